Source: an optimization exercise on an open RTL-to-GDS flow (aim: small area). Production flows keep margins and buffers that such runs may drop.
Where RTL was checked, it was by simulation tests only, not by an equivalence proof against the original.
Order is by start time. A run may have started before the one above it ended, and the first run may already hold edits.
Not every run is shown, and edits may drop behaviour that the tests do not exercise.
For runs 1 to 9, 13 to 17, 29, 34 to 36 and 40, only the layout was checked, not whether the RTL still works.

**design/flow/run.sh**
```bash
#!/bin/bash
# synth_recipe.tcl (not shown) runs the flow's synth.tcl, then flattens the netlist and writes it again
# the make line also repeats each setting of config.mk as NAME=value (left out here)
make -C /OpenROAD-flow-scripts/flow DESIGN_CONFIG=/design/flow/config.mk WORK_HOME=/design/flow/orfs CLKGATE_MAP_FILE= SYNTH_SCRIPT=/design/flow/synth_recipe.tcl finish
```
**design/flow/constraint.sdc**
```tcl
create_clock -name core_clock -period 4.0 [get_ports {clk}]
set_input_delay 0.8000 -clock core_clock [delete_from_list [all_inputs] [get_ports {clk}]]
set_output_delay 0.8000 -clock core_clock [all_outputs]
set_load 0.01 [all_outputs]
```
**design/flow/design.v**
```verilog
package AggrCDMAPkg;
    parameter int CDMA_CODE_WIDTH = 16;                      
    parameter int NUM_PORTS       = CDMA_CODE_WIDTH;         
    parameter int DATA_WIDTH      = 8;                       
    parameter int LOG_CODE_WIDTH  = $clog2(CDMA_CODE_WIDTH-1); 
    parameter int COUNTER_WIDTH   = $clog2(CDMA_CODE_WIDTH-1);   
    parameter logic [CDMA_CODE_WIDTH*CDMA_CODE_WIDTH-1:0] CDMA_CODES    
                   = { 16'd0,
                       16'd21845,
                       16'd13107,
                       16'd26214,
                       16'd3855,
                       16'd23130,
                       16'd15420,
                       16'd26985,
                       16'd255,
                       16'd21930,
                       16'd13260,
                       16'd26265,
                       16'd4080,
                       16'd23205,
                       16'd15555,
                       16'd27030};
    typedef   logic [DATA_WIDTH-1:0] dataWord;  
endpackage
import AggrCDMAPkg::*;
module encoder 
	#(
	parameter CODE_NUM = 0
	) (
	input clk,     
	input rst,   
	input  logic rotate_code,
	input  logic [COUNTER_WIDTH-1:0] counter,
	input  logic [DATA_WIDTH-1:0] data,
	output logic [DATA_WIDTH-1:0] encoded,
	output logic chip 
);
logic [CDMA_CODE_WIDTH-1:0] code_reg;
always_ff @(posedge clk) begin : proc_code_reg
	if(counter == {COUNTER_WIDTH{1'b1}}) begin
		code_reg <= CDMA_CODES[(CDMA_CODE_WIDTH-1-CODE_NUM)*CDMA_CODE_WIDTH +: CDMA_CODE_WIDTH];
	end else if(rotate_code) begin		 
		code_reg <= {code_reg[0], code_reg[CDMA_CODE_WIDTH-1:1]};	
	end
end
assign encoded = data ^ {(DATA_WIDTH){code_reg[0]}};
assign chip = code_reg[0];
endmodule
import AggrCDMAPkg::*;
module adder(
	input  logic clk,
	input  logic [NUM_PORTS-1:0] spreadingChips,
	input  logic [NUM_PORTS-1:0][DATA_WIDTH-1:0] encoded,
	output logic [DATA_WIDTH+LOG_CODE_WIDTH-1 :0] sum
);
logic [NUM_PORTS/2  -1:0][DATA_WIDTH+1:0] sum_stage1;
logic [NUM_PORTS/4  -1:0][DATA_WIDTH+2:0] sum_stage2;
logic [NUM_PORTS/8  -1:0][DATA_WIDTH+3:0] sum_stage3;
logic [DATA_WIDTH+4:0] sum_stage4;    
always_ff@(posedge clk) begin : proc_adder_stage1
	for (int i = 0; i < NUM_PORTS; i=i+2) begin    
		sum_stage1[i/2] <= {{2{encoded[i][DATA_WIDTH-1]}}, encoded[i]} + {{2{encoded[i+1][DATA_WIDTH-1]}}, encoded[i+1]} + spreadingChips[i] + spreadingChips[i+1];
	end
end
always_ff@(posedge clk) begin : proc_adder_stage2
	for (int i = 0; i < NUM_PORTS/2; i=i+2) begin  
		sum_stage2[i/2] <= {sum_stage1[  i][DATA_WIDTH+1], sum_stage1[  i]} 
						+ {sum_stage1[i+1][DATA_WIDTH+1], sum_stage1[i+1]};
	end
end
always_ff@(posedge clk) begin : proc_adder_stage3
	for (int i = 0; i < NUM_PORTS/4; i=i+2) begin  
		sum_stage3[i/2] <= {sum_stage2[  i][DATA_WIDTH+2], sum_stage2[  i]} 
						+ {sum_stage2[i+1][DATA_WIDTH+2], sum_stage2[i+1]};
	end
end
generate 
	if (CDMA_CODE_WIDTH==16) begin
		always_ff@(posedge clk) begin : proc_adder_stage4
			sum_stage4 <= {sum_stage3[0][DATA_WIDTH+3], sum_stage3[0]} 
						+ {sum_stage3[1][DATA_WIDTH+3], sum_stage3[1]};
		end
		assign sum = sum_stage4[DATA_WIDTH+LOG_CODE_WIDTH-1:0];
	end else begin
		assign sum = sum_stage3[0][DATA_WIDTH+LOG_CODE_WIDTH-1:0];
	end
endgenerate
endmodule  
import AggrCDMAPkg::*;
module decoder 	#(
	parameter CODE_NUM = 0
	) (
	input clk,     
	input rst,   
	input  logic rotate_code,
	input  logic [COUNTER_WIDTH-1:0] counter,
	input  logic [DATA_WIDTH+LOG_CODE_WIDTH-1:0] channel,
	output logic [DATA_WIDTH-1:0] decoded
);
logic [CDMA_CODE_WIDTH-1:0] code_reg;
logic [DATA_WIDTH + 2*LOG_CODE_WIDTH -2:0] acc, acc_input, srcA, srcB;
logic chip, srcC;
always_ff @(posedge clk) begin : proc_code_reg
	if(counter == {COUNTER_WIDTH{1'b1}}) begin
		code_reg <= CDMA_CODES[(CDMA_CODE_WIDTH-1-CODE_NUM)*CDMA_CODE_WIDTH +: CDMA_CODE_WIDTH];
	end else if(rotate_code) begin		 
		code_reg <= {code_reg[0], code_reg[CDMA_CODE_WIDTH-1:1]};	
	end
end
always@(posedge clk) begin
    acc = acc_input;
end
assign chip = code_reg[0];
always@(*) begin
    if(chip == 0) begin
        srcB = {1'b0, channel};
        srcC = 0;
    end else begin
        srcB = {1'b0, ~channel};
        srcC = 1;
    end
    if(counter == 0)
    	srcA = 0;
    else
    	srcA = acc;
end
assign acc_input = srcA + srcB + srcC;
assign decoded = acc >> LOG_CODE_WIDTH;
endmodule
import AggrCDMAPkg::*;
module acdma_top (
	input  clk,    	 
	input  rst, 	 
	input  logic [NUM_PORTS*DATA_WIDTH-1:0] data_in,
	output logic [NUM_PORTS*DATA_WIDTH-1:0] decoded_out
);
logic [NUM_PORTS-1:0][DATA_WIDTH-1:0] data, decoded;
assign data        = data_in;
assign decoded_out = decoded;
logic [NUM_PORTS-1:0][DATA_WIDTH-1:0] encoded, encoded_reg1;
logic [NUM_PORTS-1:0] spreadingChips, spreadingChips_reg1;
logic [COUNTER_WIDTH-1:0] counter, counter_reg1, counter_reg2, counter_reg3, counter_reg4;
logic [COUNTER_WIDTH-1:0] counter1_reg4;  
logic [COUNTER_WIDTH-1:0] decoder_counter, decoder_counter1;
logic [DATA_WIDTH+LOG_CODE_WIDTH-1:0] channel;
logic rotate_code;
genvar x;
always_ff @(posedge clk) begin : proc_counter
	if(rst) begin
		counter  <= -1;
	end else begin
		counter  <= counter + 1;
	end
end
generate
	for ( x = 0; x < NUM_PORTS; x++) begin
		encoder #(
			.CODE_NUM(x)
		) encoder (
			.clk(clk),
			.rst(rst),
			.rotate_code(rotate_code),
			.counter(counter),
			.data(data[x]),
			.encoded(encoded[x]),
			.chip(spreadingChips[x])
		);
	end
endgenerate
assign rotate_code = 1'b1;
always_ff@(posedge clk) begin 
	encoded_reg1 <= encoded;
	counter_reg1 <= counter;
	spreadingChips_reg1 <= spreadingChips;
end
adder adder (
	.clk(clk),
	.spreadingChips(spreadingChips_reg1),
	.encoded(encoded_reg1),
	.sum(channel)
);
always_ff@(posedge clk) begin 
	counter_reg2  <= counter_reg1;
	counter_reg3  <= counter_reg2;
	counter_reg4  <= counter_reg3;
	counter1_reg4 <= counter_reg3;
end
generate
	if (CDMA_CODE_WIDTH==16) begin
		logic [COUNTER_WIDTH-1:0] counter_reg5, counter1_reg5;
		always_ff@(posedge clk) begin 
			counter_reg5  <= counter_reg4;
			counter1_reg5 <= counter_reg4;
		end
		assign decoder_counter  = counter_reg5;
		assign decoder_counter1 = counter1_reg5;
	end else begin
		assign decoder_counter  = counter_reg4;
		assign decoder_counter1 = counter1_reg4;
	end
endgenerate
generate
	for ( x = 0; x < NUM_PORTS/2; x++) begin
		decoder #(
		.CODE_NUM(x)
		) decoder (
		.clk(clk),     
		.rst(rst),   
		.rotate_code(rotate_code),
		.counter(decoder_counter),
		.channel(channel),
		.decoded(decoded[x])
		);
	end
	for ( x = NUM_PORTS/2; x < NUM_PORTS; x++) begin
		decoder #(
		.CODE_NUM(x)
		) decoder (
		.clk(clk),     
		.rst(rst),   
		.rotate_code(rotate_code),
		.counter(decoder_counter1),
		.channel(channel),
		.decoded(decoded[x])
		);
	end
endgenerate
endmodule
```
**design/flow/config.mk**
```make
export PLATFORM = sky130hd
export DESIGN_NAME = acdma_top
export DESIGN_NICKNAME = acdma_top
export VERILOG_FILES = /design/flow/design.v
export SDC_FILE = /design/flow/constraint.sdc
export NUM_CORES = 4
export LEC_CHECK = 0
export CAP_MARGIN = 20
export CORE_MARGIN = 2
export CORE_UTILIZATION = 40
export PLACE_DENSITY = 0.6
export SLEW_MARGIN = 20
```
==> results of run 1 <==
per-layer routing:
| layer | wire, um | vias to the layer above | share of wire, % | global-route usage (%) |
|---|---|---|---|---|
| met3 | 3540 | 152 | 4.3 | 2.80 |
| met4 | 2320 | 2 | 2.8 | 4.95 |
| met2 | 36500 | 430 | 44 | 24.0 |
| li1 | - | 14100 | - | - |
| met5 | 15 | - | 0.018 | 0 |
| met1 | 40500 | 12400 | 49 | 19.9 |
cell usage in the layout (no fill, tap or decap), types with 19 or more instances in the layout:
cell                n
o21a_1             19
and2_1            440
a21oi_1           196
nand2_1           127
o21ai_0           117
clkinv_2           23
or2_2              20
xor2_1            384
nor2_1             97
dfxtp_1          1032
nor2b_1            20
clkbuf_8           24
o21bai_1           25
a21boi_0           23
clkbuf_16         108
inv_1             120
nor3_1             37
fa_1               39
nor4_1             36
nand3_1            39
ha_1              306
xnor2_1           242
clkdlybuf4s50_1   257
buf_4              31
a31oi_1            25
or3_1              22
a21o_1             59
nand2b_1          261
final timing paths:
check / startpoint / end / slack [ps] / cells after the start
worst max register to register: genblk2.counter1_reg5[0]$_DFF_P_ / genblk4[13].decoder.acc[11]$_DFF_P_ / 570 / 11
worst min-delay path: counter_reg1[0]$_DFF_P_ / counter_reg2[0]$_DFF_P_ / 330 / 0
worst min register to register: counter_reg1[0]$_DFF_P_ / counter_reg2[0]$_DFF_P_ / 330 / 0
worst max-delay path: genblk2.counter1_reg5[0]$_DFF_P_ / genblk4[13].decoder.acc[11]$_DFF_P_ / 570 / 11
layout make-up:
cell class                      count  area (um2)
Fill cell                       10100       57900
Multi-Input combinational cell   2756       20900
Sequential cell                  1032       20700
Clock buffer                      141        3070
Timing Repair Buffer              294        2930
Tap cell                         1414        1770
Clock inverter                     55         733
Inverter                          121         454
critical path: stages (launching register included):
cell	delay, ps
dfxtp_1	320
or4_4	720
buf_12	310
buf_4	260
and2_1	170
ha_1	210
or2_2	300
a221o_1	310
a41oi_2	260
nand3b_1	180
a31oi_1	110
xnor2_1	130
stage by stage:
step	instances	cell area (um2)	worst slack, ps	util (%)	hold WS, ps
after floorplan	4192	43500	802	-	310
after global placement	5617	46700	608	43.1	314
after detailed placement	5617	46700	582	43.1	312
after CTS	5813	50500	545	46.6	326
after global routing	5813	50500	355	46.6	329
final	5813	50500	566	46.6	325
kinds of logic (layout without fill, tap and decap cells):
| family | count (synthesis) | after routing | share of synthesized area (%) |
|---|---|---|---|
| AOI/OAI and AO/OA | 605 | 605 | 9.09 |
| xor gates and xnor gates | 626 | 626 | 12.6 |
| adders and majority gates | 345 | 345 | 10.6 |
| buffers and inverters | 404 | 611 | 4.60 |
| DFF | 1032 | 1032 | 47.4 |
| muxes | 3 | 3 | 0.0718 |
| and+or+nand+nor | 1177 | 1177 | 15.6 |
==> qor.txt, run 1 <==
Worst Skew: 29.6 ps
post-CTS sizing: 0
max reg flops: 256
Post-synth top cells: 1032 x dfxtp_1, 440 x and2_1, 384 x xor2_1
Final setup viols: 0
Seq cells post-synth: 1032
Rel. slew slack: 24.5%
most common cell in the synthesized netlist: dfxtp_1
dominant cell type by area after synthesis: dfxtp_1
hold_buf cts: 0
top_reg_cell synth: dfxtp_1
startpoint types: flip-flop
Setup crit end kind: flip-flop
total core area: 108000 um2
Detailed Place HPWL: 56600 um
Horiz. Die Dim: 334 um
Synth Instances: 4192
Setup TNS: 0 ps
CTS Buffer Depth: 3
Port Buffers: 257
total track usage: 14.9%
critical path class: reg -> reg
first-pass GRT wire length: 136000 um
TritonCTS buffer count: 108
drt pass-1 iters: 7
fin crit period: 3430 ps
ANT nets after route: 0
post-CTS setup repair buffer count: 0
EDFF count, synth: 0
Async SR Flop Fraction: 0%
Nets: 4788
# Max-Cap Violations: 0
pin count of the biggest net entering global routing: 226
antenna violations before repair: 3
total gr overflow: 0
clk root buf: clkbuf_16
Routability Congestion: 0.844
max-slew violation count: 0
initial core utilization: 40.2%
Top Ports: 258
CTS tree: done
share of cells above drive strength 1: 6.41%
H-tree levels: 3
CTS sink cnt: 1032
Worst Tran Pin Value: 1130 ps
number of global-route vias before repair: 26.6k
clk slew on worst S/H paths: 60 ps
outcome: finished clean
post-synth top area share: 47.4%
library cells used by synthesis: 79
Max Clk Rate: 291 MHz
RSZ-0062 raised after global routing: false
num rows: 121
clock latency on the worst-skew pair: 690 ps
Avg WL per Cell: 14.3 um
Synth area leaders: dfxtp_1 47%, ha_1 8.8%, xor2_1 7.7%, and2_1 6.3%, xnor2_1 4.9%
Hold Violations, Final: 0
die area: 112000 um2
final cycle utilization of the critical path: 85.9%
Avg Cell Area, Syn: 10.4 um2
final routed DRC violation total: 0
P&R area growth vs syn: 16.0%
WP data required: 4570 ps
synth warn: 34
Arrival @ worst endpoint: 4000 ps
Worst Path Max Fanout: 107
vias post-DR: 27.1k
Post-Syn Nets: 4667
routed wire length: 82900 um
sequential cell area fraction in the yosys report: 47.4%
Min-Delay Path Class: reg -> reg
antenna fix cells: 0
DR vias/cell: 4.66
Die Y: 334 um
number of DRC markers in iteration 0: 1161
Post-Syn Area: 43500 um2
Power of run 1 is not shown: default switching activity piles up to over one toggle a cycle in this logic, so the estimate is an artifact.
==> run 2, diff against run 1 <==
==> design/flow/design.v (replaced) <==
package AggrCDMAPkg;
    parameter int CDMA_CODE_WIDTH = 16;                      
    parameter int NUM_PORTS       = CDMA_CODE_WIDTH;         
    parameter int DATA_WIDTH      = 8;                       
    parameter int LOG_CODE_WIDTH  = $clog2(CDMA_CODE_WIDTH-1); 
    parameter int COUNTER_WIDTH   = $clog2(CDMA_CODE_WIDTH-1);   
    parameter logic [CDMA_CODE_WIDTH*CDMA_CODE_WIDTH-1:0] CDMA_CODES    
                   = { 16'd0,
                       16'd21845,
                       16'd13107,
                       16'd26214,
                       16'd3855,
                       16'd23130,
                       16'd15420,
                       16'd26985,
                       16'd255,
                       16'd21930,
                       16'd13260,
                       16'd26265,
                       16'd4080,
                       16'd23205,
                       16'd15555,
                       16'd27030};
    typedef   logic [DATA_WIDTH-1:0] dataWord;  
endpackage
module acdma_top (
  input  logic         clk,
  input  logic         rst,
  input  logic [127:0] data_in,
  output logic [127:0] decoded_out
);
  logic [3:0] ph;
  always_ff @(posedge clk) ph <= rst ? 4'hf : ph + 4'h1;
  logic [15:0] chip;
  wire [3:0] nph = ~ph;
  assign chip[0] = 1'b0;
  assign chip[1] = nph[0];
  assign chip[2] = nph[1];
  assign chip[3] = nph[0] ^ nph[1];
  assign chip[4] = nph[2];
  assign chip[5] = nph[0] ^ nph[2];
  assign chip[6] = nph[1] ^ nph[2];
  assign chip[7] = nph[0] ^ nph[1] ^ nph[2];
  assign chip[8] = nph[3];
  assign chip[9] = nph[0] ^ nph[3];
  assign chip[10] = nph[1] ^ nph[3];
  assign chip[11] = nph[0] ^ nph[1] ^ nph[3];
  assign chip[12] = nph[2] ^ nph[3];
  assign chip[13] = nph[0] ^ nph[2] ^ nph[3];
  assign chip[14] = nph[1] ^ nph[2] ^ nph[3];
  assign chip[15] = nph[0] ^ nph[1] ^ nph[2] ^ nph[3];
  logic [127:0] w;
  assign w[7:0] = {~(data_in[7] ^ chip[0]), data_in[6:0] ^ {7{chip[0]}}};
  assign w[15:8] = {~(data_in[15] ^ chip[1]), data_in[14:8] ^ {7{chip[1]}}};
  assign w[23:16] = {~(data_in[23] ^ chip[2]), data_in[22:16] ^ {7{chip[2]}}};
  assign w[31:24] = {~(data_in[31] ^ chip[3]), data_in[30:24] ^ {7{chip[3]}}};
  assign w[39:32] = {~(data_in[39] ^ chip[4]), data_in[38:32] ^ {7{chip[4]}}};
  assign w[47:40] = {~(data_in[47] ^ chip[5]), data_in[46:40] ^ {7{chip[5]}}};
  assign w[55:48] = {~(data_in[55] ^ chip[6]), data_in[54:48] ^ {7{chip[6]}}};
  assign w[63:56] = {~(data_in[63] ^ chip[7]), data_in[62:56] ^ {7{chip[7]}}};
  assign w[71:64] = {~(data_in[71] ^ chip[8]), data_in[70:64] ^ {7{chip[8]}}};
  assign w[79:72] = {~(data_in[79] ^ chip[9]), data_in[78:72] ^ {7{chip[9]}}};
  assign w[87:80] = {~(data_in[87] ^ chip[10]), data_in[86:80] ^ {7{chip[10]}}};
  assign w[95:88] = {~(data_in[95] ^ chip[11]), data_in[94:88] ^ {7{chip[11]}}};
  assign w[103:96] = {~(data_in[103] ^ chip[12]), data_in[102:96] ^ {7{chip[12]}}};
  assign w[111:104] = {~(data_in[111] ^ chip[13]), data_in[110:104] ^ {7{chip[13]}}};
  assign w[119:112] = {~(data_in[119] ^ chip[14]), data_in[118:112] ^ {7{chip[14]}}};
  assign w[127:120] = {~(data_in[127] ^ chip[15]), data_in[126:120] ^ {7{chip[15]}}};
  wire ts0, tc0;
  assign {tc0, ts0} = w[120] + w[112] + w[104];
  wire ts1, tc1;
  assign {tc1, ts1} = w[96] + w[88];
  wire ts2, tc2;
  assign {tc2, ts2} = w[121] + w[113] + w[105];
  wire ts3, tc3;
  assign {tc3, ts3} = w[97] + w[89] + w[81];
  wire ts4, tc4;
  assign {tc4, ts4} = w[73] + w[65];
  wire ts5, tc5;
  assign {tc5, ts5} = w[122] + w[114] + w[106];
  wire ts6, tc6;
  assign {tc6, ts6} = w[98] + w[90] + w[82];
  wire ts7, tc7;
  assign {tc7, ts7} = w[74] + w[66] + w[58];
  wire ts8, tc8;
  assign {tc8, ts8} = w[123] + w[115] + w[107];
  wire ts9, tc9;
  assign {tc9, ts9} = w[99] + w[91] + w[83];
  wire ts10, tc10;
  assign {tc10, ts10} = w[75] + w[67] + w[59];
  wire ts11, tc11;
  assign {tc11, ts11} = w[124] + w[116] + w[108];
  wire ts12, tc12;
  assign {tc12, ts12} = w[100] + w[92] + w[84];
  wire ts13, tc13;
  assign {tc13, ts13} = w[76] + w[68] + w[60];
  wire ts14, tc14;
  assign {tc14, ts14} = w[125] + w[117] + w[109];
  wire ts15, tc15;
  assign {tc15, ts15} = w[101] + w[93] + w[85];
  wire ts16, tc16;
  assign {tc16, ts16} = w[77] + w[69] + w[61];
  wire ts17, tc17;
  assign {tc17, ts17} = w[126] + w[118] + w[110];
  wire ts18, tc18;
  assign {tc18, ts18} = w[102] + w[94] + w[86];
  wire ts19, tc19;
  assign {tc19, ts19} = w[78] + w[70] + w[62];
  wire ts20, tc20;
  assign {tc20, ts20} = w[127] + w[119] + w[111];
  wire ts21, tc21;
  assign {tc21, ts21} = w[103] + w[95] + w[87];
  wire ts22, tc22;
  assign {tc22, ts22} = w[79] + w[71] + w[63];
  wire ts23, tc23;
  assign {tc23, ts23} = w[80] + w[72] + w[64];
  wire ts24, tc24;
  assign {tc24, ts24} = w[56] + w[48] + w[40];
  wire ts25, tc25;
  assign {tc25, ts25} = tc1 + tc0 + w[57];
  wire ts26, tc26;
  assign {tc26, ts26} = w[49] + w[41] + w[33];
  wire ts27, tc27;
  assign {tc27, ts27} = w[25] + w[17] + w[9];
  wire ts28, tc28;
  assign {tc28, ts28} = tc4 + tc3 + tc2;
  wire ts29, tc29;
  assign {tc29, ts29} = w[50] + w[42] + w[34];
  wire ts30, tc30;
  assign {tc30, ts30} = w[26] + w[18] + w[10];
  wire ts31, tc31;
  assign {tc31, ts31} = w[2] + ts7;
  wire ts32, tc32;
  assign {tc32, ts32} = tc7 + tc6 + tc5;
  wire ts33, tc33;
  assign {tc33, ts33} = w[51] + w[43] + w[35];
  wire ts34, tc34;
  assign {tc34, ts34} = w[27] + w[19] + w[11];
  wire ts35, tc35;
  assign {tc35, ts35} = w[3] + ts10 + ts9;
  wire ts36, tc36;
  assign {tc36, ts36} = tc10 + tc9 + tc8;
  wire ts37, tc37;
  assign {tc37, ts37} = w[52] + w[44] + w[36];
  wire ts38, tc38;
  assign {tc38, ts38} = w[28] + w[20] + w[12];
  wire ts39, tc39;
  assign {tc39, ts39} = w[4] + ts13 + ts12;
  wire ts40, tc40;
  assign {tc40, ts40} = tc13 + tc12 + tc11;
  wire ts41, tc41;
  assign {tc41, ts41} = w[53] + w[45] + w[37];
  wire ts42, tc42;
  assign {tc42, ts42} = w[29] + w[21] + w[13];
  wire ts43, tc43;
  assign {tc43, ts43} = w[5] + ts16 + ts15;
  wire ts44, tc44;
  assign {tc44, ts44} = tc16 + tc15 + tc14;
  wire ts45, tc45;
  assign {tc45, ts45} = w[54] + w[46] + w[38];
  wire ts46, tc46;
  assign {tc46, ts46} = w[30] + w[22] + w[14];
  wire ts47, tc47;
  assign {tc47, ts47} = w[6] + ts19 + ts18;
  wire ts48, tc48;
  assign {tc48, ts48} = tc19 + tc18 + tc17;
  wire ts49, tc49;
  assign {tc49, ts49} = w[55] + w[47] + w[39];
  wire ts50, tc50;
  assign {tc50, ts50} = w[31] + w[23] + w[15];
  wire ts51, tc51;
  assign {tc51, ts51} = w[7] + ts22 + ts21;
  wire ts52, tc52;
  assign {tc52, ts52} = w[32] + w[24] + w[16];
  wire ts53, tc53;
  assign {tc53, ts53} = w[8] + w[0];
  wire ts54, tc54;
  assign {tc54, ts54} = tc24 + tc23 + w[1];
  wire ts55, tc55;
  assign {tc55, ts55} = ts4 + ts3 + ts2;
  wire ts56, tc56;
  assign {tc56, ts56} = ts27 + ts26;
  wire ts57, tc57;
  assign {tc57, ts57} = tc27 + tc26 + tc25;
  wire ts58, tc58;
  assign {tc58, ts58} = ts6 + ts5 + ts31;
  wire ts59, tc59;
  assign {tc59, ts59} = ts30 + ts29 + ts28;
  wire ts60, tc60;
  assign {tc60, ts60} = tc31 + tc30 + tc29;
  wire ts61, tc61;
  assign {tc61, ts61} = tc28 + ts8 + ts35;
  wire ts62, tc62;
  assign {tc62, ts62} = ts34 + ts33 + ts32;
  wire ts63, tc63;
  assign {tc63, ts63} = tc35 + tc34 + tc33;
  wire ts64, tc64;
  assign {tc64, ts64} = tc32 + ts11 + ts39;
  wire ts65, tc65;
  assign {tc65, ts65} = ts38 + ts37 + ts36;
  wire ts66, tc66;
  assign {tc66, ts66} = tc39 + tc38 + tc37;
  wire ts67, tc67;
  assign {tc67, ts67} = tc36 + ts14 + ts43;
  wire ts68, tc68;
  assign {tc68, ts68} = ts42 + ts41 + ts40;
  wire ts69, tc69;
  assign {tc69, ts69} = tc43 + tc42 + tc41;
  wire ts70, tc70;
  assign {tc70, ts70} = tc40 + ts17 + ts47;
  wire ts71, tc71;
  assign {tc71, ts71} = ts46 + ts45 + ts44;
  wire ts72, tc72;
  assign {tc72, ts72} = tc47 + tc46 + tc45;
  wire ts73, tc73;
  assign {tc73, ts73} = tc44 + ts20 + ts51;
  wire ts74, tc74;
  assign {tc74, ts74} = ts50 + ts49 + ts48;
  wire ts75, tc75;
  assign {tc75, ts75} = tc51 + tc50 + tc49;
  wire ts76, tc76;
  assign {tc76, ts76} = tc48 + tc22 + tc21;
  wire ts77, tc77;
  assign {tc77, ts77} = ts1 + ts0 + ts24;
  wire ts78, tc78;
  assign {tc78, ts78} = tc53 + tc52 + ts25;
  wire ts79, tc79;
  assign {tc79, ts79} = ts56 + ts55;
  wire ts80, tc80;
  assign {tc80, ts80} = tc56 + tc55 + tc54;
  wire ts81, tc81;
  assign {tc81, ts81} = ts59 + ts58 + ts57;
  wire ts82, tc82;
  assign {tc82, ts82} = tc59 + tc58 + tc57;
  wire ts83, tc83;
  assign {tc83, ts83} = ts62 + ts61 + ts60;
  wire ts84, tc84;
  assign {tc84, ts84} = tc62 + tc61 + tc60;
  wire ts85, tc85;
  assign {tc85, ts85} = ts65 + ts64 + ts63;
  wire ts86, tc86;
  assign {tc86, ts86} = tc65 + tc64 + tc63;
  wire ts87, tc87;
  assign {tc87, ts87} = ts68 + ts67 + ts66;
  wire ts88, tc88;
  assign {tc88, ts88} = tc68 + tc67 + tc66;
  wire ts89, tc89;
  assign {tc89, ts89} = ts71 + ts70 + ts69;
  wire ts90, tc90;
  assign {tc90, ts90} = tc71 + tc70 + tc69;
  wire ts91, tc91;
  assign {tc91, ts91} = ts74 + ts73 + ts72;
  wire ts92, tc92;
  assign {tc92, ts92} = tc74 + tc73 + tc72;
  wire ts93, tc93;
  assign {tc93, ts93} = tc20 + ts76 + ts75;
  wire ts94, tc94;
  assign {tc94, ts94} = ts23 + ts53;
  wire ts95, tc95;
  assign {tc95, ts95} = tc77 + ts54 + ts79;
  wire ts96, tc96;
  assign {tc96, ts96} = tc79 + tc78 + ts81;
  wire ts97, tc97;
  assign {tc97, ts97} = tc81 + tc80 + ts83;
  wire ts98, tc98;
  assign {tc98, ts98} = tc83 + tc82 + ts85;
  wire ts99, tc99;
  assign {tc99, ts99} = tc85 + tc84 + ts87;
  wire ts100, tc100;
  assign {tc100, ts100} = tc87 + tc86 + ts89;
  wire ts101, tc101;
  assign {tc101, ts101} = tc89 + tc88 + ts91;
  wire ts102, tc102;
  assign {tc102, ts102} = tc91 + tc90 + ts93;
  wire ts103, tc103;
  assign {tc103, ts103} = tc93 + tc92 + tc76;
  wire ts104, tc104;
  assign {tc104, ts104} = ts52 + ts77;
  wire ts105, tc105;
  assign {tc105, ts105} = tc94 + ts78 + ts95;
  wire ts106, tc106;
  assign {tc106, ts106} = tc95 + ts80 + ts96;
  wire ts107, tc107;
  assign {tc107, ts107} = tc96 + ts82 + ts97;
  wire ts108, tc108;
  assign {tc108, ts108} = tc97 + ts84 + ts98;
  wire ts109, tc109;
  assign {tc109, ts109} = tc98 + ts86 + ts99;
  wire ts110, tc110;
  assign {tc110, ts110} = tc99 + ts88 + ts100;
  wire ts111, tc111;
  assign {tc111, ts111} = tc100 + ts90 + ts101;
  wire ts112, tc112;
  assign {tc112, ts112} = tc101 + ts92 + ts102;
  wire ts113, tc113;
  assign {tc113, ts113} = tc102 + tc75 + ts103;
  wire [11:0] ts = {1'b0, tc103, ts113, ts112, ts111, ts110, ts109, ts108, ts107, ts106, ts105, ts104};
  wire [11:0] tk = {1'b0, tc113, tc112, tc111, tc110, tc109, tc108, tc107, tc106, tc105, tc104, ts94};
  logic [11:0] as, ak, r1, r2, r3, x;
  logic [7:0]  xd;
  wire sel = ~ph[0];   
  always_ff @(posedge clk) begin
    as <= ts; ak <= tk;
    r1 <= as + ak; r2 <= r1; r3 <= r2;
    x  <= r2 + (sel ? ~r3 : r1) + {11'd0, sel};
    xd <= x[11:4];
  end
  logic [7:0] sl, sh;
  logic clr_lo, clr_hi;
  logic [3:0] klo [0:7];
  logic [7:0] khi [0:7];
  assign clr_lo = (ph == 4'd4) | (ph == 4'd5);
  assign clr_hi = (ph == 4'd5) | (ph == 4'd6);
  always_comb begin
    case (ph)
      4'd0: begin sl = 8'haa; sh = 8'hcc; end
      4'd1: begin sl = 8'h55; sh = 8'haa; end
      4'd2: begin sl = 8'h00; sh = 8'h55; end
      4'd3: begin sl = 8'h00; sh = 8'h00; end
      4'd4: begin sl = 8'h5a; sh = 8'h00; end
      4'd5: begin sl = 8'hb4; sh = 8'h5a; end
      4'd6: begin sl = 8'he1; sh = 8'hb4; end
      4'd7: begin sl = 8'hc3; sh = 8'he1; end
      4'd8: begin sl = 8'ha5; sh = 8'hc3; end
      4'd9: begin sl = 8'h4b; sh = 8'ha5; end
      4'd10: begin sl = 8'h1e; sh = 8'h4b; end
      4'd11: begin sl = 8'h3c; sh = 8'h1e; end
      4'd12: begin sl = 8'h99; sh = 8'h3c; end
      4'd13: begin sl = 8'h33; sh = 8'h99; end
      4'd14: begin sl = 8'h66; sh = 8'h33; end
      4'd15: begin sl = 8'hcc; sh = 8'h66; end
      default: begin sl = 8'h00; sh = 8'h00; end
    endcase
  end
  assign klo[0] = ph[0] ? 4'hc : 4'hc;
  assign khi[0] = ph[0] ? 8'hff : 8'hff;
  assign klo[1] = ph[0] ? 4'hc : 4'hc;
  assign khi[1] = ph[0] ? 8'hff : 8'hff;
  assign klo[2] = ph[0] ? 4'hc : 4'h8;
  assign khi[2] = ph[0] ? 8'h07 : 8'hff;
  assign klo[3] = ph[0] ? 4'h8 : 4'hc;
  assign khi[3] = ph[0] ? 8'hff : 8'hff;
  assign klo[4] = ph[0] ? 4'hc : 4'hc;
  assign khi[4] = ph[0] ? 8'hff : 8'hff;
  assign klo[5] = ph[0] ? 4'hc : 4'hc;
  assign khi[5] = ph[0] ? 8'hff : 8'hff;
  assign klo[6] = ph[0] ? 4'hc : 4'hc;
  assign khi[6] = ph[0] ? 8'hff : 8'hff;
  assign klo[7] = ph[0] ? 4'hc : 4'hc;
  assign khi[7] = ph[0] ? 8'hff : 8'hff;
  logic [11:0] ring [0:15];
  logic [7:0]  cy;
  always_ff @(posedge clk) begin
    {cy[0], ring[1][3:0]} <= {1'b0, clr_lo ? klo[0] : ring[0][3:0]} + {1'b0, x[3:0] ^ {4{sl[0]}}};
    ring[1][11:4] <= ring[0][11:4];
    ring[2][11:4] <= (clr_hi ? khi[0] : ring[1][11:4]) + (xd ^ {8{sh[0]}}) + {7'd0, cy[0]};
    ring[2][3:0] <= ring[1][3:0];
    {cy[1], ring[3][3:0]} <= {1'b0, clr_lo ? klo[1] : ring[2][3:0]} + {1'b0, x[3:0] ^ {4{sl[1]}}};
    ring[3][11:4] <= ring[2][11:4];
    ring[4][11:4] <= (clr_hi ? khi[1] : ring[3][11:4]) + (xd ^ {8{sh[1]}}) + {7'd0, cy[1]};
    ring[4][3:0] <= ring[3][3:0];
    {cy[2], ring[5][3:0]} <= {1'b0, clr_lo ? klo[2] : ring[4][3:0]} + {1'b0, x[3:0] ^ {4{sl[2]}}};
    ring[5][11:4] <= ring[4][11:4];
    ring[6][11:4] <= (clr_hi ? khi[2] : ring[5][11:4]) + (xd ^ {8{sh[2]}}) + {7'd0, cy[2]};
    ring[6][3:0] <= ring[5][3:0];
    {cy[3], ring[7][3:0]} <= {1'b0, clr_lo ? klo[3] : ring[6][3:0]} + {1'b0, x[3:0] ^ {4{sl[3]}}};
    ring[7][11:4] <= ring[6][11:4];
    ring[8][11:4] <= (clr_hi ? khi[3] : ring[7][11:4]) + (xd ^ {8{sh[3]}}) + {7'd0, cy[3]};
    ring[8][3:0] <= ring[7][3:0];
    {cy[4], ring[9][3:0]} <= {1'b0, clr_lo ? klo[4] : ring[8][3:0]} + {1'b0, x[3:0] ^ {4{sl[4]}}};
    ring[9][11:4] <= ring[8][11:4];
    ring[10][11:4] <= (clr_hi ? khi[4] : ring[9][11:4]) + (xd ^ {8{sh[4]}}) + {7'd0, cy[4]};
    ring[10][3:0] <= ring[9][3:0];
    {cy[5], ring[11][3:0]} <= {1'b0, clr_lo ? klo[5] : ring[10][3:0]} + {1'b0, x[3:0] ^ {4{sl[5]}}};
    ring[11][11:4] <= ring[10][11:4];
    ring[12][11:4] <= (clr_hi ? khi[5] : ring[11][11:4]) + (xd ^ {8{sh[5]}}) + {7'd0, cy[5]};
    ring[12][3:0] <= ring[11][3:0];
    {cy[6], ring[13][3:0]} <= {1'b0, clr_lo ? klo[6] : ring[12][3:0]} + {1'b0, x[3:0] ^ {4{sl[6]}}};
    ring[13][11:4] <= ring[12][11:4];
    ring[14][11:4] <= (clr_hi ? khi[6] : ring[13][11:4]) + (xd ^ {8{sh[6]}}) + {7'd0, cy[6]};
    ring[14][3:0] <= ring[13][3:0];
    {cy[7], ring[15][3:0]} <= {1'b0, clr_lo ? klo[7] : ring[14][3:0]} + {1'b0, x[3:0] ^ {4{sl[7]}}};
    ring[15][11:4] <= ring[14][11:4];
    ring[0][11:4] <= (clr_hi ? khi[7] : ring[15][11:4]) + (xd ^ {8{sh[7]}}) + {7'd0, cy[7]};
    ring[0][3:0] <= ring[15][3:0];
  end
  assign decoded_out[7:0] = ring[5][11:4];
  assign decoded_out[15:8] = ring[6][11:4];
  assign decoded_out[23:16] = ring[7][11:4];
  assign decoded_out[31:24] = ring[8][11:4];
  assign decoded_out[39:32] = ring[9][11:4];
  assign decoded_out[47:40] = ring[10][11:4];
  assign decoded_out[55:48] = ring[11][11:4];
  assign decoded_out[63:56] = ring[12][11:4];
  assign decoded_out[71:64] = ring[13][11:4];
  assign decoded_out[79:72] = ring[14][11:4];
  assign decoded_out[87:80] = ring[15][11:4];
  assign decoded_out[95:88] = ring[0][11:4];
  assign decoded_out[103:96] = ring[1][11:4];
  assign decoded_out[111:104] = ring[2][11:4];
  assign decoded_out[119:112] = ring[3][11:4];
  assign decoded_out[127:120] = ring[4][11:4];
endmodule
==> qor.txt, run 2 <==
outcome: complete, but fails checks (was finished clean)
Fail Reasons: setup timing
CP max stage cell: fa_2 (was or4_4)
number of global-route vias before repair: 11.6k (was 26.6k)
fin crit period: 4400 ps (was 3430 ps)
total track usage: 17.7% (was 14.9%)
Horiz. Die Dim: 211 um (was 334 um)
Synth area leaders: dfxtp_1 35%, fa_1 16%, ha_1 8.9%, xor2_1 8.1%, xnor2_1 7.5% (was dfxtp_1 47%, ha_1 8.8%, xor2_1 7.7%, and2_1 6.3%, xnor2_1 4.9%)
Setup crit end kind: flip-flop (unchanged)
library cells used by synthesis: 57 (was 79)
Nets: 2148 (was 4788)
Final setup viols: 16 (was 0)
total core area: 42100 um2 (was 108000 um2)
WP data required: 4450 ps (was 4570 ps)
hold slack: 324 ps (was 325 ps)
TritonCTS buffer count: 30 (was 108)
CTS sink cnt: 297 (was 1032)
Worst Tran Pin Value: 739 ps (was 1130 ps)
post-synth top area share: 34.7% (was 47.4%)
Routability Congestion: 0.818 (was 0.844)
RSZ-0062 raised after global routing: true (was false)
Cell Chain, Critical Path: inv_8 > ha_4 > xnor2_4 > xnor2_4 > buf_12 > xor2_4 > fa_2 > fa_2 > fa_2 > fa_1 > inv_2 > fa_2 > fa_2 (was or4_4 > buf_12 > buf_4 > and2_1 > ha_1 > or2_2 > a221o_1 > a41oi_2 > nand3b_1 > a31oi_1 > xnor2_1)
EDFF count, synth: 0 (unchanged)
sequential cell area fraction in the yosys report: 34.7% (was 47.4%)
synth warn: 4 (was 34)
initial core utilization: 40.7% (was 40.2%)
Worst Skew: 28.1 ps (was 29.6 ps)
max-slew violation count: 0 (unchanged)
Post-Syn Nets: 1988 (was 4667)
Worst Path Max Fanout: 8 (was 107)
final core occ: 49.8% (was 46.6%)
Top Ports: 258 (unchanged)
critical path class: reg -> reg (unchanged)
hold_buf cts: 0 (unchanged)
clk slew on worst S/H paths: 70 ps (was 60 ps)
max reg flops: 192 (was 256)
Avg WL per Cell: 16.4 um (was 14.3 um)
final cycle utilization of the critical path: 110% (was 85.9%)
Min-Delay Path Class: reg -> reg (unchanged)
CP peak stage delay: 570 ps (was 720 ps)
die area: 44500 um2 (was 112000 um2)
final routed DRC violation total: 0 (unchanged)
Arrival @ worst endpoint: 4840 ps (was 4000 ps)
clk root buf: clkbuf_16 (unchanged)
Synth Instances: 1603 (was 4192)
routed wire length: 38100 um (was 82900 um)
final setup margin: -398 ps (was 566 ps)
Die Y: 211 um (was 334 um)
antenna violations before repair: 1 (was 3)
worst path bufs/invs: 3 (was 2)
P&R area growth vs syn: 22.4% (was 16.0%)
Avg Cell Area, Syn: 10.7 um2 (was 10.4 um2)
top_reg_cell synth: dfxtp_1 (unchanged)
total gr overflow: 0 (unchanged)
DR vias/cell: 4.58 (was 4.66)
H-tree levels: 1 (was 3)
number of DRC markers in iteration 0: 358 (was 1161)
commonest cells after routing, fill and taps aside: 295 x dfxtp_1, 257 x clkdlybuf4s50_1, 154 x xor2_1, 142 x xnor2_1, 127 x inv_1 (was 1032 x dfxtp_1, 440 x and2_1, 384 x xor2_1, 306 x ha_1, 261 x nand2b_1)
Post-synth top cells: 297 x dfxtp_1, 158 x xor2_1, 147 x xnor2_1 (was 1032 x dfxtp_1, 440 x and2_1, 384 x xor2_1)
Async SR Flop Fraction: 0% (unchanged)
first-pass GRT wire length: 61600 um (was 136000 um)
share of cells above drive strength 1: 8.90% (was 6.41%)
clock latency on the worst-skew pair: 590 ps (was 690 ps)
Seq cells post-synth: 297 (was 1032)
Max Clk Rate: 227 MHz (was 291 MHz)
crit-path most repeated cell: fa_2
Port Buffers: 257 (unchanged)
dominant cell type by area after synthesis: dfxtp_1 (unchanged)
vias post-DR: 10.7k (was 27.1k)
filler cell count: 3755 (was 10.1k)
ANT nets after route: 0 (unchanged)
drt pass-1 iters: 4 (was 7)
startpoint types: flip-flop (unchanged)
most common cell in the synthesized netlist: dfxtp_1 (unchanged)
Setup TNS: -4190 ps (was 0 ps)
Rel. slew slack: 50.6% (was 24.5%)
# Max-Cap Violations: 0 (unchanged)
pin count of the biggest net entering global routing: 35 (was 226)
commonest non-fill, non-tap cell in the layout: dfxtp_1 (unchanged)
num rows: 75 (was 121)
cell family with most CP delay: adder cells (was simple AND/OR/NAND/NOR gates)
CTS Buffer Depth: 3 (unchanged)
Detailed Place HPWL: 30700 um (was 56600 um)
CTS tree: done (unchanged)
Post-Syn Area: 17100 um2 (was 43500 um2)
Hold Violations, Final: 0 (unchanged)
run 2: cell types whose count changed in the layout (fill, tap and decap cells not counted), moves of 109 or more:
cell,before,now
xor2_1,384,154
a21oi_1,196,68
and2_1,440,18
ha_1,306,120
dfxtp_1,1032,295
nand2_1,127,18
nand2b_1,261,62
run 2: cell families after synthesis:
group / count (synthesis) / share of synthesized area, %
XOR/XNOR: 314 / 16.7
buffers and inverters: 312 / 9.83
flip-flops: 297 / 34.7
adder cells (fa/ha/maj): 255 / 24.4
AND/OR/NAND/NOR: 229 / 6.90
AO/OA/AOI/OAI: 191 / 7.00
multiplexers: 5 / 0.452
run 2: cell type report:
type                    count  area, um2  area share (%)
flip-flops and latches    297       5950            28.4
clock buffers              44        883            4.21
diodes                      1       2.50          0.0119
repair buffers            301       3010            14.3
inverters                 139        529            2.52
multi-input cells         994       9690            46.2
clock inverters            12        240            1.15
well taps                 539        674            3.21
run 2: path summary, 6_finish.rpt:
| path | slack, ps | cells after the start | startpoint | to |
|---|---|---|---|---|
| setup / recovery | -400 | 13 | ph[0]$_SDFF_PP1_ | as[7]$_DFF_P_ |
| hold / removal | 320 | 0 | ring[9][2]$_DFF_P_ | ring[10][2]$_DFF_P_ |
| setup reg to reg | -400 | 13 | ph[0]$_SDFF_PP1_ | as[7]$_DFF_P_ |
| hold reg to reg | 320 | 0 | ring[9][2]$_DFF_P_ | ring[10][2]$_DFF_P_ |
run 2: per-stage QoR:
| stage | worst slack, ps | area (um2) | std cells |
|---|---|---|---|
| 3_5_place_dp | -623 | 19700 | 2268 |
| 6_report | -398 | 21000 | 2327 |
| 3_3_place_gp | -595 | 19700 | 2268 |
| 4_1_cts | -377 | 20900 | 2325 |
| 5_1_grt | -500 | 21000 | 2327 |
| 2_1_floorplan | -720 | 17200 | 1603 |
run 2: repair_timing:
item	CTS	global route
setup buffers	1	1
endpoints found under the setup margin	16	16
pin swaps	11	20
resized for setup	14	22
run 2: layer usage:
metal	vias to the layer above	wire, um	track usage [%]
li1	5273	-	-
met1	5128	16200	21.8
met2	189	19500	32.2
met3	62	1380	2.50
met4	0	1080	5.10
met5	-	0	0
Power of run 2 is left out for the same reason.
==> run 3, diff against run 2 <==
--- a/design/flow/design.v
+++ b/design/flow/design.v
@@ -29,43 +29,47 @@
   input  logic [127:0] data_in,
   output logic [127:0] decoded_out
 );
-  logic [3:0] ph;
-  always_ff @(posedge clk) ph <= rst ? 4'hf : ph + 4'h1;
-  logic [15:0] chip;
-  wire [3:0] nph = ~ph;
-  assign chip[0] = 1'b0;
-  assign chip[1] = nph[0];
-  assign chip[2] = nph[1];
-  assign chip[3] = nph[0] ^ nph[1];
-  assign chip[4] = nph[2];
-  assign chip[5] = nph[0] ^ nph[2];
-  assign chip[6] = nph[1] ^ nph[2];
-  assign chip[7] = nph[0] ^ nph[1] ^ nph[2];
-  assign chip[8] = nph[3];
-  assign chip[9] = nph[0] ^ nph[3];
-  assign chip[10] = nph[1] ^ nph[3];
-  assign chip[11] = nph[0] ^ nph[1] ^ nph[3];
-  assign chip[12] = nph[2] ^ nph[3];
-  assign chip[13] = nph[0] ^ nph[2] ^ nph[3];
-  assign chip[14] = nph[1] ^ nph[2] ^ nph[3];
-  assign chip[15] = nph[0] ^ nph[1] ^ nph[2] ^ nph[3];
+  logic [15:1] chip;
+  wire  [15:0] chipx = {chip, 1'b0};
+  wire  [3:0]  ph = ~{chip[8], chip[4], chip[2], chip[1]};
+  wire  [3:0]  nn = ~(ph + 4'h1);
+  always_ff @(posedge clk) begin
+    if (rst) chip <= 15'd0;
+    else begin
+      chip[1] <= nn[0];
+      chip[2] <= nn[1];
+      chip[3] <= nn[0] ^ nn[1];
+      chip[4] <= nn[2];
+      chip[5] <= nn[0] ^ nn[2];
+      chip[6] <= nn[1] ^ nn[2];
+      chip[7] <= nn[0] ^ nn[1] ^ nn[2];
+      chip[8] <= nn[3];
+      chip[9] <= nn[0] ^ nn[3];
+      chip[10] <= nn[1] ^ nn[3];
+      chip[11] <= nn[0] ^ nn[1] ^ nn[3];
+      chip[12] <= nn[2] ^ nn[3];
+      chip[13] <= nn[0] ^ nn[2] ^ nn[3];
+      chip[14] <= nn[1] ^ nn[2] ^ nn[3];
+      chip[15] <= nn[0] ^ nn[1] ^ nn[2] ^ nn[3];
+    end
+  end
   logic [127:0] w;
-  assign w[7:0] = {~(data_in[7] ^ chip[0]), data_in[6:0] ^ {7{chip[0]}}};
-  assign w[15:8] = {~(data_in[15] ^ chip[1]), data_in[14:8] ^ {7{chip[1]}}};
-  assign w[23:16] = {~(data_in[23] ^ chip[2]), data_in[22:16] ^ {7{chip[2]}}};
-  assign w[31:24] = {~(data_in[31] ^ chip[3]), data_in[30:24] ^ {7{chip[3]}}};
-  assign w[39:32] = {~(data_in[39] ^ chip[4]), data_in[38:32] ^ {7{chip[4]}}};
-  assign w[47:40] = {~(data_in[47] ^ chip[5]), data_in[46:40] ^ {7{chip[5]}}};
-  assign w[55:48] = {~(data_in[55] ^ chip[6]), data_in[54:48] ^ {7{chip[6]}}};
-  assign w[63:56] = {~(data_in[63] ^ chip[7]), data_in[62:56] ^ {7{chip[7]}}};
-  assign w[71:64] = {~(data_in[71] ^ chip[8]), data_in[70:64] ^ {7{chip[8]}}};
-  assign w[79:72] = {~(data_in[79] ^ chip[9]), data_in[78:72] ^ {7{chip[9]}}};
-  assign w[87:80] = {~(data_in[87] ^ chip[10]), data_in[86:80] ^ {7{chip[10]}}};
-  assign w[95:88] = {~(data_in[95] ^ chip[11]), data_in[94:88] ^ {7{chip[11]}}};
-  assign w[103:96] = {~(data_in[103] ^ chip[12]), data_in[102:96] ^ {7{chip[12]}}};
-  assign w[111:104] = {~(data_in[111] ^ chip[13]), data_in[110:104] ^ {7{chip[13]}}};
-  assign w[119:112] = {~(data_in[119] ^ chip[14]), data_in[118:112] ^ {7{chip[14]}}};
-  assign w[127:120] = {~(data_in[127] ^ chip[15]), data_in[126:120] ^ {7{chip[15]}}};
+  assign w[7:0] = {~(data_in[7] ^ chipx[0]), data_in[6:0] ^ {7{chipx[0]}}};
+  assign w[15:8] = {~(data_in[15] ^ chipx[1]), data_in[14:8] ^ {7{chipx[1]}}};
+  assign w[23:16] = {~(data_in[23] ^ chipx[2]), data_in[22:16] ^ {7{chipx[2]}}};
+  assign w[31:24] = {~(data_in[31] ^ chipx[3]), data_in[30:24] ^ {7{chipx[3]}}};
+  assign w[39:32] = {~(data_in[39] ^ chipx[4]), data_in[38:32] ^ {7{chipx[4]}}};
+  assign w[47:40] = {~(data_in[47] ^ chipx[5]), data_in[46:40] ^ {7{chipx[5]}}};
+  assign w[55:48] = {~(data_in[55] ^ chipx[6]), data_in[54:48] ^ {7{chipx[6]}}};
+  assign w[63:56] = {~(data_in[63] ^ chipx[7]), data_in[62:56] ^ {7{chipx[7]}}};
+  assign w[71:64] = {~(data_in[71] ^ chipx[8]), data_in[70:64] ^ {7{chipx[8]}}};
+  assign w[79:72] = {~(data_in[79] ^ chipx[9]), data_in[78:72] ^ {7{chipx[9]}}};
+  assign w[87:80] = {~(data_in[87] ^ chipx[10]), data_in[86:80] ^ {7{chipx[10]}}};
+  assign w[95:88] = {~(data_in[95] ^ chipx[11]), data_in[94:88] ^ {7{chipx[11]}}};
+  assign w[103:96] = {~(data_in[103] ^ chipx[12]), data_in[102:96] ^ {7{chipx[12]}}};
+  assign w[111:104] = {~(data_in[111] ^ chipx[13]), data_in[110:104] ^ {7{chipx[13]}}};
+  assign w[119:112] = {~(data_in[119] ^ chipx[14]), data_in[118:112] ^ {7{chipx[14]}}};
+  assign w[127:120] = {~(data_in[127] ^ chipx[15]), data_in[126:120] ^ {7{chipx[15]}}};
   wire ts0, tc0;
   assign {tc0, ts0} = w[120] + w[112] + w[104];
   wire ts1, tc1;
--- a/design/flow/config.mk
+++ b/design/flow/config.mk
@@ -7,6 +7,6 @@
 export LEC_CHECK = 0
 export CAP_MARGIN = 20
 export CORE_MARGIN = 2
-export CORE_UTILIZATION = 40
-export PLACE_DENSITY = 0.6
+export CORE_UTILIZATION = 65
+export PLACE_DENSITY = 0.8
 export SLEW_MARGIN = 20
==> qor.txt, run 3 <==
outcome: complete, but fails checks (unchanged)
Fail Reasons: setup timing (unchanged)
Nets: 2122 (was 2148)
DR vias/cell: 5.24 (was 4.58)
first-pass GRT wire length: 61500 um (was 61600 um)
CP peak stage delay: 590 ps (was 570 ps)
critical path depth: 9 (was 13)
Worst Tran Pin Value: 692 ps (was 739 ps)
clock latency on the worst-skew pair: 560 ps (was 590 ps)
Post-Syn Area: 17100 um2 (about the same)
R2R depth: 10 (was 13)
fin crit period: 4030 ps (was 4400 ps)
final cycle utilization of the critical path: 101% (was 110%)
crit-path most repeated cell: fa_1 (was fa_2)
Avg WL per Cell: 18.2 um (was 16.4 um)
commonest cells after routing, fill and taps aside: 286 x dfxtp_1, 230 x clkdlybuf4s50_1, 212 x xnor2_1, 123 x fa_1, 116 x ha_1 (was 295 x dfxtp_1, 257 x clkdlybuf4s50_1, 154 x xor2_1, 142 x xnor2_1, 127 x inv_1)
share of cells above drive strength 1: 8.32% (was 8.90%)
clk slew on worst S/H paths: 60 ps (was 70 ps)
CTS Buffer Depth: 3 (unchanged)
CP max stage cell: fa_1 (was fa_2)
total track usage: 27.8% (was 17.7%)
Worst Skew: 21.7 ps (was 28.1 ps)
Routability Congestion: 0.911 (was 0.818)
max-slew violation count: 0 (unchanged)
Avg Cell Area, Syn: 10.6 um2 (was 10.7 um2)
design area: 20400 um2 (was 21000 um2)
post-synth top area share: 34.3% (was 34.7%)
worst path bufs/invs: 2 (was 3)
P&R area growth vs syn: 19.5% (was 22.4%)
Worst Path Max Fanout: 1 (was 8)
sequential cell area fraction in the yosys report: 34.3% (was 34.7%)
Port Buffers: 257 (unchanged)
Setup crit end kind: flip-flop (unchanged)
Layout Cells excl Fill: 2102 (was 2327)
Largest regs: ring (192), chip (15)
total core area: 25900 um2 (was 42100 um2)
cell family with most CP delay: adder cells (unchanged)
total gr overflow: 0 (unchanged)
Min-Delay Path Class: reg -> reg (unchanged)
TritonCTS buffer count: 30 (unchanged)
initial core utilization: 66.0% (was 40.7%)
Detailed Place HPWL: 28900 um (was 30700 um)
Hold Violations, Final: 0 (unchanged)
Seq cells post-synth: 293 (was 297)
library cells used by synthesis: 60 (was 57)
dominant cell type by area after synthesis: dfxtp_1 (unchanged)
synth warn: 4 (unchanged)
RSZ-0062 raised after global routing: true (unchanged)
H-tree levels: 1 (unchanged)
clk root buf: clkbuf_16 (unchanged)
Final setup viols: 1 (was 16)
vias post-DR: 11.0k (was 10.7k)
placed cell count: 2045 (was 2268)
Die Y: 166 um (was 211 um)
depth of the worst hold-timing path: 0 (unchanged)
Setup TNS: -27.2 ps (was -4190 ps)
max reg flops: 192 (unchanged)
placed cell area: 19100 um2 (was 19700 um2)
number of DRC markers in iteration 0: 596 (was 358)
Top Ports: 258 (unchanged)
die area: 27600 um2 (was 44500 um2)
Arrival @ worst endpoint: 4450 ps (was 4840 ps)
pin count of the biggest net entering global routing: 35 (unchanged)
# Max-Cap Violations: 0 (unchanged)
EDFF count, synth: 0 (unchanged)
antenna violations before repair: 1 (unchanged)
final routed DRC violation total: 0 (unchanged)
num rows: 59 (was 75)
number of global-route vias before repair: 12.3k (was 11.6k)
final setup margin: -27.2 ps (was -398 ps)
ANT nets after route: 0 (unchanged)
Async SR Flop Fraction: 0% (unchanged)
routed wire length: 38200 um (was 38100 um)
CTS tree: done (unchanged)
top_reg_cell synth: dfxtp_1 (unchanged)
Synth Instances: 1607 (was 1603)
most common cell in the synthesized netlist: dfxtp_1 (unchanged)
Rel. slew slack: 53.8% (was 50.6%)
startpoint types: input port (was flip-flop)
Horiz. Die Dim: 166 um (was 211 um)
critical path class: in -> reg (was reg -> reg)
Max Clk Rate: 248 MHz (was 227 MHz)
commonest non-fill, non-tap cell in the layout: dfxtp_1 (unchanged)
Post-synth top cells: 293 x dfxtp_1, 234 x xnor2_1, 133 x fa_1 (was 297 x dfxtp_1, 158 x xor2_1, 147 x xnor2_1)
Post-Syn Nets: 1986 (was 1988)
Cell Chain, Critical Path: clkdlybuf4s50_1 > xor2_2 > fa_1 > fa_2 > fa_1 > fa_1 > inv_1 > fa_1 > fa_1 (was inv_8 > ha_4 > xnor2_4 > xnor2_4 > buf_12 > xor2_4 > fa_2 > fa_2 > fa_2 > fa_1 > inv_2 > fa_2 > fa_2)
WP data required: 4420 ps (was 4450 ps)
CTS sink cnt: 293 (was 297)
Place WS: -623 ps (about the same)
Synth area leaders: dfxtp_1 34%, fa_1 16%, xnor2_1 12%, ha_1 8.5%, buf_4 5.8% (was dfxtp_1 35%, fa_1 16%, ha_1 8.9%, xor2_1 8.1%, xnor2_1 7.5%)
drt pass-1 iters: 5 (was 4)
## run 3: cell types whose count changed after synthesis, sizes merged, moves of 6 or more
cell    before  now
nand2       18   29
inv        139  115
clkbuf      31   24
nand2b      62   69
a21oi       68   79
buf        142  159
xnor2      153  236
xor2       161   77
ha         122  116
nand3        2    9
## run 3: through the flow
| step | hold WS, ps | utilization [%] |
|---|---|---|
| floorplan | 310 | - |
| global placement | 310 | 73.8 |
| detailed placement | 312 | 73.8 |
| CTS | 317 | 78.0 |
| global route | 329 | 78.9 |
| finish | 325 | 78.9 |
## run 3: area by class of cell
cell class / instances / area, um2
multi-input cells: 1016 / 9780
flip-flops and latches: 293 / 5880
fillers: 1659 / 5480
repair buffers: 287 / 2890
clock buffers: 47 / 915
inverters: 115 / 432
well taps: 335 / 419
clock inverters: 8 / 111
diodes: 1 / 2.50
## run 3: worst paths after layout
kind | from | to | slack (ps)
setup reg to reg | chip[8]$_SDFF_PP0_ | as[3]$_DFF_P_ | 100
setup / recovery | data_in[95] | as[7]$_DFF_P_ | -30
hold reg to reg | ring[5][2]$_DFF_P_ | ring[6][2]$_DFF_P_ | 330
hold / removal | ring[5][2]$_DFF_P_ | ring[6][2]$_DFF_P_ | 330
## run 3: metal layers
metal  track usage, %  vias up  share of wire (%)
met2             51.1      264                 52
met4             10.1        0                3.7
met1             33.2     5427                 41
met3             3.65       97                3.9
met5                0        -                  0
li1                 -     5236                  -
## run 3: cells by family after synthesis
kind of cell             Yosys count  synth area share (%)
adder cells (fa/ha/maj)          249                  24.1
AO/OA/AOI/OAI                    193                  7.59
AND/OR/NAND/NOR                  258                  7.86
multiplexers                       3                 0.176
buffers and inverters            298                  9.83
XOR/XNOR                         313                  16.2
flip-flops                       293                  34.3
## run 3: worst register-to-register path, delay by kind of cell (launching register included)
family,cells,cell delay [ps]
adder cells (fa/ha/maj),6,2970
flip-flops,1,520
buffers and inverters,3,150
XOR/XNOR,1,130
## run 3: what timing repair did
action | 4_1_cts | 5_1_grt
endpoints found under the setup margin | 14 | 17
pin swaps | 14 | 32
resized for setup | 23 | 48
buffers inserted | 0 | 1
endpoints found under the hold margin | 0 | 0
hold buffers | 0 | 0
Power of run 3 is left out for the same reason.
==> run 4, diff against run 3 <==
--- a/design/flow/config.mk
+++ b/design/flow/config.mk
@@ -7,6 +7,6 @@
 export LEC_CHECK = 0
 export CAP_MARGIN = 20
 export CORE_MARGIN = 2
-export CORE_UTILIZATION = 65
-export PLACE_DENSITY = 0.8
+export CORE_UTILIZATION = 40
+export PLACE_DENSITY = 0.6
 export SLEW_MARGIN = 20
==> qor.txt, run 4 <==
outcome: finished clean (was complete, but fails checks)
filler cell count: 3819 (was 1659)
Detailed Place HPWL: 30500 um (was 28900 um)
CP max stage cell: fa_2 (was fa_1)
Cell Chain, Critical Path: clkdlybuf4s50_1 > xor2_1 > fa_1 > fa_2 > fa_1 > fa_1 > inv_1 > fa_1 > fa_1 (was clkdlybuf4s50_1 > xor2_2 > fa_1 > fa_2 > fa_1 > fa_1 > inv_1 > fa_1 > fa_1)
Setup crit end kind: flip-flop (unchanged)
number of DRC markers in iteration 0: 386 (was 596)
depth of the worst hold-timing path: 0 (unchanged)
Worst Path Max Fanout: 1 (unchanged)
critical path class: in -> reg (unchanged)
Final setup viols: 0 (was 1)
fin crit period: 3940 ps (was 4030 ps)
RR Startpoint: chip[11]$_SDFF_PP0_ (was chip[8]$_SDFF_PP0_)
CTS tree: done (unchanged)
Post-Syn Area: 17100 um2 (unchanged)
Min-Delay Path Class: reg -> reg (unchanged)
Largest regs: ring (192), chip (15) (unchanged)
share of cells above drive strength 1: 8.14% (was 8.32%)
clk root buf: clkbuf_16 (unchanged)
M1 WL: 16300 um (was 15500 um)
Worst Hold End: ring[2][3]$_DFF_P_ (was ring[6][2]$_DFF_P_)
Synth Instances: 1607 (unchanged)
RSZ-0062 raised after global routing: true (unchanged)
Rel. slew slack: 40.7% (was 53.8%)
worst path bufs/invs: 2 (unchanged)
Top Ports: 258 (unchanged)
clock latency on the worst-skew pair: 560 ps (about the same)
Horiz. Die Dim: 211 um (was 166 um)
ANT nets after route: 0 (unchanged)
R2R setup slack: 100 ps (about the same)
hold_buf cts: 0 (unchanged)
WP data required: 4420 ps (about the same)
WL met2: 20100 um (was 19800 um)
Routability Congestion: 0.826 (was 0.911)
final core occ: 49.1% (was 78.9%)
Port Buffers: 257 (unchanged)
# Max-Cap Violations: 0 (unchanged)
Post-Syn Nets: 1986 (unchanged)
pin count of the biggest net entering global routing: 33 (was 35)
drt pass-1 iters: 4 (was 5)
Register Area: 5890 um2 (was 5880 um2)
H-tree levels: 1 (unchanged)
Avg WL per Cell: 16.7 um (was 18.2 um)
CP peak stage delay: 560 ps (was 590 ps)
FF-to-FF End: as[5]$_DFF_P_ (was as[3]$_DFF_P_)
total track usage: 17.5% (was 27.8%)
Nets: 2124 (was 2122)
TritonCTS buffer count: 31 (was 30)
final routed DRC violation total: 0 (unchanged)
total core area: 42000 um2 (was 25900 um2)
P&R area growth vs syn: 20.8% (was 19.5%)
Synth area leaders: dfxtp_1 34%, fa_1 16%, xnor2_1 12%, ha_1 8.5%, buf_4 5.8% (unchanged)
Seq cells post-synth: 293 (unchanged)
Post-synth top cells: 293 x dfxtp_1, 234 x xnor2_1, 133 x fa_1 (unchanged)
num rows: 75 (was 59)
DR vias/cell: 4.62 (was 5.24)
first-pass GRT wire length: 60800 um (was 61500 um)
vias post-DR: 10.7k (was 11.0k)
clk slew on worst S/H paths: 60 ps (about the same)
Worst Tran Pin Value: 890 ps (was 692 ps)
Avg Cell Area, Syn: 10.6 um2 (unchanged)
met3 routed WL: 1370 um (was 1480 um)
startpoint types: input port (unchanged)
CTS sink cnt: 293 (unchanged)
Max Clk Rate: 254 MHz (was 248 MHz)
CTS Buffer Depth: 3 (unchanged)
antenna violations before repair: 1 (unchanged)
Multi-input gate area: 9750 um2 (was 9780 um2)
crit-path most repeated cell: fa_1 (unchanged)
cell family with most CP delay: adder cells (unchanged)
sequential cell area fraction in the yosys report: 34.3% (unchanged)
total gr overflow: 0 (unchanged)
initial core utilization: 40.7% (was 66.0%)
most common cell in the synthesized netlist: dfxtp_1 (unchanged)
number of global-route vias before repair: 11.5k (was 12.3k)
uppermost layer routed: met4 (unchanged)
commonest cells after routing, fill and taps aside: 283 x dfxtp_1, 230 x clkdlybuf4s50_1, 214 x xnor2_1, 127 x fa_1, 116 x ha_1 (was 286 x dfxtp_1, 230 x clkdlybuf4s50_1, 212 x xnor2_1, 123 x fa_1, 116 x ha_1)
Arrival @ worst endpoint: 4360 ps (was 4450 ps)
Worst Skew: 17.7 ps (was 21.7 ps)
post-synth top area share: 34.3% (unchanged)
R2R depth: 11 (was 10)
max reg flops: 192 (unchanged)
max-slew violation count: 0 (unchanged)
top_reg_cell synth: dfxtp_1 (unchanged)
Die Y: 211 um (was 166 um)
synth warn: 4 (unchanged)
EDFF count, synth: 0 (unchanged)
dominant cell type by area after synthesis: dfxtp_1 (unchanged)
routed wire length: 38500 um (was 38200 um)
die area: 44400 um2 (was 27600 um2)
worst hold start: ring[1][3]$_DFF_P_ (was ring[5][2]$_DFF_P_)
library cells used by synthesis: 60 (unchanged)
Async SR Flop Fraction: 0% (unchanged)
Hold Violations, Final: 0 (unchanged)
commonest non-fill, non-tap cell in the layout: dfxtp_1 (unchanged)
final cycle utilization of the critical path: 98.5% (was 101%)
hold slack: 323 ps (was 325 ps)
==> run 4: through the flow <==
step / setup slack [ps] / area, um2 / setup TNS [ps] / std cells
6_report: 60.5 / 20600 / 0 / 2309
2_1_floorplan: -42.7 / 17100 / -171 / 1607
3_3_place_gp: -598 / 19400 / -8270 / 2248
5_1_grt: -39.3 / 20600 / -50.4 / 2309
4_1_cts: -8.81 / 20500 / -8.81 / 2305
3_5_place_dp: -624 / 19400 / -8940 / 2248
==> run 4: metal layers <==
layer	vias to the layer above	global-route usage, %
li1	5253	-
met1	5198	21.4
met2	176	32.6
met3	43	2.53
met4	0	3.45
met5	-	0
==> run 4: cells by family after synthesis <==
group,count (synthesis),synth area share [%]
AO/OA/AOI/OAI,193,7.59
XOR/XNOR,313,16.2
adder cells (fa/ha/maj),249,24.1
buffers and inverters,298,9.83
flip-flops,293,34.3
multiplexers,3,0.176
AND/OR/NAND/NOR,258,7.86
==> run 4: cell type report <==
type,instances,share of cell area [%]
multi-input cells,1016,47.2
flip-flops and latches,293,28.5
repair buffers,288,13.9
clock buffers,42,4.10
well taps,539,3.27
inverters,115,2.09
clock inverters,15,0.927
diodes,1,0.0121
==> run 4: how the worst max path moves through the flow <==
| stage | from | endpoint | slack (ps) | depth (start not counted) |
|---|---|---|---|---|
| 3_5_place_dp | data_in[93] | as[5]$_DFF_P_ | -620 | 11 |
| 6_report | data_in[79] | as[7]$_DFF_P_ | 60 | 9 |
| 3_3_place_gp | data_in[93] | as[5]$_DFF_P_ | -600 | 11 |
| 4_1_cts | data_in[93] | as[5]$_DFF_P_ | -9 | 11 |
| 5_1_grt | data_in[100] | as[4]$_DFF_P_ | -40 | 11 |
| 2_1_floorplan | data_in[91] | as[3]$_DFF_P_ | -40 | 10 |
==> run 4: timing repair <==
action / CTS / global route
setup endpoints to repair: 15 / 12
setup buffers: 0 / 3
pin swaps: 21 / 31
resized for setup: 37 / 30
Power of run 4 is left out for the same reason.
==> run 5, diff against run 4 <==
--- a/design/flow/design.v
+++ b/design/flow/design.v
@@ -354,39 +354,215 @@
   assign khi[7] = ph[0] ? 8'hff : 8'hff;
   logic [11:0] ring [0:15];
   logic [7:0]  cy;
+  wire [3:0] la0 = clr_lo ? klo[0] : ring[0][3:0];
+  wire [3:0] lb0 = x[3:0] ^ {4{sl[0]}};
+  wire [4:0] lc0;
+  wire [3:0] ls0;
+  assign lc0[0] = 1'b0;
+  assign {lc0[1], ls0[0]} = la0[0] + lb0[0] + lc0[0];
+  assign {lc0[2], ls0[1]} = la0[1] + lb0[1] + lc0[1];
+  assign {lc0[3], ls0[2]} = la0[2] + lb0[2] + lc0[2];
+  assign {lc0[4], ls0[3]} = la0[3] + lb0[3] + lc0[3];
+  wire [7:0] ha0 = clr_hi ? khi[0] : ring[1][11:4];
+  wire [7:0] hb0 = xd ^ {8{sh[0]}};
+  wire [8:0] hc0;
+  wire [7:0] hs0;
+  assign hc0[0] = cy[0];
+  assign {hc0[1], hs0[0]} = ha0[0] + hb0[0] + hc0[0];
+  assign {hc0[2], hs0[1]} = ha0[1] + hb0[1] + hc0[1];
+  assign {hc0[3], hs0[2]} = ha0[2] + hb0[2] + hc0[2];
+  assign {hc0[4], hs0[3]} = ha0[3] + hb0[3] + hc0[3];
+  assign {hc0[5], hs0[4]} = ha0[4] + hb0[4] + hc0[4];
+  assign {hc0[6], hs0[5]} = ha0[5] + hb0[5] + hc0[5];
+  assign {hc0[7], hs0[6]} = ha0[6] + hb0[6] + hc0[6];
+  assign hs0[7] = ha0[7] ^ hb0[7] ^ hc0[7];
+  assign hc0[8] = 1'b0;
+  wire [3:0] la1 = clr_lo ? klo[1] : ring[2][3:0];
+  wire [3:0] lb1 = x[3:0] ^ {4{sl[1]}};
+  wire [4:0] lc1;
+  wire [3:0] ls1;
+  assign lc1[0] = 1'b0;
+  assign {lc1[1], ls1[0]} = la1[0] + lb1[0] + lc1[0];
+  assign {lc1[2], ls1[1]} = la1[1] + lb1[1] + lc1[1];
+  assign {lc1[3], ls1[2]} = la1[2] + lb1[2] + lc1[2];
+  assign {lc1[4], ls1[3]} = la1[3] + lb1[3] + lc1[3];
+  wire [7:0] ha1 = clr_hi ? khi[1] : ring[3][11:4];
+  wire [7:0] hb1 = xd ^ {8{sh[1]}};
+  wire [8:0] hc1;
+  wire [7:0] hs1;
+  assign hc1[0] = cy[1];
+  assign {hc1[1], hs1[0]} = ha1[0] + hb1[0] + hc1[0];
+  assign {hc1[2], hs1[1]} = ha1[1] + hb1[1] + hc1[1];
+  assign {hc1[3], hs1[2]} = ha1[2] + hb1[2] + hc1[2];
+  assign {hc1[4], hs1[3]} = ha1[3] + hb1[3] + hc1[3];
+  assign {hc1[5], hs1[4]} = ha1[4] + hb1[4] + hc1[4];
+  assign {hc1[6], hs1[5]} = ha1[5] + hb1[5] + hc1[5];
+  assign {hc1[7], hs1[6]} = ha1[6] + hb1[6] + hc1[6];
+  assign hs1[7] = ha1[7] ^ hb1[7] ^ hc1[7];
+  assign hc1[8] = 1'b0;
+  wire [3:0] la2 = clr_lo ? klo[2] : ring[4][3:0];
+  wire [3:0] lb2 = x[3:0] ^ {4{sl[2]}};
+  wire [4:0] lc2;
+  wire [3:0] ls2;
+  assign lc2[0] = 1'b0;
+  assign {lc2[1], ls2[0]} = la2[0] + lb2[0] + lc2[0];
+  assign {lc2[2], ls2[1]} = la2[1] + lb2[1] + lc2[1];
+  assign {lc2[3], ls2[2]} = la2[2] + lb2[2] + lc2[2];
+  assign {lc2[4], ls2[3]} = la2[3] + lb2[3] + lc2[3];
+  wire [7:0] ha2 = clr_hi ? khi[2] : ring[5][11:4];
+  wire [7:0] hb2 = xd ^ {8{sh[2]}};
+  wire [8:0] hc2;
+  wire [7:0] hs2;
+  assign hc2[0] = cy[2];
+  assign {hc2[1], hs2[0]} = ha2[0] + hb2[0] + hc2[0];
+  assign {hc2[2], hs2[1]} = ha2[1] + hb2[1] + hc2[1];
+  assign {hc2[3], hs2[2]} = ha2[2] + hb2[2] + hc2[2];
+  assign {hc2[4], hs2[3]} = ha2[3] + hb2[3] + hc2[3];
+  assign {hc2[5], hs2[4]} = ha2[4] + hb2[4] + hc2[4];
+  assign {hc2[6], hs2[5]} = ha2[5] + hb2[5] + hc2[5];
+  assign {hc2[7], hs2[6]} = ha2[6] + hb2[6] + hc2[6];
+  assign hs2[7] = ha2[7] ^ hb2[7] ^ hc2[7];
+  assign hc2[8] = 1'b0;
+  wire [3:0] la3 = clr_lo ? klo[3] : ring[6][3:0];
+  wire [3:0] lb3 = x[3:0] ^ {4{sl[3]}};
+  wire [4:0] lc3;
+  wire [3:0] ls3;
+  assign lc3[0] = 1'b0;
+  assign {lc3[1], ls3[0]} = la3[0] + lb3[0] + lc3[0];
+  assign {lc3[2], ls3[1]} = la3[1] + lb3[1] + lc3[1];
+  assign {lc3[3], ls3[2]} = la3[2] + lb3[2] + lc3[2];
+  assign {lc3[4], ls3[3]} = la3[3] + lb3[3] + lc3[3];
+  wire [7:0] ha3 = clr_hi ? khi[3] : ring[7][11:4];
+  wire [7:0] hb3 = xd ^ {8{sh[3]}};
+  wire [8:0] hc3;
+  wire [7:0] hs3;
+  assign hc3[0] = cy[3];
+  assign {hc3[1], hs3[0]} = ha3[0] + hb3[0] + hc3[0];
+  assign {hc3[2], hs3[1]} = ha3[1] + hb3[1] + hc3[1];
+  assign {hc3[3], hs3[2]} = ha3[2] + hb3[2] + hc3[2];
+  assign {hc3[4], hs3[3]} = ha3[3] + hb3[3] + hc3[3];
+  assign {hc3[5], hs3[4]} = ha3[4] + hb3[4] + hc3[4];
+  assign {hc3[6], hs3[5]} = ha3[5] + hb3[5] + hc3[5];
+  assign {hc3[7], hs3[6]} = ha3[6] + hb3[6] + hc3[6];
+  assign hs3[7] = ha3[7] ^ hb3[7] ^ hc3[7];
+  assign hc3[8] = 1'b0;
+  wire [3:0] la4 = clr_lo ? klo[4] : ring[8][3:0];
+  wire [3:0] lb4 = x[3:0] ^ {4{sl[4]}};
+  wire [4:0] lc4;
+  wire [3:0] ls4;
+  assign lc4[0] = 1'b0;
+  assign {lc4[1], ls4[0]} = la4[0] + lb4[0] + lc4[0];
+  assign {lc4[2], ls4[1]} = la4[1] + lb4[1] + lc4[1];
+  assign {lc4[3], ls4[2]} = la4[2] + lb4[2] + lc4[2];
+  assign {lc4[4], ls4[3]} = la4[3] + lb4[3] + lc4[3];
+  wire [7:0] ha4 = clr_hi ? khi[4] : ring[9][11:4];
+  wire [7:0] hb4 = xd ^ {8{sh[4]}};
+  wire [8:0] hc4;
+  wire [7:0] hs4;
+  assign hc4[0] = cy[4];
+  assign {hc4[1], hs4[0]} = ha4[0] + hb4[0] + hc4[0];
+  assign {hc4[2], hs4[1]} = ha4[1] + hb4[1] + hc4[1];
+  assign {hc4[3], hs4[2]} = ha4[2] + hb4[2] + hc4[2];
+  assign {hc4[4], hs4[3]} = ha4[3] + hb4[3] + hc4[3];
+  assign {hc4[5], hs4[4]} = ha4[4] + hb4[4] + hc4[4];
+  assign {hc4[6], hs4[5]} = ha4[5] + hb4[5] + hc4[5];
+  assign {hc4[7], hs4[6]} = ha4[6] + hb4[6] + hc4[6];
+  assign hs4[7] = ha4[7] ^ hb4[7] ^ hc4[7];
+  assign hc4[8] = 1'b0;
+  wire [3:0] la5 = clr_lo ? klo[5] : ring[10][3:0];
+  wire [3:0] lb5 = x[3:0] ^ {4{sl[5]}};
+  wire [4:0] lc5;
+  wire [3:0] ls5;
+  assign lc5[0] = 1'b0;
+  assign {lc5[1], ls5[0]} = la5[0] + lb5[0] + lc5[0];
+  assign {lc5[2], ls5[1]} = la5[1] + lb5[1] + lc5[1];
+  assign {lc5[3], ls5[2]} = la5[2] + lb5[2] + lc5[2];
+  assign {lc5[4], ls5[3]} = la5[3] + lb5[3] + lc5[3];
+  wire [7:0] ha5 = clr_hi ? khi[5] : ring[11][11:4];
+  wire [7:0] hb5 = xd ^ {8{sh[5]}};
+  wire [8:0] hc5;
+  wire [7:0] hs5;
+  assign hc5[0] = cy[5];
+  assign {hc5[1], hs5[0]} = ha5[0] + hb5[0] + hc5[0];
+  assign {hc5[2], hs5[1]} = ha5[1] + hb5[1] + hc5[1];
+  assign {hc5[3], hs5[2]} = ha5[2] + hb5[2] + hc5[2];
+  assign {hc5[4], hs5[3]} = ha5[3] + hb5[3] + hc5[3];
+  assign {hc5[5], hs5[4]} = ha5[4] + hb5[4] + hc5[4];
+  assign {hc5[6], hs5[5]} = ha5[5] + hb5[5] + hc5[5];
+  assign {hc5[7], hs5[6]} = ha5[6] + hb5[6] + hc5[6];
+  assign hs5[7] = ha5[7] ^ hb5[7] ^ hc5[7];
+  assign hc5[8] = 1'b0;
+  wire [3:0] la6 = clr_lo ? klo[6] : ring[12][3:0];
+  wire [3:0] lb6 = x[3:0] ^ {4{sl[6]}};
+  wire [4:0] lc6;
+  wire [3:0] ls6;
+  assign lc6[0] = 1'b0;
+  assign {lc6[1], ls6[0]} = la6[0] + lb6[0] + lc6[0];
+  assign {lc6[2], ls6[1]} = la6[1] + lb6[1] + lc6[1];
+  assign {lc6[3], ls6[2]} = la6[2] + lb6[2] + lc6[2];
+  assign {lc6[4], ls6[3]} = la6[3] + lb6[3] + lc6[3];
+  wire [7:0] ha6 = clr_hi ? khi[6] : ring[13][11:4];
+  wire [7:0] hb6 = xd ^ {8{sh[6]}};
+  wire [8:0] hc6;
+  wire [7:0] hs6;
+  assign hc6[0] = cy[6];
+  assign {hc6[1], hs6[0]} = ha6[0] + hb6[0] + hc6[0];
+  assign {hc6[2], hs6[1]} = ha6[1] + hb6[1] + hc6[1];
+  assign {hc6[3], hs6[2]} = ha6[2] + hb6[2] + hc6[2];
+  assign {hc6[4], hs6[3]} = ha6[3] + hb6[3] + hc6[3];
+  assign {hc6[5], hs6[4]} = ha6[4] + hb6[4] + hc6[4];
+  assign {hc6[6], hs6[5]} = ha6[5] + hb6[5] + hc6[5];
+  assign {hc6[7], hs6[6]} = ha6[6] + hb6[6] + hc6[6];
+  assign hs6[7] = ha6[7] ^ hb6[7] ^ hc6[7];
+  assign hc6[8] = 1'b0;
+  wire [3:0] la7 = clr_lo ? klo[7] : ring[14][3:0];
+  wire [3:0] lb7 = x[3:0] ^ {4{sl[7]}};
+  wire [4:0] lc7;
+  wire [3:0] ls7;
+  assign lc7[0] = 1'b0;
+  assign {lc7[1], ls7[0]} = la7[0] + lb7[0] + lc7[0];
+  assign {lc7[2], ls7[1]} = la7[1] + lb7[1] + lc7[1];
+  assign {lc7[3], ls7[2]} = la7[2] + lb7[2] + lc7[2];
+  assign {lc7[4], ls7[3]} = la7[3] + lb7[3] + lc7[3];
+  wire [7:0] ha7 = clr_hi ? khi[7] : ring[15][11:4];
+  wire [7:0] hb7 = xd ^ {8{sh[7]}};
+  wire [8:0] hc7;
+  wire [7:0] hs7;
+  assign hc7[0] = cy[7];
+  assign {hc7[1], hs7[0]} = ha7[0] + hb7[0] + hc7[0];
+  assign {hc7[2], hs7[1]} = ha7[1] + hb7[1] + hc7[1];
+  assign {hc7[3], hs7[2]} = ha7[2] + hb7[2] + hc7[2];
+  assign {hc7[4], hs7[3]} = ha7[3] + hb7[3] + hc7[3];
+  assign {hc7[5], hs7[4]} = ha7[4] + hb7[4] + hc7[4];
+  assign {hc7[6], hs7[5]} = ha7[5] + hb7[5] + hc7[5];
+  assign {hc7[7], hs7[6]} = ha7[6] + hb7[6] + hc7[6];
+  assign hs7[7] = ha7[7] ^ hb7[7] ^ hc7[7];
+  assign hc7[8] = 1'b0;
   always_ff @(posedge clk) begin
-    {cy[0], ring[1][3:0]} <= {1'b0, clr_lo ? klo[0] : ring[0][3:0]} + {1'b0, x[3:0] ^ {4{sl[0]}}};
-    ring[1][11:4] <= ring[0][11:4];
-    ring[2][11:4] <= (clr_hi ? khi[0] : ring[1][11:4]) + (xd ^ {8{sh[0]}}) + {7'd0, cy[0]};
-    ring[2][3:0] <= ring[1][3:0];
-    {cy[1], ring[3][3:0]} <= {1'b0, clr_lo ? klo[1] : ring[2][3:0]} + {1'b0, x[3:0] ^ {4{sl[1]}}};
-    ring[3][11:4] <= ring[2][11:4];
-    ring[4][11:4] <= (clr_hi ? khi[1] : ring[3][11:4]) + (xd ^ {8{sh[1]}}) + {7'd0, cy[1]};
-    ring[4][3:0] <= ring[3][3:0];
-    {cy[2], ring[5][3:0]} <= {1'b0, clr_lo ? klo[2] : ring[4][3:0]} + {1'b0, x[3:0] ^ {4{sl[2]}}};
-    ring[5][11:4] <= ring[4][11:4];
-    ring[6][11:4] <= (clr_hi ? khi[2] : ring[5][11:4]) + (xd ^ {8{sh[2]}}) + {7'd0, cy[2]};
-    ring[6][3:0] <= ring[5][3:0];
-    {cy[3], ring[7][3:0]} <= {1'b0, clr_lo ? klo[3] : ring[6][3:0]} + {1'b0, x[3:0] ^ {4{sl[3]}}};
-    ring[7][11:4] <= ring[6][11:4];
-    ring[8][11:4] <= (clr_hi ? khi[3] : ring[7][11:4]) + (xd ^ {8{sh[3]}}) + {7'd0, cy[3]};
-    ring[8][3:0] <= ring[7][3:0];
-    {cy[4], ring[9][3:0]} <= {1'b0, clr_lo ? klo[4] : ring[8][3:0]} + {1'b0, x[3:0] ^ {4{sl[4]}}};
-    ring[9][11:4] <= ring[8][11:4];
-    ring[10][11:4] <= (clr_hi ? khi[4] : ring[9][11:4]) + (xd ^ {8{sh[4]}}) + {7'd0, cy[4]};
-    ring[10][3:0] <= ring[9][3:0];
-    {cy[5], ring[11][3:0]} <= {1'b0, clr_lo ? klo[5] : ring[10][3:0]} + {1'b0, x[3:0] ^ {4{sl[5]}}};
-    ring[11][11:4] <= ring[10][11:4];
-    ring[12][11:4] <= (clr_hi ? khi[5] : ring[11][11:4]) + (xd ^ {8{sh[5]}}) + {7'd0, cy[5]};
-    ring[12][3:0] <= ring[11][3:0];
-    {cy[6], ring[13][3:0]} <= {1'b0, clr_lo ? klo[6] : ring[12][3:0]} + {1'b0, x[3:0] ^ {4{sl[6]}}};
-    ring[13][11:4] <= ring[12][11:4];
-    ring[14][11:4] <= (clr_hi ? khi[6] : ring[13][11:4]) + (xd ^ {8{sh[6]}}) + {7'd0, cy[6]};
-    ring[14][3:0] <= ring[13][3:0];
-    {cy[7], ring[15][3:0]} <= {1'b0, clr_lo ? klo[7] : ring[14][3:0]} + {1'b0, x[3:0] ^ {4{sl[7]}}};
-    ring[15][11:4] <= ring[14][11:4];
-    ring[0][11:4] <= (clr_hi ? khi[7] : ring[15][11:4]) + (xd ^ {8{sh[7]}}) + {7'd0, cy[7]};
-    ring[0][3:0] <= ring[15][3:0];
+    ring[1] <= {ring[0][11:4], ls0};
+    cy[0] <= lc0[4];
+    ring[2] <= {hs0, ring[1][3:0]};
+    ring[3] <= {ring[2][11:4], ls1};
+    cy[1] <= lc1[4];
+    ring[4] <= {hs1, ring[3][3:0]};
+    ring[5] <= {ring[4][11:4], ls2};
+    cy[2] <= lc2[4];
+    ring[6] <= {hs2, ring[5][3:0]};
+    ring[7] <= {ring[6][11:4], ls3};
+    cy[3] <= lc3[4];
+    ring[8] <= {hs3, ring[7][3:0]};
+    ring[9] <= {ring[8][11:4], ls4};
+    cy[4] <= lc4[4];
+    ring[10] <= {hs4, ring[9][3:0]};
+    ring[11] <= {ring[10][11:4], ls5};
+    cy[5] <= lc5[4];
+    ring[12] <= {hs5, ring[11][3:0]};
+    ring[13] <= {ring[12][11:4], ls6};
+    cy[6] <= lc6[4];
+    ring[14] <= {hs6, ring[13][3:0]};
+    ring[15] <= {ring[14][11:4], ls7};
+    cy[7] <= lc7[4];
+    ring[0] <= {hs7, ring[15][3:0]};
   end
   assign decoded_out[7:0] = ring[5][11:4];
   assign decoded_out[15:8] = ring[6][11:4];
==> qor.txt, run 5 <==
critical path depth: 17 (was 9)
Detailed Place HPWL: 27900 um (was 30500 um)
Hold Violations, Final: 0 (unchanged)
CP peak stage delay: 420 ps (was 560 ps)
share of cells above drive strength 1: 19.2% (was 8.14%)
Min-Delay Path Class: reg -> reg (unchanged)
total core area: 39500 um2 (was 42000 um2)
most common cell in the synthesized netlist: dfxtp_1 (unchanged)
# Max-Cap Violations: 0 (unchanged)
ANT nets after route: 0 (unchanged)
die area: 41500 um2 (was 44400 um2)
clk slew on worst S/H paths: 60 ps (about the same)
CP max stage cell: fa_2 (unchanged)
TritonCTS buffer count: 31 (unchanged)
Post-Syn Area: 16000 um2 (was 17100 um2)
post-synth top area share: 36.8% (was 34.3%)
antenna violations before repair: 2 (was 1)
clk root buf: clkbuf_16 (unchanged)
Routability Congestion: 0.821 (was 0.826)
outcome: complete, but fails checks (was finished clean)
number of DRC markers in iteration 0: 190 (was 386)
CTS Buffer Depth: 3 (unchanged)
Horiz. Die Dim: 204 um (was 211 um)
CP startpoint: chip[2]$_SDFF_PP0_ (was data_in[79])
Rel. slew slack: 56.0% (was 40.7%)
commonest cells after routing, fill and taps aside: 282 x dfxtp_1, 239 x clkdlybuf4s50_1, 175 x xnor2_1, 139 x inv_1, 127 x fa_1 (was 283 x dfxtp_1, 230 x clkdlybuf4s50_1, 214 x xnor2_1, 127 x fa_1, 116 x ha_1)
Async SR Flop Fraction: 0% (unchanged)
Avg Cell Area, Syn: 11.5 um2 (was 10.6 um2)
DR vias/cell: 4.36 (was 4.62)
Avg WL per Cell: 16.2 um (was 16.7 um)
Max Clk Rate: 224 MHz (was 254 MHz)
total gr overflow: 0 (unchanged)
Post-synth top cells: 293 x dfxtp_1, 202 x xnor2_1, 189 x fa_1 (was 293 x dfxtp_1, 234 x xnor2_1, 133 x fa_1)
vias post-DR: 9330 (was 10.7k)
Worst Skew: 14.2 ps (was 17.7 ps)
FF-to-FF End: ring[14][11]$_DFF_P_ (was as[5]$_DFF_P_)
placed cell area: 18700 um2 (was 19400 um2)
first-pass GRT wire length: 54500 um (was 60800 um)
final routed DRC violation total: 0 (unchanged)
depth of the worst hold-timing path: 0 (unchanged)
top_reg_cell synth: dfxtp_1 (unchanged)
startpoint types: flip-flop (was input port)
placed cell count: 2052 (was 2248)
Worst Tran Pin Value: 659 ps (was 890 ps)
P&R area growth vs syn: 27.8% (was 20.8%)
Port Buffers: 257 (unchanged)
design area: 20400 um2 (was 20600 um2)
final setup margin: -468 ps (was 60.5 ps)
Synth Instances: 1388 (was 1607)
Die Y: 204 um (was 211 um)
Fail Reasons: setup timing
cell family with most CP delay: adder cells (unchanged)
Nets: 1953 (was 2124)
Final setup viols: 18 (was 0)
worst path bufs/invs: 3 (was 2)
H-tree levels: 1 (unchanged)
Largest regs: ring (192), chip (15) (unchanged)
Layout Cells excl Fill: 2140 (was 2309)
final cycle utilization of the critical path: 112% (was 98.5%)
sequential cell area fraction in the yosys report: 36.8% (was 34.3%)
pin count of the biggest net entering global routing: 39 (was 33)
synth warn: 4 (unchanged)
RR Startpoint: chip[2]$_SDFF_PP0_ (was chip[11]$_SDFF_PP0_)
Setup crit end kind: flip-flop (unchanged)
clock latency on the worst-skew pair: 570 ps (was 560 ps)
fin crit period: 4470 ps (was 3940 ps)
Worst Path Max Fanout: 4 (was 1)
Arrival @ worst endpoint: 4930 ps (was 4360 ps)
commonest non-fill, non-tap cell in the layout: dfxtp_1 (unchanged)
dominant cell type by area after synthesis: dfxtp_1 (unchanged)
CTS sink cnt: 293 (unchanged)
critical path class: reg -> reg (was in -> reg)
CTS tree: done (unchanged)
R2R setup slack: -470 ps (was 100 ps)
WP data required: 4460 ps (was 4420 ps)
library cells used by synthesis: 66 (was 60)
Synth area leaders: dfxtp_1 37%, fa_1 24%, xnor2_1 11%, buf_4 6.4%, ha_1 3.6% (was dfxtp_1 34%, fa_1 16%, xnor2_1 12%, ha_1 8.5%, buf_4 5.8%)
hold_buf cts: 0 (unchanged)
R2R depth: 17 (was 11)
EDFF count, synth: 0 (unchanged)
max reg flops: 192 (unchanged)
Cell Chain, Critical Path: buf_6 > ha_4 > buf_6 > a21oi_4 > a22oi_4 > xnor2_2 > fa_2 > inv_2 > fa_2 > fa_2 > fa_2 > fa_2 > fa_2 > fa_2 > xnor2_2 > xnor2_1 > xnor2_1 (was clkdlybuf4s50_1 > xor2_1 > fa_1 > fa_2 > fa_1 > fa_1 > inv_1 > fa_1 > fa_1)
max-slew violation count: 0 (unchanged)
initial core utilization: 40.3% (was 40.7%)
Seq cells post-synth: 293 (unchanged)
total track usage: 17.0% (was 17.5%)
routed wire length: 34700 um (was 38500 um)
Setup TNS: -3710 ps (was 0 ps)
drt pass-1 iters: 4 (unchanged)
number of global-route vias before repair: 10.3k (was 11.5k)
crit-path most repeated cell: fa_2 (was fa_1)
Top Ports: 258 (unchanged)
Post-Syn Nets: 1753 (was 1986)
hold slack: 315 ps (was 323 ps)
num rows: 73 (was 75)
RSZ-0062 raised after global routing: true (unchanged)
CP endpoint: ring[14][11]$_DFF_P_ (was as[7]$_DFF_P_)
[run 5: kinds of logic (layout without fill, tap and decap cells)]
group	count (synthesis)	in the layout	share of synthesized area, %
buffers and inverters	334	559	11.3
muxes	6	6	0.463
xor gates and xnor gates	262	262	14.6
DFF	293	293	36.8
other	0	2	0
and+or+nand+nor	174	174	5.83
AOI/OAI and AO/OA	84	84	3.71
adders and majority gates	235	235	27.3
[run 5: cell type report]
cell class              count  area [um2]
fillers                  3459       19200
multi-input cells         761        8840
flip-flops and latches    293        5890
repair buffers            346        3350
clock buffers              45         918
well taps                 525         657
inverters                 155         599
clock inverters            13         119
diodes                      2        5.00
[run 5: per-layer routing]
| metal | track usage (%) | share of wire (%) | vias to the layer above |
|---|---|---|---|
| li1 | - | - | 4462 |
| met1 | 20.7 | 42 | 4606 |
| met2 | 31.2 | 52 | 208 |
| met3 | 2.60 | 4.2 | 54 |
| met4 | 4.48 | 2.5 | 0 |
| met5 | 0 | 0 | - |
[run 5: repair_timing]
item | CTS | global route
setup endpoints to repair | 31 | 30
resized for setup | 65 | 44
buffers inserted | 11 | 17
pin swaps | 46 | 40
cloned | 0 | 0
[run 5: stage by stage]
step | util (%) | setup slack, ps
global route | 51.5 | -639
CTS | 50.8 | -509
global placement | 47.3 | -600
finish | 51.5 | -468
detailed placement | 47.3 | -644
floorplan | - | -531
[run 5: how the worst min path moves through the flow]
stage,start,endpoint,slack [ps]
floorplan,ring[15][0]$_DFF_P_,ring[0][0]$_DFF_P_,310
detailed placement,ring[15][2]$_DFF_P_,ring[0][2]$_DFF_P_,310
global placement,x[6]$_DFF_P_,xd[2]$_DFF_P_,310
global route,ring[5][2]$_DFF_P_,ring[6][2]$_DFF_P_,320
CTS,ring[5][2]$_DFF_P_,ring[6][2]$_DFF_P_,310
finish,x[6]$_DFF_P_,xd[2]$_DFF_P_,320
Power of run 5 is left out for the same reason.
==> run 6, diff against run 5 <==
--- a/design/flow/design.v
+++ b/design/flow/design.v
@@ -278,72 +278,60 @@
   assign {tc102, ts102} = tc91 + tc90 + ts93;
   wire ts103, tc103;
   assign {tc103, ts103} = tc93 + tc92 + tc76;
-  wire ts104, tc104;
-  assign {tc104, ts104} = ts52 + ts77;
-  wire ts105, tc105;
-  assign {tc105, ts105} = tc94 + ts78 + ts95;
-  wire ts106, tc106;
-  assign {tc106, ts106} = tc95 + ts80 + ts96;
-  wire ts107, tc107;
-  assign {tc107, ts107} = tc96 + ts82 + ts97;
-  wire ts108, tc108;
-  assign {tc108, ts108} = tc97 + ts84 + ts98;
-  wire ts109, tc109;
-  assign {tc109, ts109} = tc98 + ts86 + ts99;
-  wire ts110, tc110;
-  assign {tc110, ts110} = tc99 + ts88 + ts100;
-  wire ts111, tc111;
-  assign {tc111, ts111} = tc100 + ts90 + ts101;
-  wire ts112, tc112;
-  assign {tc112, ts112} = tc101 + ts92 + ts102;
-  wire ts113, tc113;
-  assign {tc113, ts113} = tc102 + tc75 + ts103;
-  wire [11:0] ts = {1'b0, tc103, ts113, ts112, ts111, ts110, ts109, ts108, ts107, ts106, ts105, ts104};
-  wire [11:0] tk = {1'b0, tc113, tc112, tc111, tc110, tc109, tc108, tc107, tc106, tc105, tc104, ts94};
-  logic [11:0] as, ak, r1, r2, r3, x;
-  logic [7:0]  xd;
+  wire [11:0] t0 = {1'b0, tc103, ts103, ts102, ts101, ts100, ts99, ts98, ts97, ts96, ts95, ts94};
+  wire [11:0] t1 = {1'b0, 1'b0, tc75, ts92, ts90, ts88, ts86, ts84, ts82, ts80, ts78, ts77};
+  wire [11:0] t2 = {1'b0, 1'b0, tc102, tc101, tc100, tc99, tc98, tc97, tc96, tc95, tc94, ts52};
+  logic [11:0] a0, a1, a2;
+  logic [11:0] r1, r2, x;
+  logic [7:0] xd;
   wire sel = ~ph[0];   
   always_ff @(posedge clk) begin
-    as <= ts; ak <= tk;
-    r1 <= as + ak; r2 <= r1; r3 <= r2;
-    x  <= r2 + (sel ? ~r3 : r1) + {11'd0, sel};
+    a0 <= t0;
+    a1 <= t1;
+    a2 <= t2;
+    r1 <= a0 + a1 + a2;
+    r2 <= r1;
+    x  <= (sel ? {r2[10:0], 1'b0} : r2) + (sel ? ~x : r1);
     xd <= x[11:4];
   end
   logic [7:0] sl, sh;
   logic clr_lo, clr_hi;
-  logic [3:0] klo [0:7];
-  logic [7:0] khi [0:7];
   assign clr_lo = (ph == 4'd4) | (ph == 4'd5);
-  assign clr_hi = (ph == 4'd5) | (ph == 4'd6);
   always_comb begin
     case (ph)
-      4'd0: begin sl = 8'haa; sh = 8'hcc; end
-      4'd1: begin sl = 8'h55; sh = 8'haa; end
-      4'd2: begin sl = 8'h00; sh = 8'h55; end
-      4'd3: begin sl = 8'h00; sh = 8'h00; end
-      4'd4: begin sl = 8'h5a; sh = 8'h00; end
-      4'd5: begin sl = 8'hb4; sh = 8'h5a; end
-      4'd6: begin sl = 8'he1; sh = 8'hb4; end
-      4'd7: begin sl = 8'hc3; sh = 8'he1; end
-      4'd8: begin sl = 8'ha5; sh = 8'hc3; end
-      4'd9: begin sl = 8'h4b; sh = 8'ha5; end
-      4'd10: begin sl = 8'h1e; sh = 8'h4b; end
-      4'd11: begin sl = 8'h3c; sh = 8'h1e; end
-      4'd12: begin sl = 8'h99; sh = 8'h3c; end
-      4'd13: begin sl = 8'h33; sh = 8'h99; end
-      4'd14: begin sl = 8'h66; sh = 8'h33; end
-      4'd15: begin sl = 8'hcc; sh = 8'h66; end
-      default: begin sl = 8'h00; sh = 8'h00; end
+      4'd0: sl = 8'haa;
+      4'd1: sl = 8'h55;
+      4'd2: sl = 8'h00;
+      4'd3: sl = 8'h00;
+      4'd4: sl = 8'h5a;
+      4'd5: sl = 8'hb4;
+      4'd6: sl = 8'he1;
+      4'd7: sl = 8'hc3;
+      4'd8: sl = 8'ha5;
+      4'd9: sl = 8'h4b;
+      4'd10: sl = 8'h1e;
+      4'd11: sl = 8'h3c;
+      4'd12: sl = 8'h99;
+      4'd13: sl = 8'h33;
+      4'd14: sl = 8'h66;
+      4'd15: sl = 8'hcc;
+      default: sl = 8'h00;
     endcase
   end
+  always_ff @(posedge clk) begin
+    sh <= sl;
+    clr_hi <= clr_lo;
+  end
+  logic [3:0] klo [0:7];
+  logic [7:0] khi [0:7];
   assign klo[0] = ph[0] ? 4'hc : 4'hc;
   assign khi[0] = ph[0] ? 8'hff : 8'hff;
   assign klo[1] = ph[0] ? 4'hc : 4'hc;
   assign khi[1] = ph[0] ? 8'hff : 8'hff;
   assign klo[2] = ph[0] ? 4'hc : 4'h8;
-  assign khi[2] = ph[0] ? 8'h07 : 8'hff;
-  assign klo[3] = ph[0] ? 4'h8 : 4'hc;
-  assign khi[3] = ph[0] ? 8'hff : 8'hff;
+  assign khi[2] = ph[0] ? 8'h7 : 8'hff;
+  assign klo[3] = ph[0] ? 4'h0 : 4'hc;
+  assign khi[3] = ph[0] ? 8'hff : 8'h0;
   assign klo[4] = ph[0] ? 4'hc : 4'hc;
   assign khi[4] = ph[0] ? 8'hff : 8'hff;
   assign klo[5] = ph[0] ? 4'hc : 4'hc;
@@ -365,7 +353,7 @@
   assign {lc0[4], ls0[3]} = la0[3] + lb0[3] + lc0[3];
   wire [7:0] ha0 = clr_hi ? khi[0] : ring[1][11:4];
   wire [7:0] hb0 = xd ^ {8{sh[0]}};
-  wire [8:0] hc0;
+  wire [7:0] hc0;
   wire [7:0] hs0;
   assign hc0[0] = cy[0];
   assign {hc0[1], hs0[0]} = ha0[0] + hb0[0] + hc0[0];
@@ -376,7 +364,6 @@
   assign {hc0[6], hs0[5]} = ha0[5] + hb0[5] + hc0[5];
   assign {hc0[7], hs0[6]} = ha0[6] + hb0[6] + hc0[6];
   assign hs0[7] = ha0[7] ^ hb0[7] ^ hc0[7];
-  assign hc0[8] = 1'b0;
   wire [3:0] la1 = clr_lo ? klo[1] : ring[2][3:0];
   wire [3:0] lb1 = x[3:0] ^ {4{sl[1]}};
   wire [4:0] lc1;
@@ -388,7 +375,7 @@
   assign {lc1[4], ls1[3]} = la1[3] + lb1[3] + lc1[3];
   wire [7:0] ha1 = clr_hi ? khi[1] : ring[3][11:4];
   wire [7:0] hb1 = xd ^ {8{sh[1]}};
-  wire [8:0] hc1;
+  wire [7:0] hc1;
   wire [7:0] hs1;
   assign hc1[0] = cy[1];
   assign {hc1[1], hs1[0]} = ha1[0] + hb1[0] + hc1[0];
@@ -399,7 +386,6 @@
   assign {hc1[6], hs1[5]} = ha1[5] + hb1[5] + hc1[5];
   assign {hc1[7], hs1[6]} = ha1[6] + hb1[6] + hc1[6];
   assign hs1[7] = ha1[7] ^ hb1[7] ^ hc1[7];
-  assign hc1[8] = 1'b0;
   wire [3:0] la2 = clr_lo ? klo[2] : ring[4][3:0];
   wire [3:0] lb2 = x[3:0] ^ {4{sl[2]}};
   wire [4:0] lc2;
@@ -411,7 +397,7 @@
   assign {lc2[4], ls2[3]} = la2[3] + lb2[3] + lc2[3];
   wire [7:0] ha2 = clr_hi ? khi[2] : ring[5][11:4];
   wire [7:0] hb2 = xd ^ {8{sh[2]}};
-  wire [8:0] hc2;
+  wire [7:0] hc2;
   wire [7:0] hs2;
   assign hc2[0] = cy[2];
   assign {hc2[1], hs2[0]} = ha2[0] + hb2[0] + hc2[0];
@@ -422,7 +408,6 @@
   assign {hc2[6], hs2[5]} = ha2[5] + hb2[5] + hc2[5];
   assign {hc2[7], hs2[6]} = ha2[6] + hb2[6] + hc2[6];
   assign hs2[7] = ha2[7] ^ hb2[7] ^ hc2[7];
-  assign hc2[8] = 1'b0;
   wire [3:0] la3 = clr_lo ? klo[3] : ring[6][3:0];
   wire [3:0] lb3 = x[3:0] ^ {4{sl[3]}};
   wire [4:0] lc3;
@@ -434,7 +419,7 @@
   assign {lc3[4], ls3[3]} = la3[3] + lb3[3] + lc3[3];
   wire [7:0] ha3 = clr_hi ? khi[3] : ring[7][11:4];
   wire [7:0] hb3 = xd ^ {8{sh[3]}};
-  wire [8:0] hc3;
+  wire [7:0] hc3;
   wire [7:0] hs3;
   assign hc3[0] = cy[3];
   assign {hc3[1], hs3[0]} = ha3[0] + hb3[0] + hc3[0];
@@ -445,7 +430,6 @@
   assign {hc3[6], hs3[5]} = ha3[5] + hb3[5] + hc3[5];
   assign {hc3[7], hs3[6]} = ha3[6] + hb3[6] + hc3[6];
   assign hs3[7] = ha3[7] ^ hb3[7] ^ hc3[7];
-  assign hc3[8] = 1'b0;
   wire [3:0] la4 = clr_lo ? klo[4] : ring[8][3:0];
   wire [3:0] lb4 = x[3:0] ^ {4{sl[4]}};
   wire [4:0] lc4;
@@ -457,7 +441,7 @@
   assign {lc4[4], ls4[3]} = la4[3] + lb4[3] + lc4[3];
   wire [7:0] ha4 = clr_hi ? khi[4] : ring[9][11:4];
   wire [7:0] hb4 = xd ^ {8{sh[4]}};
-  wire [8:0] hc4;
+  wire [7:0] hc4;
   wire [7:0] hs4;
   assign hc4[0] = cy[4];
   assign {hc4[1], hs4[0]} = ha4[0] + hb4[0] + hc4[0];
@@ -468,7 +452,6 @@
   assign {hc4[6], hs4[5]} = ha4[5] + hb4[5] + hc4[5];
   assign {hc4[7], hs4[6]} = ha4[6] + hb4[6] + hc4[6];
   assign hs4[7] = ha4[7] ^ hb4[7] ^ hc4[7];
-  assign hc4[8] = 1'b0;
   wire [3:0] la5 = clr_lo ? klo[5] : ring[10][3:0];
   wire [3:0] lb5 = x[3:0] ^ {4{sl[5]}};
   wire [4:0] lc5;
@@ -480,7 +463,7 @@
   assign {lc5[4], ls5[3]} = la5[3] + lb5[3] + lc5[3];
   wire [7:0] ha5 = clr_hi ? khi[5] : ring[11][11:4];
   wire [7:0] hb5 = xd ^ {8{sh[5]}};
-  wire [8:0] hc5;
+  wire [7:0] hc5;
   wire [7:0] hs5;
   assign hc5[0] = cy[5];
   assign {hc5[1], hs5[0]} = ha5[0] + hb5[0] + hc5[0];
@@ -491,7 +474,6 @@
   assign {hc5[6], hs5[5]} = ha5[5] + hb5[5] + hc5[5];
   assign {hc5[7], hs5[6]} = ha5[6] + hb5[6] + hc5[6];
   assign hs5[7] = ha5[7] ^ hb5[7] ^ hc5[7];
-  assign hc5[8] = 1'b0;
   wire [3:0] la6 = clr_lo ? klo[6] : ring[12][3:0];
   wire [3:0] lb6 = x[3:0] ^ {4{sl[6]}};
   wire [4:0] lc6;
@@ -503,7 +485,7 @@
   assign {lc6[4], ls6[3]} = la6[3] + lb6[3] + lc6[3];
   wire [7:0] ha6 = clr_hi ? khi[6] : ring[13][11:4];
   wire [7:0] hb6 = xd ^ {8{sh[6]}};
-  wire [8:0] hc6;
+  wire [7:0] hc6;
   wire [7:0] hs6;
   assign hc6[0] = cy[6];
   assign {hc6[1], hs6[0]} = ha6[0] + hb6[0] + hc6[0];
@@ -514,7 +496,6 @@
   assign {hc6[6], hs6[5]} = ha6[5] + hb6[5] + hc6[5];
   assign {hc6[7], hs6[6]} = ha6[6] + hb6[6] + hc6[6];
   assign hs6[7] = ha6[7] ^ hb6[7] ^ hc6[7];
-  assign hc6[8] = 1'b0;
   wire [3:0] la7 = clr_lo ? klo[7] : ring[14][3:0];
   wire [3:0] lb7 = x[3:0] ^ {4{sl[7]}};
   wire [4:0] lc7;
@@ -526,7 +507,7 @@
   assign {lc7[4], ls7[3]} = la7[3] + lb7[3] + lc7[3];
   wire [7:0] ha7 = clr_hi ? khi[7] : ring[15][11:4];
   wire [7:0] hb7 = xd ^ {8{sh[7]}};
-  wire [8:0] hc7;
+  wire [7:0] hc7;
   wire [7:0] hs7;
   assign hc7[0] = cy[7];
   assign {hc7[1], hs7[0]} = ha7[0] + hb7[0] + hc7[0];
@@ -537,7 +518,6 @@
   assign {hc7[6], hs7[5]} = ha7[5] + hb7[5] + hc7[5];
   assign {hc7[7], hs7[6]} = ha7[6] + hb7[6] + hc7[6];
   assign hs7[7] = ha7[7] ^ hb7[7] ^ hc7[7];
-  assign hc7[8] = 1'b0;
   always_ff @(posedge clk) begin
     ring[1] <= {ring[0][11:4], ls0};
     cy[0] <= lc0[4];
==> qor.txt, run 6 <==
ANT nets after route: 0 (unchanged)
Hold Violations, Final: 0 (unchanged)
die area: 41300 um2 (was 41500 um2)
Async SR Flop Fraction: 0% (unchanged)
Synth Area in XOR/XNOR: 14.8% (was 14.6%)
clk slew on worst S/H paths: 60 ps (about the same)
Max Clk Rate: 261 MHz (was 224 MHz)
dominant cell type by area after synthesis: dfxtp_1 (unchanged)
placed cell count: 2019 (was 2052)
Detailed Place HPWL: 27400 um (was 27900 um)
total gr overflow: 0 (unchanged)
filler cell count: 3488 (was 3459)
Nets: 1897 (was 1953)
Min-Delay Path Class: reg -> reg (unchanged)
startpoint types: flip-flop (unchanged)
number of DRC markers in iteration 0: 223 (was 190)
Post-Syn Nets: 1745 (was 1753)
commonest cells after routing, fill and taps aside: 296 x dfxtp_1, 257 x clkdlybuf4s50_1, 187 x xnor2_1, 175 x inv_1, 168 x fa_1 (was 282 x dfxtp_1, 239 x clkdlybuf4s50_1, 175 x xnor2_1, 139 x inv_1, 127 x fa_1)
TritonCTS buffer count: 35 (was 31)
H-tree levels: 2 (was 1)
num rows: 72 (was 73)
Post-Syn Area: 15900 um2 (was 16000 um2)
Synth area leaders: dfxtp_1 38%, fa_1 24%, xnor2_1 10%, buf_4 6.3%, inv_1 4.1% (was dfxtp_1 37%, fa_1 24%, xnor2_1 11%, buf_4 6.4%, ha_1 3.6%)
main combinational cell family by area after synthesis: adder cells (unchanged)
routed wire length: 33100 um (was 34700 um)
WL met2: 17100 um (was 17900 um)
RSZ-0062 raised after global routing: false (was true)
max-slew violation count: 0 (unchanged)
final routed DRC violation total: 0 (unchanged)
M1 WL: 13600 um (was 14500 um)
most common cell in the synthesized netlist: dfxtp_1 (unchanged)
DR vias/cell: 4.30 (was 4.36)
WP data required: 4390 ps (was 4460 ps)
Worst Skew: 11.7 ps (was 14.2 ps)
Place WS: -255 ps (was -644 ps)
CTS Buffer Depth: 3 (unchanged)
Worst Tran Pin Value: 614 ps (was 659 ps)
Routability Congestion: 0.851 (was 0.821)
outcome: finished clean (was complete, but fails checks)
critical path class: reg -> reg (unchanged)
synth warn: 4 (unchanged)
share of cells above drive strength 1: 12.4% (was 19.2%)
uppermost layer routed: met4 (unchanged)
Compound-Gate Fraction of Synth Area: 2.65% (was 3.71%)
total track usage: 16.6% (was 17.0%)
Horiz. Die Dim: 203 um (was 204 um)
clk root buf: clkbuf_16 (unchanged)
top_reg_cell synth: dfxtp_1 (unchanged)
Synth Instances: 1386 (was 1388)
drt pass-1 iters: 4 (unchanged)
Rel. slew slack: 59.0% (was 56.0%)
Avg Cell Area, Syn: 11.4 um2 (was 11.5 um2)
Setup TNS: 0 ps (was -3710 ps)
final cycle utilization of the critical path: 95.9% (was 112%)
mux share of post-synthesis cell area: 1.37% (was 0.463%)
P&R area growth vs syn: 22.7% (was 27.8%)
CTS sink cnt: 299 (was 293)
hold_buf cts: 0 (unchanged)
vias post-DR: 8931 (was 9330)
Synth Area in Simple Gates: 4.65% (was 5.83%)
Avg WL per Cell: 15.9 um (was 16.2 um)
Seq cells post-synth: 299 (was 293)
Adder-Cell Fraction of Synth Area: 27.0% (was 27.3%)
Layout Cells excl Fill: 2078 (was 2140)
sequential cell area fraction in the yosys report: 37.7% (was 36.8%)
library cells used by synthesis: 42 (was 66)
antenna fix cells: 0 (was 2)
final setup margin: 162 ps (was -468 ps)
commonest non-fill, non-tap cell in the layout: dfxtp_1 (unchanged)
EDFF count, synth: 0 (unchanged)
Die Y: 203 um (was 204 um)
Largest regs: ring (192), chip (15) (unchanged)
Port Buffers: 257 (unchanged)
Post-synth top cells: 299 x dfxtp_1, 190 x xnor2_1, 189 x fa_1 (was 293 x dfxtp_1, 202 x xnor2_1, 189 x fa_1)
CTS tree: done (unchanged)
total core area: 38900 um2 (was 39500 um2)
Setup crit end kind: flip-flop (unchanged)
initial core utilization: 40.8% (was 40.3%)
Top Ports: 258 (unchanged)
antenna violations before repair: 0 (was 2)
first-pass GRT wire length: 52400 um (was 54500 um)
post-CTS setup repair buffer count: 0 (was 11)
Arrival @ worst endpoint: 4220 ps (was 4930 ps)
fin crit period: 3840 ps (was 4470 ps)
pin count of the biggest net entering global routing: 34 (was 39)
Final setup viols: 0 (was 18)
Worst Path Max Fanout: 10 (was 4)
max reg flops: 192 (unchanged)
post-synth top area share: 37.7% (was 36.8%)
# Max-Cap Violations: 0 (unchanged)
number of global-route vias before repair: 9899 (was 10.3k)
met3 routed WL: 1650 um (was 1450 um)
clock latency on the worst-skew pair: 500 ps (was 570 ps)
[run 6: cell types whose count changed in the layout (fill, tap and decap cells not counted), moves of 12 or more]
cell	change
buf_4	-33
clkdlybuf4s50_1	+18
dfxtp_1	+14
fa_1	+41
fa_2	-41
inv_1	+36
inv_2	-13
nand2b_1	-42
or2_2	+38
xnor2_1	+12
xnor2_2	-23
xor2_1	+17
[run 6: cell families (layout without fill, tap and decap cells)]
logic type / after synthesis / in the layout
buffers and inverters: 359 / 533
adder cells (fa/ha/maj): 229 / 229
XOR/XNOR: 265 / 265
AO/OA/AOI/OAI: 67 / 67
flip-flops: 299 / 299
AND/OR/NAND/NOR: 147 / 147
multiplexers: 20 / 20
[run 6: cell type report]
type / instances / area [um2] / share of cell area [%]
multi-input combinational: 728 / 8110 / 41.6
sequential: 299 / 5990 / 30.8
inverter: 176 / 662 / 3.40
timing repair buffer: 298 / 2910 / 14.9
clock inverter: 8 / 97.6 / 0.501
tap: 518 / 648 / 3.33
clock buffer: 51 / 1060 / 5.44
[run 6: path summary, 6_finish.rpt]
check / cells after the start / slack, ps / start / to
setup / recovery: 12 / 160 / clr_hi$_DFF_P_ / ring[12][11]$_DFF_P_
hold / removal: 0 / 320 / ring[5][1]$_DFF_P_ / ring[6][1]$_DFF_P_
setup reg to reg: 12 / 160 / clr_hi$_DFF_P_ / ring[12][11]$_DFF_P_
hold reg to reg: 0 / 320 / ring[5][1]$_DFF_P_ / ring[6][1]$_DFF_P_
[run 6: stage by stage]
stage / hold WS [ps] / cell area (um2) / util (%)
2_1_floorplan: 310 / 15900 / -
3_3_place_gp: 310 / 18200 / 46.9
3_5_place_dp: 312 / 18200 / 46.9
4_1_cts: 316 / 19400 / 49.9
5_1_grt: 329 / 19500 / 50.0
6_report: 323 / 19500 / 50.0
[run 6: critical path, cell delays in order (launching register included)]
cell and delay (ps):
dfxtp_2 340, buf_12 140, buf_4 140, nor2_1 150, fa_1 190, inv_1 50
fa_1 430, fa_1 440, fa_2 410, fa_1 430, fa_1 430, fa_1 430
xnor2_1 140
[run 6: routing by layer]
layer / GRT usage, % / vias to the layer above
met5: 0 / -
met1: 19.4 / 4363
li1: - / 4307
met4: 4.72 / 0
met2: 31.1 / 207
met3: 2.73 / 54
[run 6: timing repair]
item / 4_1_cts / 5_1_grt
gates resized for setup: 5 / 21
setup endpoints to repair: 6 / 8
pin swaps: 1 / 4
Power of run 6 is not shown: the default activity estimate is doubtful for this run.
==> run 7: too many edits to list; what changed since run 6 <==
design/flow/design.v: 563 -> 574 lines; modules unchanged: 0
  acdma_top: edited, 538 -> 549 lines, shown in part
==> module acdma_top, changes in run 7, first 53 of 402 lines <==
@@ -258,7 +258,7 @@
   wire [11:0] t2 = {1'b0, 1'b0, tc102, tc101, tc100, tc99, tc98, tc97, tc96, tc95, tc94, ts52};
   logic [11:0] a0, a1, a2;
   logic [11:0] r1, r2, x;
-  logic [7:0] xd;
+  logic [6:0] xd;
   wire sel = ~ph[0];   
   always_ff @(posedge clk) begin
     a0 <= t0;
@@ -267,7 +267,7 @@
     r1 <= a0 + a1 + a2;
     r2 <= r1;
     x  <= (sel ? {r2[10:0], 1'b0} : r2) + (sel ? ~x : r1);
-    xd <= x[11:4];
+    xd <= x[11:5];
   end
   logic [7:0] sl, sh;
   logic clr_lo, clr_hi;
@@ -297,39 +297,40 @@
     sh <= sl;
     clr_hi <= clr_lo;
   end
-  logic [3:0] klo [0:7];
-  logic [7:0] khi [0:7];
-  assign klo[0] = ph[0] ? 4'hc : 4'hc;
-  assign khi[0] = ph[0] ? 8'hff : 8'hff;
-  assign klo[1] = ph[0] ? 4'hc : 4'hc;
-  assign khi[1] = ph[0] ? 8'hff : 8'hff;
-  assign klo[2] = ph[0] ? 4'hc : 4'h8;
-  assign khi[2] = ph[0] ? 8'h7 : 8'hff;
-  assign klo[3] = ph[0] ? 4'h0 : 4'hc;
-  assign khi[3] = ph[0] ? 8'hff : 8'h0;
-  assign klo[4] = ph[0] ? 4'hc : 4'hc;
-  assign khi[4] = ph[0] ? 8'hff : 8'hff;
-  assign klo[5] = ph[0] ? 4'hc : 4'hc;
-  assign khi[5] = ph[0] ? 8'hff : 8'hff;
-  assign klo[6] = ph[0] ? 4'hc : 4'hc;
-  assign khi[6] = ph[0] ? 8'hff : 8'hff;
-  assign klo[7] = ph[0] ? 4'hc : 4'hc;
-  assign khi[7] = ph[0] ? 8'hff : 8'hff;
+  logic [4:0] klo [0:7];
+  logic [6:0] khi [0:7];
+  assign klo[0] = ph[0] ? 5'h1c : 5'h1c;
+  assign khi[0] = ph[0] ? 7'h7f : 7'h7f;
+  assign klo[1] = ph[0] ? 5'h1c : 5'h1c;
+  assign khi[1] = ph[0] ? 7'h7f : 7'h7f;
+  assign klo[2] = ph[0] ? 5'h1c : 5'h18;
+  assign khi[2] = ph[0] ? 7'h3 : 7'h7f;
+  assign klo[3] = ph[0] ? 5'h0 : 5'h1c;
+  assign khi[3] = ph[0] ? 7'h7f : 7'h0;
+  assign klo[4] = ph[0] ? 5'h1c : 5'h1c;
+  assign khi[4] = ph[0] ? 7'h7f : 7'h7f;
+  assign klo[5] = ph[0] ? 5'h1c : 5'h1c;
==> qor.txt, run 7 <==
Synth area leaders: dfxtp_1 38%, fa_1 23%, xnor2_1 11%, buf_4 6.1%, inv_1 4.1% (was dfxtp_1 38%, fa_1 24%, xnor2_1 10%, buf_4 6.3%, inv_1 4.1%)
worst hold start: ring[5][2]$_DFF_P_ (was ring[5][1]$_DFF_P_)
cell family with most CP delay: adder cells (unchanged)
CP max stage cell: dfxtp_2 (was fa_1)
Seq cells post-synth: 306 (was 299)
CTS Buffer Depth: 3 (unchanged)
total track usage: 16.3% (was 16.6%)
Avg WL per Cell: 15.6 um (was 15.9 um)
worst path bufs/invs: 3 (unchanged)
max-slew violation count: 0 (unchanged)
CTS sink cnt: 306 (was 299)
vias post-DR: 9179 (was 8931)
final cycle utilization of the critical path: 94.7% (was 95.9%)
Cell Chain, Critical Path: clkinv_1 > ha_1 > nor2b_2 > a211oi_1 > a21oi_4 > xnor2_1 > ha_1 > fa_1 > fa_1 > fa_1 > inv_1 > fa_1 > inv_1 (was buf_12 > buf_4 > nor2_1 > fa_1 > inv_1 > fa_1 > fa_1 > fa_2 > fa_1 > fa_1 > fa_1 > xnor2_1)
Avg Cell Area, Syn: 11.5 um2 (was 11.4 um2)
clk slew on worst S/H paths: 60 ps (about the same)
Worst Skew: 27.4 ps (was 11.7 ps)
drt pass-1 iters: 6 (was 4)
commonest cells after routing, fill and taps aside: 303 x dfxtp_1, 257 x clkdlybuf4s50_1, 201 x xnor2_1, 189 x fa_1, 177 x inv_1 (was 296 x dfxtp_1, 257 x clkdlybuf4s50_1, 187 x xnor2_1, 175 x inv_1, 168 x fa_1)
Port Buffers: 257 (unchanged)
TritonCTS buffer count: 35 (unchanged)
EDFF count, synth: 0 (unchanged)
top_reg_cell synth: dfxtp_1 (unchanged)
Post-Syn Area: 16300 um2 (was 15900 um2)
Setup crit end kind: flip-flop (unchanged)
Post-synth top cells: 306 x dfxtp_1, 201 x xnor2_1, 189 x fa_1 (was 299 x dfxtp_1, 190 x xnor2_1, 189 x fa_1)
clock latency on the worst-skew pair: 530 ps (was 500 ps)
Nets: 1928 (was 1897)
share of cells above drive strength 1: 10.1% (was 12.4%)
pin count of the biggest net entering global routing: 45 (was 34)
Min-Delay Path Class: reg -> reg (unchanged)
filler cell count: 3631 (was 3488)
H-tree levels: 2 (unchanged)
crit-path most repeated cell: fa_1 (unchanged)
final routed DRC violation total: 0 (unchanged)
number of DRC markers in iteration 0: 303 (was 223)
met3 routed WL: 1870 um (was 1650 um)
critical path class: reg -> reg (unchanged)
initial core utilization: 40.7% (was 40.8%)
Post-Syn Nets: 1780 (was 1745)
antenna fix cells: 0 (unchanged)
number of global-route vias before repair: 10.0k (was 9899)
CTS tree: done (unchanged)
first-pass GRT wire length: 52600 um (was 52400 um)
num rows: 73 (was 72)
Async SR Flop Fraction: 0% (unchanged)
CP peak stage delay: 440 ps (about the same)
DR vias/cell: 4.34 (was 4.30)
design area: 19700 um2 (was 19500 um2)
CP startpoint: chip[1]$_SDFF_PP0_ (was clr_hi$_DFF_P_)
ANT nets after route: 0 (unchanged)
Arrival @ worst endpoint: 4250 ps (was 4220 ps)
post-synth top area share: 37.7% (about the same)
P&R area growth vs syn: 21.2% (was 22.7%)
Final setup viols: 0 (unchanged)
WL met2: 16400 um (was 17100 um)
max reg flops: 192 (unchanged)
Die Y: 206 um (was 203 um)
clk root buf: clkbuf_16 (unchanged)
# Max-Cap Violations: 0 (unchanged)
sequential cell area fraction in the yosys report: 37.7% (about the same)
commonest non-fill, non-tap cell in the layout: dfxtp_1 (unchanged)
Rel. slew slack: 59.7% (was 59.0%)
startpoint types: flip-flop (unchanged)
Largest regs: ring (192), chip (15) (unchanged)
total core area: 39900 um2 (was 38900 um2)
RR Startpoint: chip[1]$_SDFF_PP0_ (was clr_hi$_DFF_P_)
antenna violations before repair: 1 (was 0)
most common cell in the synthesized netlist: dfxtp_1 (unchanged)
Worst Tran Pin Value: 604 ps (was 614 ps)
M1 WL: 13800 um (was 13600 um)
Worst Path Max Fanout: 6 (was 10)
RSZ-0062 raised after global routing: false (unchanged)
die area: 42300 um2 (was 41300 um2)
library cells used by synthesis: 58 (was 42)
placed cell area: 18600 um2 (was 18200 um2)
outcome: finished clean (unchanged)
total gr overflow: 0 (unchanged)
Hold Violations, Final: 0 (unchanged)
synth warn: 5 (was 4)
Routability Congestion: 0.838 (was 0.851)
Detailed Place HPWL: 27500 um (was 27400 um)
Max Clk Rate: 264 MHz (was 261 MHz)
fin crit period: 3790 ps (was 3840 ps)
routed wire length: 33000 um (was 33100 um)
final core occ: 49.4% (was 50.0%)
Top Ports: 258 (unchanged)
dominant cell type by area after synthesis: dfxtp_1 (unchanged)
uppermost layer routed: met4 (unchanged)
Horiz. Die Dim: 206 um (was 203 um)
Synth Instances: 1419 (was 1386)
WP data required: 4460 ps (was 4390 ps)
==> run 7: repair_timing <==
item	in CTS	in global routing
endpoints found under the hold margin	0	0
buffers inserted	0	0
endpoints found under the setup margin	0	4
hold buffers	0	0
gates resized for setup	0	2
==> run 7: layer usage <==
metal,track usage (%),vias to the layer above
li1,-,4430
met4,5.01,0
met2,29.1,246
met3,3.29,60
met1,19.6,4443
met5,0,-
==> run 7: final cells by class <==
cell class / instances / area (um2) / share of cell area, %
repair buffers: 294 / 2860 / 14.5
flip-flops and latches: 306 / 6130 / 31.1
well taps: 525 / 657 / 3.33
inverters: 180 / 676 / 3.43
clock inverters: 9 / 104 / 0.527
clock buffers: 49 / 1020 / 5.17
multi-input cells: 750 / 8260 / 41.9
==> run 7: final timing paths <==
kind | to | slack [ps] | cells past startpoint
setup / recovery | ring[15][4]$_DFF_P_ | 210 | 13
hold / removal | ring[6][2]$_DFF_P_ | 310 | 0
setup reg to reg | ring[15][4]$_DFF_P_ | 210 | 13
hold reg to reg | ring[6][2]$_DFF_P_ | 310 | 0
==> run 7: cells by family after synthesis <==
group                    count (synthesis)  synth area share [%]
XOR/XNOR                               262                  14.3
buffers and inverters                  363                  11.5
adder cells (fa/ha/maj)                231                  26.5
AO/OA/AOI/OAI                           80                  3.78
multiplexers                            15                  1.00
AND/OR/NAND/NOR                        162                  5.21
flip-flops                             306                  37.7
==> run 7: worst register-to-register path: stages (launching register included) <==
cell	delay [ps]
dfxtp_2	440
clkinv_1	120
ha_1	340
nor2b_2	200
a211oi_1	390
a21oi_4	70
xnor2_1	150
ha_1	220
fa_1	420
fa_1	430
fa_1	410
inv_1	90
fa_1	410
inv_1	60
==> run 7: through the flow <==
step	cells	hold slack (ps)	setup TNS, ps	worst slack, ps
2_1_floorplan	1419	310	0	72.8
3_3_place_gp	2055	310	-1910	-260
3_5_place_dp	2055	312	-2170	-250
4_1_cts	2113	313	0	155
5_1_grt	2113	327	0	5.42
6_report	2113	313	0	212
Power of run 7 is not shown: the default activity estimate is doubtful for this run.
--- run 8: outline of the changes from run 7 ---
design/flow/design.v: 574 -> 574 lines; modules unchanged: 0
  acdma_top: edited, 549 -> 549 lines, shown in part
==> module acdma_top, changes in run 8, first 52 of 411 lines <==
@@ -258,7 +258,7 @@
   wire [11:0] t2 = {1'b0, 1'b0, tc102, tc101, tc100, tc99, tc98, tc97, tc96, tc95, tc94, ts52};
   logic [11:0] a0, a1, a2;
   logic [11:0] r1, r2, x;
-  logic [6:0] xd;
+  logic [5:0] xd;
   wire sel = ~ph[0];   
   always_ff @(posedge clk) begin
     a0 <= t0;
@@ -267,7 +267,7 @@
     r1 <= a0 + a1 + a2;
     r2 <= r1;
     x  <= (sel ? {r2[10:0], 1'b0} : r2) + (sel ? ~x : r1);
-    xd <= x[11:5];
+    xd <= x[11:6];
   end
   logic [7:0] sl, sh;
   logic clr_lo, clr_hi;
@@ -297,253 +297,253 @@
     sh <= sl;
     clr_hi <= clr_lo;
   end
-  logic [4:0] klo [0:7];
-  logic [6:0] khi [0:7];
-  assign klo[0] = ph[0] ? 5'h1c : 5'h1c;
-  assign khi[0] = ph[0] ? 7'h7f : 7'h7f;
-  assign klo[1] = ph[0] ? 5'h1c : 5'h1c;
-  assign khi[1] = ph[0] ? 7'h7f : 7'h7f;
-  assign klo[2] = ph[0] ? 5'h1c : 5'h18;
-  assign khi[2] = ph[0] ? 7'h3 : 7'h7f;
-  assign klo[3] = ph[0] ? 5'h0 : 5'h1c;
-  assign khi[3] = ph[0] ? 7'h7f : 7'h0;
-  assign klo[4] = ph[0] ? 5'h1c : 5'h1c;
-  assign khi[4] = ph[0] ? 7'h7f : 7'h7f;
-  assign klo[5] = ph[0] ? 5'h1c : 5'h1c;
-  assign khi[5] = ph[0] ? 7'h7f : 7'h7f;
-  assign klo[6] = ph[0] ? 5'h1c : 5'h1c;
-  assign khi[6] = ph[0] ? 7'h7f : 7'h7f;
-  assign klo[7] = ph[0] ? 5'h1c : 5'h1c;
-  assign khi[7] = ph[0] ? 7'h7f : 7'h7f;
+  logic [5:0] klo [0:7];
+  logic [5:0] khi [0:7];
+  assign klo[0] = ph[0] ? 6'h3c : 6'h3c;
+  assign khi[0] = ph[0] ? 6'h3f : 6'h3f;
+  assign klo[1] = ph[0] ? 6'h3c : 6'h3c;
+  assign khi[1] = ph[0] ? 6'h3f : 6'h3f;
+  assign klo[2] = ph[0] ? 6'h3c : 6'h38;
+  assign khi[2] = ph[0] ? 6'h1 : 6'h3f;
+  assign klo[3] = ph[0] ? 6'h0 : 6'h3c;
+  assign khi[3] = ph[0] ? 6'h3f : 6'h0;
+  assign klo[4] = ph[0] ? 6'h3c : 6'h3c;
+  assign khi[4] = ph[0] ? 6'h3f : 6'h3f;
==> qor.txt, run 8 <==
sequential cell area fraction in the yosys report: 38.9% (was 37.7%)
antenna fix cells: 0 (unchanged)
Worst Skew: 17.9 ps (was 27.4 ps)
Setup crit end kind: flip-flop (unchanged)
CTS sink cnt: 313 (was 306)
placed cell count: 2040 (was 2055)
main combinational cell family by area after synthesis: adder cells (unchanged)
top_reg_cell synth: dfxtp_1 (unchanged)
RSZ-0062 raised after global routing: false (unchanged)
Horiz. Die Dim: 205 um (was 206 um)
CTS Buffer Depth: 3 (unchanged)
M2 GR Usage: 30.0% (was 29.1%)
H-tree levels: 2 (unchanged)
Routability Congestion: 0.869 (was 0.838)
Final setup viols: 0 (unchanged)
Avg Cell Area, Syn: 11.6 um2 (was 11.5 um2)
filler cell count: 3559 (was 3631)
Synth Instances: 1390 (was 1419)
Post-Syn Nets: 1751 (was 1780)
Hold Violations, Final: 0 (unchanged)
Top Ports: 258 (unchanged)
Post-Syn Area: 16100 um2 (was 16300 um2)
met1 usage: 20.4% (was 19.6%)
dominant cell type by area after synthesis: dfxtp_1 (unchanged)
Multi-input gate area: 8190 um2 (was 8260 um2)
R2R setup slack: 200 ps (was 210 ps)
library cells used by synthesis: 47 (was 58)
Avg WL per Cell: 15.8 um (was 15.6 um)
placed cell area: 18600 um2 (about the same)
synth warn: 5 (unchanged)
num rows: 73 (unchanged)
fin crit period: 3800 ps (was 3790 ps)
met3 Use GR: 2.94% (was 3.29%)
critical path class: reg -> reg (unchanged)
CP startpoint: chip[1]$_SDFF_PP0_ (unchanged)
drt pass-1 iters: 4 (was 6)
initial core utilization: 40.6% (was 40.7%)
Die Y: 205 um (was 206 um)
total gr overflow: 0 (unchanged)
Seq cells post-synth: 313 (was 306)
pin count of the biggest net entering global routing: 46 (was 45)
share of cells above drive strength 1: 10.5% (was 10.1%)
commonest cells after routing, fill and taps aside: 311 x dfxtp_1, 257 x clkdlybuf4s50_1, 206 x xnor2_1, 179 x fa_1, 172 x inv_1 (was 303 x dfxtp_1, 257 x clkdlybuf4s50_1, 201 x xnor2_1, 189 x fa_1, 177 x inv_1)
# Max-Cap Violations: 0 (unchanged)
Largest regs: ring (192), cap (16), chip (15) (was ring (192), chip (15))
Min-Delay Path Class: reg -> reg (unchanged)
die area: 41900 um2 (was 42300 um2)
Compound-Gate Fraction of Synth Area: 3.34% (was 3.78%)
Port Buffers: 257 (unchanged)
CP peak stage delay: 440 ps (about the same)
RR Startpoint: chip[1]$_SDFF_PP0_ (unchanged)
commonest non-fill, non-tap cell in the layout: dfxtp_1 (unchanged)
final routed DRC violation total: 0 (unchanged)
outcome: finished clean (unchanged)
Synth area leaders: dfxtp_1 39%, fa_1 23%, xnor2_1 11%, buf_4 5.4%, inv_1 4.1% (was dfxtp_1 38%, fa_1 23%, xnor2_1 11%, buf_4 6.1%, inv_1 4.1%)
post-synth top area share: 38.9% (was 37.7%)
DR vias/cell: 4.33 (was 4.34)
Post-synth top cells: 313 x dfxtp_1, 206 x xnor2_1, 189 x fa_1 (was 306 x dfxtp_1, 201 x xnor2_1, 189 x fa_1)
Rel. slew slack: 55.3% (was 59.7%)
most common cell in the synthesized netlist: dfxtp_1 (unchanged)
mux share of post-synthesis cell area: 1.01% (was 1.00%)
CP endpoint: ring[13][5]$_DFF_P_ (was ring[15][4]$_DFF_P_)
crit-path most repeated cell: fa_1 (unchanged)
final core occ: 50.0% (was 49.4%)
Worst Tran Pin Value: 669 ps (was 604 ps)
number of global-route vias before repair: 10.1k (was 10.0k)
design area: 19900 um2 (was 19700 um2)
clk slew on worst S/H paths: 60 ps (about the same)
startpoint types: flip-flop (unchanged)
Nets: 1915 (was 1928)
P&R area growth vs syn: 23.1% (was 21.2%)
Arrival @ worst endpoint: 4250 ps (about the same)
Cell Chain, Critical Path: inv_4 > ha_1 > a211oi_1 > a21oi_4 > xnor2_1 > ha_1 > fa_1 > fa_1 > fa_1 > fa_1 > inv_1 > fa_1 > inv_1 (was clkinv_1 > ha_1 > nor2b_2 > a211oi_1 > a21oi_4 > xnor2_1 > ha_1 > fa_1 > fa_1 > fa_1 > inv_1 > fa_1 > inv_1)
ANT nets after route: 0 (unchanged)
FF-to-FF End: ring[13][5]$_DFF_P_ (was ring[15][4]$_DFF_P_)
Worst Path Max Fanout: 4 (was 6)
Place WS: -259 ps (was -250 ps)
Detailed Place HPWL: 27500 um (about the same)
max reg flops: 192 (unchanged)
Register Area: 6270 um2 (was 6130 um2)
clk root buf: clkbuf_16 (unchanged)
routed wire length: 33200 um (was 33000 um)
total core area: 39700 um2 (was 39900 um2)
CP max stage cell: fa_1 (was dfxtp_2)
Synth Area in Simple Gates: 4.77% (was 5.21%)
Synth Area in XOR/XNOR: 14.5% (was 14.3%)
most used routing layer: met2 (unchanged)
vias post-DR: 9119 (was 9179)
first-pass GRT wire length: 53300 um (was 52600 um)
CTS tree: done (unchanged)
WP data required: 4460 ps (about the same)
EDFF count, synth: 0 (unchanged)
hold_buf cts: 0 (unchanged)
TritonCTS buffer count: 35 (unchanged)
Max Clk Rate: 263 MHz (was 264 MHz)
max-slew violation count: 0 (unchanged)
Async SR Flop Fraction: 0% (unchanged)
R2R depth: 13 (unchanged)
number of DRC markers in iteration 0: 236 (was 303)
Layout Cells excl Fill: 2104 (was 2113)
antenna violations before repair: 0 (was 1)
final setup margin: 204 ps (was 212 ps)
total track usage: 16.5% (was 16.3%)
final cycle utilization of the critical path: 94.9% (was 94.7%)
Adder-Cell Fraction of Synth Area: 26.7% (was 26.5%)
clock latency on the worst-skew pair: 510 ps (was 530 ps)
[run 8: changes by cell type after synthesis, sizes merged, moves of 3 or more]
cell,change
a21o,-5
buf,-18
dfxtp,+7
nand2,+4
nand2b,+10
nand3,-3
nor2,-10
nor3,-5
o21ai,+3
or2,-7
or3,+3
xnor2,+5
[run 8: worst min-delay path by stage]
stage                         from             endpoint  cells after the start
5_1_grt         ring[5][2]$_DFF_P_   ring[6][2]$_DFF_P_                      0
4_1_cts         ring[7][5]$_DFF_P_   ring[8][5]$_DFF_P_                      0
3_3_place_gp    ring[3][5]$_DFF_P_   ring[4][5]$_DFF_P_                      0
6_report        ring[5][2]$_DFF_P_   ring[6][2]$_DFF_P_                      0
3_5_place_dp   ring[11][4]$_DFF_P_  ring[12][4]$_DFF_P_                      0
2_1_floorplan  ring[15][0]$_DFF_P_   ring[0][0]$_DFF_P_                      0
[run 8: logic make-up (layout without fill, tap and decap cells)]
family / Yosys count / count (layout)
buffers and inverters: 343 / 532
adders and majority gates: 231 / 231
AOI/OAI and AO/OA: 74 / 74
DFF: 313 / 313
muxes: 15 / 15
xor gates and xnor gates: 265 / 265
and+or+nand+nor: 149 / 149
[run 8: area by class of cell]
class                           count  share of cell area, %
Clock inverter                     11                  0.876
Multi-Input combinational cell    734                   41.3
Inverter                          177                   3.36
Timing Repair Buffer              293                   14.4
Tap cell                          525                   3.31
Clock buffer                       51                   5.17
Sequential cell                   313                   31.6
[run 8: through the flow]
| stage | hold WS (ps) | setup TNS [ps] |
|---|---|---|
| floorplan | 310 | 0 |
| global placement | 310 | -1620 |
| detailed placement | 312 | -1770 |
| CTS | 309 | 0 |
| global route | 317 | 0 |
| finish | 309 | 0 |
[run 8: timing repair]
action,4_1_cts,5_1_grt
setup endpoints to repair,0,4
gates resized for setup,0,3
buffers inserted,0,2
[run 8: metal layers]
| layer | vias up | routed length (um) |
|---|---|---|
| met5 | - | 0 |
| met2 | 235 | 16900 |
| met1 | 4474 | 14000 |
| met4 | 0 | 538 |
| li1 | 4371 | - |
| met3 | 39 | 1740 |
[run 8: critical path, delay by kind of cell, from the launching register on]
kind            cells  cell delay [ps]
fa+ha+maj           7             2560
compound gates      2              440
flops               1              410
buf+inv             3              220
xor+xnor            1              140
Power of run 8 is not shown: the default activity estimate is doubtful for this run.
==> run 9: too many edits to list; what changed since run 8 <==
design/flow/design.v: 574 -> 581 lines; modules unchanged: 0
  acdma_top: edited, 549 -> 556 lines, shown in part
==> module acdma_top, changes in run 9, first 49 of 440 lines <==
@@ -253,21 +253,39 @@
   assign {tc102, ts102} = tc91 + tc90 + ts93;
   wire ts103, tc103;
   assign {tc103, ts103} = tc93 + tc92 + tc76;
-  wire [11:0] t0 = {1'b0, tc103, ts103, ts102, ts101, ts100, ts99, ts98, ts97, ts96, ts95, ts94};
-  wire [11:0] t1 = {1'b0, 1'b0, tc75, ts92, ts90, ts88, ts86, ts84, ts82, ts80, ts78, ts77};
-  wire [11:0] t2 = {1'b0, 1'b0, tc102, tc101, tc100, tc99, tc98, tc97, tc96, tc95, tc94, ts52};
-  logic [11:0] a0, a1, a2;
+  wire ts104, tc104;
+  assign {tc104, ts104} = ts52 + ts77;
+  wire ts105, tc105;
+  assign {tc105, ts105} = tc94 + ts78 + ts95;
+  wire ts106, tc106;
+  assign {tc106, ts106} = tc95 + ts80 + ts96;
+  wire ts107, tc107;
+  assign {tc107, ts107} = tc96 + ts82 + ts97;
+  wire ts108, tc108;
+  assign {tc108, ts108} = tc97 + ts84 + ts98;
+  wire ts109, tc109;
+  assign {tc109, ts109} = tc98 + ts86 + ts99;
+  wire ts110, tc110;
+  assign {tc110, ts110} = tc99 + ts88 + ts100;
+  wire ts111, tc111;
+  assign {tc111, ts111} = tc100 + ts90 + ts101;
+  wire ts112, tc112;
+  assign {tc112, ts112} = tc101 + ts92 + ts102;
+  wire ts113, tc113;
+  assign {tc113, ts113} = tc102 + tc75 + ts103;
+  wire [11:0] t0 = {1'b0, tc103, ts113, ts112, ts111, ts110, ts109, ts108, ts107, ts106, ts105, ts104};
+  wire [11:0] t1 = {1'b0, tc113, tc112, tc111, tc110, tc109, tc108, tc107, tc106, tc105, tc104, ts94};
+  logic [11:0] a0, a1;
   logic [11:0] r1, r2, x;
-  logic [5:0] xd;
+  logic [7:0] xd;
   wire sel = ~ph[0];   
   always_ff @(posedge clk) begin
     a0 <= t0;
     a1 <= t1;
-    a2 <= t2;
-    r1 <= a0 + a1 + a2;
+    r1 <= a0 + a1;
     r2 <= r1;
     x  <= (sel ? {r2[10:0], 1'b0} : r2) + (sel ? ~x : r1);
-    xd <= x[11:6];
+    xd <= x[11:4];
   end
   logic [7:0] sl, sh;
   logic clr_lo, clr_hi;
@@ -297,253 +315,242 @@
==> qor.txt, run 9 <==
outcome: finished clean (unchanged)
share of cells above drive strength 1: 15.9% (was 10.5%)
top_reg_cell synth: dfxtp_1 (unchanged)
Async SR Flop Fraction: 0% (unchanged)
met3 Use GR: 2.83% (was 2.94%)
placed cell area: 18100 um2 (was 18600 um2)
CP endpoint: a0[6]$_DFF_P_ (was ring[13][5]$_DFF_P_)
total gr overflow: 0 (unchanged)
critical path class: in -> reg (was reg -> reg)
startpoint types: input port (was flip-flop)
Arrival @ worst endpoint: 4400 ps (was 4250 ps)
post-synth top area share: 36.7% (was 38.9%)
Avg Cell Area, Syn: 11.4 um2 (was 11.6 um2)
RR Startpoint: chip[11]$_SDFF_PP0_ (was chip[1]$_SDFF_PP0_)
Max Clk Rate: 252 MHz (was 263 MHz)
library cells used by synthesis: 59 (was 47)
antenna violations before repair: 1 (was 0)
Setup TNS: 0 ps (unchanged)
TritonCTS buffer count: 31 (was 35)
number of DRC markers in iteration 0: 256 (was 236)
Worst Skew: 31.7 ps (was 17.9 ps)
clk root buf: clkbuf_16 (unchanged)
drt pass-1 iters: 6 (was 4)
Adder-Cell Fraction of Synth Area: 27.1% (was 26.7%)
synth warn: 4 (was 5)
max-slew violation count: 0 (unchanged)
FF-to-FF End: a0[6]$_DFF_P_ (was ring[13][5]$_DFF_P_)
post-CTS setup repair buffer count: 0 (unchanged)
number of global-route vias before repair: 10.3k (was 10.1k)
CP startpoint: data_in[109] (was chip[1]$_SDFF_PP0_)
dominant cell type by area after synthesis: dfxtp_1 (unchanged)
CTS sink cnt: 290 (was 313)
Port Buffers: 257 (unchanged)
RSZ-0062 raised after global routing: true (was false)
Post-synth top cells: 290 x dfxtp_1, 192 x xnor2_1, 188 x fa_1 (was 313 x dfxtp_1, 206 x xnor2_1, 189 x fa_1)
Synth Area in Simple Gates: 5.26% (was 4.77%)
final core occ: 50.9% (was 50.0%)
Rel. slew slack: 46.3% (was 55.3%)
num rows: 72 (was 73)
Synth Area in XOR/XNOR: 14.7% (was 14.5%)
clk slew on worst S/H paths: 60 ps (about the same)
R2R setup slack: 80 ps (was 200 ps)
Synth Instances: 1391 (was 1390)
CTS Buffer Depth: 3 (unchanged)
Seq cells post-synth: 290 (was 313)
fin crit period: 3970 ps (was 3800 ps)
routed wire length: 33300 um (was 33200 um)
Avg WL per Cell: 16.1 um (was 15.8 um)
met1 usage: 19.9% (was 20.4%)
# Max-Cap Violations: 0 (unchanged)
die area: 41200 um2 (was 41900 um2)
Hold Violations, Final: 0 (unchanged)
most used routing layer: met2 (unchanged)
clock latency on the worst-skew pair: 580 ps (was 510 ps)
mux share of post-synthesis cell area: 1.38% (was 1.01%)
total core area: 38800 um2 (was 39700 um2)
ANT nets after route: 0 (unchanged)
final routed DRC violation total: 0 (unchanged)
CTS tree: done (unchanged)
final setup margin: 32.3 ps (was 204 ps)
R2R depth: 11 (was 13)
commonest cells after routing, fill and taps aside: 279 x dfxtp_1, 224 x clkdlybuf4s50_1, 158 x fa_1, 156 x xnor2_1, 155 x inv_1 (was 311 x dfxtp_1, 257 x clkdlybuf4s50_1, 206 x xnor2_1, 179 x fa_1, 172 x inv_1)
total track usage: 16.6% (was 16.5%)
pin count of the biggest net entering global routing: 27 (was 46)
Die Y: 203 um (was 205 um)
EDFF count, synth: 0 (unchanged)
Compound-Gate Fraction of Synth Area: 3.38% (was 3.34%)
final cycle utilization of the critical path: 99.2% (was 94.9%)
Nets: 1885 (was 1915)
Synth area leaders: dfxtp_1 37%, fa_1 24%, xnor2_1 11%, buf_4 6.2%, inv_1 3.8% (was dfxtp_1 39%, fa_1 23%, xnor2_1 11%, buf_4 5.4%, inv_1 4.1%)
Min-Delay Path Class: reg -> reg (unchanged)
Top Ports: 258 (unchanged)
design area: 19700 um2 (was 19900 um2)
P&R area growth vs syn: 24.8% (was 23.1%)
Worst Tran Pin Value: 805 ps (was 669 ps)
initial core utilization: 40.8% (was 40.6%)
M2 GR Usage: 30.8% (was 30.0%)
Post-Syn Nets: 1751 (unchanged)
main combinational cell family by area after synthesis: adder cells (unchanged)
Largest regs: ring (192), chip (15) (was ring (192), cap (16), chip (15))
Final setup viols: 0 (unchanged)
DR vias/cell: 4.38 (was 4.33)
commonest non-fill, non-tap cell in the layout: dfxtp_1 (unchanged)
sequential cell area fraction in the yosys report: 36.7% (was 38.9%)
Setup crit end kind: flip-flop (unchanged)
Horiz. Die Dim: 203 um (was 205 um)
Worst Path Max Fanout: 1 (was 4)
Routability Congestion: 0.814 (was 0.869)
WP data required: 4430 ps (was 4460 ps)
Detailed Place HPWL: 27400 um (was 27500 um)
filler cell count: 3440 (was 3559)
Post-Syn Area: 15800 um2 (was 16100 um2)
H-tree levels: 1 (was 2)
max reg flops: 192 (unchanged)
vias post-DR: 9062 (was 9119)
first-pass GRT wire length: 53500 um (was 53300 um)
Place WS: -639 ps (was -259 ps)
most common cell in the synthesized netlist: dfxtp_1 (unchanged)
-- run 9: changes by cell type after synthesis, moves of 10 or more --
cell / delta
dfxtp_1: -23
nand2b_1: -21
or2_2: +21
nor2b_1: +17
buf_4: +15
and2_1: -14
xnor2_1: -14
inv_1: -12
xor2_1: +10
-- run 9: critical path: stages --
cell and delay [ps]:
clkdlybuf4s50_1 430, xnor2_1 170, fa_2 390, fa_1 550
fa_1 540, fa_1 520, inv_1 50, fa_2 540
fa_1 410
-- run 9: cell families (layout without fill, tap and decap cells) --
logic type	count (synthesis)	count (layout)
compound gates	79	79
xor+xnor	261	261
fa+ha+maj	230	230
buf+inv	351	510
flops	290	290
mux	20	20
other cells	0	1
simple gates	160	160
-- run 9: cell type report --
class                   count  area (um2)  area share, %
repair buffers            289        2900           14.7
multi-input cells         750        8570           43.4
inverters                 163         613           3.10
well taps                 518         648           3.28
clock buffers              37         818           4.14
flip-flops and latches    290        5830           29.5
diodes                      1        2.50         0.0127
clock inverters            21         359           1.82
-- run 9: worst min path at each step --
stage | end | start | slack (ps) | cells after the start
2_1_floorplan | ring[0][0]$_DFF_P_ | ring[15][0]$_DFF_P_ | 310 | 0
3_3_place_gp | ring[12][1]$_DFF_P_ | ring[11][1]$_DFF_P_ | 310 | 0
3_5_place_dp | ring[12][0]$_DFF_P_ | ring[11][0]$_DFF_P_ | 310 | 0
4_1_cts | ring[4][3]$_DFF_P_ | ring[3][3]$_DFF_P_ | 300 | 0
5_1_grt | ring[4][3]$_DFF_P_ | ring[3][3]$_DFF_P_ | 310 | 0
6_report | ring[4][3]$_DFF_P_ | ring[3][3]$_DFF_P_ | 310 | 0
-- run 9: per-stage QoR --
| stage | hold WS, ps | std cells |
|---|---|---|
| after floorplan | 310 | 1391 |
| after global placement | 310 | 2010 |
| after detailed placement | 312 | 2010 |
| after CTS | 298 | 2068 |
| after global routing | 310 | 2069 |
| final | 306 | 2069 |
-- run 9: per-layer routing --
metal | vias up | share of wire (%)
li1 | 4337 | -
met1 | 4471 | 41
met2 | 209 | 52
met3 | 45 | 4.9
met4 | 0 | 2.0
met5 | - | 0
-- run 9: timing repair --
action / 4_1_cts / 5_1_grt
pin swaps: 25 / 41
gates cloned: 0 / 0
hold buffers: 0 / 0
setup endpoints to repair: 20 / 21
gates resized for setup: 39 / 86
Power of run 9 is not shown: default switching activity piles up to over one toggle a cycle in this logic, so the estimate is an artifact.
## Run 10: large edit since run 9, in outline
design/flow/design.v: 581 -> 582 lines; modules unchanged: 0
  fa3: new, 10 lines
  ha2: new, 9 lines
  acdma_top: edited, 556 -> 538 lines, shown in part
==> module fa3 as of run 10 <==
module fa3 (
  input  logic a,
  input  logic b,
  input  logic c,
  output logic s,
  output logic co
);
  assign s  = a ^ b ^ c;
  assign co = (a & b) | (a & c) | (b & c);
endmodule
==> module ha2 as of run 10 <==
module ha2 (
  input  logic a,
  input  logic b,
  output logic s,
  output logic co
);
  assign s  = a ^ b;
  assign co = a & b;
endmodule
==> module acdma_top, changes in run 10, first 40 of 619 lines <==
@@ -46,243 +46,225 @@
   assign w[119:112] = {~(data_in[119] ^ chipx[14]), data_in[118:112] ^ {7{chipx[14]}}};
   assign w[127:120] = {~(data_in[127] ^ chipx[15]), data_in[126:120] ^ {7{chipx[15]}}};
   wire ts0, tc0;
-  assign {tc0, ts0} = w[120] + w[112] + w[104];
+  fa3 uts0 (.a(w[120]), .b(w[112]), .c(w[104]), .s(ts0), .co(tc0));
   wire ts1, tc1;
-  assign {tc1, ts1} = w[96] + w[88];
+  ha2 uts1 (.a(w[96]), .b(w[88]), .s(ts1), .co(tc1));
   wire ts2, tc2;
-  assign {tc2, ts2} = w[121] + w[113] + w[105];
+  fa3 uts2 (.a(w[121]), .b(w[113]), .c(w[105]), .s(ts2), .co(tc2));
   wire ts3, tc3;
-  assign {tc3, ts3} = w[97] + w[89] + w[81];
+  fa3 uts3 (.a(w[97]), .b(w[89]), .c(w[81]), .s(ts3), .co(tc3));
   wire ts4, tc4;
-  assign {tc4, ts4} = w[73] + w[65];
+  ha2 uts4 (.a(w[73]), .b(w[65]), .s(ts4), .co(tc4));
   wire ts5, tc5;
-  assign {tc5, ts5} = w[122] + w[114] + w[106];
+  fa3 uts5 (.a(w[122]), .b(w[114]), .c(w[106]), .s(ts5), .co(tc5));
   wire ts6, tc6;
-  assign {tc6, ts6} = w[98] + w[90] + w[82];
+  fa3 uts6 (.a(w[98]), .b(w[90]), .c(w[82]), .s(ts6), .co(tc6));
   wire ts7, tc7;
-  assign {tc7, ts7} = w[74] + w[66] + w[58];
+  fa3 uts7 (.a(w[74]), .b(w[66]), .c(w[58]), .s(ts7), .co(tc7));
   wire ts8, tc8;
-  assign {tc8, ts8} = w[123] + w[115] + w[107];
+  fa3 uts8 (.a(w[123]), .b(w[115]), .c(w[107]), .s(ts8), .co(tc8));
   wire ts9, tc9;
-  assign {tc9, ts9} = w[99] + w[91] + w[83];
+  fa3 uts9 (.a(w[99]), .b(w[91]), .c(w[83]), .s(ts9), .co(tc9));
   wire ts10, tc10;
-  assign {tc10, ts10} = w[75] + w[67] + w[59];
+  fa3 uts10 (.a(w[75]), .b(w[67]), .c(w[59]), .s(ts10), .co(tc10));
   wire ts11, tc11;
-  assign {tc11, ts11} = w[124] + w[116] + w[108];
+  fa3 uts11 (.a(w[124]), .b(w[116]), .c(w[108]), .s(ts11), .co(tc11));
   wire ts12, tc12;
--- a/design/flow/config.mk
+++ b/design/flow/config.mk
@@ -10,3 +10,5 @@
 export CORE_UTILIZATION = 40
 export PLACE_DENSITY = 0.6
 export SLEW_MARGIN = 20
+export SYNTH_HIERARCHICAL = 1
+export SYNTH_MINIMUM_KEEP_SIZE = 0
==> qor.txt, run 10 <==
EDFF count, synth: 0 (unchanged)
Async SR Flop Fraction: 0% (unchanged)
number of DRC markers in iteration 0: 219 (was 256)
critical path class: reg -> reg (was in -> reg)
post-synth top area share: 38.6% (was 36.7%)
clock latency on the worst-skew pair: 500 ps (was 580 ps)
total gr overflow: 0 (unchanged)
CP max stage cell: fa_2 (was fa_1)
Post-Syn Area: 15500 um2 (was 15800 um2)
Top Ports: 258 (unchanged)
share of cells above drive strength 1: 13.9% (was 15.9%)
most common cell in the synthesized netlist: dfxtp_1 (unchanged)
post-CTS setup repair buffer count: 0 (unchanged)
num rows: 72 (unchanged)
vias post-DR: 8604 (was 9062)
Worst Skew: 16.0 ps (was 31.7 ps)
Horiz. Die Dim: 201 um (was 203 um)
Min-Delay Path Class: reg -> reg (unchanged)
sequential cell area fraction in the yosys report: 38.6% (was 36.7%)
Setup TNS: 0 ps (unchanged)
commonest non-fill, non-tap cell in the layout: dfxtp_1 (unchanged)
Arrival @ worst endpoint: 4300 ps (was 4400 ps)
Detailed Place HPWL: 26400 um (was 27400 um)
max-slew violation count: 0 (unchanged)
worst path bufs/invs: 0 (was 2)
Rel. slew slack: 52.8% (was 46.3%)
clk root buf: clkbuf_16 (unchanged)
Hold Violations, Final: 0 (unchanged)
Synth Instances: 1275 (was 1391)
crit-path most repeated cell: fa_2 (was fa_1)
ANT nets after route: 0 (unchanged)
final cycle utilization of the critical path: 97.7% (was 99.2%)
# Max-Cap Violations: 0 (unchanged)
DR vias/cell: 4.41 (was 4.38)
P&R area growth vs syn: 22.3% (was 24.8%)
antenna violations before repair: 0 (was 1)
WP data required: 4390 ps (was 4430 ps)
Post-synth top cells: 299 x dfxtp_1, 189 x fa_1, 170 x xor2_1 (was 290 x dfxtp_1, 192 x xnor2_1, 188 x fa_1)
H-tree levels: 2 (was 1)
total core area: 38500 um2 (was 38800 um2)
CP peak stage delay: 400 ps (was 550 ps)
Synth area leaders: dfxtp_1 39%, fa_1 24%, xor2_1 9.6%, buf_4 6.3%, xnor2_1 4.9% (was dfxtp_1 37%, fa_1 24%, xnor2_1 11%, buf_4 6.2%, inv_1 3.8%)
Routability Congestion: 0.835 (was 0.814)
filler cell count: 3431 (was 3440)
Cell Chain, Critical Path: or2_2 > fa_2 > fa_2 > fa_2 > fa_1 > fa_1 > fa_1 > fa_2 > xnor2_1 > xnor2_1 > xnor2_1 (was clkdlybuf4s50_1 > xnor2_1 > fa_2 > fa_1 > fa_1 > fa_1 > inv_1 > fa_2 > fa_1)
library cells used by synthesis: 51 (was 59)
drt pass-1 iters: 6 (unchanged)
Worst Tran Pin Value: 708 ps (was 805 ps)
max reg flops: 192 (unchanged)
fin crit period: 3910 ps (was 3970 ps)
Die Y: 201 um (was 203 um)
Final setup viols: 0 (unchanged)
Largest regs: ring (192), chip (15) (unchanged)
clk slew on worst S/H paths: 60 ps (about the same)
die area: 40300 um2 (was 41200 um2)
cell family with most CP delay: adder cells (unchanged)
Avg Cell Area, Syn: 12.2 um2 (was 11.4 um2)
synth warn: 10 (was 4)
dominant cell type by area after synthesis: dfxtp_1 (unchanged)
number of global-route vias before repair: 9804 (was 10.3k)
TritonCTS buffer count: 34 (was 31)
Register Area: 5990 um2 (was 5830 um2)
hold slack: 312 ps (was 306 ps)
pin count of the biggest net entering global routing: 51 (was 27)
final routed DRC violation total: 0 (unchanged)
first-pass GRT wire length: 52000 um (was 53500 um)
startpoint types: flip-flop (was input port)
Post-Syn Nets: 1634 (was 1751)
routed wire length: 32600 um (was 33300 um)
CTS sink cnt: 299 (was 290)
Port Buffers: 257 (unchanged)
RSZ-0062 raised after global routing: true (unchanged)
Worst Path Max Fanout: 4 (was 1)
CTS Buffer Depth: 3 (unchanged)
Avg WL per Cell: 16.7 um (was 16.1 um)
Setup crit end kind: flip-flop (unchanged)
Seq cells post-synth: 299 (was 290)
outcome: finished clean (unchanged)
Nets: 1774 (was 1885)
initial core utilization: 40.3% (was 40.8%)
total track usage: 16.6% (about the same)
CTS tree: done (unchanged)
top_reg_cell synth: dfxtp_1 (unchanged)
Multi-input gate area: 8280 um2 (was 8570 um2)
Max Clk Rate: 256 MHz (was 252 MHz)
commonest cells after routing, fill and taps aside: 297 x dfxtp_1, 257 x clkdlybuf4s50_1, 170 x xor2_1, 141 x fa_1, 85 x xnor2_1 (was 279 x dfxtp_1, 224 x clkdlybuf4s50_1, 158 x fa_1, 156 x xnor2_1, 155 x inv_1)
[run 10: cell count changes in the layout (fill, tap and decap cells not counted), sizes merged, moves of 9 or more]
cell / previous run / this run
nand2b: 4 / 18
dfxtp: 290 / 299
and2: 2 / 17
xnor2: 194 / 88
nor2b: 22 / 6
xor2: 67 / 171
clkbuf: 37 / 51
nor2: 50 / 41
clkdlybuf4s50: 224 / 257
dlymetal6s2s: 24 / 0
inv: 164 / 41
dlygate4sd2: 9 / 0
[run 10: final cells by class]
cell class,count,share of cell area [%]
diodes,1,0.0132
well taps,518,3.42
clock buffers,51,5.26
repair buffers,290,14.9
flip-flops and latches,299,31.6
clock inverters,4,0.284
multi-input cells,750,43.7
inverters,40,0.793
[run 10: through the flow]
| stage | worst slack, ps | cells | utilization, % | instance area, um2 |
|---|---|---|---|---|
| after floorplan | 0.760 | 1275 | - | 15600 |
| after global placement | -51.1 | 1897 | 46.3 | 17800 |
| after detailed placement | -105 | 1897 | 46.3 | 17800 |
| after CTS | 17.6 | 1952 | 49.1 | 18900 |
| after global routing | -13.7 | 1952 | 49.2 | 18900 |
| final | 93.0 | 1953 | 49.2 | 18900 |
[run 10: timing repair]
action                                  in CTS  in global routing
gates resized for setup                     15                 13
pin swaps                                    5                  8
endpoints found under the setup margin       8                  8
hold buffers                                 0                  0
[run 10: kinds of logic (layout without fill, tap and decap cells)]
| kind of cell | Yosys count | count (layout) | share of synthesized area, % |
|---|---|---|---|
| AOI/OAI and AO/OA | 79 | 79 | 3.21 |
| adders and majority gates | 229 | 229 | 27.7 |
| xor gates and xnor gates | 259 | 259 | 14.9 |
| and+or+nand+nor | 170 | 170 | 5.83 |
| other | 0 | 1 | 0 |
| muxes | 13 | 13 | 1.03 |
| buffers and inverters | 226 | 385 | 8.79 |
| DFF | 299 | 299 | 38.6 |
[run 10: modules after synthesis, one instance, submodules excluded]
| module | copies in the design | cell area [um2] |
|---|---|---|
| fa3 | 177 | 20.0 |
| acdma_top | 1 | 11800 |
| ha2 | 15 | 12.5 |
[run 10: routing by layer]
| layer | track usage, % | part of all wire [%] | vias to the layer above |
|---|---|---|---|
| met4 | 5.50 | 2.9 | 0 |
| li1 | - | - | 4101 |
| met5 | 0 | 0 | - |
| met3 | 2.84 | 3.9 | 57 |
| met2 | 30.6 | 52 | 181 |
| met1 | 19.5 | 41 | 4265 |
[run 10: worst paths after layout]
kind | from | end | slack [ps] | cells past startpoint
setup / recovery | clr_hi$_DFF_P_ | ring[2][11]$_DFF_P_ | 90 | 11
hold / removal | ring[3][1]$_DFF_P_ | ring[4][1]$_DFF_P_ | 310 | 0
setup reg to reg | clr_hi$_DFF_P_ | ring[2][11]$_DFF_P_ | 90 | 11
hold reg to reg | ring[3][1]$_DFF_P_ | ring[4][1]$_DFF_P_ | 310 | 0
Power of run 10 is not shown: the default activity estimate is doubtful for this run.
==> run 11, diff against run 10 <==
==> design/flow/flow/run.sh (new file) <==
#!/bin/bash
# The standard layout, with the smallest buffer on every input and output port
# instead of the flow's default choice.  make's output goes to flow_make.log.
set -euo pipefail
export BUFFER_PORTS_ARGS="-buffer_cell sky130_fd_sc_hd__buf_1"
bash standard.sh > flow_make.log 2>&1
==> design/flow/standard.sh (new file) <==
#!/bin/bash
# synth_recipe.tcl (not shown) runs the flow's synth.tcl, then flattens the netlist and writes it again
# the make line also repeats each setting of config.mk as NAME=value (left out here)
make -C /OpenROAD-flow-scripts/flow DESIGN_CONFIG=/design/flow/config.mk WORK_HOME=/design/flow/orfs CLKGATE_MAP_FILE= SYNTH_SCRIPT=/design/flow/synth_recipe.tcl "${@:-finish}"
removed: design/flow/run.sh
==> qor.txt, run 11 <==
antenna violations before repair: 0 (unchanged)
sequential cell area fraction in the yosys report: 38.6% (unchanged)
Synth area leaders: dfxtp_1 39%, fa_1 24%, xor2_1 9.6%, buf_4 6.3%, xnor2_1 4.9% (unchanged)
Cell Chain, Critical Path: buf_6 > or2_2 > fa_2 > fa_2 > fa_2 > fa_2 > fa_2 > fa_2 > fa_2 > xnor2_1 > xnor2_1 > xnor2_1 (was or2_2 > fa_2 > fa_2 > fa_2 > fa_1 > fa_1 > fa_1 > fa_2 > xnor2_1 > xnor2_1 > xnor2_1)
WP data required: 4440 ps (was 4390 ps)
final routed DRC violation total: 0 (unchanged)
max-slew violation count: 0 (unchanged)
clk slew on worst S/H paths: 60 ps (about the same)
fin crit period: 3910 ps (about the same)
filler cell count: 3590 (was 3431)
Arrival @ worst endpoint: 4350 ps (was 4300 ps)
antenna fix cells: 0 (was 1)
CP max stage cell: fa_2 (unchanged)
Port Buffers: 257 (unchanged)
Seq cells post-synth: 299 (unchanged)
Die Y: 201 um (unchanged)
H-tree levels: 1 (was 2)
CTS tree: done (unchanged)
CTS sink cnt: 299 (unchanged)
Worst Skew: 11.7 ps (was 16.0 ps)
Avg Cell Area, Syn: 12.2 um2 (unchanged)
Max Clk Rate: 256 MHz (about the same)
worst path bufs/invs: 1 (was 0)
CP peak stage delay: 430 ps (was 400 ps)
EDFF count, synth: 0 (unchanged)
CTS Buffer Depth: 3 (unchanged)
Setup crit end kind: flip-flop (unchanged)
# Max-Cap Violations: 0 (unchanged)
total core area: 38500 um2 (unchanged)
clk root buf: clkbuf_16 (unchanged)
max reg flops: 192 (unchanged)
top_reg_cell synth: dfxtp_1 (unchanged)
Async SR Flop Fraction: 0% (unchanged)
P&R area growth vs syn: 12.8% (was 22.3%)
library cells used by synthesis: 51 (unchanged)
Layout Cells excl Fill: 1953 (unchanged)
Worst Path Max Fanout: 11 (was 4)
clock latency on the worst-skew pair: 560 ps (was 500 ps)
M2 GR Usage: 30.0% (was 30.6%)
post-CTS setup repair buffer count: 0 (unchanged)
number of global-route vias before repair: 9702 (was 9804)
Min-Delay Path Class: reg -> reg (unchanged)
met1 usage: 18.7% (was 19.5%)
Nets: 1769 (was 1774)
ANT nets after route: 0 (unchanged)
initial core utilization: 40.3% (unchanged)
Avg WL per Cell: 15.8 um (was 16.7 um)
share of cells above drive strength 1: 14.7% (was 13.9%)
commonest cells after routing, fill and taps aside: 297 x dfxtp_1, 257 x buf_1, 170 x xor2_1, 139 x fa_1, 84 x xnor2_1 (was 297 x dfxtp_1, 257 x clkdlybuf4s50_1, 170 x xor2_1, 141 x fa_1, 85 x xnor2_1)
total gr overflow: 0 (unchanged)
num rows: 72 (unchanged)
vias post-DR: 8564 (was 8604)
Hold Violations, Final: 0 (unchanged)
post-synth top area share: 38.6% (unchanged)
drt pass-1 iters: 4 (was 6)
most common cell in the synthesized netlist: dfxtp_1 (unchanged)
synth warn: 10 (unchanged)
Post-Syn Area: 15500 um2 (unchanged)
Top Ports: 258 (unchanged)
die area: 40300 um2 (unchanged)
routed wire length: 30800 um (was 32600 um)
critical path class: reg -> reg (unchanged)
Largest regs: ring (192), chip (15) (unchanged)
final cycle utilization of the critical path: 97.8% (was 97.7%)
RSZ-0062 raised after global routing: true (unchanged)
Rel. slew slack: 55.7% (was 52.8%)
Routability Congestion: 0.857 (was 0.835)
total track usage: 15.8% (was 16.6%)
TritonCTS buffer count: 31 (was 34)
most used routing layer: met2 (unchanged)
first-pass GRT wire length: 50300 um (was 52000 um)
commonest non-fill, non-tap cell in the layout: dfxtp_1 (unchanged)
placed cell count: 1895 (was 1897)
dominant cell type by area after synthesis: dfxtp_1 (unchanged)
startpoint types: flip-flop (unchanged)
number of DRC markers in iteration 0: 301 (was 219)
met3 Use GR: 2.27% (was 2.84%)
DR vias/cell: 4.39 (was 4.41)
crit-path most repeated cell: fa_2 (unchanged)
Detailed Place HPWL: 24700 um (was 26400 um)
Post-synth top cells: 299 x dfxtp_1, 189 x fa_1, 170 x xor2_1 (unchanged)
Horiz. Die Dim: 201 um (unchanged)
pin count of the biggest net entering global routing: 51 (unchanged)
Final setup viols: 0 (unchanged)
Post-Syn Nets: 1634 (unchanged)
Worst Tran Pin Value: 663 ps (was 708 ps)
outcome: finished clean (unchanged)
Synth Instances: 1275 (unchanged)
cell family with most CP delay: adder cells (unchanged)
[run 11: cell counts after synthesis]
No cell type changed its count.
[run 11: cell type report]
class                   count  area (um2)  share of cell area [%]
multi-input cells         750        8290                    47.4
flip-flops and latches    299        5990                    34.3
repair buffers            288        1210                    6.95
clock buffers              39         856                    4.90
well taps                 518         648                    3.71
clock inverters            19         330                    1.89
inverters                  40         150                   0.859
[run 11: logic make-up after synthesis]
| logic type | synth area share (%) |
|---|---|
| flip-flops | 38.6 |
| multiplexers | 1.03 |
| AO/OA/AOI/OAI | 3.21 |
| XOR/XNOR | 14.9 |
| AND/OR/NAND/NOR | 5.83 |
| adder cells (fa/ha/maj) | 27.7 |
| buffers and inverters | 8.79 |
[run 11: routing by layer]
layer	routed length, um	part of all wire [%]
met5	0	0
met3	1080	3.5
met2	16400	53
met4	794	2.6
met1	12500	41
[run 11: metrics by stage]
step | hold WS, ps | TNS, ps | utilization [%] | area (um2) | setup slack, ps
after floorplan | 310 | 0 | - | 15600 | 0.760
after global placement | 310 | 0 | 42.1 | 16200 | 27.7
after detailed placement | 312 | -78.7 | 42.1 | 16200 | -30.6
after CTS | 326 | 0 | 45.3 | 17400 | 4.21
after global routing | 328 | -27.5 | 45.4 | 17500 | -25.4
final | 317 | 0 | 45.4 | 17500 | 89.2
[run 11: worst paths after layout]
check	cells past startpoint	slack, ps	endpoint	from
worst min register to register	0	320	ring[4][3]$_DFF_P_	ring[3][3]$_DFF_P_
worst max register to register	12	90	ring[14][11]$_DFF_P_	clr_hi$_DFF_P_
worst min-delay path	0	320	ring[4][3]$_DFF_P_	ring[3][3]$_DFF_P_
worst max-delay path	12	90	ring[14][11]$_DFF_P_	clr_hi$_DFF_P_
[run 11: what timing repair did]
| action | CTS | global route |
|---|---|---|
| endpoints found under the setup margin | 5 | 8 |
| gates resized for setup | 7 | 23 |
| hold buffers | 0 | 0 |
| pin swaps | 4 | 14 |
[run 11: per-module statistics from Yosys, one instance, submodules excluded]
| module | cells inside | flip-flops and latches | times used | cell area, um2 |
|---|---|---|---|---|
| acdma_top | 1083 | 299 | 1 | 11800 |
| ha2 | 1 | 0 | 15 | 12.5 |
| fa3 | 1 | 0 | 177 | 20.0 |
Power of run 11 is left out: the tool's default activity adds up to more than one toggle a clock period on the data nets, which glitch-free logic cannot reach.
==> run 12, diff against run 11 <==
==> design/flow/flow/run.sh (replaced) <==
#!/bin/bash
# The standard layout, with the smallest buffer on every input and output port
# instead of the flow's default choice, and clock tree synthesis without dummy
# loads and with smaller clock buffers.  make's output goes to flow_make.log.
set -euo pipefail
export BUFFER_PORTS_ARGS="-buffer_cell sky130_fd_sc_hd__buf_1"
export CTS_ARGS="-sink_clustering_enable -repair_clock_nets -dont_use_dummy_load -buf_list {sky130_fd_sc_hd__clkbuf_4 sky130_fd_sc_hd__clkbuf_8}"
bash standard.sh > flow_make.log 2>&1
==> qor.txt, run 12 <==
Seq cells post-synth: 299 (unchanged)
Post-Syn Nets: 1634 (unchanged)
clk root buf: clkbuf_8 (was clkbuf_16)
num rows: 72 (unchanged)
Worst Path Max Fanout: 11 (unchanged)
total track usage: 16.0% (was 15.8%)
number of global-route vias before repair: 9830 (was 9702)
worst path bufs/invs: 1 (unchanged)
routed wire length: 30800 um (about the same)
Setup crit end kind: flip-flop (unchanged)
most common cell in the synthesized netlist: dfxtp_1 (unchanged)
final cycle utilization of the critical path: 97.6% (was 97.8%)
ANT nets after route: 0 (unchanged)
WP data required: 4490 ps (was 4440 ps)
Cell Chain, Critical Path: buf_4 > or2_2 > fa_2 > fa_2 > fa_2 > fa_2 > fa_2 > fa_2 > fa_2 > xnor2_2 > xnor2_1 > xnor2_1 (was buf_6 > or2_2 > fa_2 > fa_2 > fa_2 > fa_2 > fa_2 > fa_2 > fa_2 > xnor2_1 > xnor2_1 > xnor2_1)
Worst Skew: 93.0 ps (was 11.7 ps)
Synth Instances: 1275 (unchanged)
Rel. slew slack: 51.7% (was 55.7%)
CTS sink cnt: 299 (unchanged)
Avg WL per Cell: 15.8 um (about the same)
total gr overflow: 0 (unchanged)
Port Buffers: 257 (unchanged)
Hold Violations, Final: 0 (unchanged)
Top Ports: 258 (unchanged)
first-pass GRT wire length: 50200 um (was 50300 um)
CTS tree: done (unchanged)
top_reg_cell synth: dfxtp_1 (unchanged)
Multi-input gate area: 8300 um2 (was 8290 um2)
# Max-Cap Violations: 0 (unchanged)
CTS Buffer Depth: 3 (unchanged)
TritonCTS buffer count: 49 (was 31)
clk slew on worst S/H paths: 60 ps (about the same)
Largest regs: ring (192), chip (15) (unchanged)
filler cell count: 3646 (was 3590)
FF-to-FF End: ring[10][11]$_DFF_P_ (was ring[14][11]$_DFF_P_)
DR vias/cell: 4.45 (was 4.39)
Layout Cells excl Fill: 1944 (was 1953)
Worst Tran Pin Value: 724 ps (was 663 ps)
pin count of the biggest net entering global routing: 51 (unchanged)
EDFF count, synth: 0 (unchanged)
number of DRC markers in iteration 0: 246 (was 301)
final routed DRC violation total: 0 (unchanged)
antenna fix cells: 0 (unchanged)
critical path depth: 12 (unchanged)
sequential cell area fraction in the yosys report: 38.6% (unchanged)
max reg flops: 192 (unchanged)
Post-synth top cells: 299 x dfxtp_1, 189 x fa_1, 170 x xor2_1 (unchanged)
Final setup viols: 0 (unchanged)
hold slack: 241 ps (was 317 ps)
Register Area: 5990 um2 (unchanged)
H-tree levels: 2 (was 1)
share of cells above drive strength 1: 14.5% (was 14.7%)
dominant cell type by area after synthesis: dfxtp_1 (unchanged)
Async SR Flop Fraction: 0% (unchanged)
Die Y: 201 um (unchanged)
CP endpoint: ring[10][11]$_DFF_P_ (was ring[14][11]$_DFF_P_)
Avg Cell Area, Syn: 12.2 um2 (unchanged)
initial core utilization: 40.3% (unchanged)
Nets: 1787 (was 1769)
startpoint types: flip-flop (unchanged)
fin crit period: 3910 ps (about the same)
Post-Syn Area: 15500 um2 (unchanged)
hold_buf cts: 0 (unchanged)
crit-path most repeated cell: fa_2 (unchanged)
drt pass-1 iters: 4 (unchanged)
clock latency on the worst-skew pair: 580 ps (was 560 ps)
RSZ-0062 raised after global routing: true (unchanged)
Max Clk Rate: 256 MHz (about the same)
commonest cells after routing, fill and taps aside: 297 x dfxtp_1, 257 x buf_1, 170 x xor2_1, 138 x fa_1, 83 x xnor2_1 (was 297 x dfxtp_1, 257 x buf_1, 170 x xor2_1, 139 x fa_1, 84 x xnor2_1)
Min-Delay Path Class: reg -> reg (unchanged)
antenna violations before repair: 0 (unchanged)
critical path class: reg -> reg (unchanged)
P&R area growth vs syn: 9.53% (was 12.8%)
cell family with most CP delay: adder cells (unchanged)
post-synth top area share: 38.6% (unchanged)
library cells used by synthesis: 51 (unchanged)
outcome: finished clean (unchanged)
RR Startpoint: clr_hi$_DFF_P_ (unchanged)
R2R depth: 12 (unchanged)
Arrival @ worst endpoint: 4400 ps (was 4350 ps)
depth of the worst hold-timing path: 0 (unchanged)
R2R setup slack: 90 ps (about the same)
Detailed Place HPWL: 24700 um (unchanged)
Setup TNS: 0 ps (unchanged)
CP startpoint: clr_hi$_DFF_P_ (unchanged)
Routability Congestion: 0.857 (unchanged)
commonest non-fill, non-tap cell in the layout: dfxtp_1 (unchanged)
total core area: 38500 um2 (unchanged)
post-CTS setup repair buffer count: 0 (unchanged)
die area: 40300 um2 (unchanged)
placed cell count: 1895 (unchanged)
synth warn: 10 (unchanged)
max-slew violation count: 0 (unchanged)
Horiz. Die Dim: 201 um (unchanged)
vias post-DR: 8645 (was 8564)
Synth area leaders: dfxtp_1 39%, fa_1 24%, xor2_1 9.6%, buf_4 6.3%, xnor2_1 4.9% (unchanged)
CP peak stage delay: 400 ps (was 430 ps)
CP max stage cell: fa_2 (unchanged)
[run 12: cell counts after synthesis]
No cell type changed its count.
[run 12: routing by layer]
layer / global-route usage, % / share of wire [%]
met5: 0 / 0
met4: 5.00 / 2.4
met3: 2.95 / 4.4
met2: 29.9 / 53
met1: 18.3 / 40
[run 12: worst min path at each step]
stage | from | end | slack [ps]
after CTS | ring[3][3]$_DFF_P_ | ring[4][3]$_DFF_P_ | 240
after floorplan | ring[15][0]$_DFF_P_ | ring[0][0]$_DFF_P_ | 310
after detailed placement | ring[9][0]$_DFF_P_ | ring[10][0]$_DFF_P_ | 310
after global placement | ring[5][3]$_DFF_P_ | ring[6][3]$_DFF_P_ | 310
after global routing | ring[3][3]$_DFF_P_ | ring[4][3]$_DFF_P_ | 260
final | ring[3][3]$_DFF_P_ | ring[4][3]$_DFF_P_ | 240
[run 12: worst register-to-register path, delay by kind of cell (launching register included)]
kind / cells / cell delay, ps
XOR/XNOR: 3 / 490
AND/OR/NAND/NOR: 1 / 320
flip-flops: 1 / 340
buffers and inverters: 1 / 170
adder cells (fa/ha/maj): 7 / 2490
[run 12: area by class of cell]
cell class              count  area share [%]
inverters                  40           0.885
flip-flops and latches    299            35.3
well taps                 518            3.82
multi-input cells         750            48.9
repair buffers            288            7.13
clock buffers              49            3.97
[run 12: metrics by stage]
step	setup slack (ps)	instance area [um2]	util [%]
floorplan	0.760	15600	-
global placement	27.7	16200	42.1
detailed placement	-30.6	16200	42.1
CTS	4.43	16900	44.0
global route	-40.8	17000	44.1
finish	94.1	17000	44.1
[run 12: kinds of logic (layout without fill, tap and decap cells)]
logic type / after synthesis / count (layout) / synth area share (%)
flops: 299 / 299 / 38.6
buf+inv: 226 / 377 / 8.79
mux: 13 / 13 / 1.03
fa+ha+maj: 229 / 229 / 27.7
compound gates: 79 / 79 / 3.21
xor+xnor: 259 / 259 / 14.9
simple gates: 170 / 170 / 5.83
[run 12: what timing repair did]
action,in CTS,in global routing
gates resized for setup,17,14
endpoints found under the setup margin,8,8
pin swaps,9,16
[run 12: per-module statistics from Yosys (local to each module, per instance)]
module	cells inside	flops+latches	copies in the design
fa3	1	0	177
acdma_top	1083	299	1
ha2	1	0	15
Power of run 12 is left out for the same reason.
==> run 13, diff against run 12 <==
--- a/design/flow/design.v
+++ b/design/flow/design.v
@@ -297,22 +297,67 @@
   fa3 uts102 (.a(tc91), .b(tc90), .c(ts93), .s(ts102), .co(tc102));
   wire ts103, tc103;
   fa3 uts103 (.a(tc93), .b(tc92), .c(tc76), .s(ts103), .co(tc103));
-  wire [11:0] t0 = {1'b0, tc103, ts103, ts102, ts101, ts100, ts99, ts98, ts97, ts96, ts95, ts94};
-  wire [11:0] t1 = {1'b0, 1'b0, tc75, ts92, ts90, ts88, ts86, ts84, ts82, ts80, ts78, ts77};
-  wire [11:0] t2 = {1'b0, 1'b0, tc102, tc101, tc100, tc99, tc98, tc97, tc96, tc95, tc94, ts52};
-  logic [11:0] a0, a1, a2;
-  logic [11:0] r1, r2, x;
+  wire ts104, tc104;
+  ha2 uts104 (.a(ts52), .b(ts77), .s(ts104), .co(tc104));
+  wire ts105, tc105;
+  fa3 uts105 (.a(tc94), .b(ts78), .c(ts95), .s(ts105), .co(tc105));
+  wire ts106, tc106;
+  fa3 uts106 (.a(tc95), .b(ts80), .c(ts96), .s(ts106), .co(tc106));
+  wire ts107, tc107;
+  fa3 uts107 (.a(tc96), .b(ts82), .c(ts97), .s(ts107), .co(tc107));
+  wire ts108, tc108;
+  fa3 uts108 (.a(tc97), .b(ts84), .c(ts98), .s(ts108), .co(tc108));
+  wire ts109, tc109;
+  fa3 uts109 (.a(tc98), .b(ts86), .c(ts99), .s(ts109), .co(tc109));
+  wire ts110, tc110;
+  fa3 uts110 (.a(tc99), .b(ts88), .c(ts100), .s(ts110), .co(tc110));
+  wire ts111, tc111;
+  fa3 uts111 (.a(tc100), .b(ts90), .c(ts101), .s(ts111), .co(tc111));
+  wire ts112, tc112;
+  fa3 uts112 (.a(tc101), .b(ts92), .c(ts102), .s(ts112), .co(tc112));
+  wire ts113, tc113;
+  fa3 uts113 (.a(tc102), .b(tc75), .c(ts103), .s(ts113), .co(tc113));
+  wire [11:0] t0 = {1'b0, tc103, ts113, ts112, ts111, ts110, ts109, ts108, ts107, ts106, ts105, ts104};
+  wire [11:0] t1 = {1'b0, tc113, tc112, tc111, tc110, tc109, tc108, tc107, tc106, tc105, tc104, ts94};
+  logic [11:0] a0, a1;
+  logic [11:0] r1, r2;
+  logic [11:3] r3;
+  logic [3:0] xl;
   logic [7:0] xd;
-  wire sel = ~ph[0];   
+  logic cx;
+  wire sel = ~ph[0];
+  wire [3:0] xa = sel ? {r2[2:0], 1'b0} : r2[3:0];
+  wire [3:0] xb = sel ? ~xl : r1[3:0];
+  wire [4:0] xc;
+  wire [3:0] xs;
+  ha2 uxl0 (.a(xa[0]), .b(xb[0]), .s(xs[0]), .co(xc[1]));
+  fa3 uxl1 (.a(xa[1]), .b(xb[1]), .c(xc[1]), .s(xs[1]), .co(xc[2]));
+  fa3 uxl2 (.a(xa[2]), .b(xb[2]), .c(xc[2]), .s(xs[2]), .co(xc[3]));
+  fa3 uxl3 (.a(xa[3]), .b(xb[3]), .c(xc[3]), .s(xs[3]), .co(xc[4]));
+  wire [7:0] ya = sel ? r3[11:4] : r3[10:3];
+  wire [7:0] yb = sel ? r2[11:4] : ~xd;
+  wire [8:0] yc;
+  wire [7:0] ys;
+  assign yc[0] = cx;
+  fa3 uxh0 (.a(ya[0]), .b(yb[0]), .c(yc[0]), .s(ys[0]), .co(yc[1]));
+  fa3 uxh1 (.a(ya[1]), .b(yb[1]), .c(yc[1]), .s(ys[1]), .co(yc[2]));
+  fa3 uxh2 (.a(ya[2]), .b(yb[2]), .c(yc[2]), .s(ys[2]), .co(yc[3]));
+  fa3 uxh3 (.a(ya[3]), .b(yb[3]), .c(yc[3]), .s(ys[3]), .co(yc[4]));
+  fa3 uxh4 (.a(ya[4]), .b(yb[4]), .c(yc[4]), .s(ys[4]), .co(yc[5]));
+  fa3 uxh5 (.a(ya[5]), .b(yb[5]), .c(yc[5]), .s(ys[5]), .co(yc[6]));
+  fa3 uxh6 (.a(ya[6]), .b(yb[6]), .c(yc[6]), .s(ys[6]), .co(yc[7]));
+  assign ys[7] = ya[7] ^ yb[7] ^ yc[7];
   always_ff @(posedge clk) begin
     a0 <= t0;
     a1 <= t1;
-    a2 <= t2;
-    r1 <= a0 + a1 + a2;
+    r1 <= a0 + a1;
     r2 <= r1;
-    x  <= (sel ? {r2[10:0], 1'b0} : r2) + (sel ? ~x : r1);
-    xd <= x[11:4];
+    r3 <= r2[11:3];
+    xl <= xs;
+    cx <= xc[4];
+    xd <= ys;
   end
+  wire [3:0] xlo = xl;
   logic [7:0] sl, sh;
   logic clr_lo, clr_hi;
   assign clr_lo = (ph == 4'd4) | (ph == 4'd5);
@@ -362,7 +407,7 @@
   logic [11:0] ring [0:15];
   logic [7:0]  cy;
   wire [3:0] la0 = clr_lo ? klo[0] : ring[0][3:0];
-  wire [3:0] lb0 = x[3:0] ^ {4{sl[0]}};
+  wire [3:0] lb0 = xlo ^ {4{sl[0]}};
   wire [4:0] lc0;
   wire [3:0] ls0;
   assign lc0[0] = 1'b0;
@@ -384,7 +429,7 @@
   fa3 uh0_6 (.a(ha0[6]), .b(hb0[6]), .c(hc0[6]), .s(hs0[6]), .co(hc0[7]));
   assign hs0[7] = ha0[7] ^ hb0[7] ^ hc0[7];
   wire [3:0] la1 = clr_lo ? klo[1] : ring[2][3:0];
-  wire [3:0] lb1 = x[3:0] ^ {4{sl[1]}};
+  wire [3:0] lb1 = xlo ^ {4{sl[1]}};
   wire [4:0] lc1;
   wire [3:0] ls1;
   assign lc1[0] = 1'b0;
@@ -406,7 +451,7 @@
   fa3 uh1_6 (.a(ha1[6]), .b(hb1[6]), .c(hc1[6]), .s(hs1[6]), .co(hc1[7]));
   assign hs1[7] = ha1[7] ^ hb1[7] ^ hc1[7];
   wire [3:0] la2 = clr_lo ? klo[2] : ring[4][3:0];
-  wire [3:0] lb2 = x[3:0] ^ {4{sl[2]}};
+  wire [3:0] lb2 = xlo ^ {4{sl[2]}};
   wire [4:0] lc2;
   wire [3:0] ls2;
   assign lc2[0] = 1'b0;
@@ -428,7 +473,7 @@
   fa3 uh2_6 (.a(ha2[6]), .b(hb2[6]), .c(hc2[6]), .s(hs2[6]), .co(hc2[7]));
   assign hs2[7] = ha2[7] ^ hb2[7] ^ hc2[7];
   wire [3:0] la3 = clr_lo ? klo[3] : ring[6][3:0];
-  wire [3:0] lb3 = x[3:0] ^ {4{sl[3]}};
+  wire [3:0] lb3 = xlo ^ {4{sl[3]}};
   wire [4:0] lc3;
   wire [3:0] ls3;
   assign lc3[0] = 1'b0;
@@ -450,7 +495,7 @@
   fa3 uh3_6 (.a(ha3[6]), .b(hb3[6]), .c(hc3[6]), .s(hs3[6]), .co(hc3[7]));
   assign hs3[7] = ha3[7] ^ hb3[7] ^ hc3[7];
   wire [3:0] la4 = clr_lo ? klo[4] : ring[8][3:0];
-  wire [3:0] lb4 = x[3:0] ^ {4{sl[4]}};
+  wire [3:0] lb4 = xlo ^ {4{sl[4]}};
   wire [4:0] lc4;
   wire [3:0] ls4;
   assign lc4[0] = 1'b0;
@@ -472,7 +517,7 @@
   fa3 uh4_6 (.a(ha4[6]), .b(hb4[6]), .c(hc4[6]), .s(hs4[6]), .co(hc4[7]));
   assign hs4[7] = ha4[7] ^ hb4[7] ^ hc4[7];
   wire [3:0] la5 = clr_lo ? klo[5] : ring[10][3:0];
-  wire [3:0] lb5 = x[3:0] ^ {4{sl[5]}};
+  wire [3:0] lb5 = xlo ^ {4{sl[5]}};
   wire [4:0] lc5;
   wire [3:0] ls5;
   assign lc5[0] = 1'b0;
@@ -494,7 +539,7 @@
   fa3 uh5_6 (.a(ha5[6]), .b(hb5[6]), .c(hc5[6]), .s(hs5[6]), .co(hc5[7]));
   assign hs5[7] = ha5[7] ^ hb5[7] ^ hc5[7];
   wire [3:0] la6 = clr_lo ? klo[6] : ring[12][3:0];
-  wire [3:0] lb6 = x[3:0] ^ {4{sl[6]}};
+  wire [3:0] lb6 = xlo ^ {4{sl[6]}};
   wire [4:0] lc6;
   wire [3:0] ls6;
   assign lc6[0] = 1'b0;
@@ -516,7 +561,7 @@
   fa3 uh6_6 (.a(ha6[6]), .b(hb6[6]), .c(hc6[6]), .s(hs6[6]), .co(hc6[7]));
   assign hs6[7] = ha6[7] ^ hb6[7] ^ hc6[7];
   wire [3:0] la7 = clr_lo ? klo[7] : ring[14][3:0];
-  wire [3:0] lb7 = x[3:0] ^ {4{sl[7]}};
+  wire [3:0] lb7 = xlo ^ {4{sl[7]}};
   wire [4:0] lc7;
   wire [3:0] ls7;
   assign lc7[0] = 1'b0;
==> qor.txt, run 13 <==
outcome: finished clean (unchanged)
Avg WL per Cell: 16.3 um (was 15.8 um)
Die Y: 198 um (was 201 um)
Async SR Flop Fraction: 0% (unchanged)
pin count of the biggest net entering global routing: 49 (was 51)
critical path class: reg -> reg (unchanged)
Hold Violations, Final: 0 (unchanged)
total track usage: 16.2% (was 16.0%)
Largest regs: ring (192), chip (15) (unchanged)
drt pass-1 iters: 4 (unchanged)
Detailed Place HPWL: 24700 um (about the same)
Nets: 1737 (was 1787)
worst hold start: ring[8][7]$_DFF_P_ (was ring[3][3]$_DFF_P_)
post-synth top area share: 38.8% (was 38.6%)
final routed DRC violation total: 0 (unchanged)
startpoint types: flip-flop (unchanged)
ANT nets after route: 0 (unchanged)
Synth area leaders: dfxtp_1 39%, fa_1 26%, xor2_1 9.6%, buf_4 6.4%, xnor2_1 5.1% (was dfxtp_1 39%, fa_1 24%, xor2_1 9.6%, buf_4 6.3%, xnor2_1 4.9%)
Post-Syn Area: 15100 um2 (was 15500 um2)
Layout Cells excl Fill: 1885 (was 1944)
dominant cell type by area after synthesis: dfxtp_1 (unchanged)
Avg Cell Area, Syn: 12.5 um2 (was 12.2 um2)
initial core utilization: 40.3% (about the same)
CTS Buffer Depth: 3 (unchanged)
R2R depth: 9 (was 12)
commonest non-fill, non-tap cell in the layout: dfxtp_1 (unchanged)
CTS tree: done (unchanged)
# Max-Cap Violations: 0 (unchanged)
antenna fix cells: 0 (unchanged)
H-tree levels: 2 (unchanged)
R2R setup slack: 100 ps (was 90 ps)
depth of the worst hold-timing path: 0 (unchanged)
TritonCTS buffer count: 47 (was 49)
clk slew on worst S/H paths: 50 ps (was 60 ps)
num rows: 71 (was 72)
fin crit period: 3900 ps (was 3910 ps)
clk root buf: clkbuf_8 (unchanged)
first-pass GRT wire length: 48600 um (was 50200 um)
clock latency on the worst-skew pair: 550 ps (was 580 ps)
Setup TNS: 0 ps (unchanged)
synth warn: 10 (unchanged)
RR Startpoint: chip[1]$_SDFF_PP0_ (was clr_hi$_DFF_P_)
Post-synth top cells: 292 x dfxtp_1, 197 x fa_1, 165 x xor2_1 (was 299 x dfxtp_1, 189 x fa_1, 170 x xor2_1)
total core area: 37400 um2 (was 38500 um2)
Post-Syn Nets: 1569 (was 1634)
Worst Tran Pin Value: 685 ps (was 724 ps)
WP data required: 4380 ps (was 4490 ps)
top_reg_cell synth: dfxtp_1 (unchanged)
Top Ports: 258 (unchanged)
design area: 16700 um2 (was 17000 um2)
placed cell count: 1838 (was 1895)
Horiz. Die Dim: 198 um (was 201 um)
library cells used by synthesis: 41 (was 51)
Min-Delay Path Class: reg -> reg (unchanged)
Rel. slew slack: 54.3% (was 51.7%)
vias post-DR: 8290 (was 8645)
antenna violations before repair: 0 (unchanged)
CTS sink cnt: 292 (was 299)
commonest cells after routing, fill and taps aside: 287 x dfxtp_1, 257 x buf_1, 165 x xor2_1, 146 x fa_1, 87 x xnor2_1 (was 297 x dfxtp_1, 257 x buf_1, 170 x xor2_1, 138 x fa_1, 83 x xnor2_1)
Worst Path Max Fanout: 6 (was 11)
sequential cell area fraction in the yosys report: 38.8% (was 38.6%)
Arrival @ worst endpoint: 4270 ps (was 4400 ps)
Seq cells post-synth: 292 (was 299)
hold slack: 286 ps (was 241 ps)
P&R area growth vs syn: 10.9% (was 9.53%)
routed wire length: 30700 um (was 30800 um)
total gr overflow: 0 (unchanged)
post-CTS setup repair buffer count: 0 (unchanged)
most common cell in the synthesized netlist: dfxtp_1 (unchanged)
number of DRC markers in iteration 0: 284 (was 246)
final cycle utilization of the critical path: 97.4% (was 97.6%)
Synth Instances: 1208 (was 1275)
Routability Congestion: 0.833 (was 0.857)
die area: 39200 um2 (was 40300 um2)
placed cell area: 16000 um2 (was 16200 um2)
hold_buf cts: 0 (unchanged)
Worst Skew: 71.7 ps (was 93.0 ps)
Worst Hold End: ring[9][7]$_DFF_P_ (was ring[4][3]$_DFF_P_)
number of global-route vias before repair: 9229 (was 9830)
FF-to-FF End: xd[7]$_DFF_P_ (was ring[10][11]$_DFF_P_)
share of cells above drive strength 1: 15.4% (was 14.5%)
Port Buffers: 257 (unchanged)
DR vias/cell: 4.40 (was 4.45)
Final setup viols: 0 (unchanged)
RSZ-0062 raised after global routing: true (unchanged)
max-slew violation count: 0 (unchanged)
Max Clk Rate: 257 MHz (was 256 MHz)
EDFF count, synth: 0 (unchanged)
max reg flops: 192 (unchanged)
Setup crit end kind: flip-flop (unchanged)
-- run 13: cell types whose count changed in the layout (fill, tap and decap cells not counted), sizes merged, moves of 6 or more --
cell / before / now
ha: 40 / 34
dfxtp: 299 / 292
buf: 288 / 302
nor2: 41 / 30
xor2: 171 / 165
inv: 40 / 24
fa: 189 / 197
a21oi: 27 / 12
-- run 13: layout make-up --
class	count	area, um2
multi-input combinational	709	8090
fill	3534	20700
sequential	292	5850
inverter	24	90.1
timing repair buffer	302	1380
clock buffer	47	647
tap	511	639
-- run 13: how the worst max path moves through the flow --
stage	start	endpoint	slack, ps	depth (start not counted)
finish	chip[1]$_SDFF_PP0_	xd[7]$_DFF_P_	100	9
detailed placement	data_in[100]	a0[5]$_DFF_P_	-250	9
floorplan	chip[1]$_SDFF_PP0_	xd[7]$_DFF_P_	-20	11
global route	xd[0]$_DFF_P_	xd[7]$_DFF_P_	-30	10
CTS	clr_hi$_DFF_P_	ring[6][11]$_DFF_P_	0.02	12
global placement	data_in[100]	a0[5]$_DFF_P_	-200	9
-- run 13: cells by family (layout without fill, tap and decap cells) --
group	after synthesis	count (layout)	synth area share [%]
AO/OA/AOI/OAI	63	63	2.72
adder cells (fa/ha/maj)	231	231	29.0
XOR/XNOR	255	255	15.0
AND/OR/NAND/NOR	148	148	5.22
multiplexers	12	12	0.880
flip-flops	292	292	38.8
buffers and inverters	207	373	8.40
-- run 13: critical path, cell delays in order (launching register included) --
cell,delay (ps)
dfxtp_4,400
mux2_2,360
fa_1,460
fa_1,410
fa_1,400
fa_1,390
fa_1,400
fa_1,390
fa_1,380
xnor2_1,140
-- run 13: per-layer routing --
layer  routed length [um]  up-vias  track usage, %
met4                  744        0            5.04
met1                13500     4057            20.7
met5                    0        -               0
met2                15000      273            28.0
met3                 1480       50            2.73
li1                     -     3910               -
-- run 13: stage by stage --
step	worst slack, ps	utilization (%)
floorplan	-23.2	-
global placement	-201	42.7
detailed placement	-252	42.7
CTS	0.0226	44.5
global route	-30.8	44.7
finish	105	44.7
-- run 13: modules after synthesis, one instance, submodules excluded --
module | area [um2] | flip-flops and latches
fa3 | 20.0 | 0
acdma_top | 10900 | 292
ha2 | 12.5 | 0
-- run 13: timing repair --
action                                  in CTS  in global routing
endpoints found under the setup margin       9                 15
endpoints found under the hold margin        0                  0
pin swaps                                    5                 12
resized for setup                           17                 19
Power of run 13 is left out for the same reason.
==> run 14, diff against run 13 <==
--- a/design/flow/design.v
+++ b/design/flow/design.v
@@ -297,29 +297,10 @@
   fa3 uts102 (.a(tc91), .b(tc90), .c(ts93), .s(ts102), .co(tc102));
   wire ts103, tc103;
   fa3 uts103 (.a(tc93), .b(tc92), .c(tc76), .s(ts103), .co(tc103));
-  wire ts104, tc104;
-  ha2 uts104 (.a(ts52), .b(ts77), .s(ts104), .co(tc104));
-  wire ts105, tc105;
-  fa3 uts105 (.a(tc94), .b(ts78), .c(ts95), .s(ts105), .co(tc105));
-  wire ts106, tc106;
-  fa3 uts106 (.a(tc95), .b(ts80), .c(ts96), .s(ts106), .co(tc106));
-  wire ts107, tc107;
-  fa3 uts107 (.a(tc96), .b(ts82), .c(ts97), .s(ts107), .co(tc107));
-  wire ts108, tc108;
-  fa3 uts108 (.a(tc97), .b(ts84), .c(ts98), .s(ts108), .co(tc108));
-  wire ts109, tc109;
-  fa3 uts109 (.a(tc98), .b(ts86), .c(ts99), .s(ts109), .co(tc109));
-  wire ts110, tc110;
-  fa3 uts110 (.a(tc99), .b(ts88), .c(ts100), .s(ts110), .co(tc110));
-  wire ts111, tc111;
-  fa3 uts111 (.a(tc100), .b(ts90), .c(ts101), .s(ts111), .co(tc111));
-  wire ts112, tc112;
-  fa3 uts112 (.a(tc101), .b(ts92), .c(ts102), .s(ts112), .co(tc112));
-  wire ts113, tc113;
-  fa3 uts113 (.a(tc102), .b(tc75), .c(ts103), .s(ts113), .co(tc113));
-  wire [11:0] t0 = {1'b0, tc103, ts113, ts112, ts111, ts110, ts109, ts108, ts107, ts106, ts105, ts104};
-  wire [11:0] t1 = {1'b0, tc113, tc112, tc111, tc110, tc109, tc108, tc107, tc106, tc105, tc104, ts94};
-  logic [11:0] a0, a1;
+  wire [11:0] t0 = {1'b0, tc103, ts103, ts102, ts101, ts100, ts99, ts98, ts97, ts96, ts95, ts94};
+  wire [11:0] t1 = {1'b0, 1'b0, tc75, ts92, ts90, ts88, ts86, ts84, ts82, ts80, ts78, ts77};
+  wire [11:0] t2 = {1'b0, 1'b0, tc102, tc101, tc100, tc99, tc98, tc97, tc96, tc95, tc94, ts52};
+  logic [11:0] a0, a1, a2;
   logic [11:0] r1, r2;
   logic [11:3] r3;
   logic [3:0] xl;
@@ -350,7 +331,8 @@
   always_ff @(posedge clk) begin
     a0 <= t0;
     a1 <= t1;
-    r1 <= a0 + a1;
+    a2 <= t2;
+    r1 <= a0 + a1 + a2;
     r2 <= r1;
     r3 <= r2[11:3];
     xl <= xs;
==> qor.txt, run 14 <==
ANT nets after route: 0 (unchanged)
clock latency on the worst-skew pair: 560 ps (was 550 ps)
pin count of the biggest net entering global routing: 27 (was 49)
Final setup viols: 0 (unchanged)
WL met2: 15100 um (was 15000 um)
EDFF count, synth: 0 (unchanged)
Cell Chain, Critical Path: or2_2 > fa_1 > fa_2 > fa_2 > fa_2 > fa_1 > fa_2 > fa_1 > xnor2_1 > xnor2_1 > xnor2_1 (was mux2_2 > fa_1 > fa_1 > fa_1 > fa_1 > fa_1 > fa_1 > fa_1 > xnor2_1)
clk root buf: clkbuf_8 (unchanged)
DR vias/cell: 4.34 (was 4.40)
placed cell count: 1829 (was 1838)
Largest regs: ring (192), chip (15) (unchanged)
Die Y: 199 um (was 198 um)
Rel. slew slack: 52.9% (was 54.3%)
Post-Syn Area: 15200 um2 (was 15100 um2)
H-tree levels: 2 (unchanged)
number of DRC markers in iteration 0: 244 (was 284)
Worst Skew: 47.3 ps (was 71.7 ps)
most common cell in the synthesized netlist: dfxtp_1 (unchanged)
Worst Tran Pin Value: 707 ps (was 685 ps)
final core occ: 44.4% (was 44.7%)
total gr overflow: 0 (unchanged)
post-CTS setup repair buffer count: 0 (unchanged)
Top Ports: 258 (unchanged)
Synth Instances: 1212 (was 1208)
CTS Buffer Depth: 3 (unchanged)
final cycle utilization of the critical path: 97.1% (was 97.4%)
CP max stage cell: fa_1 (unchanged)
CTS tree: done (unchanged)
synth warn: 10 (unchanged)
uppermost layer routed: met4 (unchanged)
crit-path most repeated cell: fa_2 (was fa_1)
initial core utilization: 40.5% (was 40.3%)
Layout Cells excl Fill: 1878 (was 1885)
startpoint types: flip-flop (unchanged)
TritonCTS buffer count: 49 (was 47)
total core area: 37600 um2 (was 37400 um2)
fin crit period: 3880 ps (was 3900 ps)
max reg flops: 192 (unchanged)
Hold Violations, Final: 0 (unchanged)
max-slew violation count: 0 (unchanged)
Detailed Place HPWL: 26000 um (was 24700 um)
clk slew on worst S/H paths: 60 ps (was 50 ps)
cell family with most CP delay: adder cells (unchanged)
worst path bufs/invs: 0 (unchanged)
die area: 39600 um2 (was 39200 um2)
met3 routed WL: 1990 um (was 1480 um)
number of global-route vias before repair: 9241 (was 9229)
CP peak stage delay: 440 ps (was 460 ps)
M1 WL: 13800 um (was 13500 um)
library cells used by synthesis: 46 (was 41)
commonest non-fill, non-tap cell in the layout: dfxtp_1 (unchanged)
antenna fix cells: 0 (unchanged)
Nets: 1727 (was 1737)
commonest cells after routing, fill and taps aside: 298 x dfxtp_1, 257 x buf_1, 166 x xor2_1, 148 x fa_1, 84 x xnor2_1 (was 287 x dfxtp_1, 257 x buf_1, 165 x xor2_1, 146 x fa_1, 87 x xnor2_1)
dominant cell type by area after synthesis: dfxtp_1 (unchanged)
Setup crit end kind: flip-flop (unchanged)
Post-Syn Nets: 1570 (was 1569)
Setup TNS: 0 ps (unchanged)
placed cell area: 15900 um2 (was 16000 um2)
Seq cells post-synth: 301 (was 292)
# Max-Cap Violations: 0 (unchanged)
Avg WL per Cell: 16.8 um (was 16.3 um)
Post-synth top cells: 301 x dfxtp_1, 198 x fa_1, 166 x xor2_1 (was 292 x dfxtp_1, 197 x fa_1, 165 x xor2_1)
final routed DRC violation total: 0 (unchanged)
top_reg_cell synth: dfxtp_1 (unchanged)
share of cells above drive strength 1: 15.1% (was 15.4%)
num rows: 71 (unchanged)
outcome: finished clean (unchanged)
Avg Cell Area, Syn: 12.6 um2 (was 12.5 um2)
Max Clk Rate: 257 MHz (about the same)
Arrival @ worst endpoint: 4370 ps (was 4270 ps)
drt pass-1 iters: 5 (was 4)
WP data required: 4490 ps (was 4380 ps)
RSZ-0062 raised after global routing: true (unchanged)
first-pass GRT wire length: 49000 um (was 48600 um)
design area: 16700 um2 (about the same)
Async SR Flop Fraction: 0% (unchanged)
Port Buffers: 257 (unchanged)
routed wire length: 31500 um (was 30700 um)
total track usage: 16.4% (was 16.2%)
Min-Delay Path Class: reg -> reg (unchanged)
post-synth top area share: 39.6% (was 38.8%)
vias post-DR: 8153 (was 8290)
Routability Congestion: 0.888 (was 0.833)
Worst Path Max Fanout: 4 (was 6)
antenna violations before repair: 0 (unchanged)
Horiz. Die Dim: 199 um (was 198 um)
critical path class: reg -> reg (unchanged)
P&R area growth vs syn: 9.63% (was 10.9%)
CTS sink cnt: 301 (was 292)
Synth area leaders: dfxtp_1 40%, fa_1 26%, xor2_1 9.6%, buf_4 6.5%, xnor2_1 4.9% (was dfxtp_1 39%, fa_1 26%, xor2_1 9.6%, buf_4 6.4%, xnor2_1 5.1%)
sequential cell area fraction in the yosys report: 39.6% (was 38.8%)
[run 14: per-stage QoR]
step           hold WS [ps]  worst slack, ps
2_1_floorplan           310            -54.6
3_3_place_gp            310           -0.635
4_1_cts                 316            -34.1
6_report                312              115
5_1_grt                 319            -35.5
3_5_place_dp            312            -53.4
[run 14: repair_timing]
action / in CTS / in global routing
hold buffers: 0 / 0
pin swaps: 4 / 17
resized for setup: 10 / 21
endpoints found under the setup margin: 6 / 8
[run 14: worst reg2reg max path, delay by kind of cell (launching register included)]
family	cells	cell delay, ps
xor+xnor	3	480
simple gates	1	310
fa+ha+maj	7	2700
flops	1	330
[run 14: final timing paths]
kind	startpoint	endpoint	slack [ps]	cells after the start
worst min register to register	ring[7][1]$_DFF_P_	ring[8][1]$_DFF_P_	310	0
worst max-delay path	clr_hi$_DFF_P_	ring[2][11]$_DFF_P_	120	11
worst min-delay path	ring[7][1]$_DFF_P_	ring[8][1]$_DFF_P_	310	0
worst max register to register	clr_hi$_DFF_P_	ring[2][11]$_DFF_P_	120	11
[run 14: cells by family (layout without fill, tap and decap cells)]
kind of cell	after synthesis	after routing	synth area share (%)
DFF	301	301	39.6
xor gates and xnor gates	254	254	14.8
adders and majority gates	228	228	28.5
buffers and inverters	222	377	8.82
and+or+nand+nor	142	142	4.99
AOI/OAI and AO/OA	52	52	2.20
muxes	13	13	1.04
[run 14: modules after synthesis (local to each module, per instance)]
module     cell area [um2]  copies in the design
acdma_top            11300                     1
fa3                   20.0                   187
ha2                   12.5                    16
[run 14: per-layer routing]
layer	GRT usage, %	up-vias
met5	0	-
met4	4.56	0
met3	3.39	49
met2	28.2	293
met1	20.9	3950
li1	-	3861
[run 14: cell type report]
type / instances / area (um2)
Fill cell: 3547 / 20900
Multi-Input combinational cell: 689 / 7990
Sequential cell: 301 / 6030
Timing Repair Buffer: 290 / 1210
Clock buffer: 49 / 674
Tap cell: 511 / 639
Inverter: 38 / 143
Power of run 14 is left out for the same reason.
==> run 15, diff against run 14 <==
==> design/flow/flow/run.sh (replaced) <==
#!/bin/bash
# The standard layout, with the smallest buffer on every input and output port
# instead of the flow's default choice, and clock tree synthesis without dummy
# loads and with smaller clock buffers.  make's output goes to flow_make.log.
set -euo pipefail
export BUFFER_PORTS_ARGS="-buffer_cell sky130_fd_sc_hd__buf_1"
export CTS_ARGS="-sink_clustering_enable -repair_clock_nets -dont_use_dummy_load -buf_list {sky130_fd_sc_hd__clkbuf_8 sky130_fd_sc_hd__clkbuf_16} -sink_clustering_size 30 -sink_clustering_max_diameter 100"
bash standard.sh > flow_make.log 2>&1
==> qor.txt, run 15 <==
outcome: finished clean (unchanged)
Setup crit end kind: flip-flop (unchanged)
Horiz. Die Dim: 199 um (unchanged)
fin crit period: 3900 ps (was 3880 ps)
hold slack: 299 ps (was 312 ps)
Arrival @ worst endpoint: 4340 ps (was 4370 ps)
P&R area growth vs syn: 7.53% (was 9.63%)
commonest cells after routing, fill and taps aside: 298 x dfxtp_1, 257 x buf_1, 166 x xor2_1, 145 x fa_1, 84 x xnor2_1 (was 298 x dfxtp_1, 257 x buf_1, 166 x xor2_1, 148 x fa_1, 84 x xnor2_1)
CP peak stage delay: 420 ps (was 440 ps)
Avg Cell Area, Syn: 12.6 um2 (unchanged)
Post-synth top cells: 301 x dfxtp_1, 198 x fa_1, 166 x xor2_1 (unchanged)
Port Buffers: 257 (unchanged)
H-tree levels: 1 (was 2)
pin count of the biggest net entering global routing: 31 (was 27)
sequential cell area fraction in the yosys report: 39.6% (unchanged)
final cycle utilization of the critical path: 97.6% (was 97.1%)
Largest regs: ring (192), chip (15) (unchanged)
Die Y: 199 um (unchanged)
clk root buf: clkbuf_16 (was clkbuf_8)
cell family with most CP delay: adder cells (unchanged)
WP data required: 4430 ps (was 4490 ps)
number of DRC markers in iteration 0: 255 (was 244)
antenna violations before repair: 0 (unchanged)
Seq cells post-synth: 301 (unchanged)
Top Ports: 258 (unchanged)
Rel. slew slack: 53.9% (was 52.9%)
Synth Instances: 1212 (unchanged)
Min-Delay Path Class: reg -> reg (unchanged)
antenna fix cells: 0 (unchanged)
first-pass GRT wire length: 48200 um (was 49000 um)
dominant cell type by area after synthesis: dfxtp_1 (unchanged)
drt pass-1 iters: 4 (was 5)
Cell Chain, Critical Path: buf_4 > or2_2 > fa_2 > fa_2 > fa_2 > fa_2 > fa_2 > fa_2 > fa_2 > xnor2_1 > xnor2_1 > xnor2_1 (was or2_2 > fa_1 > fa_2 > fa_2 > fa_2 > fa_1 > fa_2 > fa_1 > xnor2_1 > xnor2_1 > xnor2_1)
initial core utilization: 40.5% (unchanged)
commonest non-fill, non-tap cell in the layout: dfxtp_1 (unchanged)
ANT nets after route: 0 (unchanged)
worst path bufs/invs: 1 (was 0)
library cells used by synthesis: 46 (unchanged)
top_reg_cell synth: dfxtp_1 (unchanged)
Post-Syn Area: 15200 um2 (unchanged)
DR vias/cell: 4.31 (was 4.34)
num rows: 71 (unchanged)
vias post-DR: 7952 (was 8153)
Worst Tran Pin Value: 691 ps (was 707 ps)
die area: 39600 um2 (unchanged)
Detailed Place HPWL: 26000 um (unchanged)
filler cell count: 3562 (was 3547)
most common cell in the synthesized netlist: dfxtp_1 (unchanged)
Nets: 1692 (was 1727)
Final setup viols: 0 (unchanged)
Max Clk Rate: 256 MHz (was 257 MHz)
Worst Path Max Fanout: 7 (was 4)
Async SR Flop Fraction: 0% (unchanged)
TritonCTS buffer count: 14 (was 49)
final routed DRC violation total: 0 (unchanged)
max-slew violation count: 0 (unchanged)
EDFF count, synth: 0 (unchanged)
Hold Violations, Final: 0 (unchanged)
clock latency on the worst-skew pair: 480 ps (was 560 ps)
CTS tree: done (unchanged)
share of cells above drive strength 1: 13.1% (was 15.1%)
Worst Skew: 35.8 ps (was 47.3 ps)
CP max stage cell: fa_2 (was fa_1)
CTS Buffer Depth: 3 (unchanged)
CTS sink cnt: 301 (unchanged)
crit-path most repeated cell: fa_2 (unchanged)
max reg flops: 192 (unchanged)
Post-Syn Nets: 1570 (unchanged)
total core area: 37600 um2 (unchanged)
Avg WL per Cell: 16.8 um (about the same)
startpoint types: flip-flop (unchanged)
post-synth top area share: 39.6% (unchanged)
Routability Congestion: 0.888 (unchanged)
clk slew on worst S/H paths: 110 ps (was 60 ps)
RSZ-0062 raised after global routing: true (unchanged)
Synth area leaders: dfxtp_1 40%, fa_1 26%, xor2_1 9.6%, buf_4 6.5%, xnor2_1 4.9% (unchanged)
# Max-Cap Violations: 0 (unchanged)
routed wire length: 30900 um (was 31500 um)
critical path class: reg -> reg (unchanged)
number of global-route vias before repair: 8934 (was 9241)
synth warn: 10 (unchanged)
total track usage: 16.0% (was 16.4%)
total gr overflow: 0 (unchanged)
[run 15: cell counts after synthesis]
Identical to the previous run, type by type.
[run 15: what timing repair did]
item / CTS / global route
endpoints found under the setup margin: 7 / 8
buffers inserted: 0 / 0
hold buffers: 0 / 0
resized for setup: 16 / 17
pin swaps: 8 / 17
[run 15: metrics by stage]
stage	cell area [um2]	instances	setup slack [ps]	TNS [ps]	utilization, %
after detailed placement	15900	1829	-53.4	-228	42.4
final	16400	1843	97.3	0	43.5
after global routing	16400	1843	-57.1	-78.4	43.5
after floorplan	15300	1212	-54.6	-54.6	-
after global placement	15900	1829	-0.635	-0.875	42.4
after CTS	16300	1843	15.8	0	43.4
[run 15: layer usage]
| metal | vias to the layer above | track usage (%) | share of wire (%) |
|---|---|---|---|
| met1 | 3888 | 21.1 | 45 |
| li1 | 3790 | - | - |
| met2 | 242 | 28.1 | 48 |
| met4 | 0 | 3.18 | 1.7 |
| met3 | 32 | 2.23 | 4.9 |
| met5 | - | 0 | 0 |
[run 15: area by class of cell]
cell class                      count  area (um2)  area share [%]
Tap cell                          511         639            3.91
Timing Repair Buffer              290        1210            7.41
Inverter                           38         143           0.872
Sequential cell                   301        6030            36.8
Clock buffer                       14         350            2.14
Multi-Input combinational cell    689        7990            48.8
[run 15: cells by family after synthesis]
| group | count (synthesis) | share of synthesized area (%) |
|---|---|---|
| multiplexers | 13 | 1.04 |
| flip-flops | 301 | 39.6 |
| buffers and inverters | 222 | 8.82 |
| AO/OA/AOI/OAI | 52 | 2.20 |
| XOR/XNOR | 254 | 14.8 |
| adder cells (fa/ha/maj) | 228 | 28.5 |
| AND/OR/NAND/NOR | 142 | 4.99 |
[run 15: path summary, 6_finish.rpt]
check | startpoint | to | slack (ps) | cells past startpoint
max | clr_hi$_DFF_P_ | ring[12][11]$_DFF_P_ | 100 | 12
min | r1[8]$_DFF_P_ | r2[8]$_DFF_P_ | 300 | 0
max reg2reg | clr_hi$_DFF_P_ | ring[12][11]$_DFF_P_ | 100 | 12
min reg2reg | r1[8]$_DFF_P_ | r2[8]$_DFF_P_ | 300 | 0
[run 15: per-module statistics from Yosys, one instance, submodules excluded]
module     cells  times used  flops+latches
acdma_top   1009           1            301
ha2            1          16              0
fa3            1         187              0
Power of run 15 is left out for the same reason.
==> run 16, diff against run 15 <==
==> design/flow/flow/run.sh (replaced) <==
#!/bin/bash
# The standard layout, with the smallest buffer on every input and output port
# instead of the flow's default choice, and clock tree synthesis without dummy
# loads and with smaller clock buffers.  make's output goes to flow_make.log.
set -euo pipefail
export BUFFER_PORTS_ARGS="-buffer_cell sky130_fd_sc_hd__buf_1"
export CTS_ARGS="-sink_clustering_enable -repair_clock_nets -dont_use_dummy_load -buf_list {sky130_fd_sc_hd__clkbuf_2 sky130_fd_sc_hd__clkbuf_4 sky130_fd_sc_hd__clkbuf_8}"
bash standard.sh > flow_make.log 2>&1
==> qor.txt, run 16 <==
outcome: finished clean (unchanged)
depth of the worst hold-timing path: 0 (unchanged)
commonest non-fill, non-tap cell in the layout: dfxtp_1 (unchanged)
total core area: 37600 um2 (unchanged)
Min-Delay Path Class: reg -> reg (unchanged)
antenna violations before repair: 0 (unchanged)
Post-synth top cells: 301 x dfxtp_1, 198 x fa_1, 166 x xor2_1 (unchanged)
die area: 39600 um2 (unchanged)
Setup crit end kind: flip-flop (unchanged)
Detailed Place HPWL: 26000 um (unchanged)
worst hold start: ring[7][1]$_DFF_P_ (was r1[8]$_DFF_P_)
total track usage: 16.4% (was 16.0%)
library cells used by synthesis: 46 (unchanged)
Compound-Gate Fraction of Synth Area: 2.20% (unchanged)
max-slew violation count: 0 (unchanged)
Synth Area in Simple Gates: 4.99% (unchanged)
Avg Cell Area, Syn: 12.6 um2 (unchanged)
ANT nets after route: 0 (unchanged)
RR Startpoint: clr_hi$_DFF_P_ (unchanged)
Horiz. Die Dim: 199 um (unchanged)
TritonCTS buffer count: 49 (was 14)
# Max-Cap Violations: 0 (unchanged)
Post-Syn Area: 15200 um2 (unchanged)
Nets: 1727 (was 1692)
startpoint types: flip-flop (unchanged)
CTS sink cnt: 301 (unchanged)
Seq cells post-synth: 301 (unchanged)
max reg flops: 192 (unchanged)
clk slew on worst S/H paths: 60 ps (was 110 ps)
hold_buf cts: 0 (unchanged)
clk root buf: clkbuf_8 (was clkbuf_16)
Top Ports: 258 (unchanged)
share of cells above drive strength 1: 15.1% (was 13.1%)
FF-to-FF End: ring[2][11]$_DFF_P_ (was ring[12][11]$_DFF_P_)
CP startpoint: clr_hi$_DFF_P_ (unchanged)
most common cell in the synthesized netlist: dfxtp_1 (unchanged)
CTS Buffer Depth: 3 (unchanged)
Place WS: -53.4 ps (unchanged)
synth warn: 10 (unchanged)
number of global-route vias before repair: 9241 (was 8934)
clock latency on the worst-skew pair: 560 ps (was 480 ps)
post-synth top area share: 39.6% (unchanged)
final routed DRC violation total: 0 (unchanged)
critical path class: reg -> reg (unchanged)
R2R setup slack: 120 ps (was 100 ps)
Worst Skew: 47.3 ps (was 35.8 ps)
first-pass GRT wire length: 49000 um (was 48200 um)
CTS tree: done (unchanged)
Hold Violations, Final: 0 (unchanged)
Largest regs: ring (192), chip (15) (unchanged)
Synth Area in XOR/XNOR: 14.8% (unchanged)
final cycle utilization of the critical path: 97.1% (was 97.6%)
Async SR Flop Fraction: 0% (unchanged)
Worst Hold End: ring[8][1]$_DFF_P_ (was r2[8]$_DFF_P_)
initial core utilization: 40.5% (unchanged)
Worst Tran Pin Value: 707 ps (was 691 ps)
number of DRC markers in iteration 0: 244 (was 255)
commonest cells after routing, fill and taps aside: 298 x dfxtp_1, 257 x buf_1, 166 x xor2_1, 148 x fa_1, 84 x xnor2_1 (was 298 x dfxtp_1, 257 x buf_1, 166 x xor2_1, 145 x fa_1, 84 x xnor2_1)
P&R area growth vs syn: 9.63% (was 7.53%)
Rel. slew slack: 52.9% (was 53.9%)
sequential cell area fraction in the yosys report: 39.6% (unchanged)
pin count of the biggest net entering global routing: 27 (was 31)
num rows: 71 (unchanged)
main combinational cell family by area after synthesis: adder cells (unchanged)
Synth Instances: 1212 (unchanged)
DR vias/cell: 4.34 (was 4.31)
fin crit period: 3880 ps (was 3900 ps)
Synth area leaders: dfxtp_1 40%, fa_1 26%, xor2_1 9.6%, buf_4 6.5%, xnor2_1 4.9% (unchanged)
Die Y: 199 um (unchanged)
dominant cell type by area after synthesis: dfxtp_1 (unchanged)
top_reg_cell synth: dfxtp_1 (unchanged)
EDFF count, synth: 0 (unchanged)
Routability Congestion: 0.888 (unchanged)
Arrival @ worst endpoint: 4370 ps (was 4340 ps)
RSZ-0062 raised after global routing: true (unchanged)
Worst Path Max Fanout: 4 (was 7)
Adder-Cell Fraction of Synth Area: 28.5% (unchanged)
Post-Syn Nets: 1570 (unchanged)
Max Clk Rate: 257 MHz (was 256 MHz)
Avg WL per Cell: 16.8 um (about the same)
vias post-DR: 8153 (was 7952)
mux share of post-synthesis cell area: 1.04% (unchanged)
Final setup viols: 0 (unchanged)
Port Buffers: 257 (unchanged)
R2R depth: 11 (was 12)
hold slack: 312 ps (was 299 ps)
H-tree levels: 2 (was 1)
WP data required: 4490 ps (was 4430 ps)
drt pass-1 iters: 5 (was 4)
total gr overflow: 0 (unchanged)
antenna fix cells: 0 (unchanged)
final setup margin: 115 ps (was 97.3 ps)
Setup TNS: 0 ps (unchanged)
routed wire length: 31500 um (was 30900 um)
==> run 16: per-layer routing <==
| layer | share of wire [%] | wire length [um] | global-route usage [%] | vias up |
|---|---|---|---|---|
| li1 | - | - | - | 3861 |
| met1 | 44 | 13800 | 20.9 | 3950 |
| met2 | 48 | 15100 | 28.2 | 293 |
| met3 | 6.3 | 1990 | 3.39 | 49 |
| met4 | 1.9 | 612 | 4.56 | 0 |
| met5 | 0 | 0 | 0 | - |
==> run 16: worst max-delay path, cell delays in order, from the launching register on <==
cell,delay [ps]
dfxtp_2,330
or2_2,310
fa_1,440
fa_2,360
fa_2,360
fa_2,410
fa_1,390
fa_2,350
fa_1,390
xnor2_1,150
xnor2_1,200
xnor2_1,130
==> run 16: logic make-up (layout without fill, tap and decap cells) <==
| logic type | count (synthesis) | in the layout |
|---|---|---|
| XOR/XNOR | 254 | 254 |
| adder cells (fa/ha/maj) | 228 | 228 |
| buffers and inverters | 222 | 377 |
| multiplexers | 13 | 13 |
| AO/OA/AOI/OAI | 52 | 52 |
| flip-flops | 301 | 301 |
| AND/OR/NAND/NOR | 142 | 142 |
==> run 16: how the worst max path moves through the flow <==
stage                                      end  slack (ps)  cells after the start
after floorplan            ring[6][11]$_DFF_P_         -50                     13
after global placement     ring[8][11]$_DFF_P_        -0.6                     13
after detailed placement   ring[6][11]$_DFF_P_         -50                     12
after CTS                  ring[6][11]$_DFF_P_         -30                     12
after global routing      ring[12][11]$_DFF_P_         -40                     12
final                      ring[2][11]$_DFF_P_         120                     11
==> run 16: what timing repair did <==
| item | in CTS | in global routing |
|---|---|---|
| gates resized for setup | 10 | 21 |
| buffers inserted | 0 | 0 |
| pin swaps | 4 | 17 |
| endpoints found under the setup margin | 6 | 8 |
| gates cloned | 0 | 0 |
==> run 16: area by class of cell <==
cell class	instances	area, um2
Fill cell	3547	20900
Inverter	38	143
Clock buffer	49	674
Tap cell	511	639
Timing Repair Buffer	290	1210
Multi-Input combinational cell	689	7990
Sequential cell	301	6030
==> run 16: per-module statistics from Yosys (local to each module, per instance) <==
module | cells inside | flops+latches
acdma_top | 1009 | 301
fa3 | 1 | 0
ha2 | 1 | 0
==> run 16: per-stage QoR <==
stage	utilization, %	cell area (um2)	cells
floorplan	-	15300	1212
global placement	42.4	15900	1829
detailed placement	42.4	15900	1829
CTS	44.3	16600	1878
global route	44.4	16700	1878
finish	44.4	16700	1878
Power of run 16 is left out for the same reason.
==> run 17, diff against run 16 <==
--- a/design/flow/design.v
+++ b/design/flow/design.v
@@ -53,25 +53,25 @@
   wire  [3:0]  ph = ~{chip[8], chip[4], chip[2], chip[1]};
   wire  [3:0]  nn = ~(ph + 4'h1);
   always_ff @(posedge clk) begin
-    if (rst) chip <= 15'd0;
+    if (rst) {chip[12], chip[8], chip[4], chip[3], chip[2], chip[1]} <= 6'd0;
     else begin
       chip[1] <= nn[0];
       chip[2] <= nn[1];
       chip[3] <= nn[0] ^ nn[1];
       chip[4] <= nn[2];
-      chip[5] <= nn[0] ^ nn[2];
-      chip[6] <= nn[1] ^ nn[2];
-      chip[7] <= nn[0] ^ nn[1] ^ nn[2];
       chip[8] <= nn[3];
-      chip[9] <= nn[0] ^ nn[3];
-      chip[10] <= nn[1] ^ nn[3];
-      chip[11] <= nn[0] ^ nn[1] ^ nn[3];
       chip[12] <= nn[2] ^ nn[3];
-      chip[13] <= nn[0] ^ nn[2] ^ nn[3];
-      chip[14] <= nn[1] ^ nn[2] ^ nn[3];
-      chip[15] <= nn[0] ^ nn[1] ^ nn[2] ^ nn[3];
     end
   end
+  assign chip[5] = chip[1] ^ chip[4];
+  assign chip[6] = chip[2] ^ chip[4];
+  assign chip[7] = chip[3] ^ chip[4];
+  assign chip[9] = chip[1] ^ chip[8];
+  assign chip[10] = chip[2] ^ chip[8];
+  assign chip[11] = chip[3] ^ chip[8];
+  assign chip[13] = chip[1] ^ chip[12];
+  assign chip[14] = chip[2] ^ chip[12];
+  assign chip[15] = chip[3] ^ chip[12];
   logic [127:0] w;
   assign w[7:0] = {~(data_in[7] ^ chipx[0]), data_in[6:0] ^ {7{chipx[0]}}};
   assign w[15:8] = {~(data_in[15] ^ chipx[1]), data_in[14:8] ^ {7{chipx[1]}}};
@@ -297,10 +297,29 @@
   fa3 uts102 (.a(tc91), .b(tc90), .c(ts93), .s(ts102), .co(tc102));
   wire ts103, tc103;
   fa3 uts103 (.a(tc93), .b(tc92), .c(tc76), .s(ts103), .co(tc103));
-  wire [11:0] t0 = {1'b0, tc103, ts103, ts102, ts101, ts100, ts99, ts98, ts97, ts96, ts95, ts94};
-  wire [11:0] t1 = {1'b0, 1'b0, tc75, ts92, ts90, ts88, ts86, ts84, ts82, ts80, ts78, ts77};
-  wire [11:0] t2 = {1'b0, 1'b0, tc102, tc101, tc100, tc99, tc98, tc97, tc96, tc95, tc94, ts52};
-  logic [11:0] a0, a1, a2;
+  wire ts104, tc104;
+  ha2 uts104 (.a(ts52), .b(ts77), .s(ts104), .co(tc104));
+  wire ts105, tc105;
+  fa3 uts105 (.a(tc94), .b(ts78), .c(ts95), .s(ts105), .co(tc105));
+  wire ts106, tc106;
+  fa3 uts106 (.a(tc95), .b(ts80), .c(ts96), .s(ts106), .co(tc106));
+  wire ts107, tc107;
+  fa3 uts107 (.a(tc96), .b(ts82), .c(ts97), .s(ts107), .co(tc107));
+  wire ts108, tc108;
+  fa3 uts108 (.a(tc97), .b(ts84), .c(ts98), .s(ts108), .co(tc108));
+  wire ts109, tc109;
+  fa3 uts109 (.a(tc98), .b(ts86), .c(ts99), .s(ts109), .co(tc109));
+  wire ts110, tc110;
+  fa3 uts110 (.a(tc99), .b(ts88), .c(ts100), .s(ts110), .co(tc110));
+  wire ts111, tc111;
+  fa3 uts111 (.a(tc100), .b(ts90), .c(ts101), .s(ts111), .co(tc111));
+  wire ts112, tc112;
+  fa3 uts112 (.a(tc101), .b(ts92), .c(ts102), .s(ts112), .co(tc112));
+  wire ts113, tc113;
+  fa3 uts113 (.a(tc102), .b(tc75), .c(ts103), .s(ts113), .co(tc113));
+  wire [11:0] t0 = {1'b0, tc103, ts113, ts112, ts111, ts110, ts109, ts108, ts107, ts106, ts105, ts104};
+  wire [11:0] t1 = {1'b0, tc113, tc112, tc111, tc110, tc109, tc108, tc107, tc106, tc105, tc104, ts94};
+  logic [11:0] a0, a1;
   logic [11:0] r1, r2;
   logic [11:3] r3;
   logic [3:0] xl;
@@ -331,8 +350,7 @@
   always_ff @(posedge clk) begin
     a0 <= t0;
     a1 <= t1;
-    a2 <= t2;
-    r1 <= a0 + a1 + a2;
+    r1 <= a0 + a1;
     r2 <= r1;
     r3 <= r2[11:3];
     xl <= xs;
==> design/flow/flow/run.sh (replaced) <==
#!/bin/bash
# The standard layout, with the smallest buffer on every input and output port
# instead of the flow's default choice, and clock tree synthesis without dummy
# loads and with smaller clock buffers.  make's output goes to flow_make.log.
set -euo pipefail
export BUFFER_PORTS_ARGS="-buffer_cell sky130_fd_sc_hd__buf_1"
export CTS_ARGS="-sink_clustering_enable -repair_clock_nets -dont_use_dummy_load -buf_list {sky130_fd_sc_hd__clkbuf_8 sky130_fd_sc_hd__clkbuf_16} -sink_clustering_size 30 -sink_clustering_max_diameter 100"
bash standard.sh > flow_make.log 2>&1
==> qor.txt, run 17 <==
outcome: complete, but fails checks (was finished clean)
Fail Reasons: setup timing
sequential cell area fraction in the yosys report: 38.1% (was 39.6%)
RSZ-0062 raised after global routing: true (unchanged)
Async SR Flop Fraction: 0% (unchanged)
num rows: 70 (was 71)
Post-Syn Area: 14900 um2 (was 15200 um2)
startpoint types: flip-flop (unchanged)
Synth Area in Simple Gates: 5.20% (was 4.99%)
number of DRC markers in iteration 0: 274 (was 244)
Seq cells post-synth: 283 (was 301)
library cells used by synthesis: 43 (was 46)
most common cell in the synthesized netlist: dfxtp_1 (unchanged)
Synth area leaders: dfxtp_1 38%, fa_1 27%, xnor2_1 7.7%, xor2_1 6.8%, buf_4 6.6% (was dfxtp_1 40%, fa_1 26%, xor2_1 9.6%, buf_4 6.5%, xnor2_1 4.9%)
Compound-Gate Fraction of Synth Area: 2.54% (was 2.20%)
fin crit period: 4050 ps (was 3880 ps)
initial core utilization: 40.6% (was 40.5%)
total track usage: 16.1% (was 16.4%)
mux share of post-synthesis cell area: 0.892% (was 1.04%)
Max Clk Rate: 247 MHz (was 257 MHz)
R2R setup slack: -50 ps (was 120 ps)
Final setup viols: 3 (was 0)
Post-Syn Nets: 1538 (was 1570)
Rel. slew slack: 52.3% (was 52.9%)
dominant cell type by area after synthesis: dfxtp_1 (unchanged)
WP data required: 4350 ps (was 4490 ps)
clk root buf: clkbuf_16 (was clkbuf_8)
CP startpoint: chip[3]$_SDFF_PP0_ (was clr_hi$_DFF_P_)
# Max-Cap Violations: 0 (unchanged)
H-tree levels: 1 (was 2)
vias post-DR: 8049 (was 8153)
Multi-input gate area: 8410 um2 (was 7990 um2)
Avg Cell Area, Syn: 12.6 um2 (about the same)
total core area: 36600 um2 (was 37600 um2)
max-slew violation count: 0 (unchanged)
number of global-route vias before repair: 8892 (was 9241)
Horiz. Die Dim: 197 um (was 199 um)
clk slew on worst S/H paths: 110 ps (was 60 ps)
DR vias/cell: 4.46 (was 4.34)
Top Ports: 258 (unchanged)
CTS sink cnt: 283 (was 301)
RR Startpoint: chip[3]$_SDFF_PP0_ (was clr_hi$_DFF_P_)
P&R area growth vs syn: 12.5% (was 9.63%)
Routability Congestion: 0.836 (was 0.888)
Nets: 1700 (was 1727)
Worst Skew: 21.2 ps (was 47.3 ps)
Worst Tran Pin Value: 714 ps (was 707 ps)
first-pass GRT wire length: 48200 um (was 49000 um)
ANT nets after route: 0 (unchanged)
Post-synth top cells: 283 x dfxtp_1, 197 x fa_1, 130 x buf_4, 130 x xnor2_1, 116 x xor2_1 (was 301 x dfxtp_1, 198 x fa_1, 166 x xor2_1)
commonest non-fill, non-tap cell in the layout: dfxtp_1 (unchanged)
top_reg_cell synth: dfxtp_1 (unchanged)
Worst Path Max Fanout: 6 (was 4)
Avg WL per Cell: 16.8 um (about the same)
critical path class: reg -> reg (unchanged)
Synth Instances: 1177 (was 1212)
antenna violations before repair: 0 (unchanged)
max reg flops: 192 (unchanged)
depth of the worst hold-timing path: 0 (unchanged)
final cycle utilization of the critical path: 101% (was 97.1%)
total gr overflow: 0 (unchanged)
Synth Area in XOR/XNOR: 15.4% (was 14.8%)
post-synth top area share: 38.1% (was 39.6%)
antenna fix cells: 0 (unchanged)
CTS tree: done (unchanged)
R2R depth: 10 (was 11)
final setup margin: -46.3 ps (was 115 ps)
hold_buf cts: 0 (unchanged)
main combinational cell family by area after synthesis: adder cells (unchanged)
Register Area: 5680 um2 (was 6030 um2)
Arrival @ worst endpoint: 4390 ps (was 4370 ps)
hold slack: 330 ps (was 312 ps)
CTS Buffer Depth: 3 (unchanged)
routed wire length: 30400 um (was 31500 um)
EDFF count, synth: 0 (unchanged)
Min-Delay Path Class: reg -> reg (unchanged)
synth warn: 19 (was 10)
pin count of the biggest net entering global routing: 40 (was 27)
Setup TNS: -102 ps (was 0 ps)
Setup crit end kind: flip-flop (unchanged)
share of cells above drive strength 1: 19.1% (was 15.1%)
CP endpoint: a0[5]$_DFF_P_ (was ring[2][11]$_DFF_P_)
final routed DRC violation total: 0 (unchanged)
Largest regs: ring (192), r1 (12), r2 (12) (was ring (192), chip (15))
filler cell count: 3401 (was 3547)
Port Buffers: 257 (unchanged)
Hold Violations, Final: 0 (unchanged)
die area: 38700 um2 (was 39600 um2)
TritonCTS buffer count: 13 (was 49)
commonest cells after routing, fill and taps aside: 276 x dfxtp_1, 257 x buf_1, 122 x fa_1, 114 x xnor2_1, 112 x xor2_1 (was 298 x dfxtp_1, 257 x buf_1, 166 x xor2_1, 148 x fa_1, 84 x xnor2_1)
clock latency on the worst-skew pair: 480 ps (was 560 ps)
Die Y: 197 um (was 199 um)
Adder-Cell Fraction of Synth Area: 29.4% (was 28.5%)
FF-to-FF End: a0[5]$_DFF_P_ (was ring[2][11]$_DFF_P_)
drt pass-1 iters: 4 (was 5)
Detailed Place HPWL: 25000 um (was 26000 um)
-- run 17: how the worst min path moves through the flow --
stage | end | from
after floorplan | r2[10]$_DFF_P_ | r1[10]$_DFF_P_
after detailed placement | r2[7]$_DFF_P_ | r1[7]$_DFF_P_
after global routing | ring[4][3]$_DFF_P_ | ring[3][3]$_DFF_P_
after CTS | r2[7]$_DFF_P_ | r1[7]$_DFF_P_
final | ring[4][3]$_DFF_P_ | ring[3][3]$_DFF_P_
after global placement | ring[12][1]$_DFF_P_ | ring[11][1]$_DFF_P_
-- run 17: cells by family after synthesis --
kind of cell | after synthesis
AOI/OAI and AO/OA | 58
DFF | 283
adders and majority gates | 231
xor gates and xnor gates | 254
and+or+nand+nor | 140
buffers and inverters | 199
muxes | 12
-- run 17: Yosys stat by module, one instance, submodules excluded --
module | flops+latches | times used | area [um2] | cells inside
acdma_top | 283 | 1 | 10700 | 964
fa3 | 0 | 196 | 20.0 | 1
ha2 | 0 | 17 | 12.5 | 1
-- run 17: area by class of cell --
type | instances | share of cell area (%)
Multi-Input combinational cell | 695 | 50.3
Sequential cell | 283 | 34.0
Timing Repair Buffer | 323 | 9.79
Tap cell | 468 | 3.50
Clock buffer | 13 | 1.95
Inverter | 23 | 0.516
-- run 17: repair_timing --
action,4_1_cts,5_1_grt
gates resized for setup,31,60
setup buffers,3,5
endpoints found under the setup margin,24,24
pin swaps,13,29
-- run 17: critical path, cell delays in order, from the launching register on --
cell	delay (ps)
dfxtp_4	360
buf_12	140
xnor2_4	150
buf_12	150
xnor2_2	150
fa_2	580
fa_1	440
fa_1	530
fa_2	450
fa_2	540
fa_2	430
-- run 17: per-layer routing --
metal  vias up  GRT usage, %  wire [um]
met5         -             0          0
met4         0          2.76        437
met3        26          2.04       1400
met2       242          28.6      15100
met1      3956          21.2      13400
li1       3825             -          -
-- run 17: metrics by stage --
| step | area [um2] | util, % | std cells | worst slack, ps |
|---|---|---|---|---|
| finish | 16700 | 45.7 | 1805 | -46.3 |
| global route | 16700 | 45.7 | 1805 | -136 |
| CTS | 16400 | 44.9 | 1800 | -6.80 |
| detailed placement | 15900 | 43.5 | 1784 | -204 |
| global placement | 15900 | 43.5 | 1784 | -183 |
| floorplan | 15000 | - | 1177 | -18.9 |
Power of run 17 is left out for the same reason.
==> run 18, diff against run 17 <==
--- a/design/flow/design.v
+++ b/design/flow/design.v
@@ -297,29 +297,10 @@
   fa3 uts102 (.a(tc91), .b(tc90), .c(ts93), .s(ts102), .co(tc102));
   wire ts103, tc103;
   fa3 uts103 (.a(tc93), .b(tc92), .c(tc76), .s(ts103), .co(tc103));
-  wire ts104, tc104;
-  ha2 uts104 (.a(ts52), .b(ts77), .s(ts104), .co(tc104));
-  wire ts105, tc105;
-  fa3 uts105 (.a(tc94), .b(ts78), .c(ts95), .s(ts105), .co(tc105));
-  wire ts106, tc106;
-  fa3 uts106 (.a(tc95), .b(ts80), .c(ts96), .s(ts106), .co(tc106));
-  wire ts107, tc107;
-  fa3 uts107 (.a(tc96), .b(ts82), .c(ts97), .s(ts107), .co(tc107));
-  wire ts108, tc108;
-  fa3 uts108 (.a(tc97), .b(ts84), .c(ts98), .s(ts108), .co(tc108));
-  wire ts109, tc109;
-  fa3 uts109 (.a(tc98), .b(ts86), .c(ts99), .s(ts109), .co(tc109));
-  wire ts110, tc110;
-  fa3 uts110 (.a(tc99), .b(ts88), .c(ts100), .s(ts110), .co(tc110));
-  wire ts111, tc111;
-  fa3 uts111 (.a(tc100), .b(ts90), .c(ts101), .s(ts111), .co(tc111));
-  wire ts112, tc112;
-  fa3 uts112 (.a(tc101), .b(ts92), .c(ts102), .s(ts112), .co(tc112));
-  wire ts113, tc113;
-  fa3 uts113 (.a(tc102), .b(tc75), .c(ts103), .s(ts113), .co(tc113));
-  wire [11:0] t0 = {1'b0, tc103, ts113, ts112, ts111, ts110, ts109, ts108, ts107, ts106, ts105, ts104};
-  wire [11:0] t1 = {1'b0, tc113, tc112, tc111, tc110, tc109, tc108, tc107, tc106, tc105, tc104, ts94};
-  logic [11:0] a0, a1;
+  wire [11:0] t0 = {1'b0, tc103, ts103, ts102, ts101, ts100, ts99, ts98, ts97, ts96, ts95, ts94};
+  wire [11:0] t1 = {1'b0, 1'b0, tc75, ts92, ts90, ts88, ts86, ts84, ts82, ts80, ts78, ts77};
+  wire [11:0] t2 = {1'b0, 1'b0, tc102, tc101, tc100, tc99, tc98, tc97, tc96, tc95, tc94, ts52};
+  logic [11:0] a0, a1, a2;
   logic [11:0] r1, r2;
   logic [11:3] r3;
   logic [3:0] xl;
@@ -350,7 +331,8 @@
   always_ff @(posedge clk) begin
     a0 <= t0;
     a1 <= t1;
-    r1 <= a0 + a1;
+    a2 <= t2;
+    r1 <= a0 + a1 + a2;
     r2 <= r1;
     r3 <= r2[11:3];
     xl <= xs;
==> qor.txt, run 18 <==
outcome: finished clean (was complete, but fails checks)
P&R area growth vs syn: 8.06% (was 12.5%)
Avg WL per Cell: 16.9 um (was 16.8 um)
commonest non-fill, non-tap cell in the layout: dfxtp_1 (unchanged)
antenna violations before repair: 0 (unchanged)
drt pass-1 iters: 4 (unchanged)
Largest regs: ring (192), r1 (12), r2 (12) (unchanged)
TritonCTS buffer count: 13 (unchanged)
CTS tree: done (unchanged)
routed wire length: 30900 um (was 30400 um)
dominant cell type by area after synthesis: dfxtp_1 (unchanged)
RSZ-0062 raised after global routing: true (unchanged)
final cycle utilization of the critical path: 97.9% (was 101%)
number of global-route vias before repair: 8665 (was 8892)
clock latency on the worst-skew pair: 490 ps (was 480 ps)
vias post-DR: 7839 (was 8049)
Setup crit end kind: flip-flop (unchanged)
Avg Cell Area, Syn: 12.7 um2 (was 12.6 um2)
WP data required: 4410 ps (was 4350 ps)
Horiz. Die Dim: 198 um (was 197 um)
Die Y: 198 um (was 197 um)
initial core utilization: 40.3% (was 40.6%)
post-synth top area share: 38.8% (was 38.1%)
clk slew on worst S/H paths: 110 ps (about the same)
Max Clk Rate: 255 MHz (was 247 MHz)
Port Buffers: 257 (unchanged)
Multi-input gate area: 8050 um2 (was 8410 um2)
pin count of the biggest net entering global routing: 35 (was 40)
Seq cells post-synth: 292 (was 283)
total track usage: 16.0% (was 16.1%)
Setup TNS: 0 ps (was -102 ps)
share of cells above drive strength 1: 14.0% (was 19.1%)
Routability Congestion: 0.868 (was 0.836)
Nets: 1675 (was 1700)
post-CTS setup repair buffer count: 0 (was 3)
Hold Violations, Final: 0 (unchanged)
worst path bufs/invs: 1 (was 2)
Arrival @ worst endpoint: 4320 ps (was 4390 ps)
filler cell count: 3528 (was 3401)
CTS Buffer Depth: 3 (unchanged)
placed cell area: 15900 um2 (about the same)
design area: 16300 um2 (was 16700 um2)
clk root buf: clkbuf_16 (unchanged)
final setup margin: 84.5 ps (was -46.3 ps)
commonest cells after routing, fill and taps aside: 289 x dfxtp_1, 257 x buf_1, 145 x fa_1, 128 x xnor2_1, 116 x xor2_1 (was 276 x dfxtp_1, 257 x buf_1, 122 x fa_1, 114 x xnor2_1, 112 x xor2_1)
sequential cell area fraction in the yosys report: 38.8% (was 38.1%)
max reg flops: 192 (unchanged)
H-tree levels: 1 (unchanged)
Worst Tran Pin Value: 810 ps (was 714 ps)
Post-Syn Nets: 1541 (was 1538)
total gr overflow: 0 (unchanged)
Rel. slew slack: 45.7% (was 52.3%)
Synth area leaders: dfxtp_1 39%, fa_1 26%, xnor2_1 7.5%, xor2_1 6.7%, buf_4 6.6% (was dfxtp_1 38%, fa_1 27%, xnor2_1 7.7%, xor2_1 6.8%, buf_4 6.6%)
DR vias/cell: 4.29 (was 4.46)
Place WS: -82.5 ps (was -204 ps)
Worst Path Max Fanout: 11 (was 6)
cell family with most CP delay: adder cells (unchanged)
Min-Delay Path Class: reg -> reg (unchanged)
Worst Skew: 37.9 ps (was 21.2 ps)
Detailed Place HPWL: 25800 um (was 25000 um)
Final setup viols: 0 (was 3)
Post-synth top cells: 292 x dfxtp_1, 198 x fa_1, 133 x buf_4 (was 283 x dfxtp_1, 197 x fa_1, 130 x buf_4, 130 x xnor2_1, 116 x xor2_1)
CTS sink cnt: 292 (was 283)
critical path class: reg -> reg (unchanged)
first-pass GRT wire length: 47800 um (was 48200 um)
num rows: 71 (was 70)
Cell Chain, Critical Path: buf_6 > or2_2 > fa_2 > fa_2 > fa_2 > fa_2 > fa_2 > fa_2 > fa_2 > xnor2_2 > xnor2_1 > xnor2_1 (was buf_12 > xnor2_4 > buf_12 > xnor2_2 > fa_2 > fa_1 > fa_1 > fa_2 > fa_2 > fa_2)
library cells used by synthesis: 45 (was 43)
# Max-Cap Violations: 0 (unchanged)
Synth Instances: 1183 (was 1177)
hold_buf cts: 0 (unchanged)
Top Ports: 258 (unchanged)
top_reg_cell synth: dfxtp_1 (unchanged)
CP max stage cell: fa_2 (unchanged)
ANT nets after route: 0 (unchanged)
EDFF count, synth: 0 (unchanged)
CP peak stage delay: 400 ps (was 580 ps)
Post-Syn Area: 15100 um2 (was 14900 um2)
die area: 39300 um2 (was 38700 um2)
number of DRC markers in iteration 0: 224 (was 274)
antenna fix cells: 0 (unchanged)
fin crit period: 3920 ps (was 4050 ps)
startpoint types: flip-flop (unchanged)
Async SR Flop Fraction: 0% (unchanged)
most common cell in the synthesized netlist: dfxtp_1 (unchanged)
crit-path most repeated cell: fa_2 (unchanged)
Register Area: 5850 um2 (was 5680 um2)
total core area: 37400 um2 (was 36600 um2)
synth warn: 19 (unchanged)
max-slew violation count: 0 (unchanged)
final routed DRC violation total: 0 (unchanged)
-- run 18: changes by cell type in the layout (fill, tap and decap cells not counted), sizes merged, moves of 3 or more --
cell    change
o21ai      +13
inv        +15
nand2       +6
a211oi      -3
a21oi       -7
a21boi      +3
dfxtp       +9
nand3       -9
buf        -29
nor2b       -4
ha          -4
o21a        -7
-- run 18: cell type report --
class,count,share of cell area [%]
Inverter,38,0.952
Timing Repair Buffer,294,7.80
Sequential cell,292,35.9
Clock buffer,13,2.00
Tap cell,511,3.92
Multi-Input combinational cell,678,49.4
-- run 18: Yosys stat by module, one instance, submodules excluded --
module	cells	flip-flops and latches	copies in the design
acdma_top	980	292	1
fa3	1	0	187
ha2	1	0	16
-- run 18: repair_timing --
item	CTS	global route
resized for setup	19	18
pin swaps	10	16
endpoints found under the setup margin	9	10
-- run 18: stage by stage --
step / std cells / hold WS [ps] / utilization (%)
floorplan: 1183 / 310 / -
global placement: 1813 / 310 / 42.4
detailed placement: 1813 / 312 / 42.4
CTS: 1826 / 321 / 43.4
global route: 1826 / 325 / 43.6
finish: 1826 / 322 / 43.6
-- run 18: cells by family after synthesis --
kind of cell,after synthesis,share of synthesized area (%)
buffers and inverters,213,8.82
and+or+nand+nor,132,4.78
DFF,292,38.8
adders and majority gates,228,28.8
AOI/OAI and AO/OA,52,2.20
muxes,13,1.05
xor gates and xnor gates,253,15.6
-- run 18: worst reg2reg max path: stages (launching register included) --
cell     delay (ps)
dfxtp_4         370
buf_6           130
or2_2           310
fa_2            400
fa_2            360
fa_2            370
fa_2            350
fa_2            340
fa_2            350
fa_2            370
xnor2_2         150
xnor2_1         190
xnor2_1         140
-- run 18: path summary, 6_finish.rpt --
| check | startpoint | to | slack [ps] | cells past startpoint |
|---|---|---|---|---|
| max reg2reg | clr_hi$_DFF_P_ | ring[4][11]$_DFF_P_ | 80 | 12 |
| max | clr_hi$_DFF_P_ | ring[4][11]$_DFF_P_ | 80 | 12 |
| min reg2reg | ring[7][0]$_DFF_P_ | ring[8][0]$_DFF_P_ | 320 | 0 |
| min | ring[7][0]$_DFF_P_ | ring[8][0]$_DFF_P_ | 320 | 0 |
-- run 18: metal layers --
metal | global-route usage, % | routed length (um) | vias to the layer above
met4 | 3.43 | 448 | 0
met3 | 1.82 | 1530 | 25
met5 | 0 | 0 | -
met2 | 27.2 | 14600 | 247
met1 | 22.0 | 14300 | 3829
li1 | - | - | 3738
Power of run 18 is left out for the same reason.
==> run 19, diff against run 18 <==
--- a/design/flow/config.mk
+++ b/design/flow/config.mk
@@ -8,6 +8,7 @@
 export CAP_MARGIN = 20
 export CORE_MARGIN = 2
 export CORE_UTILIZATION = 40
+export GPL_TIMING_DRIVEN = 0
 export PLACE_DENSITY = 0.6
 export SLEW_MARGIN = 20
 export SYNTH_HIERARCHICAL = 1
==> qor.txt, run 19 <==
outcome: complete, but fails checks (was finished clean)
Fail Reasons: setup timing
commonest non-fill, non-tap cell in the layout: dfxtp_1 (unchanged)
Routability Congestion: 0.863 (was 0.868)
top_reg_cell synth: dfxtp_1 (unchanged)
WP data required: 4400 ps (was 4410 ps)
final routed DRC violation total: 0 (unchanged)
Synth Instances: 1183 (unchanged)
P&R area growth vs syn: 15.3% (was 8.06%)
Largest regs: ring (192), r1 (12), r2 (12) (unchanged)
startpoint types: flip-flop (unchanged)
clk slew on worst S/H paths: 110 ps (about the same)
sequential cell area fraction in the yosys report: 38.8% (unchanged)
DR vias/cell: 4.23 (was 4.29)
vias post-DR: 8295 (was 7839)
Max Clk Rate: 249 MHz (was 255 MHz)
# Max-Cap Violations: 0 (unchanged)
Port Buffers: 257 (unchanged)
CTS tree: done (unchanged)
Avg Cell Area, Syn: 12.7 um2 (unchanged)
Place WS: -448 ps (was -82.5 ps)
Multi-input gate area: 8110 um2 (was 8050 um2)
Nets: 1811 (was 1675)
EDFF count, synth: 0 (unchanged)
share of cells above drive strength 1: 22.1% (was 14.0%)
max-slew violation count: 0 (unchanged)
Rel. slew slack: 45.6% (was 45.7%)
total gr overflow: 0 (unchanged)
number of global-route vias before repair: 9151 (was 8665)
CP startpoint: clr_hi$_DFF_P_ (unchanged)
Register Area: 5860 um2 (was 5850 um2)
ANT nets after route: 0 (unchanged)
H-tree levels: 1 (unchanged)
Worst Skew: 20.8 ps (was 37.9 ps)
Post-Syn Nets: 1541 (unchanged)
Hold Violations, Final: 0 (unchanged)
Min-Delay Path Class: reg -> reg (unchanged)
commonest cells after routing, fill and taps aside: 286 x dfxtp_1, 261 x buf_1, 139 x buf_4, 138 x fa_1, 127 x xnor2_1 (was 289 x dfxtp_1, 257 x buf_1, 145 x fa_1, 128 x xnor2_1, 116 x xor2_1)
Top Ports: 258 (unchanged)
num rows: 71 (unchanged)
clock latency on the worst-skew pair: 490 ps (about the same)
worst hold start: ring[11][1]$_DFF_P_ (was ring[7][0]$_DFF_P_)
R2R setup slack: -20 ps (was 80 ps)
Avg WL per Cell: 16.1 um (was 16.9 um)
Arrival @ worst endpoint: 4420 ps (was 4320 ps)
Horiz. Die Dim: 198 um (unchanged)
initial core utilization: 40.3% (unchanged)
fin crit period: 4020 ps (was 3920 ps)
Synth area leaders: dfxtp_1 39%, fa_1 26%, xnor2_1 7.5%, xor2_1 6.7%, buf_4 6.6% (unchanged)
first-pass GRT wire length: 50100 um (was 47800 um)
antenna violations before repair: 0 (unchanged)
hold slack: 334 ps (was 322 ps)
CTS Buffer Depth: 3 (unchanged)
Die Y: 198 um (unchanged)
total core area: 37400 um2 (unchanged)
Post-synth top cells: 292 x dfxtp_1, 198 x fa_1, 133 x buf_4 (unchanged)
RSZ-0062 raised after global routing: true (unchanged)
max reg flops: 192 (unchanged)
dominant cell type by area after synthesis: dfxtp_1 (unchanged)
Seq cells post-synth: 292 (unchanged)
total track usage: 16.7% (was 16.0%)
final setup margin: -15.8 ps (was 84.5 ps)
RR Startpoint: clr_hi$_DFF_P_ (unchanged)
Setup crit end kind: flip-flop (unchanged)
Worst Tran Pin Value: 812 ps (was 810 ps)
critical path class: reg -> reg (unchanged)
antenna fix cells: 0 (unchanged)
Final setup viols: 2 (was 0)
pin count of the biggest net entering global routing: 31 (was 35)
die area: 39300 um2 (unchanged)
most common cell in the synthesized netlist: dfxtp_1 (unchanged)
Worst Path Max Fanout: 5 (was 11)
TritonCTS buffer count: 13 (unchanged)
synth warn: 19 (unchanged)
drt pass-1 iters: 4 (unchanged)
Post-Syn Area: 15100 um2 (unchanged)
number of DRC markers in iteration 0: 321 (was 224)
post-synth top area share: 38.8% (unchanged)
clk root buf: clkbuf_16 (unchanged)
library cells used by synthesis: 45 (unchanged)
Detailed Place HPWL: 26200 um (was 25800 um)
Async SR Flop Fraction: 0% (unchanged)
final cycle utilization of the critical path: 100% (was 97.9%)
CTS sink cnt: 292 (unchanged)
filler cell count: 3469 (was 3528)
routed wire length: 31600 um (was 30900 um)
[run 19: cell counts after synthesis]
Identical to the previous run, type by type.
[run 19: logic make-up after synthesis]
family,Yosys count,synth area share (%)
xor+xnor,253,15.6
buf+inv,213,8.82
compound gates,52,2.20
flops,292,38.8
simple gates,132,4.78
fa+ha+maj,228,28.8
mux,13,1.05
[run 19: layer usage]
| layer | global-route usage (%) | routed length, um | vias to the layer above |
|---|---|---|---|
| met1 | 21.4 | 13900 | 4003 |
| met5 | 0 | 0 | - |
| li1 | - | - | 4013 |
| met2 | 30.1 | 15500 | 252 |
| met4 | 3.43 | 537 | 0 |
| met3 | 2.04 | 1620 | 27 |
[run 19: layout make-up]
class	count	share of cell area [%]
Sequential cell	292	33.7
Timing Repair Buffer	265	5.96
Multi-Input combinational cell	678	46.6
Buffer	165	7.30
Inverter	38	0.892
Clock buffer	13	1.87
Tap cell	511	3.68
[run 19: repair_timing]
action / 4_1_cts / 5_1_grt
setup buffers: 5 / 3
pin swaps: 13 / 15
resized for setup: 47 / 18
setup endpoints to repair: 28 / 24
hold buffers: 0 / 0
[run 19: through the flow]
stage / util, % / instances / setup TNS, ps / area, um2
finish: 46.5 / 1962 / -23.7 / 17400
global route: 46.5 / 1962 / -607 / 17400
CTS: 46.3 / 1959 / -377 / 17300
detailed placement: 45.0 / 1951 / -6690 / 16800
global placement: 45.0 / 1951 / -6010 / 16800
floorplan: - / 1183 / -15.1 / 15200
[run 19: per-module statistics from Yosys, one instance, submodules excluded]
module	cells inside	cell area, um2	flip-flops and latches
acdma_top	980	11100	292
fa3	1	20.0	0
ha2	1	12.5	0
[run 19: final timing paths]
path / end / cells after the start
max: ring[4][11]$_DFF_P_ / 13
min: ring[12][1]$_DFF_P_ / 0
max reg2reg: ring[4][11]$_DFF_P_ / 13
min reg2reg: ring[12][1]$_DFF_P_ / 0
[run 19: critical path, cell delays in order (launching register included)]
cell	delay [ps]
dfxtp_4	380
clkbuf_16	160
clkbuf_16	140
or2_4	250
fa_2	390
fa_2	360
fa_2	370
fa_2	350
fa_2	340
fa_2	360
fa_2	350
xnor2_1	140
xnor2_1	200
xnor2_1	160
Power of run 19 is not shown: the default activity estimate is doubtful for this run.
==> run 20, diff against run 19 <==
==> design/flow/config.mk (replaced) <==
export PLATFORM = sky130hd
export DESIGN_NAME = acdma_top
export DESIGN_NICKNAME = acdma_top
export VERILOG_FILES = /design/flow/design.v
export SDC_FILE = /design/flow/constraint.sdc
export NUM_CORES = 4
export LEC_CHECK = 0
export CAP_MARGIN = 0
export CORE_MARGIN = 2
export CORE_UTILIZATION = 40
export PLACE_DENSITY = 0.6
export SLEW_MARGIN = 0
export SYNTH_HIERARCHICAL = 1
export SYNTH_MINIMUM_KEEP_SIZE = 0
==> qor.txt, run 20 <==
synth warn: 19 (unchanged)
Cell Chain, Critical Path: buf_6 > or2_2 > fa_2 > fa_2 > fa_2 > fa_2 > fa_2 > fa_2 > fa_2 > xnor2_2 > xnor2_1 > xnor2_1 (was clkbuf_16 > clkbuf_16 > or2_4 > fa_2 > fa_2 > fa_2 > fa_2 > fa_2 > fa_2 > fa_2 > xnor2_1 > xnor2_1 > xnor2_1)
Final setup viols: 0 (was 2)
die area: 39300 um2 (unchanged)
# Max-Cap Violations: 0 (unchanged)
Worst Tran Pin Value: 810 ps (was 812 ps)
Top Ports: 258 (unchanged)
first-pass GRT wire length: 47800 um (was 50100 um)
Post-Syn Area: 15100 um2 (unchanged)
WP data required: 4410 ps (was 4400 ps)
Die Y: 198 um (unchanged)
crit-path most repeated cell: fa_2 (unchanged)
Arrival @ worst endpoint: 4320 ps (was 4420 ps)
P&R area growth vs syn: 8.06% (was 15.3%)
post-CTS setup repair buffer count: 0 (was 5)
R2R depth: 12 (was 13)
total gr overflow: 0 (unchanged)
Async SR Flop Fraction: 0% (unchanged)
startpoint types: flip-flop (unchanged)
clk root buf: clkbuf_16 (unchanged)
Synth Instances: 1183 (unchanged)
drt pass-1 iters: 4 (unchanged)
ANT nets after route: 0 (unchanged)
antenna violations before repair: 0 (unchanged)
library cells used by synthesis: 45 (unchanged)
critical path class: reg -> reg (unchanged)
H-tree levels: 1 (unchanged)
outcome: finished clean (was complete, but fails checks)
Setup crit end kind: flip-flop (unchanged)
Synth area leaders: dfxtp_1 39%, fa_1 26%, xnor2_1 7.5%, xor2_1 6.7%, buf_4 6.6% (unchanged)
clock latency on the worst-skew pair: 490 ps (about the same)
Rel. slew slack: 45.7% (was 45.6%)
depth of the worst hold-timing path: 0 (unchanged)
routed wire length: 30900 um (was 31600 um)
max reg flops: 192 (unchanged)
Horiz. Die Dim: 198 um (unchanged)
EDFF count, synth: 0 (unchanged)
CP max stage cell: fa_2 (unchanged)
clk slew on worst S/H paths: 110 ps (about the same)
Worst Path Max Fanout: 11 (was 5)
commonest non-fill, non-tap cell in the layout: dfxtp_1 (unchanged)
vias post-DR: 7839 (was 8295)
commonest cells after routing, fill and taps aside: 289 x dfxtp_1, 257 x buf_1, 145 x fa_1, 128 x xnor2_1, 116 x xor2_1 (was 286 x dfxtp_1, 261 x buf_1, 139 x buf_4, 138 x fa_1, 127 x xnor2_1)
Max Clk Rate: 255 MHz (was 249 MHz)
total track usage: 16.0% (was 16.7%)
Largest regs: ring (192), r1 (12), r2 (12) (unchanged)
TritonCTS buffer count: 13 (unchanged)
pin count of the biggest net entering global routing: 35 (was 31)
R2R setup slack: 80 ps (was -20 ps)
antenna fix cells: 0 (unchanged)
final routed DRC violation total: 0 (unchanged)
top_reg_cell synth: dfxtp_1 (unchanged)
num rows: 71 (unchanged)
Nets: 1675 (was 1811)
hold slack: 322 ps (was 334 ps)
Seq cells post-synth: 292 (unchanged)
Hold Violations, Final: 0 (unchanged)
initial core utilization: 40.3% (unchanged)
total core area: 37400 um2 (unchanged)
max-slew violation count: 0 (unchanged)
Min-Delay Path Class: reg -> reg (unchanged)
dominant cell type by area after synthesis: dfxtp_1 (unchanged)
Avg Cell Area, Syn: 12.7 um2 (unchanged)
fin crit period: 3920 ps (was 4020 ps)
CTS Buffer Depth: 3 (unchanged)
Post-Syn Nets: 1541 (unchanged)
Post-synth top cells: 292 x dfxtp_1, 198 x fa_1, 133 x buf_4 (unchanged)
Port Buffers: 257 (unchanged)
Avg WL per Cell: 16.9 um (was 16.1 um)
sequential cell area fraction in the yosys report: 38.8% (unchanged)
number of global-route vias before repair: 8665 (was 9151)
share of cells above drive strength 1: 14.0% (was 22.1%)
final cycle utilization of the critical path: 97.9% (was 100%)
RSZ-0062 raised after global routing: true (unchanged)
Routability Congestion: 0.868 (was 0.863)
post-synth top area share: 38.8% (unchanged)
number of DRC markers in iteration 0: 224 (was 321)
most common cell in the synthesized netlist: dfxtp_1 (unchanged)
CTS tree: done (unchanged)
CTS sink cnt: 292 (unchanged)
DR vias/cell: 4.29 (was 4.23)
Worst Skew: 37.9 ps (was 20.8 ps)
Detailed Place HPWL: 25800 um (was 26200 um)
CP peak stage delay: 400 ps (was 390 ps)
-- run 20: cell counts after synthesis --
Identical to the previous run, type by type.
-- run 20: logic make-up after synthesis --
family,Yosys count,share of synthesized area [%]
compound gates,52,2.20
buf+inv,213,8.82
mux,13,1.05
simple gates,132,4.78
flops,292,38.8
fa+ha+maj,228,28.8
xor+xnor,253,15.6
-- run 20: cell type report --
type	instances	area, um2
inverter	38	155
multi-input combinational	678	8050
clock buffer	13	325
sequential	292	5850
fill	3528	21100
tap	511	639
timing repair buffer	294	1270
-- run 20: per-module statistics from Yosys (local to each module, per instance) --
module / flops+latches / cells inside
ha2: 0 / 1
fa3: 0 / 1
acdma_top: 292 / 980
-- run 20: worst max-delay path, delay by kind of cell (launching register included) --
| family | cells | cell delay, ps |
|---|---|---|
| adder cells (fa/ha/maj) | 7 | 2540 |
| buffers and inverters | 1 | 130 |
| flip-flops | 1 | 370 |
| AND/OR/NAND/NOR | 1 | 310 |
| XOR/XNOR | 3 | 480 |
-- run 20: per-stage QoR --
step	instances	setup slack, ps	cell area (um2)	setup TNS (ps)	utilization [%]
after global routing	1826	-21.0	16300	-40.7	43.6
after floorplan	1183	-15.1	15200	-15.1	-
after detailed placement	1813	-82.5	15900	-220	42.4
after CTS	1826	-3.10	16200	-3.10	43.4
after global placement	1813	-9.82	15900	-18.2	42.4
final	1826	84.5	16300	0	43.6
-- run 20: repair_timing --
action                     4_1_cts  5_1_grt
gates resized for setup         19       18
hold buffers                     0        0
cloned                           0        0
pin swaps                       10       16
setup endpoints to repair        9       10
-- run 20: final timing paths --
kind | start | end
worst min-delay path | ring[7][0]$_DFF_P_ | ring[8][0]$_DFF_P_
worst max register to register | clr_hi$_DFF_P_ | ring[4][11]$_DFF_P_
worst max-delay path | clr_hi$_DFF_P_ | ring[4][11]$_DFF_P_
worst min register to register | ring[7][0]$_DFF_P_ | ring[8][0]$_DFF_P_
-- run 20: routing by layer --
metal | vias to the layer above | share of wire, % | GRT usage (%)
met3 | 25 | 4.9 | 1.82
met2 | 247 | 47 | 27.2
li1 | 3738 | - | -
met5 | - | 0 | 0
met4 | 0 | 1.5 | 3.43
met1 | 3829 | 46 | 22.0
Power of run 20 is not shown: default switching activity piles up to over one toggle a cycle in this logic, so the estimate is an artifact.
--- run 21: outline of the changes from run 20 ---
design/flow/design.v: 609 -> 620 lines; modules unchanged: 2
  acdma_top: edited, 565 -> 576 lines, shown in part
==> module acdma_top, changes in run 21, first 47 of 445 lines <==
@@ -258,23 +258,24 @@
   wire [11:0] t2 = {1'b0, 1'b0, tc102, tc101, tc100, tc99, tc98, tc97, tc96, tc95, tc94, ts52};
   logic [11:0] a0, a1, a2;
   logic [11:0] r1, r2;
-  logic [11:3] r3;
-  logic [3:0] xl;
-  logic [7:0] xd;
+  logic [11:4] r3;
+  logic [4:0] xl;
+  logic [6:0] xd;
   logic cx;
   wire sel = ~ph[0];
-  wire [3:0] xa = sel ? {r2[2:0], 1'b0} : r2[3:0];
-  wire [3:0] xb = sel ? ~xl : r1[3:0];
-  wire [4:0] xc;
-  wire [3:0] xs;
+  wire [4:0] xa = sel ? {r2[3:0], 1'b0} : r2[4:0];
+  wire [4:0] xb = sel ? ~xl : r1[4:0];
+  wire [5:0] xc;
+  wire [4:0] xs;
   ha2 uxl0 (.a(xa[0]), .b(xb[0]), .s(xs[0]), .co(xc[1]));
   fa3 uxl1 (.a(xa[1]), .b(xb[1]), .c(xc[1]), .s(xs[1]), .co(xc[2]));
   fa3 uxl2 (.a(xa[2]), .b(xb[2]), .c(xc[2]), .s(xs[2]), .co(xc[3]));
   fa3 uxl3 (.a(xa[3]), .b(xb[3]), .c(xc[3]), .s(xs[3]), .co(xc[4]));
-  wire [7:0] ya = sel ? r3[11:4] : r3[10:3];
-  wire [7:0] yb = sel ? r2[11:4] : ~xd;
-  wire [8:0] yc;
-  wire [7:0] ys;
+  fa3 uxl4 (.a(xa[4]), .b(xb[4]), .c(xc[4]), .s(xs[4]), .co(xc[5]));
+  wire [6:0] ya = sel ? r3[11:5] : r3[10:4];
+  wire [6:0] yb = sel ? r2[11:5] : ~xd;
+  wire [7:0] yc;
+  wire [6:0] ys;
   assign yc[0] = cx;
   fa3 uxh0 (.a(ya[0]), .b(yb[0]), .c(yc[0]), .s(ys[0]), .co(yc[1]));
   fa3 uxh1 (.a(ya[1]), .b(yb[1]), .c(yc[1]), .s(ys[1]), .co(yc[2]));
@@ -282,20 +283,19 @@
   fa3 uxh3 (.a(ya[3]), .b(yb[3]), .c(yc[3]), .s(ys[3]), .co(yc[4]));
   fa3 uxh4 (.a(ya[4]), .b(yb[4]), .c(yc[4]), .s(ys[4]), .co(yc[5]));
   fa3 uxh5 (.a(ya[5]), .b(yb[5]), .c(yc[5]), .s(ys[5]), .co(yc[6]));
-  fa3 uxh6 (.a(ya[6]), .b(yb[6]), .c(yc[6]), .s(ys[6]), .co(yc[7]));
-  assign ys[7] = ya[7] ^ yb[7] ^ yc[7];
+  assign ys[6] = ya[6] ^ yb[6] ^ yc[6];
   always_ff @(posedge clk) begin
     a0 <= t0;
     a1 <= t1;
     a2 <= t2;
--- a/design/flow/config.mk
+++ b/design/flow/config.mk
@@ -5,10 +5,10 @@
 export SDC_FILE = /design/flow/constraint.sdc
 export NUM_CORES = 4
 export LEC_CHECK = 0
-export CAP_MARGIN = 0
+export CAP_MARGIN = 20
 export CORE_MARGIN = 2
 export CORE_UTILIZATION = 40
 export PLACE_DENSITY = 0.6
-export SLEW_MARGIN = 0
+export SLEW_MARGIN = 20
 export SYNTH_HIERARCHICAL = 1
 export SYNTH_MINIMUM_KEEP_SIZE = 0
==> qor.txt, run 21 <==
critical path class: reg -> reg (unchanged)
Final setup viols: 0 (unchanged)
worst hold start: r1[5]$_DFF_P_ (was ring[7][0]$_DFF_P_)
share of cells above drive strength 1: 9.07% (was 14.0%)
fin crit period: 3810 ps (was 3920 ps)
final routed DRC violation total: 0 (unchanged)
Max Clk Rate: 262 MHz (was 255 MHz)
TritonCTS buffer count: 13 (unchanged)
Largest regs: ring (192), r1 (12), r2 (12) (unchanged)
most common cell in the synthesized netlist: dfxtp_1 (unchanged)
Compound-Gate Fraction of Synth Area: 2.14% (was 2.20%)
routed wire length: 29700 um (was 30900 um)
outcome: finished clean (unchanged)
Rel. slew slack: 44.5% (was 45.7%)
vias post-DR: 7935 (was 7839)
Synth area leaders: dfxtp_1 39%, fa_1 26%, xnor2_1 7.9%, buf_4 6.6%, xor2_1 6.2% (was dfxtp_1 39%, fa_1 26%, xnor2_1 7.5%, xor2_1 6.7%, buf_4 6.6%)
Port Buffers: 257 (unchanged)
H-tree levels: 1 (unchanged)
R2R setup slack: 190 ps (was 80 ps)
dominant cell type by area after synthesis: dfxtp_1 (unchanged)
die area: 39500 um2 (was 39300 um2)
Worst Hold End: r2[5]$_DFF_P_ (was ring[8][0]$_DFF_P_)
# Max-Cap Violations: 0 (unchanged)
DR vias/cell: 4.33 (was 4.29)
Post-Syn Nets: 1549 (was 1541)
clk root buf: clkbuf_16 (unchanged)
P&R area growth vs syn: 7.13% (was 8.06%)
R2R depth: 10 (was 12)
ANT nets after route: 0 (unchanged)
main combinational cell family by area after synthesis: adder cells (unchanged)
Detailed Place HPWL: 24800 um (was 25800 um)
Worst Path Max Fanout: 21 (was 11)
final cycle utilization of the critical path: 95.4% (was 97.9%)
Cell Chain, Critical Path: or2_2 > fa_1 > fa_1 > fa_1 > fa_1 > fa_1 > fa_1 > xnor2_1 > xnor2_1 > xnor2_1 (was buf_6 > or2_2 > fa_2 > fa_2 > fa_2 > fa_2 > fa_2 > fa_2 > fa_2 > xnor2_2 > xnor2_1 > xnor2_1)
antenna fix cells: 0 (unchanged)
number of global-route vias before repair: 8663 (was 8665)
Worst Skew: 10.7 ps (was 37.9 ps)
top_reg_cell synth: dfxtp_1 (unchanged)
Setup crit end kind: flip-flop (unchanged)
Setup TNS: 0 ps (unchanged)
num rows: 71 (unchanged)
crit-path most repeated cell: fa_1 (was fa_2)
Synth Area in XOR/XNOR: 15.3% (was 15.6%)
Routability Congestion: 0.908 (was 0.868)
Worst Tran Pin Value: 828 ps (was 810 ps)
depth of the worst hold-timing path: 0 (unchanged)
antenna violations before repair: 0 (unchanged)
Arrival @ worst endpoint: 4220 ps (was 4320 ps)
hold slack: 330 ps (was 322 ps)
Synth Instances: 1191 (was 1183)
Async SR Flop Fraction: 0% (unchanged)
CTS sink cnt: 299 (was 292)
Adder-Cell Fraction of Synth Area: 28.6% (was 28.8%)
Avg Cell Area, Syn: 12.7 um2 (about the same)
clock latency on the worst-skew pair: 480 ps (was 490 ps)
WP data required: 4410 ps (about the same)
Nets: 1683 (was 1675)
library cells used by synthesis: 42 (was 45)
commonest non-fill, non-tap cell in the layout: dfxtp_1 (unchanged)
CTS tree: done (unchanged)
cell family with most CP delay: adder cells (unchanged)
Post-synth top cells: 299 x dfxtp_1, 198 x fa_1, 137 x xnor2_1 (was 292 x dfxtp_1, 198 x fa_1, 133 x buf_4)
RSZ-0062 raised after global routing: false (was true)
post-synth top area share: 39.4% (was 38.8%)
RR Startpoint: clr_hi$_DFF_P_ (unchanged)
total gr overflow: 0 (unchanged)
synth warn: 20 (was 19)
EDFF count, synth: 0 (unchanged)
max reg flops: 192 (unchanged)
Die Y: 199 um (was 198 um)
total core area: 37500 um2 (was 37400 um2)
clk slew on worst S/H paths: 110 ps (about the same)
CP peak stage delay: 440 ps (was 400 ps)
Min-Delay Path Class: reg -> reg (unchanged)
pin count of the biggest net entering global routing: 31 (was 35)
Avg WL per Cell: 16.2 um (was 16.9 um)
Seq cells post-synth: 299 (was 292)
initial core utilization: 40.5% (was 40.3%)
commonest cells after routing, fill and taps aside: 297 x dfxtp_1, 257 x buf_1, 198 x fa_1, 137 x xnor2_1, 108 x xor2_1 (was 289 x dfxtp_1, 257 x buf_1, 145 x fa_1, 128 x xnor2_1, 116 x xor2_1)
sequential cell area fraction in the yosys report: 39.4% (was 38.8%)
total track usage: 15.6% (was 16.0%)
Hold Violations, Final: 0 (unchanged)
mux share of post-synthesis cell area: 1.10% (was 1.05%)
Top Ports: 258 (unchanged)
Post-Syn Area: 15200 um2 (was 15100 um2)
hold_buf cts: 0 (unchanged)
max-slew violation count: 0 (unchanged)
startpoint types: flip-flop (unchanged)
CP max stage cell: fa_1 (was fa_2)
CTS Buffer Depth: 3 (unchanged)
first-pass GRT wire length: 47200 um (was 47800 um)
Synth Area in Simple Gates: 4.74% (was 4.78%)
Horiz. Die Dim: 199 um (was 198 um)
number of DRC markers in iteration 0: 252 (was 224)
worst path bufs/invs: 0 (was 1)
drt pass-1 iters: 4 (unchanged)
FF-to-FF End: ring[4][11]$_DFF_P_ (unchanged)
[run 21: how the worst max path moves through the flow]
stage,start,end,slack [ps],cells past startpoint
2_1_floorplan,chip[2]$_SDFF_PP0_,ring[15][4]$_DFF_P_,130,12
3_3_place_gp,chip[1]$_SDFF_PP0_,ring[8][11]$_DFF_P_,40,12
5_1_grt,clr_hi$_DFF_P_,ring[6][11]$_DFF_P_,2,10
6_report,clr_hi$_DFF_P_,ring[4][11]$_DFF_P_,190,10
3_5_place_dp,chip[1]$_SDFF_PP0_,ring[8][11]$_DFF_P_,50,12
4_1_cts,chip[1]$_SDFF_PP0_,ring[8][11]$_DFF_P_,30,12
[run 21: cell type report]
type / instances / area, um2
repair buffers: 295 / 1270
inverters: 37 / 143
fillers: 3572 / 21200
clock buffers: 13 / 325
well taps: 511 / 639
multi-input cells: 679 / 7880
flip-flops and latches: 299 / 5990
[run 21: Yosys stat by module, one instance, submodules excluded]
| module | copies in the design | flops+latches | cell area, um2 |
|---|---|---|---|
| fa3 | 187 | 0 | 20.0 |
| acdma_top | 1 | 299 | 11200 |
| ha2 | 16 | 0 | 12.5 |
[run 21: cell families (layout without fill, tap and decap cells)]
logic type | Yosys count | after routing
flops | 299 | 299
buf+inv | 213 | 345
fa+ha+maj | 228 | 228
compound gates | 51 | 51
simple gates | 134 | 134
xor+xnor | 253 | 253
mux | 13 | 13
[run 21: per-stage QoR]
step           setup slack (ps)  cells  util (%)  instance area [um2]
2_1_floorplan               133   1191         -                15200
3_5_place_dp               47.4   1815      42.3                15900
3_3_place_gp               44.8   1815      42.3                15900
6_report                    186   1834      43.4                16300
4_1_cts                    29.0   1828      43.2                16200
5_1_grt                    1.69   1834      43.4                16300
[run 21: what timing repair did]
item,CTS,global route
gates resized for setup,0,4
endpoints found under the setup margin,0,10
setup buffers,0,6
[run 21: layer usage]
layer / vias to the layer above / GRT usage (%) / wire [um]
met5: - / 0 / 0
met4: 0 / 2.79 / 388
met3: 26 / 1.75 / 1420
met2: 248 / 27.1 / 14200
met1: 3899 / 21.2 / 13700
li1: 3762 / - / -
Power of run 21 is left out for the same reason.
==> run 22, diff against run 21 <==
--- a/design/flow/config.mk
+++ b/design/flow/config.mk
@@ -7,8 +7,8 @@
 export LEC_CHECK = 0
 export CAP_MARGIN = 20
 export CORE_MARGIN = 2
-export CORE_UTILIZATION = 40
-export PLACE_DENSITY = 0.6
+export CORE_UTILIZATION = 55
+export PLACE_DENSITY = 0.7
 export SLEW_MARGIN = 20
 export SYNTH_HIERARCHICAL = 1
 export SYNTH_MINIMUM_KEEP_SIZE = 0
==> qor.txt, run 22 <==
total gr overflow: 0 (unchanged)
Layout Cells excl Fill: 1649 (was 1834)
CP max stage cell: xnor2_2 (was fa_1)
CTS sink cnt: 299 (unchanged)
post-synth top area share: 39.4% (unchanged)
drt pass-1 iters: 4 (unchanged)
crit-path most repeated cell: fa_1 (unchanged)
Avg WL per Cell: 17.4 um (was 16.2 um)
antenna violations before repair: 0 (unchanged)
final setup margin: 131 ps (was 186 ps)
pin count of the biggest net entering global routing: 31 (unchanged)
Worst Tran Pin Value: 783 ps (was 828 ps)
Multi-input gate area: 7870 um2 (was 7880 um2)
Detailed Place HPWL: 24000 um (was 24800 um)
Max Clk Rate: 258 MHz (was 262 MHz)
placed cell count: 1636 (was 1815)
final routed DRC violation total: 0 (unchanged)
ANT nets after route: 0 (unchanged)
Min-Delay Path Class: reg -> reg (unchanged)
top_reg_cell synth: dfxtp_1 (unchanged)
clk root buf: clkbuf_16 (unchanged)
RSZ-0062 raised after global routing: true (was false)
worst hold start: r1[7]$_DFF_P_ (was r1[5]$_DFF_P_)
cell family with most CP delay: adder cells (unchanged)
first-pass GRT wire length: 45300 um (was 47200 um)
CP peak stage delay: 610 ps (was 440 ps)
Routability Congestion: 0.875 (was 0.908)
Cell Chain, Critical Path: buf_12 > xnor2_2 > xnor2_1 > fa_1 > fa_1 > fa_1 > fa_1 > fa_1 (was or2_2 > fa_1 > fa_1 > fa_1 > fa_1 > fa_1 > fa_1 > xnor2_1 > xnor2_1 > xnor2_1)
Nets: 1668 (was 1683)
final cycle utilization of the critical path: 96.7% (was 95.4%)
P&R area growth vs syn: 4.96% (was 7.13%)
total track usage: 20.6% (was 15.6%)
Place WS: 111 ps (was 47.4 ps)
outcome: finished clean (unchanged)
die area: 28900 um2 (was 39500 um2)
hold slack: 336 ps (was 330 ps)
Seq cells post-synth: 299 (unchanged)
clock latency on the worst-skew pair: 480 ps (about the same)
Die Y: 170 um (was 199 um)
Rel. slew slack: 47.5% (was 44.5%)
number of global-route vias before repair: 8534 (was 8663)
post-CTS sizing: 0 (unchanged)
share of cells above drive strength 1: 8.03% (was 9.07%)
Horiz. Die Dim: 170 um (was 199 um)
startpoint types: flip-flop (unchanged)
antenna fix cells: 0 (unchanged)
total core area: 27000 um2 (was 37500 um2)
num rows: 60 (was 71)
CTS Buffer Depth: 3 (unchanged)
post-CTS setup repair buffer count: 0 (unchanged)
clk slew on worst S/H paths: 110 ps (about the same)
vias post-DR: 7813 (was 7935)
EDFF count, synth: 0 (unchanged)
commonest non-fill, non-tap cell in the layout: dfxtp_1 (unchanged)
H-tree levels: 1 (unchanged)
dominant cell type by area after synthesis: dfxtp_1 (unchanged)
most common cell in the synthesized netlist: dfxtp_1 (unchanged)
library cells used by synthesis: 42 (unchanged)
fin crit period: 3870 ps (was 3810 ps)
commonest cells after routing, fill and taps aside: 296 x dfxtp_1, 257 x buf_1, 198 x fa_1, 137 x xnor2_1, 108 x xor2_1 (was 297 x dfxtp_1, 257 x buf_1, 198 x fa_1, 137 x xnor2_1, 108 x xor2_1)
Register Area: 5990 um2 (about the same)
number of DRC markers in iteration 0: 288 (was 252)
Post-synth top cells: 299 x dfxtp_1, 198 x fa_1, 137 x xnor2_1 (unchanged)
max-slew violation count: 0 (unchanged)
Worst Skew: 13.6 ps (was 10.7 ps)
worst path bufs/invs: 1 (was 0)
Top Ports: 258 (unchanged)
TritonCTS buffer count: 13 (unchanged)
critical path class: reg -> reg (unchanged)
Hold Violations, Final: 0 (unchanged)
Arrival @ worst endpoint: 4240 ps (was 4220 ps)
Port Buffers: 257 (unchanged)
sequential cell area fraction in the yosys report: 39.4% (unchanged)
Setup crit end kind: flip-flop (unchanged)
Largest regs: ring (192), r1 (12), r2 (12) (unchanged)
Async SR Flop Fraction: 0% (unchanged)
max reg flops: 192 (unchanged)
filler cell count: 2217 (was 3572)
Synth Instances: 1191 (unchanged)
WP data required: 4370 ps (was 4410 ps)
CP startpoint: chip[8]$_SDFF_PP0_ (was clr_hi$_DFF_P_)
# Max-Cap Violations: 0 (unchanged)
Setup TNS: 0 ps (unchanged)
Post-Syn Nets: 1549 (unchanged)
Worst Path Max Fanout: 9 (was 21)
routed wire length: 28700 um (was 29700 um)
initial core utilization: 56.2% (was 40.5%)
DR vias/cell: 4.74 (was 4.33)
RR Startpoint: chip[8]$_SDFF_PP0_ (was clr_hi$_DFF_P_)
Final setup viols: 0 (unchanged)
CTS tree: done (unchanged)
synth warn: 20 (unchanged)
Avg Cell Area, Syn: 12.7 um2 (unchanged)
Synth area leaders: dfxtp_1 39%, fa_1 26%, xnor2_1 7.9%, buf_4 6.6%, xor2_1 6.2% (unchanged)
hold_buf cts: 0 (unchanged)
Post-Syn Area: 15200 um2 (unchanged)
-- run 22: cell counts after synthesis --
No cell type changed its count.
-- run 22: metal layers --
| metal | global-route usage [%] | share of wire (%) | vias up |
|---|---|---|---|
| met3 | 2.72 | 5.1 | 23 |
| met1 | 26.7 | 43 | 3807 |
| met5 | 0 | 0 | - |
| met2 | 37.1 | 50 | 247 |
| li1 | - | - | 3736 |
| met4 | 3.98 | 1.4 | 0 |
-- run 22: worst paths after layout --
path,to,slack [ps],cells past startpoint
worst min register to register,r2[7]$_DFF_P_,340,0
worst max register to register,a0[3]$_DFF_P_,130,8
worst max-delay path,a0[3]$_DFF_P_,130,8
worst min-delay path,r2[7]$_DFF_P_,340,0
-- run 22: kinds of logic (layout without fill, tap and decap cells) --
family                   count (synthesis)  in the layout  synth area share (%)
AND/OR/NAND/NOR                        134            134                  4.74
XOR/XNOR                               253            253                  15.3
AO/OA/AOI/OAI                           51             51                  2.14
multiplexers                            13             13                  1.10
buffers and inverters                  213            330                  8.69
adder cells (fa/ha/maj)                228            228                  28.6
flip-flops                             299            299                  39.4
-- run 22: area by class of cell --
cell class / count / share of cell area, %
clock buffer: 13 / 2.04
timing repair buffer: 280 / 7.38
tap: 341 / 2.68
sequential: 299 / 37.6
multi-input combinational: 679 / 49.4
inverter: 37 / 0.872
-- run 22: worst reg2reg max path, delay by kind of cell, from the launching register on --
family     cells  cell delay, ps
flops          1             350
xor+xnor       2             850
buf+inv        1             160
fa+ha+maj      5            2390
-- run 22: modules after synthesis, one instance, submodules excluded --
module	cells	flip-flops and latches	times used
acdma_top	988	299	1
fa3	1	0	187
ha2	1	0	16
-- run 22: stage by stage --
step | utilization, % | instance area, um2
floorplan | - | 15200
global placement | 57.7 | 15600
detailed placement | 57.7 | 15600
CTS | 58.9 | 15900
global route | 58.9 | 15900
finish | 58.9 | 15900
Power of run 22 is left out for the same reason.
==> run 23, diff against run 22 <==
--- a/design/flow/config.mk
+++ b/design/flow/config.mk
@@ -7,8 +7,8 @@
 export LEC_CHECK = 0
 export CAP_MARGIN = 20
 export CORE_MARGIN = 2
-export CORE_UTILIZATION = 55
-export PLACE_DENSITY = 0.7
+export CORE_UTILIZATION = 30
+export PLACE_DENSITY = 0.5
 export SLEW_MARGIN = 20
 export SYNTH_HIERARCHICAL = 1
 export SYNTH_MINIMUM_KEEP_SIZE = 0
==> qor.txt, run 23 <==
outcome: finished clean (unchanged)
startpoint types: flip-flop (unchanged)
WP data required: 4380 ps (was 4370 ps)
clk slew on worst S/H paths: 110 ps (about the same)
ANT nets after route: 0 (unchanged)
Max Clk Rate: 260 MHz (was 258 MHz)
most common cell in the synthesized netlist: dfxtp_1 (unchanged)
first-pass GRT wire length: 51200 um (was 45300 um)
FF-to-FF End: ring[8][11]$_DFF_P_ (was a0[3]$_DFF_P_)
clock latency on the worst-skew pair: 490 ps (was 480 ps)
Final setup viols: 0 (unchanged)
P&R area growth vs syn: 8.62% (was 4.96%)
RSZ-0062 raised after global routing: false (was true)
RR Startpoint: chip[1]$_SDFF_PP0_ (was chip[8]$_SDFF_PP0_)
Arrival @ worst endpoint: 4220 ps (was 4240 ps)
Port Buffers: 257 (unchanged)
antenna fix cells: 0 (unchanged)
final core occ: 32.9% (was 58.9%)
Rel. slew slack: 46.7% (was 47.5%)
Avg Cell Area, Syn: 12.7 um2 (unchanged)
Worst Hold End: ring[6][2]$_DFF_P_ (was r2[7]$_DFF_P_)
Post-synth top cells: 299 x dfxtp_1, 198 x fa_1, 137 x xnor2_1 (unchanged)
number of global-route vias before repair: 8779 (was 8534)
max-slew violation count: 0 (unchanged)
vias post-DR: 7774 (was 7813)
EDFF count, synth: 0 (unchanged)
Async SR Flop Fraction: 0% (unchanged)
Top Ports: 258 (unchanged)
Setup TNS: 0 ps (unchanged)
total core area: 50100 um2 (was 27000 um2)
R2R depth: 12 (was 8)
Horiz. Die Dim: 229 um (was 170 um)
depth of the worst hold-timing path: 0 (unchanged)
Avg WL per Cell: 16.5 um (was 17.4 um)
CTS tree: done (unchanged)
commonest cells after routing, fill and taps aside: 295 x dfxtp_1, 257 x buf_1, 198 x fa_1, 135 x xnor2_1, 108 x xor2_1 (was 296 x dfxtp_1, 257 x buf_1, 198 x fa_1, 137 x xnor2_1, 108 x xor2_1)
worst hold start: ring[5][2]$_DFF_P_ (was r1[7]$_DFF_P_)
Worst Path Max Fanout: 6 (was 9)
Nets: 1677 (was 1668)
pin count of the biggest net entering global routing: 31 (unchanged)
synth warn: 20 (unchanged)
Post-Syn Area: 15200 um2 (unchanged)
Setup crit end kind: flip-flop (unchanged)
Post-Syn Nets: 1549 (unchanged)
fin crit period: 3840 ps (was 3870 ps)
share of cells above drive strength 1: 8.96% (was 8.03%)
Routability Congestion: 0.813 (was 0.875)
Synth Instances: 1191 (unchanged)
# Max-Cap Violations: 0 (unchanged)
num rows: 82 (was 60)
total track usage: 12.6% (was 20.6%)
Die Y: 229 um (was 170 um)
H-tree levels: 1 (unchanged)
max reg flops: 192 (unchanged)
TritonCTS buffer count: 15 (was 13)
Worst Skew: 51.4 ps (was 13.6 ps)
commonest non-fill, non-tap cell in the layout: dfxtp_1 (unchanged)
Worst Tran Pin Value: 796 ps (was 783 ps)
drt pass-1 iters: 4 (unchanged)
initial core utilization: 30.3% (was 56.2%)
dominant cell type by area after synthesis: dfxtp_1 (unchanged)
number of DRC markers in iteration 0: 255 (was 288)
CTS Buffer Depth: 3 (unchanged)
routed wire length: 32900 um (was 28700 um)
CTS sink cnt: 299 (unchanged)
final cycle utilization of the critical path: 96.0% (was 96.7%)
final routed DRC violation total: 0 (unchanged)
critical path class: reg -> reg (unchanged)
Synth area leaders: dfxtp_1 39%, fa_1 26%, xnor2_1 7.9%, buf_4 6.6%, xor2_1 6.2% (unchanged)
antenna violations before repair: 0 (unchanged)
post-synth top area share: 39.4% (unchanged)
Largest regs: ring (192), r1 (12), r2 (12) (unchanged)
hold_buf cts: 0 (unchanged)
Seq cells post-synth: 299 (unchanged)
top_reg_cell synth: dfxtp_1 (unchanged)
R2R setup slack: 160 ps (was 130 ps)
library cells used by synthesis: 42 (unchanged)
die area: 52400 um2 (was 28900 um2)
sequential cell area fraction in the yosys report: 39.4% (unchanged)
DR vias/cell: 3.91 (was 4.74)
Min-Delay Path Class: reg -> reg (unchanged)
Detailed Place HPWL: 27000 um (was 24000 um)
clk root buf: clkbuf_16 (unchanged)
total gr overflow: 0 (unchanged)
Hold Violations, Final: 0 (unchanged)
-- run 23: cell counts after synthesis --
No cell type changed its count.
-- run 23: per-stage QoR --
stage               hold slack (ps)  worst slack, ps  cells  area (um2)
global route                    298             10.7   1989       16500
detailed placement              312             59.9   1971       16000
global placement                310             73.8   1971       16000
floorplan                       310              133   1191       15200
finish                          292              159   1989       16500
CTS                             293             2.54   1986       16400
-- run 23: critical path: stages (launching register included) --
cell and delay [ps]:
dfxtp_4 420, clkinvlp_4 180, nand2_1 120, o21ai_0 120, fa_1 470, fa_1 410, fa_1 390, fa_1 390
fa_1 390, fa_1 380, xor2_1 160, xnor2_1 160, xnor2_1 130
-- run 23: timing repair --
| action | 4_1_cts | 5_1_grt |
|---|---|---|
| buffers inserted | 0 | 2 |
| setup endpoints to repair | 0 | 7 |
| hold endpoints to repair | 0 | 0 |
| resized for setup | 0 | 8 |
-- run 23: how the worst max path moves through the flow --
stage	start	endpoint	slack, ps
2_1_floorplan	chip[2]$_SDFF_PP0_	ring[15][4]$_DFF_P_	130
3_3_place_gp	chip[12]$_SDFF_PP0_	a0[6]$_DFF_P_	70
3_5_place_dp	chip[12]$_SDFF_PP0_	a0[6]$_DFF_P_	60
4_1_cts	chip[12]$_SDFF_PP0_	a0[6]$_DFF_P_	3
5_1_grt	chip[1]$_SDFF_PP0_	a0[6]$_DFF_P_	10
6_report	chip[1]$_SDFF_PP0_	ring[8][11]$_DFF_P_	160
-- run 23: cells by family after synthesis --
logic type      after synthesis  share of synthesized area, %
flops                       299                          39.4
mux                          13                          1.10
simple gates                134                          4.74
compound gates               51                          2.14
fa+ha+maj                   228                          28.6
buf+inv                     213                          8.69
xor+xnor                    253                          15.3
-- run 23: metal layers --
layer	track usage, %	wire, um	part of all wire [%]	up-vias
li1	-	-	-	3751
met1	17.4	15700	48	3774
met2	21.5	15400	47	226
met3	1.66	1350	4.1	23
met4	2.05	439	1.3	0
met5	0	0	0	-
-- run 23: final cells by class --
class / count / area [um2]
Clock buffer: 15 / 375
Fill cell: 5081 / 33600
Inverter: 37 / 143
Multi-Input combinational cell: 679 / 7900
Sequential cell: 299 / 6000
Tap cell: 672 / 841
Timing Repair Buffer: 287 / 1230
-- run 23: modules after synthesis, one instance, submodules excluded --
| module | cells | flops+latches | times used | area (um2) |
|---|---|---|---|---|
| acdma_top | 988 | 299 | 1 | 11200 |
| fa3 | 1 | 0 | 187 | 20.0 |
| ha2 | 1 | 0 | 16 | 12.5 |
Power of run 23 is left out for the same reason.
==> run 24, diff against run 23 <==
--- a/design/flow/config.mk
+++ b/design/flow/config.mk
@@ -7,8 +7,8 @@
 export LEC_CHECK = 0
 export CAP_MARGIN = 20
 export CORE_MARGIN = 2
-export CORE_UTILIZATION = 30
-export PLACE_DENSITY = 0.5
+export CORE_UTILIZATION = 60
+export PLACE_DENSITY = 0.9
 export SLEW_MARGIN = 20
 export SYNTH_HIERARCHICAL = 1
 export SYNTH_MINIMUM_KEEP_SIZE = 0
==> qor.txt, run 24 <==
clk root buf: clkbuf_16 (unchanged)
outcome: finished clean (unchanged)
sequential cell area fraction in the yosys report: 39.4% (unchanged)
P&R area growth vs syn: 5.24% (was 8.62%)
final routed DRC violation total: 0 (unchanged)
DR vias/cell: 5.02 (was 3.91)
Max Clk Rate: 259 MHz (was 260 MHz)
routed wire length: 31200 um (was 32900 um)
Layout Cells excl Fill: 1641 (was 1989)
library cells used by synthesis: 42 (unchanged)
Setup crit end kind: flip-flop (unchanged)
Synth Instances: 1191 (unchanged)
Arrival @ worst endpoint: 4280 ps (was 4220 ps)
antenna violations before repair: 0 (unchanged)
initial core utilization: 60.6% (was 30.3%)
Place WS: 38.5 ps (was 59.9 ps)
max reg flops: 192 (unchanged)
antenna fix cells: 0 (unchanged)
CTS tree: done (unchanged)
share of cells above drive strength 1: 8.39% (was 8.96%)
pin count of the biggest net entering global routing: 47 (was 31)
clk slew on worst S/H paths: 110 ps (about the same)
Worst Tran Pin Value: 756 ps (was 796 ps)
Top Ports: 258 (unchanged)
total gr overflow: 0 (unchanged)
Hold Violations, Final: 0 (unchanged)
placed cell count: 1628 (was 1971)
post-synth top area share: 39.4% (unchanged)
number of global-route vias before repair: 9225 (was 8779)
top_reg_cell synth: dfxtp_1 (unchanged)
vias post-DR: 8239 (was 7774)
total track usage: 23.9% (was 12.6%)
post-CTS setup repair buffer count: 0 (unchanged)
Horiz. Die Dim: 163 um (was 229 um)
H-tree levels: 1 (unchanged)
Worst Path Max Fanout: 46 (was 6)
number of DRC markers in iteration 0: 393 (was 255)
Routability Congestion: 0.932 (was 0.813)
placed cell area: 15600 um2 (was 16000 um2)
Port Buffers: 257 (unchanged)
# Max-Cap Violations: 0 (unchanged)
Min-Delay Path Class: reg -> reg (unchanged)
ANT nets after route: 0 (unchanged)
filler cell count: 1883 (was 5081)
CTS sink cnt: 299 (unchanged)
final setup margin: 134 ps (was 159 ps)
critical path class: reg -> reg (unchanged)
Die Y: 163 um (was 229 um)
drt pass-1 iters: 4 (unchanged)
commonest non-fill, non-tap cell in the layout: dfxtp_1 (unchanged)
Final setup viols: 0 (unchanged)
die area: 26600 um2 (was 52400 um2)
post-CTS sizing: 0 (unchanged)
Synth area leaders: dfxtp_1 39%, fa_1 26%, xnor2_1 7.9%, buf_4 6.6%, xor2_1 6.2% (unchanged)
commonest cells after routing, fill and taps aside: 298 x dfxtp_1, 257 x buf_1, 195 x fa_1, 137 x xnor2_1, 108 x xor2_1 (was 295 x dfxtp_1, 257 x buf_1, 198 x fa_1, 135 x xnor2_1, 108 x xor2_1)
Rel. slew slack: 49.3% (was 46.7%)
Async SR Flop Fraction: 0% (unchanged)
Largest regs: ring (192), r1 (12), r2 (12) (unchanged)
Seq cells post-synth: 299 (unchanged)
design area: 16000 um2 (was 16500 um2)
Avg WL per Cell: 19.0 um (was 16.5 um)
first-pass GRT wire length: 48100 um (was 51200 um)
Post-Syn Area: 15200 um2 (unchanged)
Post-Syn Nets: 1549 (unchanged)
Nets: 1671 (was 1677)
Avg Cell Area, Syn: 12.7 um2 (unchanged)
Detailed Place HPWL: 25400 um (was 27000 um)
Post-synth top cells: 299 x dfxtp_1, 198 x fa_1, 137 x xnor2_1 (unchanged)
most common cell in the synthesized netlist: dfxtp_1 (unchanged)
synth warn: 20 (unchanged)
fin crit period: 3870 ps (was 3840 ps)
EDFF count, synth: 0 (unchanged)
num rows: 58 (was 82)
final cycle utilization of the critical path: 96.6% (was 96.0%)
WP data required: 4420 ps (was 4380 ps)
CTS Buffer Depth: 3 (unchanged)
hold_buf cts: 0 (unchanged)
total core area: 25000 um2 (was 50100 um2)
TritonCTS buffer count: 13 (was 15)
max-slew violation count: 0 (unchanged)
RSZ-0062 raised after global routing: false (unchanged)
startpoint types: flip-flop (unchanged)
Worst Skew: 16.5 ps (was 51.4 ps)
dominant cell type by area after synthesis: dfxtp_1 (unchanged)
Setup TNS: 0 ps (unchanged)
clock latency on the worst-skew pair: 490 ps (about the same)
## run 24: cell counts after synthesis
No cell type changed its count.
## run 24: kinds of logic after synthesis
| logic type | after synthesis | synth area share, % |
|---|---|---|
| simple gates | 134 | 4.74 |
| flops | 299 | 39.4 |
| mux | 13 | 1.10 |
| fa+ha+maj | 228 | 28.6 |
| compound gates | 51 | 2.14 |
| xor+xnor | 253 | 15.3 |
| buf+inv | 213 | 8.69 |
## run 24: area by class of cell
cell class,count,area [um2],share of cell area [%]
Sequential cell,299,5990,37.5
Timing Repair Buffer,283,1220,7.65
Clock buffer,13,325,2.04
Inverter,37,139,0.870
Tap cell,330,413,2.59
Multi-Input combinational cell,679,7880,49.3
## run 24: worst paths after layout
kind / start / end / cells after the start / slack [ps]
worst max-delay path: clr_hi$_DFF_P_ / ring[4][11]$_DFF_P_ / 11 / 130
worst min-delay path: r1[11]$_DFF_P_ / r2[11]$_DFF_P_ / 0 / 340
worst max register to register: clr_hi$_DFF_P_ / ring[4][11]$_DFF_P_ / 11 / 130
worst min register to register: r1[11]$_DFF_P_ / r2[11]$_DFF_P_ / 0 / 340
## run 24: stage by stage
stage | hold WS, ps | util (%)
6_report | 336 | 63.8
5_1_grt | 340 | 63.8
4_1_cts | 335 | 63.7
3_5_place_dp | 312 | 62.4
3_3_place_gp | 310 | 62.4
2_1_floorplan | 310 | -
## run 24: routing by layer
metal | up-vias | track usage [%] | routed length, um
met2 | 332 | 44.6 | 16300
li1 | 3742 | - | -
met5 | - | 0 | 0
met1 | 4116 | 28.4 | 12300
met4 | 0 | 7.00 | 807
met3 | 49 | 3.81 | 1730
## run 24: worst max-delay path, cell delays in order (launching register included)
cell and delay (ps):
dfxtp_1 340, buf_12 170, or2_2 330, fa_1 430, fa_1 420, fa_1 400
fa_1 390, fa_1 400, fa_1 390, xnor2_1 210, xnor2_1 160, xnor2_1 150
## run 24: modules after synthesis, one instance, submodules excluded
module	times used	area [um2]	cells
ha2	16	12.5	1
fa3	187	20.0	1
acdma_top	1	11200	988
Power of run 24 is left out for the same reason.
==> run 25, diff against run 24 <==
--- a/design/flow/config.mk
+++ b/design/flow/config.mk
@@ -7,8 +7,8 @@
 export LEC_CHECK = 0
 export CAP_MARGIN = 20
 export CORE_MARGIN = 2
-export CORE_UTILIZATION = 60
-export PLACE_DENSITY = 0.9
+export CORE_UTILIZATION = 70
+export PLACE_DENSITY = 0.8
 export SLEW_MARGIN = 20
 export SYNTH_HIERARCHICAL = 1
 export SYNTH_MINIMUM_KEEP_SIZE = 0
==> qor.txt, run 25 <==
share of cells above drive strength 1: 8.17% (was 8.39%)
fin crit period: 3830 ps (was 3870 ps)
Synth area leaders: dfxtp_1 39%, fa_1 26%, xnor2_1 7.9%, buf_4 6.6%, xor2_1 6.2% (unchanged)
post-CTS setup repair buffer count: 0 (unchanged)
clk root buf: clkbuf_16 (unchanged)
Async SR Flop Fraction: 0% (unchanged)
filler cell count: 1411 (was 1883)
Cell Chain, Critical Path: xnor2_2 > xnor2_1 > fa_1 > fa_1 > fa_1 > fa_1 > fa_1 (was buf_12 > or2_2 > fa_1 > fa_1 > fa_1 > fa_1 > fa_1 > fa_1 > xnor2_1 > xnor2_1 > xnor2_1)
Horiz. Die Dim: 151 um (was 163 um)
commonest cells after routing, fill and taps aside: 295 x dfxtp_1, 257 x buf_1, 198 x fa_1, 137 x xnor2_1, 108 x xor2_1 (was 298 x dfxtp_1, 257 x buf_1, 195 x fa_1, 137 x xnor2_1, 108 x xor2_1)
Rel. slew slack: 45.6% (was 49.3%)
ANT nets after route: 0 (unchanged)
post-CTS sizing: 0 (unchanged)
antenna fix cells: 0 (unchanged)
final routed DRC violation total: 0 (unchanged)
most common cell in the synthesized netlist: dfxtp_1 (unchanged)
Avg WL per Cell: 17.7 um (was 19.0 um)
main combinational cell family by area after synthesis: adder cells (unchanged)
design area: 15800 um2 (was 16000 um2)
worst path bufs/invs: 0 (was 1)
CTS tree: done (unchanged)
Post-Syn Area: 15200 um2 (unchanged)
Setup TNS: 0 ps (unchanged)
final core occ: 74.9% (was 63.8%)
Place WS: 52.8 ps (was 38.5 ps)
num rows: 53 (was 58)
clock latency on the worst-skew pair: 490 ps (about the same)
Arrival @ worst endpoint: 4180 ps (was 4280 ps)
max-slew violation count: 0 (unchanged)
initial core utilization: 71.7% (was 60.6%)
CTS Buffer Depth: 3 (unchanged)
Largest regs: ring (192), r1 (12), r2 (12) (unchanged)
EDFF count, synth: 0 (unchanged)
vias post-DR: 7950 (was 8239)
max reg flops: 192 (unchanged)
Synth Area in XOR/XNOR: 15.3% (unchanged)
CTS sink cnt: 299 (unchanged)
Die Y: 151 um (was 163 um)
number of DRC markers in iteration 0: 314 (was 393)
pin count of the biggest net entering global routing: 32 (was 47)
# Max-Cap Violations: 0 (unchanged)
final setup margin: 169 ps (was 134 ps)
Worst Path Max Fanout: 8 (was 46)
H-tree levels: 1 (unchanged)
cell family with most CP delay: adder cells (unchanged)
Nets: 1669 (was 1671)
total core area: 21200 um2 (was 25000 um2)
Detailed Place HPWL: 23200 um (was 25400 um)
Synth Instances: 1191 (unchanged)
hold_buf cts: 0 (unchanged)
Avg Cell Area, Syn: 12.7 um2 (unchanged)
Post-Syn Nets: 1549 (unchanged)
routed wire length: 28000 um (was 31200 um)
Synth Area in Simple Gates: 4.74% (unchanged)
Post-synth top cells: 299 x dfxtp_1, 198 x fa_1, 137 x xnor2_1 (unchanged)
dominant cell type by area after synthesis: dfxtp_1 (unchanged)
Hold Violations, Final: 0 (unchanged)
post-synth top area share: 39.4% (unchanged)
clk slew on worst S/H paths: 100 ps (was 110 ps)
Min-Delay Path Class: reg -> reg (unchanged)
CP max stage cell: xnor2_2 (was fa_1)
total gr overflow: 0 (unchanged)
outcome: finished clean (unchanged)
first-pass GRT wire length: 44700 um (was 48100 um)
Compound-Gate Fraction of Synth Area: 2.14% (unchanged)
commonest non-fill, non-tap cell in the layout: dfxtp_1 (unchanged)
critical path class: reg -> reg (unchanged)
Worst Tran Pin Value: 812 ps (was 756 ps)
Seq cells post-synth: 299 (unchanged)
WP data required: 4350 ps (was 4420 ps)
placed cell area: 15500 um2 (was 15600 um2)
RSZ-0062 raised after global routing: false (unchanged)
Final setup viols: 0 (unchanged)
drt pass-1 iters: 4 (unchanged)
Routability Congestion: 0.872 (was 0.932)
sequential cell area fraction in the yosys report: 39.4% (unchanged)
CP peak stage delay: 680 ps (was 430 ps)
mux share of post-synthesis cell area: 1.10% (unchanged)
Worst Skew: 40.5 ps (was 16.5 ps)
Max Clk Rate: 261 MHz (was 259 MHz)
synth warn: 20 (unchanged)
Adder-Cell Fraction of Synth Area: 28.6% (unchanged)
final cycle utilization of the critical path: 95.8% (was 96.6%)
top_reg_cell synth: dfxtp_1 (unchanged)
startpoint types: flip-flop (unchanged)
DR vias/cell: 5.02 (about the same)
P&R area growth vs syn: 4.41% (was 5.24%)
crit-path most repeated cell: fa_1 (unchanged)
die area: 22900 um2 (was 26600 um2)
Port Buffers: 257 (unchanged)
TritonCTS buffer count: 13 (unchanged)
antenna violations before repair: 0 (unchanged)
library cells used by synthesis: 42 (unchanged)
number of global-route vias before repair: 8964 (was 9225)
total track usage: 25.7% (was 23.9%)
Top Ports: 258 (unchanged)
Setup crit end kind: flip-flop (unchanged)
-- run 25: changes by cell type in the layout (fill, tap and decap cells not counted), sizes merged --
cell / previous run / this run
buf: 283 / 281
-- run 25: cells by family (layout without fill, tap and decap cells) --
logic type | Yosys count | in the layout
flops | 299 | 299
xor+xnor | 253 | 253
fa+ha+maj | 228 | 228
buf+inv | 213 | 331
simple gates | 134 | 134
compound gates | 51 | 51
mux | 13 | 13
-- run 25: per-module statistics from Yosys, one instance, submodules excluded --
module / copies in the design / cells inside / cell area, um2 / flip-flops and latches
acdma_top: 1 / 988 / 11200 / 299
fa3: 187 / 1 / 20.0 / 0
ha2: 16 / 1 / 12.5 / 0
-- run 25: metrics by stage --
stage / instances / hold slack [ps]
floorplan: 1191 / 310
global placement: 1571 / 310
detailed placement: 1571 / 312
CTS: 1584 / 306
global route: 1584 / 320
finish: 1584 / 309
-- run 25: per-layer routing --
metal / track usage, % / vias up / share of wire (%)
li1: - / 3733 / -
met1: 31.7 / 3888 / 40
met2: 47.3 / 279 / 52
met3: 3.43 / 50 / 5.3
met4: 7.20 / 0 / 2.7
met5: 0 / - / 0
-- run 25: layout make-up --
cell class | instances | area [um2] | area share [%]
clock buffer | 13 | 325 | 2.05
inverter | 37 | 139 | 0.876
multi-input combinational | 679 | 7880 | 49.7
sequential | 299 | 5990 | 37.8
tap | 275 | 344 | 2.17
timing repair buffer | 281 | 1160 | 7.33
-- run 25: final timing paths --
check,depth (start not counted),startpoint,end,slack [ps]
worst max-delay path,7,chip[2]$_SDFF_PP0_,a0[3]$_DFF_P_,170
worst max register to register,7,chip[2]$_SDFF_PP0_,a0[3]$_DFF_P_,170
worst min register to register,0,ring[3][3]$_DFF_P_,ring[4][3]$_DFF_P_,310
worst min-delay path,0,ring[3][3]$_DFF_P_,ring[4][3]$_DFF_P_,310
-- run 25: worst reg2reg max path, cell delays in order (launching register included) --
cell     delay, ps
dfxtp_1        420
xnor2_2        680
xnor2_1        200
fa_1           440
fa_1           550
fa_1           440
fa_1           580
fa_1           420
Power of run 25 is left out for the same reason.
==> run 26, diff against run 25 <==
==> design/flow/flow/run.sh (replaced) <==
#!/bin/bash
# The standard layout, with the smallest buffer on every input and output port
# instead of the flow's default choice, and clock tree synthesis without dummy
# loads and with smaller clock buffers.  make's output goes to flow_make.log.
set -euo pipefail
export BUFFER_PORTS_ARGS="-buffer_cell sky130_fd_sc_hd__buf_1"
export CTS_ARGS="-sink_clustering_enable -repair_clock_nets -dont_use_dummy_load -buf_list {sky130_fd_sc_hd__clkbuf_8} -sink_clustering_size 20 -sink_clustering_max_diameter 60"
bash standard.sh > flow_make.log 2>&1
==> qor.txt, run 26 <==
Synth area leaders: dfxtp_1 39%, fa_1 26%, xnor2_1 7.9%, buf_4 6.6%, xor2_1 6.2% (unchanged)
WP data required: 4410 ps (was 4350 ps)
Synth Instances: 1191 (unchanged)
final cycle utilization of the critical path: 96.4% (was 95.8%)
Post-Syn Nets: 1549 (unchanged)
TritonCTS buffer count: 19 (was 13)
Die Y: 151 um (unchanged)
FF-to-FF End: a0[3]$_DFF_P_ (unchanged)
RSZ-0062 raised after global routing: false (unchanged)
Worst Tran Pin Value: 809 ps (was 812 ps)
commonest cells after routing, fill and taps aside: 295 x dfxtp_1, 257 x buf_1, 198 x fa_1, 137 x xnor2_1, 108 x xor2_1 (unchanged)
Min-Delay Path Class: reg -> reg (unchanged)
R2R depth: 7 (unchanged)
hold_buf cts: 0 (unchanged)
DR vias/cell: 5.03 (was 5.02)
Synth Area in XOR/XNOR: 15.3% (unchanged)
number of DRC markers in iteration 0: 280 (was 314)
clk slew on worst S/H paths: 110 ps (was 100 ps)
Seq cells post-synth: 299 (unchanged)
Worst Path Max Fanout: 8 (unchanged)
clock latency on the worst-skew pair: 530 ps (was 490 ps)
fin crit period: 3860 ps (was 3830 ps)
Synth Area in Simple Gates: 4.74% (unchanged)
Setup crit end kind: flip-flop (unchanged)
Arrival @ worst endpoint: 4270 ps (was 4180 ps)
Worst Hold End: ring[12][0]$_DFF_P_ (was ring[4][3]$_DFF_P_)
most common cell in the synthesized netlist: dfxtp_1 (unchanged)
Hold Violations, Final: 0 (unchanged)
critical path class: reg -> reg (unchanged)
total core area: 21200 um2 (unchanged)
routed wire length: 28100 um (was 28000 um)
Adder-Cell Fraction of Synth Area: 28.6% (unchanged)
max-slew violation count: 0 (unchanged)
worst path bufs/invs: 0 (unchanged)
crit-path most repeated cell: fa_1 (unchanged)
num rows: 53 (unchanged)
Top Ports: 258 (unchanged)
cell family with most CP delay: adder cells (unchanged)
# Max-Cap Violations: 0 (unchanged)
share of cells above drive strength 1: 8.73% (was 8.17%)
Rel. slew slack: 45.8% (was 45.6%)
main combinational cell family by area after synthesis: adder cells (unchanged)
Avg WL per Cell: 17.7 um (about the same)
final core occ: 74.7% (was 74.9%)
final setup margin: 143 ps (was 169 ps)
CP max stage cell: xnor2_2 (unchanged)
filler cell count: 1428 (was 1411)
CTS sink cnt: 299 (unchanged)
startpoint types: flip-flop (unchanged)
drt pass-1 iters: 4 (unchanged)
dominant cell type by area after synthesis: dfxtp_1 (unchanged)
Avg Cell Area, Syn: 12.7 um2 (unchanged)
sequential cell area fraction in the yosys report: 39.4% (unchanged)
Async SR Flop Fraction: 0% (unchanged)
Cell Chain, Critical Path: xnor2_2 > xnor2_1 > fa_1 > fa_1 > fa_1 > fa_1 > fa_1 (unchanged)
worst hold start: ring[11][0]$_DFF_P_ (was ring[3][3]$_DFF_P_)
CTS Buffer Depth: 3 (unchanged)
ANT nets after route: 0 (unchanged)
max reg flops: 192 (unchanged)
number of global-route vias before repair: 9005 (was 8964)
Port Buffers: 257 (unchanged)
Horiz. Die Dim: 151 um (unchanged)
depth of the worst hold-timing path: 0 (unchanged)
Compound-Gate Fraction of Synth Area: 2.14% (unchanged)
RR Startpoint: chip[2]$_SDFF_PP0_ (unchanged)
outcome: finished clean (unchanged)
synth warn: 20 (unchanged)
initial core utilization: 71.7% (unchanged)
Largest regs: ring (192), r1 (12), r2 (12) (unchanged)
H-tree levels: 1 (unchanged)
total gr overflow: 0 (unchanged)
first-pass GRT wire length: 44700 um (about the same)
library cells used by synthesis: 42 (unchanged)
hold slack: 319 ps (was 309 ps)
Place WS: 52.8 ps (unchanged)
Routability Congestion: 0.872 (unchanged)
Final setup viols: 0 (unchanged)
Detailed Place HPWL: 23200 um (unchanged)
Setup TNS: 0 ps (unchanged)
vias post-DR: 8004 (was 7950)
P&R area growth vs syn: 4.09% (was 4.41%)
final routed DRC violation total: 0 (unchanged)
post-synth top area share: 39.4% (unchanged)
die area: 22900 um2 (unchanged)
EDFF count, synth: 0 (unchanged)
Post-synth top cells: 299 x dfxtp_1, 198 x fa_1, 137 x xnor2_1 (unchanged)
total track usage: 25.7% (about the same)
antenna violations before repair: 0 (unchanged)
R2R setup slack: 140 ps (was 170 ps)
Post-Syn Area: 15200 um2 (unchanged)
top_reg_cell synth: dfxtp_1 (unchanged)
CTS tree: done (unchanged)
Worst Skew: 57.9 ps (was 40.5 ps)
pin count of the biggest net entering global routing: 32 (unchanged)
clk root buf: clkbuf_8 (was clkbuf_16)
commonest non-fill, non-tap cell in the layout: dfxtp_1 (unchanged)
CP peak stage delay: 690 ps (was 680 ps)
antenna fix cells: 0 (unchanged)
Max Clk Rate: 259 MHz (was 261 MHz)
Nets: 1677 (was 1669)
mux share of post-synthesis cell area: 1.10% (unchanged)
run 26: kinds of logic after synthesis:
family | Yosys count
compound gates | 51
xor+xnor | 253
fa+ha+maj | 228
buf+inv | 213
flops | 299
mux | 13
simple gates | 134
run 26: worst register-to-register path, cell delays in order, from the launching register on:
cell and delay (ps):
dfxtp_1 420, xnor2_2 690, xnor2_1 190, fa_1 440
fa_1 560, fa_1 440, fa_1 580, fa_1 420
run 26: worst max path at each step:
stage                        from                   to  slack, ps  cells past startpoint
2_1_floorplan  chip[2]$_SDFF_PP0_  ring[15][4]$_DFF_P_        130                     12
3_3_place_gp       clr_hi$_DFF_P_  ring[8][11]$_DFF_P_        140                     10
3_5_place_dp       clr_hi$_DFF_P_  ring[2][11]$_DFF_P_         50                     10
4_1_cts            clr_hi$_DFF_P_  ring[2][11]$_DFF_P_         30                     10
5_1_grt            clr_hi$_DFF_P_  ring[2][11]$_DFF_P_         20                     10
6_report       chip[2]$_SDFF_PP0_        a0[3]$_DFF_P_        140                      7
run 26: metal layers:
metal	vias up	global-route usage, %	routed length (um)
li1	3756	-	-
met5	-	0	0
met1	3929	31.4	11400
met4	0	7.38	719
met3	48	4.01	1490
met2	271	47.2	14500
run 26: through the flow:
step / instance area [um2] / instances
floorplan: 15200 / 1191
global placement: 15500 / 1571
detailed placement: 15500 / 1571
CTS: 15800 / 1590
global route: 15800 / 1592
finish: 15800 / 1592
run 26: what timing repair did:
action,in CTS,in global routing
setup buffers,0,2
resized for setup,0,6
endpoints found under the setup margin,0,13
run 26: per-module statistics from Yosys (local to each module, per instance):
| module | cell area [um2] | cells | copies in the design |
|---|---|---|---|
| acdma_top | 11200 | 988 | 1 |
| fa3 | 20.0 | 1 | 187 |
| ha2 | 12.5 | 1 | 16 |
run 26: layout make-up:
type,instances,area [um2],share of cell area [%]
Clock buffer,19,262,1.66
Inverter,37,139,0.879
Multi-Input combinational cell,679,7880,49.9
Sequential cell,299,5990,37.9
Tap cell,275,344,2.18
Timing Repair Buffer,283,1180,7.45
Power of run 26 is left out for the same reason.
==> run 27, diff against run 26 <==
--- a/design/flow/config.mk
+++ b/design/flow/config.mk
@@ -8,7 +8,7 @@
 export CAP_MARGIN = 20
 export CORE_MARGIN = 2
 export CORE_UTILIZATION = 70
-export PLACE_DENSITY = 0.8
+export PLACE_DENSITY = 0.7
 export SLEW_MARGIN = 20
 export SYNTH_HIERARCHICAL = 1
 export SYNTH_MINIMUM_KEEP_SIZE = 0
==> qor.txt, run 27 <==
die area: 22900 um2 (unchanged)
RSZ-0062 raised after global routing: false (unchanged)
CTS tree: done (unchanged)
DR vias/cell: 4.98 (was 5.03)
antenna violations before repair: 0 (unchanged)
Layout Cells excl Fill: 1594 (was 1592)
Post-synth top cells: 299 x dfxtp_1, 198 x fa_1, 137 x xnor2_1 (unchanged)
number of global-route vias before repair: 8604 (was 9005)
first-pass GRT wire length: 43600 um (was 44700 um)
max-slew violation count: 0 (unchanged)
Async SR Flop Fraction: 0% (unchanged)
Min-Delay Path Class: reg -> reg (unchanged)
top_reg_cell synth: dfxtp_1 (unchanged)
placed cell area: 15500 um2 (about the same)
Setup crit end kind: flip-flop (unchanged)
final setup margin: 151 ps (was 143 ps)
CTS sink cnt: 299 (unchanged)
post-synth top area share: 39.4% (unchanged)
CP max stage cell: xnor2_2 (unchanged)
most common cell in the synthesized netlist: dfxtp_1 (unchanged)
# Max-Cap Violations: 0 (unchanged)
ANT nets after route: 0 (unchanged)
CTS Buffer Depth: 3 (unchanged)
drt pass-1 iters: 4 (unchanged)
total gr overflow: 0 (unchanged)
Detailed Place HPWL: 23000 um (was 23200 um)
Worst Skew: 50.5 ps (was 57.9 ps)
Post-Syn Area: 15200 um2 (unchanged)
num rows: 53 (unchanged)
final routed DRC violation total: 0 (unchanged)
total core area: 21200 um2 (unchanged)
Avg WL per Cell: 17.3 um (was 17.7 um)
Place WS: 119 ps (was 52.8 ps)
outcome: finished clean (unchanged)
Largest regs: ring (192), r1 (12), r2 (12) (unchanged)
design area: 15800 um2 (about the same)
max reg flops: 192 (unchanged)
Setup TNS: 0 ps (unchanged)
H-tree levels: 1 (unchanged)
crit-path most repeated cell: fa_1 (unchanged)
Worst Tran Pin Value: 838 ps (was 809 ps)
Horiz. Die Dim: 151 um (unchanged)
EDFF count, synth: 0 (unchanged)
Synth area leaders: dfxtp_1 39%, fa_1 26%, xnor2_1 7.9%, buf_4 6.6%, xor2_1 6.2% (unchanged)
dominant cell type by area after synthesis: dfxtp_1 (unchanged)
share of cells above drive strength 1: 8.72% (was 8.73%)
antenna fix cells: 0 (unchanged)
Max Clk Rate: 260 MHz (was 259 MHz)
commonest cells after routing, fill and taps aside: 297 x dfxtp_1, 257 x buf_1, 198 x fa_1, 137 x xnor2_1, 108 x xor2_1 (was 295 x dfxtp_1, 257 x buf_1, 198 x fa_1, 137 x xnor2_1, 108 x xor2_1)
Top Ports: 258 (unchanged)
WP data required: 4390 ps (was 4410 ps)
routed wire length: 27600 um (was 28100 um)
synth warn: 20 (unchanged)
fin crit period: 3850 ps (was 3860 ps)
Nets: 1679 (was 1677)
Hold Violations, Final: 0 (unchanged)
clock latency on the worst-skew pair: 540 ps (was 530 ps)
worst path bufs/invs: 1 (was 0)
Synth Instances: 1191 (unchanged)
P&R area growth vs syn: 4.20% (was 4.09%)
Avg Cell Area, Syn: 12.7 um2 (unchanged)
cell family with most CP delay: adder cells (unchanged)
Final setup viols: 0 (unchanged)
Routability Congestion: 0.890 (was 0.872)
library cells used by synthesis: 42 (unchanged)
placed cell count: 1572 (was 1571)
TritonCTS buffer count: 22 (was 19)
sequential cell area fraction in the yosys report: 39.4% (unchanged)
Arrival @ worst endpoint: 4240 ps (was 4270 ps)
number of DRC markers in iteration 0: 297 (was 280)
total track usage: 25.2% (was 25.7%)
clk slew on worst S/H paths: 110 ps (about the same)
pin count of the biggest net entering global routing: 32 (unchanged)
Port Buffers: 257 (unchanged)
vias post-DR: 7946 (was 8004)
critical path class: reg -> reg (unchanged)
CP peak stage delay: 610 ps (was 690 ps)
Cell Chain, Critical Path: buf_4 > xnor2_2 > xnor2_1 > fa_1 > fa_1 > fa_1 > fa_1 > fa_1 (was xnor2_2 > xnor2_1 > fa_1 > fa_1 > fa_1 > fa_1 > fa_1)
Post-Syn Nets: 1549 (unchanged)
Die Y: 151 um (unchanged)
commonest non-fill, non-tap cell in the layout: dfxtp_1 (unchanged)
Worst Path Max Fanout: 8 (unchanged)
hold_buf cts: 0 (unchanged)
initial core utilization: 71.7% (unchanged)
final cycle utilization of the critical path: 96.2% (was 96.4%)
filler cell count: 1469 (was 1428)
Seq cells post-synth: 299 (unchanged)
Rel. slew slack: 43.9% (was 45.8%)
startpoint types: flip-flop (unchanged)
clk root buf: clkbuf_8 (unchanged)
## run 27: cell counts after synthesis
No cell type changed its count.
## run 27: area by class of cell
class                   count  area, um2  share of cell area, %
repair buffers            282       1160                   7.37
flip-flops and latches    299       5990                   37.9
inverters                  37        139                  0.878
well taps                 275        344                   2.18
multi-input cells         679       7870                   49.8
clock buffers              22        303                   1.91
## run 27: repair_timing
| item | CTS | global route |
|---|---|---|
| buffers inserted | 0 | 0 |
| gates resized for setup | 0 | 1 |
| setup endpoints to repair | 0 | 1 |
## run 27: stage by stage
stage	hold slack, ps	util, %
6_report	279	74.8
5_1_grt	269	74.8
4_1_cts	279	74.7
3_5_place_dp	312	73.3
3_3_place_gp	310	73.3
2_1_floorplan	310	-
## run 27: final timing paths
path / start / end / slack (ps) / cells after the start
worst max-delay path: chip[1]$_SDFF_PP0_ / a0[6]$_DFF_P_ / 150 / 8
worst min register to register: ring[5][0]$_DFF_P_ / ring[6][0]$_DFF_P_ / 280 / 0
worst max register to register: chip[1]$_SDFF_PP0_ / a0[6]$_DFF_P_ / 150 / 8
worst min-delay path: ring[5][0]$_DFF_P_ / ring[6][0]$_DFF_P_ / 280 / 0
## run 27: worst reg2reg max path, delay by kind of cell (launching register included)
family | cells | cell delay, ps
flip-flops | 1 | 380
buffers and inverters | 1 | 170
adder cells (fa/ha/maj) | 5 | 2360
XOR/XNOR | 2 | 820
## run 27: cells by family (layout without fill, tap and decap cells)
logic type | after synthesis | after routing | synth area share (%)
buf+inv | 213 | 341 | 8.69
flops | 299 | 299 | 39.4
fa+ha+maj | 228 | 228 | 28.6
compound gates | 51 | 51 | 2.14
xor+xnor | 253 | 253 | 15.3
mux | 13 | 13 | 1.10
simple gates | 134 | 134 | 4.74
## run 27: modules after synthesis (local to each module, per instance)
module | copies in the design | cells
acdma_top | 1 | 988
fa3 | 187 | 1
ha2 | 16 | 1
## run 27: metal layers
layer  part of all wire, %  global-route usage (%)  vias to the layer above
met5                     0                       0                        -
met4                   2.5                    6.87                        0
met3                   5.5                    3.58                       47
met2                    51                    45.3                      260
met1                    41                    32.0                     3885
li1                      -                       -                     3754
Power of run 27 is left out for the same reason.
==> run 28, diff against run 27 <==
--- a/design/flow/config.mk
+++ b/design/flow/config.mk
@@ -8,7 +8,7 @@
 export CAP_MARGIN = 20
 export CORE_MARGIN = 2
 export CORE_UTILIZATION = 70
-export PLACE_DENSITY = 0.7
+export PLACE_DENSITY = 0.9
 export SLEW_MARGIN = 20
 export SYNTH_HIERARCHICAL = 1
 export SYNTH_MINIMUM_KEEP_SIZE = 0
==> qor.txt, run 28 <==
Multi-input gate area: 7910 um2 (was 7870 um2)
total track usage: 27.2% (was 25.2%)
max-slew violation count: 0 (unchanged)
Die Y: 151 um (unchanged)
final routed DRC violation total: 0 (unchanged)
final setup margin: 78.1 ps (was 151 ps)
Horiz. Die Dim: 151 um (unchanged)
number of global-route vias before repair: 9192 (was 8604)
Worst Path Max Fanout: 8 (unchanged)
pin count of the biggest net entering global routing: 35 (was 32)
R2R depth: 7 (was 8)
number of DRC markers in iteration 0: 395 (was 297)
Worst Tran Pin Value: 811 ps (was 838 ps)
Avg Cell Area, Syn: 12.7 um2 (unchanged)
Place WS: -40.9 ps (was 119 ps)
Worst Skew: 47.4 ps (was 50.5 ps)
clock latency on the worst-skew pair: 550 ps (was 540 ps)
Register Area: 5990 um2 (about the same)
post-synth top area share: 39.4% (unchanged)
antenna violations before repair: 0 (unchanged)
# Max-Cap Violations: 0 (unchanged)
most common cell in the synthesized netlist: dfxtp_1 (unchanged)
Port Buffers: 257 (unchanged)
ANT nets after route: 0 (unchanged)
Async SR Flop Fraction: 0% (unchanged)
fin crit period: 3920 ps (was 3850 ps)
CP startpoint: chip[8]$_SDFF_PP0_ (was chip[1]$_SDFF_PP0_)
Largest regs: ring (192), r1 (12), r2 (12) (unchanged)
CTS sink cnt: 299 (unchanged)
Detailed Place HPWL: 25000 um (was 23000 um)
routed wire length: 30400 um (was 27600 um)
Avg WL per Cell: 19.1 um (was 17.3 um)
hold_buf cts: 0 (unchanged)
hold slack: 295 ps (was 279 ps)
share of cells above drive strength 1: 8.89% (was 8.72%)
Synth Instances: 1191 (unchanged)
total core area: 21200 um2 (unchanged)
sequential cell area fraction in the yosys report: 39.4% (unchanged)
CP endpoint: a0[5]$_DFF_P_ (was a0[6]$_DFF_P_)
FF-to-FF End: a0[5]$_DFF_P_ (was a0[6]$_DFF_P_)
drt pass-1 iters: 4 (unchanged)
library cells used by synthesis: 42 (unchanged)
dominant cell type by area after synthesis: dfxtp_1 (unchanged)
Nets: 1676 (was 1679)
Rel. slew slack: 45.7% (was 43.9%)
Post-synth top cells: 299 x dfxtp_1, 198 x fa_1, 137 x xnor2_1 (unchanged)
P&R area growth vs syn: 4.20% (about the same)
clk root buf: clkbuf_8 (unchanged)
commonest non-fill, non-tap cell in the layout: dfxtp_1 (unchanged)
commonest cells after routing, fill and taps aside: 296 x dfxtp_1, 257 x buf_1, 196 x fa_1, 137 x xnor2_1, 108 x xor2_1 (was 297 x dfxtp_1, 257 x buf_1, 198 x fa_1, 137 x xnor2_1, 108 x xor2_1)
H-tree levels: 1 (unchanged)
outcome: finished clean (unchanged)
top_reg_cell synth: dfxtp_1 (unchanged)
synth warn: 20 (unchanged)
first-pass GRT wire length: 46800 um (was 43600 um)
initial core utilization: 71.7% (unchanged)
CTS Buffer Depth: 3 (unchanged)
TritonCTS buffer count: 19 (was 22)
Hold Violations, Final: 0 (unchanged)
Arrival @ worst endpoint: 4380 ps (was 4240 ps)
clk slew on worst S/H paths: 110 ps (about the same)
Min-Delay Path Class: reg -> reg (unchanged)
total gr overflow: 0 (unchanged)
final cycle utilization of the critical path: 98.0% (was 96.2%)
num rows: 53 (unchanged)
vias post-DR: 8238 (was 7946)
max reg flops: 192 (unchanged)
Top Ports: 258 (unchanged)
Setup crit end kind: flip-flop (unchanged)
critical path class: reg -> reg (unchanged)
EDFF count, synth: 0 (unchanged)
RSZ-0062 raised after global routing: true (was false)
Routability Congestion: 0.940 (was 0.890)
Final setup viols: 0 (unchanged)
Max Clk Rate: 255 MHz (was 260 MHz)
final core occ: 74.8% (about the same)
antenna fix cells: 0 (unchanged)
WP data required: 4460 ps (was 4390 ps)
Seq cells post-synth: 299 (unchanged)
R2R setup slack: 80 ps (was 150 ps)
Post-Syn Nets: 1549 (unchanged)
RR Startpoint: chip[8]$_SDFF_PP0_ (was chip[1]$_SDFF_PP0_)
startpoint types: flip-flop (unchanged)
CTS tree: done (unchanged)
DR vias/cell: 5.18 (was 4.98)
filler cell count: 1338 (was 1469)
Synth area leaders: dfxtp_1 39%, fa_1 26%, xnor2_1 7.9%, buf_4 6.6%, xor2_1 6.2% (unchanged)
Post-Syn Area: 15200 um2 (unchanged)
die area: 22900 um2 (unchanged)
run 28: cell counts after synthesis:
Identical to the previous run, type by type.
run 28: final cells by class:
type | instances | share of cell area (%)
tap | 275 | 2.18
multi-input combinational | 679 | 50.0
inverter | 37 | 0.902
sequential | 299 | 37.9
timing repair buffer | 282 | 7.37
clock buffer | 19 | 1.65
run 28: routing by layer:
layer  part of all wire, %  GRT usage [%]  vias up
li1                      -              -     3754
met1                    37           31.5     4050
met2                    53           50.0      343
met3                   5.5           3.37       91
met4                   4.8           13.2        0
met5                     0              0        -
run 28: worst max-delay path, stage by stage (launching register included):
cell,delay [ps]
dfxtp_1,430
xnor2_2,670
xnor2_1,290
fa_1,560
fa_1,430
fa_1,470
fa_1,450
fa_1,540
run 28: timing repair:
| item | CTS | global route |
|---|---|---|
| gates resized for setup | 3 | 8 |
| endpoints found under the setup margin | 2 | 7 |
| cloned | 0 | 0 |
| pin swaps | 0 | 3 |
| endpoints found under the hold margin | 0 | 0 |
| buffers inserted | 0 | 4 |
run 28: cells by family (layout without fill, tap and decap cells):
family | Yosys count | in the layout | synth area share [%]
simple gates | 134 | 134 | 4.74
xor+xnor | 253 | 253 | 15.3
fa+ha+maj | 228 | 228 | 28.6
compound gates | 51 | 51 | 2.14
mux | 13 | 13 | 1.10
buf+inv | 213 | 338 | 8.69
flops | 299 | 299 | 39.4
run 28: modules after synthesis, one instance, submodules excluded:
module     area [um2]  cells  times used  flops+latches
fa3              20.0      1         187              0
acdma_top       11200    988           1            299
ha2              12.5      1          16              0
run 28: worst min-delay path by stage:
stage | start | endpoint | slack (ps) | depth (start not counted)
2_1_floorplan | r1[10]$_DFF_P_ | r2[10]$_DFF_P_ | 310 | 0
3_3_place_gp | ring[7][4]$_DFF_P_ | ring[8][4]$_DFF_P_ | 310 | 0
3_5_place_dp | r1[6]$_DFF_P_ | r2[6]$_DFF_P_ | 310 | 0
4_1_cts | ring[11][1]$_DFF_P_ | ring[12][1]$_DFF_P_ | 290 | 0
5_1_grt | ring[11][1]$_DFF_P_ | ring[12][1]$_DFF_P_ | 290 | 0
6_report | ring[11][1]$_DFF_P_ | ring[12][1]$_DFF_P_ | 290 | 0
run 28: stage by stage:
stage / area [um2] / setup TNS, ps / cells
after global placement: 15500 / 0 / 1568
after floorplan: 15200 / 0 / 1191
after CTS: 15700 / 0 / 1587
after global routing: 15800 / -20.7 / 1591
final: 15800 / 0 / 1591
after detailed placement: 15500 / -40.9 / 1568
Power of run 28 is left out for the same reason.
## Run 29: large edit since run 28, in outline
design/flow/design.v: 620 -> 601 lines; modules unchanged: 2
  acdma_top: edited, 576 -> 557 lines, shown in part
==> module acdma_top, changes in run 29, first 35 of 760 lines <==
@@ -46,236 +46,227 @@
   assign w[119:112] = {~(data_in[119] ^ chipx[14]), data_in[118:112] ^ {7{chipx[14]}}};
   assign w[127:120] = {~(data_in[127] ^ chipx[15]), data_in[126:120] ^ {7{chipx[15]}}};
   wire ts0, tc0;
-  fa3 uts0 (.a(w[120]), .b(w[112]), .c(w[104]), .s(ts0), .co(tc0));
+  fa3 uts0 (.a(w[0]), .b(w[8]), .c(w[16]), .s(ts0), .co(tc0));
   wire ts1, tc1;
-  ha2 uts1 (.a(w[96]), .b(w[88]), .s(ts1), .co(tc1));
+  fa3 uts1 (.a(w[24]), .b(w[32]), .c(w[64]), .s(ts1), .co(tc1));
   wire ts2, tc2;
-  fa3 uts2 (.a(w[121]), .b(w[113]), .c(w[105]), .s(ts2), .co(tc2));
+  fa3 uts2 (.a(w[96]), .b(w[40]), .c(w[48]), .s(ts2), .co(tc2));
   wire ts3, tc3;
-  fa3 uts3 (.a(w[97]), .b(w[89]), .c(w[81]), .s(ts3), .co(tc3));
+  fa3 uts3 (.a(w[56]), .b(w[72]), .c(w[80]), .s(ts3), .co(tc3));
   wire ts4, tc4;
-  ha2 uts4 (.a(w[73]), .b(w[65]), .s(ts4), .co(tc4));
+  fa3 uts4 (.a(w[88]), .b(w[104]), .c(w[112]), .s(ts4), .co(tc4));
   wire ts5, tc5;
-  fa3 uts5 (.a(w[122]), .b(w[114]), .c(w[106]), .s(ts5), .co(tc5));
+  fa3 uts5 (.a(w[120]), .b(ts0), .c(ts1), .s(ts5), .co(tc5));
   wire ts6, tc6;
-  fa3 uts6 (.a(w[98]), .b(w[90]), .c(w[82]), .s(ts6), .co(tc6));
+  fa3 uts6 (.a(ts2), .b(ts3), .c(ts4), .s(ts6), .co(tc6));
   wire ts7, tc7;
-  fa3 uts7 (.a(w[74]), .b(w[66]), .c(w[58]), .s(ts7), .co(tc7));
+  fa3 uts7 (.a(w[1]), .b(w[9]), .c(w[17]), .s(ts7), .co(tc7));
   wire ts8, tc8;
-  fa3 uts8 (.a(w[123]), .b(w[115]), .c(w[107]), .s(ts8), .co(tc8));
+  fa3 uts8 (.a(w[25]), .b(w[33]), .c(w[65]), .s(ts8), .co(tc8));
   wire ts9, tc9;
-  fa3 uts9 (.a(w[99]), .b(w[91]), .c(w[83]), .s(ts9), .co(tc9));
+  fa3 uts9 (.a(w[97]), .b(w[41]), .c(w[49]), .s(ts9), .co(tc9));
   wire ts10, tc10;
-  fa3 uts10 (.a(w[75]), .b(w[67]), .c(w[59]), .s(ts10), .co(tc10));
--- a/design/flow/config.mk
+++ b/design/flow/config.mk
@@ -8,7 +8,7 @@
 export CAP_MARGIN = 20
 export CORE_MARGIN = 2
 export CORE_UTILIZATION = 70
-export PLACE_DENSITY = 0.9
+export PLACE_DENSITY = 0.8
 export SLEW_MARGIN = 20
 export SYNTH_HIERARCHICAL = 1
 export SYNTH_MINIMUM_KEEP_SIZE = 0
==> qor.txt, run 29 <==
Multi-input gate area: 8040 um2 (was 7910 um2)
final cycle utilization of the critical path: 96.8% (was 98.0%)
Routability Congestion: 0.898 (was 0.940)
Min-Delay Path Class: reg -> reg (unchanged)
Post-Syn Area: 15000 um2 (was 15200 um2)
total track usage: 25.4% (was 27.2%)
library cells used by synthesis: 44 (was 42)
total core area: 21000 um2 (was 21200 um2)
Async SR Flop Fraction: 0% (unchanged)
P&R area growth vs syn: 5.51% (was 4.20%)
Horiz. Die Dim: 150 um (was 151 um)
dominant cell type by area after synthesis: dfxtp_1 (unchanged)
Avg Cell Area, Syn: 12.7 um2 (about the same)
clk slew on worst S/H paths: 110 ps (about the same)
Register Area: 5790 um2 (was 5990 um2)
startpoint types: flip-flop (unchanged)
Final setup viols: 0 (unchanged)
RSZ-0062 raised after global routing: true (unchanged)
Synth Instances: 1176 (was 1191)
final routed DRC violation total: 0 (unchanged)
clock latency on the worst-skew pair: 530 ps (was 550 ps)
TritonCTS buffer count: 18 (was 19)
Post-Syn Nets: 1530 (was 1549)
filler cell count: 1373 (was 1338)
number of global-route vias before repair: 8639 (was 9192)
met3 routed WL: 1380 um (was 1680 um)
Die Y: 150 um (was 151 um)
Setup crit end kind: flip-flop (unchanged)
WL met2: 14400 um (was 16100 um)
EDFF count, synth: 0 (unchanged)
Hold Violations, Final: 0 (unchanged)
CTS tree: done (unchanged)
DR vias/cell: 5.05 (was 5.18)
post-synth top area share: 38.7% (was 39.4%)
# Max-Cap Violations: 0 (unchanged)
Largest regs: ring (192), r1 (12), r2 (12) (unchanged)
initial core utilization: 71.2% (was 71.7%)
Avg WL per Cell: 17.5 um (was 19.1 um)
vias post-DR: 7987 (was 8238)
clk root buf: clkbuf_8 (unchanged)
critical path class: reg -> reg (unchanged)
most common cell in the synthesized netlist: dfxtp_1 (unchanged)
Max Clk Rate: 258 MHz (was 255 MHz)
top_reg_cell synth: dfxtp_1 (unchanged)
first-pass GRT wire length: 43500 um (was 46800 um)
Detailed Place HPWL: 22600 um (was 25000 um)
antenna fix cells: 0 (unchanged)
synth warn: 19 (was 20)
die area: 22600 um2 (was 22900 um2)
commonest cells after routing, fill and taps aside: 286 x dfxtp_1, 257 x buf_1, 146 x fa_1, 128 x xor2_1, 114 x xnor2_1 (was 296 x dfxtp_1, 257 x buf_1, 196 x fa_1, 137 x xnor2_1, 108 x xor2_1)
drt pass-1 iters: 4 (unchanged)
Rel. slew slack: 49.0% (was 45.7%)
num rows: 53 (unchanged)
share of cells above drive strength 1: 14.1% (was 8.89%)
Synth area leaders: dfxtp_1 39%, fa_1 26%, xor2_1 7.5%, xnor2_1 6.8%, buf_4 6.7% (was dfxtp_1 39%, fa_1 26%, xnor2_1 7.9%, buf_4 6.6%, xor2_1 6.2%)
fin crit period: 3870 ps (was 3920 ps)
Arrival @ worst endpoint: 4270 ps (was 4380 ps)
Worst Tran Pin Value: 761 ps (was 811 ps)
antenna violations before repair: 1 (was 0)
outcome: finished clean (unchanged)
Seq cells post-synth: 289 (was 299)
max reg flops: 192 (unchanged)
routed wire length: 27800 um (was 30400 um)
depth of the worst hold-timing path: 0 (unchanged)
H-tree levels: 1 (unchanged)
WP data required: 4400 ps (was 4460 ps)
uppermost layer routed: met5 (was met4)
commonest non-fill, non-tap cell in the layout: dfxtp_1 (unchanged)
CTS sink cnt: 289 (was 299)
sequential cell area fraction in the yosys report: 38.7% (was 39.4%)
CTS Buffer Depth: 3 (unchanged)
ANT nets after route: 0 (unchanged)
Layout Cells excl Fill: 1583 (was 1591)
Post-synth top cells: 289 x dfxtp_1, 198 x fa_1, 134 x buf_4 (was 299 x dfxtp_1, 198 x fa_1, 137 x xnor2_1)
Port Buffers: 257 (unchanged)
pin count of the biggest net entering global routing: 35 (unchanged)
Nets: 1664 (was 1676)
Worst Skew: 37.7 ps (was 47.4 ps)
Worst Path Max Fanout: 4 (was 8)
M1 WL: 11300 um (was 11200 um)
R2R depth: 9 (was 7)
total gr overflow: 0 (unchanged)
max-slew violation count: 0 (unchanged)
Setup TNS: 0 ps (unchanged)
placed cell count: 1565 (was 1568)
number of DRC markers in iteration 0: 280 (was 395)
Top Ports: 258 (unchanged)
## run 29: cell count changes after synthesis, moves of 3 or more
| cell | delta |
|---|---|
| xnor2_1 | -20 |
| xor2_1 | +20 |
| dfxtp_1 | -10 |
| or2_2 | +8 |
| nand2b_1 | -5 |
| a21oi_1 | +4 |
| ha_1 | -4 |
| inv_2 | -3 |
| nor3_1 | -3 |
| o21ai_0 | +3 |
| o21ai_1 | -3 |
## run 29: what timing repair did
item	in CTS	in global routing
hold buffers	0	0
buffers inserted	0	0
gates resized for setup	16	23
setup endpoints to repair	7	10
pin swaps	11	11
## run 29: per-module statistics from Yosys, one instance, submodules excluded
module / cells / times used / flip-flops and latches / cell area, um2
acdma_top: 977 / 1 / 289 / 11000
ha2: 1 / 9 / 0 / 12.5
fa3: 1 / 190 / 0 / 20.0
## run 29: worst max-delay path: stages (launching register included)
cell and delay, ps:
dfxtp_4 420, mux2_2 360, fa_1 450, fa_1 420, fa_1 410, fa_1 390
fa_1 390, fa_1 390, fa_1 390, xnor2_1 130
## run 29: per-layer routing
layer  track usage (%)  up-vias
met5                 0        -
met1              31.3     3946
met4              7.17        2
li1                  -     3718
met3              2.88       54
met2              47.1      267
## run 29: path summary, 6_finish.rpt
path	start	to	slack [ps]
max	chip[1]$_SDFF_PP0_	xd[7]$_DFF_P_	130
min	r1[5]$_DFF_P_	r2[5]$_DFF_P_	320
max reg2reg	chip[1]$_SDFF_PP0_	xd[7]$_DFF_P_	130
min reg2reg	r1[5]$_DFF_P_	r2[5]$_DFF_P_	320
## run 29: per-stage QoR
step	cell area [um2]	hold slack [ps]	setup WS, ps	util (%)
global placement	15400	310	36.2	73.3
CTS	15700	324	10.5	74.7
detailed placement	15400	312	-64.6	73.3
floorplan	15100	310	-33.0	-
global route	15800	341	-2.79	75.1
finish	15800	319	127	75.1
## run 29: cells by family after synthesis
group	share of synthesized area, %
AOI/OAI and AO/OA	2.43
xor gates and xnor gates	15.6
adders and majority gates	28.7
buffers and inverters	8.83
DFF	38.7
muxes	0.970
and+or+nand+nor	4.84
## run 29: cell type report
| cell class | instances | area share (%) |
|---|---|---|
| clock buffers | 18 | 1.57 |
| inverters | 34 | 0.888 |
| multi-input cells | 678 | 50.9 |
| flip-flops and latches | 289 | 36.7 |
| well taps | 275 | 2.18 |
| repair buffers | 289 | 7.76 |
Power of run 29 is not shown: the default activity estimate is doubtful for this run.
--- run 30: outline of the changes from run 29 ---
design/flow/design.v: 601 -> 612 lines; modules unchanged: 2
  acdma_top: edited, 557 -> 568 lines, shown in part
==> module acdma_top, changes in run 30, first 47 of 445 lines <==
@@ -250,23 +250,24 @@
   wire [11:0] t2 = {1'b0, 1'b0, tc98, ts98, ts93, ts80, ts67, ts54, 1'b0, 1'b0, ts16, 1'b0};
   logic [11:0] a0, a1, a2;
   logic [11:0] r1, r2;
-  logic [11:3] r3;
-  logic [3:0] xl;
-  logic [7:0] xd;
+  logic [11:4] r3;
+  logic [4:0] xl;
+  logic [6:0] xd;
   logic cx;
   wire sel = ~ph[0];
-  wire [3:0] xa = sel ? {r2[2:0], 1'b0} : r2[3:0];
-  wire [3:0] xb = sel ? ~xl : r1[3:0];
-  wire [4:0] xc;
-  wire [3:0] xs;
+  wire [4:0] xa = sel ? {r2[3:0], 1'b0} : r2[4:0];
+  wire [4:0] xb = sel ? ~xl : r1[4:0];
+  wire [5:0] xc;
+  wire [4:0] xs;
   ha2 uxl0 (.a(xa[0]), .b(xb[0]), .s(xs[0]), .co(xc[1]));
   fa3 uxl1 (.a(xa[1]), .b(xb[1]), .c(xc[1]), .s(xs[1]), .co(xc[2]));
   fa3 uxl2 (.a(xa[2]), .b(xb[2]), .c(xc[2]), .s(xs[2]), .co(xc[3]));
   fa3 uxl3 (.a(xa[3]), .b(xb[3]), .c(xc[3]), .s(xs[3]), .co(xc[4]));
-  wire [7:0] ya = sel ? r3[11:4] : r3[10:3];
-  wire [7:0] yb = sel ? r2[11:4] : ~xd;
-  wire [8:0] yc;
-  wire [7:0] ys;
+  fa3 uxl4 (.a(xa[4]), .b(xb[4]), .c(xc[4]), .s(xs[4]), .co(xc[5]));
+  wire [6:0] ya = sel ? r3[11:5] : r3[10:4];
+  wire [6:0] yb = sel ? r2[11:5] : ~xd;
+  wire [7:0] yc;
+  wire [6:0] ys;
   assign yc[0] = cx;
   fa3 uxh0 (.a(ya[0]), .b(yb[0]), .c(yc[0]), .s(ys[0]), .co(yc[1]));
   fa3 uxh1 (.a(ya[1]), .b(yb[1]), .c(yc[1]), .s(ys[1]), .co(yc[2]));
@@ -274,20 +275,19 @@
   fa3 uxh3 (.a(ya[3]), .b(yb[3]), .c(yc[3]), .s(ys[3]), .co(yc[4]));
   fa3 uxh4 (.a(ya[4]), .b(yb[4]), .c(yc[4]), .s(ys[4]), .co(yc[5]));
   fa3 uxh5 (.a(ya[5]), .b(yb[5]), .c(yc[5]), .s(ys[5]), .co(yc[6]));
-  fa3 uxh6 (.a(ya[6]), .b(yb[6]), .c(yc[6]), .s(ys[6]), .co(yc[7]));
-  assign ys[7] = ya[7] ^ yb[7] ^ yc[7];
+  assign ys[6] = ya[6] ^ yb[6] ^ yc[6];
   always_ff @(posedge clk) begin
     a0 <= t0;
     a1 <= t1;
     a2 <= t2;
==> qor.txt, run 30 <==
fin crit period: 3780 ps (was 3870 ps)
top_reg_cell synth: dfxtp_1 (unchanged)
TritonCTS buffer count: 19 (was 18)
die area: 22800 um2 (was 22600 um2)
RR Startpoint: chip[4]$_SDFF_PP0_ (was chip[1]$_SDFF_PP0_)
library cells used by synthesis: 41 (was 44)
Worst Path Max Fanout: 6 (was 4)
Max Clk Rate: 265 MHz (was 258 MHz)
ANT nets after route: 0 (unchanged)
CTS tree: done (unchanged)
Seq cells post-synth: 296 (was 289)
final routed DRC violation total: 0 (unchanged)
# Max-Cap Violations: 0 (unchanged)
crit-path most repeated cell: fa_1 (unchanged)
Min-Delay Path Class: reg -> reg (unchanged)
clock latency on the worst-skew pair: 520 ps (was 530 ps)
WP data required: 4350 ps (was 4400 ps)
Setup crit end kind: flip-flop (unchanged)
Largest regs: ring (192), r1 (12), r2 (12) (unchanged)
post-CTS setup repair buffer count: 0 (unchanged)
most common cell in the synthesized netlist: dfxtp_1 (unchanged)
RSZ-0062 raised after global routing: false (was true)
EDFF count, synth: 0 (unchanged)
Setup TNS: 0 ps (unchanged)
critical path class: reg -> reg (unchanged)
Arrival @ worst endpoint: 4130 ps (was 4270 ps)
CTS Buffer Depth: 3 (unchanged)
R2R depth: 9 (unchanged)
routed wire length: 28100 um (was 27800 um)
filler cell count: 1446 (was 1373)
clk slew on worst S/H paths: 110 ps (about the same)
initial core utilization: 71.6% (was 71.2%)
CTS sink cnt: 296 (was 289)
num rows: 53 (unchanged)
Routability Congestion: 0.876 (was 0.898)
Horiz. Die Dim: 151 um (was 150 um)
antenna fix cells: 0 (unchanged)
commonest non-fill, non-tap cell in the layout: dfxtp_1 (unchanged)
post-synth top area share: 39.3% (was 38.7%)
antenna violations before repair: 0 (was 1)
pin count of the biggest net entering global routing: 36 (was 35)
hold_buf cts: 0 (unchanged)
commonest cells after routing, fill and taps aside: 293 x dfxtp_1, 257 x buf_1, 198 x fa_1, 123 x xor2_1, 122 x xnor2_1 (was 286 x dfxtp_1, 257 x buf_1, 146 x fa_1, 128 x xor2_1, 114 x xnor2_1)
DR vias/cell: 5.11 (was 5.05)
Synth Instances: 1184 (was 1176)
Multi-input gate area: 7860 um2 (was 8040 um2)
post-CTS sizing: 0 (was 16)
Post-Syn Nets: 1538 (was 1530)
Final setup viols: 0 (unchanged)
total track usage: 25.9% (was 25.4%)
vias post-DR: 8091 (was 7987)
Worst Skew: 52.0 ps (was 37.7 ps)
Avg Cell Area, Syn: 12.7 um2 (about the same)
Nets: 1664 (unchanged)
Avg WL per Cell: 17.8 um (was 17.5 um)
CP peak stage delay: 470 ps (was 450 ps)
Async SR Flop Fraction: 0% (unchanged)
synth warn: 20 (was 19)
final cycle utilization of the critical path: 94.5% (was 96.8%)
FF-to-FF End: a2[4]$_DFF_P_ (was xd[7]$_DFF_P_)
drt pass-1 iters: 5 (was 4)
P&R area growth vs syn: 3.94% (was 5.51%)
Port Buffers: 257 (unchanged)
max reg flops: 192 (unchanged)
Rel. slew slack: 45.0% (was 49.0%)
max-slew violation count: 0 (unchanged)
number of DRC markers in iteration 0: 315 (was 280)
first-pass GRT wire length: 44600 um (was 43500 um)
Die Y: 151 um (was 150 um)
total core area: 21100 um2 (was 21000 um2)
number of global-route vias before repair: 8749 (was 8639)
CP startpoint: chip[4]$_SDFF_PP0_ (was chip[1]$_SDFF_PP0_)
CP endpoint: a2[4]$_DFF_P_ (was xd[7]$_DFF_P_)
dominant cell type by area after synthesis: dfxtp_1 (unchanged)
H-tree levels: 1 (unchanged)
Post-Syn Area: 15100 um2 (was 15000 um2)
sequential cell area fraction in the yosys report: 39.3% (was 38.7%)
Post-synth top cells: 296 x dfxtp_1, 198 x fa_1, 130 x buf_4 (was 289 x dfxtp_1, 198 x fa_1, 134 x buf_4)
CP max stage cell: fa_1 (unchanged)
outcome: finished clean (unchanged)
total gr overflow: 0 (unchanged)
Register Area: 5930 um2 (was 5790 um2)
Cell Chain, Critical Path: inv_1 > ha_2 > buf_4 > xor2_1 > fa_1 > fa_1 > fa_1 > fa_1 > fa_1 (was mux2_2 > fa_1 > fa_1 > fa_1 > fa_1 > fa_1 > fa_1 > fa_1 > xnor2_1)
Top Ports: 258 (unchanged)
R2R setup slack: 220 ps (was 130 ps)
Detailed Place HPWL: 23100 um (was 22600 um)
startpoint types: flip-flop (unchanged)
clk root buf: clkbuf_8 (unchanged)
Synth area leaders: dfxtp_1 39%, fa_1 26%, xor2_1 7.1%, xnor2_1 7.1%, buf_4 6.5% (was dfxtp_1 39%, fa_1 26%, xor2_1 7.5%, xnor2_1 6.8%, buf_4 6.7%)
Hold Violations, Final: 0 (unchanged)
share of cells above drive strength 1: 8.72% (was 14.1%)
Worst Tran Pin Value: 822 ps (was 761 ps)
-- run 30: cell types whose count changed after synthesis, moves of 2 or more --
cell / delta
buf_1: +2
buf_2: +3
buf_4: -4
dfxtp_1: +7
nand2_1: +3
nand2b_1: +7
or2_2: -7
xnor2_1: +5
xor2_1: -5
-- run 30: critical path: cells and delay by family, from the launching register on --
family,cells,cell delay [ps]
XOR/XNOR,1,210
buffers and inverters,2,330
adder cells (fa/ha/maj),6,2610
flip-flops,1,450
-- run 30: layout make-up --
cell class              instances  share of cell area [%]
clock buffers                  19                    1.67
inverters                      33                   0.790
multi-input cells             679                    50.1
flip-flops and latches        296                    37.8
well taps                     275                    2.19
repair buffers                281                    7.46
-- run 30: logic make-up (layout without fill, tap and decap cells) --
family,Yosys count,in the layout,synth area share [%]
buf+inv,209,333,8.72
xor+xnor,253,253,15.4
fa+ha+maj,224,224,28.4
simple gates,136,136,4.83
flops,296,296,39.3
compound gates,54,54,2.44
mux,12,12,0.962
-- run 30: how the worst min path moves through the flow --
stage,startpoint,endpoint,slack (ps),cells after the start
after floorplan,r1[10]$_DFF_P_,r2[10]$_DFF_P_,310,0
after global placement,ring[1][1]$_DFF_P_,ring[2][1]$_DFF_P_,310,0
after detailed placement,ring[11][4]$_DFF_P_,ring[12][4]$_DFF_P_,310,0
after CTS,r1[4]$_DFF_P_,r2[4]$_DFF_P_,280,0
after global routing,r1[4]$_DFF_P_,r2[4]$_DFF_P_,280,0
final,r1[4]$_DFF_P_,r2[4]$_DFF_P_,290,0
-- run 30: metal layers --
metal	up-vias	track usage (%)	part of all wire, %
li1	3731	-	-
met3	47	3.16	5.1
met5	-	0	0
met4	0	7.10	2.4
met2	290	47.1	52
met1	4023	32.8	40
-- run 30: modules after synthesis (local to each module, per instance) --
module | cell area [um2] | copies in the design
acdma_top | 11200 | 1
fa3 | 20.0 | 190
ha2 | 12.5 | 9
-- run 30: per-stage QoR --
step | std cells | hold slack, ps | utilization (%) | setup slack (ps) | cell area [um2]
6_report | 1583 | 286 | 74.4 | 219 | 15700
3_5_place_dp | 1564 | 312 | 73.1 | 109 | 15400
3_3_place_gp | 1564 | 310 | 73.1 | 165 | 15400
5_1_grt | 1583 | 283 | 74.4 | 14.6 | 15700
4_1_cts | 1583 | 285 | 74.4 | 103 | 15700
2_1_floorplan | 1184 | 310 | - | 82.4 | 15100
Power of run 30 is not shown: the default activity estimate is doubtful for this run.
==> run 31, diff against run 30 <==
==> design/flow/flow/run.sh (replaced) <==
#!/bin/bash
# The standard layout, with the smallest buffer on every input and output port
# instead of the flow's default choice, and clock tree synthesis without dummy
# loads and with smaller clock buffers.  make's output goes to flow_make.log.
set -euo pipefail
export BUFFER_PORTS_ARGS="-buffer_cell sky130_fd_sc_hd__buf_1"
export CTS_ARGS="-sink_clustering_enable -repair_clock_nets -dont_use_dummy_load -buf_list {sky130_fd_sc_hd__clkbuf_8} -sink_clustering_size 16 -sink_clustering_max_diameter 50"
bash standard.sh > flow_make.log 2>&1
==> qor.txt, run 31 <==
max-slew violation count: 0 (unchanged)
CP max stage cell: fa_1 (unchanged)
Die Y: 151 um (unchanged)
Max Clk Rate: 262 MHz (was 265 MHz)
WP data required: 4390 ps (was 4350 ps)
library cells used by synthesis: 41 (unchanged)
num rows: 53 (unchanged)
Hold Violations, Final: 0 (unchanged)
total track usage: 25.8% (was 25.9%)
Seq cells post-synth: 296 (unchanged)
Worst Skew: 45.3 ps (was 52.0 ps)
Port Buffers: 257 (unchanged)
synth warn: 20 (unchanged)
Routability Congestion: 0.876 (unchanged)
drt pass-1 iters: 4 (was 5)
Avg WL per Cell: 17.6 um (was 17.8 um)
Rel. slew slack: 44.4% (was 45.0%)
TritonCTS buffer count: 24 (was 19)
Largest regs: ring (192), r1 (12), r2 (12) (unchanged)
met3 routed WL: 1530 um (was 1450 um)
fin crit period: 3810 ps (was 3780 ps)
total core area: 21100 um2 (unchanged)
RSZ-0062 raised after global routing: false (unchanged)
FF-to-FF End: ring[2][11]$_DFF_P_ (was a2[4]$_DFF_P_)
CTS Buffer Depth: 3 (unchanged)
Min-Delay Path Class: reg -> reg (unchanged)
final cycle utilization of the critical path: 95.4% (was 94.5%)
total gr overflow: 0 (unchanged)
Arrival @ worst endpoint: 4210 ps (was 4130 ps)
die area: 22800 um2 (unchanged)
Setup TNS: 0 ps (unchanged)
antenna violations before repair: 0 (unchanged)
Setup crit end kind: flip-flop (unchanged)
clk root buf: clkbuf_8 (unchanged)
initial core utilization: 71.6% (unchanged)
Worst Hold End: ring[5][8]$_DFF_P_ (was r2[4]$_DFF_P_)
crit-path most repeated cell: fa_1 (unchanged)
DR vias/cell: 5.10 (was 5.11)
Post-Syn Nets: 1538 (unchanged)
Avg Cell Area, Syn: 12.7 um2 (unchanged)
max reg flops: 192 (unchanged)
depth of the worst hold-timing path: 0 (unchanged)
pin count of the biggest net entering global routing: 36 (unchanged)
Top Ports: 258 (unchanged)
routed wire length: 28000 um (was 28100 um)
Synth Instances: 1184 (unchanged)
Async SR Flop Fraction: 0% (unchanged)
CTS sink cnt: 296 (unchanged)
# Max-Cap Violations: 0 (unchanged)
clk slew on worst S/H paths: 100 ps (was 110 ps)
clock latency on the worst-skew pair: 550 ps (was 520 ps)
CP peak stage delay: 460 ps (was 470 ps)
number of global-route vias before repair: 8770 (was 8749)
RR Startpoint: clr_hi$_DFF_P_ (was chip[4]$_SDFF_PP0_)
Post-Syn Area: 15100 um2 (unchanged)
Detailed Place HPWL: 23100 um (unchanged)
filler cell count: 1423 (was 1446)
vias post-DR: 8099 (was 8091)
M1 WL: 11300 um (was 11400 um)
CTS tree: done (unchanged)
uppermost layer routed: met4 (unchanged)
Final setup viols: 0 (unchanged)
Horiz. Die Dim: 151 um (unchanged)
dominant cell type by area after synthesis: dfxtp_1 (unchanged)
top_reg_cell synth: dfxtp_1 (unchanged)
R2R depth: 10 (was 9)
ANT nets after route: 0 (unchanged)
Cell Chain, Critical Path: or2_2 > fa_1 > fa_1 > fa_1 > fa_1 > fa_1 > fa_1 > xnor2_1 > xnor2_1 > xnor2_1 (was inv_1 > ha_2 > buf_4 > xor2_1 > fa_1 > fa_1 > fa_1 > fa_1 > fa_1)
critical path class: reg -> reg (unchanged)
P&R area growth vs syn: 4.38% (was 3.94%)
Synth area leaders: dfxtp_1 39%, fa_1 26%, xor2_1 7.1%, xnor2_1 7.1%, buf_4 6.5% (unchanged)
post-synth top area share: 39.3% (unchanged)
most common cell in the synthesized netlist: dfxtp_1 (unchanged)
Nets: 1669 (was 1664)
worst path bufs/invs: 0 (was 2)
commonest cells after routing, fill and taps aside: 293 x dfxtp_1, 257 x buf_1, 198 x fa_1, 123 x xor2_1, 122 x xnor2_1 (unchanged)
R2R setup slack: 190 ps (was 220 ps)
number of DRC markers in iteration 0: 329 (was 315)
commonest non-fill, non-tap cell in the layout: dfxtp_1 (unchanged)
startpoint types: flip-flop (unchanged)
Post-synth top cells: 296 x dfxtp_1, 198 x fa_1, 130 x buf_4 (unchanged)
Worst Path Max Fanout: 20 (was 6)
outcome: finished clean (unchanged)
final routed DRC violation total: 0 (unchanged)
worst hold start: ring[4][8]$_DFF_P_ (was r1[4]$_DFF_P_)
H-tree levels: 1 (unchanged)
WL met2: 14400 um (was 14600 um)
share of cells above drive strength 1: 8.99% (was 8.72%)
CP startpoint: clr_hi$_DFF_P_ (was chip[4]$_SDFF_PP0_)
Worst Tran Pin Value: 830 ps (was 822 ps)
EDFF count, synth: 0 (unchanged)
Register Area: 5930 um2 (unchanged)
Multi-input gate area: 7850 um2 (was 7860 um2)
sequential cell area fraction in the yosys report: 39.3% (unchanged)
cell family with most CP delay: adder cells (unchanged)
antenna fix cells: 0 (unchanged)
hold_buf cts: 0 (unchanged)
first-pass GRT wire length: 44300 um (was 44600 um)
## run 31: cell types whose count changed in the layout (fill, tap and decap cells not counted), sizes merged
cell    previous run  this run
clkbuf            19        24
## run 31: how the worst max path moves through the flow
stage                     slack (ps)             endpoint  cells past startpoint
after global placement           170  ring[8][11]$_DFF_P_                     12
after global routing              10  ring[2][11]$_DFF_P_                     10
after CTS                        110   ring[9][4]$_DFF_P_                     13
after floorplan                   80        a1[3]$_DFF_P_                     10
after detailed placement         110   ring[9][4]$_DFF_P_                     13
final                            190  ring[2][11]$_DFF_P_                     10
## run 31: per-module statistics from Yosys (local to each module, per instance)
| module | cell area, um2 | cells | copies in the design |
|---|---|---|---|
| acdma_top | 11200 | 985 | 1 |
| ha2 | 12.5 | 1 | 9 |
| fa3 | 20.0 | 1 | 190 |
## run 31: layout make-up
| class | instances | area share [%] |
|---|---|---|
| inverters | 33 | 0.786 |
| flip-flops and latches | 296 | 37.7 |
| multi-input cells | 679 | 49.8 |
| clock buffers | 24 | 2.10 |
| well taps | 275 | 2.18 |
| repair buffers | 281 | 7.43 |
## run 31: stage by stage
step | setup slack (ps) | hold WS [ps] | utilization (%) | instances | cell area, um2
after floorplan | 82.4 | 310 | - | 1184 | 15100
after global placement | 165 | 310 | 73.1 | 1564 | 15400
after detailed placement | 109 | 312 | 73.1 | 1564 | 15400
after CTS | 108 | 327 | 74.7 | 1588 | 15700
after global routing | 13.3 | 332 | 74.7 | 1588 | 15800
final | 185 | 326 | 74.7 | 1588 | 15800
## run 31: cells by family (layout without fill, tap and decap cells)
family                     Yosys count  count (layout)  share of synthesized area, %
DFF                                296             296                          39.3
xor gates and xnor gates           253             253                          15.4
adders and majority gates          224             224                          28.4
buffers and inverters              209             338                          8.72
and+or+nand+nor                    136             136                          4.83
AOI/OAI and AO/OA                   54              54                          2.44
muxes                               12              12                         0.962
## run 31: timing repair
| action | CTS | global route |
|---|---|---|
| setup endpoints to repair | 0 | 3 |
| resized for setup | 0 | 3 |
| setup buffers | 0 | 0 |
## run 31: metal layers
layer	vias to the layer above	track usage, %
met4	0	8.41
met5	-	0
met2	291	46.3
li1	3743	-
met1	4008	32.5
met3	57	3.46
Power of run 31 is not shown: the default activity estimate is doubtful for this run.
==> run 32, diff against run 31 <==
==> design/flow/flow/run.sh (replaced) <==
#!/bin/bash
# The standard layout, with the smallest buffer on every input and output port
# instead of the flow's default choice, and clock tree synthesis without dummy
# loads and with smaller clock buffers, then downsizing of gates off the
# critical paths after global routing (power recovery).  make's output goes to flow_make.log.
set -euo pipefail
export BUFFER_PORTS_ARGS="-buffer_cell sky130_fd_sc_hd__buf_1"
export CTS_ARGS="-sink_clustering_enable -repair_clock_nets -dont_use_dummy_load -buf_list {sky130_fd_sc_hd__clkbuf_8} -sink_clustering_size 20 -sink_clustering_max_diameter 60"
export RECOVER_POWER=100
bash standard.sh > flow_make.log 2>&1
==> qor.txt, run 32 <==
outcome: finished clean (unchanged)
max reg flops: 192 (unchanged)
Synth area leaders: dfxtp_1 39%, fa_1 26%, xor2_1 7.1%, xnor2_1 7.1%, buf_4 6.5% (unchanged)
dominant cell type by area after synthesis: dfxtp_1 (unchanged)
final routed DRC violation total: 0 (unchanged)
library cells used by synthesis: 41 (unchanged)
ANT nets after route: 0 (unchanged)
TritonCTS buffer count: 19 (was 24)
sequential cell area fraction in the yosys report: 39.3% (unchanged)
antenna violations before repair: 0 (unchanged)
hold_buf cts: 0 (unchanged)
R2R depth: 11 (was 10)
filler cell count: 1449 (was 1423)
startpoint types: flip-flop (unchanged)
Setup TNS: 0 ps (unchanged)
drt pass-1 iters: 4 (unchanged)
post-CTS setup repair buffer count: 0 (unchanged)
H-tree levels: 1 (unchanged)
Synth Instances: 1184 (unchanged)
WP data required: 4410 ps (was 4390 ps)
Arrival @ worst endpoint: 4200 ps (was 4210 ps)
pin count of the biggest net entering global routing: 36 (unchanged)
fin crit period: 3790 ps (was 3810 ps)
share of cells above drive strength 1: 8.33% (was 8.99%)
RSZ-0062 raised after global routing: false (unchanged)
number of global-route vias before repair: 8749 (was 8770)
most common cell in the synthesized netlist: dfxtp_1 (unchanged)
Post-Syn Nets: 1538 (unchanged)
Worst Path Max Fanout: 8 (was 20)
routed wire length: 28200 um (was 28000 um)
final cycle utilization of the critical path: 94.8% (was 95.4%)
critical path class: reg -> reg (unchanged)
clk root buf: clkbuf_8 (unchanged)
Rel. slew slack: 45.0% (was 44.4%)
Detailed Place HPWL: 23100 um (unchanged)
Hold Violations, Final: 0 (unchanged)
Avg Cell Area, Syn: 12.7 um2 (unchanged)
Port Buffers: 257 (unchanged)
Post-synth top cells: 296 x dfxtp_1, 198 x fa_1, 130 x buf_4 (unchanged)
num rows: 53 (unchanged)
Final setup viols: 0 (unchanged)
Worst Tran Pin Value: 822 ps (was 830 ps)
initial core utilization: 71.6% (unchanged)
Largest regs: ring (192), r1 (12), r2 (12) (unchanged)
Horiz. Die Dim: 151 um (unchanged)
total gr overflow: 0 (unchanged)
Async SR Flop Fraction: 0% (unchanged)
commonest cells after routing, fill and taps aside: 293 x dfxtp_1, 257 x buf_1, 198 x fa_1, 123 x xor2_1, 122 x xnor2_1 (unchanged)
DR vias/cell: 5.11 (was 5.10)
Max Clk Rate: 264 MHz (was 262 MHz)
# Max-Cap Violations: 0 (unchanged)
Min-Delay Path Class: reg -> reg (unchanged)
P&R area growth vs syn: 3.77% (was 4.38%)
clock latency on the worst-skew pair: 530 ps (was 550 ps)
total track usage: 25.9% (was 25.8%)
Routability Congestion: 0.876 (unchanged)
Avg WL per Cell: 17.8 um (was 17.6 um)
Post-Syn Area: 15100 um2 (unchanged)
Worst Skew: 54.0 ps (was 45.3 ps)
depth of the worst hold-timing path: 0 (unchanged)
post-synth top area share: 39.3% (unchanged)
clk slew on worst S/H paths: 110 ps (was 100 ps)
CTS sink cnt: 296 (unchanged)
Seq cells post-synth: 296 (unchanged)
Nets: 1664 (was 1669)
vias post-DR: 8089 (was 8099)
antenna fix cells: 0 (unchanged)
commonest non-fill, non-tap cell in the layout: dfxtp_1 (unchanged)
max-slew violation count: 0 (unchanged)
die area: 22800 um2 (unchanged)
CTS Buffer Depth: 3 (unchanged)
total core area: 21100 um2 (unchanged)
synth warn: 20 (unchanged)
number of DRC markers in iteration 0: 313 (was 329)
Setup crit end kind: flip-flop (unchanged)
Top Ports: 258 (unchanged)
CTS tree: done (unchanged)
first-pass GRT wire length: 44600 um (was 44300 um)
EDFF count, synth: 0 (unchanged)
top_reg_cell synth: dfxtp_1 (unchanged)
Die Y: 151 um (unchanged)
R2R setup slack: 210 ps (was 190 ps)
run 32: cell counts after synthesis:
Identical to the previous run, type by type.
run 32: cell families after synthesis:
group           after synthesis  share of synthesized area (%)
simple gates                136                           4.83
compound gates               54                           2.44
flops                       296                           39.3
fa+ha+maj                   224                           28.4
xor+xnor                    253                           15.4
mux                          12                          0.962
buf+inv                     209                           8.72
run 32: final cells by class:
type                    instances  area (um2)  share of cell area [%]
clock buffers                  19         262                    1.67
inverters                      33         124                   0.791
multi-input cells             679        7830                    50.0
flip-flops and latches        296        5930                    37.9
well taps                     275         344                    2.20
repair buffers                281        1170                    7.44
run 32: path summary, 6_finish.rpt:
kind | endpoint | startpoint
worst min-delay path | r2[4]$_DFF_P_ | r1[4]$_DFF_P_
worst min register to register | r2[4]$_DFF_P_ | r1[4]$_DFF_P_
worst max register to register | ring[11][4]$_DFF_P_ | chip[1]$_SDFF_PP0_
worst max-delay path | ring[11][4]$_DFF_P_ | chip[1]$_SDFF_PP0_
run 32: metrics by stage:
stage                     hold WS, ps  area, um2  std cells  worst slack (ps)  util, %
final                             286      15700       1583               209     74.3
after global routing              283      15700       1583              14.6     74.3
after CTS                         285      15700       1583               103     74.4
after detailed placement          312      15400       1564               109     73.1
after global placement            310      15400       1564               165     73.1
after floorplan                   310      15100       1184              82.4        -
run 32: critical path, stage by stage, from the launching register on:
cell      delay, ps
dfxtp_4         430
inv_1           140
buf_4           190
ha_1            530
a21oi_1         130
a31oi_4         190
clkbuf_1        290
xor2_1          140
fa_1            430
fa_1            400
fa_1            390
fa_1            430
run 32: per-layer routing:
metal	track usage (%)	routed length [um]
met5	0	0
met4	7.10	670
met3	3.16	1430
met2	47.1	14600
met1	32.8	11500
run 32: per-module statistics from Yosys (local to each module, per instance):
module / flip-flops and latches / cell area, um2
ha2: 0 / 12.5
fa3: 0 / 20.0
acdma_top: 296 / 11200
run 32: what timing repair did:
| item | 4_1_cts | 5_1_grt |
|---|---|---|
| endpoints found under the hold margin | 0 | 0 |
| setup endpoints to repair | 0 | 5 |
| resized for setup | 0 | 4 |
Power of run 32 is not shown: the default activity estimate is doubtful for this run.
==> run 33, diff against run 32 <==
--- a/design/flow/design.v
+++ b/design/flow/design.v
@@ -337,22 +337,22 @@
   assign clr_lo = (ph == 4'd4) | (ph == 4'd5);
   always_comb begin
     case (ph)
-      4'd0: sl = 8'haa;
-      4'd1: sl = 8'h55;
+      4'd0: sl = 8'h4e;
+      4'd1: sl = 8'h1b;
       4'd2: sl = 8'h00;
       4'd3: sl = 8'h00;
-      4'd4: sl = 8'h5a;
-      4'd5: sl = 8'hb4;
-      4'd6: sl = 8'he1;
-      4'd7: sl = 8'hc3;
-      4'd8: sl = 8'ha5;
-      4'd9: sl = 8'h4b;
-      4'd10: sl = 8'h1e;
-      4'd11: sl = 8'h3c;
-      4'd12: sl = 8'h99;
-      4'd13: sl = 8'h33;
-      4'd14: sl = 8'h66;
-      4'd15: sl = 8'hcc;
+      4'd4: sl = 8'h1e;
+      4'd5: sl = 8'h35;
+      4'd6: sl = 8'h4e;
+      4'd7: sl = 8'hb2;
+      4'd8: sl = 8'h35;
+      4'd9: sl = 8'h59;
+      4'd10: sl = 8'ha3;
+      4'd11: sl = 8'hd1;
+      4'd12: sl = 8'ha6;
+      4'd13: sl = 8'hf0;
+      4'd14: sl = 8'h6a;
+      4'd15: sl = 8'h6c;
       default: sl = 8'h00;
     endcase
   end
@@ -366,18 +366,18 @@
   assign khi[0] = ph[0] ? 7'h7f : 7'h7f;
   assign klo[1] = ph[0] ? 5'h1c : 5'h1c;
   assign khi[1] = ph[0] ? 7'h7f : 7'h7f;
-  assign klo[2] = ph[0] ? 5'h1c : 5'h18;
-  assign khi[2] = ph[0] ? 7'h3 : 7'h7f;
-  assign klo[3] = ph[0] ? 5'h0 : 5'h1c;
-  assign khi[3] = ph[0] ? 7'h7f : 7'h0;
+  assign klo[2] = ph[0] ? 5'h1c : 5'h1c;
+  assign khi[2] = ph[0] ? 7'h7f : 7'h7f;
+  assign klo[3] = ph[0] ? 5'h1c : 5'h1c;
+  assign khi[3] = ph[0] ? 7'h7f : 7'h7f;
   assign klo[4] = ph[0] ? 5'h1c : 5'h1c;
   assign khi[4] = ph[0] ? 7'h7f : 7'h7f;
   assign klo[5] = ph[0] ? 5'h1c : 5'h1c;
   assign khi[5] = ph[0] ? 7'h7f : 7'h7f;
   assign klo[6] = ph[0] ? 5'h1c : 5'h1c;
   assign khi[6] = ph[0] ? 7'h7f : 7'h7f;
-  assign klo[7] = ph[0] ? 5'h1c : 5'h1c;
-  assign khi[7] = ph[0] ? 7'h7f : 7'h7f;
+  assign klo[7] = ph[0] ? 5'h0 : 5'h18;
+  assign khi[7] = ph[0] ? 7'h3 : 7'h0;
   logic [11:0] ring [0:15];
   logic [7:0]  cy;
   wire [4:0] la0 = clr_lo ? klo[0] : ring[0][4:0];
@@ -584,29 +584,29 @@
   end
   logic [0:0] cap [0:7];
   always_ff @(posedge clk) begin
-    cap[0] <= ring[4][4:4];
+    cap[0] <= ring[14][4:4];
     cap[1] <= ring[6][4:4];
-    cap[2] <= ring[8][4:4];
-    cap[3] <= ring[10][4:4];
-    cap[4] <= ring[12][4:4];
-    cap[5] <= ring[14][4:4];
-    cap[6] <= ring[0][4:4];
-    cap[7] <= ring[2][4:4];
+    cap[2] <= ring[2][4:4];
+    cap[3] <= ring[0][4:4];
+    cap[4] <= ring[4][4:4];
+    cap[5] <= ring[10][4:4];
+    cap[6] <= ring[12][4:4];
+    cap[7] <= ring[8][4:4];
   end
-  assign decoded_out[7:0] = {ring[5][11:5], cap[0]};
-  assign decoded_out[15:8] = ring[6][11:4];
+  assign decoded_out[7:0] = {ring[15][11:5], cap[0]};
+  assign decoded_out[15:8] = ring[14][11:4];
   assign decoded_out[23:16] = {ring[7][11:5], cap[1]};
-  assign decoded_out[31:24] = ring[8][11:4];
-  assign decoded_out[39:32] = {ring[9][11:5], cap[2]};
-  assign decoded_out[47:40] = ring[10][11:4];
-  assign decoded_out[55:48] = {ring[11][11:5], cap[3]};
+  assign decoded_out[31:24] = ring[4][11:4];
+  assign decoded_out[39:32] = {ring[3][11:5], cap[2]};
+  assign decoded_out[47:40] = ring[0][11:4];
+  assign decoded_out[55:48] = {ring[1][11:5], cap[3]};
   assign decoded_out[63:56] = ring[12][11:4];
-  assign decoded_out[71:64] = {ring[13][11:5], cap[4]};
-  assign decoded_out[79:72] = ring[14][11:4];
-  assign decoded_out[87:80] = {ring[15][11:5], cap[5]};
-  assign decoded_out[95:88] = ring[0][11:4];
-  assign decoded_out[103:96] = {ring[1][11:5], cap[6]};
+  assign decoded_out[71:64] = {ring[5][11:5], cap[4]};
+  assign decoded_out[79:72] = ring[8][11:4];
+  assign decoded_out[87:80] = {ring[11][11:5], cap[5]};
+  assign decoded_out[95:88] = ring[6][11:4];
+  assign decoded_out[103:96] = {ring[13][11:5], cap[6]};
   assign decoded_out[111:104] = ring[2][11:4];
-  assign decoded_out[119:112] = {ring[3][11:5], cap[7]};
-  assign decoded_out[127:120] = ring[4][11:4];
+  assign decoded_out[119:112] = {ring[9][11:5], cap[7]};
+  assign decoded_out[127:120] = ring[10][11:4];
 endmodule
==> qor.txt, run 33 <==
Post-Syn Area: 14900 um2 (was 15100 um2)
Horiz. Die Dim: 150 um (was 151 um)
CTS tree: done (unchanged)
EDFF count, synth: 0 (unchanged)
final cycle utilization of the critical path: 96.2% (was 94.8%)
TritonCTS buffer count: 21 (was 19)
clk slew on worst S/H paths: 110 ps (about the same)
Worst Skew: 49.3 ps (was 54.0 ps)
drt pass-1 iters: 4 (unchanged)
commonest non-fill, non-tap cell in the layout: dfxtp_1 (unchanged)
Min-Delay Path Class: reg -> reg (unchanged)
startpoint types: flip-flop (unchanged)
Routability Congestion: 0.916 (was 0.876)
DR vias/cell: 5.04 (was 5.11)
P&R area growth vs syn: 4.27% (was 3.77%)
share of cells above drive strength 1: 9.39% (was 8.33%)
routed wire length: 27800 um (was 28200 um)
worst path bufs/invs: 0 (was 3)
first-pass GRT wire length: 43400 um (was 44600 um)
final setup margin: 152 ps (was 209 ps)
Multi-input gate area: 7710 um2 (was 7830 um2)
Max Clk Rate: 260 MHz (was 264 MHz)
fin crit period: 3850 ps (was 3790 ps)
Nets: 1659 (was 1664)
antenna violations before repair: 0 (unchanged)
Top Ports: 258 (unchanged)
CP peak stage delay: 460 ps (was 530 ps)
sequential cell area fraction in the yosys report: 39.7% (was 39.3%)
# Max-Cap Violations: 0 (unchanged)
Die Y: 150 um (was 151 um)
Synth area leaders: dfxtp_1 40%, fa_1 27%, xnor2_1 7.9%, xor2_1 6.9%, buf_4 6.5% (was dfxtp_1 39%, fa_1 26%, xor2_1 7.1%, xnor2_1 7.1%, buf_4 6.5%)
vias post-DR: 7937 (was 8089)
Avg Cell Area, Syn: 12.8 um2 (was 12.7 um2)
post-CTS setup repair buffer count: 0 (unchanged)
synth warn: 20 (unchanged)
die area: 22500 um2 (was 22800 um2)
Async SR Flop Fraction: 0% (unchanged)
Synth Instances: 1169 (was 1184)
CP max stage cell: fa_1 (was ha_1)
Cell Chain, Critical Path: or2_2 > fa_1 > fa_1 > fa_1 > fa_1 > fa_1 > fa_1 > xnor2_1 > xnor2_1 > xnor2_1 (was inv_1 > buf_4 > ha_1 > a21oi_1 > a31oi_4 > clkbuf_1 > xor2_1 > fa_1 > fa_1 > fa_1 > fa_1)
total gr overflow: 0 (unchanged)
antenna fix cells: 0 (unchanged)
CTS sink cnt: 296 (unchanged)
dominant cell type by area after synthesis: dfxtp_1 (unchanged)
number of DRC markers in iteration 0: 291 (was 313)
pin count of the biggest net entering global routing: 46 (was 36)
Port Buffers: 257 (unchanged)
filler cell count: 1462 (was 1449)
library cells used by synthesis: 35 (was 41)
ANT nets after route: 0 (unchanged)
Arrival @ worst endpoint: 4260 ps (was 4200 ps)
Place WS: 136 ps (was 109 ps)
Post-synth top cells: 296 x dfxtp_1, 198 x fa_1, 135 x xnor2_1 (was 296 x dfxtp_1, 198 x fa_1, 130 x buf_4)
Setup TNS: 0 ps (unchanged)
final routed DRC violation total: 0 (unchanged)
critical path class: reg -> reg (unchanged)
max-slew violation count: 0 (unchanged)
CTS Buffer Depth: 3 (unchanged)
num rows: 53 (unchanged)
top_reg_cell synth: dfxtp_1 (unchanged)
Hold Violations, Final: 0 (unchanged)
WP data required: 4410 ps (about the same)
Largest regs: ring (192), r1 (12), r2 (12) (unchanged)
total track usage: 25.5% (was 25.9%)
Post-Syn Nets: 1527 (was 1538)
Rel. slew slack: 54.7% (was 45.0%)
crit-path most repeated cell: fa_1 (unchanged)
Avg WL per Cell: 17.7 um (was 17.8 um)
clock latency on the worst-skew pair: 540 ps (was 530 ps)
initial core utilization: 71.2% (was 71.6%)
outcome: finished clean (unchanged)
max reg flops: 192 (unchanged)
RSZ-0062 raised after global routing: false (unchanged)
most common cell in the synthesized netlist: dfxtp_1 (unchanged)
total core area: 21000 um2 (was 21100 um2)
Worst Tran Pin Value: 675 ps (was 822 ps)
Worst Path Max Fanout: 19 (was 8)
post-synth top area share: 39.7% (was 39.3%)
cell family with most CP delay: adder cells (unchanged)
Seq cells post-synth: 296 (unchanged)
clk root buf: clkbuf_8 (unchanged)
number of global-route vias before repair: 8545 (was 8749)
Detailed Place HPWL: 22800 um (was 23100 um)
Final setup viols: 0 (unchanged)
H-tree levels: 1 (unchanged)
commonest cells after routing, fill and taps aside: 293 x dfxtp_1, 257 x buf_1, 198 x fa_1, 135 x xnor2_1, 117 x xor2_1 (was 293 x dfxtp_1, 257 x buf_1, 198 x fa_1, 123 x xor2_1, 122 x xnor2_1)
Register Area: 5930 um2 (about the same)
Setup crit end kind: flip-flop (unchanged)
-- run 33: cell count changes in the layout (fill, tap and decap cells not counted), sizes merged, moves of 5 or more --
| cell | previous run | this run |
|---|---|---|
| and2 | 16 | 0 |
| inv | 33 | 24 |
| nand2 | 32 | 19 |
| nand2b | 23 | 2 |
| nor2b | 4 | 27 |
| o21ai | 32 | 22 |
| or2 | 40 | 63 |
| xnor2 | 130 | 135 |
| xor2 | 123 | 117 |
-- run 33: kinds of logic after synthesis --
family	synth area share [%]
simple gates	5.00
xor+xnor	14.8
buf+inv	8.53
flops	39.7
fa+ha+maj	29.1
mux	0.889
compound gates	2.02
-- run 33: worst paths after layout --
kind                            slack (ps)                start                   end  cells past startpoint
worst min-delay path                   310  ring[11][4]$_DFF_P_   ring[12][4]$_DFF_P_                      0
worst max register to register         150       clr_hi$_DFF_P_  ring[12][11]$_DFF_P_                     10
worst min register to register         310  ring[11][4]$_DFF_P_   ring[12][4]$_DFF_P_                      0
worst max-delay path                   150       clr_hi$_DFF_P_  ring[12][11]$_DFF_P_                     10
-- run 33: routing by layer --
| layer | vias to the layer above | track usage, % | share of wire [%] |
|---|---|---|---|
| met2 | 276 | 46.2 | 51 |
| li1 | 3697 | - | - |
| met5 | - | 0 | 0 |
| met1 | 3918 | 31.6 | 40 |
| met4 | 0 | 7.17 | 2.7 |
| met3 | 46 | 4.30 | 5.9 |
-- run 33: repair_timing --
item,CTS,global route
resized for setup,0,3
setup endpoints to repair,0,4
hold buffers,0,0
-- run 33: layout make-up --
cell class,count,area share (%)
flip-flops and latches,296,38.1
repair buffers,285,7.72
well taps,275,2.21
inverters,24,0.579
multi-input cells,673,49.5
clock buffers,21,1.86
-- run 33: modules after synthesis, one instance, submodules excluded --
module | flops+latches | cell area (um2) | copies in the design
acdma_top | 296 | 11000 | 1
fa3 | 0 | 20.0 | 190
ha2 | 0 | 12.5 | 9
-- run 33: stage by stage --
stage | instances | utilization, % | area [um2] | hold slack, ps
2_1_floorplan | 1169 | - | 14900 | 310
3_3_place_gp | 1553 | 73.0 | 15300 | 310
3_5_place_dp | 1553 | 73.0 | 15300 | 312
4_1_cts | 1574 | 74.4 | 15600 | 312
5_1_grt | 1574 | 74.3 | 15600 | 320
6_report | 1574 | 74.3 | 15600 | 314
Power of run 33 is not shown: the default activity estimate is doubtful for this run.
==> run 34, diff against run 33 <==
--- a/design/flow/design.v
+++ b/design/flow/design.v
@@ -337,22 +337,22 @@
   assign clr_lo = (ph == 4'd4) | (ph == 4'd5);
   always_comb begin
     case (ph)
-      4'd0: sl = 8'h4e;
-      4'd1: sl = 8'h1b;
+      4'd0: sl = 8'h2b;
+      4'd1: sl = 8'h2b;
       4'd2: sl = 8'h00;
       4'd3: sl = 8'h00;
-      4'd4: sl = 8'h1e;
-      4'd5: sl = 8'h35;
-      4'd6: sl = 8'h4e;
-      4'd7: sl = 8'hb2;
-      4'd8: sl = 8'h35;
-      4'd9: sl = 8'h59;
-      4'd10: sl = 8'ha3;
+      4'd4: sl = 8'h99;
+      4'd5: sl = 8'h99;
+      4'd6: sl = 8'h6a;
+      4'd7: sl = 8'h6a;
+      4'd8: sl = 8'h5a;
+      4'd9: sl = 8'h5a;
+      4'd10: sl = 8'hd1;
       4'd11: sl = 8'hd1;
-      4'd12: sl = 8'ha6;
-      4'd13: sl = 8'hf0;
-      4'd14: sl = 8'h6a;
-      4'd15: sl = 8'h6c;
+      4'd12: sl = 8'h3a;
+      4'd13: sl = 8'h3a;
+      4'd14: sl = 8'he1;
+      4'd15: sl = 8'he1;
       default: sl = 8'h00;
     endcase
   end
@@ -374,10 +374,10 @@
   assign khi[4] = ph[0] ? 7'h7f : 7'h7f;
   assign klo[5] = ph[0] ? 5'h1c : 5'h1c;
   assign khi[5] = ph[0] ? 7'h7f : 7'h7f;
-  assign klo[6] = ph[0] ? 5'h1c : 5'h1c;
-  assign khi[6] = ph[0] ? 7'h7f : 7'h7f;
-  assign klo[7] = ph[0] ? 5'h0 : 5'h18;
-  assign khi[7] = ph[0] ? 7'h3 : 7'h0;
+  assign klo[6] = ph[0] ? 5'h0 : 5'h18;
+  assign khi[6] = ph[0] ? 7'h3 : 7'h0;
+  assign klo[7] = ph[0] ? 5'h1c : 5'h1c;
+  assign khi[7] = ph[0] ? 7'h7f : 7'h7f;
   logic [11:0] ring [0:15];
   logic [7:0]  cy;
   wire [4:0] la0 = clr_lo ? klo[0] : ring[0][4:0];
@@ -584,29 +584,29 @@
   end
   logic [0:0] cap [0:7];
   always_ff @(posedge clk) begin
-    cap[0] <= ring[14][4:4];
-    cap[1] <= ring[6][4:4];
-    cap[2] <= ring[2][4:4];
-    cap[3] <= ring[0][4:4];
-    cap[4] <= ring[4][4:4];
+    cap[0] <= ring[12][4:4];
+    cap[1] <= ring[14][4:4];
+    cap[2] <= ring[0][4:4];
+    cap[3] <= ring[4][4:4];
+    cap[4] <= ring[8][4:4];
     cap[5] <= ring[10][4:4];
-    cap[6] <= ring[12][4:4];
-    cap[7] <= ring[8][4:4];
+    cap[6] <= ring[2][4:4];
+    cap[7] <= ring[6][4:4];
   end
-  assign decoded_out[7:0] = {ring[15][11:5], cap[0]};
-  assign decoded_out[15:8] = ring[14][11:4];
-  assign decoded_out[23:16] = {ring[7][11:5], cap[1]};
-  assign decoded_out[31:24] = ring[4][11:4];
-  assign decoded_out[39:32] = {ring[3][11:5], cap[2]};
+  assign decoded_out[7:0] = {ring[13][11:5], cap[0]};
+  assign decoded_out[15:8] = ring[12][11:4];
+  assign decoded_out[23:16] = {ring[15][11:5], cap[1]};
+  assign decoded_out[31:24] = ring[14][11:4];
+  assign decoded_out[39:32] = {ring[1][11:5], cap[2]};
   assign decoded_out[47:40] = ring[0][11:4];
-  assign decoded_out[55:48] = {ring[1][11:5], cap[3]};
-  assign decoded_out[63:56] = ring[12][11:4];
-  assign decoded_out[71:64] = {ring[5][11:5], cap[4]};
+  assign decoded_out[55:48] = {ring[5][11:5], cap[3]};
+  assign decoded_out[63:56] = ring[4][11:4];
+  assign decoded_out[71:64] = {ring[9][11:5], cap[4]};
   assign decoded_out[79:72] = ring[8][11:4];
   assign decoded_out[87:80] = {ring[11][11:5], cap[5]};
-  assign decoded_out[95:88] = ring[6][11:4];
-  assign decoded_out[103:96] = {ring[13][11:5], cap[6]};
+  assign decoded_out[95:88] = ring[10][11:4];
+  assign decoded_out[103:96] = {ring[3][11:5], cap[6]};
   assign decoded_out[111:104] = ring[2][11:4];
-  assign decoded_out[119:112] = {ring[9][11:5], cap[7]};
-  assign decoded_out[127:120] = ring[10][11:4];
+  assign decoded_out[119:112] = {ring[7][11:5], cap[7]};
+  assign decoded_out[127:120] = ring[6][11:4];
 endmodule
==> qor.txt, run 34 <==
Cell Chain, Critical Path: or2_2 > fa_1 > fa_1 > fa_1 > fa_1 > fa_1 > fa_1 > xnor2_1 > xnor2_1 > xnor2_1 (unchanged)
Die Y: 150 um (about the same)
Avg Cell Area, Syn: 13.0 um2 (was 12.8 um2)
initial core utilization: 71.1% (was 71.2%)
final cycle utilization of the critical path: 95.1% (was 96.2%)
fin crit period: 3810 ps (was 3850 ps)
Setup TNS: 0 ps (unchanged)
Post-Syn Nets: 1497 (was 1527)
final routed DRC violation total: 0 (unchanged)
drt pass-1 iters: 4 (unchanged)
clk root buf: clkbuf_8 (unchanged)
EDFF count, synth: 0 (unchanged)
H-tree levels: 1 (unchanged)
antenna violations before repair: 0 (unchanged)
Detailed Place HPWL: 22600 um (was 22800 um)
sequential cell area fraction in the yosys report: 39.8% (was 39.7%)
Worst Tran Pin Value: 888 ps (was 675 ps)
R2R setup slack: 190 ps (was 150 ps)
ANT nets after route: 0 (unchanged)
num rows: 53 (unchanged)
clk slew on worst S/H paths: 110 ps (about the same)
Max Clk Rate: 263 MHz (was 260 MHz)
Hold Violations, Final: 0 (unchanged)
design area: 15400 um2 (was 15600 um2)
Register Area: 5910 um2 (was 5930 um2)
TritonCTS buffer count: 19 (was 21)
RR Startpoint: clr_hi$_DFF_P_ (unchanged)
Nets: 1628 (was 1659)
most common cell in the synthesized netlist: dfxtp_1 (unchanged)
top_reg_cell synth: dfxtp_1 (unchanged)
RSZ-0062 raised after global routing: false (unchanged)
CP max stage cell: fa_1 (unchanged)
Port Buffers: 257 (unchanged)
critical path class: reg -> reg (unchanged)
P&R area growth vs syn: 3.83% (was 4.27%)
number of DRC markers in iteration 0: 302 (was 291)
antenna fix cells: 0 (unchanged)
pin count of the biggest net entering global routing: 28 (was 46)
hold slack: 291 ps (was 314 ps)
DR vias/cell: 5.08 (was 5.04)
Horiz. Die Dim: 150 um (about the same)
depth of the worst hold-timing path: 0 (unchanged)
Synth area leaders: dfxtp_1 40%, fa_1 27%, xnor2_1 7.0%, xor2_1 6.9%, buf_4 6.7% (was dfxtp_1 40%, fa_1 27%, xnor2_1 7.9%, xor2_1 6.9%, buf_4 6.5%)
final core occ: 73.8% (was 74.3%)
commonest cells after routing, fill and taps aside: 292 x dfxtp_1, 257 x buf_1, 198 x fa_1, 118 x xnor2_1, 117 x xor2_1 (was 293 x dfxtp_1, 257 x buf_1, 198 x fa_1, 135 x xnor2_1, 117 x xor2_1)
total track usage: 26.6% (was 25.5%)
FF-to-FF End: ring[8][11]$_DFF_P_ (was ring[12][11]$_DFF_P_)
WP data required: 4430 ps (was 4410 ps)
Min-Delay Path Class: reg -> reg (unchanged)
Largest regs: ring (192), r1 (12), r2 (12) (unchanged)
crit-path most repeated cell: fa_1 (unchanged)
total core area: 20900 um2 (was 21000 um2)
Post-Syn Area: 14800 um2 (was 14900 um2)
Worst Skew: 77.0 ps (was 49.3 ps)
startpoint types: flip-flop (unchanged)
CTS Buffer Depth: 3 (unchanged)
commonest non-fill, non-tap cell in the layout: dfxtp_1 (unchanged)
R2R depth: 10 (unchanged)
clock latency on the worst-skew pair: 550 ps (was 540 ps)
synth warn: 20 (unchanged)
outcome: finished clean (unchanged)
die area: 22400 um2 (was 22500 um2)
worst path bufs/invs: 0 (unchanged)
dominant cell type by area after synthesis: dfxtp_1 (unchanged)
Worst Hold End: r2[2]$_DFF_P_ (was ring[12][4]$_DFF_P_)
number of global-route vias before repair: 8895 (was 8545)
Avg WL per Cell: 18.2 um (was 17.7 um)
Multi-input gate area: 7650 um2 (was 7710 um2)
Post-synth top cells: 295 x dfxtp_1, 198 x fa_1, 133 x buf_4 (was 296 x dfxtp_1, 198 x fa_1, 135 x xnor2_1)
Rel. slew slack: 40.5% (was 54.7%)
Synth Instances: 1141 (was 1169)
CTS tree: done (unchanged)
CP peak stage delay: 430 ps (was 460 ps)
vias post-DR: 7844 (was 7937)
first-pass GRT wire length: 45000 um (was 43400 um)
post-CTS setup repair buffer count: 0 (unchanged)
share of cells above drive strength 1: 8.58% (was 9.39%)
cell family with most CP delay: adder cells (unchanged)
filler cell count: 1428 (was 1462)
library cells used by synthesis: 37 (was 35)
# Max-Cap Violations: 0 (unchanged)
Routability Congestion: 0.879 (was 0.916)
total gr overflow: 0 (unchanged)
Final setup viols: 0 (unchanged)
Worst Path Max Fanout: 13 (was 19)
placed cell area: 15200 um2 (was 15300 um2)
worst hold start: r1[2]$_DFF_P_ (was ring[11][4]$_DFF_P_)
CTS sink cnt: 295 (was 296)
hold_buf cts: 0 (unchanged)
max-slew violation count: 0 (unchanged)
Setup crit end kind: flip-flop (unchanged)
Top Ports: 258 (unchanged)
post-synth top area share: 39.8% (was 39.7%)
Arrival @ worst endpoint: 4230 ps (was 4260 ps)
Seq cells post-synth: 295 (was 296)
max reg flops: 192 (unchanged)
Async SR Flop Fraction: 0% (unchanged)
routed wire length: 28100 um (was 27800 um)
## run 34: cell count changes in the layout (fill, tap and decap cells not counted), sizes merged, moves of 4 or more
cell / delta
nor2b: -19
xnor2: -9
and2: +17
or2: -21
clkbuf: -4
nand2b: +18
## run 34: layout make-up
class                   instances  share of cell area (%)
inverters                      25                   0.609
clock buffers                  19                    1.70
repair buffers                283                    7.50
multi-input cells             648                    49.6
well taps                     275                    2.23
flip-flops and latches        295                    38.3
## run 34: what timing repair did
item,CTS,global route
endpoints found under the hold margin,0,0
gates resized for setup,0,2
endpoints found under the setup margin,0,6
## run 34: logic make-up (layout without fill, tap and decap cells)
kind of cell	after synthesis	after routing	share of synthesized area, %
buf+inv	198	327	8.60
mux	12	12	0.927
compound gates	38	38	1.61
fa+ha+maj	226	226	29.1
flops	295	295	39.8
xor+xnor	243	243	15.2
simple gates	129	129	4.84
## run 34: per-stage QoR
| stage | std cells | worst slack [ps] |
|---|---|---|
| after global routing | 1545 | 16.9 |
| final | 1545 | 194 |
| after CTS | 1545 | 104 |
| after floorplan | 1141 | 92.2 |
| after global placement | 1526 | 249 |
| after detailed placement | 1526 | 102 |
## run 34: how the worst max path moves through the flow
| stage | start | endpoint | slack (ps) | cells after the start |
|---|---|---|---|---|
| floorplan | chip[1]$_SDFF_PP0_ | ring[14][11]$_DFF_P_ | 90 | 14 |
| global placement | xd[0]$_DFF_P_ | ring[14][11]$_DFF_P_ | 250 | 10 |
| detailed placement | xd[0]$_DFF_P_ | ring[12][11]$_DFF_P_ | 100 | 10 |
| CTS | xd[0]$_DFF_P_ | ring[12][11]$_DFF_P_ | 100 | 10 |
| global route | sh[5]$_DFF_P_ | ring[12][11]$_DFF_P_ | 20 | 10 |
| finish | clr_hi$_DFF_P_ | ring[8][11]$_DFF_P_ | 190 | 10 |
## run 34: modules after synthesis (local to each module, per instance)
module     area, um2  times used
acdma_top      10900           1
fa3             20.0         190
ha2             12.5           9
## run 34: metal layers
layer	track usage, %	vias to the layer above	part of all wire (%)
li1	-	3593	-
met1	33.0	3920	39
met2	47.2	253	52
met3	4.33	78	5.2
met4	9.71	0	3.5
met5	0	-	0
Power of run 34 is not shown: the default activity estimate is doubtful for this run.
==> run 35, diff against run 34 <==
--- a/design/flow/design.v
+++ b/design/flow/design.v
@@ -337,22 +337,22 @@
   assign clr_lo = (ph == 4'd4) | (ph == 4'd5);
   always_comb begin
     case (ph)
-      4'd0: sl = 8'h2b;
-      4'd1: sl = 8'h2b;
+      4'd0: sl = 8'h33;
+      4'd1: sl = 8'h33;
       4'd2: sl = 8'h00;
       4'd3: sl = 8'h00;
-      4'd4: sl = 8'h99;
-      4'd5: sl = 8'h99;
-      4'd6: sl = 8'h6a;
-      4'd7: sl = 8'h6a;
-      4'd8: sl = 8'h5a;
-      4'd9: sl = 8'h5a;
-      4'd10: sl = 8'hd1;
-      4'd11: sl = 8'hd1;
-      4'd12: sl = 8'h3a;
-      4'd13: sl = 8'h3a;
-      4'd14: sl = 8'he1;
-      4'd15: sl = 8'he1;
+      4'd4: sl = 8'h65;
+      4'd5: sl = 8'h65;
+      4'd6: sl = 8'h53;
+      4'd7: sl = 8'h53;
+      4'd8: sl = 8'h3c;
+      4'd9: sl = 8'h3c;
+      4'd10: sl = 8'h1e;
+      4'd11: sl = 8'h1e;
+      4'd12: sl = 8'h6a;
+      4'd13: sl = 8'h6a;
+      4'd14: sl = 8'h4d;
+      4'd15: sl = 8'h4d;
       default: sl = 8'h00;
     endcase
   end
@@ -370,12 +370,12 @@
   assign khi[2] = ph[0] ? 7'h7f : 7'h7f;
   assign klo[3] = ph[0] ? 5'h1c : 5'h1c;
   assign khi[3] = ph[0] ? 7'h7f : 7'h7f;
-  assign klo[4] = ph[0] ? 5'h1c : 5'h1c;
-  assign khi[4] = ph[0] ? 7'h7f : 7'h7f;
+  assign klo[4] = ph[0] ? 5'h0 : 5'h18;
+  assign khi[4] = ph[0] ? 7'h3 : 7'h0;
   assign klo[5] = ph[0] ? 5'h1c : 5'h1c;
   assign khi[5] = ph[0] ? 7'h7f : 7'h7f;
-  assign klo[6] = ph[0] ? 5'h0 : 5'h18;
-  assign khi[6] = ph[0] ? 7'h3 : 7'h0;
+  assign klo[6] = ph[0] ? 5'h1c : 5'h1c;
+  assign khi[6] = ph[0] ? 7'h7f : 7'h7f;
   assign klo[7] = ph[0] ? 5'h1c : 5'h1c;
   assign khi[7] = ph[0] ? 7'h7f : 7'h7f;
   logic [11:0] ring [0:15];
@@ -584,29 +584,29 @@
   end
   logic [0:0] cap [0:7];
   always_ff @(posedge clk) begin
-    cap[0] <= ring[12][4:4];
-    cap[1] <= ring[14][4:4];
-    cap[2] <= ring[0][4:4];
-    cap[3] <= ring[4][4:4];
-    cap[4] <= ring[8][4:4];
-    cap[5] <= ring[10][4:4];
+    cap[0] <= ring[8][4:4];
+    cap[1] <= ring[4][4:4];
+    cap[2] <= ring[10][4:4];
+    cap[3] <= ring[6][4:4];
+    cap[4] <= ring[0][4:4];
+    cap[5] <= ring[14][4:4];
     cap[6] <= ring[2][4:4];
-    cap[7] <= ring[6][4:4];
+    cap[7] <= ring[12][4:4];
   end
-  assign decoded_out[7:0] = {ring[13][11:5], cap[0]};
-  assign decoded_out[15:8] = ring[12][11:4];
-  assign decoded_out[23:16] = {ring[15][11:5], cap[1]};
-  assign decoded_out[31:24] = ring[14][11:4];
-  assign decoded_out[39:32] = {ring[1][11:5], cap[2]};
-  assign decoded_out[47:40] = ring[0][11:4];
-  assign decoded_out[55:48] = {ring[5][11:5], cap[3]};
-  assign decoded_out[63:56] = ring[4][11:4];
-  assign decoded_out[71:64] = {ring[9][11:5], cap[4]};
-  assign decoded_out[79:72] = ring[8][11:4];
-  assign decoded_out[87:80] = {ring[11][11:5], cap[5]};
-  assign decoded_out[95:88] = ring[10][11:4];
+  assign decoded_out[7:0] = {ring[9][11:5], cap[0]};
+  assign decoded_out[15:8] = ring[8][11:4];
+  assign decoded_out[23:16] = {ring[5][11:5], cap[1]};
+  assign decoded_out[31:24] = ring[4][11:4];
+  assign decoded_out[39:32] = {ring[11][11:5], cap[2]};
+  assign decoded_out[47:40] = ring[10][11:4];
+  assign decoded_out[55:48] = {ring[7][11:5], cap[3]};
+  assign decoded_out[63:56] = ring[6][11:4];
+  assign decoded_out[71:64] = {ring[1][11:5], cap[4]};
+  assign decoded_out[79:72] = ring[0][11:4];
+  assign decoded_out[87:80] = {ring[15][11:5], cap[5]};
+  assign decoded_out[95:88] = ring[14][11:4];
   assign decoded_out[103:96] = {ring[3][11:5], cap[6]};
   assign decoded_out[111:104] = ring[2][11:4];
-  assign decoded_out[119:112] = {ring[7][11:5], cap[7]};
-  assign decoded_out[127:120] = ring[6][11:4];
+  assign decoded_out[119:112] = {ring[13][11:5], cap[7]};
+  assign decoded_out[127:120] = ring[12][11:4];
 endmodule
==> qor.txt, run 35 <==
drt pass-1 iters: 5 (was 4)
total gr overflow: 0 (unchanged)
die area: 22200 um2 (was 22400 um2)
Synth Instances: 1138 (was 1141)
CP max stage cell: xnor2_2 (was fa_1)
clk slew on worst S/H paths: 110 ps (about the same)
Setup crit end kind: flip-flop (unchanged)
# Max-Cap Violations: 0 (unchanged)
design area: 15300 um2 (was 15400 um2)
final routed DRC violation total: 0 (unchanged)
number of global-route vias before repair: 8495 (was 8895)
RSZ-0062 raised after global routing: true (was false)
Worst Tran Pin Value: 955 ps (was 888 ps)
Rel. slew slack: 36.0% (was 40.5%)
Post-synth top cells: 295 x dfxtp_1, 198 x fa_1, 129 x buf_4 (was 295 x dfxtp_1, 198 x fa_1, 133 x buf_4)
CTS sink cnt: 295 (unchanged)
commonest cells after routing, fill and taps aside: 292 x dfxtp_1, 257 x buf_1, 198 x fa_1, 124 x xnor2_1, 113 x xor2_1 (was 292 x dfxtp_1, 257 x buf_1, 198 x fa_1, 118 x xnor2_1, 117 x xor2_1)
pin count of the biggest net entering global routing: 44 (was 28)
most common cell in the synthesized netlist: dfxtp_1 (unchanged)
final core occ: 73.6% (was 73.8%)
H-tree levels: 1 (unchanged)
first-pass GRT wire length: 42400 um (was 45000 um)
Worst Skew: 55.2 ps (was 77.0 ps)
Synth area leaders: dfxtp_1 40%, fa_1 27%, xnor2_1 7.4%, xor2_1 6.7%, buf_4 6.6% (was dfxtp_1 40%, fa_1 27%, xnor2_1 7.0%, xor2_1 6.9%, buf_4 6.7%)
Cell Chain, Critical Path: xnor2_2 > xnor2_1 > fa_1 > fa_1 > fa_1 > fa_1 > fa_1 (was or2_2 > fa_1 > fa_1 > fa_1 > fa_1 > fa_1 > fa_1 > xnor2_1 > xnor2_1 > xnor2_1)
Die Y: 149 um (was 150 um)
Routability Congestion: 0.838 (was 0.879)
R2R depth: 7 (was 10)
Top Ports: 258 (unchanged)
routed wire length: 26900 um (was 28100 um)
CTS Buffer Depth: 3 (unchanged)
CP peak stage delay: 820 ps (was 430 ps)
critical path class: reg -> reg (unchanged)
share of cells above drive strength 1: 8.10% (was 8.58%)
top_reg_cell synth: dfxtp_1 (unchanged)
commonest non-fill, non-tap cell in the layout: dfxtp_1 (unchanged)
library cells used by synthesis: 33 (was 37)
EDFF count, synth: 0 (unchanged)
number of DRC markers in iteration 0: 261 (was 302)
R2R setup slack: 60 ps (was 190 ps)
sequential cell area fraction in the yosys report: 40.1% (was 39.8%)
Largest regs: ring (192), r1 (12), r2 (12) (unchanged)
DR vias/cell: 5.02 (was 5.08)
synth warn: 20 (unchanged)
CP endpoint: a2[5]$_DFF_P_ (was ring[8][11]$_DFF_P_)
max reg flops: 192 (unchanged)
max-slew violation count: 0 (unchanged)
total core area: 20800 um2 (was 20900 um2)
Port Buffers: 257 (unchanged)
Min-Delay Path Class: reg -> reg (unchanged)
clk root buf: clkbuf_8 (unchanged)
crit-path most repeated cell: fa_1 (unchanged)
Post-Syn Area: 14700 um2 (was 14800 um2)
Avg Cell Area, Syn: 12.9 um2 (was 13.0 um2)
clock latency on the worst-skew pair: 530 ps (was 550 ps)
Detailed Place HPWL: 21500 um (was 22600 um)
num rows: 53 (unchanged)
Seq cells post-synth: 295 (unchanged)
Nets: 1616 (was 1628)
placed cell area: 15100 um2 (was 15200 um2)
antenna fix cells: 0 (unchanged)
vias post-DR: 7707 (was 7844)
dominant cell type by area after synthesis: dfxtp_1 (unchanged)
antenna violations before repair: 0 (unchanged)
Async SR Flop Fraction: 0% (unchanged)
FF-to-FF End: a2[5]$_DFF_P_ (was ring[8][11]$_DFF_P_)
CP startpoint: chip[8]$_SDFF_PP0_ (was clr_hi$_DFF_P_)
initial core utilization: 70.7% (was 71.1%)
final cycle utilization of the critical path: 98.6% (was 95.1%)
ANT nets after route: 0 (unchanged)
Place WS: 101 ps (was 102 ps)
Final setup viols: 0 (unchanged)
RR Startpoint: chip[8]$_SDFF_PP0_ (was clr_hi$_DFF_P_)
Hold Violations, Final: 0 (unchanged)
Avg WL per Cell: 17.5 um (was 18.2 um)
WP data required: 4370 ps (was 4430 ps)
Worst Path Max Fanout: 8 (was 13)
total track usage: 25.2% (was 26.6%)
post-synth top area share: 40.1% (was 39.8%)
startpoint types: flip-flop (unchanged)
CTS tree: done (unchanged)
TritonCTS buffer count: 19 (unchanged)
filler cell count: 1403 (was 1428)
P&R area growth vs syn: 4.10% (was 3.83%)
Max Clk Rate: 254 MHz (was 263 MHz)
Horiz. Die Dim: 149 um (was 150 um)
fin crit period: 3940 ps (was 3810 ps)
Post-Syn Nets: 1493 (was 1497)
final setup margin: 57.6 ps (was 194 ps)
outcome: finished clean (unchanged)
post-CTS setup repair buffer count: 0 (unchanged)
Arrival @ worst endpoint: 4310 ps (was 4230 ps)
## run 35: cell types whose count changed after synthesis, sizes merged, moves of 2 or more
cell	change
xnor2	+6
clkbuf	+9
nand2b	+2
buf	-8
xor2	-4
or2b	-2
## run 35: worst min path at each step
stage | cells past startpoint | startpoint | end
floorplan | 0 | r1[10]$_DFF_P_ | r2[10]$_DFF_P_
global placement | 0 | ring[13][0]$_DFF_P_ | ring[14][0]$_DFF_P_
detailed placement | 0 | ring[13][0]$_DFF_P_ | ring[14][0]$_DFF_P_
CTS | 0 | r2[4]$_DFF_P_ | r3[4]$_DFF_P_
global route | 0 | ring[11][0]$_DFF_P_ | ring[12][0]$_DFF_P_
finish | 0 | ring[11][0]$_DFF_P_ | ring[12][0]$_DFF_P_
## run 35: timing repair
action | CTS | global route
hold buffers | 0 | 0
endpoints found under the setup margin | 0 | 3
gates resized for setup | 0 | 3
## run 35: kinds of logic after synthesis
kind of cell	Yosys count	share of synthesized area [%]
muxes	11	0.841
DFF	295	40.1
adders and majority gates	225	29.2
xor gates and xnor gates	245	15.1
and+or+nand+nor	128	4.82
buffers and inverters	199	8.51
AOI/OAI and AO/OA	35	1.39
## run 35: cell type report
cell class	instances	area [um2]	share of cell area [%]
repair buffers	276	1140	7.44
well taps	275	344	2.24
flip-flops and latches	295	5910	38.6
inverters	25	93.8	0.612
clock buffers	19	262	1.71
multi-input cells	644	7580	49.4
## run 35: Yosys stat by module (local to each module, per instance)
module	area [um2]	copies in the design
fa3	20.0	190
ha2	12.5	9
acdma_top	10800	1
## run 35: through the flow
step / TNS, ps / std cells / hold WS [ps]
detailed placement: 0 / 1515 / 312
floorplan: 0 / 1138 / 310
global placement: 0 / 1515 / 310
CTS: 0 / 1534 / 313
global route: -51.2 / 1534 / 325
finish: 0 / 1534 / 315
## run 35: worst max-delay path, delay by kind of cell, from the launching register on
| kind | cells | cell delay [ps] |
|---|---|---|
| adder cells (fa/ha/maj) | 5 | 2240 |
| XOR/XNOR | 2 | 1050 |
| flip-flops | 1 | 480 |
## run 35: routing by layer
metal  global-route usage, %  wire [um]  up-vias
met5                       0          0        -
met1                    30.5      10600     3823
li1                        -          -     3564
met3                    3.55       1440       63
met2                    45.4      13900      257
met4                    10.0        988        0
Power of run 35 is not shown: the default activity estimate is doubtful for this run.
==> run 36, diff against run 35 <==
--- a/design/flow/design.v
+++ b/design/flow/design.v
@@ -337,22 +337,22 @@
   assign clr_lo = (ph == 4'd4) | (ph == 4'd5);
   always_comb begin
     case (ph)
-      4'd0: sl = 8'h33;
-      4'd1: sl = 8'h33;
+      4'd0: sl = 8'haa;
+      4'd1: sl = 8'haa;
       4'd2: sl = 8'h00;
       4'd3: sl = 8'h00;
-      4'd4: sl = 8'h65;
-      4'd5: sl = 8'h65;
-      4'd6: sl = 8'h53;
-      4'd7: sl = 8'h53;
-      4'd8: sl = 8'h3c;
-      4'd9: sl = 8'h3c;
-      4'd10: sl = 8'h1e;
-      4'd11: sl = 8'h1e;
-      4'd12: sl = 8'h6a;
-      4'd13: sl = 8'h6a;
-      4'd14: sl = 8'h4d;
-      4'd15: sl = 8'h4d;
+      4'd4: sl = 8'h96;
+      4'd5: sl = 8'h96;
+      4'd6: sl = 8'h3c;
+      4'd7: sl = 8'h3c;
+      4'd8: sl = 8'h5a;
+      4'd9: sl = 8'h5a;
+      4'd10: sl = 8'hf0;
+      4'd11: sl = 8'hf0;
+      4'd12: sl = 8'h66;
+      4'd13: sl = 8'h66;
+      4'd14: sl = 8'hcc;
+      4'd15: sl = 8'hcc;
       default: sl = 8'h00;
     endcase
   end
@@ -362,16 +362,16 @@
   end
   logic [4:0] klo [0:7];
   logic [6:0] khi [0:7];
-  assign klo[0] = ph[0] ? 5'h1c : 5'h1c;
-  assign khi[0] = ph[0] ? 7'h7f : 7'h7f;
+  assign klo[0] = ph[0] ? 5'h0 : 5'h18;
+  assign khi[0] = ph[0] ? 7'h3 : 7'h0;
   assign klo[1] = ph[0] ? 5'h1c : 5'h1c;
   assign khi[1] = ph[0] ? 7'h7f : 7'h7f;
   assign klo[2] = ph[0] ? 5'h1c : 5'h1c;
   assign khi[2] = ph[0] ? 7'h7f : 7'h7f;
   assign klo[3] = ph[0] ? 5'h1c : 5'h1c;
   assign khi[3] = ph[0] ? 7'h7f : 7'h7f;
-  assign klo[4] = ph[0] ? 5'h0 : 5'h18;
-  assign khi[4] = ph[0] ? 7'h3 : 7'h0;
+  assign klo[4] = ph[0] ? 5'h1c : 5'h1c;
+  assign khi[4] = ph[0] ? 7'h7f : 7'h7f;
   assign klo[5] = ph[0] ? 5'h1c : 5'h1c;
   assign khi[5] = ph[0] ? 7'h7f : 7'h7f;
   assign klo[6] = ph[0] ? 5'h1c : 5'h1c;
@@ -559,54 +559,54 @@
   always_ff @(posedge clk) begin
     ring[1] <= {ring[0][11:5], ls0};
     cy[0] <= lc0[5];
-    ring[2] <= {hs0, ring[1][4:0]};
+    ring[0] <= {hs0, ring[1][4:0]};
     ring[3] <= {ring[2][11:5], ls1};
     cy[1] <= lc1[5];
-    ring[4] <= {hs1, ring[3][4:0]};
+    ring[2] <= {hs1, ring[3][4:0]};
     ring[5] <= {ring[4][11:5], ls2};
     cy[2] <= lc2[5];
-    ring[6] <= {hs2, ring[5][4:0]};
+    ring[4] <= {hs2, ring[5][4:0]};
     ring[7] <= {ring[6][11:5], ls3};
     cy[3] <= lc3[5];
-    ring[8] <= {hs3, ring[7][4:0]};
+    ring[6] <= {hs3, ring[7][4:0]};
     ring[9] <= {ring[8][11:5], ls4};
     cy[4] <= lc4[5];
-    ring[10] <= {hs4, ring[9][4:0]};
+    ring[8] <= {hs4, ring[9][4:0]};
     ring[11] <= {ring[10][11:5], ls5};
     cy[5] <= lc5[5];
-    ring[12] <= {hs5, ring[11][4:0]};
+    ring[10] <= {hs5, ring[11][4:0]};
     ring[13] <= {ring[12][11:5], ls6};
     cy[6] <= lc6[5];
-    ring[14] <= {hs6, ring[13][4:0]};
+    ring[12] <= {hs6, ring[13][4:0]};
     ring[15] <= {ring[14][11:5], ls7};
     cy[7] <= lc7[5];
-    ring[0] <= {hs7, ring[15][4:0]};
+    ring[14] <= {hs7, ring[15][4:0]};
   end
   logic [0:0] cap [0:7];
   always_ff @(posedge clk) begin
-    cap[0] <= ring[8][4:4];
-    cap[1] <= ring[4][4:4];
-    cap[2] <= ring[10][4:4];
+    cap[0] <= ring[0][4:4];
+    cap[1] <= ring[2][4:4];
+    cap[2] <= ring[4][4:4];
     cap[3] <= ring[6][4:4];
-    cap[4] <= ring[0][4:4];
-    cap[5] <= ring[14][4:4];
-    cap[6] <= ring[2][4:4];
-    cap[7] <= ring[12][4:4];
+    cap[4] <= ring[8][4:4];
+    cap[5] <= ring[10][4:4];
+    cap[6] <= ring[12][4:4];
+    cap[7] <= ring[14][4:4];
   end
-  assign decoded_out[7:0] = {ring[9][11:5], cap[0]};
-  assign decoded_out[15:8] = ring[8][11:4];
-  assign decoded_out[23:16] = {ring[5][11:5], cap[1]};
-  assign decoded_out[31:24] = ring[4][11:4];
-  assign decoded_out[39:32] = {ring[11][11:5], cap[2]};
-  assign decoded_out[47:40] = ring[10][11:4];
+  assign decoded_out[7:0] = {ring[1][11:5], cap[0]};
+  assign decoded_out[15:8] = ring[0][11:4];
+  assign decoded_out[23:16] = {ring[3][11:5], cap[1]};
+  assign decoded_out[31:24] = ring[2][11:4];
+  assign decoded_out[39:32] = {ring[5][11:5], cap[2]};
+  assign decoded_out[47:40] = ring[4][11:4];
   assign decoded_out[55:48] = {ring[7][11:5], cap[3]};
   assign decoded_out[63:56] = ring[6][11:4];
-  assign decoded_out[71:64] = {ring[1][11:5], cap[4]};
-  assign decoded_out[79:72] = ring[0][11:4];
-  assign decoded_out[87:80] = {ring[15][11:5], cap[5]};
-  assign decoded_out[95:88] = ring[14][11:4];
-  assign decoded_out[103:96] = {ring[3][11:5], cap[6]};
-  assign decoded_out[111:104] = ring[2][11:4];
-  assign decoded_out[119:112] = {ring[13][11:5], cap[7]};
-  assign decoded_out[127:120] = ring[12][11:4];
+  assign decoded_out[71:64] = {ring[9][11:5], cap[4]};
+  assign decoded_out[79:72] = ring[8][11:4];
+  assign decoded_out[87:80] = {ring[11][11:5], cap[5]};
+  assign decoded_out[95:88] = ring[10][11:4];
+  assign decoded_out[103:96] = {ring[13][11:5], cap[6]};
+  assign decoded_out[111:104] = ring[12][11:4];
+  assign decoded_out[119:112] = {ring[15][11:5], cap[7]};
+  assign decoded_out[127:120] = ring[14][11:4];
 endmodule
==> qor.txt, run 36 <==
startpoint types: flip-flop (unchanged)
Final setup viols: 0 (unchanged)
Layout Cells excl Fill: 1533 (was 1534)
CTS tree: done (unchanged)
hold slack: 316 ps (was 315 ps)
cell family with most CP delay: adder cells (unchanged)
critical path class: reg -> reg (unchanged)
fin crit period: 3810 ps (was 3940 ps)
Horiz. Die Dim: 149 um (about the same)
crit-path most repeated cell: fa_1 (unchanged)
EDFF count, synth: 0 (unchanged)
Post-Syn Area: 14800 um2 (was 14700 um2)
CTS Buffer Depth: 3 (unchanged)
Avg WL per Cell: 16.8 um (was 17.5 um)
max-slew violation count: 0 (unchanged)
total gr overflow: 0 (unchanged)
total core area: 20900 um2 (was 20800 um2)
num rows: 53 (unchanged)
Top Ports: 258 (unchanged)
most common cell in the synthesized netlist: dfxtp_1 (unchanged)
DR vias/cell: 4.96 (was 5.02)
main combinational cell family by area after synthesis: adder cells (unchanged)
filler cell count: 1418 (was 1403)
share of cells above drive strength 1: 7.00% (was 8.10%)
synth warn: 20 (unchanged)
P&R area growth vs syn: 4.11% (was 4.10%)
Rel. slew slack: 35.4% (was 36.0%)
clk slew on worst S/H paths: 120 ps (was 110 ps)
Nets: 1616 (unchanged)
CP peak stage delay: 440 ps (was 820 ps)
ANT nets after route: 0 (unchanged)
initial core utilization: 70.8% (was 70.7%)
Multi-input gate area: 7620 um2 (was 7580 um2)
number of DRC markers in iteration 0: 210 (was 261)
Register Area: 5910 um2 (about the same)
clk root buf: clkbuf_8 (unchanged)
Cell Chain, Critical Path: buf_12 > or2_2 > fa_1 > fa_2 > fa_1 > fa_1 > fa_1 > fa_1 > xnor2_1 > xnor2_1 > xnor2_1 (was xnor2_2 > xnor2_1 > fa_1 > fa_1 > fa_1 > fa_1 > fa_1)
final routed DRC violation total: 0 (unchanged)
pin count of the biggest net entering global routing: 23 (was 44)
CTS sink cnt: 295 (unchanged)
placed cell count: 1514 (was 1515)
mux share of post-synthesis cell area: 0.761% (was 0.841%)
final cycle utilization of the critical path: 95.3% (was 98.6%)
Async SR Flop Fraction: 0% (unchanged)
Synth Area in Simple Gates: 4.87% (was 4.82%)
top_reg_cell synth: dfxtp_1 (unchanged)
worst path bufs/invs: 1 (was 0)
CP max stage cell: fa_1 (was xnor2_2)
Synth Instances: 1135 (was 1138)
Port Buffers: 257 (unchanged)
Avg Cell Area, Syn: 13.0 um2 (was 12.9 um2)
dominant cell type by area after synthesis: dfxtp_1 (unchanged)
Seq cells post-synth: 295 (unchanged)
TritonCTS buffer count: 19 (unchanged)
die area: 22300 um2 (was 22200 um2)
WP data required: 4440 ps (was 4370 ps)
post-synth top area share: 39.9% (was 40.1%)
Largest regs: ring (192), r1 (12), r2 (12) (unchanged)
Hold Violations, Final: 0 (unchanged)
Min-Delay Path Class: reg -> reg (unchanged)
outcome: finished clean (unchanged)
Place WS: 97.6 ps (was 101 ps)
Post-synth top cells: 295 x dfxtp_1, 198 x fa_1, 133 x buf_4 (was 295 x dfxtp_1, 198 x fa_1, 129 x buf_4)
number of global-route vias before repair: 8533 (was 8495)
Worst Tran Pin Value: 968 ps (was 955 ps)
vias post-DR: 7603 (was 7707)
# Max-Cap Violations: 0 (unchanged)
Routability Congestion: 0.842 (was 0.838)
commonest cells after routing, fill and taps aside: 293 x dfxtp_1, 257 x buf_1, 197 x fa_1, 124 x xnor2_1, 112 x xor2_1 (was 292 x dfxtp_1, 257 x buf_1, 198 x fa_1, 124 x xnor2_1, 113 x xor2_1)
clock latency on the worst-skew pair: 540 ps (was 530 ps)
post-CTS setup repair buffer count: 0 (unchanged)
routed wire length: 25800 um (was 26900 um)
Worst Path Max Fanout: 22 (was 8)
Setup crit end kind: flip-flop (unchanged)
Adder-Cell Fraction of Synth Area: 29.2% (about the same)
commonest non-fill, non-tap cell in the layout: dfxtp_1 (unchanged)
first-pass GRT wire length: 41900 um (was 42400 um)
antenna fix cells: 0 (unchanged)
Die Y: 149 um (about the same)
RSZ-0062 raised after global routing: false (was true)
Max Clk Rate: 262 MHz (was 254 MHz)
Synth area leaders: dfxtp_1 40%, fa_1 27%, xnor2_1 7.3%, buf_4 6.8%, xor2_1 6.6% (was dfxtp_1 40%, fa_1 27%, xnor2_1 7.4%, xor2_1 6.7%, buf_4 6.6%)
Setup TNS: 0 ps (unchanged)
Detailed Place HPWL: 20600 um (was 21500 um)
H-tree levels: 1 (unchanged)
library cells used by synthesis: 32 (was 33)
final setup margin: 187 ps (was 57.6 ps)
max reg flops: 192 (unchanged)
Post-Syn Nets: 1491 (was 1493)
sequential cell area fraction in the yosys report: 39.9% (was 40.1%)
Synth Area in XOR/XNOR: 15.5% (was 15.1%)
Worst Skew: 78.1 ps (was 55.2 ps)
R2R setup slack: 190 ps (was 60 ps)
total track usage: 24.6% (was 25.2%)
Arrival @ worst endpoint: 4260 ps (was 4310 ps)
drt pass-1 iters: 4 (was 5)
Compound-Gate Fraction of Synth Area: 1.29% (was 1.39%)
antenna violations before repair: 0 (unchanged)
-- run 36: cell families after synthesis --
family,count (synthesis)
xor+xnor,244
mux,10
buf+inv,197
fa+ha+maj,226
compound gates,32
flops,295
simple gates,131
-- run 36: through the flow --
| stage | util, % | instance area, um2 |
|---|---|---|
| floorplan | - | 14800 |
| detailed placement | 72.5 | 15100 |
| finish | 73.7 | 15400 |
| global route | 73.7 | 15400 |
| CTS | 73.8 | 15400 |
| global placement | 72.5 | 15100 |
-- run 36: worst register-to-register path, delay by kind of cell, from the launching register on --
family                     cells  cell delay, ps
adders and majority gates      6            2350
xor gates and xnor gates       3             510
DFF                            1             390
and+or+nand+nor                1             320
buffers and inverters          1             150
-- run 36: modules after synthesis, one instance, submodules excluded --
module / cells inside / times used
ha2: 1 / 9
fa3: 1 / 190
acdma_top: 936 / 1
-- run 36: routing by layer --
layer	vias up	global-route usage [%]	wire length [um]	part of all wire, %
li1	3553	-	-	-
met1	3790	31.0	10300	40
met2	208	44.3	13600	53
met3	52	3.43	1220	4.7
met4	0	7.38	671	2.6
met5	-	0	0	0
-- run 36: worst paths after layout --
kind | end | from | cells past startpoint
max | ring[14][11]$_DFF_P_ | clr_hi$_DFF_P_ | 11
min | ring[2][3]$_DFF_P_ | ring[3][3]$_DFF_P_ | 0
max reg2reg | ring[14][11]$_DFF_P_ | clr_hi$_DFF_P_ | 11
min reg2reg | ring[2][3]$_DFF_P_ | ring[3][3]$_DFF_P_ | 0
-- run 36: layout make-up --
| cell class | instances | share of cell area (%) |
|---|---|---|
| inverters | 24 | 0.585 |
| clock buffers | 19 | 1.70 |
| multi-input cells | 643 | 49.5 |
| well taps | 275 | 2.23 |
| flip-flops and latches | 295 | 38.4 |
| repair buffers | 277 | 7.57 |
-- run 36: repair_timing --
| action | in CTS | in global routing |
|---|---|---|
| hold buffers | 0 | 0 |
| setup endpoints to repair | 0 | 4 |
| resized for setup | 0 | 4 |
Power of run 36 is not shown: the default activity estimate is doubtful for this run.
==> run 37, diff against run 36 <==
--- a/design/flow/design.v
+++ b/design/flow/design.v
@@ -337,22 +337,22 @@
   assign clr_lo = (ph == 4'd4) | (ph == 4'd5);
   always_comb begin
     case (ph)
-      4'd0: sl = 8'haa;
-      4'd1: sl = 8'haa;
+      4'd0: sl = 8'h1e;
+      4'd1: sl = 8'h1e;
       4'd2: sl = 8'h00;
       4'd3: sl = 8'h00;
-      4'd4: sl = 8'h96;
-      4'd5: sl = 8'h96;
-      4'd6: sl = 8'h3c;
-      4'd7: sl = 8'h3c;
-      4'd8: sl = 8'h5a;
-      4'd9: sl = 8'h5a;
-      4'd10: sl = 8'hf0;
-      4'd11: sl = 8'hf0;
-      4'd12: sl = 8'h66;
-      4'd13: sl = 8'h66;
-      4'd14: sl = 8'hcc;
-      4'd15: sl = 8'hcc;
+      4'd4: sl = 8'h9c;
+      4'd5: sl = 8'h9c;
+      4'd6: sl = 8'hc9;
+      4'd7: sl = 8'hc9;
+      4'd8: sl = 8'h4b;
+      4'd9: sl = 8'h4b;
+      4'd10: sl = 8'h55;
+      4'd11: sl = 8'h55;
+      4'd12: sl = 8'h63;
+      4'd13: sl = 8'h63;
+      4'd14: sl = 8'hc9;
+      4'd15: sl = 8'hc9;
       default: sl = 8'h00;
     endcase
   end
@@ -559,54 +559,54 @@
   always_ff @(posedge clk) begin
     ring[1] <= {ring[0][11:5], ls0};
     cy[0] <= lc0[5];
-    ring[0] <= {hs0, ring[1][4:0]};
+    ring[2] <= {hs0, ring[1][4:0]};
     ring[3] <= {ring[2][11:5], ls1};
     cy[1] <= lc1[5];
-    ring[2] <= {hs1, ring[3][4:0]};
+    ring[4] <= {hs1, ring[3][4:0]};
     ring[5] <= {ring[4][11:5], ls2};
     cy[2] <= lc2[5];
-    ring[4] <= {hs2, ring[5][4:0]};
+    ring[6] <= {hs2, ring[5][4:0]};
     ring[7] <= {ring[6][11:5], ls3};
     cy[3] <= lc3[5];
-    ring[6] <= {hs3, ring[7][4:0]};
+    ring[8] <= {hs3, ring[7][4:0]};
     ring[9] <= {ring[8][11:5], ls4};
     cy[4] <= lc4[5];
-    ring[8] <= {hs4, ring[9][4:0]};
+    ring[10] <= {hs4, ring[9][4:0]};
     ring[11] <= {ring[10][11:5], ls5};
     cy[5] <= lc5[5];
-    ring[10] <= {hs5, ring[11][4:0]};
+    ring[12] <= {hs5, ring[11][4:0]};
     ring[13] <= {ring[12][11:5], ls6};
     cy[6] <= lc6[5];
-    ring[12] <= {hs6, ring[13][4:0]};
+    ring[14] <= {hs6, ring[13][4:0]};
     ring[15] <= {ring[14][11:5], ls7};
     cy[7] <= lc7[5];
-    ring[14] <= {hs7, ring[15][4:0]};
+    ring[0] <= {hs7, ring[15][4:0]};
   end
   logic [0:0] cap [0:7];
   always_ff @(posedge clk) begin
     cap[0] <= ring[0][4:4];
-    cap[1] <= ring[2][4:4];
+    cap[1] <= ring[8][4:4];
     cap[2] <= ring[4][4:4];
-    cap[3] <= ring[6][4:4];
-    cap[4] <= ring[8][4:4];
+    cap[3] <= ring[12][4:4];
+    cap[4] <= ring[14][4:4];
     cap[5] <= ring[10][4:4];
-    cap[6] <= ring[12][4:4];
-    cap[7] <= ring[14][4:4];
+    cap[6] <= ring[2][4:4];
+    cap[7] <= ring[6][4:4];
   end
   assign decoded_out[7:0] = {ring[1][11:5], cap[0]};
   assign decoded_out[15:8] = ring[0][11:4];
-  assign decoded_out[23:16] = {ring[3][11:5], cap[1]};
-  assign decoded_out[31:24] = ring[2][11:4];
+  assign decoded_out[23:16] = {ring[9][11:5], cap[1]};
+  assign decoded_out[31:24] = ring[8][11:4];
   assign decoded_out[39:32] = {ring[5][11:5], cap[2]};
   assign decoded_out[47:40] = ring[4][11:4];
-  assign decoded_out[55:48] = {ring[7][11:5], cap[3]};
-  assign decoded_out[63:56] = ring[6][11:4];
-  assign decoded_out[71:64] = {ring[9][11:5], cap[4]};
-  assign decoded_out[79:72] = ring[8][11:4];
+  assign decoded_out[55:48] = {ring[13][11:5], cap[3]};
+  assign decoded_out[63:56] = ring[12][11:4];
+  assign decoded_out[71:64] = {ring[15][11:5], cap[4]};
+  assign decoded_out[79:72] = ring[14][11:4];
   assign decoded_out[87:80] = {ring[11][11:5], cap[5]};
   assign decoded_out[95:88] = ring[10][11:4];
-  assign decoded_out[103:96] = {ring[13][11:5], cap[6]};
-  assign decoded_out[111:104] = ring[12][11:4];
-  assign decoded_out[119:112] = {ring[15][11:5], cap[7]};
-  assign decoded_out[127:120] = ring[14][11:4];
+  assign decoded_out[103:96] = {ring[3][11:5], cap[6]};
+  assign decoded_out[111:104] = ring[2][11:4];
+  assign decoded_out[119:112] = {ring[7][11:5], cap[7]};
+  assign decoded_out[127:120] = ring[6][11:4];
 endmodule
==> qor.txt, run 37 <==
Synth Area in Simple Gates: 4.98% (was 4.87%)
Min-Delay Path Class: reg -> reg (unchanged)
total track usage: 25.4% (was 24.6%)
P&R area growth vs syn: 3.24% (was 4.11%)
dominant cell type by area after synthesis: dfxtp_1 (unchanged)
Compound-Gate Fraction of Synth Area: 1.61% (was 1.29%)
post-CTS setup repair buffer count: 0 (unchanged)
post-synth top area share: 39.7% (was 39.9%)
Detailed Place HPWL: 22400 um (was 20600 um)
H-tree levels: 1 (unchanged)
share of cells above drive strength 1: 9.88% (was 7.00%)
Synth area leaders: dfxtp_1 40%, fa_1 27%, xnor2_1 7.1%, buf_4 6.8%, xor2_1 6.0% (was dfxtp_1 40%, fa_1 27%, xnor2_1 7.3%, buf_4 6.8%, xor2_1 6.6%)
number of global-route vias before repair: 8479 (was 8533)
total gr overflow: 0 (unchanged)
die area: 22400 um2 (was 22300 um2)
max reg flops: 192 (unchanged)
vias post-DR: 7565 (was 7603)
most common cell in the synthesized netlist: dfxtp_1 (unchanged)
RSZ-0062 raised after global routing: false (unchanged)
startpoint types: flip-flop (unchanged)
Worst Tran Pin Value: 845 ps (was 968 ps)
WP data required: 4410 ps (was 4440 ps)
Setup TNS: 0 ps (unchanged)
Async SR Flop Fraction: 0% (unchanged)
commonest non-fill, non-tap cell in the layout: dfxtp_1 (unchanged)
total core area: 20900 um2 (unchanged)
Final setup viols: 0 (unchanged)
critical path class: reg -> reg (unchanged)
Setup crit end kind: flip-flop (unchanged)
Post-synth top cells: 294 x dfxtp_1, 198 x fa_1, 134 x buf_4 (was 295 x dfxtp_1, 198 x fa_1, 133 x buf_4)
Synth Instances: 1126 (was 1135)
Post-Syn Area: 14800 um2 (about the same)
Arrival @ worst endpoint: 4240 ps (was 4260 ps)
number of DRC markers in iteration 0: 287 (was 210)
filler cell count: 1454 (was 1418)
Horiz. Die Dim: 150 um (was 149 um)
max-slew violation count: 0 (unchanged)
Synth Area in XOR/XNOR: 14.5% (was 15.5%)
CTS tree: done (unchanged)
clk slew on worst S/H paths: 110 ps (was 120 ps)
initial core utilization: 71.0% (was 70.8%)
clk root buf: clkbuf_8 (unchanged)
Routability Congestion: 0.877 (was 0.842)
Post-Syn Nets: 1483 (was 1491)
synth warn: 20 (unchanged)
Adder-Cell Fraction of Synth Area: 29.2% (about the same)
ANT nets after route: 0 (unchanged)
Worst Skew: 23.2 ps (was 78.1 ps)
fin crit period: 3830 ps (was 3810 ps)
Seq cells post-synth: 294 (was 295)
antenna violations before repair: 0 (unchanged)
routed wire length: 27000 um (was 25800 um)
M2 GR Usage: 46.1% (was 44.3%)
met1 usage: 31.7% (was 31.0%)
library cells used by synthesis: 41 (was 32)
clock latency on the worst-skew pair: 520 ps (was 540 ps)
Register Area: 5890 um2 (was 5910 um2)
Largest regs: ring (192), r1 (12), r2 (12) (unchanged)
commonest cells after routing, fill and taps aside: 292 x dfxtp_1, 257 x buf_1, 198 x fa_1, 120 x xnor2_1, 101 x xor2_1 (was 293 x dfxtp_1, 257 x buf_1, 197 x fa_1, 124 x xnor2_1, 112 x xor2_1)
drt pass-1 iters: 4 (unchanged)
EDFF count, synth: 0 (unchanged)
met3 Use GR: 3.23% (was 3.43%)
CTS sink cnt: 294 (was 295)
main combinational cell family by area after synthesis: adder cells (unchanged)
first-pass GRT wire length: 43100 um (was 41900 um)
Max Clk Rate: 261 MHz (was 262 MHz)
num rows: 53 (unchanged)
CTS Buffer Depth: 3 (unchanged)
sequential cell area fraction in the yosys report: 39.7% (was 39.9%)
most used routing layer: met2 (unchanged)
final routed DRC violation total: 0 (unchanged)
# Max-Cap Violations: 0 (unchanged)
Multi-input gate area: 7620 um2 (about the same)
outcome: finished clean (unchanged)
Nets: 1604 (was 1616)
hold_buf cts: 0 (unchanged)
pin count of the biggest net entering global routing: 43 (was 23)
mux share of post-synthesis cell area: 1.22% (was 0.761%)
Avg WL per Cell: 17.8 um (was 16.8 um)
DR vias/cell: 4.98 (was 4.96)
Die Y: 150 um (was 149 um)
Port Buffers: 257 (unchanged)
Hold Violations, Final: 0 (unchanged)
Worst Path Max Fanout: 9 (was 22)
top_reg_cell synth: dfxtp_1 (unchanged)
Top Ports: 258 (unchanged)
Rel. slew slack: 42.0% (was 35.4%)
antenna fix cells: 0 (unchanged)
TritonCTS buffer count: 18 (was 19)
final cycle utilization of the critical path: 95.8% (was 95.3%)
Avg Cell Area, Syn: 13.2 um2 (was 13.0 um2)
post-CTS sizing: 0 (unchanged)
final core occ: 73.3% (was 73.7%)
## run 37: worst max-delay path: stages (launching register included)
cell and delay [ps]:
dfxtp_2 640, buf_4 310, mux2i_1 740, xnor2_1 140, ha_1 230, fa_1 400
fa_1 420, fa_1 410, fa_1 430
## run 37: worst paths after layout
check        cells after the start  slack [ps]                from            endpoint
max                              8         170  chip[8]$_SDFF_PP0_  ring[3][4]$_DFF_P_
min                              0         330       r1[9]$_DFF_P_       r2[9]$_DFF_P_
max reg2reg                      8         170  chip[8]$_SDFF_PP0_  ring[3][4]$_DFF_P_
min reg2reg                      0         330       r1[9]$_DFF_P_       r2[9]$_DFF_P_
## run 37: cells by family (layout without fill, tap and decap cells)
logic type / after synthesis / after routing
fa+ha+maj: 227 / 227
buf+inv: 198 / 317
simple gates: 130 / 130
xor+xnor: 229 / 229
flops: 294 / 294
mux: 13 / 13
compound gates: 35 / 35
## run 37: area by class of cell
| type | instances | area share [%] |
|---|---|---|
| sequential | 294 | 38.5 |
| multi-input combinational | 634 | 49.8 |
| inverter | 25 | 0.613 |
| timing repair buffer | 274 | 7.25 |
| tap | 275 | 2.25 |
| clock buffer | 18 | 1.62 |
## run 37: Yosys stat by module, one instance, submodules excluded
module     cells inside  cell area (um2)
acdma_top           927            10900
fa3                   1             20.0
ha2                   1             12.5
## run 37: per-stage QoR
stage | cells | instance area [um2] | hold WS, ps | setup slack, ps
floorplan | 1126 | 14800 | 310 | 66.1
global placement | 1502 | 15100 | 310 | 279
detailed placement | 1502 | 15100 | 312 | 237
CTS | 1520 | 15300 | 332 | 243
global route | 1520 | 15300 | 330 | 32.3
finish | 1520 | 15300 | 327 | 167
## run 37: metal layers
metal | up-vias | share of wire, %
met3 | 53 | 5.0
li1 | 3538 | -
met1 | 3707 | 40
met4 | 0 | 3.2
met5 | - | 0
met2 | 267 | 51
Power of run 37 is not shown: the default activity estimate is doubtful for this run.
==> run 38, diff against run 37 <==
--- a/design/flow/design.v
+++ b/design/flow/design.v
@@ -337,20 +337,20 @@
   assign clr_lo = (ph == 4'd4) | (ph == 4'd5);
   always_comb begin
     case (ph)
-      4'd0: sl = 8'h1e;
-      4'd1: sl = 8'h1e;
+      4'd0: sl = 8'he1;
+      4'd1: sl = 8'he1;
       4'd2: sl = 8'h00;
       4'd3: sl = 8'h00;
-      4'd4: sl = 8'h9c;
-      4'd5: sl = 8'h9c;
+      4'd4: sl = 8'h63;
+      4'd5: sl = 8'h63;
       4'd6: sl = 8'hc9;
       4'd7: sl = 8'hc9;
-      4'd8: sl = 8'h4b;
-      4'd9: sl = 8'h4b;
+      4'd8: sl = 8'hb4;
+      4'd9: sl = 8'hb4;
       4'd10: sl = 8'h55;
       4'd11: sl = 8'h55;
-      4'd12: sl = 8'h63;
-      4'd13: sl = 8'h63;
+      4'd12: sl = 8'h9c;
+      4'd13: sl = 8'h9c;
       4'd14: sl = 8'hc9;
       4'd15: sl = 8'hc9;
       default: sl = 8'h00;
@@ -362,25 +362,25 @@
   end
   logic [4:0] klo [0:7];
   logic [6:0] khi [0:7];
-  assign klo[0] = ph[0] ? 5'h0 : 5'h18;
-  assign khi[0] = ph[0] ? 7'h3 : 7'h0;
-  assign klo[1] = ph[0] ? 5'h1c : 5'h1c;
+  assign klo[0] = ph[0] ? 5'h1c : 5'h14;
+  assign khi[0] = ph[0] ? 7'h3 : 7'h7f;
+  assign klo[1] = ph[0] ? 5'h18 : 5'h18;
   assign khi[1] = ph[0] ? 7'h7f : 7'h7f;
-  assign klo[2] = ph[0] ? 5'h1c : 5'h1c;
+  assign klo[2] = ph[0] ? 5'h18 : 5'h18;
   assign khi[2] = ph[0] ? 7'h7f : 7'h7f;
-  assign klo[3] = ph[0] ? 5'h1c : 5'h1c;
+  assign klo[3] = ph[0] ? 5'h18 : 5'h18;
   assign khi[3] = ph[0] ? 7'h7f : 7'h7f;
-  assign klo[4] = ph[0] ? 5'h1c : 5'h1c;
+  assign klo[4] = ph[0] ? 5'h18 : 5'h18;
   assign khi[4] = ph[0] ? 7'h7f : 7'h7f;
-  assign klo[5] = ph[0] ? 5'h1c : 5'h1c;
+  assign klo[5] = ph[0] ? 5'h18 : 5'h18;
   assign khi[5] = ph[0] ? 7'h7f : 7'h7f;
-  assign klo[6] = ph[0] ? 5'h1c : 5'h1c;
+  assign klo[6] = ph[0] ? 5'h18 : 5'h18;
   assign khi[6] = ph[0] ? 7'h7f : 7'h7f;
-  assign klo[7] = ph[0] ? 5'h1c : 5'h1c;
+  assign klo[7] = ph[0] ? 5'h18 : 5'h18;
   assign khi[7] = ph[0] ? 7'h7f : 7'h7f;
   logic [11:0] ring [0:15];
   logic [7:0]  cy;
-  wire [4:0] la0 = clr_lo ? klo[0] : ring[0][4:0];
+  wire [4:0] la0 = ~(clr_lo ? klo[0] : ring[0][4:0]);
   wire [4:0] lb0 = xlo ^ {5{sl[0]}};
   wire [5:0] lc0;
   wire [4:0] ls0;
@@ -390,7 +390,7 @@
   fa3 ul0_2 (.a(la0[2]), .b(lb0[2]), .c(lc0[2]), .s(ls0[2]), .co(lc0[3]));
   fa3 ul0_3 (.a(la0[3]), .b(lb0[3]), .c(lc0[3]), .s(ls0[3]), .co(lc0[4]));
   fa3 ul0_4 (.a(la0[4]), .b(lb0[4]), .c(lc0[4]), .s(ls0[4]), .co(lc0[5]));
-  wire [6:0] ha0 = clr_hi ? khi[0] : ring[1][11:5];
+  wire [6:0] ha0 = ~(clr_hi ? khi[0] : ring[1][11:5]);
   wire [6:0] hb0 = xd ^ {7{sh[0]}};
   wire [6:0] hc0;
   wire [6:0] hs0;
@@ -402,7 +402,7 @@
   fa3 uh0_4 (.a(ha0[4]), .b(hb0[4]), .c(hc0[4]), .s(hs0[4]), .co(hc0[5]));
   fa3 uh0_5 (.a(ha0[5]), .b(hb0[5]), .c(hc0[5]), .s(hs0[5]), .co(hc0[6]));
   assign hs0[6] = ha0[6] ^ hb0[6] ^ hc0[6];
-  wire [4:0] la1 = clr_lo ? klo[1] : ring[2][4:0];
+  wire [4:0] la1 = ~(clr_lo ? klo[1] : ring[2][4:0]);
   wire [4:0] lb1 = xlo ^ {5{sl[1]}};
   wire [5:0] lc1;
   wire [4:0] ls1;
@@ -412,7 +412,7 @@
   fa3 ul1_2 (.a(la1[2]), .b(lb1[2]), .c(lc1[2]), .s(ls1[2]), .co(lc1[3]));
   fa3 ul1_3 (.a(la1[3]), .b(lb1[3]), .c(lc1[3]), .s(ls1[3]), .co(lc1[4]));
   fa3 ul1_4 (.a(la1[4]), .b(lb1[4]), .c(lc1[4]), .s(ls1[4]), .co(lc1[5]));
-  wire [6:0] ha1 = clr_hi ? khi[1] : ring[3][11:5];
+  wire [6:0] ha1 = ~(clr_hi ? khi[1] : ring[3][11:5]);
   wire [6:0] hb1 = xd ^ {7{sh[1]}};
   wire [6:0] hc1;
   wire [6:0] hs1;
@@ -424,7 +424,7 @@
   fa3 uh1_4 (.a(ha1[4]), .b(hb1[4]), .c(hc1[4]), .s(hs1[4]), .co(hc1[5]));
   fa3 uh1_5 (.a(ha1[5]), .b(hb1[5]), .c(hc1[5]), .s(hs1[5]), .co(hc1[6]));
   assign hs1[6] = ha1[6] ^ hb1[6] ^ hc1[6];
-  wire [4:0] la2 = clr_lo ? klo[2] : ring[4][4:0];
+  wire [4:0] la2 = ~(clr_lo ? klo[2] : ring[4][4:0]);
   wire [4:0] lb2 = xlo ^ {5{sl[2]}};
   wire [5:0] lc2;
   wire [4:0] ls2;
@@ -434,7 +434,7 @@
   fa3 ul2_2 (.a(la2[2]), .b(lb2[2]), .c(lc2[2]), .s(ls2[2]), .co(lc2[3]));
   fa3 ul2_3 (.a(la2[3]), .b(lb2[3]), .c(lc2[3]), .s(ls2[3]), .co(lc2[4]));
   fa3 ul2_4 (.a(la2[4]), .b(lb2[4]), .c(lc2[4]), .s(ls2[4]), .co(lc2[5]));
-  wire [6:0] ha2 = clr_hi ? khi[2] : ring[5][11:5];
+  wire [6:0] ha2 = ~(clr_hi ? khi[2] : ring[5][11:5]);
   wire [6:0] hb2 = xd ^ {7{sh[2]}};
   wire [6:0] hc2;
   wire [6:0] hs2;
@@ -446,7 +446,7 @@
   fa3 uh2_4 (.a(ha2[4]), .b(hb2[4]), .c(hc2[4]), .s(hs2[4]), .co(hc2[5]));
   fa3 uh2_5 (.a(ha2[5]), .b(hb2[5]), .c(hc2[5]), .s(hs2[5]), .co(hc2[6]));
   assign hs2[6] = ha2[6] ^ hb2[6] ^ hc2[6];
-  wire [4:0] la3 = clr_lo ? klo[3] : ring[6][4:0];
+  wire [4:0] la3 = ~(clr_lo ? klo[3] : ring[6][4:0]);
   wire [4:0] lb3 = xlo ^ {5{sl[3]}};
   wire [5:0] lc3;
   wire [4:0] ls3;
@@ -456,7 +456,7 @@
   fa3 ul3_2 (.a(la3[2]), .b(lb3[2]), .c(lc3[2]), .s(ls3[2]), .co(lc3[3]));
   fa3 ul3_3 (.a(la3[3]), .b(lb3[3]), .c(lc3[3]), .s(ls3[3]), .co(lc3[4]));
   fa3 ul3_4 (.a(la3[4]), .b(lb3[4]), .c(lc3[4]), .s(ls3[4]), .co(lc3[5]));
-  wire [6:0] ha3 = clr_hi ? khi[3] : ring[7][11:5];
+  wire [6:0] ha3 = ~(clr_hi ? khi[3] : ring[7][11:5]);
   wire [6:0] hb3 = xd ^ {7{sh[3]}};
   wire [6:0] hc3;
   wire [6:0] hs3;
@@ -468,7 +468,7 @@
   fa3 uh3_4 (.a(ha3[4]), .b(hb3[4]), .c(hc3[4]), .s(hs3[4]), .co(hc3[5]));
   fa3 uh3_5 (.a(ha3[5]), .b(hb3[5]), .c(hc3[5]), .s(hs3[5]), .co(hc3[6]));
   assign hs3[6] = ha3[6] ^ hb3[6] ^ hc3[6];
-  wire [4:0] la4 = clr_lo ? klo[4] : ring[8][4:0];
+  wire [4:0] la4 = ~(clr_lo ? klo[4] : ring[8][4:0]);
   wire [4:0] lb4 = xlo ^ {5{sl[4]}};
   wire [5:0] lc4;
   wire [4:0] ls4;
@@ -478,7 +478,7 @@
   fa3 ul4_2 (.a(la4[2]), .b(lb4[2]), .c(lc4[2]), .s(ls4[2]), .co(lc4[3]));
   fa3 ul4_3 (.a(la4[3]), .b(lb4[3]), .c(lc4[3]), .s(ls4[3]), .co(lc4[4]));
   fa3 ul4_4 (.a(la4[4]), .b(lb4[4]), .c(lc4[4]), .s(ls4[4]), .co(lc4[5]));
-  wire [6:0] ha4 = clr_hi ? khi[4] : ring[9][11:5];
+  wire [6:0] ha4 = ~(clr_hi ? khi[4] : ring[9][11:5]);
   wire [6:0] hb4 = xd ^ {7{sh[4]}};
   wire [6:0] hc4;
   wire [6:0] hs4;
@@ -490,7 +490,7 @@
   fa3 uh4_4 (.a(ha4[4]), .b(hb4[4]), .c(hc4[4]), .s(hs4[4]), .co(hc4[5]));
   fa3 uh4_5 (.a(ha4[5]), .b(hb4[5]), .c(hc4[5]), .s(hs4[5]), .co(hc4[6]));
   assign hs4[6] = ha4[6] ^ hb4[6] ^ hc4[6];
-  wire [4:0] la5 = clr_lo ? klo[5] : ring[10][4:0];
+  wire [4:0] la5 = ~(clr_lo ? klo[5] : ring[10][4:0]);
   wire [4:0] lb5 = xlo ^ {5{sl[5]}};
   wire [5:0] lc5;
   wire [4:0] ls5;
@@ -500,7 +500,7 @@
   fa3 ul5_2 (.a(la5[2]), .b(lb5[2]), .c(lc5[2]), .s(ls5[2]), .co(lc5[3]));
   fa3 ul5_3 (.a(la5[3]), .b(lb5[3]), .c(lc5[3]), .s(ls5[3]), .co(lc5[4]));
   fa3 ul5_4 (.a(la5[4]), .b(lb5[4]), .c(lc5[4]), .s(ls5[4]), .co(lc5[5]));
-  wire [6:0] ha5 = clr_hi ? khi[5] : ring[11][11:5];
+  wire [6:0] ha5 = ~(clr_hi ? khi[5] : ring[11][11:5]);
   wire [6:0] hb5 = xd ^ {7{sh[5]}};
   wire [6:0] hc5;
   wire [6:0] hs5;
@@ -512,7 +512,7 @@
   fa3 uh5_4 (.a(ha5[4]), .b(hb5[4]), .c(hc5[4]), .s(hs5[4]), .co(hc5[5]));
   fa3 uh5_5 (.a(ha5[5]), .b(hb5[5]), .c(hc5[5]), .s(hs5[5]), .co(hc5[6]));
   assign hs5[6] = ha5[6] ^ hb5[6] ^ hc5[6];
-  wire [4:0] la6 = clr_lo ? klo[6] : ring[12][4:0];
+  wire [4:0] la6 = ~(clr_lo ? klo[6] : ring[12][4:0]);
   wire [4:0] lb6 = xlo ^ {5{sl[6]}};
   wire [5:0] lc6;
   wire [4:0] ls6;
@@ -522,7 +522,7 @@
   fa3 ul6_2 (.a(la6[2]), .b(lb6[2]), .c(lc6[2]), .s(ls6[2]), .co(lc6[3]));
   fa3 ul6_3 (.a(la6[3]), .b(lb6[3]), .c(lc6[3]), .s(ls6[3]), .co(lc6[4]));
   fa3 ul6_4 (.a(la6[4]), .b(lb6[4]), .c(lc6[4]), .s(ls6[4]), .co(lc6[5]));
-  wire [6:0] ha6 = clr_hi ? khi[6] : ring[13][11:5];
+  wire [6:0] ha6 = ~(clr_hi ? khi[6] : ring[13][11:5]);
   wire [6:0] hb6 = xd ^ {7{sh[6]}};
   wire [6:0] hc6;
   wire [6:0] hs6;
@@ -534,7 +534,7 @@
   fa3 uh6_4 (.a(ha6[4]), .b(hb6[4]), .c(hc6[4]), .s(hs6[4]), .co(hc6[5]));
   fa3 uh6_5 (.a(ha6[5]), .b(hb6[5]), .c(hc6[5]), .s(hs6[5]), .co(hc6[6]));
   assign hs6[6] = ha6[6] ^ hb6[6] ^ hc6[6];
-  wire [4:0] la7 = clr_lo ? klo[7] : ring[14][4:0];
+  wire [4:0] la7 = ~(clr_lo ? klo[7] : ring[14][4:0]);
   wire [4:0] lb7 = xlo ^ {5{sl[7]}};
   wire [5:0] lc7;
   wire [4:0] ls7;
@@ -544,7 +544,7 @@
   fa3 ul7_2 (.a(la7[2]), .b(lb7[2]), .c(lc7[2]), .s(ls7[2]), .co(lc7[3]));
   fa3 ul7_3 (.a(la7[3]), .b(lb7[3]), .c(lc7[3]), .s(ls7[3]), .co(lc7[4]));
   fa3 ul7_4 (.a(la7[4]), .b(lb7[4]), .c(lc7[4]), .s(ls7[4]), .co(lc7[5]));
-  wire [6:0] ha7 = clr_hi ? khi[7] : ring[15][11:5];
+  wire [6:0] ha7 = ~(clr_hi ? khi[7] : ring[15][11:5]);
   wire [6:0] hb7 = xd ^ {7{sh[7]}};
   wire [6:0] hc7;
   wire [6:0] hs7;
==> qor.txt, run 38 <==
total track usage: 26.0% (was 25.4%)
total core area: 20400 um2 (was 20900 um2)
share of cells above drive strength 1: 5.31% (was 9.88%)
dominant cell type by area after synthesis: dfxtp_1 (unchanged)
Top Ports: 258 (unchanged)
most common cell in the synthesized netlist: dfxtp_1 (unchanged)
# Max-Cap Violations: 0 (unchanged)
clock latency on the worst-skew pair: 530 ps (was 520 ps)
die area: 22100 um2 (was 22400 um2)
Worst Skew: 43.8 ps (was 23.2 ps)
Hold Violations, Final: 0 (unchanged)
antenna fix cells: 0 (unchanged)
placed cell area: 14900 um2 (was 15100 um2)
num rows: 52 (was 53)
Synth area leaders: dfxtp_1 40%, fa_1 27%, xor2_1 6.9%, buf_4 6.8%, xnor2_1 6.4% (was dfxtp_1 40%, fa_1 27%, xnor2_1 7.1%, buf_4 6.8%, xor2_1 6.0%)
cell family with most CP delay: adder cells (unchanged)
Largest regs: ring (192), r1 (12), r2 (12) (unchanged)
filler cell count: 1372 (was 1454)
Horiz. Die Dim: 149 um (was 150 um)
P&R area growth vs syn: 3.59% (was 3.24%)
hold_buf cts: 0 (unchanged)
CP startpoint: chip[1]$_SDFF_PP0_ (was chip[8]$_SDFF_PP0_)
Seq cells post-synth: 294 (unchanged)
Setup TNS: 0 ps (unchanged)
CTS sink cnt: 294 (unchanged)
final cycle utilization of the critical path: 93.7% (was 95.8%)
Min-Delay Path Class: reg -> reg (unchanged)
EDFF count, synth: 0 (unchanged)
Worst Tran Pin Value: 643 ps (was 845 ps)
Multi-input gate area: 7460 um2 (was 7620 um2)
commonest non-fill, non-tap cell in the layout: dfxtp_1 (unchanged)
clk slew on worst S/H paths: 120 ps (was 110 ps)
Post-synth top cells: 294 x dfxtp_1, 198 x fa_1, 133 x buf_4 (was 294 x dfxtp_1, 198 x fa_1, 134 x buf_4)
library cells used by synthesis: 41 (unchanged)
synth warn: 20 (unchanged)
CP max stage cell: dfxtp_2 (was mux2i_1)
post-synth top area share: 40.3% (was 39.7%)
antenna violations before repair: 0 (unchanged)
Routability Congestion: 0.856 (was 0.877)
Worst Path Max Fanout: 9 (unchanged)
Synth Instances: 1118 (was 1126)
CP peak stage delay: 520 ps (was 740 ps)
Register Area: 5890 um2 (about the same)
post-CTS sizing: 0 (unchanged)
critical path depth: 8 (unchanged)
outcome: finished clean (unchanged)
commonest cells after routing, fill and taps aside: 291 x dfxtp_1, 257 x buf_1, 198 x fa_1, 115 x xor2_1, 106 x xnor2_1 (was 292 x dfxtp_1, 257 x buf_1, 198 x fa_1, 120 x xnor2_1, 101 x xor2_1)
worst path bufs/invs: 1 (unchanged)
Detailed Place HPWL: 22200 um (was 22400 um)
CTS tree: done (unchanged)
vias post-DR: 7582 (was 7565)
Avg WL per Cell: 18.0 um (was 17.8 um)
Nets: 1601 (was 1604)
fin crit period: 3750 ps (was 3830 ps)
ANT nets after route: 0 (unchanged)
RSZ-0062 raised after global routing: false (unchanged)
pin count of the biggest net entering global routing: 28 (was 43)
Max Clk Rate: 267 MHz (was 261 MHz)
sequential cell area fraction in the yosys report: 40.3% (was 39.7%)
Rel. slew slack: 57.1% (was 42.0%)
R2R setup slack: 250 ps (was 170 ps)
startpoint types: flip-flop (unchanged)
H-tree levels: 1 (unchanged)
number of DRC markers in iteration 0: 283 (was 287)
Port Buffers: 257 (unchanged)
drt pass-1 iters: 4 (unchanged)
final core occ: 74.4% (was 73.3%)
FF-to-FF End: a2[8]$_DFF_P_ (was ring[3][4]$_DFF_P_)
Post-Syn Nets: 1475 (was 1483)
Arrival @ worst endpoint: 4150 ps (was 4240 ps)
clk root buf: clkbuf_8 (unchanged)
Post-Syn Area: 14600 um2 (was 14800 um2)
initial core utilization: 71.8% (was 71.0%)
routed wire length: 27300 um (was 27000 um)
Final setup viols: 0 (unchanged)
design area: 15100 um2 (was 15300 um2)
Async SR Flop Fraction: 0% (unchanged)
RR Startpoint: chip[1]$_SDFF_PP0_ (was chip[8]$_SDFF_PP0_)
WP data required: 4400 ps (was 4410 ps)
Cell Chain, Critical Path: buf_4 > xor2_1 > fa_1 > fa_1 > fa_1 > fa_1 > fa_1 > fa_1 (was buf_4 > mux2i_1 > xnor2_1 > ha_1 > fa_1 > fa_1 > fa_1 > fa_1)
number of global-route vias before repair: 8432 (was 8479)
CTS Buffer Depth: 3 (unchanged)
CP endpoint: a2[8]$_DFF_P_ (was ring[3][4]$_DFF_P_)
TritonCTS buffer count: 19 (was 18)
first-pass GRT wire length: 43500 um (was 43100 um)
R2R depth: 8 (unchanged)
Avg Cell Area, Syn: 13.1 um2 (was 13.2 um2)
critical path class: reg -> reg (unchanged)
Die Y: 149 um (was 150 um)
DR vias/cell: 5.01 (was 4.98)
Setup crit end kind: flip-flop (unchanged)
max-slew violation count: 0 (unchanged)
post-CTS setup repair buffer count: 0 (unchanged)
max reg flops: 192 (unchanged)
final routed DRC violation total: 0 (unchanged)
total gr overflow: 0 (unchanged)
crit-path most repeated cell: fa_1 (unchanged)
top_reg_cell synth: dfxtp_1 (unchanged)
run 38: changes by cell type after synthesis, sizes merged, moves of 5 or more:
cell   change
nor2      +64
or2       -63
nor2b     -23
nand2     +21
xnor2     -14
xor2      +14
mux2i      +6
inv        -5
o21ai      -5
run 38: area by class of cell:
class / instances / share of cell area [%]
flip-flops and latches: 294 / 38.9
multi-input cells: 634 / 49.2
repair buffers: 275 / 7.40
well taps: 270 / 2.23
clock buffers: 19 / 1.73
inverters: 20 / 0.496
run 38: logic make-up after synthesis:
kind of cell               after synthesis  share of synthesized area, %
DFF                                    294                          40.3
xor gates and xnor gates               229                          14.7
adders and majority gates              227                          29.6
buffers and inverters                  190                          8.51
and+or+nand+nor                        128                          3.63
AOI/OAI and AO/OA                       31                          1.61
muxes                                   19                          1.64
run 38: metal layers:
metal	vias to the layer above	routed length, um	global-route usage (%)	part of all wire, %
li1	3535	-	-	-
met3	36	1420	3.50	5.2
met2	239	14400	48.3	53
met4	0	615	6.05	2.3
met5	-	0	0	0
met1	3772	10800	32.3	40
run 38: modules after synthesis (local to each module, per instance):
| module | flip-flops and latches | cell area [um2] | copies in the design | cells inside |
|---|---|---|---|---|
| acdma_top | 294 | 10700 | 1 | 919 |
| fa3 | 0 | 20.0 | 190 | 1 |
| ha2 | 0 | 12.5 | 9 | 1 |
run 38: how the worst min path moves through the flow:
stage	cells past startpoint	to	start	slack, ps
detailed placement	0	ring[14][4]$_DFF_P_	ring[13][4]$_DFF_P_	310
CTS	0	ring[2][0]$_DFF_P_	ring[1][0]$_DFF_P_	280
finish	0	ring[2][0]$_DFF_P_	ring[1][0]$_DFF_P_	280
global route	0	ring[2][0]$_DFF_P_	ring[1][0]$_DFF_P_	290
global placement	0	ring[12][2]$_DFF_P_	ring[11][2]$_DFF_P_	310
floorplan	0	r2[10]$_DFF_P_	r1[10]$_DFF_P_	310
run 38: stage by stage:
stage / hold slack [ps] / std cells / worst slack, ps
2_1_floorplan: 310 / 1118 / 36.9
3_3_place_gp: 310 / 1493 / 257
3_5_place_dp: 312 / 1493 / 228
6_report: 282 / 1512 / 250
4_1_cts: 283 / 1512 / 220
5_1_grt: 288 / 1512 / 52.6
Power of run 38 is not shown: the default activity estimate is doubtful for this run.
## Run 39: large edit since run 38, in outline
design/flow/design.v: 612 -> 601 lines; modules unchanged: 2
  acdma_top: edited, 568 -> 557 lines, shown in part
==> module acdma_top, changes in run 39, first 47 of 445 lines <==
@@ -250,24 +250,23 @@
   wire [11:0] t2 = {1'b0, 1'b0, tc98, ts98, ts93, ts80, ts67, ts54, 1'b0, 1'b0, ts16, 1'b0};
   logic [11:0] a0, a1, a2;
   logic [11:0] r1, r2;
-  logic [11:4] r3;
-  logic [4:0] xl;
-  logic [6:0] xd;
+  logic [11:3] r3;
+  logic [3:0] xl;
+  logic [7:0] xd;
   logic cx;
   wire sel = ~ph[0];
-  wire [4:0] xa = sel ? {r2[3:0], 1'b0} : r2[4:0];
-  wire [4:0] xb = sel ? ~xl : r1[4:0];
-  wire [5:0] xc;
-  wire [4:0] xs;
+  wire [3:0] xa = sel ? {r2[2:0], 1'b0} : r2[3:0];
+  wire [3:0] xb = sel ? ~xl : r1[3:0];
+  wire [4:0] xc;
+  wire [3:0] xs;
   ha2 uxl0 (.a(xa[0]), .b(xb[0]), .s(xs[0]), .co(xc[1]));
   fa3 uxl1 (.a(xa[1]), .b(xb[1]), .c(xc[1]), .s(xs[1]), .co(xc[2]));
   fa3 uxl2 (.a(xa[2]), .b(xb[2]), .c(xc[2]), .s(xs[2]), .co(xc[3]));
   fa3 uxl3 (.a(xa[3]), .b(xb[3]), .c(xc[3]), .s(xs[3]), .co(xc[4]));
-  fa3 uxl4 (.a(xa[4]), .b(xb[4]), .c(xc[4]), .s(xs[4]), .co(xc[5]));
-  wire [6:0] ya = sel ? r3[11:5] : r3[10:4];
-  wire [6:0] yb = sel ? r2[11:5] : ~xd;
-  wire [7:0] yc;
-  wire [6:0] ys;
+  wire [7:0] ya = sel ? r3[11:4] : r3[10:3];
+  wire [7:0] yb = sel ? r2[11:4] : ~xd;
+  wire [8:0] yc;
+  wire [7:0] ys;
   assign yc[0] = cx;
   fa3 uxh0 (.a(ya[0]), .b(yb[0]), .c(yc[0]), .s(ys[0]), .co(yc[1]));
   fa3 uxh1 (.a(ya[1]), .b(yb[1]), .c(yc[1]), .s(ys[1]), .co(yc[2]));
@@ -275,19 +274,20 @@
   fa3 uxh3 (.a(ya[3]), .b(yb[3]), .c(yc[3]), .s(ys[3]), .co(yc[4]));
   fa3 uxh4 (.a(ya[4]), .b(yb[4]), .c(yc[4]), .s(ys[4]), .co(yc[5]));
   fa3 uxh5 (.a(ya[5]), .b(yb[5]), .c(yc[5]), .s(ys[5]), .co(yc[6]));
-  assign ys[6] = ya[6] ^ yb[6] ^ yc[6];
+  fa3 uxh6 (.a(ya[6]), .b(yb[6]), .c(yc[6]), .s(ys[6]), .co(yc[7]));
+  assign ys[7] = ya[7] ^ yb[7] ^ yc[7];
   always_ff @(posedge clk) begin
     a0 <= t0;
     a1 <= t1;
     a2 <= t2;
==> qor.txt, run 39 <==
outcome: finished clean (unchanged)
placed cell area: 14700 um2 (was 14900 um2)
Layout Cells excl Fill: 1510 (was 1512)
commonest non-fill, non-tap cell in the layout: dfxtp_1 (unchanged)
Avg Cell Area, Syn: 13.0 um2 (was 13.1 um2)
total core area: 20200 um2 (was 20400 um2)
RSZ-0062 raised after global routing: false (unchanged)
num rows: 52 (unchanged)
Seq cells post-synth: 287 (was 294)
Port Buffers: 257 (unchanged)
startpoint types: flip-flop (unchanged)
number of DRC markers in iteration 0: 385 (was 283)
Async SR Flop Fraction: 0% (unchanged)
post-synth top area share: 39.8% (was 40.3%)
most common cell in the synthesized netlist: dfxtp_1 (unchanged)
# Max-Cap Violations: 0 (unchanged)
die area: 21800 um2 (was 22100 um2)
Min-Delay Path Class: reg -> reg (unchanged)
Avg WL per Cell: 17.8 um (was 18.0 um)
Detailed Place HPWL: 21900 um (was 22200 um)
R2R depth: 11 (was 8)
final routed DRC violation total: 0 (unchanged)
number of global-route vias before repair: 8498 (was 8432)
drt pass-1 iters: 4 (unchanged)
fin crit period: 3880 ps (was 3750 ps)
Die Y: 148 um (was 149 um)
critical path class: reg -> reg (unchanged)
final setup margin: 122 ps (was 250 ps)
Worst Path Max Fanout: 7 (was 9)
Final setup viols: 0 (unchanged)
max reg flops: 192 (unchanged)
critical path depth: 11 (was 8)
crit-path most repeated cell: fa_1 (unchanged)
clock latency on the worst-skew pair: 540 ps (was 530 ps)
cell family with most CP delay: adder cells (unchanged)
Top Ports: 258 (unchanged)
max-slew violation count: 0 (unchanged)
Post-synth top cells: 287 x dfxtp_1, 198 x fa_1, 132 x buf_4 (was 294 x dfxtp_1, 198 x fa_1, 133 x buf_4)
Routability Congestion: 0.884 (was 0.856)
CP max stage cell: fa_1 (was dfxtp_2)
Place WS: -132 ps (was 228 ps)
routed wire length: 26900 um (was 27300 um)
Arrival @ worst endpoint: 4320 ps (was 4150 ps)
Synth Instances: 1109 (was 1118)
Horiz. Die Dim: 148 um (was 149 um)
synth warn: 19 (was 20)
CTS tree: done (unchanged)
total gr overflow: 0 (unchanged)
Worst Skew: 83.9 ps (was 43.8 ps)
sequential cell area fraction in the yosys report: 39.8% (was 40.3%)
DR vias/cell: 5.03 (was 5.01)
P&R area growth vs syn: 3.86% (was 3.59%)
commonest cells after routing, fill and taps aside: 284 x dfxtp_1, 257 x buf_1, 190 x fa_1, 118 x xor2_1, 103 x xnor2_1 (was 291 x dfxtp_1, 257 x buf_1, 198 x fa_1, 115 x xor2_1, 106 x xnor2_1)
pin count of the biggest net entering global routing: 33 (was 28)
library cells used by synthesis: 40 (was 41)
hold slack: 308 ps (was 282 ps)
Nets: 1599 (was 1601)
antenna fix cells: 0 (unchanged)
Synth area leaders: dfxtp_1 40%, fa_1 27%, xor2_1 7.2%, buf_4 6.9%, xnor2_1 6.2% (was dfxtp_1 40%, fa_1 27%, xor2_1 6.9%, buf_4 6.8%, xnor2_1 6.4%)
share of cells above drive strength 1: 6.13% (was 5.31%)
final cycle utilization of the critical path: 97.0% (was 93.7%)
placed cell count: 1491 (was 1493)
clk slew on worst S/H paths: 120 ps (about the same)
Cell Chain, Critical Path: xor2_1 > fa_1 > fa_1 > fa_1 > fa_1 > fa_1 > fa_1 > fa_1 > xor2_1 > xnor2_1 > xnor2_1 (was buf_4 > xor2_1 > fa_1 > fa_1 > fa_1 > fa_1 > fa_1 > fa_1)
worst path bufs/invs: 0 (was 1)
CTS sink cnt: 287 (was 294)
TritonCTS buffer count: 19 (unchanged)
ANT nets after route: 0 (unchanged)
Post-Syn Nets: 1466 (was 1475)
antenna violations before repair: 0 (unchanged)
total track usage: 25.8% (was 26.0%)
initial core utilization: 71.4% (was 71.8%)
depth of the worst hold-timing path: 0 (unchanged)
WP data required: 4440 ps (was 4400 ps)
CTS Buffer Depth: 3 (unchanged)
top_reg_cell synth: dfxtp_1 (unchanged)
CP peak stage delay: 410 ps (was 520 ps)
first-pass GRT wire length: 43100 um (was 43500 um)
R2R setup slack: 120 ps (was 250 ps)
filler cell count: 1341 (was 1372)
dominant cell type by area after synthesis: dfxtp_1 (unchanged)
clk root buf: clkbuf_8 (unchanged)
Worst Tran Pin Value: 815 ps (was 643 ps)
Hold Violations, Final: 0 (unchanged)
Largest regs: ring (192), r1 (12), r2 (12) (unchanged)
vias post-DR: 7593 (was 7582)
Setup crit end kind: flip-flop (unchanged)
Post-Syn Area: 14400 um2 (was 14600 um2)
Max Clk Rate: 258 MHz (was 267 MHz)
Rel. slew slack: 45.6% (was 57.1%)
design area: 15000 um2 (was 15100 um2)
EDFF count, synth: 0 (unchanged)
H-tree levels: 1 (unchanged)
## run 39: cell count changes after synthesis, moves of 3 or more
cell / before / now
dfxtp_1: 294 / 287
xnor2_1: 106 / 102
a211oi_1: 0 / 3
a211oi_2: 3 / 0
buf_1: 7 / 4
buf_6: 2 / 5
o21ai_0: 12 / 15
xor2_1: 115 / 118
## run 39: what timing repair did
item	in CTS	in global routing
pin swaps	0	3
hold buffers	0	0
cloned	0	0
resized for setup	1	11
endpoints found under the setup margin	5	5
buffers inserted	0	0
## run 39: Yosys stat by module (local to each module, per instance)
| module | cell area, um2 | times used |
|---|---|---|
| acdma_top | 10500 | 1 |
| fa3 | 20.0 | 190 |
| ha2 | 12.5 | 9 |
## run 39: per-stage QoR
step	utilization, %	setup TNS (ps)
final	74.1	0
after detailed placement	72.9	-274
after global placement	72.9	-6.72
after CTS	74.2	0
after floorplan	-	-6.74
after global routing	74.1	0
## run 39: cell families (layout without fill, tap and decap cells)
kind of cell	after synthesis	after routing	synth area share, %
buf+inv	188	319	8.68
fa+ha+maj	227	227	30.0
simple gates	128	128	3.57
xor+xnor	229	229	15.0
flops	287	287	39.8
compound gates	31	31	1.36
mux	19	19	1.66
## run 39: worst paths after layout
path	from	endpoint
setup / recovery	xd[0]$_DFF_P_	ring[0][11]$_DFF_P_
hold / removal	ring[13][2]$_DFF_P_	ring[14][2]$_DFF_P_
setup reg to reg	xd[0]$_DFF_P_	ring[0][11]$_DFF_P_
hold reg to reg	ring[13][2]$_DFF_P_	ring[14][2]$_DFF_P_
## run 39: area by class of cell
class	instances	area, um2	share of cell area [%]
clock buffer	19	262	1.74
inverter	20	75.1	0.501
multi-input combinational	634	7440	49.6
sequential	287	5760	38.4
tap	270	338	2.25
timing repair buffer	280	1130	7.53
## run 39: per-layer routing
layer / vias up / global-route usage [%] / wire [um]
met5: - / 0 / 0
met4: 0 / 8.22 / 872
met3: 59 / 3.21 / 1130
met2: 219 / 46.3 / 14200
met1: 3792 / 32.8 / 10800
li1: 3523 / - / -
Power of run 39 is not shown: the default activity estimate is doubtful for this run.
==> run 40, diff against run 39 <==
--- a/design/flow/design.v
+++ b/design/flow/design.v
@@ -337,22 +337,22 @@
   assign clr_lo = (ph == 4'd4) | (ph == 4'd5);
   always_comb begin
     case (ph)
-      4'd0: sl = 8'he1;
-      4'd1: sl = 8'he1;
+      4'd0: sl = 8'h55;
+      4'd1: sl = 8'h55;
       4'd2: sl = 8'h00;
       4'd3: sl = 8'h00;
-      4'd4: sl = 8'h63;
-      4'd5: sl = 8'h63;
-      4'd6: sl = 8'hc9;
-      4'd7: sl = 8'hc9;
-      4'd8: sl = 8'hb4;
-      4'd9: sl = 8'hb4;
-      4'd10: sl = 8'h55;
-      4'd11: sl = 8'h55;
-      4'd12: sl = 8'h9c;
-      4'd13: sl = 8'h9c;
-      4'd14: sl = 8'hc9;
-      4'd15: sl = 8'hc9;
+      4'd4: sl = 8'h69;
+      4'd5: sl = 8'h69;
+      4'd6: sl = 8'h3c;
+      4'd7: sl = 8'h3c;
+      4'd8: sl = 8'ha5;
+      4'd9: sl = 8'ha5;
+      4'd10: sl = 8'hf0;
+      4'd11: sl = 8'hf0;
+      4'd12: sl = 8'h99;
+      4'd13: sl = 8'h99;
+      4'd14: sl = 8'hcc;
+      4'd15: sl = 8'hcc;
       default: sl = 8'h00;
     endcase
   end
@@ -559,43 +559,43 @@
   always_ff @(posedge clk) begin
     ring[1] <= {ring[0][11:4], ls0};
     cy[0] <= lc0[4];
-    ring[2] <= {hs0, ring[1][3:0]};
+    ring[0] <= {hs0, ring[1][3:0]};
     ring[3] <= {ring[2][11:4], ls1};
     cy[1] <= lc1[4];
-    ring[4] <= {hs1, ring[3][3:0]};
+    ring[2] <= {hs1, ring[3][3:0]};
     ring[5] <= {ring[4][11:4], ls2};
     cy[2] <= lc2[4];
-    ring[6] <= {hs2, ring[5][3:0]};
+    ring[4] <= {hs2, ring[5][3:0]};
     ring[7] <= {ring[6][11:4], ls3};
     cy[3] <= lc3[4];
-    ring[8] <= {hs3, ring[7][3:0]};
+    ring[6] <= {hs3, ring[7][3:0]};
     ring[9] <= {ring[8][11:4], ls4};
     cy[4] <= lc4[4];
-    ring[10] <= {hs4, ring[9][3:0]};
+    ring[8] <= {hs4, ring[9][3:0]};
     ring[11] <= {ring[10][11:4], ls5};
     cy[5] <= lc5[4];
-    ring[12] <= {hs5, ring[11][3:0]};
+    ring[10] <= {hs5, ring[11][3:0]};
     ring[13] <= {ring[12][11:4], ls6};
     cy[6] <= lc6[4];
-    ring[14] <= {hs6, ring[13][3:0]};
+    ring[12] <= {hs6, ring[13][3:0]};
     ring[15] <= {ring[14][11:4], ls7};
     cy[7] <= lc7[4];
-    ring[0] <= {hs7, ring[15][3:0]};
+    ring[14] <= {hs7, ring[15][3:0]};
   end
   assign decoded_out[7:0] = ring[1][11:4];
   assign decoded_out[15:8] = ring[0][11:4];
-  assign decoded_out[23:16] = ring[9][11:4];
-  assign decoded_out[31:24] = ring[8][11:4];
+  assign decoded_out[23:16] = ring[3][11:4];
+  assign decoded_out[31:24] = ring[2][11:4];
   assign decoded_out[39:32] = ring[5][11:4];
   assign decoded_out[47:40] = ring[4][11:4];
-  assign decoded_out[55:48] = ring[13][11:4];
-  assign decoded_out[63:56] = ring[12][11:4];
-  assign decoded_out[71:64] = ring[15][11:4];
-  assign decoded_out[79:72] = ring[14][11:4];
+  assign decoded_out[55:48] = ring[7][11:4];
+  assign decoded_out[63:56] = ring[6][11:4];
+  assign decoded_out[71:64] = ring[9][11:4];
+  assign decoded_out[79:72] = ring[8][11:4];
   assign decoded_out[87:80] = ring[11][11:4];
   assign decoded_out[95:88] = ring[10][11:4];
-  assign decoded_out[103:96] = ring[3][11:4];
-  assign decoded_out[111:104] = ring[2][11:4];
-  assign decoded_out[119:112] = ring[7][11:4];
-  assign decoded_out[127:120] = ring[6][11:4];
+  assign decoded_out[103:96] = ring[13][11:4];
+  assign decoded_out[111:104] = ring[12][11:4];
+  assign decoded_out[119:112] = ring[15][11:4];
+  assign decoded_out[127:120] = ring[14][11:4];
 endmodule
==> qor.txt, run 40 <==
crit-path most repeated cell: fa_1 (unchanged)
outcome: finished clean (unchanged)
hold_buf cts: 0 (unchanged)
Cell Chain, Critical Path: buf_12 > xnor2_2 > xnor2_1 > fa_1 > fa_1 > fa_1 > fa_1 > fa_1 (was xor2_1 > fa_1 > fa_1 > fa_1 > fa_1 > fa_1 > fa_1 > fa_1 > xor2_1 > xnor2_1 > xnor2_1)
R2R setup slack: 110 ps (was 120 ps)
ANT nets after route: 0 (unchanged)
Min-Delay Path Class: reg -> reg (unchanged)
WL met2: 14000 um (was 14200 um)
clk slew on worst S/H paths: 120 ps (about the same)
antenna violations before repair: 1 (was 0)
post-synth top area share: 39.9% (was 39.8%)
Horiz. Die Dim: 148 um (about the same)
CTS tree: done (unchanged)
Top Ports: 258 (unchanged)
depth of the worst hold-timing path: 0 (unchanged)
Hold Violations, Final: 0 (unchanged)
Post-Syn Nets: 1479 (was 1466)
total track usage: 25.8% (about the same)
Synth area leaders: dfxtp_1 40%, fa_1 27%, xor2_1 7.7%, buf_4 6.9%, xnor2_1 6.6% (was dfxtp_1 40%, fa_1 27%, xor2_1 7.2%, buf_4 6.9%, xnor2_1 6.2%)
uppermost layer routed: met4 (unchanged)
final cycle utilization of the critical path: 97.4% (was 97.0%)
Setup crit end kind: flip-flop (unchanged)
worst path bufs/invs: 1 (was 0)
RR Startpoint: chip[1]$_SDFF_PP0_ (was xd[0]$_DFF_P_)
EDFF count, synth: 0 (unchanged)
share of cells above drive strength 1: 6.60% (was 6.13%)
dominant cell type by area after synthesis: dfxtp_1 (unchanged)
clock latency on the worst-skew pair: 550 ps (was 540 ps)
Async SR Flop Fraction: 0% (unchanged)
total core area: 20200 um2 (unchanged)
fin crit period: 3890 ps (was 3880 ps)
Arrival @ worst endpoint: 4230 ps (was 4320 ps)
P&R area growth vs syn: 5.13% (was 3.86%)
Die Y: 148 um (about the same)
number of global-route vias before repair: 8758 (was 8498)
hold slack: 317 ps (was 308 ps)
M1 WL: 10800 um (about the same)
TritonCTS buffer count: 19 (unchanged)
Max Clk Rate: 257 MHz (was 258 MHz)
H-tree levels: 1 (unchanged)
synth warn: 19 (unchanged)
top_reg_cell synth: dfxtp_1 (unchanged)
Post-Syn Area: 14400 um2 (about the same)
CP max stage cell: xnor2_2 (was fa_1)
worst hold start: ring[13][2]$_DFF_P_ (unchanged)
CTS Buffer Depth: 3 (unchanged)
most common cell in the synthesized netlist: dfxtp_1 (unchanged)
library cells used by synthesis: 32 (was 40)
cell family with most CP delay: adder cells (unchanged)
max reg flops: 192 (unchanged)
Post-synth top cells: 288 x dfxtp_1, 198 x fa_1, 133 x buf_4 (was 287 x dfxtp_1, 198 x fa_1, 132 x buf_4)
Nets: 1615 (was 1599)
routed wire length: 26800 um (was 26900 um)
num rows: 52 (unchanged)
FF-to-FF End: a2[6]$_DFF_P_ (was ring[0][11]$_DFF_P_)
clk root buf: clkbuf_8 (unchanged)
Worst Skew: 93.7 ps (was 83.9 ps)
final core occ: 75.0% (was 74.1%)
Routability Congestion: 0.859 (was 0.884)
number of DRC markers in iteration 0: 277 (was 385)
# Max-Cap Violations: 0 (unchanged)
max-slew violation count: 0 (unchanged)
commonest cells after routing, fill and taps aside: 286 x dfxtp_1, 257 x buf_1, 174 x fa_1, 127 x xor2_1, 109 x xnor2_1 (was 284 x dfxtp_1, 257 x buf_1, 190 x fa_1, 118 x xor2_1, 103 x xnor2_1)
first-pass GRT wire length: 43600 um (was 43100 um)
Avg Cell Area, Syn: 12.9 um2 (was 13.0 um2)
Detailed Place HPWL: 21200 um (was 21900 um)
final routed DRC violation total: 0 (unchanged)
Rel. slew slack: 44.0% (was 45.6%)
CTS sink cnt: 288 (was 287)
Final setup viols: 0 (unchanged)
drt pass-1 iters: 6 (was 4)
Port Buffers: 257 (unchanged)
Worst Path Max Fanout: 25 (was 7)
Largest regs: ring (192), r1 (12), r2 (12) (unchanged)
vias post-DR: 7764 (was 7593)
sequential cell area fraction in the yosys report: 39.9% (was 39.8%)
Worst Hold End: ring[12][2]$_DFF_P_ (was ring[14][2]$_DFF_P_)
startpoint types: flip-flop (unchanged)
pin count of the biggest net entering global routing: 26 (was 33)
CP peak stage delay: 660 ps (was 410 ps)
critical path class: reg -> reg (unchanged)
commonest non-fill, non-tap cell in the layout: dfxtp_1 (unchanged)
Avg WL per Cell: 17.5 um (was 17.8 um)
Synth Instances: 1123 (was 1109)
R2R depth: 8 (was 11)
DR vias/cell: 5.08 (was 5.03)
die area: 21800 um2 (about the same)
Seq cells post-synth: 288 (was 287)
met3 routed WL: 1180 um (was 1130 um)
initial core utilization: 71.3% (was 71.4%)
WP data required: 4340 ps (was 4440 ps)
total gr overflow: 0 (unchanged)
Worst Tran Pin Value: 836 ps (was 815 ps)
==> run 40: cell types whose count changed after synthesis, moves of 4 or more <==
| cell | delta |
|---|---|
| buf_6 | -5 |
| xnor2_1 | +6 |
| mux2_1 | +10 |
| o21ai_1 | +13 |
| inv_2 | +4 |
| xor2_1 | +9 |
| mux2_2 | -10 |
| clkbuf_1 | +9 |
| o21ai_0 | -13 |
==> run 40: metal layers <==
| layer | track usage (%) | vias up |
|---|---|---|
| met2 | 46.7 | 235 |
| met3 | 3.06 | 60 |
| met4 | 8.13 | 0 |
| met5 | 0 | - |
| met1 | 32.7 | 3905 |
| li1 | - | 3564 |
==> run 40: how the worst max path moves through the flow <==
stage                             startpoint              endpoint  slack [ps]  cells after the start
after global routing           xd[0]$_DFF_P_  ring[12][11]$_DFF_P_          -4                     12
final                     chip[1]$_SDFF_PP0_         a2[6]$_DFF_P_         110                      8
after detailed placement       xd[0]$_DFF_P_   ring[6][11]$_DFF_P_         -50                     12
after floorplan               clr_hi$_DFF_P_  ring[12][11]$_DFF_P_          20                     14
after global placement         xd[0]$_DFF_P_   ring[6][11]$_DFF_P_         100                     12
after CTS                      xd[0]$_DFF_P_   ring[4][11]$_DFF_P_           9                     12
==> run 40: repair_timing <==
item                                    in CTS  in global routing
buffers inserted                             0                  0
endpoints found under the setup margin       4                 11
gates cloned                                 1                  0
resized for setup                            7                 16
pin swaps                                    4                  8
==> run 40: metrics by stage <==
step	setup TNS, ps	setup WS, ps	std cells	instance area, um2
3_5_place_dp	-85.0	-49.0	1507	14800
2_1_floorplan	0	16.6	1123	14500
5_1_grt	-5.60	-3.95	1528	15200
4_1_cts	0	9.46	1527	15100
3_3_place_gp	0	95.7	1507	14800
6_report	0	106	1528	15200
==> run 40: per-module statistics from Yosys, one instance, submodules excluded <==
| module | flops+latches | cell area (um2) |
|---|---|---|
| fa3 | 0 | 20.0 |
| ha2 | 0 | 12.5 |
| acdma_top | 288 | 10500 |
==> run 40: cell type report <==
cell class                      count  area (um2)
Inverter                           22        82.6
Sequential cell                   288        5770
Tap cell                          270         338
Antenna cell                        1        2.50
Fill cell                        1359        5060
Clock buffer                       19         262
Timing Repair Buffer              286        1230
Multi-Input combinational cell    642        7490
==> run 40: logic make-up after synthesis <==
kind of cell	count (synthesis)	synth area share [%]
AO/OA/AOI/OAI	32	1.36
XOR/XNOR	244	15.7
adder cells (fa/ha/maj)	226	29.9
buffers and inverters	193	8.57
flip-flops	288	39.9
multiplexers	15	1.13
AND/OR/NAND/NOR	125	3.43
Power of run 40 is not shown: the default activity estimate is doubtful for this run.

[static timing again, ports no longer ideal]
Ports are ideal in the flow. The routed layouts listed here were re-timed in OpenROAD.
Step 1 sets driving cells, clkbuf_16 on the clock port and buf_2 on the other inputs (assumed; they add their load-dependent delay and slew).
Step 2 moves the port delays by t, midway between the first and last clock arrival at a register: inputs arrive t later, outputs are due t later. That takes back most of the time a late clock gives input paths.
Slacks: ideal / step 1 / step 2; pairs: ideal / step 1.
| run | shift t [ns] | slack for setup (ns) | worst setup path at the end | clock arrival spread, ns |
|---|---|---|---|---|
| run 1 | 0.746 | 0.566 / 0.566 / 0.566 | register to register | 0.033 / 0.032 |
| run 2 | 0.625 | -0.398 / -0.398 / -0.630 | input to register | 0.030 / 0.029 |
| run 3 | 0.598 | -0.027 / -0.003 / -0.601 | input to register | 0.023 / 0.022 |
| run 4 | 0.611 | 0.060 / 0.092 / -0.518 | input to register | 0.022 / 0.021 |
| run 5 | 0.611 | -0.468 / -0.468 / -0.639 | input to register | 0.018 / 0.019 |
| run 6 | 0.548 | 0.162 / 0.162 / -0.248 | input to register | 0.012 / 0.012 |
| run 7 | 0.565 | 0.212 / 0.212 / -0.243 | input to register | 0.028 / 0.027 |
| run 8 | 0.551 | 0.204 / 0.204 / -0.256 | input to register | 0.018 / 0.018 |
| run 9 | 0.611 | 0.032 / 0.058 / -0.553 | input to register | 0.033 / 0.033 |
| run 10 | 0.544 | 0.093 / 0.093 / -0.057 | input to register | 0.017 / 0.017 |
| run 11 | 0.603 | 0.089 / 0.089 / 0.089 | register to register | 0.013 / 0.013 |
| run 12 | 0.586 | 0.094 / 0.094 / 0.094 | register to register | 0.097 / 0.096 |
| run 13 | 0.564 | 0.105 / 0.105 / -0.240 | input to register | 0.072 / 0.072 |
| run 14 | 0.573 | 0.115 / 0.115 / 0.115 | register to register | 0.060 / 0.060 |
| run 15 | 0.522 | 0.097 / 0.097 / 0.097 | register to register | 0.045 / 0.044 |
| run 16 | 0.573 | 0.115 / 0.115 / 0.115 | register to register | 0.060 / 0.060 |
| run 17 | 0.518 | -0.046 / -0.046 / -0.254 | input to register | 0.021 / 0.021 |
| run 18 | 0.523 | 0.085 / 0.085 / 0.085 | register to register | 0.041 / 0.040 |
| run 19 | 0.524 | -0.016 / -0.016 / -0.016 | register to register | 0.021 / 0.021 |
| run 20 | 0.523 | 0.085 / 0.085 / 0.085 | register to register | 0.041 / 0.040 |
| run 21 | 0.525 | 0.186 / 0.186 / 0.186 | register to register | 0.012 / 0.012 |
| run 22 | 0.525 | 0.131 / 0.131 / 0.131 | register to register | 0.014 / 0.014 |
| run 23 | 0.525 | 0.159 / 0.159 / 0.159 | register to register | 0.060 / 0.060 |
| run 24 | 0.525 | 0.134 / 0.134 / 0.134 | register to register | 0.018 / 0.018 |
| run 25 | 0.516 | 0.169 / 0.169 / 0.169 | register to register | 0.043 / 0.043 |
| run 26 | 0.538 | 0.143 / 0.143 / 0.143 | register to register | 0.063 / 0.063 |
| run 27 | 0.554 | 0.151 / 0.151 / 0.151 | register to register | 0.054 / 0.054 |
| run 28 | 0.566 | 0.078 / 0.078 / 0.078 | register to register | 0.048 / 0.048 |
| run 29 | 0.546 | 0.127 / 0.127 / 0.127 | register to register | 0.038 / 0.038 |
| run 30 | 0.545 | 0.219 / 0.219 / 0.205 | input to register | 0.062 / 0.062 |
| run 31 | 0.565 | 0.185 / 0.185 / 0.184 | input to register | 0.047 / 0.048 |
| run 32 | 0.545 | 0.209 / 0.209 / 0.205 | input to register | 0.064 / 0.064 |
| run 33 | 0.553 | 0.152 / 0.152 / 0.152 | register to register | 0.049 / 0.050 |
| run 34 | 0.557 | 0.194 / 0.194 / 0.194 | register to register | 0.077 / 0.077 |
| run 35 | 0.547 | 0.058 / 0.058 / 0.058 | register to register | 0.057 / 0.057 |
| run 36 | 0.549 | 0.187 / 0.187 / 0.187 | register to register | 0.087 / 0.087 |
| run 37 | 0.546 | 0.167 / 0.167 / 0.167 | register to register | 0.024 / 0.024 |
| run 38 | 0.555 | 0.250 / 0.250 / 0.231 | input to register | 0.045 / 0.046 |
| run 39 | 0.536 | 0.122 / 0.122 / 0.122 | register to register | 0.084 / 0.084 |
| run 40 | 0.545 | 0.106 / 0.106 / 0.106 | register to register | 0.093 / 0.094 |
Met with ideal ports but missed after step 2: setup timing in 7 of these runs. The setup slack of run 9, which loses most, moves by +0.026 ns with the drivers and by -0.585 ns with both steps.
